From an optimization exercise on the open Yosys and OpenROAD flow, aimed at small area; shortcuts taken in it are not production practice. RTL that was checked went through simulation tests only; none was proved equivalent to the original. Runs are listed by start time; runs that overlapped did not see each other's results, and the first one shown may already differ from the original design. Not every run is shown, and edits may drop behaviour that the tests do not exercise. The RTL of runs 2 to 7, 20 to 22, 26 and 27 was laid out without a check of its function.

==> flow/design.v <==
module input_debounce(CLK, RESET, Btn, Btn_pulse);
input CLK;
input RESET;
input Btn;
output Btn_pulse;
localparam [10:0] RST = 11'd58;
reg s;
reg P;
reg [10:0] C;
assign Btn_pulse = P;
wire last = (C[9] == 1'b0) && (C[7:0] == 8'b0011_0000);
wire go   = (Btn ^ s) & ~P;            
wire adv  = go & ~last;
wire [10:0] Cs = {C[9:0], ~(C[10] ^ C[8])};
always @(posedge CLK, posedge RESET)
begin
	if (RESET) begin
		s <= 1'b0;
		P <= 1'b0;
		C <= RST;
	end
	else begin
		C <= adv ? Cs : RST;
		if (go & last) s <= ~s;
		P <= go & last & ~s;
	end
end
endmodule
module hvsync_generator(clk, reset, vga_h_sync, vga_v_sync, xb, xs, yb, ys);
input clk;
input reset;
output vga_h_sync, vga_v_sync;
output reg [3:0] xb;
output reg [5:0] xs;
output reg [3:0] yb;
output reg [5:0] ys;
reg vga_HS, vga_VS;
wire xs_end = (xs == 6'd50);
wire x_wrap = xs_end && (xb == 4'd15);
wire x_800  = (xb == 4'd13) && (xs == 6'd30);    
wire y_521  = (yb == 4'd9)  && (ys == 6'd31);    
wire ys_end = (ys == 6'd50);
wire y_wrap = (yb == 4'd10) && (ys == 6'd21);
always @(posedge clk)
begin
	if (reset) begin
		xb <= 4'd13; xs <= 6'd31;
	end
	else if (x_wrap) begin
		xb <= 4'd0; xs <= 6'd0;
	end
	else if (xs_end) begin
		xb <= xb + 4'd1; xs <= 6'd1;
	end
	else
		xs <= xs + 6'd1;
end
always @(posedge clk)
begin
	if (reset) begin
		yb <= 4'd9; ys <= 6'd32;
	end
	else if (y_521 || x_800) begin
		if (y_wrap) begin
			yb <= 4'd0; ys <= 6'd0;
		end
		else if (ys_end) begin
			yb <= yb + 4'd1; ys <= 6'd1;
		end
		else
			ys <= ys + 6'd1;
	end
end
always @(posedge clk)
begin
	vga_HS <= ((xb == 4'd10) && (xs >= 6'd36)) || (xb == 4'd11) || ((xb == 4'd12) && (xs <= 6'd31));
	vga_VS <= ((yb == 4'd8) && (ys == 6'd50)) || ((yb == 4'd9) && (ys == 6'd1));
end
assign vga_h_sync = ~vga_HS;
assign vga_v_sync = ~vga_VS;
endmodule
module display_interface(
	CLK, RESET,
	HSYNC, VSYNC, R, G, B,
	PIECE, CUR_SQ, NEXT_SQ, COL_END,
	CURSOR_ADDR, SELECT_ADDR, SELECT_EN
	);
input wire CLK, RESET;
output wire HSYNC, VSYNC;
output wire [2:0] R;
output wire [2:0] G;
output wire [1:0] B;
input wire [3:0] PIECE;
output wire [5:0] CUR_SQ;
output wire [5:0] NEXT_SQ;
output wire COL_END;
input wire [5:0] CURSOR_ADDR;
input wire [5:0] SELECT_ADDR;
input wire SELECT_EN;
wire [3:0] xb, yb;
wire [5:0] xs, ys;
hvsync_generator syncgen(.clk(CLK), .reset(RESET),
	.vga_h_sync(HSYNC), .vga_v_sync(VSYNC),
	.xb(xb), .xs(xs), .yb(yb), .ys(ys));
wire [2:0] row = yb[2:0];
wire [2:0] col = xb[2:0];
assign CUR_SQ  = {row, col};
assign NEXT_SQ = {row, (xb[3] || col == 3'd7) ? 3'd0 : col + 3'd1};
assign COL_END = (xs == 6'd50);
localparam [0:63] pawnArt = {
	8'b00000000, 8'b00000000, 8'b00000000, 8'b00000000,
	8'b00011000, 8'b00111100, 8'b01111110, 8'b01111110 };
localparam [0:63] bishopArt = {
	8'b00000000, 8'b00011000, 8'b00111100, 8'b00111100,
	8'b00011000, 8'b00011000, 8'b00111100, 8'b11100111 };
localparam [0:63] knightArt = {
	8'b00011000, 8'b01111100, 8'b11111110, 8'b11101111,
	8'b00000111, 8'b00011111, 8'b00111111, 8'b01111110 };
localparam [0:63] queenArt = {
	8'b00000000, 8'b01010101, 8'b01010101, 8'b01010101,
	8'b01010101, 8'b01111111, 8'b01111111, 8'b01111111 };
localparam [0:63] kingArt = {
	8'b00011000, 8'b01111110, 8'b00011000, 8'b00011000,
	8'b00111100, 8'b01111110, 8'b01111110, 8'b00111100 };
localparam [0:63] rookArt = {
	8'b00000000, 8'b01011010, 8'b01111110, 8'b00111100,
	8'b00011000, 8'b00011000, 8'b00111100, 8'b01111110 };
function [2:0] art_idx;
	input [5:0] s;
	begin
		if      (s <= 6'd10) art_idx = 3'd0;
		else if (s <= 6'd15) art_idx = 3'd1;
		else if (s <= 6'd20) art_idx = 3'd2;
		else if (s <= 6'd25) art_idx = 3'd3;
		else if (s <= 6'd30) art_idx = 3'd4;
		else if (s <= 6'd35) art_idx = 3'd5;
		else if (s <= 6'd40) art_idx = 3'd6;
		else                 art_idx = 3'd7;
	end
endfunction
wire [5:0] art_a = {art_idx(ys), art_idx(xs)};
reg art_bit;
always @(*) begin
	case (PIECE[2:0])
		3'd1: art_bit = pawnArt[art_a];
		3'd2: art_bit = knightArt[art_a];
		3'd3: art_bit = bishopArt[art_a];
		3'd4: art_bit = rookArt[art_a];
		3'd5: art_bit = queenArt[art_a];
		3'd6: art_bit = kingArt[art_a];
		default: art_bit = 1'b0;
	endcase
end
wire in_board = ~xb[3] && ~yb[3] && !(col == 3'd7 && xs == 6'd50) && !(row == 3'd7 && ys == 6'd50);
wire border = (xs <= 6'd5) || (xs >= 6'd45) || (ys <= 6'd5) || (ys >= 6'd45);
wire dark = row[0] ^ col[0];
localparam C_OUT = 3'd0, C_DARK = 3'd1, C_LIGHT = 3'd2, C_BLACK = 3'd3,
           C_WHITE = 3'd4, C_CURSOR = 3'd5, C_SEL = 3'd6;
reg [2:0] code;
reg [2:0] code_next;
always @(*) begin
	if (RESET || !in_board) code_next = C_OUT;
	else if (border) begin
		if (CURSOR_ADDR == CUR_SQ) code_next = C_CURSOR;
		else if (SELECT_EN && SELECT_ADDR == CUR_SQ) code_next = C_SEL;
		else code_next = dark ? C_DARK : C_LIGHT;
	end
	else if (art_bit) code_next = PIECE[3] ? C_BLACK : C_WHITE;
	else code_next = dark ? C_DARK : C_LIGHT;
end
always @(posedge CLK) code <= code_next;
reg [7:0] color;
always @(*) begin
	case (code)
		C_DARK:   color = 8'b101_000_00;
		C_LIGHT:  color = 8'b111_110_10;
		C_BLACK:  color = 8'b001_001_01;
		C_WHITE:  color = 8'b111_111_11;
		C_CURSOR: color = 8'b000_000_11;
		C_SEL:    color = 8'b111_000_00;
		default:  color = 8'b000_000_00;
	endcase
end
assign R = color[7:5];
assign G = color[4:2];
assign B = color[1:0];
endmodule
module game_logic(
	CLK, RESET,
	BtnL, BtnU, BtnR, BtnD, BtnC,
	cursor_contents, cursor_stale, ahead_empty,
	cursor_addr, selected_addr, sel_piece, dest_addr,
	state, player_to_move, move_is_legal
	);
input wire CLK, RESET;
input wire BtnL, BtnU, BtnR, BtnD, BtnC;
input wire [3:0] cursor_contents;
input wire cursor_stale;  
input wire ahead_empty;   
output reg [5:0] cursor_addr;
output reg [5:0] selected_addr;
output reg [3:0] sel_piece;
output reg [5:0] dest_addr;
output reg [2:0] state;
output wire move_is_legal;
localparam PIECE_NONE   = 3'b000;
localparam PIECE_PAWN   = 3'b001;
localparam PIECE_KNIGHT = 3'b010;
localparam PIECE_BISHOP = 3'b011;
localparam PIECE_ROOK   = 3'b100;
localparam PIECE_QUEEN  = 3'b101;
localparam PIECE_KING   = 3'b110;
localparam COLOR_WHITE  = 0;
localparam COLOR_BLACK  = 1;
localparam INITIAL = 3'b000,
	PIECE_SEL = 3'b001, PIECE_MOVE = 3'b010,
	WRITE_NEW_PIECE = 3'b011, ERASE_OLD_PIECE = 3'b100;
output reg player_to_move;
reg sel_empty;
wire [2:0] sel_type = sel_empty ? PIECE_NONE : sel_piece[2:0];
wire cur_own = (cursor_contents[3] == player_to_move) && (cursor_contents[2:0] != PIECE_NONE);
always @(posedge CLK, posedge RESET) begin
	if (RESET) begin
		state <= INITIAL;
		player_to_move <= COLOR_WHITE;
		cursor_addr <= 6'b110_100;
	end
	else begin
		case (state)
			INITIAL: state <= PIECE_SEL;
			PIECE_SEL:
				if (BtnC && cur_own) state <= PIECE_MOVE;
			PIECE_MOVE:
				if (BtnC) begin
					if (!cur_own && legal) state <= WRITE_NEW_PIECE;
					else if (!cur_own) state <= PIECE_SEL;
				end
			WRITE_NEW_PIECE: state <= ERASE_OLD_PIECE;
			ERASE_OLD_PIECE: begin
				state <= PIECE_SEL;
				player_to_move <= ~player_to_move;
			end
			default: ;
		endcase
		if      (BtnL && cursor_addr[2:0] != 3'b000) cursor_addr <= cursor_addr - 6'b000_001;
		else if (BtnR && cursor_addr[2:0] != 3'b111) cursor_addr <= cursor_addr + 6'b000_001;
		else if (BtnU && cursor_addr[5:3] != 3'b000) cursor_addr <= cursor_addr - 6'b001_000;
		else if (BtnD && cursor_addr[5:3] != 3'b111) cursor_addr <= cursor_addr + 6'b001_000;
	end
end
always @(posedge CLK) begin
	if (state == INITIAL) begin
		selected_addr <= 6'd0;
		sel_piece <= {1'b1, PIECE_ROOK};
		sel_empty <= 1'b0;
	end
	else begin
		if ((state == PIECE_SEL || state == PIECE_MOVE) && BtnC && cur_own) begin
			selected_addr <= cursor_addr;
			sel_piece <= cursor_contents;
			sel_empty <= 1'b0;
		end
		if (state == ERASE_OLD_PIECE) sel_empty <= 1'b1;
	end
	if (state == PIECE_MOVE) dest_addr <= cursor_addr;
end
wire [2:0] cr = cursor_addr[5:3], cc = cursor_addr[2:0];
wire [2:0] sr = selected_addr[5:3], sc = selected_addr[2:0];
wire [2:0] h_delta = (cc >= sc) ? cc - sc : sc - cc;
wire [2:0] v_delta = (cr >= sr) ? cr - sr : sr - cr;
wire dest_empty = (cursor_contents[2:0] == PIECE_NONE);
reg legal;
always @(*) begin
	case (sel_type)
		PIECE_PAWN:
			if (cursor_stale)
				legal = 1'b0;
			else if (player_to_move == COLOR_WHITE)
				legal = (cr < sr) && (
					  (v_delta == 3'd2 && h_delta == 3'd0 && sr == 3'b110 && dest_empty && ahead_empty)
					|| (v_delta == 3'd1 && h_delta == 3'd0 && dest_empty)
					|| (v_delta == 3'd1 && h_delta == 3'd1 && cursor_contents[3] == COLOR_BLACK && !dest_empty));
			else
				legal = (cr > sr) && (
					  (v_delta == 3'd2 && h_delta == 3'd0 && sr == 3'b001 && dest_empty && ahead_empty)
					|| (v_delta == 3'd1 && h_delta == 3'd0 && dest_empty)
					|| (v_delta == 3'd1 && h_delta == 3'd1 && cursor_contents[3] == COLOR_WHITE && !dest_empty));
		PIECE_ROOK:   legal = (h_delta == 3'd0 || v_delta == 3'd0);
		PIECE_QUEEN:  legal = (h_delta == 3'd0 || v_delta == 3'd0 || h_delta == v_delta);
		PIECE_KING:   legal = (h_delta <= 3'd1) && (v_delta <= 3'd1);
		PIECE_BISHOP: legal = (h_delta == v_delta);
		PIECE_KNIGHT: legal = (h_delta == 3'd2 && v_delta == 3'd1) || (v_delta == 3'd2 && h_delta == 3'd1);
		default:      legal = 1'b0;
	endcase
end
assign move_is_legal = legal && (state != INITIAL);
endmodule
`timescale 1ns / 1ps
module chess_top( MemOE, MemWR, RamCS, FlashCS, QuadSpiFlashCS,
		ClkPort,
		BtnL, BtnU, BtnD, BtnR, BtnC,
		Sw0,
		vga_hsync, vga_vsync,
		vga_r0, vga_r1, vga_r2,
		vga_g0, vga_g1, vga_g2,
		vga_b0, vga_b1,
		Ld0, Ld1, Ld2, Ld3, Ld4
	);
input		Sw0;
input		BtnL, BtnU, BtnD, BtnR, BtnC;
input		ClkPort;
output wire	MemOE, MemWR, RamCS, FlashCS, QuadSpiFlashCS;
assign MemOE = 1'b0;
assign MemWR = 1'b0;
assign RamCS = 1'b0;
assign FlashCS = 1'b0;
assign QuadSpiFlashCS = 1'b0;
output wire vga_hsync, vga_vsync;
output wire vga_r0, vga_r1, vga_r2;
output wire vga_g0, vga_g1, vga_g2;
output wire vga_b0, vga_b1;
output wire Ld0, Ld1, Ld2, Ld3, Ld4;
wire Reset = Sw0;
wire[2:0] vga_r;
wire[2:0] vga_g;
wire[1:0] vga_b;
assign vga_r0 = vga_r[2]; assign vga_r1 = vga_r[1]; assign vga_r2 = vga_r[0];
assign vga_g0 = vga_g[2]; assign vga_g1 = vga_g[1]; assign vga_g2 = vga_b[0];
assign vga_b0 = vga_b[1]; assign vga_b1 = vga_b[0];
wire BtnC_pulse, BtnU_pulse, BtnR_pulse, BtnL_pulse, BtnD_pulse;
input_debounce L_debounce(.CLK(ClkPort), .RESET(Reset), .Btn(BtnL), .Btn_pulse(BtnL_pulse));
input_debounce R_debounce(.CLK(ClkPort), .RESET(Reset), .Btn(BtnR), .Btn_pulse(BtnR_pulse));
input_debounce U_debounce(.CLK(ClkPort), .RESET(Reset), .Btn(BtnU), .Btn_pulse(BtnU_pulse));
input_debounce D_debounce(.CLK(ClkPort), .RESET(Reset), .Btn(BtnD), .Btn_pulse(BtnD_pulse));
input_debounce C_debounce(.CLK(ClkPort), .RESET(Reset), .Btn(BtnC), .Btn_pulse(BtnC_pulse));
function [3:0] init_piece;
	input [5:0] sq;
	reg [2:0] back;
	begin
		case (sq[2:0])
			3'd0, 3'd7: back = 3'd4;
			3'd1, 3'd6: back = 3'd2;
			3'd2, 3'd5: back = 3'd3;
			3'd3:       back = 3'd5;
			default:    back = 3'd6;
		endcase
		case (sq[5:3])
			3'd0: init_piece = {1'b1, back};
			3'd1: init_piece = 4'b1001;
			3'd6: init_piece = 4'b0001;
			3'd7: init_piece = {1'b0, back};
			default: init_piece = 4'b0000;
		endcase
	end
endfunction
wire [5:0] cursor_addr, selected_addr, dest_addr;
wire [3:0] sel_piece;
wire [2:0] logic_state;
wire [3:0] cursor_contents;
reg ahead_empty;
wire player_is_black;
game_logic logic_module(
	.CLK(ClkPort), .RESET(Reset),
	.BtnL(BtnL_pulse), .BtnU(BtnU_pulse), .BtnR(BtnR_pulse), .BtnD(BtnD_pulse), .BtnC(BtnC_pulse),
	.cursor_contents(cursor_contents), .cursor_stale(pend_dest && cursor_addr == dest_addr),
	.ahead_empty(ahead_empty),
	.cursor_addr(cursor_addr), .selected_addr(selected_addr),
	.sel_piece(sel_piece), .dest_addr(dest_addr),
	.state(logic_state), .player_to_move(player_is_black), .move_is_legal(Ld4));
assign { Ld3, Ld2, Ld1, Ld0 } = { 1'b0, logic_state };
wire st_initial = (logic_state == 3'd0);
wire st_write   = (logic_state == 3'd3);
wire st_erase   = (logic_state == 3'd4);
reg [255:0] ring;            
reg [5:0] phase;             
reg init_pending;
reg pend_dest, pend_src;     
wire [3:0] slot0  = ring[3:0];
wire [3:0] slot32 = ring[131:128];
reg [3:0] head_in;           
always @(*) begin
	if (init_pending) head_in = init_piece(phase);
	else if (pend_dest && phase == dest_addr) head_in = sel_piece;
	else if (pend_src && phase == selected_addr) head_in = 4'b0000;
	else head_in = slot0;
end
always @(posedge ClkPort) begin
	ring <= {head_in, ring[255:4]};
	phase <= st_initial ? 6'd0 : phase + 6'd1;
	init_pending <= st_initial | (init_pending & (phase != 6'd63));
	pend_dest <= ~st_initial & (st_write | (pend_dest & (phase != dest_addr)));
	pend_src  <= ~st_initial & (st_erase | (pend_src & (phase != selected_addr)));
end
wire [5:0] cursor_slot = cursor_addr - phase;
assign cursor_contents = ring[{cursor_slot, 2'b00} +: 4];
wire [5:0] ahead_sq = {(player_is_black ? 3'd2 : 3'd5), selected_addr[2:0]};
always @(posedge ClkPort)
	if (phase == ahead_sq) ahead_empty <= (head_in[2:0] == 3'b000);
wire [5:0] cur_sq, next_sq;
wire col_end;
reg [3:0] dcur, dnext;
wire [5:0] next_off = next_sq - phase;
wire [5:0] cur_off = cur_sq - phase;
always @(posedge ClkPort) begin
	if (next_off[4:0] == 5'd0) dnext <= next_off[5] ? slot32 : head_in;
	if (col_end) dcur <= (next_off == 6'd0) ? head_in : dnext;
	else if (cur_off == 6'd0) dcur <= head_in;
end
reg [3:0] disp_piece;
always @(*) begin
	if (init_pending) disp_piece = init_piece(cur_sq);
	else if (pend_dest && cur_sq == dest_addr) disp_piece = sel_piece;
	else if (pend_src && cur_sq == selected_addr) disp_piece = 4'b0000;
	else disp_piece = dcur;
end
display_interface display_interface(
	.CLK(ClkPort), .RESET(Reset),
	.HSYNC(vga_hsync), .VSYNC(vga_vsync),
	.R(vga_r), .G(vga_g), .B(vga_b),
	.PIECE(disp_piece), .CUR_SQ(cur_sq), .NEXT_SQ(next_sq), .COL_END(col_end),
	.CURSOR_ADDR(cursor_addr), .SELECT_ADDR(selected_addr),
	.SELECT_EN(logic_state == 3'd2));
endmodule
==> flow/run.sh <==
#!/bin/bash
# synth_recipe.tcl (not shown) runs the flow's synth.tcl, then flattens the netlist and writes it again
# the make line also repeats each setting of config.mk as NAME=value (left out here)
make -C /OpenROAD-flow-scripts/flow DESIGN_CONFIG=/design/flow/config.mk WORK_HOME=/design/flow/orfs CLKGATE_MAP_FILE= SYNTH_SCRIPT=/design/flow/synth_recipe.tcl finish
==> flow/config.mk <==
export PLATFORM = sky130hd
export DESIGN_NAME = chess_top
export DESIGN_NICKNAME = chess_top
export VERILOG_FILES = /design/flow/design.v
export SDC_FILE = /design/flow/constraint.sdc
export NUM_CORES = 8
export LEC_CHECK = 0
export CAP_MARGIN = 20
export CORE_MARGIN = 2
export CORE_UTILIZATION = 25
export PLACE_DENSITY = 0.45
export SLEW_MARGIN = 20
==> flow/constraint.sdc <==
create_clock -name core_clock -period 10.0 [get_ports {ClkPort}]
set_input_delay 2.0000 -clock core_clock [delete_from_list [all_inputs] [get_ports {ClkPort}]]
set_output_delay 2.0000 -clock core_clock [all_outputs]
set_load 0.01 [all_outputs]
==> results.txt, run 1 <==
- Status: no timing/DRC/antenna violations
- Part of the Yosys area used for sequential elements: 0.5101
- Cells after Synth: 1365
- Drt first pass iters: 4
- Die H: 260.4 µm
- Io pins: 27
- Routed Antenna Nets: 0
- Post-CTS Setup Inserts: 0
- Starting density of the core: 0.2540
- Post-cts repair resize count: 0
- DR WL/cell: around 15 µm
- Worst hold endpoint: ring[120]$_DFF_P_
- Setup TNS Final: 0 ps
- CTS Hold Bufs: 0
- I/O Buffers: 20
- Max Freq: 124.5 MHz
- CP startpoint kind: flip-flop
- Placed insts: 2177
- Chip width: 260.4 µm
- Syn Area/Cell: between 10 and 15 µm²
- Fraction of layout cells with a size suffix above 1: 0.1617
- Synthesis-stage register bit count: around 400
- TritonCTS clock tree: done
- Req. time, crit path: 8000 ps
- Routed WL: ~35000 µm
- CTS Sinks: 391
- Hold Path Stages: 0
- Asr flop ratio synth: 0.1918
- FF-to-FF Start: logic_module.cursor_addr[1]$_DFFE_PP0P_
- RSZ-0062 raised after global routing: false
- Initial antenna violation count: 0
- Min Tclk post-route: 8034 ps
- Vias per Instance: roughly 4.5
- Total track usage: 0.1044
- # nets final: 1434
- Max Clock Skew: about 21 ps
- DP Area: 17330 µm²
- First-pass GRT wire length: between 50000 and 60000 µm
- Max-Cap Viols: 0
- CTS buffer count: 41
- CP Class: reg -> out
- Worst-path clk slew: 60 ps
- Final std cells w/o fill: 2253
- Worst Max-Slew Pin Slew: approximately 1000 ps
- Most common cell after layout, fill and taps aside: dfxtp_1
- Most frequent cells in the layout: 301 x dfxtp_1, 75 x mux4_2, 67 x nor2_1
- Initial drt markers: 515
- Via Count: 10120
- Deepest clock path buffer count: 3
- Root Buffer: clkbuf_16
- Setup Viol. Count Final: 0
- Fin. max-slew vios: 0
- Synth-to-layout area growth: 13.66%
- Arrival @ worst endpoint: 6030 ps
- Hold wc startpoint: ring[124]$_DFF_P_
- Full die area: 67800 µm²
- Core Rows: 93
- Core ar.: approximately 65000 µm²
- Number of synthesized flops with an enable pin: 15
- Max-slew headroom: 0.3001
- Main flop type after synthesis: dfxtp_1
- RD Place Congestion: between 0.7 and 0.8
- Hold WC Path Type: reg -> reg
- H-tree depth: 2
- CP Capture Type: output pin
- Cell variety after synth: 99
- Worst-path fanout max: 64
- Worst Reg-to-Reg Cells: 10
- Total of fill cells in the finished design: 6615
- Reg-to-reg endpoint: logic_module.state[1]$_DFFE_PP0P_
- Final worst-path cycle share: 0.8034
- Final hold vios: 0
- FF-to-FF setup slack: 4980 ps
- Design area: approximately 19000 µm²
- Drt drc: 0
- Largest net degree at the start of global routing: 76
- Synth warnings: 5
- Number of diodes: 0
- Vias in the first global route: 10232
- Global route overflow: 0
- Clk Latency, worst-skew pair: approximately 560 ps
- Post-Syn Area: roughly 16000 µm²
- DP HPWL: about 23000 µm
state kept, by name (all words and copies together), names as in the netlist, 11 cells and up:
name	cells
D_debounce.C	11
ring	256
C_debounce.C	11
L_debounce.C	11
U_debounce.C	11
R_debounce.C	11
worst max path at each step:
| stage | from | to | cells after the start |
|---|---|---|---|
| after global routing | logic_module.cursor_addr[1]$_DFFE_PP0P_ | Ld4 | 11 |
| after CTS | logic_module.cursor_addr[1]$_DFFE_PP0P_ | Ld4 | 11 |
| after detailed placement | logic_module.cursor_addr[1]$_DFFE_PP0P_ | Ld4 | 11 |
| after floorplan | logic_module.cursor_addr[0]$_DFFE_PP0P_ | Ld4 | 14 |
| after global placement | logic_module.cursor_addr[1]$_DFFE_PP0P_ | Ld4 | 11 |
| final | logic_module.cursor_addr[1]$_DFFE_PP0P_ | Ld4 | 11 |
synth_stat cells, types with 22 or more instances:
cell type,count,area (µm²)
clkbuf_1,26,97.59
a21oi_1,56,280.3
o21ai_0,37,185.2
xor2_1,29,254.0
inv_1,56,210.2
dfstp_2,23,604.3
nor2_1,67,251.5
nor3_1,30,150.1
mux2i_1,23,230.2
dfrtp_1,52,1301
mux4_2,75,1689
ha_1,56,700.7
nand2b_1,35,219.0
nand3_1,33,165.2
nand2_1,51,191.4
dfxtp_1,301,6026
buf_2,22,110.1
xnor2_1,51,446.7
and2_1,30,187.7
cell type report:
class	count	area, µm²	area share
tap	855	1070	0.05728
timing repair buffer	29	267.8	0.01434
multi-input combinational	845	7392	0.3958
sequential	391	8382	0.4488
inverter	57	215.2	0.01152
clock buffer	56	1134	0.06070
clock inverter	20	216.5	0.01159
critical path, cell delays in order (launching register included):
cell and delay [ps]:
dfrtp_1 640, inv_1 260, fa_4 1520, mux4_1 420, mux4_2 490, mux2i_1 200
mux2_2 250, xor2_2 160, or4b_1 500, a311o_1 300, nor2_1 110, clkdlybuf4s50_1 560
per-layer routing:
metal | global-route usage | routed length [µm] | vias to the layer above
met2 | 0.1618 | 15510 | 129
li1 | - | - | 4935
met1 | 0.1490 | 17160 | 5013
met4 | 0.02635 | 617 | 0
met5 | 0 | 0 | -
met3 | 0.01972 | 1215 | 43
cell families after synthesis:
kind of cell / count (synthesis) / share of synthesized area
XOR/XNOR: 83 / 0.04561
multiplexers: 121 / 0.1371
flip-flops: 391 / 0.5101
AO/OA/AOI/OAI: 219 / 0.09259
adder cells (fa/ha/maj): 65 / 0.05178
other: 1 / 0.0002282
AND/OR/NAND/NOR: 351 / 0.1192
buffers and inverters: 134 / 0.04340
per-stage QoR:
stage,hold slack (ps),util,setup slack (ps)
finish,333.6,0.2887,1966
global route,346.6,0.2887,1661
CTS,334.6,0.2887,1870
detailed placement,331.4,0.2678,2476
global placement,329.3,0.2678,2567
floorplan,322.9,-,4142
Power of run 1 is not shown: the default activity estimate is doubtful for this run.
==> run 2: changes to the inputs <==
--- a/flow/design.v
+++ b/flow/design.v
@@ -26,55 +26,75 @@
 	end
 end
 endmodule
-module hvsync_generator(clk, reset, vga_h_sync, vga_v_sync, xb, xs, yb, ys);
+module hvsync_generator(clk, reset, vga_h_sync, vga_v_sync, xb, xu, xr5, yb, yu, yr5);
 input clk;
 input reset;
 output vga_h_sync, vga_v_sync;
 output reg [3:0] xb;
-output reg [5:0] xs;
+output reg [3:0] xu;
+output wire xr5;
 output reg [3:0] yb;
-output reg [5:0] ys;
+output reg [3:0] yu;
+output wire yr5;
+reg [2:0] xr, yr;
 reg vga_HS, vga_VS;
-wire xs_end = (xs == 6'd50);
-wire x_wrap = xs_end && (xb == 4'd15);
-wire x_800  = (xb == 4'd13) && (xs == 6'd30);    
-wire y_521  = (yb == 4'd9)  && (ys == 6'd31);    
-wire ys_end = (ys == 6'd50);
-wire y_wrap = (yb == 4'd10) && (ys == 6'd21);
+assign xr5 = xr[2] & ~xr[1];
+assign yr5 = yr[2] & ~yr[1];
+wire xr1 = ~xr[2] & xr[0] & ~xr[1];
+wire yr1 = ~yr[2] & yr[0] & ~yr[1];
+wire x_blk_end = xr5 && (xu == 4'd8);                
+wire x_wrap    = x_blk_end && (xb == 4'd15);
+wire x_800     = xr5 && (xu == 4'd7) && (xb == 4'd13);  
+reg [3:0] xu_next;
+always @(*) begin
+	case (xu)
+		4'd15: xu_next = 4'd0;
+		4'd0:  xu_next = 4'd1;
+		4'd1:  xu_next = 4'd2;
+		4'd2:  xu_next = 4'd3;
+		4'd3:  xu_next = 4'd7;
+		4'd7:  xu_next = 4'd6;
+		4'd6:  xu_next = 4'd5;
+		4'd5:  xu_next = 4'd4;
+		4'd4:  xu_next = 4'd8;
+		default: xu_next = 4'd15;
+	endcase
+end
+wire y_521     = yr1 && (yu == 4'd5) && (yb == 4'd9);
+wire y_blk_end = yr5 && (yu == 4'd8);
+wire y_wrap    = yr1 && (yu == 4'd3) && (yb == 4'd10);
 always @(posedge clk)
 begin
 	if (reset) begin
-		xb <= 4'd13; xs <= 6'd31;
-	end
-	else if (x_wrap) begin
-		xb <= 4'd0; xs <= 6'd0;
+		xb <= 4'd13; xu <= 4'd6; xr <= 3'b001;      
 	end
-	else if (xs_end) begin
-		xb <= xb + 4'd1; xs <= 6'd1;
+	else begin
+		xr <= {xr[1:0], (~xr[2] | ~xr[1]) & ~x_wrap};
+		if (xr5) xu <= xu_next;
+		if (x_blk_end) xb <= xb + 4'd1;
 	end
-	else
-		xs <= xs + 6'd1;
 end
 always @(posedge clk)
 begin
 	if (reset) begin
-		yb <= 4'd9; ys <= 6'd32;
+		yb <= 4'd9; yu <= 4'd5; yr <= 3'b011;       
 	end
 	else if (y_521 || x_800) begin
 		if (y_wrap) begin
-			yb <= 4'd0; ys <= 6'd0;
+			yb <= 4'd0; yu <= 4'd15; yr <= 3'b000;
 		end
-		else if (ys_end) begin
-			yb <= yb + 4'd1; ys <= 6'd1;
+		else begin
+			yr <= {yr[1:0], ~yr[2] | ~yr[1]};
+			if (yr5) yu <= (yu == 4'd8) ? 4'd15 : yu + 4'd1;
+			if (y_blk_end) yb <= yb + 4'd1;
 		end
-		else
-			ys <= ys + 6'd1;
 	end
 end
 always @(posedge clk)
 begin
-	vga_HS <= ((xb == 4'd10) && (xs >= 6'd36)) || (xb == 4'd11) || ((xb == 4'd12) && (xs <= 6'd31));
-	vga_VS <= ((yb == 4'd8) && (ys == 6'd50)) || ((yb == 4'd9) && (ys == 6'd1));
+	vga_HS <= ((xb == 4'd10) && (xu == 4'd5 || xu == 4'd4 || xu == 4'd8)) || (xb == 4'd11)
+	       || ((xb == 4'd12) && (xu == 4'd15 || xu <= 4'd3 || xu == 4'd7 || (xu == 4'd6 && xr1)));
+	vga_VS <= ((yb == 4'd8) && (yu == 4'd8) && yr5) || ((yb == 4'd9) && (yu == 4'd15) && yr1);
 end
 assign vga_h_sync = ~vga_HS;
 assign vga_v_sync = ~vga_VS;
@@ -97,62 +117,56 @@
 input wire [5:0] CURSOR_ADDR;
 input wire [5:0] SELECT_ADDR;
 input wire SELECT_EN;
-wire [3:0] xb, yb;
-wire [5:0] xs, ys;
+wire [3:0] xb, yb, xu, yu;
+wire xr5, yr5;
 hvsync_generator syncgen(.clk(CLK), .reset(RESET),
 	.vga_h_sync(HSYNC), .vga_v_sync(VSYNC),
-	.xb(xb), .xs(xs), .yb(yb), .ys(ys));
+	.xb(xb), .xu(xu), .xr5(xr5), .yb(yb), .yu(yu), .yr5(yr5));
 wire [2:0] row = yb[2:0];
 wire [2:0] col = xb[2:0];
 assign CUR_SQ  = {row, col};
 assign NEXT_SQ = {row, (xb[3] || col == 3'd7) ? 3'd0 : col + 3'd1};
-assign COL_END = (xs == 6'd50);
-localparam [0:63] pawnArt = {
-	8'b00000000, 8'b00000000, 8'b00000000, 8'b00000000,
-	8'b00011000, 8'b00111100, 8'b01111110, 8'b01111110 };
-localparam [0:63] bishopArt = {
-	8'b00000000, 8'b00011000, 8'b00111100, 8'b00111100,
-	8'b00011000, 8'b00011000, 8'b00111100, 8'b11100111 };
-localparam [0:63] knightArt = {
-	8'b00011000, 8'b01111100, 8'b11111110, 8'b11101111,
-	8'b00000111, 8'b00011111, 8'b00111111, 8'b01111110 };
-localparam [0:63] queenArt = {
-	8'b00000000, 8'b01010101, 8'b01010101, 8'b01010101,
-	8'b01010101, 8'b01111111, 8'b01111111, 8'b01111111 };
-localparam [0:63] kingArt = {
-	8'b00011000, 8'b01111110, 8'b00011000, 8'b00011000,
-	8'b00111100, 8'b01111110, 8'b01111110, 8'b00111100 };
-localparam [0:63] rookArt = {
-	8'b00000000, 8'b01011010, 8'b01111110, 8'b00111100,
-	8'b00011000, 8'b00011000, 8'b00111100, 8'b01111110 };
-function [2:0] art_idx;
-	input [5:0] s;
-	begin
-		if      (s <= 6'd10) art_idx = 3'd0;
-		else if (s <= 6'd15) art_idx = 3'd1;
-		else if (s <= 6'd20) art_idx = 3'd2;
-		else if (s <= 6'd25) art_idx = 3'd3;
-		else if (s <= 6'd30) art_idx = 3'd4;
-		else if (s <= 6'd35) art_idx = 3'd5;
-		else if (s <= 6'd40) art_idx = 3'd6;
-		else                 art_idx = 3'd7;
-	end
-endfunction
-wire [5:0] art_a = {art_idx(ys), art_idx(xs)};
+assign COL_END = (xu == 4'd8) && xr5;       
 reg art_bit;
 always @(*) begin
-	case (PIECE[2:0])
-		3'd1: art_bit = pawnArt[art_a];
-		3'd2: art_bit = knightArt[art_a];
-		3'd3: art_bit = bishopArt[art_a];
-		3'd4: art_bit = rookArt[art_a];
-		3'd5: art_bit = queenArt[art_a];
-		3'd6: art_bit = kingArt[art_a];
+	case ({PIECE[2:0], yu[2:0], xu[2:0]})
+		9'o143, 9'o147, 9'o152, 9'o153, 9'o156, 9'o157, 9'o161, 9'o162,
+		9'o163, 9'o165, 9'o166, 9'o167, 9'o171, 9'o172, 9'o173, 9'o175,
+		9'o176, 9'o177:
+			art_bit = 1'b1;
+		9'o203, 9'o207, 9'o211, 9'o212, 9'o213, 9'o216, 9'o217, 9'o220,
+		9'o221, 9'o222, 9'o223, 9'o225, 9'o226, 9'o227, 9'o230, 9'o231,
+		9'o232, 9'o234, 9'o235, 9'o236, 9'o237, 9'o244, 9'o245, 9'o246,
+		9'o253, 9'o254, 9'o255, 9'o256, 9'o257, 9'o262, 9'o263, 9'o264,
+		9'o265, 9'o266, 9'o267, 9'o271, 9'o272, 9'o273, 9'o275, 9'o276,
+		9'o277:
+			art_bit = 1'b1;
+		9'o313, 9'o317, 9'o322, 9'o323, 9'o326, 9'o327, 9'o332, 9'o333,
+		9'o336, 9'o337, 9'o343, 9'o347, 9'o353, 9'o357, 9'o362, 9'o363,
+		9'o366, 9'o367, 9'o370, 9'o371, 9'o372, 9'o374, 9'o375, 9'o376:
+			art_bit = 1'b1;
+		9'o411, 9'o413, 9'o415, 9'o417, 9'o421, 9'o422, 9'o423, 9'o425,
+		9'o426, 9'o427, 9'o432, 9'o433, 9'o436, 9'o437, 9'o443, 9'o447,
+		9'o453, 9'o457, 9'o462, 9'o463, 9'o466, 9'o467, 9'o471, 9'o472,
+		9'o473, 9'o475, 9'o476, 9'o477:
+			art_bit = 1'b1;
+		9'o511, 9'o513, 9'o514, 9'o516, 9'o521, 9'o523, 9'o524, 9'o526,
+		9'o531, 9'o533, 9'o534, 9'o536, 9'o541, 9'o543, 9'o544, 9'o546,
+		9'o551, 9'o552, 9'o553, 9'o554, 9'o555, 9'o556, 9'o557, 9'o561,
+		9'o562, 9'o563, 9'o564, 9'o565, 9'o566, 9'o567, 9'o571, 9'o572,
+		9'o573, 9'o574, 9'o575, 9'o576, 9'o577:
+			art_bit = 1'b1;
+		9'o603, 9'o607, 9'o611, 9'o612, 9'o613, 9'o615, 9'o616, 9'o617,
+		9'o623, 9'o627, 9'o633, 9'o637, 9'o642, 9'o643, 9'o646, 9'o647,
+		9'o651, 9'o652, 9'o653, 9'o655, 9'o656, 9'o657, 9'o661, 9'o662,
+		9'o663, 9'o665, 9'o666, 9'o667, 9'o672, 9'o673, 9'o676, 9'o677:
+			art_bit = 1'b1;
 		default: art_bit = 1'b0;
 	endcase
 end
-wire in_board = ~xb[3] && ~yb[3] && !(col == 3'd7 && xs == 6'd50) && !(row == 3'd7 && ys == 6'd50);
-wire border = (xs <= 6'd5) || (xs >= 6'd45) || (ys <= 6'd5) || (ys >= 6'd45);
+wire in_board = ~xb[3] && ~yb[3] && !(col == 3'd7 && COL_END) && !(row == 3'd7 && yu == 4'd8 && yr5);
+wire border = (xu == 4'd15) || (xu == 4'd8) || (xu == 4'd4 && xr5)
+           || (yu == 4'd15) || (yu == 4'd8) || (yu == 4'd7 && yr5);
 wire dark = row[0] ^ col[0];
 localparam C_OUT = 3'd0, C_DARK = 3'd1, C_LIGHT = 3'd2, C_BLACK = 3'd3,
            C_WHITE = 3'd4, C_CURSOR = 3'd5, C_SEL = 3'd6;
@@ -242,10 +256,10 @@
 			end
 			default: ;
 		endcase
-		if      (BtnL && cursor_addr[2:0] != 3'b000) cursor_addr <= cursor_addr - 6'b000_001;
-		else if (BtnR && cursor_addr[2:0] != 3'b111) cursor_addr <= cursor_addr + 6'b000_001;
-		else if (BtnU && cursor_addr[5:3] != 3'b000) cursor_addr <= cursor_addr - 6'b001_000;
-		else if (BtnD && cursor_addr[5:3] != 3'b111) cursor_addr <= cursor_addr + 6'b001_000;
+		if      (BtnL && cursor_addr[2:0] != 3'b000) cursor_addr[2:0] <= cursor_addr[2:0] - 3'd1;
+		else if (BtnR && cursor_addr[2:0] != 3'b111) cursor_addr[2:0] <= cursor_addr[2:0] + 3'd1;
+		else if (BtnU && cursor_addr[5:3] != 3'b000) cursor_addr[5:3] <= cursor_addr[5:3] - 3'd1;
+		else if (BtnD && cursor_addr[5:3] != 3'b111) cursor_addr[5:3] <= cursor_addr[5:3] + 3'd1;
 	end
 end
 always @(posedge CLK) begin
@@ -399,17 +413,17 @@
 wire [5:0] cur_sq, next_sq;
 wire col_end;
 reg [3:0] dcur, dnext;
-wire [5:0] next_off = next_sq - phase;
-wire [5:0] cur_off = cur_sq - phase;
+wire next_any  = (next_sq[4:0] == phase[4:0]);      
+wire next_head = next_any && (next_sq[5] == phase[5]);
+wire cur_head  = (cur_sq == phase);
 always @(posedge ClkPort) begin
-	if (next_off[4:0] == 5'd0) dnext <= next_off[5] ? slot32 : head_in;
-	if (col_end) dcur <= (next_off == 6'd0) ? head_in : dnext;
-	else if (cur_off == 6'd0) dcur <= head_in;
+	if (next_any) dnext <= next_head ? head_in : slot32;
+	if (col_end) dcur <= next_head ? head_in : dnext;
+	else if (cur_head) dcur <= head_in;
 end
 reg [3:0] disp_piece;
 always @(*) begin
-	if (init_pending) disp_piece = init_piece(cur_sq);
-	else if (pend_dest && cur_sq == dest_addr) disp_piece = sel_piece;
+	if (pend_dest && cur_sq == dest_addr) disp_piece = sel_piece;
 	else if (pend_src && cur_sq == selected_addr) disp_piece = 4'b0000;
 	else disp_piece = dcur;
 end
--- a/flow/config.mk
+++ b/flow/config.mk
@@ -8,5 +8,7 @@
 export CAP_MARGIN = 20
 export CORE_MARGIN = 2
 export CORE_UTILIZATION = 25
+export CTS_BUF_LIST = sky130_fd_sc_hd__clkbuf_4
+export CTS_CLUSTER_SIZE = 30
 export PLACE_DENSITY = 0.45
 export SLEW_MARGIN = 20
==> run 2 against run 1 <==
  * Non-clock buffer count increased by 1
  * Sequential cell count increased by 2
  * Worst hold slack got worse by 13 ps
  * Utilization increased by 0.28 points
  * Register-to-register slack got worse by 250 ps
  * Setup slack got worse by 310 ps
  * Sequential share of layout area increased by 2.0 points
  * Largest cell class unchanged
  * Highest routed layer is now met5
==> results.txt, run 2 <==
- Status: no timing/DRC/antenna violations
- Post-CTS Setup Inserts: 0
- Post-Syn Area: around 16000 µm²
- Routed Antenna Nets: 0
- Max Clock Skew: 49.01 ps
- Worst Max-Slew Pin Slew: about 950 ps
- Vias in the first global route: 10474
- Most common cell after layout, fill and taps aside: dfxtp_1
- RSZ-0062 raised after global routing: false
- Core Rows: 91
- RD Place Congestion: 0.8010
- Die H: 253.6 µm
- CP Capture Type: output pin
- Starting density of the core: 0.2528
- Cell with the most instances after synthesis: dfxtp_1
- Synth warnings: 5
- Cells after Synth: around 1300
- Number of synthesized flops with an enable pin: 15
- CP Class: reg -> out
- Most flops, register: ring
- CTS buffer count: between 100 and 150
- CTS Sinks: 393
- Hold slack final: 320.4 ps
- Top post-synthesis cells by area: dfxtp_1 39%, dfrtp_1 8.4%, mux4_2 7.5%
- Full die area: 64300 µm²
- Vias per Instance: 4.355
- DP HPWL: 22130 µm
- Part of the Yosys area used for sequential elements: 0.5409
- Via Count: 10096
- Worst-path clk slew: 60 ps
- Root Buffer: clkbuf_4
- Max stage delay on crit path: 1390 ps
- Max reg flops: around 260
- Setup TNS Final: 0 ps
- FF-to-FF setup slack: about 4700 ps
- Max Freq: 119.9 MHz
- Largest net degree at the start of global routing: 76
- DR WL/cell: 14.59 µm
- Clk Latency, worst-skew pair: 820 ps
- Min Tclk post-route: ~8300 ps
- Synth area leader: dfxtp_1
- Setup Viol. Count Final: 0
- Final worst-path cycle share: 0.8343
- Core ar.: 61600 µm²
- Main flop type after synthesis: dfxtp_1
- Io pins: 27
- CP startpoint kind: flip-flop
- Worst-path fanout max: 49
- Global route overflow: 0
- Initial drt markers: 450
- TritonCTS clock tree: done
- Fin. max-slew vios: 0
- Total track usage: 0.1087
- Deepest clock path buffer count: 3
- H-tree depth: 3
- First-pass GRT wire length: 55500 µm
- Most frequent cells in the layout: 303 x dfxtp_1, 157 x clkbuf_4, 81 x nand2_1
- Top cells by count, synth: 303 x dfxtp_1, 81 x nand2_1, 63 x mux2i_1
- Synthesis-stage register bit count: 393
- Final hold vios: 0
- Drt first pass iters: 4
- CTS Hold Bufs: 0
- Fraction of layout cells with a size suffix above 1: 0.1974
- Yosys top cell area share: 0.3896
- Hold WC Path Type: reg -> reg
- Cell Chain, Critical Path: inv_1, fa_4, buf_4, mux4_2, mux4_2, a21oi_1, a22oi_1, nor3_2, nand2_1, a221o_1, a21oi_1, clkdlybuf4s50_1
- I/O Buffers: 20
- Initial antenna violation count: 2
- Drt drc: 0
- Asr flop ratio synth: 0.1908
- Max-Cap Viols: 0
- Synth-to-layout area growth: 15.32%
- Chip width: approximately 250 µm
- Arrival @ worst endpoint: 6340 ps
- Post-cts repair resize count: 0
- Req. time, crit path: 8000 ps
- Routed WL: 33820 µm
- Cell variety after synth: 77
- Max-slew headroom: 0.3658
- # nets final: 1443
- Syn Area/Cell: 11.74 µm²
- CP max-delay cell: fa_4
## run 2: layer usage
layer	vias up	track usage	share of wire	routed length, µm
met5	-	0	0.00038	13
met1	4897	0.1393	0.48	16230
li1	4924	-	-	-
met2	206	0.1687	0.45	15060
met3	67	0.03042	0.050	1681
met4	2	0.05173	0.025	830
## run 2: worst max-delay path, delay by kind of cell, from the launching register on
kind	cells	cell delay, ps
muxes	2	830
DFF	1	610
buffers and inverters	3	1230
AOI/OAI and AO/OA	4	930
and+or+nand+nor	2	490
adders and majority gates	1	1390
## run 2: layout make-up
class | instances | area [µm²]
Antenna cell | 2 | 5.005
Timing Repair Buffer | 30 | 275.3
Clock inverter | 36 | 165.2
Sequential cell | 393 | 8422
Clock buffer | 157 | 1179
Multi-Input combinational cell | 818 | 6694
Inverter | 45 | 170.2
Tap cell | 837 | 1047
Fill cell | 6303 | 43640
## run 2: worst paths after layout
kind / from / end / cells after the start
setup reg to reg: logic_module.cursor_addr[1]$_DFFE_PP0N_ / logic_module.selected_addr[3]$_SDFFE_PP0P_ / 14
hold / removal: ring[48]$_DFF_P_ / ring[44]$_DFF_P_ / 0
setup / recovery: logic_module.cursor_addr[1]$_DFFE_PP0N_ / Ld4 / 12
hold reg to reg: ring[48]$_DFF_P_ / ring[44]$_DFF_P_ / 0
max in group asynchronous: Sw0 / R_debounce.C[2]$_DFF_PP0_ / 3
min in group asynchronous: Sw0 / logic_module.state[2]$_DFFE_PP0P_ / 3
## run 2: kinds of logic after synthesis
family / Yosys count / share of synthesized area
other cells: 1 / 0.0002408
flops: 393 / 0.5409
simple gates: 390 / 0.1371
compound gates: 163 / 0.06975
mux: 137 / 0.1345
fa+ha+maj: 42 / 0.03712
xor+xnor: 80 / 0.04620
buf+inv: 120 / 0.03423
## run 2: metrics by stage
stage	area (µm²)	cells	setup slack [ps]	utilization
floorplan	15590	1331	4221	-
global placement	16610	2123	2504	0.2696
detailed placement	16610	2123	2435	0.2696
CTS	17950	2316	1501	0.2914
global route	17950	2317	1244	0.2915
finish	17960	2318	1657	0.2915
Power of run 2 is not shown: the default activity estimate is doubtful for this run.
==> run 3: changes to the inputs <==
--- a/flow/config.mk
+++ b/flow/config.mk
@@ -7,8 +7,7 @@
 export LEC_CHECK = 0
 export CAP_MARGIN = 20
 export CORE_MARGIN = 2
-export CORE_UTILIZATION = 25
-export CTS_BUF_LIST = sky130_fd_sc_hd__clkbuf_4
-export CTS_CLUSTER_SIZE = 30
-export PLACE_DENSITY = 0.45
+export CORE_UTILIZATION = 60
+export CTS_BUF_LIST = sky130_fd_sc_hd__clkbuf_8
+export PLACE_DENSITY = 0.7
 export SLEW_MARGIN = 20
==> run 3 against run 2 <==
  * Fmax increased by 3.3%
  * Die area decreased by 58%
  * Sequential cell count unchanged
  * Utilization increased by 40 points
  * Setup slack improved by 270 ps
==> results.txt, run 3 <==
- Final std cells w/o fill: 1727
- Top post-synthesis cells by area: dfxtp_1 39%, dfrtp_1 8.4%, mux4_2 7.5%
- DR WL/cell: 17.50 µm
- Initial antenna violation count: 1
- Routed Antenna Nets: 0
- Chip width: about 170 µm
- CP Capture Type: output pin
- Cell with the most instances after synthesis: dfxtp_1
- Synth warnings: 5
- Post-Syn Area: 15570 µm²
- Arrival @ worst endpoint: 6080 ps
- H-tree depth: 2
- Full die area: 27260 µm²
- Drt first pass iters: 5
- Global route overflow: 0
- # nets final: 1396
- Hold WC Path Type: reg -> reg
- CTS Sinks: 393
- CTS buffer count: 61
- Register area: 8422 µm²
- FF-to-FF Start: logic_module.cursor_addr[0]$_DFFE_PP0N_
- Vias in the first global route: 9714
- Min Tclk post-route: 8075 ps
- RSZ-0062 raised after global routing: false
- Cells after Synth: 1326
- Largest net degree at the start of global routing: 86
- Fraction of layout cells with a size suffix above 1: 0.1632
- Setup Viol. Count Final: 0
- Synth area leader: dfxtp_1
- Routed WL: 30220 µm
- Deepest clock path buffer count: 3
- Req. time, crit path: ~8000 ps
- Worst-path fanout max: 68
- Final worst-path cycle share: 0.8075
- Synth-to-layout area growth: 12.11%
- Multi-input gate area: 6694 µm²
- Placed insts: 1613
- Max Freq: 123.8 MHz
- Asr flop ratio synth: 0.1908
- I/O Buffers: 20
- Main flop type after synthesis: dfxtp_1
- Total of fill cells in the finished design: 1856
- Most flops, register: ring
- TritonCTS clock tree: done
- Max-slew headroom: 0.3390
- Io pins: 27
- Synthesis-stage register bit count: 393
- Yosys top cell area share: 0.3896
- Via Count: 9876
- Initial drt markers: 703
- Number of diodes: 0
- Total track usage: 0.2282
- Drt drc: 0
- Max-Cap Viols: 0
- Post-CTS Setup Inserts: 0
- RD Place Congestion: 0.8568
- Part of the Yosys area used for sequential elements: 0.5409
- Root Buffer: clkbuf_8
- Status: no timing/DRC/antenna violations
- Setup TNS Final: 0 ps
- Final hold vios: 0
- Starting density of the core: 0.6148
- Number of synthesized flops with an enable pin: 15
- Worst-path clk slew: 60 ps
- Crit. Startpoint: logic_module.cursor_addr[0]$_DFFE_PP0N_
- Clk Latency, worst-skew pair: slightly above 600 ps
- Vias per Instance: 5.719
- CP Class: reg -> out
- CP startpoint kind: flip-flop
- Core Rows: 58
- Most common cell after layout, fill and taps aside: dfxtp_1
- CTS Hold Bufs: 0
- Core ar.: 25330 µm²
- Max reg flops: 256
- DP HPWL: 19890 µm
- Die H: 165.1 µm
- Cell variety after synth: between 70 and 80
- Syn Area/Cell: approximately 12 µm²
- Fin. max-slew vios: 0
- Hold wc startpoint: ring[224]$_DFF_P_
- Worst Max-Slew Pin Slew: a little under 1000 ps
- Most frequent cells in the layout: 303 x dfxtp_1, 90 x clkbuf_8, 81 x nand2_1
- Post-cts repair resize count: 0
- Max Clock Skew: 17.98 ps
- Top cells by count, synth: 303 x dfxtp_1, 81 x nand2_1, 63 x mux2i_1
- First-pass GRT wire length: 49200 µm
## run 3: cell counts after synthesis
No cell type changed its count.
## run 3: logic make-up (layout without fill, tap and decap cells)
| group | Yosys count | count (layout) | synth area share |
|---|---|---|---|
| simple gates | 390 | 390 | 0.1371 |
| flops | 393 | 393 | 0.5409 |
| buf+inv | 120 | 186 | 0.03423 |
| xor+xnor | 80 | 80 | 0.04620 |
| fa+ha+maj | 42 | 42 | 0.03712 |
| mux | 137 | 137 | 0.1345 |
| compound gates | 163 | 163 | 0.06975 |
| other cells | 1 | 6 | 0.0002408 |
## run 3: layout make-up
type / instances / area share
sequential: 393 / 0.4824
multi-input combinational: 818 / 0.3835
clock buffer: 90 / 0.07096
tap: 330 / 0.02365
timing repair buffer: 28 / 0.01534
clock inverter: 23 / 0.01441
inverter: 45 / 0.009748
## run 3: path summary, 6_finish.rpt
check / end / slack, ps / depth (start not counted)
worst max-delay path: Ld4 / 1920 / 14
worst min-delay path: ring[220]$_DFF_P_ / 340 / 0
worst max register to register: logic_module.sel_piece[2]$_SDFFE_PP1P_ / 4580 / 13
worst min register to register: ring[220]$_DFF_P_ / 340 / 0
max in group asynchronous: R_debounce.C[6]$_DFF_PP0_ / 7200 / 3
min in group asynchronous: logic_module.cursor_addr[3]$_DFFE_PP0P_ / 2310 / 3
## run 3: per-layer routing
| layer | routed length [µm] | GRT usage |
|---|---|---|
| met2 | 13900 | 0.3629 |
| met1 | 14100 | 0.3160 |
| met3 | 1353 | 0.04196 |
| met5 | 0 | 0 |
| met4 | 860 | 0.08024 |
## run 3: metrics by stage
step / instance area (µm²) / util / hold WS, ps / worst slack, ps
after floorplan: 15590 / - / 322.4 / 4221
after global placement: 15950 / 0.6298 / 326.5 / 2620
after detailed placement: 15950 / 0.6298 / 327.9 / 2552
after CTS: 17440 / 0.6887 / 322.0 / 1887
after global routing: 17460 / 0.6893 / 330.6 / 1544
final: 17460 / 0.6893 / 341.4 / 1925
## run 3: worst max-delay path, stage by stage, from the launching register on
cell and delay (ps):
dfrtp_1 560, inv_1 220, ha_4 220, fa_4 1300
buf_4 470, mux4_2 360, mux2i_1 160, mux2i_1 110
a2bb2o_1 270, a31oi_1 70, nor3_2 450, nand2_1 100
a221o_1 350, a21oi_1 170, clkdlybuf4s50_1 560
Power of run 3 is not shown: the default activity estimate is doubtful for this run.
==> run 4: changes to the inputs <==
--- a/flow/config.mk
+++ b/flow/config.mk
@@ -7,7 +7,9 @@
 export LEC_CHECK = 0
 export CAP_MARGIN = 20
 export CORE_MARGIN = 2
-export CORE_UTILIZATION = 60
-export CTS_BUF_LIST = sky130_fd_sc_hd__clkbuf_8
-export PLACE_DENSITY = 0.7
+export CORE_UTILIZATION = 50
+export CTS_BUF_LIST = sky130_fd_sc_hd__clkbuf_16
+export CTS_CLUSTER_DIAMETER = 80
+export CTS_CLUSTER_SIZE = 22
+export PLACE_DENSITY = 0.65
 export SLEW_MARGIN = 20
==> run 4 against run 3 <==
  * Still clean
  * Die area increased by 19%
  * Critical path depth down 1
  * Routed wire length shrank 3.2%
  * Utilization shrank 14 points
  * Sequential share of layout area up 2.3 points
  * Fmax decreased by 0.32%
  * Synthesized cell count stayed put
  * Largest cell class unchanged
==> results.txt, run 4 <==
- DR WL/cell: 17.11 µm
- Top post-synthesis cells by area: dfxtp_1 39%, dfrtp_1 8.4%, mux4_2 7.5%
- Worst-path clk slew: 90 ps
- Synth area leader: dfxtp_1
- Met3 Wirelength: 891 µm
- Req. time, crit path: 8000 ps
- Total track usage: 0.1809
- TritonCTS clock tree: done
- DP HPWL: 20000 µm
- Max Clock Skew: 15.60 ps
- FF-to-FF Start: logic_module.cursor_addr[0]$_DFFE_PP0N_
- Part of the Yosys area used for sequential elements: 0.5409
- Die H: 180.5 µm
- CP Capture Type: output pin
- Io pins: 27
- Via Count: 9452
- DR top layer: met4
- CTS buffer count: 22
- Synth warnings: 5
- Max reg flops: 256
- Cell variety after synth: 77
- Post-Syn Area: 15570 µm²
- Hold Path Stages: 0
- Routed WL: 29260 µm
- Main flop type after synthesis: dfxtp_1
- Post-Synth Adder-Cell Area: 0.03712
- Multi-input gate area: 6694 µm²
- Global route overflow: 0
- First-pass GRT wire length: 48980 µm
- Vias per Instance: 5.527
- FF-to-FF setup slack: 4680 ps
- Worst Max-Slew Pin Slew: 1128 ps
- # nets final: around 1400
- Fin. max-slew vios: 0
- Worst-path fanout max: 60
- CP Class: reg -> out
- Reg-to-reg endpoint: logic_module.selected_addr[1]$_SDFFE_PP0P_
- Number of diodes: 0
- Chip width: between 150 and 200 µm
- Clk Latency, worst-skew pair: ~550 ps
- Starting density of the core: 0.5090
- Post-cts repair resize count: 0
- Total of fill cells in the finished design: 2607
- Max-slew headroom: 0.2471
- Drt first pass iters: 5
- Drt drc: 0
- Post-CTS Setup Inserts: 0
- Initial drt markers: 518
- Hold WC Path Type: reg -> reg
- Final worst-path cycle share: 0.8101
- Worst Reg-to-Reg Cells: 15
- Vias in the first global route: 9438
- Setup TNS Final: 0 ps
- Synth-to-layout area growth: 7.063%
- Final hold vios: 0
- Register area: about 8400 µm²
- Synthesis-stage register bit count: 393
- Mux contribution to synthesized area: 0.1345
- Cells after Synth: ~1300
- Deepest clock path buffer count: 3
- CTS Sinks: a little under 400
- Most common cell after layout, fill and taps aside: dfxtp_1
- Asr flop ratio synth: 0.1908
- Cell with the most instances after synthesis: dfxtp_1
- Post-synthesis xor/xnor area fraction: 0.04620
- Status: no timing/DRC/antenna violations
- Yosys top cell area share: 0.3896
- Fraction of layout cells with a size suffix above 1: 0.1126
- Initial antenna violation count: 0
- Max-Cap Viols: 0
- Root Buffer: clkbuf_16
- Core Rows: 64
- Simple-Gate Fraction of Synth Area: 0.1371
- Arrival @ worst endpoint: 6100 ps
- Wl on met1: between 10000 and 15000 µm
- Largest net degree at the start of global routing: 86
- Routed Antenna Nets: 0
- Top cells by count, synth: 303 x dfxtp_1, 81 x nand2_1, 63 x mux2i_1
- Most frequent cells in the layout: 303 x dfxtp_1, 81 x nand2_1, 63 x mux2i_1
- RD Place Congestion: about 0.83
- Worst hold endpoint: ring[142]$_DFF_P_
- Number of synthesized flops with an enable pin: 15
- Max Freq: 123.4 MHz
- Core ar.: roughly 30000 µm²
- Syn Area/Cell: ~12 µm²
- Wire length on met2: 13510 µm
- Post-synthesis compound-gate area fraction: 0.06975
- Full die area: 32570 µm²
- Setup Viol. Count Final: 0
- RSZ-0062 raised after global routing: false
- I/O Buffers: 20
- Min Tclk post-route: 8101 ps
- CTS Hold Bufs: 0
- H-tree depth: 1
- Largest family of logic cells by synthesized area: simple AND/OR/NAND/NOR gates
- Hold wc startpoint: ring[146]$_DFF_P_
- Most flops, register: ring
- CP startpoint kind: flip-flop
run 4: cell counts after synthesis:
No cell type changed its count.
run 4: per-stage QoR:
step                      hold slack, ps  setup WS [ps]    util  cell area [µm²]  cells
final                              339.6           1899  0.5450            16670   1710
after detailed placement           330.9           2404  0.5239            16030   1678
after floorplan                    322.4           4221       -            15590   1331
after global routing               352.7           1561  0.5450            16670   1710
after global placement             327.3           2485  0.5239            16030   1678
after CTS                          340.7           1815  0.5445            16660   1709
run 4: how the worst max path moves through the flow:
stage                                                       start   to
final                     logic_module.cursor_addr[0]$_DFFE_PP0N_  Ld4
after global routing      logic_module.cursor_addr[1]$_DFFE_PP0N_  Ld4
after CTS                 logic_module.cursor_addr[1]$_DFFE_PP0N_  Ld4
after detailed placement  logic_module.cursor_addr[1]$_DFFE_PP0N_  Ld4
after global placement    logic_module.cursor_addr[0]$_DFFE_PP0N_  Ld4
after floorplan           logic_module.cursor_addr[0]$_DFFE_PP0N_  Ld4
run 4: layer usage:
metal	global-route usage	vias to the layer above
li1	-	4642
met1	0.2574	4634
met2	0.2945	137
met3	0.02183	39
met4	0.04710	0
met5	0	-
run 4: cells by family after synthesis:
kind of cell | count (synthesis)
flip-flops | 393
AND/OR/NAND/NOR | 390
AO/OA/AOI/OAI | 163
multiplexers | 137
buffers and inverters | 120
XOR/XNOR | 80
adder cells (fa/ha/maj) | 42
other | 1
run 4: cell type report:
cell class | count | area share
inverters | 45 | 0.01021
repair buffers | 27 | 0.01561
clock buffers | 22 | 0.03302
multi-input cells | 818 | 0.4015
clock inverters | 9 | 0.004728
flip-flops and latches | 393 | 0.5052
well taps | 396 | 0.02972
run 4: critical path, cell delays in order (launching register included):
cell and delay [ps]:
dfrtp_1 560, inv_1 230, ha_4 220, fa_4 1270
buf_4 500, mux4_2 370, mux4_2 460, mux2i_1 130
mux2i_1 140, nor3_2 450, nand2_1 100, a221o_1 350
a21oi_1 150, clkdlybuf4s50_1 580
Power of run 4 is not shown: the default activity estimate is doubtful for this run.
==> run 5: changes to the inputs <==
--- a/flow/config.mk
+++ b/flow/config.mk
@@ -9,7 +9,7 @@
 export CORE_MARGIN = 2
 export CORE_UTILIZATION = 50
 export CTS_BUF_LIST = sky130_fd_sc_hd__clkbuf_16
-export CTS_CLUSTER_DIAMETER = 80
-export CTS_CLUSTER_SIZE = 22
+export CTS_CLUSTER_DIAMETER = 100
+export CTS_CLUSTER_SIZE = 30
 export PLACE_DENSITY = 0.65
 export SLEW_MARGIN = 20
==> run 5 against run 4 <==
  * Still clean
  * Highest routed layer unchanged
  * Critical path type unchanged
  * Critical path depth is the same
  * Cell area shrank 0.71%
  * Utilization shrank 0.38 points
  * Sequential cell count is the same
==> results.txt, run 5 <==
- Clk Latency, worst-skew pair: 540 ps
- Max Freq: 122.8 MHz
- Final worst-path cycle share: 0.8143
- Vias per Instance: 5.519
- CP Capture Type: output pin
- RD Place Congestion: 0.8280
- Die H: 180.5 µm
- Most common cell after layout, fill and taps aside: dfxtp_1
- Wire length on met2: 13420 µm
- Setup Viol. Count Final: 0
- # nets final: 1352
- Most frequent cells in the layout: 303 x dfxtp_1, 81 x nand2_1, 63 x mux2i_1
- Vias in the first global route: ~9400
- I/O Buffers: 20
- FF-to-FF Start: logic_module.cursor_addr[0]$_DFFE_PP0N_
- Part of the Yosys area used for sequential elements: 0.5409
- CP Class: reg -> out
- Synth warnings: 5
- Hold Path Stages: 0
- Crit. path cell count: 13
- Cells after Synth: 1326
- DP HPWL: roughly 20000 µm
- Req. time, crit path: 8000 ps
- Post-Syn Area: 15570 µm²
- Starting density of the core: 0.5090
- Chip width: between 150 and 200 µm
- Max stage delay on crit path: 1280 ps
- Global route overflow: 0
- CTS buffer count: 17
- Syn Area/Cell: between 10 and 15 µm²
- Synth-to-layout area growth: 6.308%
- Via Count: 9405
- Max Clock Skew: 31.41 ps
- First-pass GRT wire length: 48760 µm
- Cell Chain, Critical Path: inv_1, ha_4, fa_4, buf_4, mux4_2, mux4_2, mux2i_1, mux2i_1, nor3_2, nand2_1, a221o_1, a21oi_1, clkdlybuf4s50_1
- Total track usage: 0.1800
- Top cells by count, synth: 303 x dfxtp_1, 81 x nand2_1, 63 x mux2i_1
- Max reg flops: 256
- Core ar.: just over 30000 µm²
- CTS Hold Bufs: 0
- CP startpoint kind: flip-flop
- Post-cts repair resize count: 0
- Min Tclk post-route: ~8100 ps
- TritonCTS clock tree: done
- Drt drc: 0
- Worst Reg-to-Reg Cells: 15
- Routed WL: 29070 µm
- Asr flop ratio synth: 0.1908
- Synth area leader: dfxtp_1
- Largest net degree at the start of global routing: 86
- Reg-to-reg endpoint: logic_module.selected_addr[1]$_SDFFE_PP0P_
- RSZ-0062 raised after global routing: false
- CTS Sinks: around 400
- Fraction of layout cells with a size suffix above 1: 0.1086
- Worst-path fanout max: 60
- Worst Max-Slew Pin Slew: 865.6 ps
- Buffers & Inverters on Critical Path: 3
- H-tree depth: 1
- Total of fill cells in the finished design: 2631
- Arrival @ worst endpoint: around 6100 ps
- Met3 Wirelength: 854 µm
- Final design utilization: 0.5411
- Max-slew headroom: 0.4217
- Number of diodes: 0
- Full die area: about 33000 µm²
- Cell variety after synth: 77
- Most flops, register: ring
- DR WL/cell: 17.06 µm
- Wl on met1: 14060 µm
- Top post-synthesis cells by area: dfxtp_1 39%, dfrtp_1 8.4%, mux4_2 7.5%
- Root Buffer: clkbuf_16
- DR top layer: met4
- Worst-path clk slew: between 100 and 150 ps
- Final hold vios: 0
- Yosys top cell area share: 0.3896
- Routed Antenna Nets: 0
- Synthesis-stage register bit count: 393
- Max-Cap Viols: 0
- Status: no timing/DRC/antenna violations
- Hold WC Path Type: reg -> reg
- Io pins: 27
- Hold wc startpoint: ring[42]$_DFF_P_
- FF-to-FF setup slack: 4620 ps
- Setup TNS Final: 0 ps
- Core Rows: 64
- Main flop type after synthesis: dfxtp_1
- CP max-delay cell: fa_4
- Drt first pass iters: 5
- Initial drt markers: 474
- Post-CTS Setup Inserts: 0
- Cell with the most instances after synthesis: dfxtp_1
- Worst hold endpoint: ring[38]$_DFF_P_
- Worst path top cell family by delay: adder cells
- Deepest clock path buffer count: 3
- Initial antenna violation count: 0
- Fin. max-slew vios: 0
- Number of synthesized flops with an enable pin: 15
-- run 5: layout make-up --
cell class / count / area, µm² / area share
Inverter: 45 / 170.2 / 0.01028
Tap cell: 396 / 495.5 / 0.02993
Clock inverter: 7 / 58.81 / 0.003553
Multi-Input combinational cell: 818 / 6694 / 0.4044
Sequential cell: 393 / 8422 / 0.5088
Clock buffer: 17 / 425.4 / 0.02570
Timing Repair Buffer: 28 / 287.8 / 0.01738
-- run 5: layer usage --
metal | track usage | vias up
met5 | 0 | -
met4 | 0.04903 | 0
met3 | 0.01960 | 39
met2 | 0.2911 | 136
met1 | 0.2582 | 4589
li1 | - | 4641
-- run 5: worst register-to-register path: stages, from the launching register on --
cell,delay (ps)
dfrtp_1,580
inv_1,230
ha_4,220
fa_4,1280
buf_4,530
nand3b_1,130
mux2_2,280
nand4_1,90
mux2i_1,70
mux2i_1,420
mux2_2,250
nand4b_1,190
nor4_4,630
buf_6,250
nand2_1,70
o31ai_1,90
-- run 5: how the worst max path moves through the flow --
stage                                                       start  end  slack, ps
after CTS                 logic_module.cursor_addr[1]$_DFFE_PP0N_  Ld4       1820
after floorplan           logic_module.cursor_addr[0]$_DFFE_PP0N_  Ld4       4220
after global routing      logic_module.cursor_addr[1]$_DFFE_PP0N_  Ld4       1570
after detailed placement  logic_module.cursor_addr[1]$_DFFE_PP0N_  Ld4       2400
final                     logic_module.cursor_addr[0]$_DFFE_PP0N_  Ld4       1860
after global placement    logic_module.cursor_addr[0]$_DFFE_PP0N_  Ld4       2480
-- run 5: stage by stage --
| stage | cell area, µm² | cells | worst slack [ps] | hold WS (ps) |
|---|---|---|---|---|
| 2_1_floorplan | 15590 | 1331 | 4221 | 322.4 |
| 4_1_cts | 16510 | 1702 | 1818 | 329.4 |
| 6_report | 16550 | 1704 | 1857 | 327.5 |
| 3_5_place_dp | 16030 | 1678 | 2404 | 330.9 |
| 3_3_place_gp | 16030 | 1678 | 2485 | 327.3 |
| 5_1_grt | 16550 | 1704 | 1574 | 326.8 |
-- run 5: logic make-up after synthesis --
| kind of cell | after synthesis | synth area share |
|---|---|---|
| multiplexers | 137 | 0.1345 |
| buffers and inverters | 120 | 0.03423 |
| flip-flops | 393 | 0.5409 |
| AND/OR/NAND/NOR | 390 | 0.1371 |
| other | 1 | 0.0002408 |
| adder cells (fa/ha/maj) | 42 | 0.03712 |
| XOR/XNOR | 80 | 0.04620 |
| AO/OA/AOI/OAI | 163 | 0.06975 |
Power of run 5 is not shown: the default activity estimate is doubtful for this run.
==> run 6: changes to the inputs <==
--- a/flow/config.mk
+++ b/flow/config.mk
@@ -7,9 +7,9 @@
 export LEC_CHECK = 0
 export CAP_MARGIN = 20
 export CORE_MARGIN = 2
-export CORE_UTILIZATION = 50
+export CORE_UTILIZATION = 70
 export CTS_BUF_LIST = sky130_fd_sc_hd__clkbuf_16
 export CTS_CLUSTER_DIAMETER = 100
 export CTS_CLUSTER_SIZE = 30
-export PLACE_DENSITY = 0.65
+export PLACE_DENSITY = 0.85
 export SLEW_MARGIN = 20
==> run 6 against run 5 <==
  * Highest routed layer unchanged
  * Largest cell class unchanged
  * Register-to-register slack worse by 40 ps
  * Via count up 2.8%
  * Utilization up 21 points
  * Worst hold slack better by 1.5 ps
  * Area after synthesis unchanged
  * Critical endpoint unchanged
  * Sequential share of layout area up 0.49 points
  * Fmax down 0.54%
  * Sequential cell count unchanged
  * Clock-buffer cell count unchanged
==> results.txt, run 6 <==
- Global route overflow: 0
- Most flops, register: ring
- Chip width: ~150 µm
- Most frequent cells in the layout: 303 x dfxtp_1, 81 x nand2_1, 63 x mux2i_1
- Via Count: about 9700
- Most common cell after layout, fill and taps aside: dfxtp_1
- I/O Buffers: 20
- Total track usage: 0.2544
- Hold WC Path Type: reg -> reg
- Cells after Synth: 1326
- Max Clock Skew: 37.69 ps
- CTS buffer count: 17
- Setup TNS Final: 0 ps
- Vias per Instance: 6.081
- Arrival @ worst endpoint: 6190 ps
- Post-CTS Setup Inserts: 0
- Post-cts repair resize count: 0
- Clk Latency, worst-skew pair: approximately 540 ps
- Status: no timing/DRC/antenna violations
- Max-Cap Viols: 0
- Req. time, crit path: 8000 ps
- CTS Hold Bufs: 0
- Number of synthesized flops with an enable pin: 15
- Drt drc: 0
- Worst Max-Slew Pin Slew: ~900 ps
- Cell Chain, Critical Path: inv_1, fa_4, buf_4, nand3b_1, mux2_2, nand4_1, mux2i_1, mux2i_1, mux2_2, nand4b_1, nand4bb_1, a221o_1, a21oi_1, clkdlybuf4s50_1
- Asr flop ratio synth: 0.1908
- TritonCTS clock tree: done
- Worst-path fanout max: 57
- Synth warnings: 5
- Setup Viol. Count Final: 0
- Worst path top cell family by delay: adder cells
- Post-Syn Area: 15570 µm²
- Cell variety after synth: between 70 and 80
- CP Class: reg -> out
- Synth-to-layout area growth: 5.295%
- First-pass GRT wire length: 49000 µm
- Worst-path clk slew: 110 ps
- Buffers & Inverters on Critical Path: 3
- Deepest clock path buffer count: 3
- CP Capture Type: output pin
- Yosys top cell area share: 0.3896
- CTS Sinks: 393
- Largest net degree at the start of global routing: 86
- Final worst-path cycle share: 0.8187
- DP HPWL: 20180 µm
- Fin. max-slew vios: 0
- Synthesis-stage register bit count: 393
- Max stage delay on crit path: 1450 ps
- Top post-synthesis cells by area: dfxtp_1 39%, dfrtp_1 8.4%, mux4_2 7.5%
- Min Tclk post-route: 8187 ps
- Initial antenna violation count: 0
- Fraction of layout cells with a size suffix above 1: 0.1084
- CP max-delay cell: fa_4
- Core ar.: 21820 µm²
- Number of diodes: 0
- Routed WL: 29620 µm
- Io pins: 27
- Final hold vios: 0
- Syn Area/Cell: 11.74 µm²
- Starting density of the core: 0.7135
- Max Freq: 122.1 MHz
- Root Buffer: clkbuf_16
- DR WL/cell: 18.63 µm
- Initial drt markers: 682
- Synth area leader: dfxtp_1
- Core Rows: 54
- Full die area: 23450 µm²
- Top cells by count, synth: 303 x dfxtp_1, 81 x nand2_1, 63 x mux2i_1
- Drt first pass iters: 5
- Cell with the most instances after synthesis: dfxtp_1
- Main flop type after synthesis: dfxtp_1
- CP startpoint kind: flip-flop
- Routed Antenna Nets: 0
- RD Place Congestion: 0.8983
- Max reg flops: 256
- Part of the Yosys area used for sequential elements: 0.5409
- Max-slew headroom: 0.3946
- Hold slack final: ~330 ps
- # nets final: around 1400
- H-tree depth: 1
- Die H: 153.1 µm
- Vias in the first global route: about 10000
- RSZ-0062 raised after global routing: false
[run 6: worst paths after layout]
path                                                         start                                    endpoint  slack (ps)  cells past startpoint
min in group asynchronous                                      Sw0           logic_module.state[2]$_DFFE_PP0P_        2360                      3
hold / removal                                   ring[183]$_DFF_P_                           ring[179]$_DFF_P_         330                      0
max in group asynchronous                                      Sw0                    R_debounce.s$_DFFE_PP0P_        7130                      3
setup / recovery           logic_module.cursor_addr[1]$_DFFE_PP0N_                                         Ld4        1810                     14
hold reg to reg                                  ring[183]$_DFF_P_                           ring[179]$_DFF_P_         330                      0
setup reg to reg           logic_module.cursor_addr[1]$_DFFE_PP0N_  logic_module.selected_addr[4]$_SDFFE_PP0P_        4580                     14
[run 6: logic make-up (layout without fill, tap and decap cells)]
group,count (synthesis),after routing,share of synthesized area
xor+xnor,80,80,0.04620
fa+ha+maj,42,42,0.03712
mux,137,137,0.1345
compound gates,163,163,0.06975
other cells,1,6,0.0002408
buf+inv,120,99,0.03423
flops,393,393,0.5409
simple gates,390,390,0.1371
[run 6: final cells by class]
cell class | instances | area, µm²
Sequential cell | 393 | 8422
Clock buffer | 17 | 425.4
Clock inverter | 9 | 66.31
Timing Repair Buffer | 28 | 267.8
Multi-Input combinational cell | 818 | 6694
Fill cell | 1405 | 5428
Tap cell | 280 | 350.3
Inverter | 45 | 170.2
[run 6: metrics by stage]
stage / std cells / utilization / area, µm² / setup WS (ps)
finish: 1590 / 0.7513 / 16400 / 1813
global route: 1590 / 0.7513 / 16400 / 1474
CTS: 1589 / 0.7506 / 16380 / 1870
detailed placement: 1563 / 0.7281 / 15890 / 2434
global placement: 1563 / 0.7281 / 15890 / 2595
floorplan: 1331 / - / 15590 / 4221
[run 6: per-layer routing]
metal	vias up	track usage	wire, µm
li1	4635	-	-
met2	254	0.4235	14220
met4	0	0.07716	884
met1	4709	0.3563	13210
met5	-	0	0
met3	71	0.02779	1312
Power of run 6 is not shown: the default activity estimate is doubtful for this run.
==> run 7: changes to the inputs <==
--- a/flow/config.mk
+++ b/flow/config.mk
@@ -7,9 +7,9 @@
 export LEC_CHECK = 0
 export CAP_MARGIN = 20
 export CORE_MARGIN = 2
-export CORE_UTILIZATION = 70
+export CORE_UTILIZATION = 50
 export CTS_BUF_LIST = sky130_fd_sc_hd__clkbuf_16
-export CTS_CLUSTER_DIAMETER = 100
+export CTS_CLUSTER_DIAMETER = 60
 export CTS_CLUSTER_SIZE = 30
-export PLACE_DENSITY = 0.85
+export PLACE_DENSITY = 0.8
 export SLEW_MARGIN = 20
==> run 7 against run 6 <==
  * Worst hold slack improved by 13 ps
  * Cell area rose by 3.5%
  * Register-to-register slack barely moved
  * Utilization fell by 20 points
  * Synthesized cell count did not move
  * Via count rose by 1.3%
  * Critical path depth rose by 1
  * Die area rose by 39%
  * Critical endpoint unchanged
  * Highest routed layer unchanged
==> results.txt, run 7 <==
- Worst Max-Slew Pin Slew: 949.0 ps
- Max Freq: 120.6 MHz
- DP Worst Slack: between 2000 and 2500 ps
- Top cells by count, synth: 303 x dfxtp_1, 81 x nand2_1, 63 x mux2i_1
- Post-cts repair resize count: 0
- Hold WC Path Type: reg -> reg
- Root Buffer: clkbuf_16
- Drt first pass iters: 5
- Vias per Instance: 5.678
- Req. time, crit path: 8000 ps
- Most frequent cells in the layout: 303 x dfxtp_1, 81 x nand2_1, 63 x mux2i_1
- Core ar.: 30590 µm²
- CP startpoint kind: flip-flop
- # nets final: 1360
- DP HPWL: about 20000 µm
- First-pass GRT wire length: 49310 µm
- CP max-delay cell: fa_4
- Chip width: 180.5 µm
- CTS Sinks: slightly below 400
- Max reg flops: 256
- H-tree depth: 1
- Max stage delay on crit path: between 1000 and 1500 ps
- Most common cell after layout, fill and taps aside: dfxtp_1
- DR WL/cell: 16.99 µm
- Full die area: 32570 µm²
- Initial drt markers: 686
- Fin. max-slew vios: 0
- Post-CTS Setup Inserts: 0
- Die H: about 180 µm
- Clk Latency, worst-skew pair: 560 ps
- Starting density of the core: 0.5090
- RD Place Congestion: 0.8728
- Cells after Synth: 1326
- Status: no timing/DRC/antenna violations
- Cell Chain, Critical Path: inv_1, ha_4, fa_4, buf_4, nand3b_1, mux2_2, nand4_1, mux2i_1, mux2i_1, mux2_2, nand4b_1, nand4bb_1, a221o_1, a21oi_1, clkdlybuf4s50_1
- Via Count: 9794
- Final worst slack: 1706 ps
- Deepest clock path buffer count: 3
- TritonCTS clock tree: done
- Post-Syn Area: between 15000 and 20000 µm²
- Final hold vios: 0
- Max-Cap Viols: 0
- Asr flop ratio synth: 0.1908
- Top post-synthesis cells by area: dfxtp_1 39%, dfrtp_1 8.4%, mux4_2 7.5%
- DP Area: around 16000 µm²
- Total track usage: 0.1808
- Most flops, register: ring
- Max Clock Skew: 25.30 ps
- CTS buffer count: 25
- Part of the Yosys area used for sequential elements: 0.5409
- Placed insts: 1679
- Routed WL: 29310 µm
- Final worst-path cycle share: 0.8294
- Routed Antenna Nets: 0
- Syn Area/Cell: 11.74 µm²
- Setup TNS Final: 0 ps
- Design area: 16970 µm²
- Cell variety after synth: 77
- Global route overflow: 0
- Synthesis-stage register bit count: just under 400
- Number of diodes: 0
- Largest net degree at the start of global routing: 86
- Synth-to-layout area growth: 8.967%
- Drt drc: 0
- Core Rows: 64
- Final std cells w/o fill: 1725
- CTS Hold Bufs: 0
- Arrival @ worst endpoint: 6290 ps
- RSZ-0062 raised after global routing: false
- Fraction of layout cells with a size suffix above 1: 0.1257
- Cell with the most instances after synthesis: dfxtp_1
- Setup Viol. Count Final: 0
- Io pins: 27
- Total of fill cells in the finished design: 2425
- Synth warnings: 5
- Multi-input gate area: 6694 µm²
- Register area: 8422 µm²
- I/O Buffers: 20
- Number of synthesized flops with an enable pin: 15
- Worst-path clk slew: 100 ps
- Vias in the first global route: 9752
- Initial antenna violation count: 0
- CP Capture Type: output pin
- Worst-path fanout max: 66
- Min Tclk post-route: 8294 ps
- Max-slew headroom: 0.3673
- Yosys top cell area share: 0.3896
- CP Class: reg -> out
- Synth area leader: dfxtp_1
- Main flop type after synthesis: dfxtp_1
## run 7: cell count changes in the layout (fill, tap and decap cells not counted), sizes merged
cell / previous run / this run
clkbuf: 17 / 26
inv: 49 / 52
clkinvlp: 0 / 1
clkinv: 5 / 11
## run 7: worst paths after layout
kind,startpoint,end,slack [ps],cells after the start
worst max register to register,logic_module.cursor_addr[0]$_DFFE_PP0N_,logic_module.selected_addr[5]$_SDFFE_PP0P_,4580,15
worst max-delay path,logic_module.cursor_addr[0]$_DFFE_PP0N_,Ld4,1710,15
max in group asynchronous,Sw0,R_debounce.C[6]$_DFF_PP0_,7110,3
worst min register to register,ring[80]$_DFF_P_,ring[76]$_DFF_P_,340,0
min in group asynchronous,Sw0,U_debounce.C[2]$_DFF_PP0_,2360,3
worst min-delay path,ring[80]$_DFF_P_,ring[76]$_DFF_P_,340,0
## run 7: kinds of logic (layout without fill, tap and decap cells)
kind of cell,after synthesis,after routing,synth area share
flip-flops,393,393,0.5409
buffers and inverters,120,118,0.03423
multiplexers,137,137,0.1345
AND/OR/NAND/NOR,390,390,0.1371
XOR/XNOR,80,80,0.04620
adder cells (fa/ha/maj),42,42,0.03712
AO/OA/AOI/OAI,163,163,0.06975
other,1,6,0.0002408
## run 7: worst max-delay path: cells and delay by family, from the launching register on
family	cells	cell delay [ps]
multiplexers	4	1140
flip-flops	1	580
AND/OR/NAND/NOR	4	580
AO/OA/AOI/OAI	2	610
adder cells (fa/ha/maj)	2	1580
buffers and inverters	3	1230
## run 7: cell type report
| cell class | instances | area share |
|---|---|---|
| clock buffers | 26 | 0.03835 |
| clock inverters | 19 | 0.01578 |
| inverters | 45 | 0.01003 |
| multi-input cells | 818 | 0.3945 |
| flip-flops and latches | 393 | 0.4964 |
| well taps | 396 | 0.02920 |
| repair buffers | 28 | 0.01578 |
## run 7: per-stage QoR
step | hold slack [ps] | utilization
finish | 341.7 | 0.5547
global route | 353.9 | 0.5547
CTS | 345.6 | 0.5542
detailed placement | 328.0 | 0.5242
global placement | 325.3 | 0.5242
floorplan | 322.4 | -
## run 7: routing by layer
layer  wire length [µm]  up-vias  track usage
li1                   -     4665            -
met1              13390     4836       0.2485
met2              13790      240       0.2965
met3               1364       53      0.02526
met4                765        0      0.05871
met5                  0        -            0
Power of run 7 is not shown: the default activity estimate is doubtful for this run.
==> run 8: changes to the inputs <==
--- a/flow/design.v
+++ b/flow/design.v
@@ -280,8 +280,10 @@
 end
 wire [2:0] cr = cursor_addr[5:3], cc = cursor_addr[2:0];
 wire [2:0] sr = selected_addr[5:3], sc = selected_addr[2:0];
-wire [2:0] h_delta = (cc >= sc) ? cc - sc : sc - cc;
-wire [2:0] v_delta = (cr >= sr) ? cr - sr : sr - cr;
+wire [3:0] dh = {1'b0, cc} - {1'b0, sc};
+wire [3:0] dv = {1'b0, cr} - {1'b0, sr};
+wire [2:0] h_delta = (dh[2:0] ^ {3{dh[3]}}) + {2'b0, dh[3]};
+wire [2:0] v_delta = (dv[2:0] ^ {3{dv[3]}}) + {2'b0, dv[3]};
 wire dest_empty = (cursor_contents[2:0] == PIECE_NONE);
 reg legal;
 always @(*) begin
@@ -391,19 +393,21 @@
 reg pend_dest, pend_src;     
 wire [3:0] slot0  = ring[3:0];
 wire [3:0] slot32 = ring[131:128];
+wire absorb_dest = pend_dest && (phase == dest_addr);
+wire absorb_src  = pend_src && (phase == selected_addr);
 reg [3:0] head_in;           
 always @(*) begin
 	if (init_pending) head_in = init_piece(phase);
-	else if (pend_dest && phase == dest_addr) head_in = sel_piece;
-	else if (pend_src && phase == selected_addr) head_in = 4'b0000;
+	else if (absorb_dest) head_in = sel_piece;
+	else if (absorb_src) head_in = 4'b0000;
 	else head_in = slot0;
 end
 always @(posedge ClkPort) begin
 	ring <= {head_in, ring[255:4]};
 	phase <= st_initial ? 6'd0 : phase + 6'd1;
 	init_pending <= st_initial | (init_pending & (phase != 6'd63));
-	pend_dest <= ~st_initial & (st_write | (pend_dest & (phase != dest_addr)));
-	pend_src  <= ~st_initial & (st_erase | (pend_src & (phase != selected_addr)));
+	pend_dest <= ~st_initial & (st_write | (pend_dest & ~absorb_dest));
+	pend_src  <= ~st_initial & (st_erase | (pend_src & ~absorb_src));
 end
 wire [5:0] cursor_slot = cursor_addr - phase;
 assign cursor_contents = ring[{cursor_slot, 2'b00} +: 4];
@@ -415,11 +419,13 @@
 reg [3:0] dcur, dnext;
 wire next_any  = (next_sq[4:0] == phase[4:0]);      
 wire next_head = next_any && (next_sq[5] == phase[5]);
-wire cur_head  = (cur_sq == phase);
+wire cur_is_dest = (cur_sq == dest_addr);
+wire cur_is_src  = (cur_sq == selected_addr);
 always @(posedge ClkPort) begin
 	if (next_any) dnext <= next_head ? head_in : slot32;
 	if (col_end) dcur <= next_head ? head_in : dnext;
-	else if (cur_head) dcur <= head_in;
+	else if (absorb_dest && cur_is_dest) dcur <= sel_piece;
+	else if (absorb_src && cur_is_src) dcur <= 4'b0000;
 end
 reg [3:0] disp_piece;
 always @(*) begin
--- a/flow/config.mk
+++ b/flow/config.mk
@@ -7,9 +7,9 @@
 export LEC_CHECK = 0
 export CAP_MARGIN = 20
 export CORE_MARGIN = 2
-export CORE_UTILIZATION = 50
+export CORE_UTILIZATION = 60
 export CTS_BUF_LIST = sky130_fd_sc_hd__clkbuf_16
-export CTS_CLUSTER_DIAMETER = 60
-export CTS_CLUSTER_SIZE = 30
-export PLACE_DENSITY = 0.8
+export CTS_CLUSTER_DIAMETER = 90
+export CTS_CLUSTER_SIZE = 26
+export PLACE_DENSITY = 0.75
 export SLEW_MARGIN = 20
==> run 8 against run 7 <==
  * Cell area is 5.0% lower
  * Area after synthesis is 1.9% lower
  * Global-route usage is 3.9 points higher
  * Routed wire length is 3.1% lower
  * Sequential cell count stayed put
  * Register-to-register slack better by 140 ps
  * Clock-buffer cell count is 7 lower
  * Setup slack better by 350 ps
  * Sequential share of layout area is 2.6 points higher
  * Critical path depth is 2 lower
  * Critical path type unchanged
==> results.txt, run 8 <==
- Status: no timing/DRC/antenna violations
- Final design utilization: 0.6419
- Total of fill cells in the finished design: 1894
- Main flop type after synthesis: dfxtp_1
- Synth area leader: dfxtp_1
- Part of the Yosys area used for sequential elements: 0.5513
- TritonCTS clock tree: done
- Max reg flops: 256
- Asr flop ratio synth: 0.1908
- Via Count: 9081
- Chip width: approximately 160 µm
- Cell variety after synth: 82
- Setup TNS Final: 0 ps
- Min Tclk post-route: roughly 8000 ps
- Worst Max-Slew Pin Slew: 1055 ps
- CTS Sinks: roughly 390
- Cell with the most instances after synthesis: dfxtp_1
- Synth-to-layout area growth: 5.513%
- H-tree depth: 1
- Starting density of the core: 0.6084
- Fin. max-slew vios: 0
- Max Freq: 125.9 MHz
- Clk Latency, worst-skew pair: 530 ps
- Io pins: 27
- Max-Cap Viols: 0
- DR WL/cell: roughly 18 µm
- Core Rows: 58
- Most flops, register: ring
- Synth warnings: 5
- FF-to-FF setup slack: 4720 ps
- Worst-path clk slew: 110 ps
- Fraction of layout cells with a size suffix above 1: 0.1288
- Number of diodes: 0
- CP Class: reg -> out
- Vias in the first global route: ~9100
- Initial antenna violation count: 0
- Drt first pass iters: 5
- Max Clock Skew: 22.02 ps
- Worst-path fanout max: 34
- RD Place Congestion: about 0.89
- Most common cell after layout, fill and taps aside: dfxtp_1
- Final hold vios: 0
- Yosys top cell area share: 0.3971
- # nets final: ~1300
- Req. time, crit path: 8000 ps
- Routed WL: 28410 µm
- Reg-to-reg endpoint: logic_module.sel_piece[3]$_SDFFE_PN1P_
- RSZ-0062 raised after global routing: false
- Number of synthesized flops with an enable pin: 15
- CTS Hold Bufs: 0
- I/O Buffers: 20
- CTS buffer count: 19
- Worst hold endpoint: ring[35]$_DFF_P_
- Setup Viol. Count Final: 0
- Post-Syn Area: 15280 µm²
- Initial drt markers: 675
- Top cells by count, synth: 303 x dfxtp_1, 72 x mux4_2, 72 x nand2_1
- CP Capture Type: output pin
- Root Buffer: clkbuf_16
- Top post-synthesis cells by area: dfxtp_1 40%, mux4_2 11%, dfrtp_1 8.5%
- CP startpoint kind: flip-flop
- Vias per Instance: 5.777
- Cells after Synth: 1253
- Largest net degree at the start of global routing: a little over 80
- Core ar.: 25110 µm²
- First-pass GRT wire length: 47400 µm
- Post-CTS Setup Inserts: 0
- Die H: 163.6 µm
- Total track usage: 0.2195
- Most frequent cells in the layout: 303 x dfxtp_1, 72 x mux4_2, 72 x nand2_1
- Arrival @ worst endpoint: 5940 ps
- Global route overflow: 0
- Hold Path Stages: 0
- Hold WC Path Type: reg -> reg
- Final worst-path cycle share: 0.7944
- FF-to-FF Start: logic_module.cursor_addr[0]$_DFFE_PP0N_
- Post-cts repair resize count: 0
- Synthesis-stage register bit count: a little under 400
- Syn Area/Cell: 12.19 µm²
- Full die area: approximately 27000 µm²
- DP HPWL: between 15000 and 20000 µm
- Worst Reg-to-Reg Cells: 12
- Drt drc: 0
- Deepest clock path buffer count: 3
- Hold wc startpoint: ring[39]$_DFF_P_
- Max-slew headroom: 0.2903
- Routed Antenna Nets: 0
## run 8: cell families after synthesis
family,after synthesis,share of synthesized area
flops,393,0.5513
mux,124,0.1417
other cells,1,0.0002455
fa+ha+maj,38,0.03391
xor+xnor,82,0.04751
compound gates,142,0.06168
simple gates,355,0.1259
buf+inv,118,0.03776
## run 8: how the worst max path moves through the flow
| stage | start | to | slack (ps) | cells after the start |
|---|---|---|---|---|
| 6_report | logic_module.cursor_addr[0]$_DFFE_PP0N_ | Ld4 | 2060 | 13 |
| 5_1_grt | logic_module.cursor_addr[0]$_DFFE_PP0N_ | Ld4 | 1890 | 13 |
| 4_1_cts | logic_module.cursor_addr[0]$_DFFE_PP0N_ | Ld4 | 2060 | 13 |
| 3_5_place_dp | logic_module.cursor_addr[0]$_DFFE_PP0N_ | Ld4 | 2670 | 13 |
| 3_3_place_gp | logic_module.cursor_addr[0]$_DFFE_PP0N_ | Ld4 | 2880 | 13 |
| 2_1_floorplan | logic_module.cursor_addr[0]$_DFFE_PP0N_ | Ld4 | 4310 | 14 |
## run 8: layout make-up
class | count | area (µm²) | share of cell area
repair buffers | 27 | 256.5 | 0.01591
clock buffers | 19 | 475.5 | 0.02950
flip-flops and latches | 393 | 8422 | 0.5225
inverters | 46 | 173.9 | 0.01079
clock inverters | 10 | 63.81 | 0.003959
multi-input cells | 747 | 6314 | 0.3917
well taps | 330 | 412.9 | 0.02562
## run 8: critical path: stages, from the launching register on
cell and delay (ps):
dfrtp_1 570, inv_1 220, ha_4 210, fa_2 1070
buf_4 540, mux4_2 390, mux2_4 270, o211a_1 240
o211a_1 260, o41ai_1 570, mux2i_1 200, a21oi_1 240
nor2_1 70, clkdlybuf4s50_1 520
## run 8: per-stage QoR
stage,setup slack [ps],instance area (µm²),instances,hold slack (ps)
2_1_floorplan,4306,15290,1258,325.9
3_3_place_gp,2877,15570,1543,327.6
3_5_place_dp,2674,15570,1543,332.3
4_1_cts,2063,16110,1572,341.2
5_1_grt,1892,16120,1572,341.3
6_report,2056,16120,1572,336.3
## run 8: layer usage
layer / track usage / wire length (µm)
met2: 0.3644 / 13320
met1: 0.3165 / 13520
met5: 0 / 0
met4: 0.04386 / 442
met3: 0.02362 / 1121
Power of run 8 is not shown: the default activity estimate is doubtful for this run.
==> run 9: changes to the inputs <==
--- a/flow/config.mk
+++ b/flow/config.mk
@@ -7,9 +7,9 @@
 export LEC_CHECK = 0
 export CAP_MARGIN = 20
 export CORE_MARGIN = 2
-export CORE_UTILIZATION = 60
+export CORE_UTILIZATION = 50
 export CTS_BUF_LIST = sky130_fd_sc_hd__clkbuf_16
-export CTS_CLUSTER_DIAMETER = 90
-export CTS_CLUSTER_SIZE = 26
-export PLACE_DENSITY = 0.75
+export CTS_CLUSTER_DIAMETER = 100
+export CTS_CLUSTER_SIZE = 30
+export PLACE_DENSITY = 0.65
 export SLEW_MARGIN = 20
==> run 9 against run 8 <==
  * Die area increased by 19%
  * Area after synthesis unchanged
  * Global-route usage decreased by 3.5 points
  * Sequential cell count unchanged
  * Fmax increased by 0.35%
  * First-iteration DRC count decreased by 5.5%
  * Clock-buffer cell count decreased by 2
  * Setup slack improved by 27 ps
  * Cell count increased by 3.6%
  * Synthesized cell count unchanged
  * Via count decreased by 1.0%
  * Non-clock buffer count unchanged
  * Critical endpoint unchanged
==> results.txt, run 9 <==
- Most frequent cells in the layout: 303 x dfxtp_1, 72 x mux4_2, 72 x nand2_1
- Initial antenna violation count: 0
- Core ar.: 29870 µm²
- Req. time, crit path: about 8000 ps
- Status: no timing/DRC/antenna violations
- I/O Buffers: 20
- Post-Syn Area: 15280 µm²
- Part of the Yosys area used for sequential elements: 0.5513
- Die H: 178.8 µm
- Global route overflow: 0
- Synth-to-layout area growth: 5.635%
- Drt first pass iters: 5
- Final hold vios: 0
- CTS buffer count: 17
- Syn Area/Cell: 12.19 µm²
- Drt drc: 0
- # nets final: 1276
- Worst-path clk slew: 110 ps
- Most Crowded Layer GR: met1
- Asr flop ratio synth: 0.1908
- Min Tclk post-route: 7917 ps
- RSZ-0062 raised after global routing: false
- Initial drt markers: around 640
- Number of diodes: 0
- Setup TNS Final: 0 ps
- First-pass GRT wire length: approximately 47000 µm
- Synthesis-stage register bit count: 393
- CP startpoint kind: flip-flop
- GRT met1 Usage: 0.2869
- Cells after Synth: roughly 1300
- Main flop type after synthesis: dfxtp_1
- Fraction of layout cells with a size suffix above 1: 0.1260
- Post-cts repair resize count: 0
- Core Rows: 63
- GRT met2 Usage: 0.2715
- Worst-path fanout max: 36
- RD Place Congestion: approximately 0.85
- CTS Sinks: 393
- Root Buffer: clkbuf_16
- Arrival @ worst endpoint: 5920 ps
- H-tree depth: 1
- Full die area: 31970 µm²
- Vias in the first global route: 8871
- Setup Viol. Count Final: 0
- DR WL/cell: between 15 and 20 µm
- Max Clock Skew: 28.36 ps
- Starting density of the core: 0.5113
- Final worst-path cycle share: 0.7917
- TritonCTS clock tree: done
- Cell variety after synth: 82
- Synth area leader: dfxtp_1
- Cell with the most instances after synthesis: dfxtp_1
- Io pins: 27
- Top cells by count, synth: 303 x dfxtp_1, 72 x mux4_2, 72 x nand2_1
- Max Freq: 126.3 MHz
- Routed WL: around 28000 µm
- Most flops, register: ring
- Routing usage on met3: 0.02332
- Hold WC Path Type: reg -> reg
- Deepest clock path buffer count: 3
- Worst Max-Slew Pin Slew: 1076 ps
- Chip width: roughly 180 µm
- CP Capture Type: output pin
- Post-CTS Setup Inserts: 0
- Via Count: 8986
- Most common cell after layout, fill and taps aside: dfxtp_1
- CTS Hold Bufs: 0
- Max reg flops: 256
- Clk Latency, worst-skew pair: 540 ps
- Total track usage: 0.1843
- Max-slew headroom: 0.2829
- Synth warnings: 5
- Vias per Instance: between 5 and 6
- Max-Cap Viols: 0
- Largest net degree at the start of global routing: 83
- Routed Antenna Nets: 0
- Fin. max-slew vios: 0
- DP HPWL: 19530 µm
- Yosys top cell area share: 0.3971
- Top post-synthesis cells by area: dfxtp_1 40%, mux4_2 11%, dfrtp_1 8.5%
- Number of synthesized flops with an enable pin: 15
- CP Class: reg -> out
==> run 9: cell type report <==
class / count / area, µm²
fill: 2539 / 13740
sequential: 393 / 8422
multi-input combinational: 747 / 6311
tap: 390 / 488.0
clock buffer: 17 / 425.4
timing repair buffer: 27 / 256.5
inverter: 46 / 173.9
clock inverter: 8 / 60.06
==> run 9: critical path, cell delays in order, from the launching register on <==
cell,delay [ps]
dfrtp_1,560
inv_1,210
ha_4,210
fa_2,1240
buf_4,510
mux4_2,360
nand3_1,90
o211ai_1,90
o211a_1,180
nor4_1,570
o41ai_1,190
mux2i_1,210
a21oi_1,120
nor2_1,240
clkdlybuf4s50_1,580
==> run 9: logic make-up (layout without fill, tap and decap cells) <==
kind of cell,after synthesis,after routing,synth area share
compound gates,142,142,0.06168
xor+xnor,82,82,0.04751
fa+ha+maj,38,38,0.03391
buf+inv,118,98,0.03776
flops,393,393,0.5513
mux,124,124,0.1417
other cells,1,6,0.0002455
simple gates,355,355,0.1259
==> run 9: stage by stage <==
step             util  worst slack, ps  std cells  hold slack, ps  area (µm²)
4_1_cts        0.5400             2070       1628           345.2       16130
3_5_place_dp   0.5238             2673       1603           330.9       15650
5_1_grt        0.5401             1861       1628           341.2       16140
2_1_floorplan       -             4306       1258           325.9       15290
3_3_place_gp   0.5238             2788       1603           329.9       15650
6_report       0.5401             2083       1628           340.0       16140
==> run 9: final timing paths <==
check / to / start / slack (ps) / depth (start not counted)
min reg2reg: ring[172]$_DFF_P_ / ring[176]$_DFF_P_ / 340 / 0
max reg2reg: logic_module.sel_piece[3]$_SDFFE_PN1P_ / logic_module.cursor_addr[0]$_DFFE_PP0N_ / 4880 / 13
min in group asynchronous: logic_module.player_to_move$_DFFE_PP0P_ / Sw0 / 2460 / 3
max in group asynchronous: R_debounce.C[8]$_DFF_PP0_ / Sw0 / 6970 / 3
min: ring[172]$_DFF_P_ / ring[176]$_DFF_P_ / 340 / 0
max: Ld4 / logic_module.cursor_addr[0]$_DFFE_PP0N_ / 2080 / 14
==> run 9: per-layer routing <==
layer / up-vias / routed length [µm]
met4: 0 / 588
met2: 164 / 12080
met3: 38 / 1115
met1: 4414 / 14540
met5: - / 0
li1: 4370 / -
Power of run 9 is not shown: the default activity estimate is doubtful for this run.
==> run 10: changes to the inputs <==
--- a/flow/design.v
+++ b/flow/design.v
@@ -3,28 +3,30 @@
 input RESET;
 input Btn;
 output Btn_pulse;
-localparam [10:0] RST = 11'd58;
+localparam [10:0] FIRST = 11'd117;      
 reg s;
 reg P;
+reg idle;
 reg [10:0] C;
 assign Btn_pulse = P;
 wire last = (C[9] == 1'b0) && (C[7:0] == 8'b0011_0000);
 wire go   = (Btn ^ s) & ~P;            
-wire adv  = go & ~last;
-wire [10:0] Cs = {C[9:0], ~(C[10] ^ C[8])};
+wire done = go & ~idle & last;         
 always @(posedge CLK, posedge RESET)
 begin
 	if (RESET) begin
 		s <= 1'b0;
 		P <= 1'b0;
-		C <= RST;
+		idle <= 1'b1;
 	end
 	else begin
-		C <= adv ? Cs : RST;
-		if (go & last) s <= ~s;
-		P <= go & last & ~s;
+		if (done) s <= ~s;
+		P <= done & ~s;
+		idle <= ~go | done;
 	end
 end
+always @(posedge CLK)
+	C <= idle ? FIRST : {C[9:0], ~(C[10] ^ C[8])};
 endmodule
 module hvsync_generator(clk, reset, vga_h_sync, vga_v_sync, xb, xu, xr5, yb, yu, yr5);
 input clk;
--- a/flow/config.mk
+++ b/flow/config.mk
@@ -7,9 +7,9 @@
 export LEC_CHECK = 0
 export CAP_MARGIN = 20
 export CORE_MARGIN = 2
-export CORE_UTILIZATION = 50
+export CORE_UTILIZATION = 60
 export CTS_BUF_LIST = sky130_fd_sc_hd__clkbuf_16
-export CTS_CLUSTER_DIAMETER = 100
-export CTS_CLUSTER_SIZE = 30
-export PLACE_DENSITY = 0.65
+export CTS_CLUSTER_DIAMETER = 90
+export CTS_CLUSTER_SIZE = 26
+export PLACE_DENSITY = 0.75
 export SLEW_MARGIN = 20
==> run 10 against run 9 <==
  * Setup slack gained 300 ps
  * Critical endpoint unchanged
  * Highest routed layer unchanged
  * Sequential cell count grew 5
  * Clock-buffer cell count grew 2
  * Cell area shrank 2.2%
==> results.txt, run 10 <==
- Hold Path Stages: 0
- FF-to-FF Start: logic_module.cursor_addr[0]$_DFFE_PP0N_
- TritonCTS clock tree: done
- Multi-input gate area: 6203 µm²
- Main flop type after synthesis: dfxtp_1
- Register area: 8253 µm²
- Reg-to-reg endpoint: logic_module.sel_piece[0]$_SDFFE_PN0P_
- CTS Hold Bufs: 0
- Drt drc: 0
- Core ar.: about 24000 µm²
- Most flops, register: ring
- Worst hold endpoint: ring[134]$_DFF_P_
- Top post-synthesis cells by area: dfxtp_1 48%, mux4_2 9.6%, edfxtp_1 3.0%
- Final hold vios: 0
- Starting density of the core: 0.6125
- CP Capture Type: output pin
- Initial drt markers: 584
- Initial antenna violation count: 0
- Synth warnings: 5
- Worst-path fanout max: 33
- Final worst-path cycle share: 0.7616
- Total track usage: 0.2124
- Routed Antenna Nets: 0
- Worst Reg-to-Reg Cells: 13
- Syn Area/Cell: 11.88 µm²
- Part of the Yosys area used for sequential elements: 0.5524
- Synth-to-layout area growth: 5.594%
- DP HPWL: 18360 µm
- CP Class: reg -> out
- CTS buffer count: 19
- Via Count: approximately 9000
- DP Area: 15220 µm²
- Post-cts repair resize count: 0
- Arrival @ worst endpoint: 5620 ps
- Die H: about 160 µm
- Max Freq: 131.3 MHz
- CTS Sinks: 398
- Fin. max-slew vios: 0
- Setup TNS Final: 0 ps
- Final std cells w/o fill: 1566
- Number of synthesized flops with an enable pin: 15
- Cells after Synth: between 1000 and 1500
- RSZ-0062 raised after global routing: false
- Min Tclk post-route: 7616 ps
- Post-Syn Area: around 15000 µm²
- Vias per Instance: around 5.7
- Max-Cap Viols: 0
- Synthesis-stage register bit count: 398
- Global route overflow: 0
- Worst-path clk slew: 110 ps
- Chip width: 161.8 µm
- Max Clock Skew: about 23 ps
- Total of fill cells in the finished design: 1900
- CP startpoint kind: flip-flop
- Post-CTS Setup Inserts: 0
- First-pass GRT wire length: 45530 µm
- H-tree depth: 1
- Top cells by count, synth: 358 x dfxtp_1, 92 x nor2_1, 67 x nand2_1
- Worst Max-Slew Pin Slew: ~940 ps
- Most common cell after layout, fill and taps aside: dfxtp_1
- FF-to-FF setup slack: 5050 ps
- Design area: 15780 µm²
- Cell with the most instances after synthesis: dfxtp_1
- Root Buffer: clkbuf_16
- Number of diodes: 0
- Cell variety after synth: between 70 and 80
- Max reg flops: 256
- I/O Buffers: 20
- Largest net degree at the start of global routing: 38
- RD Place Congestion: between 0.8 and 0.9
- Core Rows: 57
- Max-slew headroom: 0.3668
- Fraction of layout cells with a size suffix above 1: 0.1329
- Routed WL: 27210 µm
- Setup Viol. Count Final: 0
- Placed insts: 1536
- Full die area: between 20000 and 30000 µm²
- Deepest clock path buffer count: 3
- Final worst slack: between 2000 and 2500 ps
- DR WL/cell: 17.38 µm
- Most frequent cells in the layout: 358 x dfxtp_1, 92 x nor2_1, 67 x nand2_1
- Status: no timing/DRC/antenna violations
- Yosys top cell area share: 0.4797
- DP Worst Slack: 2960 ps
- Req. time, crit path: 8000 ps
- Synth area leader: dfxtp_1
- Io pins: 27
- # nets final: around 1300
- Hold wc startpoint: ring[138]$_DFF_P_
- Clk Latency, worst-skew pair: 530 ps
- Drt first pass iters: 5
- Vias in the first global route: 8903
- Hold WC Path Type: reg -> reg
- Asr flop ratio synth: 0.06281
-- run 10: metal layers --
metal	GRT usage	share of wire
met5	0	0
met4	0.04787	0.016
met3	0.02375	0.038
met2	0.3408	0.46
met1	0.3143	0.49
-- run 10: worst max path at each step --
stage                                                       start   to  slack [ps]  cells past startpoint
final                     logic_module.cursor_addr[0]$_DFFE_PP0N_  Ld4        2380                     14
after global routing      logic_module.cursor_addr[0]$_DFFE_PP0N_  Ld4        2000                     14
after CTS                 logic_module.cursor_addr[0]$_DFFE_PP0N_  Ld4        2330                     13
after detailed placement  logic_module.cursor_addr[0]$_DFFE_PP0N_  Ld4        2960                     14
after global placement    logic_module.cursor_addr[0]$_DFFE_PP0N_  Ld4        3060                     14
after floorplan           logic_module.cursor_addr[0]$_DFFE_PP0N_  Ld4        4330                     16
-- run 10: worst max-delay path, stage by stage, from the launching register on --
cell	delay, ps
dfrtp_1	540
inv_1	220
ha_4	210
fa_2	1100
buf_4	530
mux4_2	270
nor2b_1	130
a211oi_1	60
a211oi_1	400
mux2i_1	420
o211ai_1	140
mux2i_1	180
a21oi_1	120
nor2_1	170
clkdlybuf4s50_1	560
-- run 10: kinds of logic after synthesis --
kind of cell               Yosys count  share of synthesized area
AOI/OAI and AO/OA                  152                    0.06725
xor gates and xnor gates            82                    0.04908
adders and majority gates           37                    0.03400
buffers and inverters              113                    0.03576
DFF                                398                     0.5524
muxes                              129                     0.1423
other                                1                  0.0002510
and+or+nand+nor                    346                     0.1189
-- run 10: final cells by class --
| type | instances | area share |
|---|---|---|
| inverter | 36 | 0.008566 |
| clock buffer | 19 | 0.03014 |
| tap | 324 | 0.02570 |
| timing repair buffer | 26 | 0.01555 |
| multi-input combinational | 752 | 0.3932 |
| clock inverter | 11 | 0.003648 |
| sequential | 398 | 0.5232 |
-- run 10: metrics by stage --
| stage | utilization | hold WS [ps] |
|---|---|---|
| global route | 0.6468 | 347.5 |
| detailed placement | 0.6242 | 332.5 |
| floorplan | - | 325.9 |
| finish | 0.6468 | 337.8 |
| CTS | 0.6460 | 341.9 |
| global placement | 0.6242 | 326.8 |
Power of run 10 is not shown: the default activity estimate is doubtful for this run.
==> run 11: changes to the inputs <==
--- a/flow/design.v
+++ b/flow/design.v
@@ -170,8 +170,7 @@
 wire border = (xu == 4'd15) || (xu == 4'd8) || (xu == 4'd4 && xr5)
            || (yu == 4'd15) || (yu == 4'd8) || (yu == 4'd7 && yr5);
 wire dark = row[0] ^ col[0];
-localparam C_OUT = 3'd0, C_DARK = 3'd1, C_LIGHT = 3'd2, C_BLACK = 3'd3,
-           C_WHITE = 3'd4, C_CURSOR = 3'd5, C_SEL = 3'd6;
+localparam C_OUT = 3'd7, C_DARK = 3'd3, C_LIGHT = 3'd5, C_BLACK = 3'd0, C_WHITE = 3'd1, C_CURSOR = 3'd2, C_SEL = 3'd4;
 reg [2:0] code;
 reg [2:0] code_next;
 always @(*) begin
@@ -205,7 +204,7 @@
 	CLK, RESET,
 	BtnL, BtnU, BtnR, BtnD, BtnC,
 	cursor_contents, cursor_stale, ahead_empty,
-	cursor_addr, selected_addr, sel_piece, dest_addr,
+	cursor_addr, selected_addr, sel_piece, sel_empty, dest_addr,
 	state, player_to_move, move_is_legal
 	);
 input wire CLK, RESET;
@@ -232,7 +231,7 @@
 	PIECE_SEL = 3'b001, PIECE_MOVE = 3'b010,
 	WRITE_NEW_PIECE = 3'b011, ERASE_OLD_PIECE = 3'b100;
 output reg player_to_move;
-reg sel_empty;
+output reg sel_empty;
 wire [2:0] sel_type = sel_empty ? PIECE_NONE : sel_piece[2:0];
 wire cur_own = (cursor_contents[3] == player_to_move) && (cursor_contents[2:0] != PIECE_NONE);
 always @(posedge CLK, posedge RESET) begin
@@ -373,6 +372,7 @@
 endfunction
 wire [5:0] cursor_addr, selected_addr, dest_addr;
 wire [3:0] sel_piece;
+wire sel_empty;
 wire [2:0] logic_state;
 wire [3:0] cursor_contents;
 reg ahead_empty;
@@ -383,7 +383,7 @@
 	.cursor_contents(cursor_contents), .cursor_stale(pend_dest && cursor_addr == dest_addr),
 	.ahead_empty(ahead_empty),
 	.cursor_addr(cursor_addr), .selected_addr(selected_addr),
-	.sel_piece(sel_piece), .dest_addr(dest_addr),
+	.sel_piece(sel_piece), .sel_empty(sel_empty), .dest_addr(dest_addr),
 	.state(logic_state), .player_to_move(player_is_black), .move_is_legal(Ld4));
 assign { Ld3, Ld2, Ld1, Ld0 } = { 1'b0, logic_state };
 wire st_initial = (logic_state == 3'd0);
@@ -392,11 +392,11 @@
 reg [255:0] ring;            
 reg [5:0] phase;             
 reg init_pending;
-reg pend_dest, pend_src;     
+reg pend_dest;               
 wire [3:0] slot0  = ring[3:0];
 wire [3:0] slot32 = ring[131:128];
 wire absorb_dest = pend_dest && (phase == dest_addr);
-wire absorb_src  = pend_src && (phase == selected_addr);
+wire absorb_src  = sel_empty && (phase == selected_addr);
 reg [3:0] head_in;           
 always @(*) begin
 	if (init_pending) head_in = init_piece(phase);
@@ -409,10 +409,23 @@
 	phase <= st_initial ? 6'd0 : phase + 6'd1;
 	init_pending <= st_initial | (init_pending & (phase != 6'd63));
 	pend_dest <= ~st_initial & (st_write | (pend_dest & ~absorb_dest));
-	pend_src  <= ~st_initial & (st_erase | (pend_src & ~absorb_src));
 end
-wire [5:0] cursor_slot = cursor_addr - phase;
-assign cursor_contents = ring[{cursor_slot, 2'b00} +: 4];
+function [1:0] mod3;
+	input [2:0] v;
+	case (v)
+		3'd0, 3'd3, 3'd6: mod3 = 2'd0;
+		3'd1, 3'd4, 3'd7: mod3 = 2'd1;
+		default:          mod3 = 2'd2;
+	endcase
+endfunction
+reg [3:0] box [0:8];
+wire [3:0] head_dr = {1'b0, phase[5:3]} - {1'b0, cursor_addr[5:3]};
+wire [3:0] head_dc = {1'b0, phase[2:0]} - {1'b0, cursor_addr[2:0]};
+wire head_near = (head_dr == 4'd0 || head_dr == 4'd1 || head_dr == 4'd15)
+              && (head_dc == 4'd0 || head_dc == 4'd1 || head_dc == 4'd15);
+always @(posedge ClkPort)
+	if (head_near) box[mod3(phase[5:3]) * 3 + mod3(phase[2:0])] <= head_in;
+assign cursor_contents = box[mod3(cursor_addr[5:3]) * 3 + mod3(cursor_addr[2:0])];
 wire [5:0] ahead_sq = {(player_is_black ? 3'd2 : 3'd5), selected_addr[2:0]};
 always @(posedge ClkPort)
 	if (phase == ahead_sq) ahead_empty <= (head_in[2:0] == 3'b000);
@@ -432,7 +445,7 @@
 reg [3:0] disp_piece;
 always @(*) begin
 	if (pend_dest && cur_sq == dest_addr) disp_piece = sel_piece;
-	else if (pend_src && cur_sq == selected_addr) disp_piece = 4'b0000;
+	else if (sel_empty && cur_sq == selected_addr) disp_piece = 4'b0000;
 	else disp_piece = dcur;
 end
 display_interface display_interface(
==> run 11 against run 10 <==
  * Cell count decreased by 1.0%
  * Via count fell by 8.7%
  * Utilization barely moved
  * Non-clock buffer count down 2
  * Worst hold slack worse by 12 ps
==> results.txt, run 11 <==
- Status: no timing/DRC/antenna violations
- Fin. max-slew vios: 0
- Initial drt markers: 558
- H-tree depth: 1
- Number of diodes: 0
- DP Worst Slack: 2844 ps
- Core ar.: 24180 µm²
- TritonCTS clock tree: done
- Core Rows: between 50 and 60
- Req. time, crit path: approximately 8000 ps
- Cells after Synth: 1215
- Asr flop ratio synth: 0.05774
- Most common cell after layout, fill and taps aside: dfxtp_1
- Cell with the most instances after synthesis: dfxtp_1
- Hold WC Path Type: reg -> reg
- Global route overflow: 0
- Post-CTS Setup Inserts: 0
- Most flops, register: ring
- Fraction of layout cells with a size suffix above 1: 0.07341
- Max-slew headroom: 0.3747
- Vias per Instance: 5.226
- DR WL/cell: 15.45 µm
- CP Class: reg -> out
- Synth warnings: 5
- RD Place Congestion: 0.8655
- Post-cts repair resize count: 0
- Main flop type after synthesis: dfxtp_1
- Syn Area/Cell: 12.08 µm²
- Worst path top cell family by delay: adder cells
- Synthesis-stage register bit count: 433
- DP HPWL: between 15000 and 20000 µm
- Most frequent cells in the layout: 357 x dfxtp_1, 77 x nand2_1, 72 x nor2_1
- CP max-delay cell: a2111oi_0
- Starting density of the core: 0.6068
- Synth area leader: dfxtp_1
- Root Buffer: clkbuf_16
- CP Capture Type: output pin
- Routed Antenna Nets: 0
- Setup TNS Final: 0 ps
- Max Freq: 129.6 MHz
- CTS Sinks: roughly 430
- Io pins: 27
- Worst-path clk slew: approximately 100 ps
- Final std cells w/o fill: 1550
- First-pass GRT wire length: roughly 40000 µm
- Arrival @ worst endpoint: 5710 ps
- Placed insts: 1515
- Drt first pass iters: 5
- Drt drc: 0
- Yosys top cell area share: 0.4871
- CTS Hold Bufs: 0
- RSZ-0062 raised after global routing: false
- Top post-synthesis cells by area: dfxtp_1 49%, edfxtp_1 10%, ha_1 4.5%
- Die H: 160.4 µm
- Routed WL: 23940 µm
- Post-Syn Area: 14670 µm²
- I/O Buffers: 20
- Initial antenna violation count: 0
- Critical Path Most Common Cell: ha_1
- Chip width: 160.4 µm
- Part of the Yosys area used for sequential elements: 0.6348
- Top cells by count, synth: 357 x dfxtp_1, 77 x nand2_1, 72 x nor2_1
- Full die area: 25720 µm²
- # nets final: 1281
- Synth-to-layout area growth: 6.661%
- Buffers & Inverters on Critical Path: 3
- Final worst slack: about 2300 ps
- CP startpoint kind: flip-flop
- Final hold vios: 0
- Cell Chain, Critical Path: inv_1, ha_1, a21o_1, a2111oi_0, ha_1, ha_1, inv_1, fa_1, mux4_2, mux2_2, mux2i_2, xor2_1, nor4_1, a21o_1, a31oi_1, nor2_1, clkdlybuf4s50_1
- Largest net degree at the start of global routing: 28
- CTS buffer count: 21
- Deepest clock path buffer count: 3
- Clk Latency, worst-skew pair: 530 ps
- Worst-path fanout max: 11
- Max Clock Skew: roughly 11 ps
- Cell variety after synth: 82
- Max-Cap Viols: 0
- Vias in the first global route: 7907
- Number of synthesized flops with an enable pin: 51
- Max stage delay on crit path: 750 ps
- Setup Viol. Count Final: 0
- Total track usage: 0.1915
- Worst Max-Slew Pin Slew: between 900 and 1000 ps
- Min Tclk post-route: roughly 7700 ps
- Via Count: between 8000 and 9000
- Max reg flops: 256
- Final worst-path cycle share: 0.7713
-- run 11: worst register-to-register path: cells and delay by family (launching register included) --
kind,cells,cell delay (ps)
xor+xnor,1,210
simple gates,3,530
flops,1,650
compound gates,2,930
buf+inv,2,250
mux,4,1030
fa+ha+maj,4,1300
-- run 11: cell families after synthesis --
kind of cell | after synthesis | share of synthesized area
buffers and inverters | 99 | 0.03147
XOR/XNOR | 79 | 0.04716
flip-flops | 433 | 0.6348
adder cells (fa/ha/maj) | 60 | 0.05475
other | 1 | 0.0002556
AND/OR/NAND/NOR | 347 | 0.1247
multiplexers | 53 | 0.04238
AO/OA/AOI/OAI | 143 | 0.06447
-- run 11: routing by layer --
layer | GRT usage | share of wire | up-vias
met5 | 0 | 0 | -
met4 | 0.05283 | 0.022 | 0
met3 | 0.02350 | 0.035 | 32
met2 | 0.3158 | 0.46 | 131
met1 | 0.2706 | 0.48 | 3832
li1 | - | - | 4105
-- run 11: through the flow --
stage | hold slack [ps] | area (µm²) | util
after global placement | 310.3 | 15040 | 0.6220
final | 325.9 | 15650 | 0.6473
after floorplan | 309.6 | 14690 | -
after detailed placement | 312.1 | 15040 | 0.6220
after global routing | 331.0 | 15650 | 0.6473
after CTS | 324.8 | 15650 | 0.6471
-- run 11: cell type report --
class / instances / area [µm²]
Clock buffer: 21 / 525.5
Clock inverter: 14 / 82.58
Fill cell: 1845 / 8528
Inverter: 46 / 172.7
Multi-Input combinational cell: 688 / 4918
Sequential cell: 433 / 9314
Tap cell: 324 / 405.4
Timing Repair Buffer: 24 / 230.2
-- run 11: final timing paths --
check                                                         from  depth (start not counted)  slack, ps                                          to
max                        logic_module.cursor_addr[1]$_DFFE_PP0N_                         17       2290                                         Ld4
min                                               ring[53]$_DFF_P_                          0        330                            ring[49]$_DFF_P_
max reg2reg                logic_module.cursor_addr[1]$_DFFE_PP0N_                         16       4980  logic_module.selected_addr[1]$_SDFFE_PP0P_
min reg2reg                                       ring[53]$_DFF_P_                          0        330                            ring[49]$_DFF_P_
max in group asynchronous                                      Sw0                          3       7070                   R_debounce.idle$_DFF_PP1_
min in group asynchronous                                      Sw0                          2       2210                    D_debounce.s$_DFFE_PP0P_
Power of run 11 is not shown: the default activity estimate is doubtful for this run.
==> run 12: changes to the inputs <==
--- a/flow/config.mk
+++ b/flow/config.mk
@@ -7,9 +7,9 @@
 export LEC_CHECK = 0
 export CAP_MARGIN = 20
 export CORE_MARGIN = 2
-export CORE_UTILIZATION = 60
+export CORE_UTILIZATION = 70
 export CTS_BUF_LIST = sky130_fd_sc_hd__clkbuf_16
-export CTS_CLUSTER_DIAMETER = 90
-export CTS_CLUSTER_SIZE = 26
-export PLACE_DENSITY = 0.75
+export CTS_CLUSTER_DIAMETER = 80
+export CTS_CLUSTER_SIZE = 32
+export PLACE_DENSITY = 0.8
 export SLEW_MARGIN = 20
==> run 12 against run 11 <==
  * Cell count decreased by 3.7%
  * Utilization increased by 11 points
  * Critical endpoint unchanged
  * First-iteration DRC count decreased by 39%
  * Clock-buffer cell count decreased by 2
  * Highest routed layer unchanged
  * Sequential cell count unchanged
  * Cell area decreased by 0.72%
==> results.txt, run 12 <==
- Post-synthesis xor/xnor area fraction: 0.04716
- Synth area leader: dfxtp_1
- First-pass GRT wire length: 41170 µm
- Full die area: ~22000 µm²
- Number of synthesized flops with an enable pin: 51
- Max-slew headroom: 0.2778
- Initial antenna violation count: 0
- Max reg flops: 256
- Chip width: roughly 150 µm
- Synth warnings: 5
- Status: no timing/DRC/antenna violations
- Setup TNS Final: 0 ps
- Top cells by count, synth: 357 x dfxtp_1, 77 x nand2_1, 72 x nor2_1
- Io pins: 27
- Post-CTS Setup Inserts: 0
- CTS buffer count: 18
- Max Freq: 129.6 MHz
- CTS Sinks: 433
- Top post-synthesis cells by area: dfxtp_1 49%, edfxtp_1 10%, ha_1 4.5%
- Max Clock Skew: 32.43 ps
- Largest net degree at the start of global routing: 35
- DP HPWL: 16500 µm
- Max-Cap Viols: 0
- Largest family of logic cells by synthesized area: simple AND/OR/NAND/NOR gates
- Simple-Gate Fraction of Synth Area: 0.1247
- Number of diodes: 0
- RSZ-0062 raised after global routing: false
- Cells after Synth: roughly 1200
- CTS Hold Bufs: 0
- Total track usage: 0.2337
- Core Rows: 52
- DR WL/cell: 16.93 µm
- # nets final: 1279
- Mux contribution to synthesized area: 0.04238
- Setup Viol. Count Final: 0
- Fin. max-slew vios: 0
- Vias in the first global route: a little under 8000
- RD Place Congestion: 0.8876
- Asr flop ratio synth: 0.05774
- Most frequent cells in the layout: 357 x dfxtp_1, 77 x nand2_1, 72 x nor2_1
- Cell variety after synth: 82
- H-tree depth: 1
- Final worst-path cycle share: 0.7717
- Syn Area/Cell: 12.08 µm²
- Die H: 148.8 µm
- Yosys top cell area share: 0.4871
- Min Tclk post-route: 7717 ps
- Post-Synth Adder-Cell Area: 0.05475
- Final hold vios: 0
- Core ar.: 20430 µm²
- Post-synthesis compound-gate area fraction: 0.06447
- TritonCTS clock tree: done
- Root Buffer: clkbuf_16
- Part of the Yosys area used for sequential elements: 0.6348
- Synth-to-layout area growth: 5.893%
- Main flop type after synthesis: dfxtp_1
- Worst Max-Slew Pin Slew: 1073 ps
- Routed Antenna Nets: 0
- Post-cts repair resize count: 0
- Synthesis-stage register bit count: 433
- Initial drt markers: 340
- Worst-path clk slew: roughly 120 ps
- CP Capture Type: output pin
- Post-Syn Area: 14670 µm²
- Most common cell after layout, fill and taps aside: dfxtp_1
- Vias per Instance: 5.510
- CP startpoint kind: flip-flop
- Via Count: 8226
- Clk Latency, worst-skew pair: 530 ps
- Drt first pass iters: 4
- Routed WL: 25270 µm
- Cell with the most instances after synthesis: dfxtp_1
- Arrival @ worst endpoint: ~5700 ps
- Most flops, register: ring
- Starting density of the core: 0.7182
- Hold WC Path Type: reg -> reg
- CP Class: reg -> out
- Fraction of layout cells with a size suffix above 1: 0.07032
- Req. time, crit path: 8000 ps
- I/O Buffers: 20
- Drt drc: 0
- Worst-path fanout max: 11
- Deepest clock path buffer count: 3
- Global route overflow: 0
## run 12: cell families (layout without fill, tap and decap cells)
family	Yosys count	in the layout
muxes	53	53
and+or+nand+nor	347	347
AOI/OAI and AO/OA	143	143
other	1	6
adders and majority gates	60	60
buffers and inverters	99	102
xor gates and xnor gates	79	79
DFF	433	433
## run 12: worst paths after layout
check	start	to	slack [ps]	cells after the start
setup / recovery	logic_module.cursor_addr[1]$_DFFE_PP0N_	Ld4	2280	17
hold / removal	ring[134]$_DFF_P_	ring[130]$_DFF_P_	320	0
setup reg to reg	logic_module.cursor_addr[1]$_DFFE_PP0N_	logic_module.selected_addr[2]$_SDFFE_PP0P_	4960	16
hold reg to reg	ring[134]$_DFF_P_	ring[130]$_DFF_P_	320	0
max in group asynchronous	Sw0	logic_module.cursor_addr[2]$_DFFE_PP1N_	7340	3
min in group asynchronous	Sw0	D_debounce.P$_DFF_PP0_	2300	3
## run 12: per-layer routing
layer  part of all wire  GRT usage
met5                  0          0
met4              0.031    0.08190
met3              0.045    0.02813
met2               0.47     0.3831
met1               0.46     0.3262
## run 12: critical path, cell delays in order (launching register included)
cell,delay (ps)
dfrtp_1,560
ha_1,290
ha_1,200
a21o_1,160
a2111oi_0,800
ha_1,370
ha_1,190
inv_1,70
fa_1,530
mux4_2,320
mux2_2,290
mux2i_2,180
xor2_1,110
nor4_1,250
a21o_1,140
a31oi_1,70
nor2_1,120
clkdlybuf4s50_1,540
## run 12: final cells by class
cell class | instances | area [µm²]
flip-flops and latches | 433 | 9314
multi-input cells | 688 | 4915
fillers | 1325 | 4893
clock buffers | 19 | 475.5
well taps | 270 | 337.8
repair buffers | 25 | 237.7
inverters | 46 | 172.7
clock inverters | 12 | 83.83
## run 12: metrics by stage
stage               cells  area [µm²]  worst slack (ps)  hold slack, ps  utilization
floorplan            1220       14690              3977           309.6            -
global placement     1461       14970              2986           309.9       0.7327
detailed placement   1461       14970              2896           312.1       0.7327
CTS                  1492       15530              2304           322.2       0.7601
global route         1493       15540              2046           333.4       0.7605
finish               1493       15540              2283           317.7       0.7605
Power of run 12 is not shown: the default activity estimate is doubtful for this run.
==> run 13: changes to the inputs <==
==> flow/flow/run.sh (new file) <==
#!/bin/bash
# Standard layout, with the port buffers made from the smallest buffer cell.
bash standard.sh BUFFER_PORTS_ARGS="-buffer_cell sky130_fd_sc_hd__buf_1" finish > standard.log 2>&1
==> flow/standard.sh (new file) <==
#!/bin/bash
# synth_recipe.tcl (not shown) runs the flow's synth.tcl, then flattens the netlist and writes it again
# the make line also repeats each setting of config.mk as NAME=value (left out here)
make -C /OpenROAD-flow-scripts/flow DESIGN_CONFIG=/design/flow/config.mk WORK_HOME=/design/flow/orfs CLKGATE_MAP_FILE= SYNTH_SCRIPT=/design/flow/synth_recipe.tcl "${@:-finish}"
--- a/flow/config.mk
+++ b/flow/config.mk
@@ -7,9 +7,9 @@
 export LEC_CHECK = 0
 export CAP_MARGIN = 20
 export CORE_MARGIN = 2
-export CORE_UTILIZATION = 70
+export CORE_UTILIZATION = 60
 export CTS_BUF_LIST = sky130_fd_sc_hd__clkbuf_16
-export CTS_CLUSTER_DIAMETER = 80
-export CTS_CLUSTER_SIZE = 32
-export PLACE_DENSITY = 0.8
+export CTS_CLUSTER_DIAMETER = 90
+export CTS_CLUSTER_SIZE = 26
+export PLACE_DENSITY = 0.75
 export SLEW_MARGIN = 20
removed: flow/run.sh
==> run 13 against run 12 <==
  * Die area up 16%
  * Fmax up 5.0%
  * Global-route usage down 4.3 points
  * Cell count up 3.8%
  * Highest routed layer unchanged
  * Largest cell class unchanged
  * Still clean on timing, DRC and antenna
  * Clock skew down 6.3 ps
  * First-iteration DRC count up 63%
==> results.txt, run 13 <==
- CP startpoint kind: flip-flop
- Setup TNS Final: 0 ps
- I/O Buffers: 20
- Max Freq: 136.1 MHz
- Status: no timing/DRC/antenna violations
- Setup Viol. Count Final: 0
- Initial drt markers: 555
- H-tree depth: 1
- Min Tclk post-route: 7348 ps
- Routed WL: 24030 µm
- CP max-delay cell: a2111oi_0
- Worst path top cell family by delay: adder cells
- Main flop type after synthesis: dfxtp_1
- Top cells by count, synth: 357 x dfxtp_1, 77 x nand2_1, 72 x nor2_1
- RD Place Congestion: 0.8543
- Cell Chain, Critical Path: inv_1, ha_1, a21o_1, a2111oi_0, ha_1, ha_1, inv_1, fa_1, mux4_2, mux2_2, mux2i_2, xor2_1, nor4_1, a21o_1, a31oi_1, nor2_1, buf_1
- Routing usage on met3: 0.02660
- Full die area: 25720 µm²
- Total track usage: 0.1909
- FF-to-FF setup slack: 4950 ps
- # nets final: 1281
- Synthesis-stage register bit count: 433
- Initial antenna violation count: 0
- Critical Path Most Common Cell: ha_1
- CTS Hold Bufs: 0
- Post-CTS Setup Inserts: 0
- CTS Sinks: approximately 430
- Max Clock Skew: 26.11 ps
- CP Capture Type: output pin
- Max-slew headroom: 0.3965
- Core ar.: 24180 µm²
- Max stage delay on crit path: 780 ps
- Io pins: 27
- First-pass GRT wire length: approximately 40000 µm
- RSZ-0062 raised after global routing: false
- Req. time, crit path: 8000 ps
- Synth-to-layout area growth: 5.944%
- Max reg flops: about 260
- Fraction of layout cells with a size suffix above 1: 0.07341
- Most Crowded Layer GR: met2
- Yosys top cell area share: 0.4871
- DR WL/cell: 15.50 µm
- Fin. max-slew vios: 0
- Chip width: 160.4 µm
- Largest net degree at the start of global routing: 28
- Arrival @ worst endpoint: 5350 ps
- Register area: 9314 µm²
- Cell variety after synth: 82
- Worst-path clk slew: 100 ps
- Deepest clock path buffer count: 3
- Number of diodes: 0
- Top post-synthesis cells by area: dfxtp_1 49%, edfxtp_1 10%, ha_1 4.5%
- Routed Antenna Nets: 0
- Drt first pass iters: 5
- Synth warnings: 5
- Worst-path fanout max: 11
- Drt drc: 0
- Cell with the most instances after synthesis: dfxtp_1
- Synth area leader: dfxtp_1
- Most frequent cells in the layout: 357 x dfxtp_1, 77 x nand2_1, 72 x nor2_1
- Final worst-path cycle share: 0.7348
- Post-cts repair resize count: 0
- Starting density of the core: 0.6068
- Clk Latency, worst-skew pair: 540 ps
- CP Class: reg -> out
- GRT met2 Usage: 0.3101
- Die H: 160.4 µm
- Vias per Instance: 5.287
- Buffers & Inverters on Critical Path: 3
- Cells after Synth: 1215
- Most flops, register: ring
- TritonCTS clock tree: done
- GRT met1 Usage: 0.2685
- Multi-input gate area: 4918 µm²
- Max-Cap Viols: 0
- Vias in the first global route: 7967
- Final hold vios: 0
- Total of fill cells in the finished design: 1820
- Part of the Yosys area used for sequential elements: 0.6348
- DP HPWL: between 15000 and 20000 µm
- Syn Area/Cell: 12.08 µm²
- Number of synthesized flops with an enable pin: 51
- Root Buffer: clkbuf_16
- Worst Max-Slew Pin Slew: about 880 ps
- Hold WC Path Type: reg -> reg
- Core Rows: 57
- Global route overflow: 0
- CTS buffer count: 21
- Via Count: 8195
- Post-Syn Area: 14670 µm²
- Most common cell after layout, fill and taps aside: dfxtp_1
- Asr flop ratio synth: 0.05774
-- run 13: cell type report --
cell class	instances	share of cell area
multi-input cells	688	0.3164
inverters	46	0.01111
clock inverters	14	0.006601
repair buffers	24	0.006762
flip-flops and latches	433	0.5992
well taps	324	0.02608
clock buffers	21	0.03381
-- run 13: kinds of logic after synthesis --
| group | after synthesis | share of synthesized area |
|---|---|---|
| AO/OA/AOI/OAI | 143 | 0.06447 |
| buffers and inverters | 99 | 0.03147 |
| adder cells (fa/ha/maj) | 60 | 0.05475 |
| other | 1 | 0.0002556 |
| XOR/XNOR | 79 | 0.04716 |
| multiplexers | 53 | 0.04238 |
| flip-flops | 433 | 0.6348 |
| AND/OR/NAND/NOR | 347 | 0.1247 |
-- run 13: worst paths after layout --
path | cells after the start | endpoint | from
worst min-delay path | 0 | ring[164]$_DFF_P_ | ring[168]$_DFF_P_
worst max-delay path | 17 | Ld4 | logic_module.cursor_addr[1]$_DFFE_PP0N_
worst max register to register | 16 | logic_module.sel_piece[2]$_SDFFE_PP1P_ | logic_module.cursor_addr[1]$_DFFE_PP0N_
max in group asynchronous | 3 | logic_module.cursor_addr[4]$_DFFE_PP1P_ | Sw0
min in group asynchronous | 2 | D_debounce.s$_DFFE_PP0P_ | Sw0
worst min register to register | 0 | ring[164]$_DFF_P_ | ring[168]$_DFF_P_
-- run 13: stage by stage --
| step | worst slack, ps | hold WS [ps] | instance area [µm²] | utilization | instances |
|---|---|---|---|---|---|
| finish | 2652 | 312.9 | 15540 | 0.6429 | 1550 |
| global route | 2278 | 333.9 | 15540 | 0.6429 | 1550 |
| CTS | 2620 | 328.2 | 15540 | 0.6428 | 1550 |
| detailed placement | 3217 | 312.1 | 14910 | 0.6168 | 1515 |
| global placement | 3300 | 310.0 | 14910 | 0.6168 | 1515 |
| floorplan | 3977 | 309.6 | 14690 | - | 1220 |
-- run 13: per-layer routing --
layer  up-vias  wire, µm
li1       4105         -
met2       147     10820
met5         -         0
met1      3891     11670
met4         0       713
met3        52       830
-- run 13: worst register-to-register path, cell delays in order (launching register included) --
cell and delay, ps:
dfrtp_1 630, inv_1 180, ha_1 220, a21o_1 180
a2111oi_0 780, ha_1 360, ha_1 190, inv_1 60
fa_1 520, mux4_2 330, mux2_2 280, mux2i_2 200
xor2_1 210, nand2b_1 140, nand3b_4 340, mux2i_1 230
nand2_1 70
Power of run 13 is not shown: the default activity estimate is doubtful for this run.
==> run 14: changes to the inputs <==
==> flow/run.sh (new file) <==
#!/bin/bash
# synth_recipe.tcl (not shown) runs the flow's synth.tcl, then flattens the netlist and writes it again
# the make line also repeats each setting of config.mk as NAME=value (left out here)
make -C /OpenROAD-flow-scripts/flow DESIGN_CONFIG=/design/flow/config.mk WORK_HOME=/design/flow/orfs CLKGATE_MAP_FILE= SYNTH_SCRIPT=/design/flow/synth_recipe.tcl finish
--- a/flow/config.mk
+++ b/flow/config.mk
@@ -9,7 +9,7 @@
 export CORE_MARGIN = 2
 export CORE_UTILIZATION = 60
 export CTS_BUF_LIST = sky130_fd_sc_hd__clkbuf_16
-export CTS_CLUSTER_DIAMETER = 90
-export CTS_CLUSTER_SIZE = 26
-export PLACE_DENSITY = 0.75
+export CTS_CLUSTER_DIAMETER = 100
+export CTS_CLUSTER_SIZE = 32
+export PLACE_DENSITY = 0.9
 export SLEW_MARGIN = 20
removed: flow/flow/run.sh
removed: flow/standard.sh
==> run 14 against run 13 <==
  * Global-route usage up 0.93 points
  * Still clean
  * Cell area down 0.10%
  * Non-clock buffer count unchanged
  * Cell count down 0.45%
  * Setup slack lost 670 ps
  * Highest routed layer unchanged
  * Routed wire length is 5.9% higher
  * Sequential cell count stayed put
  * Register-to-register slack got worse by 120 ps
  * Utilization shrank 0.067 points
  * Synthesized cell count stayed put
  * Clock-buffer cell count shrank 4
  * Die area is the same
==> results.txt, run 14 <==
- Drt first pass iters: 6
- CP startpoint kind: flip-flop
- Synth area leader: dfxtp_1
- Full die area: 25720 µm²
- Routed WL: 25450 µm
- Post-cts repair resize count: 0
- Total track usage: 0.2001
- Root Buffer: clkbuf_16
- Cell Chain, Critical Path: inv_1, ha_1, a21o_1, a2111oi_0, ha_1, ha_1, inv_1, fa_1, mux4_2, mux2_2, mux2i_2, xor2_1, nor4_1, a21o_1, a31oi_1, nor2_1, clkdlybuf4s50_1
- First-pass GRT wire length: 42180 µm
- CTS Sinks: roughly 430
- Cell with the most instances after synthesis: dfxtp_1
- Worst Max-Slew Pin Slew: ~860 ps
- Drt drc: 0
- Status: no timing/DRC/antenna violations
- Via Count: 8493
- CP Capture Type: output pin
- Max-Cap Viols: 0
- Largest net degree at the start of global routing: 34
- Max reg flops: approximately 260
- DR WL/cell: 16.50 µm
- Initial drt markers: roughly 650
- Most flops, register: ring
- Die H: 160.4 µm
- Buffers & Inverters on Critical Path: 3
- Worst path top cell family by delay: adder cells
- Worst-path fanout max: 11
- Req. time, crit path: 8000 ps
- Top cells by count, synth: 357 x dfxtp_1, 77 x nand2_1, 72 x nor2_1
- Synth warnings: 5
- Final worst-path cycle share: 0.8020
- Max-slew headroom: 0.4109
- DP Worst Slack: 2688 ps
- Final design utilization: 0.6422
- Most common cell after layout, fill and taps aside: dfxtp_1
- Clk Latency, worst-skew pair: 530 ps
- Register area: 9314 µm²
- RSZ-0062 raised after global routing: false
- Top post-synthesis cells by area: dfxtp_1 49%, edfxtp_1 10%, ha_1 4.5%
- Number of diodes: 0
- Post-Syn Area: around 15000 µm²
- Synth-to-layout area growth: 5.833%
- Vias per Instance: 5.504
- Syn Area/Cell: roughly 12 µm²
- Setup Viol. Count Final: 0
- Deepest clock path buffer count: 3
- Most frequent cells in the layout: 357 x dfxtp_1, 77 x nand2_1, 72 x nor2_1
- # nets final: between 1000 and 1500
- I/O Buffers: 20
- Max stage delay on crit path: 770 ps
- Asr flop ratio synth: 0.05774
- H-tree depth: 1
- Final hold vios: 0
- Cell variety after synth: a little over 80
- Final worst slack: 1980 ps
- Worst-path clk slew: 110 ps
- Starting density of the core: 0.6068
- Chip width: around 160 µm
- Global route overflow: 0
- Max Freq: between 100 and 150 MHz
- Io pins: 27
- Setup TNS Final: 0 ps
- Cells after Synth: 1215
- Number of synthesized flops with an enable pin: between 50 and 60
- Vias in the first global route: 8391
- Post-CTS Setup Inserts: 0
- Core Rows: 57
- Yosys top cell area share: 0.4871
- Max Clock Skew: 12.90 ps
- Min Tclk post-route: 8020 ps
- Synthesis-stage register bit count: 433
- Hold WC Path Type: reg -> reg
- CTS Hold Bufs: 0
- Multi-input gate area: ~4900 µm²
- Fraction of layout cells with a size suffix above 1: 0.06809
- Core ar.: around 24000 µm²
- RD Place Congestion: 0.9099
- Initial antenna violation count: 0
- TritonCTS clock tree: done
- Critical Path Most Common Cell: ha_1
- Total of fill cells in the finished design: approximately 1800
- Routed Antenna Nets: 0
- Part of the Yosys area used for sequential elements: 0.6348
- CP Class: reg -> out
- Arrival @ worst endpoint: about 6000 ps
- CTS buffer count: 17
- DP HPWL: 17510 µm
- Main flop type after synthesis: dfxtp_1
- CP max-delay cell: a2111oi_0
- Fin. max-slew vios: 0
## run 14: final cells by class
| type | instances | share of cell area |
|---|---|---|
| clock inverters | 11 | 0.003787 |
| repair buffers | 24 | 0.01483 |
| well taps | 324 | 0.02611 |
| multi-input cells | 688 | 0.3169 |
| inverters | 46 | 0.01112 |
| clock buffers | 17 | 0.02740 |
| flip-flops and latches | 433 | 0.5998 |
## run 14: per-layer routing
layer | vias up | wire length [µm] | GRT usage
met1 | 4095 | 11200 | 0.2650
met5 | - | 0 | 0
li1 | 4086 | - | -
met4 | 0 | 833 | 0.07289
met2 | 247 | 12240 | 0.3402
met3 | 65 | 1182 | 0.02660
## run 14: cell families after synthesis
kind of cell / Yosys count / synth area share
XOR/XNOR: 79 / 0.04716
AND/OR/NAND/NOR: 347 / 0.1247
adder cells (fa/ha/maj): 60 / 0.05475
other: 1 / 0.0002556
buffers and inverters: 99 / 0.03147
multiplexers: 53 / 0.04238
flip-flops: 433 / 0.6348
AO/OA/AOI/OAI: 143 / 0.06447
## run 14: final timing paths
path | from | to | slack, ps | cells after the start
max | logic_module.cursor_addr[1]$_DFFE_PP0N_ | Ld4 | 1980 | 17
min | ring[146]$_DFF_P_ | ring[142]$_DFF_P_ | 330 | 0
min in group asynchronous | Sw0 | D_debounce.P$_DFF_PP0_ | 2250 | 2
max in group asynchronous | Sw0 | C_debounce.idle$_DFF_PP1_ | 7050 | 3
max reg2reg | logic_module.cursor_addr[1]$_DFFE_PP0N_ | logic_module.selected_addr[0]$_SDFFE_PP0P_ | 4830 | 16
min reg2reg | ring[146]$_DFF_P_ | ring[142]$_DFF_P_ | 330 | 0
## run 14: per-stage QoR
step           hold slack [ps]  std cells  cell area [µm²]
4_1_cts                  331.9       1543            15520
3_3_place_gp             311.4       1515            15040
2_1_floorplan            309.6       1220            14690
3_5_place_dp             312.1       1515            15040
5_1_grt                  338.4       1543            15530
6_report                 329.0       1543            15530
Power of run 14 is not shown: the default activity estimate is doubtful for this run.
==> run 15: changes to the inputs <==
--- a/flow/config.mk
+++ b/flow/config.mk
@@ -9,7 +9,7 @@
 export CORE_MARGIN = 2
 export CORE_UTILIZATION = 60
 export CTS_BUF_LIST = sky130_fd_sc_hd__clkbuf_16
-export CTS_CLUSTER_DIAMETER = 100
-export CTS_CLUSTER_SIZE = 32
-export PLACE_DENSITY = 0.9
+export CTS_CLUSTER_DIAMETER = 70
+export CTS_CLUSTER_SIZE = 30
+export PLACE_DENSITY = 0.75
 export SLEW_MARGIN = 20
==> run 15 against run 14 <==
  * Sequential cell count unchanged
  * Critical path type unchanged
  * Critical endpoint unchanged
  * Worst hold slack worse by 23 ps
  * Critical path depth did not move
  * Utilization up 1.1 points
  * Via count is 4.2% lower
  * Still clean on timing, DRC and antenna
  * Area after synthesis did not move
  * Cell area increased by 1.7%
  * Synthesized cell count stayed put
  * Clock skew grew 16 ps
==> results.txt, run 15 <==
- Most common cell after layout, fill and taps aside: dfxtp_1
- Mux contribution to synthesized area: 0.04238
- Post-Syn Area: 14670 µm²
- Worst path top cell family by delay: adder cells
- CP startpoint kind: flip-flop
- Routed WL: 24220 µm
- CTS buffer count: 22
- Max-slew headroom: 0.3914
- CP Class: reg -> out
- Asr flop ratio synth: 0.05774
- Max-Cap Viols: 0
- Drt first pass iters: 5
- Chip width: between 150 and 200 µm
- Part of the Yosys area used for sequential elements: 0.6348
- Min Tclk post-route: 7726 ps
- H-tree depth: 1
- Starting density of the core: 0.6068
- Most flops, register: ring
- Full die area: between 20000 and 30000 µm²
- DP HPWL: 16320 µm
- Worst-path clk slew: 100 ps
- Worst Max-Slew Pin Slew: 904.6 ps
- Max Freq: 129.4 MHz
- Vias in the first global route: between 8000 and 9000
- Vias per Instance: 5.244
- Number of diodes: 0
- Max reg flops: 256
- Fin. max-slew vios: 0
- DR WL/cell: 15.61 µm
- RD Place Congestion: between 0.8 and 0.9
- Setup Viol. Count Final: 0
- Initial drt markers: 544
- Die H: 160.4 µm
- Largest net degree at the start of global routing: 32
- Top post-synthesis cells by area: dfxtp_1 49%, edfxtp_1 10%, ha_1 4.5%
- First-pass GRT wire length: 40450 µm
- Top cells by count, synth: 357 x dfxtp_1, 77 x nand2_1, 72 x nor2_1
- Cell Chain, Critical Path: inv_1, ha_1, a21o_1, a2111oi_0, ha_1, ha_1, inv_1, fa_1, mux4_2, mux2_2, mux2i_2, xor2_1, nor4_1, a21o_1, a31oi_1, nor2_1, clkdlybuf4s50_1
- Via Count: 8139
- Post-synthesis compound-gate area fraction: 0.06447
- Most frequent cells in the layout: 357 x dfxtp_1, 77 x nand2_1, 72 x nor2_1
- Hold WC Path Type: reg -> reg
- Post-cts repair resize count: 0
- RSZ-0062 raised after global routing: false
- Synth-to-layout area growth: 7.607%
- Synth area leader: dfxtp_1
- Io pins: 27
- Global route overflow: 0
- Arrival @ worst endpoint: 5730 ps
- Wire length on met2: around 11000 µm
- Critical Path Most Common Cell: ha_1
- Met3 Wirelength: 849 µm
- Worst-path fanout max: 11
- Total track usage: 0.1926
- Post-Synth Adder-Cell Area: 0.05475
- DR top layer: met4
- CTS Hold Bufs: 0
- Final hold vios: 0
- Yosys top cell area share: 0.4871
- Clk Latency, worst-skew pair: 550 ps
- Buffers & Inverters on Critical Path: 3
- Post-synthesis xor/xnor area fraction: 0.04716
- Routed Antenna Nets: 0
- Req. time, crit path: about 8000 ps
- Setup TNS Final: 0 ps
- CP Capture Type: output pin
- Drt drc: 0
- Initial antenna violation count: 0
- Max stage delay on crit path: ~740 ps
- Cell with the most instances after synthesis: dfxtp_1
- Status: no timing/DRC/antenna violations
- Syn Area/Cell: approximately 12 µm²
- # nets final: 1282
- Main flop type after synthesis: dfxtp_1
- I/O Buffers: 20
- Largest family of logic cells by synthesized area: simple AND/OR/NAND/NOR gates
- Core Rows: 57
- Max Clock Skew: 28.58 ps
- Number of synthesized flops with an enable pin: 51
- Synthesis-stage register bit count: 433
- TritonCTS clock tree: done
- Cells after Synth: 1215
- Core ar.: 24180 µm²
- Final worst-path cycle share: 0.7726
- Fraction of layout cells with a size suffix above 1: 0.07736
- Post-CTS Setup Inserts: 0
- Deepest clock path buffer count: 3
- Root Buffer: clkbuf_16
- CP max-delay cell: a2111oi_0
- Wl on met1: 11860 µm
- Synth warnings: 5
- CTS Sinks: 433
- Simple-Gate Fraction of Synth Area: 0.1247
- Cell variety after synth: ~80
-- run 15: layer usage --
layer / GRT usage / up-vias
li1: - / 4101
met1: 0.2701 / 3852
met2: 0.3154 / 144
met3: 0.02634 / 42
met4: 0.05815 / 0
met5: 0 / -
-- run 15: stage by stage --
stage,hold slack [ps],setup WS [ps],std cells,util,area (µm²)
floorplan,309.6,3977,1220,-,14690
global placement,310.3,2905,1515,0.6220,15040
detailed placement,312.1,2844,1515,0.6220,15040
CTS,307.5,2241,1552,0.6528,15780
global route,306.7,1894,1552,0.6530,15790
finish,306.4,2274,1552,0.6530,15790
-- run 15: kinds of logic after synthesis --
group | after synthesis
compound gates | 143
xor+xnor | 79
fa+ha+maj | 60
buf+inv | 99
flops | 433
mux | 53
other cells | 1
simple gates | 347
-- run 15: area by class of cell --
class | instances | area (µm²)
clock inverter | 15 | 196.4
clock buffer | 22 | 550.5
inverter | 46 | 172.7
timing repair buffer | 24 | 230.2
tap | 324 | 405.4
fill | 1815 | 8389
multi-input combinational | 688 | 4918
sequential | 433 | 9314
-- run 15: final timing paths --
check                                                        start                                          to  slack, ps  cells past startpoint
min in group asynchronous                                      Sw0                    D_debounce.s$_DFFE_PP0P_       2200                      2
hold / removal                                   ring[179]$_DFF_P_                           ring[175]$_DFF_P_        310                      0
setup / recovery           logic_module.cursor_addr[1]$_DFFE_PP0N_                                         Ld4       2270                     17
max in group asynchronous                                      Sw0     logic_module.cursor_addr[4]$_DFFE_PP1P_       7060                      3
hold reg to reg                                  ring[179]$_DFF_P_                           ring[175]$_DFF_P_        310                      0
setup reg to reg           logic_module.cursor_addr[1]$_DFFE_PP0N_  logic_module.selected_addr[1]$_SDFFE_PP0P_       4980                     16
Power of run 15 is not shown: the default activity estimate is doubtful for this run.
==> run 16: changes to the inputs <==
==> flow/flow/run.sh (new file) <==
#!/bin/bash
bash standard.sh BUFFER_PORTS_ARGS="-buffer_cell sky130_fd_sc_hd__buf_1" CTS_ARGS="-sink_clustering_enable -repair_clock_nets -buf_list sky130_fd_sc_hd__clkbuf_8 -sink_clustering_size 20 -sink_clustering_max_diameter 70" finish > standard.log 2>&1
==> flow/standard.sh (new file) <==
#!/bin/bash
# synth_recipe.tcl (not shown) runs the flow's synth.tcl, then flattens the netlist and writes it again
# the make line also repeats each setting of config.mk as NAME=value (left out here)
make -C /OpenROAD-flow-scripts/flow DESIGN_CONFIG=/design/flow/config.mk WORK_HOME=/design/flow/orfs CLKGATE_MAP_FILE= SYNTH_SCRIPT=/design/flow/synth_recipe.tcl "${@:-finish}"
--- a/flow/config.mk
+++ b/flow/config.mk
@@ -9,7 +9,7 @@
 export CORE_MARGIN = 2
 export CORE_UTILIZATION = 60
 export CTS_BUF_LIST = sky130_fd_sc_hd__clkbuf_16
-export CTS_CLUSTER_DIAMETER = 70
-export CTS_CLUSTER_SIZE = 30
+export CTS_CLUSTER_DIAMETER = 90
+export CTS_CLUSTER_SIZE = 26
 export PLACE_DENSITY = 0.75
 export SLEW_MARGIN = 20
removed: flow/run.sh
==> run 16 against run 15 <==
  * Still clean
  * Global-route usage fell by 0.33 points
  * Utilization is 1.4 points lower
  * Sequential share of layout area rose by 1.3 points
  * Clock skew shrank 3.8 ps
  * Worst hold slack better by 16 ps
  * Via count up 0.75%
  * Die area unchanged
  * Clock-buffer cell count rose by 5
  * Sequential cell count stayed put
  * Critical path type unchanged
  * Critical endpoint unchanged
==> results.txt, run 16 <==
- Status: no timing/DRC/antenna violations
- Arrival @ worst endpoint: around 5400 ps
- Top cells by count, synth: 357 x dfxtp_1, 77 x nand2_1, 72 x nor2_1
- Fin. max-slew vios: 0
- Post-Syn Area: 14670 µm²
- Simple-Gate Fraction of Synth Area: 0.1247
- Initial antenna violation count: 0
- Post-Synth Adder-Cell Area: 0.05475
- Final worst-path cycle share: 0.7364
- RSZ-0062 raised after global routing: false
- Max Clock Skew: 24.76 ps
- Cell variety after synth: 82
- GRT met1 Usage: 0.2676
- Drt first pass iters: 5
- Synth area leader: dfxtp_1
- Max Freq: 135.8 MHz
- Full die area: about 26000 µm²
- Worst-path fanout max: 11
- Hold WC Path Type: reg -> reg
- Setup TNS Final: 0 ps
- Vias per Instance: 5.260
- Routed Antenna Nets: 0
- Req. time, crit path: 8000 ps
- Cell Chain, Critical Path: inv_1, ha_1, a21o_1, a2111oi_0, ha_1, ha_1, inv_1, fa_1, mux4_2, mux2_2, mux2i_2, xor2_1, nor4_1, a21o_1, a31oi_1, nor2_1, buf_1
- Fraction of layout cells with a size suffix above 1: 0.07854
- Drt drc: 0
- Die H: 160.4 µm
- Number of synthesized flops with an enable pin: 51
- Post-CTS Setup Inserts: 0
- CP startpoint kind: flip-flop
- Root Buffer: clkbuf_8
- # nets final: 1287
- Buffers & Inverters on Critical Path: 3
- Max-Cap Viols: 0
- Post-cts repair resize count: 0
- CP Class: reg -> out
- Critical Path Most Common Cell: ha_1
- GRT met2 Usage: 0.2987
- Io pins: 27
- Synth warnings: 5
- Most common cell after layout, fill and taps aside: dfxtp_1
- Min Tclk post-route: 7364 ps
- Syn Area/Cell: 12.08 µm²
- Main flop type after synthesis: dfxtp_1
- FF-to-FF setup slack: 5020 ps
- I/O Buffers: 20
- Number of diodes: 0
- Chip width: 160.4 µm
- Worst-path clk slew: between 100 and 150 ps
- Most frequent cells in the layout: 357 x dfxtp_1, 77 x nand2_1, 72 x nor2_1
- Most flops, register: ring
- CP max-delay cell: a2111oi_0
- Yosys top cell area share: 0.4871
- TritonCTS clock tree: done
- H-tree depth: 1
- Global route overflow: 0
- Largest family of logic cells by synthesized area: simple AND/OR/NAND/NOR gates
- Post-synthesis compound-gate area fraction: 0.06447
- Worst path top cell family by delay: adder cells
- CTS Hold Bufs: 0
- Mux contribution to synthesized area: 0.04238
- DR WL/cell: between 15 and 20 µm
- RD Place Congestion: 0.8543
- Max-slew headroom: 0.3781
- Asr flop ratio synth: 0.05774
- CTS buffer count: 27
- Core ar.: 24180 µm²
- Deepest clock path buffer count: 3
- Clk Latency, worst-skew pair: 620 ps
- Routed WL: 23900 µm
- Total track usage: 0.1893
- Final hold vios: 0
- Routing usage on met3: 0.02893
- Starting density of the core: 0.6068
- First-pass GRT wire length: 39730 µm
- Synthesis-stage register bit count: 433
- Post-synthesis xor/xnor area fraction: 0.04716
- Core Rows: 57
- Setup Viol. Count Final: 0
- Final design utilization: 0.6389
- Initial drt markers: 543
- Max reg flops: 256
- Vias in the first global route: 7961
- Most Crowded Layer GR: met2
- Synth-to-layout area growth: 5.279%
- Cells after Synth: 1215
- Via Count: ~8000
- CTS Sinks: 433
- Cell with the most instances after synthesis: dfxtp_1
- DP HPWL: around 16000 µm
- Worst Max-Slew Pin Slew: 924.3 ps
- Part of the Yosys area used for sequential elements: 0.6348
- Max stage delay on crit path: slightly above 700 ps
- Largest net degree at the start of global routing: 23
- Top post-synthesis cells by area: dfxtp_1 49%, edfxtp_1 10%, ha_1 4.5%
- CP Capture Type: output pin
## run 16: layer usage
metal | up-vias | share of wire
li1 | 4113 | -
met1 | 3865 | 0.48
met2 | 171 | 0.44
met3 | 51 | 0.043
met4 | 0 | 0.033
met5 | - | 0
## run 16: cell families after synthesis
kind of cell / Yosys count
xor gates and xnor gates: 79
muxes: 53
and+or+nand+nor: 347
AOI/OAI and AO/OA: 143
DFF: 433
buffers and inverters: 99
other: 1
adders and majority gates: 60
## run 16: stage by stage
step | hold slack, ps | area [µm²] | cells | worst slack [ps]
final | 322.3 | 15450 | 1559 | 2636
after global routing | 335.2 | 15450 | 1559 | 2182
after CTS | 328.5 | 15440 | 1559 | 2511
after detailed placement | 312.1 | 14910 | 1515 | 3217
after global placement | 310.0 | 14910 | 1515 | 3300
after floorplan | 309.6 | 14690 | 1220 | 3977
## run 16: worst register-to-register path, stage by stage, from the launching register on
cell	delay, ps
dfrtp_1	640
inv_1	180
ha_1	220
a21o_1	180
a2111oi_0	720
ha_1	360
ha_1	190
inv_1	60
fa_1	530
mux4_2	330
mux2_2	280
mux2i_2	190
xor2_1	210
nand2b_1	150
nand3b_4	350
mux2i_1	240
nor2_1	50
## run 16: final timing paths
| check | endpoint | depth (start not counted) | start |
|---|---|---|---|
| worst max register to register | logic_module.selected_addr[1]$_SDFFE_PP0P_ | 16 | logic_module.cursor_addr[1]$_DFFE_PP0N_ |
| worst min register to register | ring[65]$_DFF_P_ | 0 | ring[69]$_DFF_P_ |
| worst max-delay path | Ld4 | 17 | logic_module.cursor_addr[1]$_DFFE_PP0N_ |
| worst min-delay path | ring[65]$_DFF_P_ | 0 | ring[69]$_DFF_P_ |
| max in group asynchronous | logic_module.cursor_addr[2]$_DFFE_PP1N_ | 3 | Sw0 |
| min in group asynchronous | U_debounce.s$_DFFE_PP0P_ | 2 | Sw0 |
## run 16: layout make-up
| class | instances | area [µm²] |
|---|---|---|
| well taps | 324 | 405.4 |
| fillers | 1834 | 8731 |
| clock inverters | 17 | 158.9 |
| repair buffers | 24 | 105.1 |
| clock buffers | 27 | 371.6 |
| inverters | 46 | 172.7 |
| flip-flops and latches | 433 | 9314 |
| multi-input cells | 688 | 4918 |
Power of run 16 is not shown: the default activity estimate is doubtful for this run.
==> run 17: changes to the inputs <==
==> flow/flow/run.sh (replaced) <==
#!/bin/bash
bash standard.sh BUFFER_PORTS_ARGS="-buffer_cell sky130_fd_sc_hd__buf_1" CTS_ARGS="-sink_clustering_enable -repair_clock_nets -buf_list sky130_fd_sc_hd__clkbuf_16 -sink_clustering_buffer sky130_fd_sc_hd__clkbuf_8 -sink_clustering_size 16 -sink_clustering_max_diameter 60" finish > standard.log 2>&1
==> run 17 against run 16 <==
  * Still clean on timing, DRC and antenna
  * Global-route usage up 0.33 points
  * First-iteration DRC count up 3.1%
  * Setup slack better by 58 ps
  * Cell count up 0.83%
  * Synthesized cell count unchanged
  * Cell area up 1.0%
  * Critical path type unchanged
  * Largest cell class unchanged
==> results.txt, run 17 <==
- Wire length on met2: 10580 µm
- Vias in the first global route: 8087
- Post-synthesis xor/xnor area fraction: 0.04716
- Req. time, crit path: 8000 ps
- Syn Area/Cell: 12.08 µm²
- Min Tclk post-route: 7305 ps
- Top post-synthesis cells by area: dfxtp_1 49%, edfxtp_1 10%, ha_1 4.5%
- Core ar.: between 20000 and 25000 µm²
- Critical Path Sink: Ld4
- Main flop type after synthesis: dfxtp_1
- RD Place Congestion: roughly 0.85
- Crit. Startpoint: logic_module.cursor_addr[1]$_DFFE_PP0N_
- Setup Viol. Count Final: 0
- Routed WL: approximately 24000 µm
- Worst Reg-to-Reg Cells: 16
- Mux contribution to synthesized area: 0.04238
- Root Buffer: clkbuf_16
- Post-CTS Setup Inserts: 0
- Worst Max-Slew Pin Slew: 907.8 ps
- Total of fill cells in the finished design: 1816
- Post-Synth Adder-Cell Area: 0.05475
- H-tree depth: 2
- CP Capture Type: output pin
- Max-slew headroom: 0.3892
- Fraction of layout cells with a size suffix above 1: 0.08574
- DP HPWL: 16110 µm
- CTS buffer count: 35
- Total track usage: 0.1926
- Worst-path fanout max: 11
- DR WL/cell: between 15 and 20 µm
- Simple-Gate Fraction of Synth Area: 0.1247
- Arrival @ worst endpoint: 5310 ps
- Post-Syn Area: 14670 µm²
- Via Count: 8257
- Io pins: 27
- Chip width: ~160 µm
- Post-synthesis compound-gate area fraction: 0.06447
- Max Clock Skew: 14.85 ps
- Max-Cap Viols: 0
- Setup TNS Final: 0 ps
- DR top layer: met4
- FF-to-FF setup slack: roughly 5000 ps
- Hold WC Path Type: reg -> reg
- Part of the Yosys area used for sequential elements: 0.6348
- Reg-to-reg endpoint: logic_module.sel_piece[2]$_SDFFE_PP1P_
- Placed insts: 1515
- Most frequent cells in the layout: 357 x dfxtp_1, 77 x nand2_1, 72 x nor2_1
- Top cells by count, synth: 357 x dfxtp_1, 77 x nand2_1, 72 x nor2_1
- Synthesis-stage register bit count: roughly 430
- CP Class: reg -> out
- Starting density of the core: 0.6068
- Final hold vios: 0
- Cell with the most instances after synthesis: dfxtp_1
- Asr flop ratio synth: 0.05774
- CTS Sinks: 433
- Synth warnings: 5
- Cells after Synth: approximately 1200
- Vias per Instance: around 5.3
- Drt drc: 0
- FF-to-FF Start: logic_module.cursor_addr[1]$_DFFE_PP0N_
- First-pass GRT wire length: 40140 µm
- Max reg flops: 256
- Fin. max-slew vios: 0
- Initial antenna violation count: 0
- RSZ-0062 raised after global routing: false
- Worst-path clk slew: 100 ps
- CTS Hold Bufs: 0
- Largest net degree at the start of global routing: 23
- # nets final: 1295
- Cell variety after synth: 82
- TritonCTS clock tree: done
- Full die area: 25720 µm²
- Deepest clock path buffer count: 3
- Initial drt markers: 560
- Routed Antenna Nets: 0
- I/O Buffers: 20
- Met3 Wirelength: 977 µm
- Max Freq: approximately 140 MHz
- Wl on met1: 11770 µm
- Synth-to-layout area growth: 6.353%
- Drt first pass iters: 5
- Synth area leader: dfxtp_1
- Post-cts repair resize count: 0
- Die H: 160.4 µm
- Final std cells w/o fill: 1572
- Final worst-path cycle share: 0.7305
- Number of synthesized flops with an enable pin: about 50
- CP startpoint kind: flip-flop
- Global route overflow: 0
- Clk Latency, worst-skew pair: 500 ps
- Most common cell after layout, fill and taps aside: dfxtp_1
- Status: no timing/DRC/antenna violations
- Yosys top cell area share: 0.4871
- Core Rows: 57
- Largest family of logic cells by synthesized area: simple AND/OR/NAND/NOR gates
- Number of diodes: 0
- Most flops, register: ring
## run 17: kinds of logic after synthesis
family | Yosys count
buffers and inverters | 99
AO/OA/AOI/OAI | 143
flip-flops | 433
other | 1
XOR/XNOR | 79
multiplexers | 53
AND/OR/NAND/NOR | 347
adder cells (fa/ha/maj) | 60
## run 17: cell type report
type                       count  area [µm²]  area share
clock inverter                21       125.1    0.008019
sequential                   433        9314      0.5969
multi-input combinational    688        4918      0.3152
clock buffer                  36       563.0     0.03608
timing repair buffer          24       105.1    0.006736
tap                          324       405.4     0.02598
inverter                      46       172.7     0.01107
## run 17: stage by stage
stage	instance area, µm²	util	hold slack (ps)	worst slack, ps
finish	15600	0.6454	323.6	2695
global placement	14910	0.6168	310.0	3300
floorplan	14690	-	309.6	3977
detailed placement	14910	0.6168	312.1	3217
global route	15600	0.6454	326.2	2315
CTS	15600	0.6452	324.5	2657
## run 17: how the worst min path moves through the flow
stage,depth (start not counted),end,from,slack (ps)
floorplan,0,ring[0]$_DFF_P_,ring[4]$_DFF_P_,310
global placement,0,ring[130]$_DFF_P_,ring[134]$_DFF_P_,310
detailed placement,0,ring[212]$_DFF_P_,ring[216]$_DFF_P_,310
CTS,0,ring[150]$_DFF_P_,ring[154]$_DFF_P_,320
global route,0,ring[165]$_DFF_P_,ring[169]$_DFF_P_,330
finish,0,ring[100]$_DFF_P_,ring[104]$_DFF_P_,320
## run 17: critical path, stage by stage (launching register included)
cell and delay (ps):
dfrtp_1 550, ha_1 290, ha_1 190, a21o_1 160, a2111oi_0 780, ha_1 360, ha_1 190, inv_1 60
fa_1 520, mux4_2 330, mux2_2 280, mux2i_2 200, xor2_1 110, nor4_1 270, a21o_1 140, a31oi_1 70
nor2_1 130, buf_1 160
## run 17: routing by layer
layer | track usage | vias up
met4 | 0.08272 | 0
met5 | 0 | -
met2 | 0.3009 | 170
met3 | 0.03306 | 54
li1 | - | 4133
met1 | 0.2680 | 3900
Power of run 17 is not shown: the default activity estimate is doubtful for this run.
==> run 18: changes to the inputs <==
==> flow/flow/run.sh (replaced) <==
#!/bin/bash
bash standard.sh BUFFER_PORTS_ARGS="-buffer_cell sky130_fd_sc_hd__buf_1" CTS_ARGS="-sink_clustering_enable -repair_clock_nets -buf_list sky130_fd_sc_hd__clkbuf_4 -sink_clustering_size 10 -sink_clustering_max_diameter 40" finish > standard.log 2>&1
==> run 18 against run 17 <==
  * Area after synthesis is the same
  * Still clean on timing, DRC and antenna
  * Worst hold slack lost 9.7 ps
  * Synthesized cell count is the same
==> results.txt, run 18 <==
- Status: no timing/DRC/antenna violations
- Vias per Instance: 5.223
- Most common cell after layout, fill and taps aside: dfxtp_1
- RD Place Congestion: 0.8543
- Top post-synthesis cells by area: dfxtp_1 49%, edfxtp_1 10%, ha_1 4.5%
- CP Class: reg -> out
- Post-cts repair resize count: 0
- # nets final: 1315
- Core ar.: 24180 µm²
- Core Rows: 57
- Buffers & Inverters on Critical Path: 3
- Min Tclk post-route: 7517 ps
- Syn Area/Cell: 12.08 µm²
- Vias in the first global route: 8243
- Arrival @ worst endpoint: 5520 ps
- Crit. Startpoint: logic_module.cursor_addr[1]$_DFFE_PP0N_
- Max-slew headroom: 0.3841
- Post-Syn Area: 14670 µm²
- Most frequent cells in the layout: 357 x dfxtp_1, 77 x nand2_1, 72 x nor2_1
- Drt drc: 0
- Max stage delay on crit path: slightly below 800 ps
- Worst-path clk slew: 110 ps
- Fraction of layout cells with a size suffix above 1: 0.1158
- Total of fill cells in the finished design: 1851
- Largest net degree at the start of global routing: 23
- Worst Reg-to-Reg Cells: 16
- Routed Antenna Nets: 0
- Part of the Yosys area used for sequential elements: 0.6348
- Deepest clock path buffer count: 3
- CTS buffer count: 55
- CP max-delay cell: a2111oi_0
- Starting density of the core: 0.6068
- RSZ-0062 raised after global routing: false
- Chip width: 160.4 µm
- Routed WL: ~24000 µm
- Worst path top cell family by delay: adder cells
- H-tree depth: 2
- Cell with the most instances after synthesis: dfxtp_1
- I/O Buffers: 20
- DR WL/cell: 15.00 µm
- CTS Sinks: 433
- Number of synthesized flops with an enable pin: 51
- Synth-to-layout area growth: 6.200%
- First-pass GRT wire length: 40270 µm
- Cells after Synth: 1215
- TritonCTS clock tree: done
- Critical Path Sink: Ld4
- Critical Path Most Common Cell: ha_1
- Via Count: between 8000 and 9000
- CP Capture Type: output pin
- Initial drt markers: ~500
- Req. time, crit path: 8000 ps
- FF-to-FF Start: logic_module.cursor_addr[1]$_DFFE_PP0N_
- Setup TNS Final: 0 ps
- Yosys top cell area share: 0.4871
- Reg-to-reg endpoint: logic_module.sel_piece[2]$_SDFFE_PP1P_
- Final worst-path cycle share: 0.7517
- Most flops, register: ring
- Root Buffer: clkbuf_4
- Clk Latency, worst-skew pair: 710 ps
- Synth warnings: 5
- Asr flop ratio synth: 0.05774
- Io pins: 27
- Worst-path fanout max: 11
- Full die area: 25720 µm²
- Worst Max-Slew Pin Slew: 915.4 ps
- FF-to-FF setup slack: 4920 ps
- Final hold vios: 0
- DP HPWL: 16110 µm
- Hold WC Path Type: reg -> reg
- Die H: 160.4 µm
- Max reg flops: 256
- Initial antenna violation count: 1
- Global route overflow: 0
- Synthesis-stage register bit count: around 430
- Crit. path cell count: 17
- CTS Hold Bufs: 0
- Max Clock Skew: approximately 35 ps
- Main flop type after synthesis: dfxtp_1
- Setup Viol. Count Final: 0
- Cell Chain, Critical Path: inv_1, ha_1, a21o_1, a2111oi_0, ha_1, ha_1, inv_1, fa_1, mux4_2, mux2_2, mux2i_2, xor2_1, nor4_1, a21o_1, a31oi_1, nor2_1, buf_1
- Post-CTS Setup Inserts: 0
- Top cells by count, synth: 357 x dfxtp_1, 77 x nand2_1, 72 x nor2_1
- CP startpoint kind: flip-flop
- Max-Cap Viols: 0
- Cell variety after synth: just over 80
- Max Freq: 133.0 MHz
- Synth area leader: dfxtp_1
- Total track usage: 0.1929
- Fin. max-slew vios: 0
- Drt first pass iters: 8
run 18: cell counts after synthesis:
No cell type changed its count.
run 18: per-layer routing:
layer | vias to the layer above | track usage | routed length (µm)
met1 | 3969 | 0.2630 | 11660
li1 | 4213 | - | -
met2 | 148 | 0.3022 | 10690
met4 | 0 | 0.08231 | 748
met5 | - | 0 | 0
met3 | 48 | 0.04003 | 965
run 18: kinds of logic after synthesis:
| family | count (synthesis) | synth area share |
|---|---|---|
| flops | 433 | 0.6348 |
| simple gates | 347 | 0.1247 |
| compound gates | 143 | 0.06447 |
| buf+inv | 99 | 0.03147 |
| xor+xnor | 79 | 0.04716 |
| fa+ha+maj | 60 | 0.05475 |
| mux | 53 | 0.04238 |
| other cells | 1 | 0.0002556 |
run 18: through the flow:
stage	setup slack, ps	utilization	hold slack, ps	cell area [µm²]	std cells
CTS	2410	0.6441	321.3	15570	1602
detailed placement	3217	0.6168	312.1	14910	1515
floorplan	3977	-	309.6	14690	1220
global placement	3300	0.6168	310.0	14910	1515
global route	2075	0.6445	322.9	15580	1604
finish	2483	0.6445	313.9	15580	1604
run 18: final cells by class:
type / count / area (µm²) / share of cell area
clock buffer: 69 / 518.0 / 0.03325
timing repair buffer: 24 / 105.1 / 0.006745
multi-input combinational: 688 / 4918 / 0.3157
tap: 324 / 405.4 / 0.02602
inverter: 46 / 172.7 / 0.01108
clock inverter: 18 / 142.6 / 0.009154
antenna: 2 / 5.005 / 0.0003212
sequential: 433 / 9314 / 0.5978
run 18: how the worst min path moves through the flow:
stage / startpoint / end / slack, ps / cells after the start
final: ring[25]$_DFF_P_ / ring[21]$_DFF_P_ / 310 / 0
after global placement: ring[134]$_DFF_P_ / ring[130]$_DFF_P_ / 310 / 0
after global routing: ring[70]$_DFF_P_ / ring[66]$_DFF_P_ / 320 / 0
after floorplan: ring[4]$_DFF_P_ / ring[0]$_DFF_P_ / 310 / 0
after CTS: ring[70]$_DFF_P_ / ring[66]$_DFF_P_ / 320 / 0
after detailed placement: ring[216]$_DFF_P_ / ring[212]$_DFF_P_ / 310 / 0
Power of run 18 is not shown: the default activity estimate is doubtful for this run.
==> run 19: changes to the inputs <==
==> flow/flow/run.sh (replaced) <==
#!/bin/bash
bash standard.sh BUFFER_PORTS_ARGS="-buffer_cell sky130_fd_sc_hd__buf_1" CTS_ARGS="-sink_clustering_enable -repair_clock_nets -buf_list sky130_fd_sc_hd__clkbuf_8 -sink_clustering_size 16 -sink_clustering_max_diameter 60" finish > standard.log 2>&1
==> run 19 against run 18 <==
  * Synthesized cell count unchanged
  * Sequential share of layout area up 0.16 points
  * Setup slack better by 170 ps
  * Clock skew down 10 ps
  * Cell count down 2.0%
  * Worst hold slack better by 7.4 ps
  * Routed wire length down 0.34%
  * First-iteration DRC count up 1.4%
  * Area after synthesis unchanged
  * Global-route usage down 0.20 points
  * Utilization down 0.17 points
  * Non-clock buffer count unchanged
  * Critical endpoint unchanged
  * Largest cell class unchanged
==> results.txt, run 19 <==
- CTS Hold Bufs: 0
- Simple-Gate Fraction of Synth Area: 0.1247
- Drt drc: 0
- Hold WC Path Type: reg -> reg
- Io pins: 27
- Cell with the most instances after synthesis: dfxtp_1
- Synth-to-layout area growth: 5.918%
- Post-synthesis xor/xnor area fraction: 0.04716
- Setup TNS Final: 0 ps
- Worst Max-Slew Pin Slew: 915.1 ps
- Top post-synthesis cells by area: dfxtp_1 49%, edfxtp_1 10%, ha_1 4.5%
- Max-Cap Viols: 0
- Final worst-path cycle share: 0.7352
- Chip width: 160.4 µm
- CP max-delay cell: a2111oi_0
- DR WL/cell: roughly 15 µm
- Critical Path Most Common Cell: ha_1
- Largest net degree at the start of global routing: 23
- CTS Sinks: 433
- Starting density of the core: 0.6068
- Clk Latency, worst-skew pair: ~560 ps
- RD Place Congestion: about 0.85
- Status: no timing/DRC/antenna violations
- CP Class: reg -> out
- Req. time, crit path: 8000 ps
- H-tree depth: 2
- Most frequent cells in the layout: 357 x dfxtp_1, 77 x nand2_1, 72 x nor2_1
- Number of synthesized flops with an enable pin: between 50 and 60
- Synth warnings: 5
- Drt first pass iters: 5
- Most flops, register: ring
- Setup Viol. Count Final: 0
- Global route overflow: 0
- Fin. max-slew vios: 0
- Worst-path clk slew: 90 ps
- Post-synthesis compound-gate area fraction: 0.06447
- Min Tclk post-route: ~7400 ps
- Synthesis-stage register bit count: 433
- Fraction of layout cells with a size suffix above 1: 0.08654
- Largest family of logic cells by synthesized area: simple AND/OR/NAND/NOR gates
- Post-cts repair resize count: 0
- Arrival @ worst endpoint: around 5400 ps
- CP Capture Type: output pin
- Post-CTS Setup Inserts: 0
- Asr flop ratio synth: 0.05774
- Core ar.: 24180 µm²
- Initial drt markers: 513
- Synth area leader: dfxtp_1
- Max Clock Skew: 24.80 ps
- DP HPWL: 16110 µm
- Cell Chain, Critical Path: ha_1, ha_1, a21o_1, a2111oi_0, ha_1, ha_1, inv_1, fa_1, mux4_2, mux2_2, mux2i_2, xor2_1, nor4_1, a21o_1, a31oi_1, nor2_1, buf_1
- Cells after Synth: 1215
- # nets final: 1295
- Routed WL: 23990 µm
- Vias per Instance: 5.252
- Syn Area/Cell: approximately 12 µm²
- Max reg flops: between 200 and 300
- Worst-path fanout max: 11
- Routed Antenna Nets: 0
- Yosys top cell area share: 0.4871
- Core Rows: 57
- Post-Synth Adder-Cell Area: 0.05475
- Placed insts: 1515
- First-pass GRT wire length: ~40000 µm
- Mux contribution to synthesized area: 0.04238
- Main flop type after synthesis: dfxtp_1
- Max Freq: ~140 MHz
- Max stage delay on crit path: 780 ps
- CP startpoint kind: flip-flop
- Post-Syn Area: around 15000 µm²
- Root Buffer: clkbuf_8
- Final std cells w/o fill: 1572
- TritonCTS clock tree: done
- Final hold vios: 0
- Top cells by count, synth: 357 x dfxtp_1, 77 x nand2_1, 72 x nor2_1
- CTS buffer count: 35
- Full die area: 25720 µm²
- RSZ-0062 raised after global routing: false
- Part of the Yosys area used for sequential elements: 0.6348
- Max-slew headroom: 0.3843
- Via Count: 8256
- Initial antenna violation count: 0
- Deepest clock path buffer count: 3
- Die H: 160.4 µm
- Vias in the first global route: 8043
- Most common cell after layout, fill and taps aside: dfxtp_1
- Cell variety after synth: 82
- Total track usage: 0.1908
- I/O Buffers: 20
- Number of diodes: 0
[run 19: cell counts after synthesis]
No cell type changed its count.
[run 19: metal layers]
| layer | track usage | wire length (µm) | vias to the layer above |
|---|---|---|---|
| li1 | - | - | 4139 |
| met3 | 0.03280 | 973 | 55 |
| met1 | 0.2664 | 11730 | 3894 |
| met4 | 0.07617 | 735 | 0 |
| met5 | 0 | 0 | - |
| met2 | 0.2999 | 10550 | 168 |
[run 19: layout make-up]
| type | count | area [µm²] |
|---|---|---|
| Clock inverter | 21 | 128.9 |
| Inverter | 46 | 172.7 |
| Timing Repair Buffer | 24 | 105.1 |
| Sequential cell | 433 | 9314 |
| Clock buffer | 36 | 495.5 |
| Multi-Input combinational cell | 688 | 4918 |
| Fill cell | 1831 | 8637 |
| Tap cell | 324 | 405.4 |
[run 19: final timing paths]
path	start	to	slack [ps]	cells after the start
max in group asynchronous	Sw0	R_debounce.idle$_DFF_PP1_	7580	3
worst max-delay path	logic_module.cursor_addr[1]$_DFFE_PP0N_	Ld4	2650	17
worst max register to register	logic_module.cursor_addr[1]$_DFFE_PP0N_	logic_module.selected_addr[0]$_SDFFE_PP0P_	4960	16
worst min register to register	ring[169]$_DFF_P_	ring[165]$_DFF_P_	320	0
min in group asynchronous	Sw0	U_debounce.s$_DFFE_PP0P_	1740	2
worst min-delay path	ring[169]$_DFF_P_	ring[165]$_DFF_P_	320	0
[run 19: cell families after synthesis]
| logic type | after synthesis |
|---|---|
| AO/OA/AOI/OAI | 143 |
| XOR/XNOR | 79 |
| adder cells (fa/ha/maj) | 60 |
| buffers and inverters | 99 |
| flip-flops | 433 |
| multiplexers | 53 |
| other | 1 |
| AND/OR/NAND/NOR | 347 |
[run 19: worst max-delay path: cells and delay by family (launching register included)]
| family | cells | cell delay, ps |
|---|---|---|
| xor+xnor | 1 | 110 |
| mux | 3 | 810 |
| fa+ha+maj | 5 | 1560 |
| buf+inv | 2 | 220 |
| simple gates | 2 | 400 |
| flops | 1 | 550 |
| compound gates | 4 | 1150 |
[run 19: metrics by stage]
step	instance area [µm²]	hold WS [ps]	setup slack, ps	util
5_1_grt	15540	325.7	2258	0.6428
6_report	15540	321.4	2648	0.6428
2_1_floorplan	14690	309.6	3977	-
4_1_cts	15540	315.2	2597	0.6426
3_3_place_gp	14910	310.0	3300	0.6168
3_5_place_dp	14910	312.1	3217	0.6168
Power of run 19 is not shown: the default activity estimate is doubtful for this run.
==> run 20: changes to the inputs <==
--- a/flow/design.v
+++ b/flow/design.v
@@ -380,7 +380,7 @@
 game_logic logic_module(
 	.CLK(ClkPort), .RESET(Reset),
 	.BtnL(BtnL_pulse), .BtnU(BtnU_pulse), .BtnR(BtnR_pulse), .BtnD(BtnD_pulse), .BtnC(BtnC_pulse),
-	.cursor_contents(cursor_contents), .cursor_stale(pend_dest && cursor_addr == dest_addr),
+	.cursor_contents(cursor_contents), .cursor_stale(pend_dest && cursor_addr[3] == dest_addr[3] && cursor_addr[0] == dest_addr[0]),
 	.ahead_empty(ahead_empty),
 	.cursor_addr(cursor_addr), .selected_addr(selected_addr),
 	.sel_piece(sel_piece), .sel_empty(sel_empty), .dest_addr(dest_addr),
==> flow/flow/run.sh (replaced) <==
#!/bin/bash
# Standard layout, with the port buffers made from the smallest buffer cell.
bash standard.sh BUFFER_PORTS_ARGS="-buffer_cell sky130_fd_sc_hd__buf_1" finish > standard.log 2>&1
==> run 20 against run 19 <==
  * Global-route usage up 0.69 points
  * First-iteration DRC count increased by 31%
  * Die area grew 0.16%
  * Sequential cell count unchanged
  * Via count up 2.6%
  * Worst hold slack worse by 1.5 ps
==> results.txt, run 20 <==
- Status: no timing/DRC/antenna violations
- Post-Syn Area: 14700 µm²
- H-tree depth: 1
- Max Freq: 141.6 MHz
- Final hold vios: 0
- TritonCTS clock tree: done
- Mux contribution to synthesized area: 0.03806
- Io pins: 27
- Yosys top cell area share: 0.4863
- Post-CTS Setup Inserts: 0
- Most common cell after layout, fill and taps aside: dfxtp_1
- Req. time, crit path: roughly 8000 ps
- Worst-path fanout max: 9
- Asr flop ratio synth: 0.05774
- Design area: 15550 µm²
- Most flops, register: ring
- Largest family of logic cells by synthesized area: simple AND/OR/NAND/NOR gates
- Cell Chain, Critical Path: inv_1, ha_1, and2_0, a211oi_1, nand2_1, ha_1, ha_1, inv_1, fa_1, mux4_2, mux2i_1, or3_1, a221oi_1, a211oi_1, nor2_1, buf_1
- Main flop type after synthesis: dfxtp_1
- Hold WC Path Type: reg -> reg
- Cells after Synth: 1233
- Worst Max-Slew Pin Slew: 1033 ps
- Chip width: 160.5 µm
- Max reg flops: 256
- # nets final: 1298
- Drt first pass iters: 5
- Number of synthesized flops with an enable pin: roughly 50
- Vias in the first global route: 8088
- Die H: 160.5 µm
- Post-cts repair resize count: 0
- Simple-Gate Fraction of Synth Area: 0.1268
- Setup Viol. Count Final: 0
- Drt drc: 0
- CP Class: reg -> out
- Global route overflow: 0
- Post-synthesis xor/xnor area fraction: 0.04529
- Total of fill cells in the finished design: between 1500 and 2000
- CP startpoint kind: flip-flop
- Core Rows: 57
- Total track usage: 0.1978
- Worst-path clk slew: 110 ps
- Max-Cap Viols: 0
- Syn Area/Cell: 11.92 µm²
- Setup TNS Final: 0 ps
- Clk Latency, worst-skew pair: roughly 540 ps
- CTS Hold Bufs: 0
- DP HPWL: 17100 µm
- Max stage delay on crit path: roughly 700 ps
- Min Tclk post-route: 7063 ps
- DR WL/cell: 16.17 µm
- Initial antenna violation count: 0
- Max Clock Skew: 16.51 ps
- First-pass GRT wire length: 41480 µm
- Synth area leader: dfxtp_1
- Deepest clock path buffer count: 3
- Post-Synth Adder-Cell Area: 0.05466
- Full die area: 25760 µm²
- Critical Path Most Common Cell: ha_1
- Synthesis-stage register bit count: 433
- Initial drt markers: about 670
- CP Capture Type: output pin
- RSZ-0062 raised after global routing: false
- Top cells by count, synth: 357 x dfxtp_1, 77 x nor2_1, 72 x nand2_1
- Cell with the most instances after synthesis: dfxtp_1
- Max-slew headroom: 0.3059
- Part of the Yosys area used for sequential elements: 0.6337
- CP max-delay cell: dfstp_2
- Routed Antenna Nets: 0
- Final worst-path cycle share: 0.7063
- Cell variety after synth: 80
- Top post-synthesis cells by area: dfxtp_1 49%, edfxtp_1 10%, ha_1 4.5%
- Post-synthesis compound-gate area fraction: 0.07100
- Number of diodes: 0
- Synth warnings: 5
- Routed WL: approximately 25000 µm
- DP Area: between 10000 and 15000 µm²
- Arrival @ worst endpoint: a little over 5000 ps
- Most frequent cells in the layout: 357 x dfxtp_1, 77 x nor2_1, 72 x nand2_1
- Synth-to-layout area growth: 5.781%
- RD Place Congestion: approximately 0.9
- Final design utilization: 0.6430
- CTS buffer count: 20
- I/O Buffers: 20
- Core ar.: between 20000 and 25000 µm²
- Fraction of layout cells with a size suffix above 1: 0.05887
- FF-to-FF setup slack: 4780 ps
- Vias per Instance: 5.418
- CTS Sinks: 433
- Via Count: around 8500
- Starting density of the core: 0.6079
- Largest net degree at the start of global routing: 34
- Fin. max-slew vios: 0
- Root Buffer: clkbuf_16
-- run 20: cell types whose count changed after synthesis, sizes merged, moves of 6 or more --
cell / change
xnor2: +6
xor2: -9
and3: +7
nor3: +6
nand2b: -8
-- run 20: final timing paths --
path / startpoint / endpoint / cells after the start
setup / recovery: logic_module.cursor_addr[4]$_DFFE_PP1P_ / Ld4 / 16
hold / removal: ring[14]$_DFF_P_ / ring[10]$_DFF_P_ / 0
setup reg to reg: logic_module.cursor_addr[4]$_DFFE_PP1P_ / logic_module.sel_piece[0]$_SDFFE_PP0P_ / 15
hold reg to reg: ring[14]$_DFF_P_ / ring[10]$_DFF_P_ / 0
max in group asynchronous: Sw0 / L_debounce.idle$_DFF_PP1_ / 3
min in group asynchronous: Sw0 / R_debounce.s$_DFFE_PP0P_ / 3
-- run 20: layout make-up --
type	instances	area, µm²	share of cell area
Inverter	50	187.7	0.01207
Tap cell	324	405.4	0.02608
Timing Repair Buffer	23	97.59	0.006278
Sequential cell	433	9314	0.5991
Multi-Input combinational cell	703	4964	0.3193
Clock buffer	21	525.5	0.03380
Clock inverter	10	52.55	0.003380
-- run 20: stage by stage --
stage	setup slack [ps]	hold slack, ps	instances
final	2937	319.9	1564
after global routing	2545	333.9	1564
after CTS	2933	321.9	1564
after detailed placement	3520	312.1	1533
after global placement	3582	310.7	1533
after floorplan	4106	309.6	1238
-- run 20: logic make-up (layout without fill, tap and decap cells) --
kind of cell,Yosys count,count (layout)
other,1,6
flip-flops,433,433
AND/OR/NAND/NOR,353,353
buffers and inverters,102,104
adder cells (fa/ha/maj),60,60
multiplexers,49,49
XOR/XNOR,76,76
AO/OA/AOI/OAI,159,159
-- run 20: metal layers --
metal  global-route usage  part of all wire  vias up
met5                    0                 0        -
met4              0.07289             0.035        0
met3              0.02531             0.042       54
met2               0.3154              0.45      203
met1               0.2796              0.47     4039
li1                     -                 -     4177
-- run 20: critical path: cells and delay by family (launching register included) --
kind / cells / cell delay (ps)
AOI/OAI and AO/OA: 3 / 760
adders and majority gates: 4 / 1320
buffers and inverters: 3 / 340
DFF: 1 / 690
muxes: 2 / 820
and+or+nand+nor: 4 / 610
Power of run 20 is not shown: the default activity estimate is doubtful for this run.
==> run 21: changes to the inputs <==
--- a/flow/config.mk
+++ b/flow/config.mk
@@ -7,9 +7,9 @@
 export LEC_CHECK = 0
 export CAP_MARGIN = 20
 export CORE_MARGIN = 2
-export CORE_UTILIZATION = 60
+export CORE_UTILIZATION = 70
 export CTS_BUF_LIST = sky130_fd_sc_hd__clkbuf_16
 export CTS_CLUSTER_DIAMETER = 90
 export CTS_CLUSTER_SIZE = 26
-export PLACE_DENSITY = 0.75
+export PLACE_DENSITY = 0.9
 export SLEW_MARGIN = 20
==> run 21 against run 20 <==
  * Non-clock buffer count shrank 1
  * Clock-buffer cell count fell by 1
  * Synthesized cell count unchanged
  * Critical path type unchanged
  * Worst hold slack got worse by 3.3 ps
==> results.txt, run 21 <==
- Post-cts repair resize count: 0
- Yosys top cell area share: 0.4863
- CTS Sinks: between 400 and 500
- # nets final: 1297
- DP Worst Slack: 3486 ps
- CP Class: reg -> out
- DP HPWL: 17780 µm
- CP Capture Type: output pin
- Hold wc startpoint: ring[155]$_DFF_P_
- Number of diodes: 0
- Reg-to-reg endpoint: logic_module.selected_addr[2]$_SDFFE_PP0P_
- Worst Max-Slew Pin Slew: 1055 ps
- Clk Latency, worst-skew pair: ~550 ps
- Final worst slack: 2873 ps
- Top post-synthesis cells by area: dfxtp_1 49%, edfxtp_1 10%, ha_1 4.5%
- Most flops, register: ring
- FF-to-FF Start: logic_module.cursor_addr[4]$_DFFE_PP1P_
- Hold WC Path Type: reg -> reg
- Worst-path fanout max: 10
- Cell with the most instances after synthesis: dfxtp_1
- Arrival @ worst endpoint: 5130 ps
- Starting density of the core: 0.7058
- Fraction of layout cells with a size suffix above 1: 0.05811
- TritonCTS clock tree: done
- Post-CTS Setup Inserts: 0
- Most frequent cells in the layout: 357 x dfxtp_1, 77 x nor2_1, 72 x nand2_1
- Syn Area/Cell: 11.92 µm²
- Post-Syn Area: 14700 µm²
- I/O Buffers: 20
- Initial antenna violation count: 0
- CTS buffer count: 20
- Synthesis-stage register bit count: 433
- Full die area: 22170 µm²
- Setup Viol. Count Final: 0
- Placed insts: 1483
- Req. time, crit path: 8000 ps
- Final hold vios: 0
- RD Place Congestion: a little over 0.9
- Via Count: about 8700
- Core ar.: 20820 µm²
- Fin. max-slew vios: 0
- RSZ-0062 raised after global routing: false
- CP startpoint kind: flip-flop
- Cell variety after synth: 80
- Design area: about 15000 µm²
- Largest net degree at the start of global routing: 29
- DR WL/cell: 17.32 µm
- Initial drt markers: 499
- Vias in the first global route: 8637
- Hold Path Stages: 0
- Routed Antenna Nets: 0
- Synth area leader: dfxtp_1
- Root Buffer: clkbuf_16
- Chip width: 148.9 µm
- FF-to-FF setup slack: slightly below 5000 ps
- Max reg flops: 256
- Hold slack final: about 320 ps
- Worst-path clk slew: 100 ps
- Routed WL: about 26000 µm
- Final worst-path cycle share: 0.7127
- Synth-to-layout area growth: 5.372%
- Asr flop ratio synth: 0.05774
- Io pins: 27
- Synth warnings: 5
- Top cells by count, synth: 357 x dfxtp_1, 77 x nor2_1, 72 x nand2_1
- Most common cell after layout, fill and taps aside: dfxtp_1
- Max-slew headroom: 0.2912
- Total of fill cells in the finished design: between 1000 and 1500
- Main flop type after synthesis: dfxtp_1
- Min Tclk post-route: 7127 ps
- Number of synthesized flops with an enable pin: 51
- Max Clock Skew: 22.34 ps
- CTS Hold Bufs: 0
- Vias per Instance: approximately 5.7
- Worst hold endpoint: ring[151]$_DFF_P_
- Cells after Synth: 1233
- Status: no timing/DRC/antenna violations
- Drt first pass iters: 5
- Part of the Yosys area used for sequential elements: 0.6337
- Die H: 148.9 µm
- Drt drc: 0
- Core Rows: 53
- Final design utilization: 0.7437
- Total track usage: 0.2448
- Worst Reg-to-Reg Cells: 15
- First-pass GRT wire length: 43160 µm
- Setup TNS Final: 0 ps
- H-tree depth: 1
- Final std cells w/o fill: 1514
- Global route overflow: 0
- DP Area: roughly 15000 µm²
- Deepest clock path buffer count: 3
- Max Freq: 140.3 MHz
- Max-Cap Viols: 0
## run 21: cell types whose count changed in the layout (fill, tap and decap cells not counted)
| cell | previous run | this run |
|---|---|---|
| inv_4 | 1 | 0 |
| o22ai_2 | 0 | 1 |
| o22ai_1 | 3 | 2 |
| bufinv_16 | 0 | 1 |
| clkinv_1 | 1 | 3 |
| inv_1 | 56 | 55 |
| clkbuf_16 | 21 | 20 |
| buf_4 | 3 | 2 |
## run 21: worst max path at each step
stage / startpoint / to / slack [ps] / depth (start not counted)
after global routing: logic_module.cursor_addr[4]$_DFFE_PP1P_ / Ld4 / 2570 / 16
after floorplan: logic_module.cursor_addr[4]$_DFFE_PP1P_ / Ld4 / 4110 / 15
after detailed placement: logic_module.cursor_addr[4]$_DFFE_PP1P_ / Ld4 / 3490 / 16
after global placement: logic_module.cursor_addr[1]$_DFFE_PP0N_ / Ld4 / 3600 / 15
after CTS: logic_module.cursor_addr[1]$_DFFE_PP0N_ / Ld4 / 2880 / 15
final: logic_module.cursor_addr[1]$_DFFE_PP0N_ / Ld4 / 2870 / 15
## run 21: area by class of cell
cell class              count  area, µm²  area share
multi-input cells         703       4970      0.3209
repair buffers             22      90.09    0.005817
inverters                  50      187.7     0.01212
flip-flops and latches    433       9314      0.6014
clock buffers              20      500.5     0.03232
well taps                 275      344.1     0.02222
clock inverters            11      80.08    0.005171
## run 21: metal layers
metal / wire length [µm] / vias to the layer above / GRT usage
li1: - / 4173 / -
met1: 10840 / 4154 / 0.3039
met2: 12830 / 287 / 0.4279
met3: 1493 / 87 / 0.03700
met4: 1065 / 0 / 0.1043
met5: 0 / - / 0
## run 21: worst max-delay path, cell delays in order, from the launching register on
cell and delay (ps):
dfrtp_1 550, ha_1 290, ha_1 190, a21o_1 160
a2111oi_0 490, ha_1 320, ha_1 200, inv_1 70
fa_1 520, mux4_2 390, mux2i_2 70, or3_1 400
a221oi_1 320, a211oi_1 150, nor2_1 260, buf_1 190
## run 21: kinds of logic (layout without fill, tap and decap cells)
family | Yosys count | count (layout) | share of synthesized area
buffers and inverters | 102 | 103 | 0.03022
DFF | 433 | 433 | 0.6337
adders and majority gates | 60 | 60 | 0.05466
other | 1 | 6 | 0.0002552
AOI/OAI and AO/OA | 159 | 159 | 0.07100
xor gates and xnor gates | 76 | 76 | 0.04529
muxes | 49 | 49 | 0.03806
and+or+nand+nor | 353 | 353 | 0.1268
Power of run 21 is not shown: the default activity estimate is doubtful for this run.
==> run 22: changes to the inputs <==
--- a/flow/config.mk
+++ b/flow/config.mk
@@ -7,9 +7,9 @@
 export LEC_CHECK = 0
 export CAP_MARGIN = 20
 export CORE_MARGIN = 2
-export CORE_UTILIZATION = 70
+export CORE_UTILIZATION = 60
 export CTS_BUF_LIST = sky130_fd_sc_hd__clkbuf_16
-export CTS_CLUSTER_DIAMETER = 90
-export CTS_CLUSTER_SIZE = 26
-export PLACE_DENSITY = 0.9
+export CTS_CLUSTER_DIAMETER = 100
+export CTS_CLUSTER_SIZE = 28
+export PLACE_DENSITY = 0.85
 export SLEW_MARGIN = 20
==> run 22 against run 21 <==
  * Utilization fell by 10 points
  * Critical path depth rose by 1
  * Critical path type unchanged
  * Routed wire length shrank 1.0%
  * Clock-buffer cell count shrank 1
  * Setup slack got worse by 59 ps
  * Register-to-register slack is essentially flat
  * Sequential cell count stayed put
  * Clock skew increased by 0.74 ps
  * Still clean
  * Area after synthesis stayed put
  * Sequential share of layout area shrank 0.087 points
  * Global-route usage down 4.4 points
==> results.txt, run 22 <==
- Vias in the first global route: 8236
- Setup Viol. Count Final: 0
- Largest family of logic cells by synthesized area: simple AND/OR/NAND/NOR gates
- Drt first pass iters: 5
- Yosys top cell area share: 0.4863
- CTS buffer count: 19
- Deepest clock path buffer count: 3
- Full die area: 25760 µm²
- Final worst-path cycle share: 0.7186
- Core ar.: 24180 µm²
- Global route overflow: 0
- Io pins: 27
- Post-synthesis compound-gate area fraction: 0.07100
- Routed Antenna Nets: 0
- Max Clock Skew: 23.09 ps
- Most frequent cells in the layout: 357 x dfxtp_1, 77 x nor2_1, 72 x nand2_1
- Largest net degree at the start of global routing: 30
- Cells after Synth: 1233
- Setup TNS Final: 0 ps
- Synth area leader: dfxtp_1
- Worst-path clk slew: 110 ps
- Synthesis-stage register bit count: 433
- Worst-path fanout max: 9
- Most common cell after layout, fill and taps aside: dfxtp_1
- Root Buffer: clkbuf_16
- Min Tclk post-route: between 7000 and 8000 ps
- Cell with the most instances after synthesis: dfxtp_1
- Max-Cap Viols: 0
- Routed WL: 25960 µm
- Simple-Gate Fraction of Synth Area: 0.1268
- DP HPWL: approximately 18000 µm
- Chip width: 160.5 µm
- Core Rows: 57
- Number of synthesized flops with an enable pin: 51
- Arrival @ worst endpoint: 5190 ps
- Post-cts repair resize count: 0
- Asr flop ratio synth: 0.05774
- Post-Synth Adder-Cell Area: 0.05466
- # nets final: 1298
- Final hold vios: 0
- Total track usage: 0.2006
- Clk Latency, worst-skew pair: 540 ps
- RSZ-0062 raised after global routing: false
- I/O Buffers: 20
- Req. time, crit path: roughly 8000 ps
- Max reg flops: 256
- Main flop type after synthesis: dfxtp_1
- Fin. max-slew vios: 0
- TritonCTS clock tree: done
- Initial antenna violation count: 0
- Worst Max-Slew Pin Slew: approximately 1000 ps
- CP Class: reg -> out
- Synth-to-layout area growth: 5.525%
- Max-slew headroom: 0.3064
- Top cells by count, synth: 357 x dfxtp_1, 77 x nor2_1, 72 x nand2_1
- CTS Hold Bufs: 0
- Initial drt markers: 677
- Starting density of the core: 0.6079
- Via Count: 8561
- Part of the Yosys area used for sequential elements: 0.6337
- Most flops, register: ring
- Max Freq: 139.2 MHz
- Die H: 160.5 µm
- CP Capture Type: output pin
- Synth warnings: 5
- Hold WC Path Type: reg -> reg
- Mux contribution to synthesized area: 0.03806
- Syn Area/Cell: ~12 µm²
- Post-CTS Setup Inserts: 0
- First-pass GRT wire length: 41740 µm
- Fraction of layout cells with a size suffix above 1: 0.05802
- Top post-synthesis cells by area: dfxtp_1 49%, edfxtp_1 10%, ha_1 4.5%
- RD Place Congestion: 0.9038
- DR WL/cell: around 17 µm
- CP startpoint kind: flip-flop
- H-tree depth: 1
- Vias per Instance: about 5.5
- Post-synthesis xor/xnor area fraction: 0.04529
- Status: no timing/DRC/antenna violations
- Number of diodes: 0
- Cell variety after synth: 80
- Drt drc: 0
- CTS Sinks: 433
- Post-Syn Area: about 15000 µm²
[run 22: cell counts after synthesis]
Identical to the previous run, type by type.
[run 22: cell type report]
type / instances / area [µm²]
clock buffers: 19 / 475.5
clock inverters: 12 / 63.81
fillers: 1827 / 8668
repair buffers: 24 / 105.1
flip-flops and latches: 433 / 9314
inverters: 50 / 187.7
well taps: 324 / 405.4
multi-input cells: 703 / 4957
[run 22: cells by family after synthesis]
group                    count (synthesis)
flip-flops                             433
XOR/XNOR                                76
AO/OA/AOI/OAI                          159
AND/OR/NAND/NOR                        353
other                                    1
multiplexers                            49
adder cells (fa/ha/maj)                 60
buffers and inverters                  102
[run 22: worst paths after layout]
path	startpoint	endpoint	slack, ps	depth (start not counted)
worst max-delay path	logic_module.cursor_addr[4]$_DFFE_PP1P_	Ld4	2810	16
worst max register to register	logic_module.cursor_addr[4]$_DFFE_PP1P_	logic_module.selected_addr[0]$_SDFFE_PP0P_	4820	15
min in group asynchronous	Sw0	logic_module.state[0]$_DFFE_PP0P_	1620	3
worst min register to register	ring[15]$_DFF_P_	ring[11]$_DFF_P_	320	0
worst min-delay path	ring[15]$_DFF_P_	ring[11]$_DFF_P_	320	0
max in group asynchronous	Sw0	logic_module.cursor_addr[4]$_DFFE_PP1P_	7660	4
[run 22: per-stage QoR]
step	area (µm²)	setup WS [ps]	cells	hold WS [ps]	utilization
after detailed placement	14970	3452	1534	312.1	0.6192
after CTS	15510	2874	1565	326.0	0.6415
after global placement	14970	3543	1534	310.1	0.6192
after floorplan	14720	4106	1238	309.6	-
final	15510	2814	1565	320.3	0.6415
after global routing	15510	2493	1565	335.5	0.6415
[run 22: routing by layer]
layer | vias to the layer above | track usage | share of wire
met5 | - | 0 | 0
met4 | 0 | 0.07821 | 0.036
met3 | 72 | 0.02712 | 0.046
met2 | 235 | 0.3262 | 0.47
met1 | 4077 | 0.2757 | 0.45
li1 | 4177 | - | -
[run 22: worst max-delay path, stage by stage (launching register included)]
cell,delay (ps)
dfstp_2,680
inv_1,140
ha_1,240
and2_0,170
a211oi_1,390
nand2_1,120
ha_1,300
ha_1,140
inv_1,50
fa_1,650
mux4_2,560
mux2i_2,210
or3_1,220
a221oi_1,100
a211oi_1,450
nor2_1,90
buf_1,140
Power of run 22 is not shown: the default activity estimate is doubtful for this run.
==> run 23: changes to the inputs <==
--- a/flow/design.v
+++ b/flow/design.v
@@ -6,27 +6,27 @@
 localparam [10:0] FIRST = 11'd117;      
 reg s;
 reg P;
-reg idle;
+reg busy;                     
 reg [10:0] C;
 assign Btn_pulse = P;
 wire last = (C[9] == 1'b0) && (C[7:0] == 8'b0011_0000);
 wire go   = (Btn ^ s) & ~P;            
-wire done = go & ~idle & last;         
+wire done = go & busy & last;         
 always @(posedge CLK, posedge RESET)
 begin
 	if (RESET) begin
 		s <= 1'b0;
 		P <= 1'b0;
-		idle <= 1'b1;
+		busy <= 1'b0;
 	end
 	else begin
 		if (done) s <= ~s;
 		P <= done & ~s;
-		idle <= ~go | done;
+		busy <= go & ~done;
 	end
 end
 always @(posedge CLK)
-	C <= idle ? FIRST : {C[9:0], ~(C[10] ^ C[8])};
+	C <= busy ? {C[9:0], ~(C[10] ^ C[8])} : FIRST;
 endmodule
 module hvsync_generator(clk, reset, vga_h_sync, vga_v_sync, xb, xu, xr5, yb, yu, yr5);
 input clk;
--- a/flow/config.mk
+++ b/flow/config.mk
@@ -9,7 +9,7 @@
 export CORE_MARGIN = 2
 export CORE_UTILIZATION = 60
 export CTS_BUF_LIST = sky130_fd_sc_hd__clkbuf_16
-export CTS_CLUSTER_DIAMETER = 100
-export CTS_CLUSTER_SIZE = 28
-export PLACE_DENSITY = 0.85
+export CTS_CLUSTER_DIAMETER = 90
+export CTS_CLUSTER_SIZE = 26
+export PLACE_DENSITY = 0.75
 export SLEW_MARGIN = 20
==> run 23 against run 22 <==
  * Still clean on timing, DRC and antenna
  * Die area is 0.36% higher
  * Synthesized cell count is 0.57% higher
  * Routed wire length is 4.9% lower
  * Worst hold slack worse by 11 ps
  * First-iteration DRC count is 6.2% lower
  * Clock skew is 16 ps higher
  * Critical path type unchanged
  * Highest routed layer unchanged
==> results.txt, run 23 <==
- Status: no timing/DRC/antenna violations
- Post-Synth Adder-Cell Area: 0.05446
- Cell with the most instances after synthesis: dfxtp_1
- Most frequent cells in the layout: 357 x dfxtp_1, 77 x nand2_1, 70 x nor2_1
- CTS Sinks: 433
- Syn Area/Cell: 11.90 µm²
- Min Tclk post-route: between 7000 and 8000 ps
- Simple-Gate Fraction of Synth Area: 0.1293
- Worst-path fanout max: 9
- Req. time, crit path: ~8000 ps
- Post-synthesis xor/xnor area fraction: 0.04453
- Drt first pass iters: 7
- Part of the Yosys area used for sequential elements: 0.6310
- Synth-to-layout area growth: 5.471%
- Routed Antenna Nets: 0
- Io pins: 27
- DP Area: 14990 µm²
- Max Freq: 139.6 MHz
- # nets final: ~1300
- Chip width: 160.8 µm
- Number of diodes: 0
- Total track usage: 0.1950
- Max-Cap Viols: 0
- Fraction of layout cells with a size suffix above 1: 0.03939
- Via Count: about 8400
- Top cells by count, synth: 357 x dfxtp_1, 77 x nand2_1, 70 x nor2_1
- Most common cell after layout, fill and taps aside: dfxtp_1
- Starting density of the core: 0.6083
- Final hold vios: 0
- Post-Syn Area: 14750 µm²
- Drt drc: 0
- Deepest clock path buffer count: 3
- Clk Latency, worst-skew pair: between 500 and 600 ps
- Core ar.: 24250 µm²
- DP HPWL: 16800 µm
- First-pass GRT wire length: 41080 µm
- Design area: 15560 µm²
- Worst Max-Slew Pin Slew: approximately 1100 ps
- Yosys top cell area share: 0.4845
- Routed WL: between 20000 and 25000 µm
- TritonCTS clock tree: done
- Max reg flops: 256
- Largest family of logic cells by synthesized area: simple AND/OR/NAND/NOR gates
- Cell variety after synth: 83
- Arrival @ worst endpoint: 5160 ps
- H-tree depth: 1
- Cells after Synth: 1240
- CP Class: reg -> out
- Hold Path Stages: 0
- Worst-path clk slew: 100 ps
- Synth area leader: dfxtp_1
- Full die area: around 26000 µm²
- Max Clock Skew: 39.22 ps
- RD Place Congestion: 0.8832
- DR WL/cell: 15.75 µm
- Setup TNS Final: 0 ps
- Synthesis-stage register bit count: 433
- Post-synthesis compound-gate area fraction: 0.06964
- Vias in the first global route: 7930
- Root Buffer: clkbuf_16
- Most flops, register: ring
- Max-slew headroom: 0.2795
- Fin. max-slew vios: 0
- Hold WC Path Type: reg -> reg
- Initial drt markers: 635
- CTS Hold Bufs: 0
- CTS buffer count: 20
- CP Capture Type: output pin
- Post-cts repair resize count: 0
- Top post-synthesis cells by area: dfxtp_1 48%, edfxtp_1 10%, ha_1 4.5%
- CP startpoint kind: flip-flop
- Worst Reg-to-Reg Cells: 15
- Vias per Instance: around 5.4
- Main flop type after synthesis: dfxtp_1
- Number of synthesized flops with an enable pin: 51
- I/O Buffers: 20
- Asr flop ratio synth: 0.05774
- Total of fill cells in the finished design: 1856
- RSZ-0062 raised after global routing: false
- Die H: 160.8 µm
- Setup Viol. Count Final: 0
- Synth warnings: 5
- Post-CTS Setup Inserts: 0
- Mux contribution to synthesized area: 0.03792
- Final worst-path cycle share: 0.7165
- Global route overflow: 0
- Largest net degree at the start of global routing: 28
- Initial antenna violation count: 0
- Core Rows: 57
## run 23: final timing paths
kind / to / slack [ps] / start
hold reg to reg: ring[162]$_DFF_P_ / 310 / ring[166]$_DFF_P_
min in group asynchronous: logic_module.cursor_addr[0]$_DFFE_PP0N_ / 1670 / Sw0
setup / recovery: Ld4 / 2840 / logic_module.cursor_addr[4]$_DFFE_PP1P_
max in group asynchronous: logic_module.state[0]$_DFFE_PP0P_ / 7680 / Sw0
setup reg to reg: logic_module.sel_piece[3]$_SDFFE_PP1P_ / 4800 / logic_module.cursor_addr[4]$_DFFE_PP1P_
hold / removal: ring[162]$_DFF_P_ / 310 / ring[166]$_DFF_P_
## run 23: per-stage QoR
stage / hold WS, ps / setup slack (ps) / utilization / cells
final: 309.4 / 2835 / 0.6416 / 1568
after global placement: 309.9 / 3550 / 0.6180 / 1538
after CTS: 323.6 / 2836 / 0.6413 / 1568
after floorplan: 309.6 / 4088 / - / 1245
after detailed placement: 312.1 / 3421 / 0.6180 / 1538
after global routing: 321.4 / 2479 / 0.6416 / 1568
## run 23: cell type report
type,count,area [µm²],area share
clock buffers,21,525.5,0.03378
multi-input cells,705,4982,0.3203
clock inverters,9,40.04,0.002574
inverters,53,198.9,0.01279
well taps,324,405.4,0.02606
repair buffers,23,97.59,0.006273
flip-flops and latches,433,9308,0.5983
## run 23: logic make-up after synthesis
group                    count (synthesis)
flip-flops                             433
AND/OR/NAND/NOR                        357
AO/OA/AOI/OAI                          158
buffers and inverters                  107
XOR/XNOR                                75
adder cells (fa/ha/maj)                 60
multiplexers                            49
other                                    1
## run 23: worst max-delay path, cell delays in order, from the launching register on
cell and delay [ps]:
dfstp_2 680, inv_1 150, ha_1 250, and2_0 180, a211oi_1 350, nand2_1 100, ha_1 290, ha_1 140
inv_1 50, fa_1 650, mux4_2 530, mux2i_1 270, or3_1 240, a221oi_1 110, a211oi_1 410, nor2_1 90
buf_1 140
## run 23: per-layer routing
| layer | GRT usage | wire length (µm) | vias to the layer above | part of all wire |
|---|---|---|---|---|
| met4 | 0.06331 | 706 | 0 | 0.029 |
| met1 | 0.2811 | 11750 | 4009 | 0.48 |
| met2 | 0.3066 | 11040 | 173 | 0.45 |
| li1 | - | - | 4196 | - |
| met5 | 0 | 0 | - | 0 |
| met3 | 0.02867 | 1200 | 57 | 0.049 |
Power of run 23 is not shown: the default activity estimate is doubtful for this run.
==> run 24: changes to the inputs <==
==> flow/flow/run.sh (replaced) <==
#!/bin/bash
bash standard.sh BUFFER_PORTS_ARGS="-buffer_cell sky130_fd_sc_hd__buf_1" RECOVER_POWER=100 finish > standard.log 2>&1
==> run 24 against run 23 <==
  * Now fails the layout checks on capacitance limit, slew limit
  * Area after synthesis is the same
  * Fmax is 1.8% lower
  * Register-to-register slack worse by 1900 ps
  * Non-clock buffer count did not move
  * Routed wire length barely moved
  * Global-route usage did not move
  * Critical endpoint unchanged
  * Largest cell class unchanged
  * Highest routed layer unchanged
==> results.txt, run 24 <==
- Simple-Gate Fraction of Synth Area: 0.1293
- Max Clock Skew: just under 40 ps
- Main flop type after synthesis: dfxtp_1
- Initial antenna violation count: 0
- Most flops, register: ring
- CTS Sinks: 433
- Max Freq: approximately 140 MHz
- Final worst-path cycle share: 0.7293
- Fraction of layout cells with a size suffix above 1: 0.03055
- Setup Viol. Count Final: 0
- Core Rows: 57
- Largest family of logic cells by synthesized area: simple AND/OR/NAND/NOR gates
- Chip width: ~160 µm
- Yosys top cell area share: 0.4845
- Final worst slack: 2707 ps
- # nets final: 1303
- Setup TNS Final: 0 ps
- Most frequent cells in the layout: 357 x dfxtp_1, 77 x nand2_1, 70 x nor2_1
- Cell Chain, Critical Path: inv_1, ha_1, and2_0, a211oi_1, nand2_1, ha_1, ha_1, inv_1, fa_1, mux4_2, mux2i_1, or3_1, a221oi_1, a211oi_1, nor2_1, buf_1
- Initial drt markers: 670
- Final hold vios: 0
- RSZ-0062 raised after global routing: false
- First-pass GRT wire length: 41080 µm
- Routed WL: between 20000 and 25000 µm
- Max stage delay on crit path: between 700 and 800 ps
- Routed Antenna Nets: 0
- Number of diodes: 0
- Fin. max-slew vios: 13
- I/O Buffers: 20
- Full die area: 25850 µm²
- Req. time, crit path: 8000 ps
- Largest net degree at the start of global routing: 28
- Number of synthesized flops with an enable pin: 51
- Post-synthesis compound-gate area fraction: 0.06964
- Top cells by count, synth: 357 x dfxtp_1, 77 x nand2_1, 70 x nor2_1
- Worst-path clk slew: 100 ps
- Max-slew headroom: -1.111
- Total track usage: 0.1950
- CTS buffer count: 20
- Max reg flops: 256
- Core ar.: 24250 µm²
- Post-CTS Setup Inserts: 0
- Starting density of the core: 0.6083
- CP startpoint kind: flip-flop
- Post-Synth Adder-Cell Area: 0.05446
- Post-synthesis xor/xnor area fraction: 0.04453
- CP max-delay cell: dfstp_1
- Root Buffer: clkbuf_16
- Synth-to-layout area growth: 5.217%
- CTS Hold Bufs: 0
- Buffers & Inverters on Critical Path: 3
- DP Area: 14990 µm²
- Vias per Instance: 5.365
- Arrival @ worst endpoint: approximately 5300 ps
- Cells after Synth: 1240
- Synth area leader: dfxtp_1
- H-tree depth: 1
- DR WL/cell: 15.74 µm
- Hold WC Path Type: reg -> reg
- CP Class: reg -> out
- Syn Area/Cell: 11.90 µm²
- DP Worst Slack: roughly 3400 ps
- Drt first pass iters: 7
- Asr flop ratio synth: 0.05774
- CP Capture Type: output pin
- Post-cts repair resize count: 0
- Worst path top cell family by delay: adder cells
- Synth warnings: 5
- TritonCTS clock tree: done
- Most common cell after layout, fill and taps aside: dfxtp_1
- Part of the Yosys area used for sequential elements: 0.6310
- Status: failed layout checks
- Io pins: 27
- Min Tclk post-route: 7294 ps
- Worst-path fanout max: 9
- Design area: 15520 µm²
- Post-Syn Area: 14750 µm²
- Die H: between 150 and 200 µm
- Cell with the most instances after synthesis: dfxtp_1
- Vias in the first global route: 7930
- Global route overflow: 0
- Synthesis-stage register bit count: 433
- Critical Path Most Common Cell: ha_1
- Worst Max-Slew Pin Slew: 3137 ps
- Via Count: 8413
- RD Place Congestion: 0.8832
- Mux contribution to synthesized area: 0.03792
- Deepest clock path buffer count: 3
- Drt drc: 0
- Layout Check Fails: capacitance limit, slew limit
- Top post-synthesis cells by area: dfxtp_1 48%, edfxtp_1 10%, ha_1 4.5%
- Clk Latency, worst-skew pair: 550 ps
- Cell variety after synth: 83
- DP HPWL: 16800 µm
- Max-Cap Viols: 1
[run 24: metrics by stage]
stage          instances  hold WS, ps    util
4_1_cts             1568        323.6  0.6413
6_report            1568        310.8  0.6400
5_1_grt             1568        321.4  0.6400
3_5_place_dp        1538        312.1  0.6180
3_3_place_gp        1538        309.9  0.6180
2_1_floorplan       1245        309.6       -
[run 24: worst register-to-register path: stages, from the launching register on]
cell      delay (ps)
dfstp_1          780
inv_1            190
ha_1             270
and2_0           180
a211oi_1         350
nand2_1          100
ha_1             290
ha_1             140
inv_1             50
fa_1             650
mux4_2           540
mux2i_1          230
nor3_1           160
nor4_1          2470
nand2_1          440
o211ai_1         240
[run 24: final cells by class]
type,count,area [µm²]
Multi-Input combinational cell,705,4956
Timing Repair Buffer,23,86.33
Clock inverter,9,40.04
Clock buffer,21,525.5
Tap cell,324,405.4
Sequential cell,433,9308
Fill cell,1864,8728
Inverter,53,198.9
[run 24: path summary, 6_finish.rpt]
| kind | slack, ps | end | startpoint | depth (start not counted) |
|---|---|---|---|---|
| max | 2710 | Ld4 | logic_module.cursor_addr[4]$_DFFE_PP1P_ | 16 |
| min | 310 | ring[162]$_DFF_P_ | ring[166]$_DFF_P_ | 0 |
| max reg2reg | 2890 | logic_module.sel_piece[3]$_SDFFE_PP1P_ | logic_module.cursor_addr[4]$_DFFE_PP1P_ | 15 |
| min reg2reg | 310 | ring[162]$_DFF_P_ | ring[166]$_DFF_P_ | 0 |
| max in group asynchronous | 6750 | logic_module.state[0]$_DFFE_PP0P_ | Sw0 | 4 |
| min in group asynchronous | 1930 | logic_module.cursor_addr[0]$_DFFE_PP0N_ | Sw0 | 3 |
[run 24: routing by layer]
metal	track usage	part of all wire	vias up	routed length (µm)
li1	-	-	4195	-
met1	0.2811	0.48	3968	11810
met2	0.3066	0.44	188	10940
met3	0.02867	0.048	62	1177
met4	0.06331	0.030	0	751
met5	0	0	-	0
[run 24: cell families after synthesis]
| family | after synthesis |
|---|---|
| fa+ha+maj | 60 |
| buf+inv | 107 |
| compound gates | 158 |
| flops | 433 |
| mux | 49 |
| xor+xnor | 75 |
| other cells | 1 |
| simple gates | 357 |
Power of run 24 is not shown: the default activity estimate is doubtful for this run.
==> run 25: changes to the inputs <==
==> flow/flow/run.sh (replaced) <==
#!/bin/bash
bash standard.sh BUFFER_PORTS_ARGS="-buffer_cell sky130_fd_sc_hd__buf_1" REMOVE_ABC_BUFFERS=1 finish > standard.log 2>&1
==> run 25 against run 24 <==
  * Now clean on timing, DRC and antenna
  * Via count increased by 0.64%
  * Setup slack improved by 130 ps
  * Sequential cell count unchanged
  * Cell count increased by 0.32%
  * Sequential share of layout area decreased by 0.42 points
  * Worst hold slack improved by 8.4 ps
  * Non-clock buffer count increased by 1
  * Utilization increased by 0.45 points
  * Area after synthesis unchanged
  * Clock skew decreased by 19 ps
  * Die area unchanged
  * Fmax increased by 1.9%
  * Highest routed layer unchanged
==> results.txt, run 25 <==
- Status: no timing/DRC/antenna violations
- CP Class: reg -> out
- Setup TNS Final: 0 ps
- Via Count: 8467
- Routed WL: 25160 µm
- Worst-path fanout max: 9
- Main flop type after synthesis: dfxtp_1
- Die H: ~160 µm
- Synth-to-layout area growth: 5.954%
- DR top layer: met4
- Crit. Startpoint: logic_module.cursor_addr[4]$_DFFE_PP1P_
- Drt drc: 0
- Fraction of layout cells with a size suffix above 1: 0.04163
- Post-Syn Area: roughly 15000 µm²
- Synthesis-stage register bit count: between 400 and 500
- Req. time, crit path: roughly 8000 ps
- Global route overflow: 0
- # nets final: 1305
- Reg-to-reg endpoint: logic_module.sel_piece[2]$_SDFFE_PP1P_
- Final hold vios: 0
- Hold WC Path Type: reg -> reg
- Worst Max-Slew Pin Slew: 1084 ps
- FF-to-FF setup slack: about 4800 ps
- Arrival @ worst endpoint: 5160 ps
- Worst-path clk slew: 100 ps
- Vias per Instance: 5.383
- DP HPWL: 17140 µm
- Yosys top cell area share: 0.4845
- Vias in the first global route: 8482
- Most frequent cells in the layout: 357 x dfxtp_1, 77 x nand2_1, 70 x nor2_1
- Wire length on met2: ~11000 µm
- Fin. max-slew vios: 0
- Most flops, register: ring
- Multi-input gate area: 4982 µm²
- Max-slew headroom: 0.2721
- FF-to-FF Start: logic_module.cursor_addr[4]$_DFFE_PP1P_
- Worst Reg-to-Reg Cells: 15
- Cells after Synth: 1240
- Critical Path Sink: Ld4
- TritonCTS clock tree: done
- DR WL/cell: 15.99 µm
- Largest net degree at the start of global routing: 28
- Deepest clock path buffer count: 3
- First-pass GRT wire length: between 40000 and 50000 µm
- Met3 Wirelength: about 1300 µm
- Number of synthesized flops with an enable pin: slightly above 50
- Core Rows: 57
- Post-cts repair resize count: 0
- Post-CTS Setup Inserts: 0
- Most common cell after layout, fill and taps aside: dfxtp_1
- RSZ-0062 raised after global routing: false
- Synth warnings: 5
- CTS Sinks: between 400 and 500
- Max-Cap Viols: 0
- Asr flop ratio synth: 0.05774
- Min Tclk post-route: 7160 ps
- Part of the Yosys area used for sequential elements: 0.6310
- Cell with the most instances after synthesis: dfxtp_1
- Max reg flops: approximately 260
- I/O Buffers: 20
- Register area: 9308 µm²
- H-tree depth: 1
- Core ar.: approximately 24000 µm²
- Drt first pass iters: 7
- Routed Antenna Nets: 0
- Full die area: about 26000 µm²
- Final worst-path cycle share: 0.7160
- CTS buffer count: 21
- Total track usage: 0.2008
- Starting density of the core: 0.6083
- Initial antenna violation count: 0
- Clk Latency, worst-skew pair: between 500 and 600 ps
- Wl on met1: around 12000 µm
- Syn Area/Cell: 11.90 µm²
- Cell variety after synth: 83
- Chip width: 160.8 µm
- Root Buffer: clkbuf_16
- Top cells by count, synth: 357 x dfxtp_1, 77 x nand2_1, 70 x nor2_1
- CTS Hold Bufs: 0
- RD Place Congestion: 0.9001
- Setup Viol. Count Final: 0
- Total of fill cells in the finished design: 1844
- CP startpoint kind: flip-flop
- Max Clock Skew: about 20 ps
- Number of diodes: 0
- Io pins: 27
- Max Freq: 139.7 MHz
- Top post-synthesis cells by area: dfxtp_1 48%, edfxtp_1 10%, ha_1 4.5%
- Initial drt markers: 682
- CP Capture Type: output pin
- Synth area leader: dfxtp_1
==> run 25: worst max-delay path, stage by stage, from the launching register on <==
cell      delay [ps]
dfstp_2          670
inv_1            150
ha_1             250
and2_0           170
a211oi_1         360
nand2_1          100
ha_1             290
ha_1             130
inv_1             50
fa_1             660
mux4_2           540
mux2i_1          280
or3_1            250
a221oi_1         110
a211oi_1         380
nor2_1            90
buf_1            140
==> run 25: logic make-up after synthesis <==
group | count (synthesis) | share of synthesized area
DFF | 433 | 0.6310
and+or+nand+nor | 357 | 0.1293
AOI/OAI and AO/OA | 158 | 0.06964
buffers and inverters | 107 | 0.03291
xor gates and xnor gates | 75 | 0.04453
adders and majority gates | 60 | 0.05446
muxes | 49 | 0.03792
other | 1 | 0.0002542
==> run 25: through the flow <==
stage / setup WS, ps / hold WS (ps) / cells / utilization / cell area (µm²)
after floorplan: 4088 / 309.6 / 1191 / - / 14480
after global placement: 3510 / 310.5 / 1539 / 0.6183 / 14990
after detailed placement: 3442 / 312.1 / 1539 / 0.6183 / 14990
after CTS: 2825 / 325.0 / 1573 / 0.6443 / 15620
after global routing: 2528 / 328.8 / 1573 / 0.6445 / 15630
final: 2840 / 319.2 / 1573 / 0.6445 / 15630
==> run 25: how the worst min path moves through the flow <==
stage	cells past startpoint	start	end	slack (ps)
2_1_floorplan	0	ring[4]$_DFF_P_	ring[0]$_DFF_P_	310
3_3_place_gp	0	ring[168]$_DFF_P_	ring[164]$_DFF_P_	310
3_5_place_dp	0	ring[211]$_DFF_P_	ring[207]$_DFF_P_	310
4_1_cts	0	ring[120]$_DFF_P_	ring[116]$_DFF_P_	320
5_1_grt	0	ring[35]$_DFF_P_	ring[31]$_DFF_P_	330
6_report	0	ring[238]$_DFF_P_	ring[234]$_DFF_P_	320
==> run 25: routing by layer <==
layer / track usage / vias to the layer above
met4: 0.07792 / 0
li1: - / 4208
met1: 0.2789 / 3989
met5: 0 / -
met2: 0.3166 / 202
met3: 0.03590 / 68
==> run 25: area by class of cell <==
cell class	instances	area share
clock inverter	12	0.005044
inverter	53	0.01273
clock buffer	22	0.03523
tap	324	0.02594
timing repair buffer	24	0.006725
sequential	433	0.5956
multi-input combinational	705	0.3188
Power of run 25 is not shown: the default activity estimate is doubtful for this run.
==> run 26: changes to the inputs <==
--- a/flow/design.v
+++ b/flow/design.v
@@ -397,6 +397,7 @@
 wire [3:0] slot32 = ring[131:128];
 wire absorb_dest = pend_dest && (phase == dest_addr);
 wire absorb_src  = sel_empty && (phase == selected_addr);
+wire phase_last = (phase[4:0] == 5'd16);
 reg [3:0] head_in;           
 always @(*) begin
 	if (init_pending) head_in = init_piece(phase);
@@ -406,9 +407,10 @@
 end
 always @(posedge ClkPort) begin
 	ring <= {head_in, ring[255:4]};
-	phase <= st_initial ? 6'd0 : phase + 6'd1;
-	init_pending <= st_initial | (init_pending & (phase != 6'd63));
-	pend_dest <= ~st_initial & (st_write | (pend_dest & ~absorb_dest));
+	phase <= st_initial ? 6'd0 : {phase[5] ^ phase_last,
+	                              phase[3:0], phase[4] ^ phase[2] ^ (phase[3:0] == 4'd0)};
+	init_pending <= st_initial | (init_pending & ~(phase_last & phase[5]));
+	pend_dest <= st_write | (pend_dest & ~absorb_dest);
 end
 function [1:0] mod3;
 	input [2:0] v;
==> flow/flow/run.sh (replaced) <==
#!/bin/bash
# Standard layout, with the port buffers made from the smallest buffer cell.
bash standard.sh BUFFER_PORTS_ARGS="-buffer_cell sky130_fd_sc_hd__buf_1" finish > standard.log 2>&1
==> run 26 against run 25 <==
  * Still clean
  * Cell count down 2.9%
  * Utilization is 0.60 points higher
  * Synthesized cell count decreased by 3.7%
  * Fmax is 2.5% lower
  * Via count shrank 4.3%
  * Critical path depth unchanged
  * Non-clock buffer count up 1
  * Worst hold slack worse by 2.5 ps
  * Cell area is 1.7% lower
  * Clock-buffer cell count down 1
  * Critical endpoint unchanged
  * Largest cell class unchanged
  * Highest routed layer unchanged
==> results.txt, run 26 <==
- Routed WL: 24210 µm
- Root Buffer: clkbuf_16
- Drt first pass iters: 7
- Register area: 9308 µm²
- Cell with the most instances after synthesis: dfxtp_1
- Max Clock Skew: approximately 19 ps
- Drt drc: 0
- CTS buffer count: 20
- DP Worst Slack: 3173 ps
- H-tree depth: 1
- Part of the Yosys area used for sequential elements: 0.6420
- Core Rows: 56
- Global route overflow: 0
- CTS Hold Bufs: 0
- Main flop type after synthesis: dfxtp_1
- Post-cts repair resize count: 0
- Chip width: 159.4 µm
- Number of diodes: 0
- Fraction of layout cells with a size suffix above 1: 0.04301
- Syn Area/Cell: 12.14 µm²
- Initial drt markers: 708
- Min Tclk post-route: around 7300 ps
- Deepest clock path buffer count: 3
- Hold WC Path Type: reg -> reg
- RSZ-0062 raised after global routing: false
- Total track usage: 0.1922
- RD Place Congestion: 0.8577
- DR WL/cell: between 15 and 20 µm
- Asr flop ratio synth: 0.05774
- Cells after Synth: approximately 1200
- TritonCTS clock tree: done
- Req. time, crit path: 8000 ps
- CTS Sinks: 433
- Initial antenna violation count: 0
- # nets final: 1261
- Final worst-path cycle share: 0.7343
- First-pass GRT wire length: 40380 µm
- Io pins: 27
- Cell variety after synth: 79
- Most frequent cells in the layout: 357 x dfxtp_1, 68 x nand2_1, 65 x nor2_1
- Fin. max-slew vios: 0
- Vias per Instance: around 5.3
- Synthesis-stage register bit count: roughly 430
- Full die area: 25420 µm²
- Worst-path clk slew: approximately 110 ps
- Hold Path Stages: 0
- I/O Buffers: 20
- CP Class: reg -> out
- Final design utilization: 0.6505
- Post-Syn Area: 14500 µm²
- Worst Max-Slew Pin Slew: 996.3 ps
- Via Count: 8103
- Final hold vios: 0
- Status: no timing/DRC/antenna violations
- Top post-synthesis cells by area: dfxtp_1 49%, edfxtp_1 11%, ha_1 4.5%
- Multi-input gate area: about 4800 µm²
- Synth-to-layout area growth: 5.955%
- Routed Antenna Nets: 0
- Post-CTS Setup Inserts: 0
- Clk Latency, worst-skew pair: 540 ps
- Die H: 159.4 µm
- Number of synthesized flops with an enable pin: 51
- Total of fill cells in the finished design: 1815
- Final worst slack: 2657 ps
- Synth area leader: dfxtp_1
- Largest net degree at the start of global routing: 28
- Top cells by count, synth: 357 x dfxtp_1, 68 x nand2_1, 65 x nor2_1
- Worst Reg-to-Reg Cells: 15
- CP startpoint kind: flip-flop
- Vias in the first global route: 8024
- Setup TNS Final: 0 ps
- Max Freq: about 140 MHz
- Max reg flops: approximately 260
- Arrival @ worst endpoint: 5340 ps
- Most flops, register: ring
- Yosys top cell area share: 0.4930
- Setup Viol. Count Final: 0
- Starting density of the core: 0.6140
- Synth warnings: 5
- Max-Cap Viols: 0
- Worst-path fanout max: 10
- DP HPWL: 16520 µm
- CP Capture Type: output pin
- Most common cell after layout, fill and taps aside: dfxtp_1
- Core ar.: 23610 µm²
- Max-slew headroom: 0.3313
[run 26: changes by cell type in the layout (fill, tap and decap cells not counted), sizes merged, moves of 5 or more]
cell and change:
nand2 -9, o21a -5, a31oi -7, nand2b +7, and2 -5, nand3 -5
nor2 -5, xnor2 -7
[run 26: cell families (layout without fill, tap and decap cells)]
logic type	count (synthesis)	in the layout	share of synthesized area
and+or+nand+nor	331	331	0.1213
DFF	433	433	0.6420
buffers and inverters	100	110	0.03098
adders and majority gates	59	59	0.05454
other	1	6	0.0002587
AOI/OAI and AO/OA	146	146	0.06645
muxes	52	52	0.04091
xor gates and xnor gates	72	72	0.04350
[run 26: layer usage]
metal / track usage / wire length (µm)
met3: 0.03100 / 1112
met4: 0.04917 / 580
met1: 0.2664 / 11420
met2: 0.3180 / 11090
met5: 0 / 0
[run 26: area by class of cell]
type                            count  share of cell area
Clock inverter                     15            0.004724
Clock buffer                       21             0.03421
Multi-Input combinational cell    666              0.3098
Timing Repair Buffer               25            0.007331
Inverter                           49             0.01197
Sequential cell                   433              0.6059
Tap cell                          319             0.02598
[run 26: final timing paths]
check / start / to / slack [ps]
min: ring[210]$_DFF_P_ / ring[206]$_DFF_P_ / 320
max in group asynchronous: Sw0 / logic_module.cursor_addr[2]$_DFFE_PP1N_ / 7420
max reg2reg: logic_module.cursor_addr[1]$_DFFE_PP0N_ / logic_module.sel_piece[0]$_SDFFE_PP0P_ / 4540
min in group asynchronous: Sw0 / C_debounce.s$_DFFE_PP0P_ / 1780
max: logic_module.cursor_addr[1]$_DFFE_PP0N_ / Ld4 / 2660
min reg2reg: ring[210]$_DFF_P_ / ring[206]$_DFF_P_ / 320
[run 26: worst max-delay path: stages (launching register included)]
cell and delay, ps:
dfrtp_1 550, ha_1 290, ha_1 200, a21o_1 170, a2111oi_0 630, ha_1 250, ha_1 140, inv_1 50
fa_1 650, mux4_2 540, mux2i_1 220, nor3_1 130, or4_1 440, a211oi_2 190, nor3_1 100, nor2_1 120
buf_1 160
[run 26: per-stage QoR]
| step | hold WS, ps | instance area (µm²) | cells |
|---|---|---|---|
| after detailed placement | 312.1 | 14760 | 1491 |
| final | 316.7 | 15360 | 1528 |
| after global placement | 310.3 | 14760 | 1491 |
| after floorplan | 309.6 | 14520 | 1199 |
| after global routing | 327.4 | 15360 | 1528 |
| after CTS | 323.2 | 15350 | 1527 |
Power of run 26 is not shown: the default activity estimate is doubtful for this run.
==> run 27: changes to the inputs <==
--- a/flow/design.v
+++ b/flow/design.v
@@ -214,7 +214,8 @@
 input wire ahead_empty;   
 output reg [5:0] cursor_addr;
 output reg [5:0] selected_addr;
-output reg [3:0] sel_piece;
+output wire [3:0] sel_piece;   
+reg [2:0] sel_kind;
 output reg [5:0] dest_addr;
 output reg [2:0] state;
 output wire move_is_legal;
@@ -232,7 +233,8 @@
 	WRITE_NEW_PIECE = 3'b011, ERASE_OLD_PIECE = 3'b100;
 output reg player_to_move;
 output reg sel_empty;
-wire [2:0] sel_type = sel_empty ? PIECE_NONE : sel_piece[2:0];
+wire [2:0] sel_type = sel_empty ? PIECE_NONE : sel_kind;
+assign sel_piece = {(state == ERASE_OLD_PIECE) ? player_to_move : ~player_to_move, sel_kind};
 wire cur_own = (cursor_contents[3] == player_to_move) && (cursor_contents[2:0] != PIECE_NONE);
 always @(posedge CLK, posedge RESET) begin
 	if (RESET) begin
@@ -266,13 +268,13 @@
 always @(posedge CLK) begin
 	if (state == INITIAL) begin
 		selected_addr <= 6'd0;
-		sel_piece <= {1'b1, PIECE_ROOK};
+		sel_kind <= PIECE_ROOK;
 		sel_empty <= 1'b0;
 	end
 	else begin
 		if ((state == PIECE_SEL || state == PIECE_MOVE) && BtnC && cur_own) begin
 			selected_addr <= cursor_addr;
-			sel_piece <= cursor_contents;
+			sel_kind <= cursor_contents[2:0];
 			sel_empty <= 1'b0;
 		end
 		if (state == ERASE_OLD_PIECE) sel_empty <= 1'b1;
==> run 27 against run 26 <==
  * Setup slack got worse by 99 ps
  * Routed wire length decreased by 0.16%
  * Synthesized cell count increased by 0.42%
  * Largest cell class unchanged
==> results.txt, run 27 <==
- Root Buffer: clkbuf_16
- Design area: 15420 µm²
- Crit. path cell count: 16
- Fraction of layout cells with a size suffix above 1: 0.04959
- Max Freq: 134.4 MHz
- Cells after Synth: 1199
- DP HPWL: 16330 µm
- FF-to-FF Start: logic_module.cursor_addr[1]$_DFFE_PP0N_
- Main flop type after synthesis: dfxtp_1
- Synth-to-layout area growth: 6.078%
- Hold slack final: 312.0 ps
- DP Area: between 10000 and 15000 µm²
- Hold wc startpoint: ring[6]$_DFF_P_
- Drt drc: 0
- Most flops, register: ring
- Asr flop ratio synth: 0.05787
- Global route overflow: 0
- Starting density of the core: 0.6155
- Synth area leader: dfxtp_1
- Worst Reg-to-Reg Cells: 16
- RSZ-0062 raised after global routing: false
- Worst Max-Slew Pin Slew: 1064 ps
- Max-Cap Viols: 0
- # nets final: 1265
- Part of the Yosys area used for sequential elements: 0.6391
- Routed WL: 24170 µm
- Chip width: about 160 µm
- CTS Sinks: 432
- Wl on met1: 11390 µm
- DR WL/cell: 15.81 µm
- First-pass GRT wire length: between 30000 and 40000 µm
- Req. time, crit path: 8000 ps
- Max stage delay on crit path: 760 ps
- Top cells by count, synth: 356 x dfxtp_1, 70 x nand2_1, 60 x nor2_1
- Worst-path fanout max: 10
- Final worst-path cycle share: 0.7442
- Most common cell after layout, fill and taps aside: dfxtp_1
- CP Capture Type: output pin
- RD Place Congestion: 0.8656
- Status: no timing/DRC/antenna violations
- Synth warnings: 5
- Syn Area/Cell: 12.12 µm²
- CP startpoint kind: flip-flop
- Worst path top cell family by delay: adder cells
- Initial drt markers: 587
- Yosys top cell area share: 0.4904
- Final hold vios: 0
- CTS buffer count: 20
- Setup Viol. Count Final: 0
- Hold WC Path Type: reg -> reg
- Buffers & Inverters on Critical Path: 2
- Most frequent cells in the layout: 356 x dfxtp_1, 70 x nand2_1, 62 x inv_1
- Full die area: 25480 µm²
- DR top layer: met4
- Met3 Wirelength: about 1100 µm
- Worst-path clk slew: approximately 110 ps
- FF-to-FF setup slack: 4670 ps
- Vias per Instance: between 5 and 6
- Via Count: 8118
- Cell with the most instances after synthesis: dfxtp_1
- Critical Path Sink: Ld4
- Top post-synthesis cells by area: dfxtp_1 49%, edfxtp_1 11%, ha_1 4.5%
- Cell variety after synth: 76
- Post-CTS Setup Inserts: 0
- Min Tclk post-route: 7442 ps
- Critical Path Most Common Cell: ha_1
- I/O Buffers: 20
- Number of diodes: 0
- Fin. max-slew vios: 0
- Core ar.: 23610 µm²
- Io pins: 27
- Setup TNS Final: 0 ps
- Initial antenna violation count: 0
- Max-slew headroom: 0.2862
- CP Class: reg -> out
- Drt first pass iters: 7
- Crit. Startpoint: logic_module.cursor_addr[1]$_DFFE_PP0N_
- Max Clock Skew: between 20 and 25 ps
- Post-cts repair resize count: 0
- TritonCTS clock tree: done
- CTS Hold Bufs: 0
- Deepest clock path buffer count: 3
- H-tree depth: 1
- Largest net degree at the start of global routing: 29
- Routed Antenna Nets: 0
- Reg-to-reg endpoint: logic_module.sel_kind[2]$_SDFFE_PP1P_
- Clk Latency, worst-skew pair: 550 ps
- CP max-delay cell: a2111oi_0
- Wire length on met2: between 10000 and 15000 µm
- Number of synthesized flops with an enable pin: 51
- Synthesis-stage register bit count: 432
- Die H: 159.6 µm
- Post-Syn Area: roughly 15000 µm²
- Arrival @ worst endpoint: 5440 ps
- Vias in the first global route: 7834
- Core Rows: 56
- Max reg flops: 256
- Total track usage: 0.1903
- Cell Chain, Critical Path: ha_1, ha_1, a21o_1, a2111oi_0, ha_1, ha_1, inv_1, fa_1, mux4_2, mux2i_1, or3_1, nand2_2, nor4bb_1, a21oi_1, nor2_1, buf_1
## run 27: cell types whose count changed in the layout (fill, tap and decap cells not counted), sizes merged, moves of 5 or more
cell | previous run | this run
and2 | 32 | 37
inv | 59 | 64
nor2 | 65 | 60
nor3 | 28 | 20
o31ai | 0 | 5
## run 27: worst register-to-register path: stages, from the launching register on
cell and delay [ps]:
dfrtp_1 560, ha_1 300, ha_1 200, a21o_1 170
a2111oi_0 760, ha_1 270, ha_1 140, inv_1 40
fa_1 670, mux4_2 550, mux2i_1 210, or3_1 200
nand2_2 100, nor3_2 560, buf_6 230, mux2i_1 220
nand2b_1 70
## run 27: per-stage QoR
stage / util / setup slack [ps] / instances
floorplan: - / 3998 / 1204
global placement: 0.6264 / 3322 / 1495
detailed placement: 0.6269 / 3117 / 1496
CTS: 0.6526 / 2494 / 1529
global route: 0.6529 / 2245 / 1529
finish: 0.6529 / 2558 / 1529
## run 27: cells by family (layout without fill, tap and decap cells)
group           after synthesis  after routing  synth area share
fa+ha+maj                    59             59           0.05441
mux                          56             56           0.04546
other cells                   1              6         0.0002580
buf+inv                     106            112           0.03237
xor+xnor                     71             71           0.04279
flops                       432            432            0.6391
compound gates              153            153           0.06793
simple gates                321            321            0.1177
## run 27: routing by layer
| layer | vias to the layer above | GRT usage |
|---|---|---|
| li1 | 4055 | - |
| met1 | 3790 | 0.2655 |
| met2 | 221 | 0.3017 |
| met3 | 52 | 0.02597 |
| met4 | 0 | 0.07934 |
| met5 | - | 0 |
## run 27: area by class of cell
class                           count  area [µm²]
Sequential cell                   432        9288
Fill cell                        1805        8197
Multi-Input combinational cell    666        4807
Clock buffer                       20       500.5
Tap cell                          319       399.1
Inverter                           55       206.4
Timing Repair Buffer               24       108.9
Clock inverter                     13       106.4
## run 27: worst min-delay path by stage
stage	slack, ps	end	cells after the start
after floorplan	310	ring[0]$_DFF_P_	0
after global routing	320	ring[2]$_DFF_P_	0
final	310	ring[2]$_DFF_P_	0
after detailed placement	310	ring[166]$_DFF_P_	0
after CTS	310	ring[2]$_DFF_P_	0
after global placement	310	ring[21]$_DFF_P_	0
Power of run 27 is not shown: the default activity estimate is doubtful for this run.
==> run 28: changes to the inputs <==
--- a/flow/design.v
+++ b/flow/design.v
@@ -214,8 +214,7 @@
 input wire ahead_empty;   
 output reg [5:0] cursor_addr;
 output reg [5:0] selected_addr;
-output wire [3:0] sel_piece;   
-reg [2:0] sel_kind;
+output reg [3:0] sel_piece;
 output reg [5:0] dest_addr;
 output reg [2:0] state;
 output wire move_is_legal;
@@ -233,8 +232,7 @@
 	WRITE_NEW_PIECE = 3'b011, ERASE_OLD_PIECE = 3'b100;
 output reg player_to_move;
 output reg sel_empty;
-wire [2:0] sel_type = sel_empty ? PIECE_NONE : sel_kind;
-assign sel_piece = {(state == ERASE_OLD_PIECE) ? player_to_move : ~player_to_move, sel_kind};
+wire [2:0] sel_type = sel_empty ? PIECE_NONE : sel_piece[2:0];
 wire cur_own = (cursor_contents[3] == player_to_move) && (cursor_contents[2:0] != PIECE_NONE);
 always @(posedge CLK, posedge RESET) begin
 	if (RESET) begin
@@ -268,13 +266,13 @@
 always @(posedge CLK) begin
 	if (state == INITIAL) begin
 		selected_addr <= 6'd0;
-		sel_kind <= PIECE_ROOK;
+		sel_piece <= {1'b1, PIECE_ROOK};
 		sel_empty <= 1'b0;
 	end
 	else begin
 		if ((state == PIECE_SEL || state == PIECE_MOVE) && BtnC && cur_own) begin
 			selected_addr <= cursor_addr;
-			sel_kind <= cursor_contents[2:0];
+			sel_piece <= cursor_contents;
 			sel_empty <= 1'b0;
 		end
 		if (state == ERASE_OLD_PIECE) sel_empty <= 1'b1;
@@ -383,7 +381,7 @@
 	.CLK(ClkPort), .RESET(Reset),
 	.BtnL(BtnL_pulse), .BtnU(BtnU_pulse), .BtnR(BtnR_pulse), .BtnD(BtnD_pulse), .BtnC(BtnC_pulse),
 	.cursor_contents(cursor_contents), .cursor_stale(pend_dest && cursor_addr[3] == dest_addr[3] && cursor_addr[0] == dest_addr[0]),
-	.ahead_empty(ahead_empty),
+	.ahead_empty(ahead_empty && !(pend_dest && dest_addr == ahead_sq)),
 	.cursor_addr(cursor_addr), .selected_addr(selected_addr),
 	.sel_piece(sel_piece), .sel_empty(sel_empty), .dest_addr(dest_addr),
 	.state(logic_state), .player_to_move(player_is_black), .move_is_legal(Ld4));
--- a/flow/config.mk
+++ b/flow/config.mk
@@ -9,7 +9,7 @@
 export CORE_MARGIN = 2
 export CORE_UTILIZATION = 60
 export CTS_BUF_LIST = sky130_fd_sc_hd__clkbuf_16
-export CTS_CLUSTER_DIAMETER = 90
-export CTS_CLUSTER_SIZE = 26
-export PLACE_DENSITY = 0.75
+export CTS_CLUSTER_DIAMETER = 100
+export CTS_CLUSTER_SIZE = 28
+export PLACE_DENSITY = 0.85
 export SLEW_MARGIN = 20
==> run 28 against run 27 <==
  * Area after synthesis grew 0.62%
  * Critical path depth shrank 1
  * Critical endpoint unchanged
  * First-iteration DRC count is 41% higher
  * Largest cell class unchanged
  * Cell count is 0.26% higher
  * Non-clock buffer count up 2
  * Cell area rose by 0.23%
  * Setup slack gained 8.0 ps
  * Register-to-register slack improved by 280 ps
==> results.txt, run 28 <==
- Io pins: 27
- Fraction of layout cells with a size suffix above 1: 0.04632
- Max Freq: 134.5 MHz
- Worst hold endpoint: ring[244]$_DFF_P_
- Vias per Instance: 5.480
- Yosys top cell area share: 0.4887
- Final worst-path cycle share: 0.7434
- Drt first pass iters: 5
- Req. time, crit path: 8000 ps
- Worst path top cell family by delay: compound AO/OA/AOI/OAI gates
- Setup TNS Final: 0 ps
- Max reg flops: 256
- Hold slack final: about 320 ps
- Setup Viol. Count Final: 0
- Deepest clock path buffer count: 3
- I/O Buffers: 20
- Status: no timing/DRC/antenna violations
- Global route overflow: 0
- Max-Cap Viols: 0
- Synth area leader: dfxtp_1
- Die H: 160.1 µm
- CTS Hold Bufs: 0
- TritonCTS clock tree: done
- Max Clock Skew: around 30 ps
- DP Area: around 15000 µm²
- Total of fill cells in the finished design: 1826
- Number of diodes: 0
- Worst-path clk slew: 120 ps
- Post-Syn Area: 14620 µm²
- Vias in the first global route: 8136
- Min Tclk post-route: 7434 ps
- CP Class: reg -> out
- Worst-path fanout max: 10
- Arrival @ worst endpoint: 5430 ps
- Via Count: 8401
- Hold Path Stages: 0
- Hold wc startpoint: ring[248]$_DFF_P_
- Clk Latency, worst-skew pair: 540 ps
- DP Worst Slack: 3152 ps
- Initial antenna violation count: 0
- Synth warnings: 5
- Starting density of the core: 0.6066
- Top post-synthesis cells by area: dfxtp_1 49%, edfxtp_1 10%, ha_1 4.4%
- Final std cells w/o fill: between 1500 and 2000
- Hold WC Path Type: reg -> reg
- RD Place Congestion: 0.8779
- Final hold vios: 0
- Synth-to-layout area growth: 5.665%
- CTS Sinks: 433
- Design area: 15450 µm²
- Cells after Synth: 1198
- Cell with the most instances after synthesis: dfxtp_1
- First-pass GRT wire length: 41760 µm
- Cell variety after synth: 80
- Most common cell after layout, fill and taps aside: dfxtp_1
- DP HPWL: approximately 17000 µm
- Number of synthesized flops with an enable pin: slightly above 50
- Largest net degree at the start of global routing: 30
- Cell Chain, Critical Path: inv_1, ha_1, a21o_1, a2111oi_0, ha_1, ha_1, mux4_1, mux2_4, mux2i_4, xor2_2, or4_1, a211oi_1, a311oi_1, nor2_1, buf_1
- Max stage delay on crit path: 650 ps
- FF-to-FF Start: logic_module.cursor_addr[1]$_DFFE_PP0N_
- Worst Max-Slew Pin Slew: ~1100 ps
- Final design utilization: 0.6410
- Core Rows: 57
- Asr flop ratio synth: 0.05774
- Full die area: 25640 µm²
- Root Buffer: clkbuf_16
- FF-to-FF setup slack: 4950 ps
- Main flop type after synthesis: dfxtp_1
- Top cells by count, synth: 357 x dfxtp_1, 73 x nand2_1, 58 x nor2_1
- Max-slew headroom: 0.2925
- CP startpoint kind: flip-flop
- Fin. max-slew vios: 0
- Reg-to-reg endpoint: logic_module.sel_piece[0]$_SDFFE_PP0P_
- CP Capture Type: output pin
- Final worst slack: 2566 ps
- CP max-delay cell: a2111oi_0
- Initial drt markers: 829
- Total track usage: 0.2008
- CTS buffer count: 19
- Routed WL: 25960 µm
- Critical Path Most Common Cell: ha_1
- Drt drc: 0
- Buffers & Inverters on Critical Path: 2
- Routed Antenna Nets: 0
- Chip width: 160.1 µm
- Core ar.: 24110 µm²
- DR WL/cell: 16.93 µm
- Post-cts repair resize count: 0
- Part of the Yosys area used for sequential elements: 0.6365
- Synthesis-stage register bit count: 433
- RSZ-0062 raised after global routing: false
- H-tree depth: 1
- Placed insts: 1501
- # nets final: 1264
- Most frequent cells in the layout: 357 x dfxtp_1, 73 x nand2_1, 58 x nor2_1
- Post-CTS Setup Inserts: 0
- Syn Area/Cell: 12.21 µm²
- Worst Reg-to-Reg Cells: 14
- Most flops, register: ring
[run 28: cell count changes after synthesis, moves of 7 or more]
cell     change
mux2i_1     -21
nor3_1      +10
nand3_1      +9
o21ai_0      +9
mux4_1       +8
o21ai_1      -8
xnor2_1      +8
a21oi_1      -7
[run 28: worst register-to-register path: cells and delay by family, from the launching register on]
kind,cells,cell delay [ps]
DFF,1,640
buffers and inverters,1,180
adders and majority gates,3,1020
xor gates and xnor gates,1,170
and+or+nand+nor,3,680
muxes,4,1480
AOI/OAI and AO/OA,2,830
[run 28: worst max-delay path by stage]
stage | startpoint | endpoint | slack [ps] | cells past startpoint
global placement | logic_module.cursor_addr[1]$_DFFE_PP0N_ | Ld4 | 3300 | 15
finish | logic_module.cursor_addr[1]$_DFFE_PP0N_ | Ld4 | 2570 | 15
CTS | logic_module.cursor_addr[1]$_DFFE_PP0N_ | Ld4 | 2570 | 15
detailed placement | logic_module.cursor_addr[1]$_DFFE_PP0N_ | Ld4 | 3150 | 15
global route | logic_module.cursor_addr[1]$_DFFE_PP0N_ | Ld4 | 2200 | 15
floorplan | logic_module.cursor_addr[4]$_DFFE_PP1P_ | Ld4 | 3740 | 17
[run 28: routing by layer]
layer | track usage | vias up | wire length [µm]
met5 | 0 | - | 0
li1 | - | 4071 | -
met4 | 0.07412 | 0 | 937
met2 | 0.3298 | 264 | 11930
met3 | 0.02779 | 68 | 1356
met1 | 0.2745 | 3998 | 11740
[run 28: layout make-up]
| type | instances | area, µm² | area share |
|---|---|---|---|
| clock buffer | 19 | 475.5 | 0.03077 |
| timing repair buffer | 26 | 120.1 | 0.007774 |
| sequential | 433 | 9308 | 0.6024 |
| clock inverter | 13 | 66.31 | 0.004292 |
| multi-input combinational | 671 | 4900 | 0.3171 |
| tap | 324 | 405.4 | 0.02624 |
| inverter | 47 | 176.4 | 0.01142 |
[run 28: cells by family after synthesis]
group / Yosys count / share of synthesized area
xor gates and xnor gates: 76 / 0.04603
and+or+nand+nor: 337 / 0.1242
muxes: 46 / 0.04312
buffers and inverters: 99 / 0.03012
other: 1 / 0.0002564
adders and majority gates: 60 / 0.05476
DFF: 433 / 0.6365
AOI/OAI and AO/OA: 146 / 0.06495
Power of run 28 is not shown: the default activity estimate is doubtful for this run.
==> run 29: changes to the inputs <==
==> flow/run.sh (new file) <==
#!/bin/bash
# synth_recipe.tcl (not shown) runs the flow's synth.tcl, then flattens the netlist and writes it again
# the make line also repeats each setting of config.mk as NAME=value (left out here)
make -C /OpenROAD-flow-scripts/flow DESIGN_CONFIG=/design/flow/config.mk WORK_HOME=/design/flow/orfs CLKGATE_MAP_FILE= SYNTH_SCRIPT=/design/flow/synth_recipe.tcl finish
--- a/flow/config.mk
+++ b/flow/config.mk
@@ -9,7 +9,7 @@
 export CORE_MARGIN = 2
 export CORE_UTILIZATION = 60
 export CTS_BUF_LIST = sky130_fd_sc_hd__clkbuf_16
-export CTS_CLUSTER_DIAMETER = 100
-export CTS_CLUSTER_SIZE = 28
-export PLACE_DENSITY = 0.85
+export CTS_CLUSTER_DIAMETER = 90
+export CTS_CLUSTER_SIZE = 26
+export PLACE_DENSITY = 0.75
 export SLEW_MARGIN = 20
removed: flow/flow/run.sh
removed: flow/standard.sh
==> run 29 against run 28 <==
  * Die area did not move
  * Sequential cell count did not move
  * Global-route usage fell by 0.30 points
  * Synthesized cell count did not move
  * Register-to-register slack barely moved
  * Clock skew fell by 15 ps
  * Routed wire length fell by 2.2%
  * Highest routed layer unchanged
==> results.txt, run 29 <==
- Cell Chain, Critical Path: inv_1, ha_1, and2_0, a211oi_1, nand2_1, ha_1, ha_1, inv_1, fa_1, mux4_1, mux2_4, mux2i_4, xor2_2, or4_1, a211oi_1, a311oi_1, nor2_1, clkdlybuf4s50_1
- Most frequent cells in the layout: 357 x dfxtp_1, 73 x nand2_1, 58 x nor2_1
- Cell variety after synth: 80
- Post-Syn Area: 14620 µm²
- Min Tclk post-route: around 7700 ps
- CP Class: reg -> out
- Post-CTS Setup Inserts: 0
- Worst-path clk slew: 100 ps
- Top cells by count, synth: 357 x dfxtp_1, 73 x nand2_1, 58 x nor2_1
- Initial drt markers: between 600 and 700
- Synthesis-stage register bit count: about 430
- Initial antenna violation count: 0
- Top post-synthesis cells by area: dfxtp_1 49%, edfxtp_1 10%, ha_1 4.4%
- Routed WL: 25400 µm
- Root Buffer: clkbuf_16
- Main flop type after synthesis: dfxtp_1
- Multi-input gate area: roughly 5000 µm²
- Cell with the most instances after synthesis: dfxtp_1
- Deepest clock path buffer count: 3
- Max-slew headroom: 0.3353
- Max-Cap Viols: 0
- Number of synthesized flops with an enable pin: 51
- Wire length on met2: 11260 µm
- CTS buffer count: 21
- Io pins: 27
- Buffers & Inverters on Critical Path: 3
- # nets final: 1265
- Die H: between 150 and 200 µm
- Hold WC Path Type: reg -> reg
- Status: no timing/DRC/antenna violations
- Chip width: 160.1 µm
- Asr flop ratio synth: 0.05774
- Arrival @ worst endpoint: 5720 ps
- Synth area leader: dfxtp_1
- Max Clock Skew: 15.42 ps
- CP max-delay cell: dfstp_2
- CP startpoint kind: flip-flop
- Clk Latency, worst-skew pair: 530 ps
- Wl on met1: 11890 µm
- Vias in the first global route: 7981
- Register area: 9308 µm²
- TritonCTS clock tree: done
- Setup Viol. Count Final: 0
- Vias per Instance: about 5.4
- I/O Buffers: 20
- DR WL/cell: 16.53 µm
- Part of the Yosys area used for sequential elements: 0.6365
- Final hold vios: 0
- Hold slack final: ~320 ps
- H-tree depth: 1
- CTS Hold Bufs: 0
- RD Place Congestion: roughly 0.87
- Largest net degree at the start of global routing: 28
- RSZ-0062 raised after global routing: false
- Routed Antenna Nets: 0
- First-pass GRT wire length: 41180 µm
- Worst path top cell family by delay: adder cells
- Syn Area/Cell: ~12 µm²
- Global route overflow: 0
- DP HPWL: 17260 µm
- DR top layer: met4
- Starting density of the core: 0.6066
- Cells after Synth: about 1200
- Post-cts repair resize count: 0
- CTS Sinks: 433
- Number of diodes: 0
- Setup TNS Final: 0 ps
- Synth-to-layout area growth: 7.051%
- Core ar.: 24110 µm²
- DP Worst Slack: 2827 ps
- Max reg flops: 256
- Final worst slack: 2278 ps
- Met3 Wirelength: around 1300 µm
- Critical Path Most Common Cell: ha_1
- Full die area: 25640 µm²
- Fin. max-slew vios: 0
- Most flops, register: ring
- Req. time, crit path: roughly 8000 ps
- Via Count: 8312
- Core Rows: 57
- Worst Max-Slew Pin Slew: 989.4 ps
- Drt drc: 0
- Total track usage: 0.1978
- Max Freq: approximately 130 MHz
- CP Capture Type: output pin
- Most common cell after layout, fill and taps aside: dfxtp_1
- Yosys top cell area share: 0.4887
- Max stage delay on crit path: ~700 ps
- Total of fill cells in the finished design: 1892
- Drt first pass iters: 5
- Fraction of layout cells with a size suffix above 1: 0.05116
- Final worst-path cycle share: 0.7722
- Worst-path fanout max: 9
- Synth warnings: 5
## run 29: cell counts after synthesis
No cell type changed its count.
## run 29: cells by family after synthesis
group / count (synthesis) / synth area share
AO/OA/AOI/OAI: 146 / 0.06495
XOR/XNOR: 76 / 0.04603
multiplexers: 46 / 0.04312
other: 1 / 0.0002564
adder cells (fa/ha/maj): 60 / 0.05476
AND/OR/NAND/NOR: 337 / 0.1242
buffers and inverters: 99 / 0.03012
flip-flops: 433 / 0.6365
## run 29: area by class of cell
class	instances	area share
Tap cell	324	0.02590
Timing Repair Buffer	25	0.01519
Multi-Input combinational cell	671	0.3136
Inverter	47	0.01127
Sequential cell	433	0.5946
Clock inverter	15	0.005915
Clock buffer	21	0.03357
## run 29: worst reg2reg max path, cell delays in order, from the launching register on
cell and delay (ps):
dfstp_2 680, inv_1 150, ha_1 250, and2_0 170, a211oi_1 370, nand2_1 100
ha_1 290, ha_1 140, inv_1 50, fa_1 610, mux4_1 320, mux2_4 290
mux2i_4 180, xor2_2 160, nor2b_4 270, nand4b_4 330, mux2_1 450, nor2_1 150
## run 29: metal layers
| layer | global-route usage | vias to the layer above |
|---|---|---|
| met5 | 0 | - |
| met4 | 0.08067 | 0 |
| met3 | 0.03221 | 58 |
| met2 | 0.3152 | 198 |
| met1 | 0.2723 | 3975 |
| li1 | - | 4081 |
## run 29: worst paths after layout
path / depth (start not counted) / endpoint / start / slack (ps)
worst max-delay path: 18 / Ld4 / logic_module.cursor_addr[4]$_DFFE_PP1P_ / 2280
worst min-delay path: 0 / ring[26]$_DFF_P_ / ring[30]$_DFF_P_ / 320
worst max register to register: 17 / logic_module.sel_piece[0]$_SDFFE_PP0P_ / logic_module.cursor_addr[4]$_DFFE_PP1P_ / 4960
worst min register to register: 0 / ring[26]$_DFF_P_ / ring[30]$_DFF_P_ / 320
max in group asynchronous: 3 / U_debounce.s$_DFFE_PP0P_ / Sw0 / 6960
min in group asynchronous: 2 / logic_module.cursor_addr[3]$_DFFE_PP0P_ / Sw0 / 2250
## run 29: metrics by stage
| step | util | std cells | cell area (µm²) |
|---|---|---|---|
| 3_3_place_gp | 0.6232 | 1500 | 15020 |
| 3_5_place_dp | 0.6232 | 1500 | 15020 |
| 6_report | 0.6494 | 1536 | 15650 |
| 2_1_floorplan | - | 1203 | 14640 |
| 4_1_cts | 0.6488 | 1536 | 15640 |
| 5_1_grt | 0.6494 | 1536 | 15650 |
Power of run 29 is not shown: the default activity estimate is doubtful for this run.
==> run 30: changes to the inputs <==
--- a/flow/design.v
+++ b/flow/design.v
@@ -381,7 +381,7 @@
 	.CLK(ClkPort), .RESET(Reset),
 	.BtnL(BtnL_pulse), .BtnU(BtnU_pulse), .BtnR(BtnR_pulse), .BtnD(BtnD_pulse), .BtnC(BtnC_pulse),
 	.cursor_contents(cursor_contents), .cursor_stale(pend_dest && cursor_addr[3] == dest_addr[3] && cursor_addr[0] == dest_addr[0]),
-	.ahead_empty(ahead_empty && !(pend_dest && dest_addr == ahead_sq)),
+	.ahead_empty(ahead_empty && !(pend_dest && ahead_is_dest)),
 	.cursor_addr(cursor_addr), .selected_addr(selected_addr),
 	.sel_piece(sel_piece), .sel_empty(sel_empty), .dest_addr(dest_addr),
 	.state(logic_state), .player_to_move(player_is_black), .move_is_legal(Ld4));
@@ -421,14 +421,21 @@
 	endcase
 endfunction
 reg [3:0] box [0:8];
-wire [3:0] head_dr = {1'b0, phase[5:3]} - {1'b0, cursor_addr[5:3]};
-wire [3:0] head_dc = {1'b0, phase[2:0]} - {1'b0, cursor_addr[2:0]};
-wire head_near = (head_dr == 4'd0 || head_dr == 4'd1 || head_dr == 4'd15)
-              && (head_dc == 4'd0 || head_dc == 4'd1 || head_dc == 4'd15);
+function near1;
+	input [2:0] a, b;
+	case ({a, b})
+		6'o00, 6'o01, 6'o10, 6'o11, 6'o12, 6'o21, 6'o22, 6'o23, 6'o32, 6'o33, 6'o34,
+		6'o43, 6'o44, 6'o45, 6'o54, 6'o55, 6'o56, 6'o65, 6'o66, 6'o67, 6'o76, 6'o77: near1 = 1'b1;
+		default: near1 = 1'b0;
+	endcase
+endfunction
+wire head_near = near1(phase[5:3], cursor_addr[5:3]) && near1(phase[2:0], cursor_addr[2:0]);
 always @(posedge ClkPort)
 	if (head_near) box[mod3(phase[5:3]) * 3 + mod3(phase[2:0])] <= head_in;
 assign cursor_contents = box[mod3(cursor_addr[5:3]) * 3 + mod3(cursor_addr[2:0])];
 wire [5:0] ahead_sq = {(player_is_black ? 3'd2 : 3'd5), selected_addr[2:0]};
+wire ahead_is_dest = (dest_addr[5] != player_is_black) && (dest_addr[3] != player_is_black)
+                  && (dest_addr[0] == selected_addr[0]);
 always @(posedge ClkPort)
 	if (phase == ahead_sq) ahead_empty <= (head_in[2:0] == 3'b000);
 wire [5:0] cur_sq, next_sq;
==> flow/flow/run.sh (new file) <==
#!/bin/bash
# Standard layout, with the port buffers made from the smallest buffer cell.
bash standard.sh BUFFER_PORTS_ARGS="-buffer_cell sky130_fd_sc_hd__buf_1" finish > standard.log 2>&1
==> flow/standard.sh (new file) <==
#!/bin/bash
# synth_recipe.tcl (not shown) runs the flow's synth.tcl, then flattens the netlist and writes it again
# the make line also repeats each setting of config.mk as NAME=value (left out here)
make -C /OpenROAD-flow-scripts/flow DESIGN_CONFIG=/design/flow/config.mk WORK_HOME=/design/flow/orfs CLKGATE_MAP_FILE= SYNTH_SCRIPT=/design/flow/synth_recipe.tcl "${@:-finish}"
--- a/flow/config.mk
+++ b/flow/config.mk
@@ -9,7 +9,7 @@
 export CORE_MARGIN = 2
 export CORE_UTILIZATION = 60
 export CTS_BUF_LIST = sky130_fd_sc_hd__clkbuf_16
-export CTS_CLUSTER_DIAMETER = 90
-export CTS_CLUSTER_SIZE = 26
-export PLACE_DENSITY = 0.75
+export CTS_CLUSTER_DIAMETER = 100
+export CTS_CLUSTER_SIZE = 28
+export PLACE_DENSITY = 0.85
 export SLEW_MARGIN = 20
removed: flow/run.sh
==> run 30 against run 29 <==
  * Highest routed layer unchanged
  * First-iteration DRC count rose by 20%
  * Synthesized cell count rose by 1.4%
  * Register-to-register slack got worse by 210 ps
  * Largest cell class unchanged
  * Fmax rose by 9.6%
  * Sequential share of layout area rose by 1.3 points
==> results.txt, run 30 <==
- CTS Hold Bufs: 0
- Global route overflow: 0
- Vias in the first global route: 8312
- Root Buffer: clkbuf_16
- Synth-to-layout area growth: 5.232%
- Largest net degree at the start of global routing: 30
- Max reg flops: 256
- Final std cells w/o fill: 1545
- GRT met2 Usage: 0.3316
- Setup TNS Final: 0 ps
- Drt drc: 0
- Max Clock Skew: 29.79 ps
- Top cells by count, synth: 357 x dfxtp_1, 74 x nand2_1, 68 x nor2_1
- Worst Max-Slew Pin Slew: around 1000 ps
- Post-synthesis compound-gate area fraction: 0.06616
- Worst-path fanout max: 11
- Post-CTS Setup Inserts: 0
- Mux contribution to synthesized area: 0.04322
- Vias per Instance: 5.412
- Post-Syn Area: 14560 µm²
- Initial drt markers: 761
- DP HPWL: ~17000 µm
- DR WL/cell: 16.27 µm
- Max Freq: 142.0 MHz
- Asr flop ratio synth: 0.05774
- Number of diodes: 0
- Full die area: 25530 µm²
- Top post-synthesis cells by area: dfxtp_1 49%, edfxtp_1 11%, ha_1 4.1%
- Synth area leader: dfxtp_1
- CP Class: reg -> out
- Status: no timing/DRC/antenna violations
- GRT met1 Usage: 0.2694
- Total of fill cells in the finished design: 1874
- CTS Sinks: 433
- Final hold vios: 0
- DP Area: 14780 µm²
- Routed WL: between 20000 and 30000 µm
- Routed Antenna Nets: 0
- Simple-Gate Fraction of Synth Area: 0.1253
- Post-synthesis xor/xnor area fraction: 0.04270
- Arrival @ worst endpoint: 5040 ps
- Cell variety after synth: 77
- Starting density of the core: 0.6041
- Placed insts: 1513
- Synthesis-stage register bit count: between 400 and 500
- Total track usage: 0.1986
- Cells after Synth: approximately 1200
- Most Crowded Layer GR: met2
- Drt first pass iters: 5
- Fraction of layout cells with a size suffix above 1: 0.03931
- Part of the Yosys area used for sequential elements: 0.6391
- Deepest clock path buffer count: 3
- Post-cts repair resize count: 0
- Die H: 159.8 µm
- CP startpoint kind: flip-flop
- Max-Cap Viols: 0
- Yosys top cell area share: 0.4908
- Hold WC Path Type: reg -> reg
- Fin. max-slew vios: 0
- Largest family of logic cells by synthesized area: simple AND/OR/NAND/NOR gates
- Min Tclk post-route: 7044 ps
- Chip width: 159.8 µm
- I/O Buffers: 20
- Routing usage on met3: 0.03091
- Max-slew headroom: 0.3260
- CTS buffer count: 19
- Number of synthesized flops with an enable pin: 51
- Cell with the most instances after synthesis: dfxtp_1
- Main flop type after synthesis: dfxtp_1
- Core Rows: between 50 and 60
- First-pass GRT wire length: 41660 µm
- Syn Area/Cell: roughly 12 µm²
- Final worst-path cycle share: 0.7044
- Io pins: 27
- Register area: 9308 µm²
- CP Capture Type: output pin
- Synth warnings: 5
- RD Place Congestion: around 0.87
- Most flops, register: ring
- Via Count: 8362
- Multi-input gate area: 4776 µm²
- Initial antenna violation count: 0
- Setup Viol. Count Final: 0
- Core ar.: 24110 µm²
- # nets final: ~1300
- Most frequent cells in the layout: 357 x dfxtp_1, 74 x nand2_1, 68 x nor2_1
- H-tree depth: 1
- RSZ-0062 raised after global routing: false
- Post-Synth Adder-Cell Area: 0.04880
- TritonCTS clock tree: done
- Worst-path clk slew: 120 ps
- Design area: 15320 µm²
- Clk Latency, worst-skew pair: between 500 and 600 ps
- Most common cell after layout, fill and taps aside: dfxtp_1
- Req. time, crit path: about 8000 ps
==> run 30: cell types whose count changed after synthesis, sizes merged, moves of 5 or more <==
cell    delta
nor2      +10
inv        +5
a21oi     +15
buf        -6
nand3b    -10
mux2i     +22
clkbuf     +8
nor3       -7
mux2      -12
o21ai      +5
o211ai     -5
==> run 30: critical path: stages (launching register included) <==
cell and delay, ps:
dfrtp_1 560, ha_1 300, ha_1 200, a21o_1 160
a2111oi_0 560, ha_1 340, ha_1 190, inv_1 60
fa_1 520, mux4_2 390, mux2i_1 80, or3_2 550
mux2i_1 210, a21oi_1 90, nor2_1 120, buf_1 160
==> run 30: final timing paths <==
kind                                                    startpoint                                          to  slack [ps]  cells past startpoint
min in group asynchronous                                      Sw0                    U_debounce.s$_DFFE_PP0P_        1810                      2
max in group asynchronous                                      Sw0     logic_module.cursor_addr[2]$_DFFE_PP1N_        7360                      3
hold reg to reg                                  ring[247]$_DFF_P_                           ring[243]$_DFF_P_         320                      0
hold / removal                                   ring[247]$_DFF_P_                           ring[243]$_DFF_P_         320                      0
setup / recovery           logic_module.cursor_addr[1]$_DFFE_PP0N_                                         Ld4        2960                     15
setup reg to reg           logic_module.cursor_addr[1]$_DFFE_PP0N_  logic_module.selected_addr[0]$_SDFFE_PP0P_        4750                     16
==> run 30: layer usage <==
layer	vias up	part of all wire	routed length (µm)
li1	4101	-	-
met1	3972	0.45	11260
met2	247	0.47	11740
met3	42	0.062	1554
met4	0	0.024	591
met5	-	0	0
==> run 30: cell families (layout without fill, tap and decap cells) <==
| group | Yosys count | count (layout) |
|---|---|---|
| DFF | 433 | 433 |
| and+or+nand+nor | 342 | 342 |
| AOI/OAI and AO/OA | 155 | 155 |
| buffers and inverters | 106 | 107 |
| xor gates and xnor gates | 71 | 71 |
| adders and majority gates | 54 | 54 |
| muxes | 53 | 53 |
| other | 1 | 6 |
==> run 30: per-stage QoR <==
| step | hold slack [ps] | setup slack, ps | util |
|---|---|---|---|
| finish | 322.9 | 2956 | 0.6357 |
| global route | 333.8 | 2612 | 0.6357 |
| CTS | 320.4 | 2917 | 0.6356 |
| detailed placement | 312.1 | 3523 | 0.6132 |
| global placement | 309.8 | 3607 | 0.6132 |
| floorplan | 309.6 | 3986 | - |
==> run 30: cell type report <==
cell class              count  share of cell area
flip-flops and latches    433              0.6074
clock buffers              19             0.03103
clock inverters            13            0.004164
multi-input cells         681              0.3116
inverters                  51             0.01249
repair buffers             24            0.006858
well taps                 324             0.02645
Power of run 30 is not shown: the default activity estimate is doubtful for this run.
==> run 31: changes to the inputs <==
--- a/flow/config.mk
+++ b/flow/config.mk
@@ -9,7 +9,7 @@
 export CORE_MARGIN = 2
 export CORE_UTILIZATION = 60
 export CTS_BUF_LIST = sky130_fd_sc_hd__clkbuf_16
-export CTS_CLUSTER_DIAMETER = 100
-export CTS_CLUSTER_SIZE = 28
-export PLACE_DENSITY = 0.85
+export CTS_CLUSTER_DIAMETER = 90
+export CTS_CLUSTER_SIZE = 26
+export PLACE_DENSITY = 0.75
 export SLEW_MARGIN = 20
==> run 31 against run 30 <==
  * Setup slack worse by 38 ps
  * Sequential share of layout area fell by 0.21 points
  * Still clean on timing, DRC and antenna
  * Highest routed layer unchanged
  * First-iteration DRC count decreased by 7.9%
  * Global-route usage decreased by 0.30 points
==> results.txt, run 31 <==
- I/O Buffers: 20
- Hold WC Path Type: reg -> reg
- Register area: 9308 µm²
- DP Worst Slack: 3514 ps
- Starting density of the core: 0.6041
- Core Rows: 57
- Min Tclk post-route: 7082 ps
- Max reg flops: 256
- Max Freq: 141.2 MHz
- Largest net degree at the start of global routing: 28
- Placed insts: 1514
- Synth warnings: 5
- Drt first pass iters: 5
- Worst Max-Slew Pin Slew: 1031 ps
- TritonCTS clock tree: done
- Fraction of layout cells with a size suffix above 1: 0.04088
- DP HPWL: 16790 µm
- Yosys top cell area share: 0.4908
- Post-CTS Setup Inserts: 0
- RD Place Congestion: 0.8737
- Number of synthesized flops with an enable pin: 51
- Worst-path clk slew: 110 ps
- Number of diodes: 0
- Top cells by count, synth: 357 x dfxtp_1, 74 x nand2_1, 68 x nor2_1
- CP Capture Type: output pin
- Deepest clock path buffer count: 3
- DR WL/cell: 15.93 µm
- Core ar.: ~24000 µm²
- Max-Cap Viols: 0
- FF-to-FF setup slack: between 4000 and 5000 ps
- Drt drc: 0
- Asr flop ratio synth: 0.05774
- Synth area leader: dfxtp_1
- RSZ-0062 raised after global routing: false
- CTS Hold Bufs: 0
- Via Count: 8234
- Max Clock Skew: 27.67 ps
- Top post-synthesis cells by area: dfxtp_1 49%, edfxtp_1 11%, ha_1 4.1%
- Initial drt markers: 701
- Final worst slack: 2918 ps
- Final design utilization: 0.6380
- Max-slew headroom: 0.3078
- CTS Sinks: 433
- Final worst-path cycle share: 0.7082
- Routed Antenna Nets: 0
- Multi-input gate area: 4782 µm²
- Fin. max-slew vios: 0
- Clk Latency, worst-skew pair: 550 ps
- CP Class: reg -> out
- Post-Syn Area: 14560 µm²
- Synthesis-stage register bit count: about 430
- Vias per Instance: 5.323
- Chip width: 159.8 µm
- Synth-to-layout area growth: 5.602%
- Arrival @ worst endpoint: 5080 ps
- Status: no timing/DRC/antenna violations
- Req. time, crit path: 8000 ps
- Syn Area/Cell: 11.99 µm²
- Final std cells w/o fill: roughly 1500
- Most flops, register: ring
- Cell with the most instances after synthesis: dfxtp_1
- Full die area: between 20000 and 30000 µm²
- Most frequent cells in the layout: 357 x dfxtp_1, 74 x nand2_1, 68 x nor2_1
- Cell variety after synth: 77
- Main flop type after synthesis: dfxtp_1
- # nets final: 1272
- Part of the Yosys area used for sequential elements: 0.6391
- Die H: 159.8 µm
- First-pass GRT wire length: 40730 µm
- Io pins: 27
- Total track usage: 0.1955
- CP startpoint kind: flip-flop
- Worst-path fanout max: 11
- H-tree depth: 1
- Initial antenna violation count: 0
- Routed WL: about 25000 µm
- Setup TNS Final: 0 ps
- Most common cell after layout, fill and taps aside: dfxtp_1
- Cells after Synth: 1215
- Total of fill cells in the finished design: approximately 1900
- Vias in the first global route: 7948
- Final hold vios: 0
- Root Buffer: clkbuf_16
- CTS buffer count: 20
- Post-cts repair resize count: 0
- Setup Viol. Count Final: 0
- Global route overflow: 0
## run 31: cell count changes in the layout (fill, tap and decap cells not counted), sizes merged
cell / before / now
clkinvlp: 0 / 1
clkinv: 2 / 1
clkbuf: 19 / 20
buf: 24 / 25
## run 31: layout make-up
class / count / area share
flip-flops and latches: 433 / 0.6052
multi-input cells: 681 / 0.3110
clock buffers: 20 / 0.03254
well taps: 324 / 0.02636
inverters: 51 / 0.01245
repair buffers: 25 / 0.007322
clock inverters: 13 / 0.005126
## run 31: final timing paths
path                                                          from                                 endpoint  cells past startpoint
setup / recovery           logic_module.cursor_addr[4]$_DFFE_PP1P_                                      Ld4                     18
hold / removal                                    ring[11]$_DFF_P_                          ring[7]$_DFF_P_                      0
setup reg to reg           logic_module.cursor_addr[4]$_DFFE_PP1P_   logic_module.sel_piece[3]$_SDFFE_PP1P_                     17
hold reg to reg                                   ring[11]$_DFF_P_                          ring[7]$_DFF_P_                      0
max in group asynchronous                                      Sw0  logic_module.cursor_addr[5]$_DFFE_PP1P_                      3
min in group asynchronous                                      Sw0                   R_debounce.P$_DFF_PP0_                      2
## run 31: metrics by stage
| step | hold slack (ps) | instance area (µm²) |
|---|---|---|
| 2_1_floorplan | 309.6 | 14580 |
| 3_3_place_gp | 309.5 | 14790 |
| 3_5_place_dp | 312.1 | 14790 |
| 4_1_cts | 320.6 | 15370 |
| 5_1_grt | 330.5 | 15380 |
| 6_report | 319.3 | 15380 |
## run 31: worst max-delay path, cell delays in order (launching register included)
cell      delay (ps)
dfstp_2          690
inv_1            130
ha_1             270
and2_1           200
a211oi_1         370
nand2_1          100
ha_1             290
ha_1             130
inv_1             40
fa_1             650
mux4_1           370
mux2_4           290
mux2i_4          150
xnor2_1          170
nand4_1          120
mux2i_1          190
a21oi_1           90
nor2_1           120
buf_1            160
## run 31: logic make-up (layout without fill, tap and decap cells)
kind of cell	Yosys count	in the layout	share of synthesized area
buffers and inverters	106	109	0.03445
AO/OA/AOI/OAI	155	155	0.06616
multiplexers	53	53	0.04322
other	1	6	0.0002575
AND/OR/NAND/NOR	342	342	0.1253
XOR/XNOR	71	71	0.04270
flip-flops	433	433	0.6391
adder cells (fa/ha/maj)	54	54	0.04880
## run 31: per-layer routing
layer,vias to the layer above,routed length (µm),track usage
met5,-,0,0
met4,0,763,0.07084
met3,49,1131,0.03377
met2,169,10890,0.3056
met1,3905,11860,0.2769
li1,4111,-,-
Power of run 31 is not shown: the default activity estimate is doubtful for this run.
==> run 32: changes to the inputs <==
--- a/flow/config.mk
+++ b/flow/config.mk
@@ -10,6 +10,6 @@
 export CORE_UTILIZATION = 60
 export CTS_BUF_LIST = sky130_fd_sc_hd__clkbuf_16
 export CTS_CLUSTER_DIAMETER = 90
-export CTS_CLUSTER_SIZE = 26
+export CTS_CLUSTER_SIZE = 24
 export PLACE_DENSITY = 0.75
 export SLEW_MARGIN = 20
==> run 32 against run 31 <==
  * Still clean
  * Synthesized cell count did not move
  * Clock skew down 0.79 ps
  * First-iteration DRC count up 3.7%
  * Clock-buffer cell count increased by 2
  * Worst hold slack better by 8.1 ps
  * Cell count rose by 0.13%
  * Via count increased by 0.47%
  * Global-route usage about the same
  * Setup slack gained 18 ps
  * Non-clock buffer count is the same
  * Critical endpoint unchanged
==> results.txt, run 32 <==
- Status: no timing/DRC/antenna violations
- Initial antenna violation count: 0
- Most frequent cells in the layout: 357 x dfxtp_1, 74 x nand2_1, 68 x nor2_1
- Largest net degree at the start of global routing: 26
- Most flops, register: ring
- Io pins: 27
- Total track usage: 0.1960
- Clk Latency, worst-skew pair: 550 ps
- TritonCTS clock tree: done
- Max Clock Skew: 26.89 ps
- Full die area: between 20000 and 30000 µm²
- Synth area leader: dfxtp_1
- Synth warnings: 5
- Core Rows: 57
- Synthesis-stage register bit count: 433
- Part of the Yosys area used for sequential elements: 0.6391
- First-pass GRT wire length: 40950 µm
- Worst-path clk slew: 100 ps
- CP startpoint kind: flip-flop
- CP Capture Type: output pin
- Final worst-path cycle share: 0.7063
- Synth-to-layout area growth: 6.049%
- Worst-path fanout max: 11
- Fin. max-slew vios: 0
- Worst Max-Slew Pin Slew: 1013 ps
- H-tree depth: 1
- Number of synthesized flops with an enable pin: 51
- Routed WL: approximately 25000 µm
- Drt drc: 0
- Routed Antenna Nets: 0
- Cell with the most instances after synthesis: dfxtp_1
- Post-cts repair resize count: 0
- CTS buffer count: 22
- Fraction of layout cells with a size suffix above 1: 0.04327
- CTS Hold Bufs: 0
- Top post-synthesis cells by area: dfxtp_1 49%, edfxtp_1 11%, ha_1 4.1%
- I/O Buffers: 20
- Final hold vios: 0
- Top cells by count, synth: 357 x dfxtp_1, 74 x nand2_1, 68 x nor2_1
- Hold WC Path Type: reg -> reg
- Vias per Instance: 5.341
- CTS Sinks: 433
- Max reg flops: 256
- Post-Syn Area: 14560 µm²
- Yosys top cell area share: 0.4908
- Req. time, crit path: roughly 8000 ps
- Syn Area/Cell: 11.99 µm²
- Root Buffer: clkbuf_16
- Hold slack final: between 300 and 400 ps
- Arrival @ worst endpoint: 5060 ps
- Vias in the first global route: 8059
- # nets final: 1274
- Cells after Synth: 1215
- RD Place Congestion: 0.8737
- Asr flop ratio synth: 0.05774
- Via Count: 8273
- RSZ-0062 raised after global routing: false
- Deepest clock path buffer count: 3
- Global route overflow: 0
- Drt first pass iters: 5
- Max-slew headroom: 0.3199
- Cell variety after synth: 77
- Post-CTS Setup Inserts: 0
- Chip width: 159.8 µm
- Starting density of the core: 0.6041
- Min Tclk post-route: 7063 ps
- Most common cell after layout, fill and taps aside: dfxtp_1
- Main flop type after synthesis: dfxtp_1
- Initial drt markers: 727
- DR WL/cell: 16.02 µm
- Setup Viol. Count Final: 0
- DP HPWL: 16790 µm
- Max-Cap Viols: 0
- Max Freq: 141.6 MHz
- Core ar.: 24110 µm²
- Setup TNS Final: 0 ps
- CP Class: reg -> out
- Die H: around 160 µm
- Number of diodes: 0
## run 32: worst paths after layout
check	slack (ps)	cells past startpoint	from	endpoint
hold reg to reg	330	0	ring[197]$_DFF_P_	ring[193]$_DFF_P_
min in group asynchronous	1770	2	Sw0	L_debounce.s$_DFFE_PP0P_
hold / removal	330	0	ring[197]$_DFF_P_	ring[193]$_DFF_P_
setup reg to reg	4670	17	logic_module.cursor_addr[4]$_DFFE_PP1P_	logic_module.sel_piece[3]$_SDFFE_PP1P_
max in group asynchronous	7420	3	Sw0	logic_module.cursor_addr[4]$_DFFE_PP1P_
setup / recovery	2940	18	logic_module.cursor_addr[4]$_DFFE_PP1P_	Ld4
## run 32: worst max-delay path, stage by stage, from the launching register on
cell and delay, ps:
dfstp_2 680, inv_1 130, ha_1 270, and2_1 200, a211oi_1 370, nand2_1 100, ha_1 290, ha_1 130
inv_1 40, fa_1 650, mux4_1 370, mux2_4 290, mux2i_4 150, xnor2_1 170, nand4_1 110, mux2i_1 180
a21oi_1 90, nor2_1 120, buf_1 160
## run 32: cell families (layout without fill, tap and decap cells)
| kind of cell | count (synthesis) | count (layout) | synth area share |
|---|---|---|---|
| flops | 433 | 433 | 0.6391 |
| simple gates | 342 | 342 | 0.1253 |
| compound gates | 155 | 155 | 0.06616 |
| buf+inv | 106 | 111 | 0.03445 |
| xor+xnor | 71 | 71 | 0.04270 |
| fa+ha+maj | 54 | 54 | 0.04880 |
| mux | 53 | 53 | 0.04322 |
| other cells | 1 | 6 | 0.0002575 |
## run 32: per-stage QoR
stage	cells	setup WS, ps	cell area (µm²)	utilization
after global placement	1514	3645	14790	0.6135
final	1549	2937	15440	0.6407
after floorplan	1220	3986	14580	-
after CTS	1549	2884	15430	0.6402
after detailed placement	1514	3514	14790	0.6135
after global routing	1549	2524	15440	0.6407
## run 32: cell type report
type,count,area [µm²]
timing repair buffer,25,112.6
sequential,433,9308
clock inverter,13,93.84
tap,324,405.4
multi-input combinational,681,4782
inverter,51,191.4
clock buffer,22,550.5
fill,1891,8662
## run 32: metal layers
metal  GRT usage  share of wire  wire, µm  up-vias
li1            -              -         -     4117
met1      0.2793           0.48     11900     3914
met2      0.3091           0.44     11010      190
met3     0.02857          0.044      1082       52
met4     0.06962          0.033       818        0
met5           0              0         0        -
Power of run 32 is not shown: the default activity estimate is doubtful for this run.
==> run 33: changes to the inputs <==
--- a/flow/config.mk
+++ b/flow/config.mk
@@ -10,6 +10,6 @@
 export CORE_UTILIZATION = 60
 export CTS_BUF_LIST = sky130_fd_sc_hd__clkbuf_16
 export CTS_CLUSTER_DIAMETER = 90
-export CTS_CLUSTER_SIZE = 24
-export PLACE_DENSITY = 0.75
+export CTS_CLUSTER_SIZE = 26
+export PLACE_DENSITY = 0.7
 export SLEW_MARGIN = 20
==> run 33 against run 32 <==
  * Still clean
  * Cell count is essentially flat
  * Sequential cell count stayed put
  * Cell area shrank 0.29%
  * Synthesized cell count is the same
==> results.txt, run 33 <==
- DR WL/cell: 15.84 µm
- Max stage delay on crit path: 690 ps
- Worst Reg-to-Reg Cells: 17
- Fraction of layout cells with a size suffix above 1: 0.04167
- Full die area: 25530 µm²
- Die H: 159.8 µm
- Yosys top cell area share: 0.4908
- Cell variety after synth: 77
- Initial antenna violation count: 0
- Buffers & Inverters on Critical Path: 3
- Min Tclk post-route: 7009 ps
- Chip width: about 160 µm
- Global route overflow: 0
- Max Clock Skew: 12.90 ps
- Io pins: 27
- Max-slew headroom: 0.2761
- Post-CTS Setup Inserts: 0
- Cells after Synth: ~1200
- Max-Cap Viols: 0
- Synthesis-stage register bit count: 433
- FF-to-FF setup slack: 4640 ps
- Total of fill cells in the finished design: 1901
- Multi-input gate area: 4776 µm²
- FF-to-FF Start: logic_module.cursor_addr[4]$_DFFE_PP1P_
- Max reg flops: ~260
- Asr flop ratio synth: 0.05774
- Root Buffer: clkbuf_16
- H-tree depth: 1
- CTS Hold Bufs: 0
- Cell with the most instances after synthesis: dfxtp_1
- First-pass GRT wire length: between 40000 and 50000 µm
- Reg-to-reg endpoint: logic_module.sel_piece[3]$_SDFFE_PP1P_
- Arrival @ worst endpoint: ~5000 ps
- CP Class: reg -> out
- Part of the Yosys area used for sequential elements: 0.6391
- TritonCTS clock tree: done
- Vias per Instance: about 5.3
- Worst Max-Slew Pin Slew: 1079 ps
- Core ar.: roughly 24000 µm²
- Critical Path Most Common Cell: ha_1
- Fin. max-slew vios: 0
- Most frequent cells in the layout: 357 x dfxtp_1, 74 x nand2_1, 68 x nor2_1
- Worst-path clk slew: 100 ps
- RSZ-0062 raised after global routing: false
- Number of diodes: 0
- Clk Latency, worst-skew pair: 530 ps
- Top post-synthesis cells by area: dfxtp_1 49%, edfxtp_1 11%, ha_1 4.1%
- Final hold vios: 0
- CTS buffer count: 21
- Starting density of the core: 0.6041
- Synth area leader: dfxtp_1
- Worst hold endpoint: ring[79]$_DFF_P_
- Drt drc: 0
- Setup Viol. Count Final: 0
- Max Freq: about 140 MHz
- # nets final: 1272
- Drt first pass iters: 5
- Number of synthesized flops with an enable pin: just over 50
- Hold wc startpoint: ring[83]$_DFF_P_
- I/O Buffers: 20
- Worst path top cell family by delay: adder cells
- DP HPWL: 16710 µm
- Total track usage: 0.1940
- Syn Area/Cell: 11.99 µm²
- CP Capture Type: output pin
- Routed WL: 24520 µm
- Most flops, register: ring
- Cell Chain, Critical Path: inv_1, ha_1, and2_1, a211oi_1, nand2_1, ha_1, ha_1, inv_1, fa_1, mux4_1, mux2_4, mux2i_4, xnor2_1, nand4_1, mux2i_1, a21oi_1, nor2_1, buf_1
- Post-Syn Area: 14560 µm²
- Via Count: 8157
- Initial drt markers: 692
- Post-cts repair resize count: 0
- Register area: 9308 µm²
- RD Place Congestion: 0.8594
- Synth-to-layout area growth: 5.739%
- Status: no timing/DRC/antenna violations
- Hold WC Path Type: reg -> reg
- Deepest clock path buffer count: 3
- Worst-path fanout max: 11
- Routed Antenna Nets: 0
- Top cells by count, synth: 357 x dfxtp_1, 74 x nand2_1, 68 x nor2_1
- Req. time, crit path: around 8000 ps
- Synth warnings: 5
- Hold Path Stages: 0
- Setup TNS Final: 0 ps
- Largest net degree at the start of global routing: 28
- CTS Sinks: 433
- Most common cell after layout, fill and taps aside: dfxtp_1
- CP max-delay cell: dfstp_2
- Main flop type after synthesis: dfxtp_1
- Core Rows: 57
- Vias in the first global route: 7787
- Final worst-path cycle share: 0.7009
- CP startpoint kind: flip-flop
run 33: cell counts after synthesis:
Identical to the previous run, type by type.
run 33: layout make-up:
| cell class | instances | area share |
|---|---|---|
| Clock buffer | 21 | 0.03413 |
| Tap cell | 324 | 0.02633 |
| Clock inverter | 14 | 0.005688 |
| Inverter | 51 | 0.01243 |
| Sequential cell | 433 | 0.6045 |
| Multi-Input combinational cell | 681 | 0.3101 |
| Timing Repair Buffer | 24 | 0.006825 |
run 33: cells by family after synthesis:
kind of cell | count (synthesis) | share of synthesized area
AOI/OAI and AO/OA | 155 | 0.06616
xor gates and xnor gates | 71 | 0.04270
adders and majority gates | 54 | 0.04880
buffers and inverters | 106 | 0.03445
DFF | 433 | 0.6391
muxes | 53 | 0.04322
other | 1 | 0.0002575
and+or+nand+nor | 342 | 0.1253
run 33: worst max path at each step:
stage                                             from  endpoint  cells after the start
4_1_cts        logic_module.cursor_addr[4]$_DFFE_PP1P_       Ld4                     18
3_3_place_gp   logic_module.cursor_addr[1]$_DFFE_PP0N_       Ld4                     15
6_report       logic_module.cursor_addr[4]$_DFFE_PP1P_       Ld4                     18
2_1_floorplan  logic_module.cursor_addr[4]$_DFFE_PP1P_       Ld4                     15
3_5_place_dp   logic_module.cursor_addr[4]$_DFFE_PP1P_       Ld4                     18
5_1_grt        logic_module.cursor_addr[4]$_DFFE_PP1P_       Ld4                     18
run 33: layer usage:
| layer | up-vias | share of wire | global-route usage |
|---|---|---|---|
| met5 | - | 0 | 0 |
| met4 | 0 | 0.030 | 0.06675 |
| met3 | 49 | 0.042 | 0.03013 |
| met2 | 168 | 0.44 | 0.3022 |
| met1 | 3827 | 0.49 | 0.2795 |
| li1 | 4113 | - | - |
run 33: through the flow:
stage / std cells / utilization / setup slack [ps] / cell area (µm²) / hold slack, ps
4_1_cts: 1548 / 0.6388 / 2919 / 15400 / 326.0
3_5_place_dp: 1513 / 0.6134 / 3522 / 14790 / 312.1
3_3_place_gp: 1513 / 0.6132 / 3633 / 14780 / 310.0
2_1_floorplan: 1220 / - / 3986 / 14580 / 309.6
5_1_grt: 1548 / 0.6388 / 2681 / 15400 / 331.9
6_report: 1548 / 0.6388 / 2991 / 15400 / 324.4
Power of run 33 is not shown: the default activity estimate is doubtful for this run.
==> run 34: changes to the inputs <==
--- a/flow/config.mk
+++ b/flow/config.mk
@@ -10,6 +10,6 @@
 export CORE_UTILIZATION = 60
 export CTS_BUF_LIST = sky130_fd_sc_hd__clkbuf_16
 export CTS_CLUSTER_DIAMETER = 90
-export CTS_CLUSTER_SIZE = 26
-export PLACE_DENSITY = 0.7
+export CTS_CLUSTER_SIZE = 28
+export PLACE_DENSITY = 0.75
 export SLEW_MARGIN = 20
==> run 34 against run 33 <==
  * Still clean on timing, DRC and antenna
  * Routed wire length rose by 0.27%
  * Synthesized cell count did not move
  * Setup slack got worse by 36 ps
  * Clock skew rose by 6.1 ps
  * Cell count fell by 0.13%
  * Worst hold slack got worse by 9.5 ps
  * Via count rose by 1.2%
==> results.txt, run 34 <==
- Post-cts repair resize count: 0
- Total of fill cells in the finished design: 1904
- Vias in the first global route: 7989
- Core Rows: between 50 and 60
- Chip width: ~160 µm
- Cell Chain, Critical Path: inv_1, ha_1, and2_1, a211oi_1, nand2_1, ha_1, ha_1, inv_1, fa_1, mux4_1, mux2_4, mux2i_4, xnor2_1, nand4_1, mux2i_1, a21oi_1, nor2_1, buf_1
- Die H: 159.8 µm
- Top cells by count, synth: 357 x dfxtp_1, 74 x nand2_1, 68 x nor2_1
- Clk Latency, worst-skew pair: 530 ps
- Fin. max-slew vios: 0
- Root Buffer: clkbuf_16
- Synth area leader: dfxtp_1
- Io pins: 27
- Deepest clock path buffer count: 3
- Final design utilization: 0.6372
- Final hold vios: 0
- CP Capture Type: output pin
- Worst path top cell family by delay: adder cells
- Setup Viol. Count Final: 0
- Core ar.: 24110 µm²
- DR WL/cell: 15.90 µm
- Worst-path fanout max: 11
- Drt drc: 0
- Arrival @ worst endpoint: 5040 ps
- Total track usage: 0.1957
- Max-slew headroom: 0.3132
- Design area: between 15000 and 20000 µm²
- Buffers & Inverters on Critical Path: 3
- Syn Area/Cell: 11.99 µm²
- Cells after Synth: 1215
- Most flops, register: ring
- Crit. Startpoint: logic_module.cursor_addr[4]$_DFFE_PP1P_
- Max reg flops: 256
- CP max-delay cell: dfstp_2
- Post-CTS Setup Inserts: 0
- Main flop type after synthesis: dfxtp_1
- Part of the Yosys area used for sequential elements: 0.6391
- Vias per Instance: about 5.3
- Initial drt markers: 651
- Routed WL: 24590 µm
- Critical Path Most Common Cell: ha_1
- Min Tclk post-route: 7045 ps
- Full die area: about 26000 µm²
- Register area: 9308 µm²
- Final worst-path cycle share: 0.7045
- Cell variety after synth: 77
- Max Clock Skew: 19.01 ps
- Number of synthesized flops with an enable pin: slightly above 50
- Status: no timing/DRC/antenna violations
- Global route overflow: 0
- I/O Buffers: 20
- Routed Antenna Nets: 0
- Yosys top cell area share: 0.4908
- Fraction of layout cells with a size suffix above 1: 0.04092
- CTS Sinks: 433
- Top post-synthesis cells by area: dfxtp_1 49%, edfxtp_1 11%, ha_1 4.1%
- Starting density of the core: 0.6041
- Worst Max-Slew Pin Slew: 1022 ps
- DP Worst Slack: 3514 ps
- First-pass GRT wire length: 40920 µm
- Hold WC Path Type: reg -> reg
- Post-Syn Area: 14560 µm²
- RD Place Congestion: 0.8737
- Max-Cap Viols: 0
- FF-to-FF setup slack: around 4700 ps
- Drt first pass iters: 5
- FF-to-FF Start: logic_module.cursor_addr[4]$_DFFE_PP1P_
- CTS buffer count: 19
- TritonCTS clock tree: done
- Asr flop ratio synth: 0.05774
- CP startpoint kind: flip-flop
- DP HPWL: around 17000 µm
- Number of diodes: 0
- RSZ-0062 raised after global routing: false
- Largest net degree at the start of global routing: 30
- Req. time, crit path: 8000 ps
- Synth-to-layout area growth: 5.482%
- DP Area: ~15000 µm²
- Cell with the most instances after synthesis: dfxtp_1
- Max stage delay on crit path: 690 ps
- Final worst slack: 2955 ps
- Synth warnings: 5
- Max Freq: 141.9 MHz
- Hold wc startpoint: ring[11]$_DFF_P_
- CTS Hold Bufs: 0
- Setup TNS Final: 0 ps
- H-tree depth: 1
- CP Class: reg -> out
- Initial antenna violation count: 0
- # nets final: 1271
- Via Count: 8252
- Most common cell after layout, fill and taps aside: dfxtp_1
- Synthesis-stage register bit count: 433
- Worst-path clk slew: around 110 ps
- Most frequent cells in the layout: 357 x dfxtp_1, 74 x nand2_1, 68 x nor2_1
- Multi-input gate area: 4782 µm²
run 34: logic make-up after synthesis:
kind of cell               Yosys count  share of synthesized area
AOI/OAI and AO/OA                  155                    0.06616
muxes                               53                    0.04322
DFF                                433                     0.6391
and+or+nand+nor                    342                     0.1253
adders and majority gates           54                    0.04880
buffers and inverters              106                    0.03445
other                                1                  0.0002575
xor gates and xnor gates            71                    0.04270
run 34: layout make-up:
cell class	count	area share
Clock buffer	19	0.03095
Sequential cell	433	0.6059
Clock inverter	13	0.005620
Multi-Input combinational cell	681	0.3113
Timing Repair Buffer	25	0.007331
Tap cell	324	0.02639
Inverter	51	0.01246
run 34: worst paths after layout:
path / endpoint / cells past startpoint
hold / removal: ring[7]$_DFF_P_ / 0
setup / recovery: Ld4 / 18
max in group asynchronous: logic_module.cursor_addr[4]$_DFFE_PP1P_ / 3
setup reg to reg: logic_module.sel_piece[3]$_SDFFE_PP1P_ / 17
min in group asynchronous: R_debounce.busy$_DFF_PP0_ / 2
hold reg to reg: ring[7]$_DFF_P_ / 0
run 34: per-layer routing:
layer  vias to the layer above  wire [µm]  global-route usage
met5                         -          0                   0
met4                         0        813             0.07002
met3                        54       1093             0.02649
met1                      3900      11730              0.2769
met2                       187      10950              0.3121
li1                       4111          -                   -
run 34: stage by stage:
stage	hold WS, ps	cells
after CTS	319.4	1546
after global routing	328.6	1546
after detailed placement	312.1	1514
after floorplan	309.6	1220
final	314.9	1546
after global placement	309.5	1514
Power of run 34 is not shown: the default activity estimate is doubtful for this run.
==> run 35: changes to the inputs <==
--- a/flow/config.mk
+++ b/flow/config.mk
@@ -7,9 +7,9 @@
 export LEC_CHECK = 0
 export CAP_MARGIN = 20
 export CORE_MARGIN = 2
-export CORE_UTILIZATION = 60
+export CORE_UTILIZATION = 50
 export CTS_BUF_LIST = sky130_fd_sc_hd__clkbuf_16
 export CTS_CLUSTER_DIAMETER = 90
-export CTS_CLUSTER_SIZE = 28
+export CTS_CLUSTER_SIZE = 26
 export PLACE_DENSITY = 0.75
 export SLEW_MARGIN = 20
==> run 35 against run 34 <==
  * Clock skew increased by 3.3 ps
  * Largest cell class unchanged
  * Register-to-register slack got worse by 70 ps
  * Cell count is 3.9% higher
  * Setup slack worse by 25 ps
  * Non-clock buffer count unchanged
  * Still clean on timing, DRC and antenna
  * Worst hold slack got worse by 1.2 ps
  * Area after synthesis unchanged
  * Cell area grew 0.51%
  * Critical path depth unchanged
  * Die area is 19% higher
  * Routed wire length down 0.93%
  * Utilization shrank 9.9 points
==> results.txt, run 35 <==
- Status: no timing/DRC/antenna violations
- Root Buffer: clkbuf_16
- Starting density of the core: 0.5074
- Top post-synthesis cells by area: dfxtp_1 49%, edfxtp_1 11%, ha_1 4.1%
- Asr flop ratio synth: 0.05774
- Arrival @ worst endpoint: roughly 5100 ps
- I/O Buffers: 20
- DP HPWL: 16640 µm
- Final design utilization: 0.5379
- Max stage delay on crit path: 690 ps
- Post-CTS Setup Inserts: 0
- Part of the Yosys area used for sequential elements: 0.6391
- CTS Hold Bufs: 0
- Number of diodes: 0
- Fraction of layout cells with a size suffix above 1: 0.03928
- Critical Path Sink: Ld4
- Fin. max-slew vios: 0
- Drt drc: 0
- Initial drt markers: around 470
- Worst Reg-to-Reg Cells: 17
- Cell Chain, Critical Path: inv_1, ha_1, and2_1, a211oi_1, nand2_1, ha_1, ha_1, inv_1, fa_1, mux4_1, mux2_4, mux2i_4, xnor2_1, nand4_1, mux2i_1, a21oi_1, nor2_1, buf_1
- Most frequent cells in the layout: 357 x dfxtp_1, 74 x nand2_1, 68 x nor2_1
- Routed Antenna Nets: 0
- Most flops, register: ring
- CTS Sinks: 433
- Vias per Instance: 5.111
- Req. time, crit path: 8000 ps
- Synth area leader: dfxtp_1
- Global route overflow: 0
- Most common cell after layout, fill and taps aside: dfxtp_1
- Initial antenna violation count: 0
- CP max-delay cell: dfstp_2
- Worst-path fanout max: 11
- Cells after Synth: approximately 1200
- Final hold vios: 0
- Synthesis-stage register bit count: 433
- Drt first pass iters: 5
- Die H: 174.7 µm
- Worst Max-Slew Pin Slew: 1077 ps
- Vias in the first global route: 8009
- Hold slack final: 313.7 ps
- CP Capture Type: output pin
- Crit. path cell count: 18
- Final worst slack: between 2000 and 3000 ps
- Largest net degree at the start of global routing: 28
- Io pins: 27
- Worst path top cell family by delay: adder cells
- Synth-to-layout area growth: 6.023%
- Number of synthesized flops with an enable pin: 51
- Worst-path clk slew: 110 ps
- RD Place Congestion: 0.8754
- Buffers & Inverters on Critical Path: 3
- TritonCTS clock tree: done
- Total track usage: 0.1625
- Max reg flops: 256
- Min Tclk post-route: 7070 ps
- Deepest clock path buffer count: 3
- RSZ-0062 raised after global routing: false
- Syn Area/Cell: 11.99 µm²
- Full die area: 30510 µm²
- Cell variety after synth: 77
- Max Freq: 141.4 MHz
- Core Rows: 62
- Final worst-path cycle share: 0.7070
- Setup Viol. Count Final: 0
- Main flop type after synthesis: dfxtp_1
- Post-Syn Area: between 10000 and 15000 µm²
- Routed WL: around 24000 µm
- Clk Latency, worst-skew pair: 550 ps
- CP startpoint kind: flip-flop
- H-tree depth: 1
- FF-to-FF Start: logic_module.cursor_addr[4]$_DFFE_PP1P_
- CP Class: reg -> out
- Hold Path Stages: 0
- Max-Cap Viols: 0
- Max Clock Skew: 22.34 ps
- Crit. Startpoint: logic_module.cursor_addr[4]$_DFFE_PP1P_
- Critical Path Most Common Cell: ha_1
- # nets final: 1272
- Yosys top cell area share: 0.4908
- Via Count: 8209
- DR WL/cell: approximately 15 µm
- Post-cts repair resize count: 0
- Core ar.: 28700 µm²
- Hold WC Path Type: reg -> reg
- Reg-to-reg endpoint: logic_module.sel_piece[3]$_SDFFE_PP1P_
- Cell with the most instances after synthesis: dfxtp_1
- Synth warnings: 5
- Top cells by count, synth: 357 x dfxtp_1, 74 x nand2_1, 68 x nor2_1
- First-pass GRT wire length: about 41000 µm
- Max-slew headroom: 0.2805
- FF-to-FF setup slack: ~4600 ps
- DP Worst Slack: 3614 ps
- CTS buffer count: 20
- Setup TNS Final: 0 ps
- Chip width: about 170 µm
==> run 35: cell types whose count changed in the layout (fill, tap and decap cells not counted) <==
cell and delta:
inv_4 +1, nor4_2 -1, clkinv_1 -1, nor4_1 +1, clkbuf_16 +1, a21oi_1 +1, bufinv_16 -1, inv_6 -1
clkinv_4 -1, a21oi_2 -1, clkinv_16 +1, inv_1 +1
==> run 35: kinds of logic after synthesis <==
family / after synthesis / share of synthesized area
compound gates: 155 / 0.06616
other cells: 1 / 0.0002575
mux: 53 / 0.04322
simple gates: 342 / 0.1253
xor+xnor: 71 / 0.04270
flops: 433 / 0.6391
fa+ha+maj: 54 / 0.04880
buf+inv: 106 / 0.03445
==> run 35: routing by layer <==
layer | GRT usage | share of wire
met1 | 0.2230 | 0.47
met2 | 0.2650 | 0.46
met3 | 0.02567 | 0.047
met4 | 0.05243 | 0.023
met5 | 0 | 0
==> run 35: final cells by class <==
cell class                      instances  area (µm²)
Timing Repair Buffer                   25       112.6
Multi-Input combinational cell        681        4772
Inverter                               51       191.4
Fill cell                            2422       13260
Clock inverter                         12       75.07
Clock buffer                           20       500.5
Tap cell                              384       480.5
Sequential cell                       433        9308
==> run 35: through the flow <==
step | area [µm²] | cells
4_1_cts | 15440 | 1606
5_1_grt | 15440 | 1606
3_3_place_gp | 14860 | 1574
2_1_floorplan | 14580 | 1220
6_report | 15440 | 1606
3_5_place_dp | 14860 | 1574
==> run 35: worst min-delay path by stage <==
stage,startpoint,end,slack [ps]
floorplan,ring[4]$_DFF_P_,ring[0]$_DFF_P_,310
global route,ring[248]$_DFF_P_,ring[244]$_DFF_P_,320
CTS,ring[13]$_DFF_P_,ring[9]$_DFF_P_,320
global placement,ring[171]$_DFF_P_,ring[167]$_DFF_P_,310
detailed placement,ring[115]$_DFF_P_,ring[111]$_DFF_P_,310
finish,ring[197]$_DFF_P_,ring[193]$_DFF_P_,310
Power of run 35 is not shown: the default activity estimate is doubtful for this run.
==> run 36: changes to the inputs <==
--- a/flow/config.mk
+++ b/flow/config.mk
@@ -7,7 +7,7 @@
 export LEC_CHECK = 0
 export CAP_MARGIN = 20
 export CORE_MARGIN = 2
-export CORE_UTILIZATION = 50
+export CORE_UTILIZATION = 70
 export CTS_BUF_LIST = sky130_fd_sc_hd__clkbuf_16
 export CTS_CLUSTER_DIAMETER = 90
 export CTS_CLUSTER_SIZE = 26
==> run 36 against run 35 <==
  * Still clean on timing, DRC and antenna
  * Cell count fell by 7.1%
  * Worst hold slack better by 8.9 ps
  * Sequential cell count did not move
  * Global-route usage grew 8.6 points
  * Register-to-register slack barely moved
  * Utilization increased by 22 points
  * Setup slack improved by 20 ps
  * Cell area shrank 0.77%
  * Synthesized cell count stayed put
  * Critical path depth is the same
  * Via count is 2.5% higher
  * Die area fell by 28%
  * Critical endpoint unchanged
==> results.txt, run 36 <==
- Io pins: 27
- CTS Sinks: 433
- Global route overflow: 0
- Max Clock Skew: roughly 22 ps
- Main flop type after synthesis: dfxtp_1
- Top post-synthesis cells by area: dfxtp_1 49%, edfxtp_1 11%, ha_1 4.1%
- Most flops, register: ring
- Vias per Instance: 5.642
- Deepest clock path buffer count: 3
- First-pass GRT wire length: 43260 µm
- H-tree depth: 1
- CTS buffer count: 21
- Total of fill cells in the finished design: approximately 1300
- Post-Syn Area: 14560 µm²
- Synthesis-stage register bit count: 433
- Clk Latency, worst-skew pair: about 530 ps
- Setup TNS Final: 0 ps
- Max-slew headroom: 0.2839
- Req. time, crit path: 8000 ps
- Post-cts repair resize count: 0
- Synth warnings: 5
- # nets final: ~1300
- Cells after Synth: 1215
- Most frequent cells in the layout: 357 x dfxtp_1, 74 x nand2_1, 68 x nor2_1
- Root Buffer: clkbuf_16
- Max stage delay on crit path: 700 ps
- Chip width: 148.2 µm
- CP Class: reg -> out
- RSZ-0062 raised after global routing: false
- Worst-path fanout max: 11
- Worst hold endpoint: ring[96]$_DFF_P_
- Worst-path clk slew: 100 ps
- Starting density of the core: 0.7174
- Status: no timing/DRC/antenna violations
- Core Rows: 52
- Setup Viol. Count Final: 0
- CP Capture Type: output pin
- DP Area: around 15000 µm²
- Buffers & Inverters on Critical Path: 3
- Arrival @ worst endpoint: a little over 5000 ps
- CTS Hold Bufs: 0
- Reg-to-reg endpoint: logic_module.sel_piece[3]$_SDFFE_PP1P_
- Full die area: approximately 22000 µm²
- Multi-input gate area: between 4000 and 5000 µm²
- Fraction of layout cells with a size suffix above 1: 0.04092
- Max reg flops: 256
- Synth area leader: dfxtp_1
- Synth-to-layout area growth: 5.206%
- Critical Path Most Common Cell: ha_1
- Drt drc: 0
- Final hold vios: 0
- Hold WC Path Type: reg -> reg
- Worst Reg-to-Reg Cells: 17
- Max-Cap Viols: 0
- Final std cells w/o fill: between 1000 and 1500
- Asr flop ratio synth: 0.05774
- Routed WL: 27040 µm
- DP Worst Slack: 3549 ps
- Part of the Yosys area used for sequential elements: 0.6391
- Die H: ~150 µm
- Via Count: 8418
- Cell variety after synth: 77
- Placed insts: 1459
- Top cells by count, synth: 357 x dfxtp_1, 74 x nand2_1, 68 x nor2_1
- Yosys top cell area share: 0.4908
- Crit. path cell count: 18
- Final worst-path cycle share: 0.7049
- Number of synthesized flops with an enable pin: about 50
- DP HPWL: between 15000 and 20000 µm
- Routed Antenna Nets: 0
- Core ar.: 20300 µm²
- Initial antenna violation count: 0
- Vias in the first global route: between 8000 and 9000
- Fin. max-slew vios: 0
- I/O Buffers: 20
- Max Freq: 141.9 MHz
- Design area: approximately 15000 µm²
- Syn Area/Cell: between 10 and 15 µm²
- Most common cell after layout, fill and taps aside: dfxtp_1
- Min Tclk post-route: 7049 ps
- Worst Max-Slew Pin Slew: 1067 ps
- TritonCTS clock tree: done
- Number of diodes: 0
- Worst path top cell family by delay: adder cells
- CP max-delay cell: dfstp_2
- CP startpoint kind: flip-flop
- Final worst slack: ~3000 ps
- Post-CTS Setup Inserts: 0
- Total track usage: 0.2487
- FF-to-FF Start: logic_module.cursor_addr[4]$_DFFE_PP1P_
- RD Place Congestion: between 0.8 and 0.9
- Drt first pass iters: 5
- Cell Chain, Critical Path: inv_1, ha_1, and2_1, a211oi_1, nand2_1, ha_1, ha_1, inv_1, fa_1, mux4_1, mux2_4, mux2i_4, xnor2_1, nand4_1, mux2i_1, a21oi_1, nor2_1, buf_1
- Hold wc startpoint: ring[100]$_DFF_P_
- Largest net degree at the start of global routing: 32
- Cell with the most instances after synthesis: dfxtp_1
- FF-to-FF setup slack: 4620 ps
- Initial drt markers: ~480
- Hold Path Stages: 0
- DR WL/cell: approximately 18 µm
- Register area: 9308 µm²
## run 36: final cells by class
class | instances | share of cell area
Multi-Input combinational cell | 681 | 0.3118
Timing Repair Buffer | 24 | 0.006860
Clock inverter | 12 | 0.004982
Clock buffer | 21 | 0.03430
Inverter | 51 | 0.01249
Sequential cell | 433 | 0.6075
Tap cell | 270 | 0.02205
## run 36: cells by family after synthesis
| group | synth area share |
|---|---|
| compound gates | 0.06616 |
| xor+xnor | 0.04270 |
| fa+ha+maj | 0.04880 |
| buf+inv | 0.03445 |
| flops | 0.6391 |
| mux | 0.04322 |
| other cells | 0.0002575 |
| simple gates | 0.1253 |
## run 36: metrics by stage
stage | utilization | hold WS, ps
2_1_floorplan | - | 309.6
3_3_place_gp | 0.7249 | 309.6
3_5_place_dp | 0.7249 | 312.1
4_1_cts | 0.7545 | 323.8
5_1_grt | 0.7547 | 323.4
6_report | 0.7547 | 322.7
## run 36: worst max path at each step
stage                                                        from   to  slack (ps)
after floorplan           logic_module.cursor_addr[4]$_DFFE_PP1P_  Ld4        3990
after global placement    logic_module.cursor_addr[1]$_DFFE_PP0N_  Ld4        3660
after detailed placement  logic_module.cursor_addr[1]$_DFFE_PP0N_  Ld4        3550
after CTS                 logic_module.cursor_addr[4]$_DFFE_PP1P_  Ld4        2940
after global routing      logic_module.cursor_addr[1]$_DFFE_PP0N_  Ld4        2580
final                     logic_module.cursor_addr[4]$_DFFE_PP1P_  Ld4        2950
## run 36: per-layer routing
| layer | GRT usage | wire length, µm | up-vias |
|---|---|---|---|
| li1 | - | - | 4130 |
| met1 | 0.3389 | 11910 | 4017 |
| met5 | 0 | 0 | - |
| met3 | 0.03129 | 1253 | 47 |
| met4 | 0.07333 | 696 | 0 |
| met2 | 0.4225 | 13180 | 224 |
Power of run 36 is not shown: the default activity estimate is doubtful for this run.
==> run 37: changes to the inputs <==
--- a/flow/config.mk
+++ b/flow/config.mk
@@ -7,9 +7,9 @@
 export LEC_CHECK = 0
 export CAP_MARGIN = 20
 export CORE_MARGIN = 2
-export CORE_UTILIZATION = 70
+export CORE_UTILIZATION = 60
 export CTS_BUF_LIST = sky130_fd_sc_hd__clkbuf_16
-export CTS_CLUSTER_DIAMETER = 90
+export CTS_CLUSTER_DIAMETER = 80
 export CTS_CLUSTER_SIZE = 26
 export PLACE_DENSITY = 0.75
 export SLEW_MARGIN = 20
==> run 37 against run 36 <==
  * Sequential share of layout area fell by 0.35 points
  * Still clean
  * Utilization shrank 12 points
  * Register-to-register slack better by 80 ps
  * Highest routed layer unchanged
  * First-iteration DRC count up 33%
  * Worst hold slack worse by 0.65 ps
  * Critical path depth unchanged
  * Die area is 16% higher
  * Area after synthesis did not move
==> results.txt, run 37 <==
- DP HPWL: 16790 µm
- FF-to-FF Start: logic_module.cursor_addr[4]$_DFFE_PP1P_
- Post-CTS Setup Inserts: 0
- Max Clock Skew: 19.02 ps
- Drt first pass iters: 5
- Max-slew headroom: 0.3120
- Full die area: 25530 µm²
- Number of synthesized flops with an enable pin: slightly above 50
- Placed insts: 1514
- Via Count: 8215
- Synth warnings: 5
- CTS Hold Bufs: 0
- Final hold vios: 0
- Hold wc startpoint: ring[11]$_DFF_P_
- Top post-synthesis cells by area: dfxtp_1 49%, edfxtp_1 11%, ha_1 4.1%
- Yosys top cell area share: 0.4908
- Arrival @ worst endpoint: 5040 ps
- Cell Chain, Critical Path: inv_1, ha_1, and2_1, a211oi_1, nand2_1, ha_1, ha_1, inv_1, fa_1, mux4_1, mux2_4, mux2i_4, xnor2_1, nand4_1, mux2i_1, a21oi_1, nor2_1, buf_1
- Req. time, crit path: 8000 ps
- CTS buffer count: 21
- Cell with the most instances after synthesis: dfxtp_1
- Root Buffer: clkbuf_16
- Synth-to-layout area growth: 5.808%
- Final worst-path cycle share: 0.7042
- Core ar.: 24110 µm²
- Routed Antenna Nets: 0
- H-tree depth: 1
- Hold WC Path Type: reg -> reg
- Worst-path clk slew: 110 ps
- TritonCTS clock tree: done
- Worst Reg-to-Reg Cells: 17
- Top cells by count, synth: 357 x dfxtp_1, 74 x nand2_1, 68 x nor2_1
- Main flop type after synthesis: dfxtp_1
- Setup TNS Final: 0 ps
- Part of the Yosys area used for sequential elements: 0.6391
- DP Worst Slack: 3514 ps
- RD Place Congestion: 0.8737
- Syn Area/Cell: 11.99 µm²
- Post-Syn Area: 14560 µm²
- Most frequent cells in the layout: 357 x dfxtp_1, 74 x nand2_1, 68 x nor2_1
- Largest net degree at the start of global routing: 28
- Worst Max-Slew Pin Slew: 1024 ps
- Worst-path fanout max: 11
- Global route overflow: 0
- Vias in the first global route: 7973
- Most flops, register: ring
- Io pins: 27
- CP startpoint kind: flip-flop
- Vias per Instance: roughly 5.3
- Synthesis-stage register bit count: 433
- Hold Path Stages: 0
- Drt drc: 0
- Max-Cap Viols: 0
- Final design utilization: 0.6392
- Worst hold endpoint: ring[7]$_DFF_P_
- Design area: 15410 µm²
- Initial drt markers: 642
- DP Area: about 15000 µm²
- FF-to-FF setup slack: 4700 ps
- Synth area leader: dfxtp_1
- CP Class: reg -> out
- Cells after Synth: 1215
- Setup Viol. Count Final: 0
- Max Freq: ~140 MHz
- DR WL/cell: 15.88 µm
- CP Capture Type: output pin
- Chip width: between 150 and 200 µm
- Number of diodes: 0
- Final worst slack: just under 3000 ps
- Routed WL: roughly 25000 µm
- Cell variety after synth: 77
- Routing usage on met3: 0.03117
- Initial antenna violation count: 0
- Most Crowded Layer GR: met2
- Reg-to-reg endpoint: logic_module.sel_piece[3]$_SDFFE_PP1P_
- Status: no timing/DRC/antenna violations
- GRT met2 Usage: 0.3066
- Starting density of the core: 0.6041
- CTS Sinks: around 430
- Final std cells w/o fill: 1549
- Asr flop ratio synth: 0.05774
- Fin. max-slew vios: 0
- Die H: around 160 µm
- # nets final: approximately 1300
- I/O Buffers: 20
- CP max-delay cell: dfstp_2
- RSZ-0062 raised after global routing: false
- First-pass GRT wire length: 40790 µm
- Critical Path Most Common Cell: ha_1
- Fraction of layout cells with a size suffix above 1: 0.04408
- Most common cell after layout, fill and taps aside: dfxtp_1
- Total of fill cells in the finished design: 1901
- Clk Latency, worst-skew pair: 540 ps
- Max stage delay on crit path: about 700 ps
- GRT met1 Usage: 0.2776
- Post-cts repair resize count: 0
- Hold slack final: 322.0 ps
- Core Rows: 57
- Min Tclk post-route: 7042 ps
- Deepest clock path buffer count: 3
- Max reg flops: approximately 260
- Total track usage: 0.1956
[run 37: cell counts after synthesis]
No cell type changed its count.
[run 37: how the worst max path moves through the flow]
stage	startpoint	endpoint	slack, ps	depth (start not counted)
2_1_floorplan	logic_module.cursor_addr[4]$_DFFE_PP1P_	Ld4	3990	15
3_3_place_gp	logic_module.cursor_addr[4]$_DFFE_PP1P_	Ld4	3650	18
3_5_place_dp	logic_module.cursor_addr[4]$_DFFE_PP1P_	Ld4	3510	18
4_1_cts	logic_module.cursor_addr[4]$_DFFE_PP1P_	Ld4	2920	18
5_1_grt	logic_module.cursor_addr[4]$_DFFE_PP1P_	Ld4	2540	18
6_report	logic_module.cursor_addr[4]$_DFFE_PP1P_	Ld4	2960	18
[run 37: kinds of logic (layout without fill, tap and decap cells)]
logic type | Yosys count | after routing | synth area share
compound gates | 155 | 155 | 0.06616
xor+xnor | 71 | 71 | 0.04270
fa+ha+maj | 54 | 54 | 0.04880
buf+inv | 106 | 111 | 0.03445
flops | 433 | 433 | 0.6391
mux | 53 | 53 | 0.04322
other cells | 1 | 6 | 0.0002575
simple gates | 342 | 342 | 0.1253
[run 37: layout make-up]
| class | instances | area [µm²] | share of cell area |
|---|---|---|---|
| Sequential cell | 433 | 9308 | 0.6041 |
| Multi-Input combinational cell | 681 | 4782 | 0.3104 |
| Clock buffer | 21 | 525.5 | 0.03410 |
| Tap cell | 324 | 405.4 | 0.02631 |
| Inverter | 51 | 191.4 | 0.01242 |
| Timing Repair Buffer | 25 | 112.6 | 0.007308 |
| Clock inverter | 14 | 83.83 | 0.005441 |
[run 37: worst max-delay path, delay by kind of cell (launching register included)]
kind                     cells  cell delay, ps
adder cells (fa/ha/maj)      4            1330
buffers and inverters        3             330
AO/OA/AOI/OAI                2             460
multiplexers                 4             980
XOR/XNOR                     1             170
AND/OR/NAND/NOR              4             530
flip-flops                   1             680
[run 37: per-layer routing]
metal  routed length [µm]  vias up
met3                 1109       54
met4                  901        0
met5                    0        -
li1                     -     4111
met2                10750      193
met1                11840     3857
Power of run 37 is not shown: the default activity estimate is doubtful for this run.
==> run 38: changes to the inputs <==
--- a/flow/config.mk
+++ b/flow/config.mk
@@ -9,7 +9,7 @@
 export CORE_MARGIN = 2
 export CORE_UTILIZATION = 60
 export CTS_BUF_LIST = sky130_fd_sc_hd__clkbuf_16
-export CTS_CLUSTER_DIAMETER = 80
+export CTS_CLUSTER_DIAMETER = 110
 export CTS_CLUSTER_SIZE = 26
 export PLACE_DENSITY = 0.75
 export SLEW_MARGIN = 20
==> run 38 against run 37 <==
  * Critical path depth unchanged
  * Area after synthesis did not move
  * Clock-buffer cell count down 1
  * Non-clock buffer count is the same
  * Global-route usage hardly changed
  * Highest routed layer unchanged
  * Utilization decreased by 0.11 points
  * Cell count decreased by 0.13%
  * Fmax decreased by 0.28%
  * Still clean
  * Die area is the same
==> results.txt, run 38 <==
- Status: no timing/DRC/antenna violations
- Main flop type after synthesis: dfxtp_1
- Largest net degree at the start of global routing: 28
- Multi-input gate area: around 4800 µm²
- CP max-delay cell: dfstp_2
- Drt first pass iters: 5
- Final worst-path cycle share: 0.7062
- Die H: 159.8 µm
- Io pins: 27
- RSZ-0062 raised after global routing: false
- Worst path top cell family by delay: adder cells
- DP HPWL: 16790 µm
- Cell variety after synth: 77
- Buffers & Inverters on Critical Path: 3
- Vias in the first global route: around 8000
- Most flops, register: ring
- Arrival @ worst endpoint: 5060 ps
- Worst Max-Slew Pin Slew: a little over 1000 ps
- Top post-synthesis cells by area: dfxtp_1 49%, edfxtp_1 11%, ha_1 4.1%
- CTS Sinks: around 430
- Drt drc: 0
- Starting density of the core: 0.6041
- Max-Cap Viols: 0
- Cells after Synth: 1215
- Routed WL: 24600 µm
- Full die area: approximately 26000 µm²
- Worst-path fanout max: 11
- Final hold vios: 0
- Syn Area/Cell: 11.99 µm²
- Post-CTS Setup Inserts: 0
- Asr flop ratio synth: 0.05774
- Clk Latency, worst-skew pair: approximately 550 ps
- Initial drt markers: 647
- Synthesis-stage register bit count: 433
- Max Clock Skew: 28.99 ps
- Yosys top cell area share: 0.4908
- Fraction of layout cells with a size suffix above 1: 0.04007
- Most common cell after layout, fill and taps aside: dfxtp_1
- Synth-to-layout area growth: 5.628%
- Critical Path Most Common Cell: ha_1
- Post-cts repair resize count: 0
- Synth area leader: dfxtp_1
- Routed Antenna Nets: 0
- Core Rows: 57
- First-pass GRT wire length: between 40000 and 50000 µm
- Vias per Instance: 5.331
- CTS Hold Bufs: 0
- H-tree depth: 1
- Max stage delay on crit path: 680 ps
- Initial antenna violation count: 0
- Post-Syn Area: 14560 µm²
- Cell with the most instances after synthesis: dfxtp_1
- Fin. max-slew vios: 0
- CTS buffer count: 20
- Part of the Yosys area used for sequential elements: 0.6391
- Worst-path clk slew: 110 ps
- Req. time, crit path: 8000 ps
- Number of synthesized flops with an enable pin: ~50
- Cell Chain, Critical Path: inv_1, ha_1, and2_1, a211oi_1, nand2_1, ha_1, ha_1, inv_1, fa_1, mux4_1, mux2_4, mux2i_4, xnor2_1, nand4_1, mux2i_1, a21oi_1, nor2_1, buf_1
- Min Tclk post-route: 7062 ps
- CP Class: reg -> out
- RD Place Congestion: between 0.8 and 0.9
- Total of fill cells in the finished design: 1892
- Deepest clock path buffer count: 3
- Top cells by count, synth: 357 x dfxtp_1, 74 x nand2_1, 68 x nor2_1
- Number of diodes: 0
- Synth warnings: 5
- I/O Buffers: 20
- Setup TNS Final: 0 ps
- Most frequent cells in the layout: 357 x dfxtp_1, 74 x nand2_1, 68 x nor2_1
- Max-slew headroom: 0.3086
- Total track usage: 0.1956
- CP Capture Type: output pin
- CP startpoint kind: flip-flop
- # nets final: around 1300
- Setup Viol. Count Final: 0
- Chip width: between 150 and 200 µm
- Via Count: 8247
- Global route overflow: 0
- Max reg flops: 256
- Hold WC Path Type: reg -> reg
- Core ar.: 24110 µm²
- Register area: 9308 µm²
- TritonCTS clock tree: done
- Max Freq: 141.6 MHz
- Root Buffer: clkbuf_16
- DR WL/cell: roughly 16 µm
==> run 38: metrics by stage <==
step | std cells | hold WS [ps] | area [µm²] | util | worst slack (ps)
after floorplan | 1220 | 309.6 | 14580 | - | 3986
after global routing | 1547 | 335.9 | 15380 | 0.6381 | 2530
after CTS | 1547 | 315.6 | 15370 | 0.6377 | 2896
after global placement | 1514 | 309.5 | 14790 | 0.6135 | 3645
after detailed placement | 1514 | 312.1 | 14790 | 0.6135 | 3514
final | 1547 | 316.2 | 15380 | 0.6381 | 2938
==> run 38: area by class of cell <==
cell class                      instances  area share
Multi-Input combinational cell        681      0.3109
Sequential cell                       433      0.6051
Clock inverter                         13    0.005368
Inverter                               51     0.01245
Tap cell                              324     0.02635
Clock buffer                           20     0.03254
Timing Repair Buffer                   25    0.007321
==> run 38: cell families after synthesis <==
group	Yosys count	share of synthesized area
AOI/OAI and AO/OA	155	0.06616
xor gates and xnor gates	71	0.04270
adders and majority gates	54	0.04880
buffers and inverters	106	0.03445
DFF	433	0.6391
muxes	53	0.04322
other	1	0.0002575
and+or+nand+nor	342	0.1253
==> run 38: routing by layer <==
metal | vias up | routed length (µm) | GRT usage
met1 | 3904 | 11670 | 0.2733
met3 | 56 | 1227 | 0.03403
li1 | 4106 | - | -
met2 | 181 | 10900 | 0.3083
met5 | - | 0 | 0
met4 | 0 | 808 | 0.07371
==> run 38: worst paths after layout <==
kind,start,end,slack (ps),depth (start not counted)
max,logic_module.cursor_addr[4]$_DFFE_PP1P_,Ld4,2940,18
min,ring[8]$_DFF_P_,ring[4]$_DFF_P_,320,0
max reg2reg,logic_module.cursor_addr[4]$_DFFE_PP1P_,logic_module.sel_piece[3]$_SDFFE_PP1P_,4690,17
min reg2reg,ring[8]$_DFF_P_,ring[4]$_DFF_P_,320,0
max in group asynchronous,Sw0,logic_module.cursor_addr[5]$_DFFE_PP1P_,7420,3
min in group asynchronous,Sw0,R_debounce.busy$_DFF_PP0_,1760,2
Power of run 38 is not shown: the default activity estimate is doubtful for this run.
==> run 39: changes to the inputs <==
==> flow/run.sh (new file) <==
#!/bin/bash
# synth_recipe.tcl (not shown) runs the flow's synth.tcl, then flattens the netlist and writes it again
# the make line also repeats each setting of config.mk as NAME=value (left out here)
make -C /OpenROAD-flow-scripts/flow DESIGN_CONFIG=/design/flow/config.mk WORK_HOME=/design/flow/orfs CLKGATE_MAP_FILE= SYNTH_SCRIPT=/design/flow/synth_recipe.tcl finish
--- a/flow/config.mk
+++ b/flow/config.mk
@@ -9,7 +9,7 @@
 export CORE_MARGIN = 2
 export CORE_UTILIZATION = 60
 export CTS_BUF_LIST = sky130_fd_sc_hd__clkbuf_16
-export CTS_CLUSTER_DIAMETER = 110
+export CTS_CLUSTER_DIAMETER = 90
 export CTS_CLUSTER_SIZE = 26
-export PLACE_DENSITY = 0.75
+export PLACE_DENSITY = 0.8
 export SLEW_MARGIN = 20
removed: flow/flow/run.sh
removed: flow/standard.sh
==> run 39 against run 38 <==
  * Still clean
  * Critical path depth is the same
  * Synthesized cell count is the same
  * Non-clock buffer count grew 1
  * Routed wire length shrank 0.53%
  * Clock-buffer cell count grew 1
  * Critical endpoint unchanged
  * Fmax shrank 4.6%
  * Global-route usage shrank 0.21 points
  * Clock skew shrank 13 ps
  * Area after synthesis is the same
  * Sequential cell count is the same
  * Die area is the same
==> results.txt, run 39 <==
- Status: no timing/DRC/antenna violations
- First-pass GRT wire length: around 40000 µm
- CP startpoint kind: flip-flop
- Cell variety after synth: 77
- Vias per Instance: 5.374
- Drt first pass iters: 5
- Number of diodes: 0
- Via Count: around 8300
- Largest family of logic cells by synthesized area: simple AND/OR/NAND/NOR gates
- Clk Latency, worst-skew pair: 540 ps
- Top post-synthesis cells by area: dfxtp_1 49%, edfxtp_1 11%, ha_1 4.1%
- Arrival @ worst endpoint: 5400 ps
- Full die area: roughly 26000 µm²
- Min Tclk post-route: 7401 ps
- RSZ-0062 raised after global routing: false
- Cells after Synth: 1215
- Post-CTS Setup Inserts: 0
- Most flops, register: ring
- CP Capture Type: output pin
- Synth area leader: dfxtp_1
- Max Clock Skew: 16.40 ps
- Simple-Gate Fraction of Synth Area: 0.1253
- Total of fill cells in the finished design: between 1500 and 2000
- Worst-path fanout max: 11
- Max-slew headroom: 0.2637
- Starting density of the core: 0.6041
- CTS Sinks: 433
- Drt drc: 0
- Vias in the first global route: 7967
- Post-Syn Area: 14560 µm²
- Number of synthesized flops with an enable pin: 51
- Fin. max-slew vios: 0
- Routed WL: between 20000 and 25000 µm
- Max reg flops: 256
- Chip width: roughly 160 µm
- Global route overflow: 0
- Hold Path Stages: 0
- Top cells by count, synth: 357 x dfxtp_1, 74 x nand2_1, 68 x nor2_1
- Final worst-path cycle share: 0.7401
- Part of the Yosys area used for sequential elements: 0.6391
- CP Class: reg -> out
- Fraction of layout cells with a size suffix above 1: 0.04245
- Syn Area/Cell: 11.99 µm²
- Die H: 159.8 µm
- # nets final: ~1300
- TritonCTS clock tree: done
- Core ar.: 24110 µm²
- CTS buffer count: 21
- Synth warnings: 5
- Main flop type after synthesis: dfxtp_1
- Largest net degree at the start of global routing: 28
- Root Buffer: clkbuf_16
- Hold WC Path Type: reg -> reg
- Post-cts repair resize count: 0
- Synthesis-stage register bit count: 433
- Synth-to-layout area growth: 6.633%
- Initial drt markers: 590
- Mux contribution to synthesized area: 0.04322
- DR WL/cell: 15.80 µm
- CTS Hold Bufs: 0
- Most frequent cells in the layout: 357 x dfxtp_1, 74 x nand2_1, 68 x nor2_1
- H-tree depth: 1
- I/O Buffers: 20
- Asr flop ratio synth: 0.05774
- RD Place Congestion: 0.8819
- Setup Viol. Count Final: 0
- Post-synthesis xor/xnor area fraction: 0.04270
- DP HPWL: ~17000 µm
- Core Rows: 57
- Io pins: 27
- Setup TNS Final: 0 ps
- Post-synthesis compound-gate area fraction: 0.06616
- Initial antenna violation count: 0
- Final hold vios: 0
- Cell with the most instances after synthesis: dfxtp_1
- Deepest clock path buffer count: 3
- Worst Max-Slew Pin Slew: around 1100 ps
- Max Freq: 135.1 MHz
- Register area: roughly 9300 µm²
- Worst Reg-to-Reg Cells: 17
- Most common cell after layout, fill and taps aside: dfxtp_1
- Yosys top cell area share: 0.4908
- Req. time, crit path: around 8000 ps
- Multi-input gate area: 4772 µm²
- Routed Antenna Nets: 0
- Worst-path clk slew: 110 ps
- Total track usage: 0.1935
- Post-Synth Adder-Cell Area: 0.04880
- Max-Cap Viols: 0
## run 39: logic make-up after synthesis
kind of cell / Yosys count
DFF: 433
and+or+nand+nor: 342
other: 1
muxes: 53
buffers and inverters: 106
adders and majority gates: 54
AOI/OAI and AO/OA: 155
xor gates and xnor gates: 71
## run 39: path summary, 6_finish.rpt
| path | endpoint | startpoint | slack (ps) |
|---|---|---|---|
| setup / recovery | Ld4 | logic_module.cursor_addr[4]$_DFFE_PP1P_ | 2600 |
| hold / removal | ring[1]$_DFF_P_ | ring[5]$_DFF_P_ | 320 |
| setup reg to reg | logic_module.sel_piece[3]$_SDFFE_PP1P_ | logic_module.cursor_addr[4]$_DFFE_PP1P_ | 4680 |
| hold reg to reg | ring[1]$_DFF_P_ | ring[5]$_DFF_P_ | 320 |
| max in group asynchronous | logic_module.cursor_addr[5]$_DFFE_PP1P_ | Sw0 | 7100 |
| min in group asynchronous | R_debounce.P$_DFF_PP0_ | Sw0 | 2120 |
## run 39: through the flow
step                      setup WS [ps]  cell area, µm²  instances  utilization  hold slack, ps
after floorplan                    3986           14580       1220            -           309.6
after global placement             3260           14910       1514       0.6187           309.8
after detailed placement           3187           14910       1514       0.6187           312.1
after CTS                          2595           15520       1548       0.6439           323.4
after global routing               2206           15530       1549       0.6442           332.3
final                              2599           15530       1549       0.6442           318.7
## run 39: layout make-up
type | instances | area share
clock inverter | 13 | 0.005237
inverter | 51 | 0.01233
sequential | 433 | 0.5994
tap | 324 | 0.02611
clock buffer | 21 | 0.03384
multi-input combinational | 681 | 0.3073
timing repair buffer | 26 | 0.01579
## run 39: layer usage
| layer | share of wire | wire length (µm) | track usage | up-vias |
|---|---|---|---|---|
| met1 | 0.47 | 11510 | 0.2702 | 3969 |
| met2 | 0.45 | 11040 | 0.3099 | 179 |
| li1 | - | - | - | 4116 |
| met4 | 0.035 | 862 | 0.06716 | 0 |
| met5 | 0 | 0 | 0 | - |
| met3 | 0.043 | 1062 | 0.03143 | 61 |
## run 39: critical path, cell delays in order (launching register included)
cell	delay [ps]
dfstp_2	670
inv_1	130
ha_1	280
and2_1	210
a211oi_1	350
nand2_1	100
ha_1	290
ha_1	130
inv_1	50
fa_1	640
mux4_1	330
mux2_4	290
mux2i_4	160
xnor2_1	170
nand4_1	110
mux2i_1	190
a21oi_1	90
nor2_1	130
clkdlybuf4s50_1	540
Power of run 39 is not shown: the default activity estimate is doubtful for this run.
==> run 40: changes to the inputs <==
==> flow/flow/run.sh (new file) <==
#!/bin/bash
# Standard layout, with the port buffers made from the smallest buffer cell.
bash standard.sh BUFFER_PORTS_ARGS="-buffer_cell sky130_fd_sc_hd__buf_1" finish > standard.log 2>&1
==> flow/standard.sh (new file) <==
#!/bin/bash
# synth_recipe.tcl (not shown) runs the flow's synth.tcl, then flattens the netlist and writes it again
# the make line also repeats each setting of config.mk as NAME=value (left out here)
make -C /OpenROAD-flow-scripts/flow DESIGN_CONFIG=/design/flow/config.mk WORK_HOME=/design/flow/orfs CLKGATE_MAP_FILE= SYNTH_SCRIPT=/design/flow/synth_recipe.tcl "${@:-finish}"
removed: flow/run.sh
==> run 40 against run 39 <==
  * First-iteration DRC count up 18%
  * Setup slack better by 350 ps
  * Die area unchanged
  * Still clean
  * Routed wire length up 1.3%
  * Cell area down 1.1%
  * Synthesized cell count unchanged
  * Sequential share of layout area up 0.69 points
  * Area after synthesis unchanged
==> results.txt, run 40 <==
- Simple-Gate Fraction of Synth Area: 0.1253
- Via Count: around 8200
- CTS buffer count: 20
- Min Tclk post-route: just over 7000 ps
- Routed WL: 24790 µm
- Largest family of logic cells by synthesized area: simple AND/OR/NAND/NOR gates
- First-pass GRT wire length: 40250 µm
- Top post-synthesis cells by area: dfxtp_1 49%, edfxtp_1 11%, ha_1 4.1%
- Worst-path fanout max: 11
- Max Freq: 141.8 MHz
- Cell variety after synth: between 70 and 80
- Post-Synth Adder-Cell Area: 0.04880
- Post-cts repair resize count: 0
- CP startpoint kind: flip-flop
- Worst-path clk slew: 100 ps
- Hold WC Path Type: reg -> reg
- Total track usage: 0.1935
- Status: no timing/DRC/antenna violations
- Synthesis-stage register bit count: 433
- Post-CTS Setup Inserts: 0
- Chip width: about 160 µm
- Setup TNS Final: 0 ps
- CTS Hold Bufs: 0
- Initial antenna violation count: 0
- Post-Syn Area: 14560 µm²
- Cells after Synth: roughly 1200
- Io pins: 27
- Initial drt markers: about 700
- Drt first pass iters: 5
- Mux contribution to synthesized area: 0.04322
- Starting density of the core: 0.6041
- RSZ-0062 raised after global routing: false
- Final worst-path cycle share: 0.7054
- Max-Cap Viols: 0
- Core ar.: around 24000 µm²
- Vias in the first global route: 7930
- Most frequent cells in the layout: 357 x dfxtp_1, 74 x nand2_1, 68 x nor2_1
- CP max-delay cell: dfstp_2
- RD Place Congestion: 0.8545
- H-tree depth: 1
- Total of fill cells in the finished design: 1848
- Worst Reg-to-Reg Cells: 17
- Max-slew headroom: 0.2971
- Cell with the most instances after synthesis: dfxtp_1
- Fin. max-slew vios: 0
- Synth warnings: 5
- Syn Area/Cell: roughly 12 µm²
- Deepest clock path buffer count: 3
- Drt drc: 0
- Critical Path Most Common Cell: ha_1
- Post-synthesis compound-gate area fraction: 0.06616
- Part of the Yosys area used for sequential elements: 0.6391
- Die H: 159.8 µm
- Most flops, register: ring
- Req. time, crit path: 8000 ps
- Vias per Instance: 5.322
- Most common cell after layout, fill and taps aside: dfxtp_1
- Number of diodes: 0
- Fraction of layout cells with a size suffix above 1: 0.03849
- Full die area: 25530 µm²
- CTS Sinks: 433
- Synth-to-layout area growth: 5.413%
- Routed Antenna Nets: 0
- # nets final: between 1000 and 1500
- Core Rows: 57
- Yosys top cell area share: 0.4908
- Asr flop ratio synth: 0.05774
- Max stage delay on crit path: 700 ps
- Max reg flops: 256
- Clk Latency, worst-skew pair: about 530 ps
- CP Capture Type: output pin
- TritonCTS clock tree: done
- DP HPWL: 16790 µm
- Setup Viol. Count Final: 0
- Largest net degree at the start of global routing: 33
- Max Clock Skew: 20.06 ps
- Root Buffer: clkbuf_16
- Arrival @ worst endpoint: 5050 ps
- Synth area leader: dfxtp_1
- Final hold vios: 0
- Top cells by count, synth: 357 x dfxtp_1, 74 x nand2_1, 68 x nor2_1
- Post-synthesis xor/xnor area fraction: 0.04270
- I/O Buffers: 20
- Hold Path Stages: 0
- Global route overflow: 0
- Worst Max-Slew Pin Slew: approximately 1000 ps
- Number of synthesized flops with an enable pin: 51
- Cell Chain, Critical Path: inv_1, ha_1, and2_1, a211oi_1, nand2_1, ha_1, ha_1, inv_1, fa_1, mux4_1, mux2_4, mux2i_4, xnor2_1, nand4_1, mux2i_1, a21oi_1, nor2_1, buf_1
- DR WL/cell: between 15 and 20 µm
- Main flop type after synthesis: dfxtp_1
- CP Class: reg -> out
[run 40: changes by cell type in the layout (fill, tap and decap cells not counted), moves of 2 or more]
| cell | previous run | this run |
|---|---|---|
| inv_1 | 59 | 61 |
| inv_6 | 4 | 0 |
| clkdlybuf4s50_1 | 20 | 0 |
| buf_1 | 0 | 20 |
[run 40: final cells by class]
cell class | count | area (µm²) | area share
flip-flops and latches | 433 | 9308 | 0.6063
multi-input cells | 681 | 4776 | 0.3111
clock buffers | 20 | 500.5 | 0.03260
well taps | 324 | 405.4 | 0.02641
inverters | 51 | 191.4 | 0.01247
repair buffers | 24 | 105.1 | 0.006847
clock inverters | 12 | 65.06 | 0.004238
[run 40: routing by layer]
layer | GRT usage | vias to the layer above | part of all wire | wire [µm]
li1 | - | 4113 | - | -
met1 | 0.2629 | 3866 | 0.46 | 11390
met2 | 0.3239 | 202 | 0.47 | 11740
met3 | 0.02883 | 41 | 0.045 | 1117
met4 | 0.05856 | 0 | 0.022 | 537
met5 | 0 | - | 0 | 0
[run 40: worst paths after layout]
kind	slack (ps)	endpoint	start
worst min-delay path	310	ring[9]$_DFF_P_	ring[13]$_DFF_P_
max in group asynchronous	7680	logic_module.cursor_addr[5]$_DFFE_PP1P_	Sw0
worst max-delay path	2950	Ld4	logic_module.cursor_addr[4]$_DFFE_PP1P_
worst min register to register	310	ring[9]$_DFF_P_	ring[13]$_DFF_P_
worst max register to register	4630	logic_module.sel_piece[3]$_SDFFE_PP1P_	logic_module.cursor_addr[4]$_DFFE_PP1P_
min in group asynchronous	1950	R_debounce.P$_DFF_PP0_	Sw0
[run 40: cell families after synthesis]
logic type,after synthesis
compound gates,155
buf+inv,106
flops,433
simple gates,342
mux,53
xor+xnor,71
fa+ha+maj,54
other cells,1
[run 40: through the flow]
stage          setup slack (ps)    util  std cells  hold WS [ps]  instance area [µm²]
2_1_floorplan              3986       -       1220         309.6                14580
3_3_place_gp               3622  0.6132       1513         309.9                14780
3_5_place_dp               3542  0.6134       1513         312.1                14790
4_1_cts                    2932  0.6368       1545         318.4                15350
5_1_grt                    2693  0.6368       1545         318.4                15350
6_report                   2946  0.6368       1545         314.1                15350
[run 40: critical path, delay by kind of cell, from the launching register on]
family | cells | cell delay (ps)
multiplexers | 4 | 980
AND/OR/NAND/NOR | 4 | 540
flip-flops | 1 | 700
buffers and inverters | 3 | 350
AO/OA/AOI/OAI | 2 | 430
XOR/XNOR | 1 | 160
adder cells (fa/ha/maj) | 4 | 1370
Power of run 40 is not shown: the default activity estimate is doubtful for this run.
==> run 41: changes to the inputs <==
--- a/flow/config.mk
+++ b/flow/config.mk
@@ -11,5 +11,6 @@
 export CTS_BUF_LIST = sky130_fd_sc_hd__clkbuf_16
 export CTS_CLUSTER_DIAMETER = 90
 export CTS_CLUSTER_SIZE = 26
+export GPL_TIMING_DRIVEN = 0
 export PLACE_DENSITY = 0.8
 export SLEW_MARGIN = 20
==> run 41 against run 40 <==
  * Still clean on timing, DRC and antenna
  * Clock skew fell by 6.4 ps
  * Highest routed layer unchanged
  * Via count is 4.8% higher
  * Worst hold slack better by 3.9 ps
  * Utilization up 1.6 points
  * Cell area grew 2.5%
  * Fmax decreased by 5.1%
  * Largest cell class unchanged
  * Clock-buffer cell count up 1
  * Critical path depth shrank 1
  * Global-route usage rose by 0.66 points
  * Register-to-register slack improved by 250 ps
==> results.txt, run 41 <==
- Final design utilization: 0.6526
- Cell with the most instances after synthesis: dfxtp_1
- Synth area leader: dfxtp_1
- Routed WL: ~26000 µm
- Core Rows: 57
- RD Place Congestion: about 0.88
- CTS Sinks: 433
- Full die area: 25530 µm²
- Vias in the first global route: approximately 8400
- CP startpoint kind: flip-flop
- Deepest clock path buffer count: 3
- Post-synthesis xor/xnor area fraction: 0.04270
- Total of fill cells in the finished design: about 1800
- Max reg flops: 256
- Post-Syn Area: 14560 µm²
- Post-Synth Adder-Cell Area: 0.04880
- Synthesis-stage register bit count: 433
- Status: no timing/DRC/antenna violations
- Multi-input gate area: 4786 µm²
- Drt first pass iters: 5
- Req. time, crit path: 8000 ps
- GRT met2 Usage: 0.3414
- First-pass GRT wire length: 41580 µm
- Arrival @ worst endpoint: 5430 ps
- Chip width: 159.8 µm
- Fraction of layout cells with a size suffix above 1: 0.05473
- Number of synthesized flops with an enable pin: 51
- Most common cell after layout, fill and taps aside: dfxtp_1
- Largest family of logic cells by synthesized area: simple AND/OR/NAND/NOR gates
- CP Capture Type: output pin
- RSZ-0062 raised after global routing: false
- CP Class: reg -> out
- DP HPWL: between 15000 and 20000 µm
- Max-Cap Viols: 0
- Asr flop ratio synth: 0.05774
- # nets final: around 1300
- Core ar.: 24110 µm²
- Fin. max-slew vios: 0
- Hold WC Path Type: reg -> reg
- Largest net degree at the start of global routing: 28
- Worst-path clk slew: 90 ps
- Cells after Synth: between 1000 and 1500
- Final worst slack: between 2000 and 3000 ps
- Worst Max-Slew Pin Slew: 856.1 ps
- Most Crowded Layer GR: met2
- Max Freq: 134.5 MHz
- Register area: 9308 µm²
- Routed Antenna Nets: 0
- Final hold vios: 0
- Worst-path fanout max: 11
- Io pins: 27
- Number of diodes: 0
- Routing usage on met3: 0.03091
- Post-CTS Setup Inserts: 0
- Final worst-path cycle share: 0.7434
- Drt drc: 0
- Main flop type after synthesis: dfxtp_1
- Part of the Yosys area used for sequential elements: 0.6391
- H-tree depth: 1
- Global route overflow: 0
- Most flops, register: ring
- Synth warnings: 5
- Mux contribution to synthesized area: 0.04322
- Most frequent cells in the layout: 357 x dfxtp_1, 74 x nand2_1, 68 x nor2_1
- Setup TNS Final: 0 ps
- Top cells by count, synth: 357 x dfxtp_1, 74 x nand2_1, 68 x nor2_1
- GRT met1 Usage: 0.2630
- Top post-synthesis cells by area: dfxtp_1 49%, edfxtp_1 11%, ha_1 4.1%
- Setup Viol. Count Final: 0
- Clk Latency, worst-skew pair: approximately 520 ps
- Die H: approximately 160 µm
- Initial drt markers: 688
- Via Count: 8613
- DP Area: 15120 µm²
- I/O Buffers: 20
- Vias per Instance: 5.373
- DP Worst Slack: 3224 ps
- Syn Area/Cell: 11.99 µm²
- CTS buffer count: 21
- Max-slew headroom: 0.4240
- Min Tclk post-route: 7434 ps
- Cell variety after synth: 77
- CTS Hold Bufs: 0
- Post-cts repair resize count: 0
- DR WL/cell: 15.94 µm
- Initial antenna violation count: 0
- Root Buffer: clkbuf_16
- Yosys top cell area share: 0.4908
- Max Clock Skew: 13.68 ps
- TritonCTS clock tree: done
- Synth-to-layout area growth: 8.024%
- Starting density of the core: 0.6041
- Total track usage: 0.2000
- Post-synthesis compound-gate area fraction: 0.06616
- Simple-Gate Fraction of Synth Area: 0.1253
- Design area: about 16000 µm²
[run 41: cell counts after synthesis]
No cell type changed its count.
[run 41: kinds of logic (layout without fill, tap and decap cells)]
logic type / count (synthesis) / after routing
adder cells (fa/ha/maj): 54 / 54
multiplexers: 53 / 53
buffers and inverters: 106 / 165
AO/OA/AOI/OAI: 155 / 155
flip-flops: 433 / 433
XOR/XNOR: 71 / 71
AND/OR/NAND/NOR: 342 / 342
other: 1 / 6
[run 41: layout make-up]
type                       instances  area share
buffer                            55     0.01980
clock buffer                      21     0.03340
clock inverter                    15    0.005488
inverter                          51     0.01217
multi-input combinational        681      0.3042
sequential                       433      0.5917
tap                              324     0.02577
timing repair buffer              23    0.007476
[run 41: worst paths after layout]
check / start / end / slack, ps / depth (start not counted)
setup / recovery: logic_module.cursor_addr[1]$_DFFE_PP0N_ / Ld4 / 2570 / 17
hold / removal: ring[211]$_DFF_P_ / ring[207]$_DFF_P_ / 320 / 0
setup reg to reg: logic_module.cursor_addr[1]$_DFFE_PP0N_ / logic_module.selected_addr[2]$_SDFFE_PP0P_ / 4880 / 17
hold reg to reg: ring[211]$_DFF_P_ / ring[207]$_DFF_P_ / 320 / 0
max in group asynchronous: Sw0 / logic_module.cursor_addr[4]$_DFFE_PP1P_ / 7730 / 4
min in group asynchronous: Sw0 / R_debounce.P$_DFF_PP0_ / 1690 / 3
[run 41: worst max-delay path, stage by stage (launching register included)]
cell	delay (ps)
dfrtp_1	590
ha_1	330
ha_1	210
a21o_1	170
a2111oi_0	650
ha_1	250
ha_1	140
inv_1	50
fa_1	640
mux4_1	350
mux2_4	300
mux2i_4	190
xnor2_1	210
nand4_1	150
mux2i_1	220
a21oi_1	140
nor2_1	140
buf_1	170
[run 41: per-layer routing]
metal / up-vias / part of all wire
met5: - / 0
met3: 56 / 0.049
met2: 207 / 0.48
met1: 4119 / 0.44
li1: 4231 / -
met4: 0 / 0.030
[run 41: stage by stage]
step                      std cells  hold WS (ps)
after floorplan                1220         309.6
after global placement         1564         310.4
after detailed placement       1567         312.1
after CTS                      1603         325.2
after global routing           1603         325.7
final                          1603         318.0
Power of run 41 is not shown: the default activity estimate is doubtful for this run.
==> run 42: changes to the inputs <==
--- a/flow/config.mk
+++ b/flow/config.mk
@@ -5,12 +5,12 @@
 export SDC_FILE = /design/flow/constraint.sdc
 export NUM_CORES = 8
 export LEC_CHECK = 0
+export ABC_AREA = 1
 export CAP_MARGIN = 20
 export CORE_MARGIN = 2
 export CORE_UTILIZATION = 60
 export CTS_BUF_LIST = sky130_fd_sc_hd__clkbuf_16
 export CTS_CLUSTER_DIAMETER = 90
 export CTS_CLUSTER_SIZE = 26
-export GPL_TIMING_DRIVEN = 0
 export PLACE_DENSITY = 0.8
 export SLEW_MARGIN = 20
==> run 42 against run 41 <==
  * Routed wire length grew 9.6%
  * Synthesized cell count grew 24%
  * Clock skew fell by 2.3 ps
  * Sequential share of layout area up 0.14 points
  * Clock-buffer cell count is 1 lower
  * Cell count increased by 16%
  * Die area up 1.9%
  * Via count increased by 13%
  * Largest cell class unchanged
  * Highest routed layer unchanged
==> results.txt, run 42 <==
- Status: no timing/DRC/antenna violations
- Routed Antenna Nets: 0
- Via Count: 9717
- Root Buffer: clkbuf_16
- Post-Synth Adder-Cell Area: 0.04721
- Clk Latency, worst-skew pair: 540 ps
- Setup TNS Final: 0 ps
- Cells after Synth: 1512
- Drt drc: 0
- Simple-Gate Fraction of Synth Area: 0.1744
- Max-Cap Viols: 0
- Arrival @ worst endpoint: slightly below 5000 ps
- Routed WL: between 20000 and 30000 µm
- DR top layer: met4
- Max-slew headroom: 0.3036
- Post-cts repair resize count: 0
- TritonCTS clock tree: done
- Met3 Wirelength: about 1700 µm
- Drt first pass iters: 6
- CTS Hold Bufs: 0
- Main flop type after synthesis: dfxtp_1
- Global route overflow: 0
- Worst-path fanout max: 10
- Multi-input gate area: 4597 µm²
- CP Class: reg -> out
- Number of diodes: 0
- Vias in the first global route: 9151
- Largest family of logic cells by synthesized area: simple AND/OR/NAND/NOR gates
- CTS buffer count: 20
- Req. time, crit path: 8000 ps
- Setup Viol. Count Final: 0
- Part of the Yosys area used for sequential elements: 0.6272
- Hold WC Path Type: reg -> reg
- Yosys top cell area share: 0.4816
- Placed insts: 1824
- Max stage delay on crit path: 640 ps
- Cell with the most instances after synthesis: dfxtp_1
- Number of synthesized flops with an enable pin: 51
- Deepest clock path buffer count: 3
- Post-synthesis xor/xnor area fraction: 0.01771
- Fin. max-slew vios: 0
- Largest net degree at the start of global routing: 32
- Die H: about 160 µm
- CP Capture Type: output pin
- DP HPWL: 19830 µm
- Final worst-path cycle share: 0.6838
- Critical Path Most Common Cell: nand2_1
- Crit. Startpoint: logic_module.cursor_addr[0]$_DFFE_PP0N_
- Synth area leader: dfxtp_1
- Initial antenna violation count: 0
- Post-Syn Area: 14840 µm²
- Starting density of the core: 0.6102
- RSZ-0062 raised after global routing: false
- Post-synthesis compound-gate area fraction: 0.06854
- Total of fill cells in the finished design: 1917
- Initial drt markers: 944
- Final std cells w/o fill: 1856
- FF-to-FF Start: logic_module.cursor_addr[0]$_DFFE_PP0N_
- Max Freq: around 150 MHz
- CP max-delay cell: a2111oi_0
- Core Rows: 57
- First-pass GRT wire length: 45800 µm
- Most frequent cells in the layout: 357 x dfxtp_1, 308 x nand2_1, 186 x inv_1
- RD Place Congestion: 0.9911
- Worst-path clk slew: ~100 ps
- Max Clock Skew: 11.38 ps
- CTS Sinks: about 430
- Hold wc startpoint: ring[51]$_DFF_P_
- Total track usage: 0.2185
- Asr flop ratio synth: 0.05774
- CP startpoint kind: flip-flop
- I/O Buffers: 20
- Most flops, register: ring
- Cell variety after synth: between 50 and 60
- Synth-to-layout area growth: 5.750%
- Final hold vios: 0
- Top post-synthesis cells by area: dfxtp_1 48%, edfxtp_1 10%, nand2_1 7.8%
- Worst Max-Slew Pin Slew: 1038 ps
- Top cells by count, synth: 357 x dfxtp_1, 308 x nand2_1, 177 x inv_1
- Max reg flops: 256
- Post-CTS Setup Inserts: 0
- Wl on met1: 12690 µm
- DR WL/cell: 15.08 µm
- Register area: 9308 µm²
- Synthesis-stage register bit count: 433
- Synth warnings: 5
- Vias per Instance: 5.235
- Fraction of layout cells with a size suffix above 1: 0.04634
- Io pins: 27
- Core ar.: 24320 µm²
- Final design utilization: 0.6453
- Cell Chain, Critical Path: clkinv_1, ha_1, inv_1, nand2_1, o21ai_0, nand2_1, a2111oi_0, ha_1, ha_1, inv_1, fa_1, inv_1, nand3_1, nand3_1, nand2_1, nor2_2, nand2_1, nand2_1, nand3_1, a21oi_1, buf_1
- Wire length on met2: 12540 µm
- H-tree depth: 1
- Mux contribution to synthesized area: 0
- Min Tclk post-route: 6838 ps
- Full die area: 26010 µm²
- Syn Area/Cell: 9.815 µm²
- # nets final: between 1500 and 2000
- Most common cell after layout, fill and taps aside: dfxtp_1
- Chip width: about 160 µm
-- run 42: cell types whose count changed after synthesis, moves of 22 or more --
cell      change
inv_1       +126
nor2_1       +44
and2_1       -36
mux2i_1      -40
nand3_1      +59
o21ai_0      +22
nand2_1     +234
xnor2_1      -30
nand2b_1     -34
clkbuf_1     -25
-- run 42: final timing paths --
path	endpoint	slack [ps]	cells after the start
max	Ld4	3160	21
min	ring[47]$_DFF_P_	320	0
max reg2reg	logic_module.sel_piece[0]$_SDFFE_PP0P_	5480	21
min reg2reg	ring[47]$_DFF_P_	320	0
max in group asynchronous	logic_module.cursor_addr[2]$_DFFE_PP1N_	7630	3
min in group asynchronous	D_debounce.busy$_DFF_PP0_	2030	3
-- run 42: final cells by class --
type,instances,area share
repair buffers,21,0.005262
well taps,324,0.02583
flip-flops and latches,433,0.5931
clock inverters,12,0.004704
inverters,192,0.04632
multi-input cells,854,0.2929
clock buffers,20,0.03189
-- run 42: layer usage --
metal | up-vias | track usage
li1 | 4860 | -
met1 | 4476 | 0.2978
met2 | 314 | 0.3566
met3 | 67 | 0.03338
met4 | 0 | 0.08157
met5 | - | 0
-- run 42: cells by family (layout without fill, tap and decap cells) --
logic type	Yosys count	after routing
other	1	6
and+or+nand+nor	592	592
DFF	433	433
xor gates and xnor gates	30	30
AOI/OAI and AO/OA	173	173
buffers and inverters	230	245
adders and majority gates	53	53
-- run 42: per-stage QoR --
stage	setup slack, ps	hold WS (ps)	cell area [µm²]
after floorplan	4656	309.6	14860
after global placement	3857	310.1	15110
after detailed placement	3770	312.1	15110
after CTS	3149	323.0	15690
after global routing	2814	328.3	15690
final	3162	324.4	15690
-- run 42: critical path: cells and delay by family (launching register included) --
| family | cells | cell delay [ps] |
|---|---|---|
| buffers and inverters | 5 | 760 |
| flip-flops | 1 | 440 |
| adder cells (fa/ha/maj) | 4 | 1370 |
| AO/OA/AOI/OAI | 3 | 850 |
| AND/OR/NAND/NOR | 9 | 900 |
Power of run 42 is not shown: the default activity estimate is doubtful for this run.
==> run 43: changes to the inputs <==
--- a/flow/design.v
+++ b/flow/design.v
@@ -377,6 +377,10 @@
 wire [3:0] cursor_contents;
 reg ahead_empty;
 wire player_is_black;
+reg pend_dest;               
+wire [5:0] ahead_sq = {(player_is_black ? 3'd2 : 3'd5), selected_addr[2:0]};
+wire ahead_is_dest = (dest_addr[5] != player_is_black) && (dest_addr[3] != player_is_black)
+                  && (dest_addr[0] == selected_addr[0]);
 game_logic logic_module(
 	.CLK(ClkPort), .RESET(Reset),
 	.BtnL(BtnL_pulse), .BtnU(BtnU_pulse), .BtnR(BtnR_pulse), .BtnD(BtnD_pulse), .BtnC(BtnC_pulse),
@@ -388,11 +392,9 @@
 assign { Ld3, Ld2, Ld1, Ld0 } = { 1'b0, logic_state };
 wire st_initial = (logic_state == 3'd0);
 wire st_write   = (logic_state == 3'd3);
-wire st_erase   = (logic_state == 3'd4);
 reg [255:0] ring;            
 reg [5:0] phase;             
 reg init_pending;
-reg pend_dest;               
 wire [3:0] slot0  = ring[3:0];
 wire [3:0] slot32 = ring[131:128];
 wire absorb_dest = pend_dest && (phase == dest_addr);
@@ -433,9 +435,6 @@
 always @(posedge ClkPort)
 	if (head_near) box[mod3(phase[5:3]) * 3 + mod3(phase[2:0])] <= head_in;
 assign cursor_contents = box[mod3(cursor_addr[5:3]) * 3 + mod3(cursor_addr[2:0])];
-wire [5:0] ahead_sq = {(player_is_black ? 3'd2 : 3'd5), selected_addr[2:0]};
-wire ahead_is_dest = (dest_addr[5] != player_is_black) && (dest_addr[3] != player_is_black)
-                  && (dest_addr[0] == selected_addr[0]);
 always @(posedge ClkPort)
 	if (phase == ahead_sq) ahead_empty <= (head_in[2:0] == 3'b000);
 wire [5:0] cur_sq, next_sq;
--- a/flow/config.mk
+++ b/flow/config.mk
@@ -5,7 +5,6 @@
 export SDC_FILE = /design/flow/constraint.sdc
 export NUM_CORES = 8
 export LEC_CHECK = 0
-export ABC_AREA = 1
 export CAP_MARGIN = 20
 export CORE_MARGIN = 2
 export CORE_UTILIZATION = 60
==> run 43 against run 42 <==
  * Still clean on timing, DRC and antenna
  * Routed wire length down 12%
  * Cell area down 1.4%
  * Non-clock buffer count up 3
  * Register-to-register slack worse by 320 ps
  * Fmax down 6.7%
  * Synthesized cell count down 19%
  * Die area down 0.95%
  * Area after synthesis down 0.98%
  * Clock-buffer cell count up 1
  * Utilization down 0.54 points
  * Clock skew up 3.6 ps
  * Setup slack worse by 490 ps
  * Largest cell class unchanged
==> results.txt, run 43 <==
- Hold wc startpoint: ring[146]$_DFF_P_
- Register area: approximately 9300 µm²
- Post-CTS Setup Inserts: 0
- CTS Sinks: 433
- Largest net degree at the start of global routing: 28
- RD Place Congestion: about 0.88
- Max-Cap Viols: 0
- Global route overflow: 0
- Starting density of the core: 0.6078
- Arrival @ worst endpoint: 5330 ps
- Syn Area/Cell: ~12 µm²
- Post-Syn Area: 14700 µm²
- Min Tclk post-route: 7328 ps
- Setup Viol. Count Final: 0
- Routed Antenna Nets: 0
- CTS Hold Bufs: 0
- Initial antenna violation count: 0
- Synthesis-stage register bit count: 433
- Top cells by count, synth: 357 x dfxtp_1, 75 x nand2_1, 56 x nor2_1
- Cells after Synth: 1220
- Core Rows: 57
- Total track usage: 0.1938
- Max Freq: 136.5 MHz
- Max reg flops: 256
- # nets final: about 1300
- Chip width: ~160 µm
- Req. time, crit path: ~8000 ps
- Via Count: 8393
- Most flops, register: ring
- Reg-to-reg endpoint: logic_module.state[1]$_DFFE_PP0P_
- Routed WL: between 20000 and 25000 µm
- Number of synthesized flops with an enable pin: 51
- Setup TNS Final: 0 ps
- Most common cell after layout, fill and taps aside: dfxtp_1
- FF-to-FF Start: logic_module.cursor_addr[1]$_DFFE_PP0N_
- Io pins: 27
- Hold Path Stages: 0
- Asr flop ratio synth: 0.05774
- Post-cts repair resize count: 0
- Drt first pass iters: 5
- Clk Latency, worst-skew pair: 520 ps
- CP startpoint kind: flip-flop
- CP Class: reg -> out
- Core ar.: 24180 µm²
- Total of fill cells in the finished design: 1857
- Hold WC Path Type: reg -> reg
- H-tree depth: 1
- DP HPWL: 16890 µm
- Initial drt markers: 691
- CTS buffer count: 20
- Max-slew headroom: 0.2434
- Final hold vios: 0
- Worst Max-Slew Pin Slew: ~1100 ps
- Worst Reg-to-Reg Cells: 14
- Multi-input gate area: 4888 µm²
- Main flop type after synthesis: dfxtp_1
- Synth-to-layout area growth: 5.279%
- Fin. max-slew vios: 0
- I/O Buffers: 20
- Most frequent cells in the layout: 357 x dfxtp_1, 75 x nand2_1, 59 x inv_1
- Drt drc: 0
- RSZ-0062 raised after global routing: false
- Synth area leader: dfxtp_1
- Final worst-path cycle share: 0.7328
- Status: no timing/DRC/antenna violations
- First-pass GRT wire length: just over 40000 µm
- Vias per Instance: between 5 and 6
- Max Clock Skew: roughly 15 ps
- TritonCTS clock tree: done
- Yosys top cell area share: 0.4863
- Worst-path clk slew: about 100 ps
- Cell with the most instances after synthesis: dfxtp_1
- Worst-path fanout max: 11
- Root Buffer: clkbuf_16
- Top post-synthesis cells by area: dfxtp_1 49%, edfxtp_1 10%, ha_1 4.1%
- FF-to-FF setup slack: 5160 ps
- Vias in the first global route: between 8000 and 9000
- Full die area: between 20000 and 30000 µm²
- Worst hold endpoint: ring[142]$_DFF_P_
- CP Capture Type: output pin
- Number of diodes: 0
- Deepest clock path buffer count: 3
- Die H: 160.5 µm
- Synth warnings: 5
- Cell variety after synth: 82
- Part of the Yosys area used for sequential elements: 0.6334
- DR WL/cell: 15.83 µm
- Fraction of layout cells with a size suffix above 1: 0.04731
- Crit. Startpoint: logic_module.cursor_addr[1]$_DFFE_PP0N_
==> run 43: cell types whose count changed after synthesis, sizes merged, moves of 24 or more <==
cell    previous run  this run
nand2b             0        38
nand3             86        25
and2               0        39
nand2            313        75
mux2i              0        33
inv              189        51
nor2             118        58
xnor2             13        37
==> run 43: final cells by class <==
cell class | instances | area share
Sequential cell | 433 | 0.6016
Timing Repair Buffer | 24 | 0.006793
Inverter | 51 | 0.01237
Tap cell | 324 | 0.02620
Multi-Input combinational cell | 686 | 0.3160
Clock buffer | 21 | 0.03397
Clock inverter | 11 | 0.003073
==> run 43: kinds of logic (layout without fill, tap and decap cells) <==
kind of cell / count (synthesis) / after routing / share of synthesized area
other cells: 1 / 6 / 0.0002552
simple gates: 337 / 337 / 0.1237
fa+ha+maj: 54 / 54 / 0.04836
mux: 50 / 50 / 0.04368
flops: 433 / 433 / 0.6334
xor+xnor: 74 / 74 / 0.04461
compound gates: 165 / 165 / 0.07075
buf+inv: 106 / 107 / 0.03525
==> run 43: critical path, stage by stage (launching register included) <==
cell and delay [ps]:
dfrtp_1 540, ha_1 300, ha_1 210, a21o_1 170
a2111oi_0 700, ha_1 370, ha_1 200, inv_1 60
fa_1 500, mux4_1 380, mux2i_1 110, or3_2 580
a41o_1 230, a21oi_1 190, nor2_1 110, buf_1 140
==> run 43: worst max path at each step <==
stage	endpoint	slack [ps]	cells past startpoint
after global routing	Ld4	2470	16
after floorplan	Ld4	4080	15
after CTS	Ld4	2710	15
after detailed placement	Ld4	3330	15
after global placement	Ld4	3480	15
final	Ld4	2670	15
==> run 43: stage by stage <==
step                      utilization  worst slack, ps  hold WS, ps  area (µm²)  cells
after floorplan                     -             4077        309.6       14710   1225
after global placement         0.6162             3479        310.0       14900   1518
after detailed placement       0.6162             3331        312.1       14900   1518
after CTS                      0.6399             2714        326.5       15470   1550
after global routing           0.6399             2466        336.3       15470   1550
final                          0.6399             2672        325.1       15470   1550
==> run 43: per-layer routing <==
metal | part of all wire | track usage | vias up
met4 | 0.040 | 0.07903 | 0
li1 | - | - | 4135
met1 | 0.47 | 0.2698 | 3954
met3 | 0.047 | 0.02841 | 76
met5 | 0 | 0 | -
met2 | 0.45 | 0.3080 | 228
Power of run 43 is not shown: the default activity estimate is doubtful for this run.
==> run 44: changes to the inputs <==
--- a/flow/design.v
+++ b/flow/design.v
@@ -442,17 +442,13 @@
 reg [3:0] dcur, dnext;
 wire next_any  = (next_sq[4:0] == phase[4:0]);      
 wire next_head = next_any && (next_sq[5] == phase[5]);
-wire cur_is_dest = (cur_sq == dest_addr);
-wire cur_is_src  = (cur_sq == selected_addr);
 always @(posedge ClkPort) begin
 	if (next_any) dnext <= next_head ? head_in : slot32;
 	if (col_end) dcur <= next_head ? head_in : dnext;
-	else if (absorb_dest && cur_is_dest) dcur <= sel_piece;
-	else if (absorb_src && cur_is_src) dcur <= 4'b0000;
 end
 reg [3:0] disp_piece;
 always @(*) begin
-	if (pend_dest && cur_sq == dest_addr) disp_piece = sel_piece;
+	if ((pend_dest || sel_empty) && cur_sq == dest_addr) disp_piece = sel_piece;
 	else if (sel_empty && cur_sq == selected_addr) disp_piece = 4'b0000;
 	else disp_piece = dcur;
 end
==> run 44 against run 43 <==
  * Sequential share of layout area is 0.43 points higher
  * Highest routed layer unchanged
  * Largest cell class unchanged
  * Critical path depth is 2 higher
  * Clock-buffer cell count stayed put
  * Area after synthesis is 1.5% lower
  * Routed wire length is 2.7% higher
  * Cell count is 1.2% lower
  * Synthesized cell count is 1.2% lower
  * Worst hold slack worse by 9.0 ps
  * Via count is 0.58% lower
==> results.txt, run 44 <==
- First-pass GRT wire length: 40970 µm
- Setup TNS Final: 0 ps
- Asr flop ratio synth: 0.05774
- Setup Viol. Count Final: 0
- Clk Latency, worst-skew pair: 540 ps
- Fin. max-slew vios: 0
- Io pins: 27
- Req. time, crit path: around 8000 ps
- Root Buffer: clkbuf_16
- Synth warnings: 5
- Top post-synthesis cells by area: dfxtp_1 49%, edfxtp_1 11%, ha_1 4.1%
- Number of diodes: 0
- Number of synthesized flops with an enable pin: 51
- I/O Buffers: 20
- H-tree depth: 1
- Die H: roughly 160 µm
- Synth area leader: dfxtp_1
- Routed WL: 25200 µm
- Worst-path clk slew: 100 ps
- Top cells by count, synth: 357 x dfxtp_1, 66 x nand2_1, 56 x nor2_1
- Max Freq: between 100 and 150 MHz
- Final hold vios: 0
- Global route overflow: 0
- DR WL/cell: between 15 and 20 µm
- Initial drt markers: 667
- CP Capture Type: output pin
- Syn Area/Cell: between 10 and 15 µm²
- Synth-to-layout area growth: 6.128%
- Min Tclk post-route: 7174 ps
- CTS buffer count: 21
- Vias in the first global route: between 8000 and 9000
- Max-Cap Viols: 0
- RD Place Congestion: about 0.92
- Worst Max-Slew Pin Slew: 794.6 ps
- CTS Hold Bufs: 0
- DP HPWL: 17270 µm
- Most flops, register: ring
- Yosys top cell area share: 0.4937
- Total track usage: 0.1972
- Core Rows: between 50 and 60
- Arrival @ worst endpoint: approximately 5200 ps
- Hold WC Path Type: reg -> reg
- Max reg flops: approximately 260
- Most frequent cells in the layout: 357 x dfxtp_1, 66 x nand2_1, 56 x nor2_1
- Chip width: 159.3 µm
- Initial antenna violation count: 0
- Largest net degree at the start of global routing: 33
- Cell variety after synth: 73
- RSZ-0062 raised after global routing: false
- Fraction of layout cells with a size suffix above 1: 0.04950
- Status: no timing/DRC/antenna violations
- CP startpoint kind: flip-flop
- Vias per Instance: between 5 and 6
- TritonCTS clock tree: done
- Core ar.: approximately 24000 µm²
- Post-cts repair resize count: 0
- Cell with the most instances after synthesis: dfxtp_1
- Synthesis-stage register bit count: around 430
- CTS Sinks: between 400 and 500
- Post-Syn Area: 14480 µm²
- Deepest clock path buffer count: 3
- Routed Antenna Nets: 0
- Cells after Synth: 1205
- Most common cell after layout, fill and taps aside: dfxtp_1
- Via Count: 8344
- CP Class: reg -> out
- Starting density of the core: 0.6130
- Final worst-path cycle share: 0.7174
- Max-slew headroom: 0.4703
- Max Clock Skew: 21.87 ps
- Part of the Yosys area used for sequential elements: 0.6430
- Worst-path fanout max: 11
- Full die area: 25380 µm²
- Drt first pass iters: 5
- # nets final: 1263
- Post-CTS Setup Inserts: 0
- Main flop type after synthesis: dfxtp_1
- Drt drc: 0
[run 44: worst paths after layout]
check / start / end / slack [ps] / cells past startpoint
min in group asynchronous: Sw0 / logic_module.cursor_addr[3]$_DFFE_PP0P_ / 1940 / 3
max reg2reg: logic_module.cursor_addr[4]$_DFFE_PP1P_ / logic_module.state[1]$_DFFE_PP0P_ / 5370 / 16
max in group asynchronous: Sw0 / logic_module.cursor_addr[2]$_DFFE_PP1N_ / 7700 / 3
max: logic_module.cursor_addr[4]$_DFFE_PP1P_ / Ld4 / 2830 / 17
min: ring[255]$_DFF_P_ / ring[251]$_DFF_P_ / 320 / 0
min reg2reg: ring[255]$_DFF_P_ / ring[251]$_DFF_P_ / 320 / 0
[run 44: kinds of logic (layout without fill, tap and decap cells)]
kind of cell             after synthesis  after routing  share of synthesized area
AO/OA/AOI/OAI                        171            171                    0.07840
multiplexers                          35             35                    0.02783
flip-flops                           433            433                     0.6430
AND/OR/NAND/NOR                      340            340                     0.1289
XOR/XNOR                              75             75                    0.04538
adder cells (fa/ha/maj)               53             53                    0.04841
other                                  1              6                  0.0002591
buffers and inverters                 97             99                    0.02783
[run 44: area by class of cell]
cell class                 instances  area [µm²]
clock buffer                      21       525.5
clock inverter                    11       75.07
fill                            1751        8250
inverter                          44       165.2
multi-input combinational        680        4792
sequential                       433        9308
tap                              319       399.1
timing repair buffer              23       97.59
[run 44: stage by stage]
stage	utilization	std cells	hold WS [ps]	cell area, µm²	setup slack [ps]
3_3_place_gp	0.6247	1498	309.8	14750	3572
6_report	0.6506	1531	316.1	15360	2826
5_1_grt	0.6506	1531	313.9	15360	2562
2_1_floorplan	-	1210	309.6	14490	4008
3_5_place_dp	0.6247	1498	312.1	14750	3488
4_1_cts	0.6501	1530	320.3	15350	2877
[run 44: critical path, cell delays in order, from the launching register on]
cell and delay, ps:
dfstp_2 670, inv_1 130, ha_1 270, and2_1 200
a211oi_1 360, nand2_1 100, ha_1 290, ha_1 140
inv_1 50, fa_1 580, nor2b_1 250, a22oi_1 110
a31o_2 300, or4_1 500, a21oi_1 220, nor2b_1 160
o21a_1 140, buf_1 160
[run 44: per-layer routing]
layer	global-route usage	share of wire	routed length, µm	up-vias
li1	-	-	-	4121
met1	0.2814	0.47	11870	3949
met3	0.02996	0.056	1407	50
met5	0.001894	0	0	-
met4	0.05826	0.026	665	0
met2	0.3144	0.45	11250	224
Power of run 44 is not shown: the default activity estimate is doubtful for this run.
==> run 45: changes to the inputs <==
--- a/flow/design.v
+++ b/flow/design.v
@@ -377,15 +377,16 @@
 wire [3:0] cursor_contents;
 reg ahead_empty;
 wire player_is_black;
-reg pend_dest;               
+wire st_erase = (logic_state == 3'd4);
+wire dest_written = st_erase | sel_empty;
 wire [5:0] ahead_sq = {(player_is_black ? 3'd2 : 3'd5), selected_addr[2:0]};
 wire ahead_is_dest = (dest_addr[5] != player_is_black) && (dest_addr[3] != player_is_black)
                   && (dest_addr[0] == selected_addr[0]);
 game_logic logic_module(
 	.CLK(ClkPort), .RESET(Reset),
 	.BtnL(BtnL_pulse), .BtnU(BtnU_pulse), .BtnR(BtnR_pulse), .BtnD(BtnD_pulse), .BtnC(BtnC_pulse),
-	.cursor_contents(cursor_contents), .cursor_stale(pend_dest && cursor_addr[3] == dest_addr[3] && cursor_addr[0] == dest_addr[0]),
-	.ahead_empty(ahead_empty && !(pend_dest && ahead_is_dest)),
+	.cursor_contents(cursor_contents), .cursor_stale(st_erase && cursor_addr[3] == dest_addr[3] && cursor_addr[0] == dest_addr[0]),
+	.ahead_empty(ahead_empty && !(st_erase && ahead_is_dest)),
 	.cursor_addr(cursor_addr), .selected_addr(selected_addr),
 	.sel_piece(sel_piece), .sel_empty(sel_empty), .dest_addr(dest_addr),
 	.state(logic_state), .player_to_move(player_is_black), .move_is_legal(Ld4));
@@ -397,7 +398,7 @@
 reg init_pending;
 wire [3:0] slot0  = ring[3:0];
 wire [3:0] slot32 = ring[131:128];
-wire absorb_dest = pend_dest && (phase == dest_addr);
+wire absorb_dest = dest_written && (phase == dest_addr);
 wire absorb_src  = sel_empty && (phase == selected_addr);
 wire phase_last = (phase[4:0] == 5'd16);
 reg [3:0] head_in;           
@@ -411,8 +412,7 @@
 	ring <= {head_in, ring[255:4]};
 	phase <= st_initial ? 6'd0 : {phase[5] ^ phase_last,
 	                              phase[3:0], phase[4] ^ phase[2] ^ (phase[3:0] == 4'd0)};
-	init_pending <= st_initial | (init_pending & ~(phase_last & phase[5]));
-	pend_dest <= st_write | (pend_dest & ~absorb_dest);
+	init_pending <= st_initial | (init_pending & ~st_write);
 end
 function [1:0] mod3;
 	input [2:0] v;
@@ -448,7 +448,7 @@
 end
 reg [3:0] disp_piece;
 always @(*) begin
-	if ((pend_dest || sel_empty) && cur_sq == dest_addr) disp_piece = sel_piece;
+	if (dest_written && cur_sq == dest_addr) disp_piece = sel_piece;
 	else if (sel_empty && cur_sq == selected_addr) disp_piece = 4'b0000;
 	else disp_piece = dcur;
 end
==> run 45 against run 44 <==
  * Still clean
  * Setup slack worse by 430 ps
  * Clock skew is 6.1 ps lower
  * Routed wire length decreased by 3.2%
  * Area after synthesis is 0.76% lower
  * Utilization shrank 0.22 points
  * Critical path type unchanged
  * Critical endpoint unchanged
  * Largest cell class unchanged
==> results.txt, run 45 <==
- Status: no timing/DRC/antenna violations
- Max-slew headroom: 0.4104
- Main flop type after synthesis: dfxtp_1
- Hold WC Path Type: reg -> reg
- Routed Antenna Nets: 0
- Synth area leader: dfxtp_1
- Number of diodes: 0
- Hold wc startpoint: ring[82]$_DFF_P_
- Yosys top cell area share: 0.4961
- Worst-path clk slew: about 110 ps
- Post-cts repair resize count: 0
- RSZ-0062 raised after global routing: false
- Cell variety after synth: 73
- Final worst-path cycle share: 0.7608
- Critical Path Most Common Cell: ha_1
- Max-Cap Viols: 0
- CP max-delay cell: a2111oi_0
- Root Buffer: clkbuf_16
- Final hold vios: 0
- Drt first pass iters: 5
- Starting density of the core: 0.6120
- Asr flop ratio synth: 0.05787
- Core ar.: 23470 µm²
- Initial antenna violation count: 0
- Max Freq: between 100 and 150 MHz
- Max stage delay on crit path: 630 ps
- Deepest clock path buffer count: 3
- CP Capture Type: output pin
- Cells after Synth: 1187
- Total of fill cells in the finished design: between 1500 and 2000
- Io pins: 27
- Most frequent cells in the layout: 356 x dfxtp_1, 67 x nor2_1, 63 x nand2_1
- Arrival @ worst endpoint: 5610 ps
- Most common cell after layout, fill and taps aside: dfxtp_1
- Synth-to-layout area growth: 5.949%
- Via Count: 8124
- Fin. max-slew vios: 0
- Req. time, crit path: 8000 ps
- TritonCTS clock tree: done
- Number of synthesized flops with an enable pin: 51
- Synth warnings: 5
- Routed WL: 24380 µm
- CP startpoint kind: flip-flop
- Min Tclk post-route: approximately 7600 ps
- CP Class: reg -> out
- Global route overflow: 0
- Top post-synthesis cells by area: dfxtp_1 50%, edfxtp_1 11%, ha_1 4.1%
- Multi-input gate area: 4690 µm²
- Drt drc: 0
- Fraction of layout cells with a size suffix above 1: 0.05046
- Syn Area/Cell: 12.10 µm²
- Post-CTS Setup Inserts: 0
- # nets final: 1240
- Most flops, register: ring
- CTS buffer count: 20
- DP HPWL: 16240 µm
- Cell Chain, Critical Path: ha_1, ha_1, a21o_1, a2111oi_0, ha_1, ha_1, inv_1, fa_1, mux4_2, mux2i_1, nor3_1, nor2_1, a2111oi_0, nor2_1, nor2_1, buf_1
- Register area: 9288 µm²
- Largest net degree at the start of global routing: 35
- DR WL/cell: 16.17 µm
- CTS Sinks: 432
- Part of the Yosys area used for sequential elements: 0.6465
- RD Place Congestion: 0.8809
- FF-to-FF Start: logic_module.cursor_addr[1]$_DFFE_PP0N_
- First-pass GRT wire length: 40230 µm
- Worst Max-Slew Pin Slew: 876.3 ps
- Cell with the most instances after synthesis: dfxtp_1
- Synthesis-stage register bit count: 432
- H-tree depth: 1
- Core Rows: between 50 and 60
- Max Clock Skew: between 15 and 20 ps
- Hold slack final: 328.0 ps
- Top cells by count, synth: 356 x dfxtp_1, 67 x nor2_1, 63 x nand2_1
- Post-Syn Area: about 14000 µm²
- Clk Latency, worst-skew pair: between 500 and 600 ps
- Crit. Startpoint: logic_module.cursor_addr[1]$_DFFE_PP0N_
- Max reg flops: 256
- Total track usage: 0.1937
- Full die area: 25200 µm²
- Vias in the first global route: 7890
- Setup Viol. Count Final: 0
- Final design utilization: 0.6484
- Worst-path fanout max: 11
- CTS Hold Bufs: 0
- Vias per Instance: 5.387
- Setup TNS Final: 0 ps
- Initial drt markers: 619
- I/O Buffers: 20
- Die H: 158.7 µm
- Chip width: 158.7 µm
run 45: area by class of cell:
class | instances | area share
Tap cell | 319 | 0.02622
Inverter | 43 | 0.01061
Timing Repair Buffer | 25 | 0.007399
Multi-Input combinational cell | 659 | 0.3081
Clock inverter | 10 | 0.004522
Clock buffer | 20 | 0.03288
Sequential cell | 432 | 0.6102
run 45: metal layers:
layer / track usage / wire, µm / vias up / part of all wire
met5: 0 / 0 / - / 0
met4: 0.06881 / 894 / 0 / 0.037
met3: 0.02926 / 1201 / 52 / 0.049
met2: 0.3098 / 10950 / 210 / 0.45
met1: 0.2704 / 11340 / 3877 / 0.46
li1: - / - / 3985 / -
run 45: worst max-delay path, delay by kind of cell, from the launching register on:
kind	cells	cell delay, ps
adder cells (fa/ha/maj)	5	1560
flip-flops	1	550
multiplexers	2	470
buffers and inverters	2	230
AND/OR/NAND/NOR	4	890
AO/OA/AOI/OAI	3	1350
run 45: kinds of logic after synthesis:
family / share of synthesized area
other cells: 0.0002611
buf+inv: 0.02961
fa+ha+maj: 0.04791
simple gates: 0.1232
xor+xnor: 0.04634
mux: 0.04259
compound gates: 0.06358
flops: 0.6465
run 45: final timing paths:
path | to | slack (ps) | cells past startpoint
min in group asynchronous | U_debounce.P$_DFF_PP0_ | 1890 | 3
max reg2reg | logic_module.selected_addr[5]$_SDFFE_PP0P_ | 4790 | 15
min reg2reg | ring[78]$_DFF_P_ | 330 | 0
max | Ld4 | 2390 | 16
max in group asynchronous | logic_module.cursor_addr[5]$_DFFE_PP1P_ | 7750 | 3
min | ring[78]$_DFF_P_ | 330 | 0
run 45: stage by stage:
| stage | std cells | worst slack, ps | cell area, µm² |
|---|---|---|---|
| after floorplan | 1192 | 3763 | 14380 |
| after global placement | 1478 | 3189 | 14630 |
| after detailed placement | 1478 | 3022 | 14640 |
| after CTS | 1508 | 2361 | 15210 |
| after global routing | 1508 | 1970 | 15220 |
| final | 1508 | 2392 | 15220 |
Power of run 45 is not shown: the default activity estimate is doubtful for this run.
==> run 46: changes to the inputs <==
==> flow/run.sh (new file) <==
#!/bin/bash
# synth_recipe.tcl (not shown) runs the flow's synth.tcl, then flattens the netlist and writes it again
# the make line also repeats each setting of config.mk as NAME=value (left out here)
make -C /OpenROAD-flow-scripts/flow DESIGN_CONFIG=/design/flow/config.mk WORK_HOME=/design/flow/orfs CLKGATE_MAP_FILE= SYNTH_SCRIPT=/design/flow/synth_recipe.tcl finish
removed: flow/flow/run.sh
removed: flow/standard.sh
==> run 46 against run 45 <==
  * Sequential share of layout area shrank 0.67 points
  * Cell area grew 1.1%
  * First-iteration DRC count shrank 11%
  * Routed wire length shrank 1.3%
  * Critical path depth is the same
  * Die area is the same
  * Critical endpoint unchanged
  * Clock-buffer cell count grew 1
  * Area after synthesis is the same
  * Synthesized cell count is the same
  * Non-clock buffer count is the same
  * Via count shrank 0.25%
==> results.txt, run 46 <==
- Status: no timing/DRC/antenna violations
- Max-slew headroom: 0.3399
- Starting density of the core: 0.6120
- Drt drc: 0
- Vias in the first global route: 7955
- First-pass GRT wire length: ~40000 µm
- CP startpoint kind: flip-flop
- Most frequent cells in the layout: 356 x dfxtp_1, 67 x nor2_1, 63 x nand2_1
- Critical Path Sink: Ld4
- Vias per Instance: 5.356
- Asr flop ratio synth: 0.05787
- Core Rows: 56
- Cell with the most instances after synthesis: dfxtp_1
- Wire length on met2: ~11000 µm
- Worst-path clk slew: around 110 ps
- Number of diodes: 0
- Total track usage: 0.1921
- Met3 Wirelength: 1061 µm
- Die H: between 150 and 200 µm
- Wl on met1: 11220 µm
- Syn Area/Cell: 12.10 µm²
- Cells after Synth: between 1000 and 1500
- Deepest clock path buffer count: 3
- Fraction of layout cells with a size suffix above 1: 0.05193
- CTS Sinks: 432
- DP Worst Slack: between 2000 and 3000 ps
- CP Class: reg -> out
- Synthesis-stage register bit count: 432
- Largest net degree at the start of global routing: 30
- Post-CTS Setup Inserts: 0
- Main flop type after synthesis: dfxtp_1
- Max Clock Skew: 25.93 ps
- CP Capture Type: output pin
- Crit. Startpoint: logic_module.cursor_addr[1]$_DFFE_PP0N_
- Global route overflow: 0
- Worst-path fanout max: 11
- Routed Antenna Nets: 0
- DP HPWL: ~16000 µm
- Req. time, crit path: 8000 ps
- Arrival @ worst endpoint: just under 6000 ps
- # nets final: 1241
- Chip width: 158.7 µm
- Worst Reg-to-Reg Cells: 15
- Root Buffer: clkbuf_16
- Via Count: 8104
- Most flops, register: ring
- Hold WC Path Type: reg -> reg
- FF-to-FF setup slack: just under 5000 ps
- Worst Max-Slew Pin Slew: 981.2 ps
- H-tree depth: 1
- Clk Latency, worst-skew pair: 540 ps
- Synth area leader: dfxtp_1
- Io pins: 27
- Reg-to-reg endpoint: logic_module.selected_addr[4]$_SDFFE_PP0P_
- Initial drt markers: 553
- TritonCTS clock tree: done
- Part of the Yosys area used for sequential elements: 0.6465
- Number of synthesized flops with an enable pin: 51
- I/O Buffers: 20
- Cell Chain, Critical Path: ha_1, ha_1, a21o_1, a2111oi_0, ha_1, ha_1, inv_1, fa_1, mux4_2, mux2i_1, nor3_1, nor2_1, a2111oi_0, nor2_1, nor2_1, clkdlybuf4s50_1
- Fin. max-slew vios: 0
- Max reg flops: about 260
- Drt first pass iters: 6
- CTS buffer count: 21
- Final worst slack: around 2100 ps
- Synth warnings: 5
- CTS Hold Bufs: 0
- Post-Syn Area: 14370 µm²
- Max Freq: 125.9 MHz
- RSZ-0062 raised after global routing: false
- Setup Viol. Count Final: 0
- Setup TNS Final: 0 ps
- Final hold vios: 0
- Synth-to-layout area growth: 7.125%
- Most common cell after layout, fill and taps aside: dfxtp_1
- Min Tclk post-route: between 7000 and 8000 ps
- CP max-delay cell: a2111oi_0
- DR WL/cell: ~16 µm
- Max-Cap Viols: 0
- Max stage delay on crit path: 610 ps
- Top cells by count, synth: 356 x dfxtp_1, 67 x nor2_1, 63 x nand2_1
- Post-cts repair resize count: 0
- Full die area: around 25000 µm²
- Routed WL: roughly 24000 µm
- Cell variety after synth: 73
- Yosys top cell area share: 0.4961
- Core ar.: 23470 µm²
- FF-to-FF Start: logic_module.cursor_addr[1]$_DFFE_PP0N_
- Critical Path Most Common Cell: ha_1
- Final worst-path cycle share: 0.7942
- RD Place Congestion: between 0.8 and 0.9
- DR top layer: met4
- Top post-synthesis cells by area: dfxtp_1 50%, edfxtp_1 11%, ha_1 4.1%
- Initial antenna violation count: 0
-- run 46: worst min path at each step --
stage	from	to	slack, ps	cells past startpoint
6_report	ring[163]$_DFF_P_	ring[159]$_DFF_P_	320	0
5_1_grt	ring[85]$_DFF_P_	ring[81]$_DFF_P_	320	0
4_1_cts	ring[163]$_DFF_P_	ring[159]$_DFF_P_	320	0
3_5_place_dp	ring[97]$_DFF_P_	ring[93]$_DFF_P_	310	0
3_3_place_gp	ring[12]$_DFF_P_	ring[8]$_DFF_P_	310	0
2_1_floorplan	ring[4]$_DFF_P_	ring[0]$_DFF_P_	310	0
-- run 46: routing by layer --
layer | vias to the layer above | GRT usage
met5 | - | 0
met4 | 0 | 0.07506
met3 | 59 | 0.02508
met2 | 200 | 0.3073
met1 | 3839 | 0.2677
li1 | 4006 | -
-- run 46: cell type report --
type                       count  area [µm²]
sequential                   432        9288
fill                        1678        8084
multi-input combinational    659        4690
clock buffer                  21       525.5
tap                          319       399.1
timing repair buffer          25       237.7
inverter                      43       161.4
clock inverter                14       87.58
-- run 46: through the flow --
| stage | cell area, µm² | cells | hold WS [ps] | util |
|---|---|---|---|---|
| 2_1_floorplan | 14380 | 1192 | 309.6 | - |
| 4_1_cts | 15370 | 1513 | 323.4 | 0.6548 |
| 6_report | 15390 | 1513 | 319.9 | 0.6556 |
| 3_3_place_gp | 14760 | 1478 | 309.8 | 0.6287 |
| 3_5_place_dp | 14760 | 1478 | 312.1 | 0.6287 |
| 5_1_grt | 15390 | 1513 | 319.9 | 0.6556 |
-- run 46: cell families (layout without fill, tap and decap cells) --
group	Yosys count	count (layout)	synth area share
AO/OA/AOI/OAI	143	143	0.06358
XOR/XNOR	76	76	0.04634
adder cells (fa/ha/maj)	52	52	0.04791
buffers and inverters	101	103	0.02961
flip-flops	432	432	0.6465
multiplexers	54	54	0.04259
other	1	6	0.0002611
AND/OR/NAND/NOR	328	328	0.1232
-- run 46: worst max-delay path: cells and delay by family (launching register included) --
family	cells	cell delay, ps
AOI/OAI and AO/OA	3	1360
and+or+nand+nor	4	850
adders and majority gates	5	1550
DFF	1	550
muxes	2	460
buffers and inverters	2	600
Power of run 46 is not shown: the default activity estimate is doubtful for this run.
==> run 47: changes to the inputs <==
==> flow/flow/run.sh (new file) <==
#!/bin/bash
# Standard layout, with the port buffers made from the smallest buffer cell.
bash standard.sh BUFFER_PORTS_ARGS="-buffer_cell sky130_fd_sc_hd__buf_1" finish > standard.log 2>&1
==> flow/standard.sh (new file) <==
#!/bin/bash
# synth_recipe.tcl (not shown) runs the flow's synth.tcl, then flattens the netlist and writes it again
# the make line also repeats each setting of config.mk as NAME=value (left out here)
make -C /OpenROAD-flow-scripts/flow DESIGN_CONFIG=/design/flow/config.mk WORK_HOME=/design/flow/orfs CLKGATE_MAP_FILE= SYNTH_SCRIPT=/design/flow/synth_recipe.tcl "${@:-finish}"
--- a/flow/config.mk
+++ b/flow/config.mk
@@ -11,5 +11,5 @@
 export CTS_BUF_LIST = sky130_fd_sc_hd__clkbuf_16
 export CTS_CLUSTER_DIAMETER = 90
 export CTS_CLUSTER_SIZE = 26
-export PLACE_DENSITY = 0.8
+export PLACE_DENSITY = 0.85
 export SLEW_MARGIN = 20
removed: flow/run.sh
==> run 47 against run 46 <==
  * Critical path type unchanged
  * Clock skew fell by 4.7 ps
  * Non-clock buffer count down 1
  * Sequential share of layout area rose by 0.67 points
  * Highest routed layer unchanged
  * Die area stayed put
  * Critical endpoint unchanged
  * Sequential cell count unchanged
  * Still clean on timing, DRC and antenna
  * Routed wire length grew 5.2%
  * Area after synthesis is the same
==> results.txt, run 47 <==
- Core Rows: 56
- CP max-delay cell: a2111oi_0
- Setup TNS Final: 0 ps
- Number of synthesized flops with an enable pin: 51
- Hold wc startpoint: ring[28]$_DFF_P_
- Part of the Yosys area used for sequential elements: 0.6465
- First-pass GRT wire length: 41280 µm
- Total track usage: 0.1993
- Final hold vios: 0
- Cells after Synth: 1187
- CP Capture Type: output pin
- CTS Hold Bufs: 0
- Clk Latency, worst-skew pair: 550 ps
- I/O Buffers: 20
- RSZ-0062 raised after global routing: false
- Cell Chain, Critical Path: ha_1, ha_1, a21o_1, a2111oi_0, ha_1, ha_1, inv_1, fa_1, mux4_2, mux2i_1, nor3_1, nor2_1, a2111oi_0, nor2_1, nor2_1, buf_1
- Top cells by count, synth: 356 x dfxtp_1, 67 x nor2_1, 63 x nand2_1
- Synth area leader: dfxtp_1
- CTS buffer count: 20
- Worst-path clk slew: 110 ps
- Initial drt markers: between 700 and 800
- Max Clock Skew: 21.22 ps
- Max stage delay on crit path: 690 ps
- Final worst-path cycle share: 0.7724
- Hold Path Stages: 0
- # nets final: 1239
- Post-cts repair resize count: 0
- Initial antenna violation count: 0
- Root Buffer: clkbuf_16
- Largest net degree at the start of global routing: 29
- Most frequent cells in the layout: 356 x dfxtp_1, 67 x nor2_1, 63 x nand2_1
- Max-Cap Viols: 0
- Io pins: 27
- Die H: 158.7 µm
- Global route overflow: 0
- Most common cell after layout, fill and taps aside: dfxtp_1
- Routed Antenna Nets: 0
- Starting density of the core: 0.6120
- Synth-to-layout area growth: 5.949%
- Hold WC Path Type: reg -> reg
- FF-to-FF setup slack: 4660 ps
- Setup Viol. Count Final: 0
- Drt first pass iters: 5
- Status: no timing/DRC/antenna violations
- Post-CTS Setup Inserts: 0
- Chip width: roughly 160 µm
- Total of fill cells in the finished design: 1697
- Worst hold endpoint: ring[24]$_DFF_P_
- CP startpoint kind: flip-flop
- TritonCTS clock tree: done
- Cell with the most instances after synthesis: dfxtp_1
- DR WL/cell: 16.79 µm
- Main flop type after synthesis: dfxtp_1
- Via Count: 8208
- H-tree depth: 1
- Final std cells w/o fill: about 1500
- DP HPWL: 16820 µm
- Arrival @ worst endpoint: roughly 5700 ps
- Deepest clock path buffer count: 3
- Max-slew headroom: 0.3609
- Yosys top cell area share: 0.4961
- Synthesis-stage register bit count: 432
- Worst Max-Slew Pin Slew: 949.9 ps
- Drt drc: 0
- Core ar.: about 23000 µm²
- Worst-path fanout max: 11
- Placed insts: around 1500
- Cell variety after synth: 73
- Critical Path Most Common Cell: ha_1
- Synth warnings: 5
- Syn Area/Cell: 12.10 µm²
- Final design utilization: 0.6484
- Most flops, register: ring
- FF-to-FF Start: logic_module.cursor_addr[1]$_DFFE_PP0N_
- Max Freq: 129.5 MHz
- Reg-to-reg endpoint: logic_module.selected_addr[1]$_SDFFE_PP0P_
- Post-Syn Area: between 10000 and 15000 µm²
- Full die area: 25200 µm²
- CTS Sinks: around 430
- RD Place Congestion: 0.9063
- Routed WL: 25310 µm
- Vias in the first global route: 8076
- Req. time, crit path: 8000 ps
- Asr flop ratio synth: 0.05787
- Top post-synthesis cells by area: dfxtp_1 50%, edfxtp_1 11%, ha_1 4.1%
- Vias per Instance: between 5 and 6
- Max reg flops: 256
- CP Class: reg -> out
- Fin. max-slew vios: 0
- Min Tclk post-route: 7724 ps
- Worst Reg-to-Reg Cells: 15
- Number of diodes: 0
- Fraction of layout cells with a size suffix above 1: 0.04966
==> run 47: layer usage <==
metal	vias to the layer above	global-route usage	wire length, µm
met2	236	0.3303	11760
li1	4007	-	-
met1	3907	0.2673	11550
met5	-	0	0
met4	0	0.07381	869
met3	58	0.02926	1128
==> run 47: kinds of logic after synthesis <==
kind of cell | synth area share
other | 0.0002611
AOI/OAI and AO/OA | 0.06358
DFF | 0.6465
xor gates and xnor gates | 0.04634
muxes | 0.04259
and+or+nand+nor | 0.1232
buffers and inverters | 0.02961
adders and majority gates | 0.04791
==> run 47: layout make-up <==
class / count / area (µm²) / share of cell area
Timing Repair Buffer: 24 / 105.1 / 0.006906
Clock buffer: 20 / 500.5 / 0.03288
Clock inverter: 10 / 70.07 / 0.004604
Tap cell: 319 / 399.1 / 0.02622
Sequential cell: 432 / 9288 / 0.6102
Multi-Input combinational cell: 659 / 4696 / 0.3085
Inverter: 43 / 161.4 / 0.01061
==> run 47: how the worst max path moves through the flow <==
| stage | from | endpoint | cells past startpoint | slack (ps) |
|---|---|---|---|---|
| 6_report | logic_module.cursor_addr[1]$_DFFE_PP0N_ | Ld4 | 16 | 2280 |
| 5_1_grt | logic_module.cursor_addr[1]$_DFFE_PP0N_ | Ld4 | 16 | 1840 |
| 4_1_cts | logic_module.cursor_addr[1]$_DFFE_PP0N_ | Ld4 | 16 | 2290 |
| 3_5_place_dp | logic_module.cursor_addr[1]$_DFFE_PP0N_ | Ld4 | 16 | 2940 |
| 3_3_place_gp | logic_module.cursor_addr[1]$_DFFE_PP0N_ | Ld4 | 16 | 3210 |
| 2_1_floorplan | logic_module.cursor_addr[4]$_DFFE_PP1P_ | Ld4 | 16 | 3760 |
==> run 47: metrics by stage <==
step                      worst slack [ps]  hold slack, ps  area [µm²]
final                                 2276           331.2       15220
after global routing                  1840           337.5       15220
after CTS                             2294           330.6       15210
after detailed placement              2942           312.1       14640
after global placement                3208           309.9       14620
after floorplan                       3763           309.6       14380
==> run 47: critical path: cells and delay by family, from the launching register on <==
kind                     cells  cell delay (ps)
AO/OA/AOI/OAI                3             1430
buffers and inverters        2              210
AND/OR/NAND/NOR              4              920
multiplexers                 2              470
flip-flops                   1              560
adder cells (fa/ha/maj)      5             1590
Power of run 47 is not shown: the default activity estimate is doubtful for this run.
==> run 48: changes to the inputs <==
--- a/flow/config.mk
+++ b/flow/config.mk
@@ -11,5 +11,5 @@
 export CTS_BUF_LIST = sky130_fd_sc_hd__clkbuf_16
 export CTS_CLUSTER_DIAMETER = 90
 export CTS_CLUSTER_SIZE = 26
-export PLACE_DENSITY = 0.85
+export PLACE_DENSITY = 0.75
 export SLEW_MARGIN = 20
==> run 48 against run 47 <==
  * Utilization is 0.13 points higher
  * Sequential cell count stayed put
  * Via count is 3.0% lower
  * Clock-buffer cell count is 2 higher
  * Non-clock buffer count is 2 higher
  * Cell count is 0.33% higher
  * Highest routed layer unchanged
==> results.txt, run 48 <==
- Syn Area/Cell: between 10 and 15 µm²
- Synth-to-layout area growth: 6.167%
- GRT met2 Usage: 0.2888
- Drt drc: 0
- DR WL/cell: 15.34 µm
- Routing usage on met3: 0.02534
- Deepest clock path buffer count: 3
- RSZ-0062 raised after global routing: false
- Final worst-path cycle share: 0.7616
- Die H: ~160 µm
- CP max-delay cell: a2111oi_0
- Most Crowded Layer GR: met2
- Synth warnings: 5
- Total track usage: 0.1850
- # nets final: 1241
- DR top layer: met4
- Number of diodes: 0
- Post-CTS Setup Inserts: 0
- Final hold vios: 0
- Wire length on met2: roughly 10000 µm
- Largest family of logic cells by synthesized area: simple AND/OR/NAND/NOR gates
- Asr flop ratio synth: 0.05787
- Full die area: roughly 25000 µm²
- Post-cts repair resize count: 0
- First-pass GRT wire length: ~39000 µm
- Core Rows: 56
- Status: no timing/DRC/antenna violations
- Initial antenna violation count: 0
- CP Class: reg -> out
- Worst Max-Slew Pin Slew: 830.1 ps
- Via Count: 7962
- Root Buffer: clkbuf_16
- Clk Latency, worst-skew pair: about 530 ps
- Post-Syn Area: around 14000 µm²
- Most frequent cells in the layout: 356 x dfxtp_1, 67 x nor2_1, 63 x nand2_1
- CTS buffer count: 20
- Cell with the most instances after synthesis: dfxtp_1
- TritonCTS clock tree: done
- FF-to-FF setup slack: 5000 ps
- Cell variety after synth: 73
- Fraction of layout cells with a size suffix above 1: 0.05113
- Met3 Wirelength: 1035 µm
- Routed Antenna Nets: 0
- Cell Chain, Critical Path: ha_1, ha_1, a21o_1, a2111oi_0, ha_1, ha_1, inv_1, fa_1, mux4_2, mux2i_1, nor3_1, nor2_1, a2111oi_0, nor2_1, nor2_1, buf_1
- Max reg flops: 256
- Yosys top cell area share: 0.4961
- Part of the Yosys area used for sequential elements: 0.6465
- Synth area leader: dfxtp_1
- Most common cell after layout, fill and taps aside: dfxtp_1
- Mux contribution to synthesized area: 0.04259
- Io pins: 27
- CP Capture Type: output pin
- Cells after Synth: 1187
- Synthesis-stage register bit count: 432
- Worst-path fanout max: 11
- Max-slew headroom: 0.4415
- Arrival @ worst endpoint: 5620 ps
- Main flop type after synthesis: dfxtp_1
- Worst path top cell family by delay: adder cells
- Starting density of the core: 0.6120
- Simple-Gate Fraction of Synth Area: 0.1232
- I/O Buffers: 20
- Min Tclk post-route: 7616 ps
- H-tree depth: 1
- Buffers & Inverters on Critical Path: 2
- Initial drt markers: 591
- Core ar.: 23470 µm²
- CTS Hold Bufs: 0
- Worst-path clk slew: 100 ps
- Setup Viol. Count Final: 0
- Hold WC Path Type: reg -> reg
- Routed WL: 23200 µm
- DP HPWL: 15710 µm
- Max-Cap Viols: 0
- Post-synthesis compound-gate area fraction: 0.06358
- Top post-synthesis cells by area: dfxtp_1 50%, edfxtp_1 11%, ha_1 4.1%
- CTS Sinks: 432
- Vias in the first global route: between 7000 and 8000
- Largest net degree at the start of global routing: 28
- GRT met1 Usage: 0.2689
- Vias per Instance: 5.266
- Wl on met1: 11480 µm
- Req. time, crit path: ~8000 ps
- Post-Synth Adder-Cell Area: 0.04791
- Max Clock Skew: ~22 ps
- Setup TNS Final: 0 ps
- Critical Path Most Common Cell: ha_1
- Fin. max-slew vios: 0
- Max Freq: 131.3 MHz
- RD Place Congestion: 0.8586
- CP startpoint kind: flip-flop
- Chip width: 158.7 µm
- Number of synthesized flops with an enable pin: ~50
- Max stage delay on crit path: 590 ps
- Top cells by count, synth: 356 x dfxtp_1, 67 x nor2_1, 63 x nand2_1
- Post-synthesis xor/xnor area fraction: 0.04634
- Most flops, register: ring
- Drt first pass iters: 4
- Global route overflow: 0
## run 48: cell families (layout without fill, tap and decap cells)
| family | after synthesis | after routing |
|---|---|---|
| adder cells (fa/ha/maj) | 52 | 52 |
| AND/OR/NAND/NOR | 328 | 328 |
| XOR/XNOR | 76 | 76 |
| AO/OA/AOI/OAI | 143 | 143 |
| other | 1 | 6 |
| buffers and inverters | 101 | 102 |
| multiplexers | 54 | 54 |
| flip-flops | 432 | 432 |
## run 48: layout make-up
| cell class | count | area [µm²] |
|---|---|---|
| Tap cell | 319 | 399.1 |
| Sequential cell | 432 | 9288 |
| Timing Repair Buffer | 26 | 120.1 |
| Clock buffer | 22 | 550.5 |
| Inverter | 43 | 161.4 |
| Multi-Input combinational cell | 659 | 4686 |
| Clock inverter | 11 | 46.29 |
| Fill cell | 1768 | 8222 |
## run 48: worst paths after layout
kind | start | end | cells after the start
worst max-delay path | logic_module.cursor_addr[1]$_DFFE_PP0N_ | Ld4 | 16
worst min-delay path | ring[193]$_DFF_P_ | ring[189]$_DFF_P_ | 0
worst max register to register | logic_module.cursor_addr[1]$_DFFE_PP0N_ | logic_module.state[1]$_DFFE_PP0P_ | 15
worst min register to register | ring[193]$_DFF_P_ | ring[189]$_DFF_P_ | 0
max in group asynchronous | Sw0 | logic_module.cursor_addr[2]$_DFFE_PP1N_ | 3
min in group asynchronous | Sw0 | logic_module.cursor_addr[0]$_DFFE_PP0N_ | 3
## run 48: metrics by stage
step | hold slack (ps) | util | setup WS, ps | instance area (µm²) | instances
6_report | 322.6 | 0.6497 | 2384 | 15250 | 1512
5_1_grt | 329.6 | 0.6497 | 1864 | 15250 | 1512
4_1_cts | 324.9 | 0.6497 | 2341 | 15250 | 1512
3_5_place_dp | 312.1 | 0.6243 | 2934 | 14650 | 1479
3_3_place_gp | 310.1 | 0.6239 | 3077 | 14640 | 1479
2_1_floorplan | 309.6 | - | 3763 | 14380 | 1192
## run 48: worst reg2reg max path, stage by stage, from the launching register on
cell and delay (ps):
dfrtp_1 540, ha_1 300, ha_1 200, a21o_1 160, a2111oi_0 590, ha_1 340, ha_1 190, inv_1 60
fa_1 520, mux4_2 380, mux2i_1 90, nor3_1 570, nor2_1 200, a2111oi_0 560, nor4_1 120, nor2_1 120
Power of run 48 is not shown: the default activity estimate is doubtful for this run.
==> run 49: changes to the inputs <==
--- a/flow/config.mk
+++ b/flow/config.mk
@@ -7,9 +7,9 @@
 export LEC_CHECK = 0
 export CAP_MARGIN = 20
 export CORE_MARGIN = 2
-export CORE_UTILIZATION = 60
+export CORE_UTILIZATION = 55
 export CTS_BUF_LIST = sky130_fd_sc_hd__clkbuf_16
 export CTS_CLUSTER_DIAMETER = 90
 export CTS_CLUSTER_SIZE = 26
-export PLACE_DENSITY = 0.75
+export PLACE_DENSITY = 0.8
 export SLEW_MARGIN = 20
==> run 49 against run 48 <==
  * Clock skew decreased by 1.3 ps
  * Worst hold slack got worse by 3.6 ps
  * Cell count is 0.99% higher
  * Critical endpoint unchanged
  * Clock-buffer cell count shrank 2
  * Routed wire length up 3.0%
  * Via count up 1.4%
  * Fmax up 1.9%
  * Still clean
  * Synthesized cell count did not move
  * First-iteration DRC count grew 18%
==> results.txt, run 49 <==
- Largest net degree at the start of global routing: 35
- Number of synthesized flops with an enable pin: between 50 and 60
- Most common cell after layout, fill and taps aside: dfxtp_1
- Most frequent cells in the layout: 356 x dfxtp_1, 67 x nor2_1, 63 x nand2_1
- Core Rows: 59
- Fin. max-slew vios: 0
- Root Buffer: clkbuf_16
- Top cells by count, synth: 356 x dfxtp_1, 67 x nor2_1, 63 x nand2_1
- Asr flop ratio synth: 0.05787
- Worst Reg-to-Reg Cells: 16
- Post-Syn Area: 14370 µm²
- H-tree depth: 1
- Chip width: roughly 170 µm
- DR WL/cell: roughly 16 µm
- TritonCTS clock tree: done
- Deepest clock path buffer count: 3
- Cells after Synth: 1187
- CTS Hold Bufs: 0
- I/O Buffers: 20
- RSZ-0062 raised after global routing: false
- RD Place Congestion: between 0.8 and 0.9
- Reg-to-reg endpoint: logic_module.sel_piece[3]$_SDFFE_PP1P_
- Cell variety after synth: 73
- Max-slew headroom: 0.3264
- Fraction of layout cells with a size suffix above 1: 0.04950
- Max-Cap Viols: 0
- Vias in the first global route: 7914
- Yosys top cell area share: 0.4961
- Cell with the most instances after synthesis: dfxtp_1
- Setup TNS Final: 0 ps
- Post-CTS Setup Inserts: 0
- Min Tclk post-route: 7477 ps
- Req. time, crit path: 8000 ps
- First-pass GRT wire length: slightly below 40000 µm
- Part of the Yosys area used for sequential elements: 0.6465
- Synth area leader: dfxtp_1
- Starting density of the core: 0.5560
- Full die area: 27430 µm²
- Routed Antenna Nets: 0
- FF-to-FF Start: logic_module.cursor_addr[4]$_DFFE_PP1P_
- CP startpoint kind: flip-flop
- Total track usage: 0.1715
- Arrival @ worst endpoint: 5480 ps
- Max reg flops: 256
- Worst-path fanout max: 11
- Synth-to-layout area growth: 6.080%
- Die H: 165.6 µm
- Drt drc: 0
- Final worst-path cycle share: 0.7477
- Core ar.: 25840 µm²
- Post-cts repair resize count: 0
- Main flop type after synthesis: dfxtp_1
- Status: no timing/DRC/antenna violations
- CTS buffer count: 20
- Drt first pass iters: 5
- Top post-synthesis cells by area: dfxtp_1 50%, edfxtp_1 11%, ha_1 4.1%
- Worst-path clk slew: 110 ps
- Initial drt markers: around 700
- Via Count: 8073
- Number of diodes: 0
- Clk Latency, worst-skew pair: 530 ps
- Final hold vios: 0
- Max Freq: 133.7 MHz
- Vias per Instance: roughly 5.3
- Critical Path Sink: Ld4
- Worst Max-Slew Pin Slew: about 1000 ps
- Most flops, register: ring
- FF-to-FF setup slack: 4840 ps
- Crit. Startpoint: logic_module.cursor_addr[1]$_DFFE_PP0N_
- Synth warnings: 5
- Syn Area/Cell: 12.10 µm²
- CP Class: reg -> out
- CTS Sinks: 432
- Max Clock Skew: 20.95 ps
- Initial antenna violation count: 0
- Synthesis-stage register bit count: 432
- Io pins: 27
- DP HPWL: around 16000 µm
- Hold WC Path Type: reg -> reg
- Setup Viol. Count Final: 0
- Hold Path Stages: 0
- Routed WL: 23890 µm
- CP Capture Type: output pin
- Global route overflow: 0
- # nets final: 1241
[run 49: cell type report]
cell class              instances  area [µm²]
clock buffers                  20       500.5
clock inverters                12       63.81
fillers                      2055       10600
inverters                      43       161.4
multi-input cells             659        4686
flip-flops and latches        432        9288
well taps                     335       419.2
repair buffers                 26       120.1
[run 49: per-layer routing]
metal / track usage / wire (µm) / up-vias
met5: 0 / 0 / -
met4: 0.06465 / 851 / 0
met3: 0.02605 / 1223 / 59
met2: 0.2733 / 10720 / 215
met1: 0.2389 / 11090 / 3802
li1: - / - / 3997
[run 49: worst max-delay path, cell delays in order (launching register included)]
cell,delay (ps)
dfrtp_1,560
ha_1,310
ha_1,200
a21o_1,160
a2111oi_0,510
ha_1,330
ha_1,200
inv_1,60
fa_1,510
mux4_2,380
mux2i_1,90
nor3_1,440
nor2_1,160
a2111oi_0,620
nor2_1,100
nor2_1,140
buf_1,160
[run 49: worst min-delay path by stage]
stage	end	from	slack (ps)
after floorplan	ring[0]$_DFF_P_	ring[4]$_DFF_P_	310
after global placement	ring[8]$_DFF_P_	ring[12]$_DFF_P_	310
after detailed placement	ring[213]$_DFF_P_	ring[217]$_DFF_P_	310
after CTS	ring[77]$_DFF_P_	ring[81]$_DFF_P_	320
after global routing	ring[65]$_DFF_P_	ring[69]$_DFF_P_	330
final	ring[77]$_DFF_P_	ring[81]$_DFF_P_	320
[run 49: cell families after synthesis]
| kind of cell | count (synthesis) | synth area share |
|---|---|---|
| other cells | 1 | 0.0002611 |
| fa+ha+maj | 52 | 0.04791 |
| flops | 432 | 0.6465 |
| compound gates | 143 | 0.06358 |
| mux | 54 | 0.04259 |
| xor+xnor | 76 | 0.04634 |
| simple gates | 328 | 0.1232 |
| buf+inv | 101 | 0.02961 |
[run 49: stage by stage]
stage          instances  hold slack, ps  cell area, µm²  setup slack (ps)    util
5_1_grt             1527           330.4           15240              2062  0.5898
6_report            1527           318.9           15240              2523  0.5898
4_1_cts             1527           324.7           15230              2528  0.5894
2_1_floorplan       1192           309.6           14380              3763       -
3_5_place_dp        1495           312.1           14670              3134  0.5676
3_3_place_gp        1495           310.2           14660              3256  0.5674
Power of run 49 is not shown: the default activity estimate is doubtful for this run.
==> run 50: changes to the inputs <==
--- a/flow/config.mk
+++ b/flow/config.mk
@@ -7,7 +7,7 @@
 export LEC_CHECK = 0
 export CAP_MARGIN = 20
 export CORE_MARGIN = 2
-export CORE_UTILIZATION = 55
+export CORE_UTILIZATION = 65
 export CTS_BUF_LIST = sky130_fd_sc_hd__clkbuf_16
 export CTS_CLUSTER_DIAMETER = 90
 export CTS_CLUSTER_SIZE = 26
==> run 50 against run 49 <==
  * Cell area is 0.30% lower
  * Sequential share of layout area is 0.18 points higher
  * Via count hardly changed
  * Critical path depth stayed put
  * Die area is 15% lower
  * Routed wire length is 2.1% higher
==> results.txt, run 50 <==
- Setup Viol. Count Final: 0
- CP Class: reg -> out
- FF-to-FF Start: logic_module.cursor_addr[1]$_DFFE_PP0N_
- Total of fill cells in the finished design: 1520
- Starting density of the core: 0.6603
- Status: no timing/DRC/antenna violations
- Hold WC Path Type: reg -> reg
- FF-to-FF setup slack: between 4000 and 5000 ps
- Initial drt markers: 520
- Initial antenna violation count: 0
- Max reg flops: approximately 260
- CP max-delay cell: a2111oi_0
- Hold wc startpoint: ring[49]$_DFF_P_
- Global route overflow: 0
- Worst hold endpoint: ring[45]$_DFF_P_
- Asr flop ratio synth: 0.05787
- Core ar.: 21760 µm²
- DR WL/cell: 16.54 µm
- Fin. max-slew vios: 0
- Cell with the most instances after synthesis: dfxtp_1
- Worst Reg-to-Reg Cells: 15
- Max-Cap Viols: 0
- Syn Area/Cell: 12.10 µm²
- Simple-Gate Fraction of Synth Area: 0.1232
- Min Tclk post-route: roughly 7700 ps
- Cell Chain, Critical Path: ha_1, ha_1, a21o_1, a2111oi_0, ha_1, ha_1, inv_1, fa_1, mux4_2, mux2i_1, nor3_1, nor2_1, a2111oi_0, nor2_1, nor2_1, buf_1
- CP startpoint kind: flip-flop
- Clk Latency, worst-skew pair: roughly 530 ps
- Worst Max-Slew Pin Slew: ~830 ps
- Worst-path clk slew: 110 ps
- Routed WL: 24390 µm
- Synth-to-layout area growth: 5.766%
- Vias per Instance: 5.473
- Most frequent cells in the layout: 356 x dfxtp_1, 67 x nor2_1, 63 x nand2_1
- Cell variety after synth: 73
- Post-Synth Adder-Cell Area: 0.04791
- Most flops, register: ring
- Main flop type after synthesis: dfxtp_1
- Max Freq: 129.8 MHz
- CTS Hold Bufs: 0
- RD Place Congestion: 0.8431
- Worst-path fanout max: 11
- Crit. Startpoint: logic_module.cursor_addr[1]$_DFFE_PP0N_
- Top cells by count, synth: 356 x dfxtp_1, 67 x nor2_1, 63 x nand2_1
- DP HPWL: 16120 µm
- Drt first pass iters: 5
- Deepest clock path buffer count: 3
- Synthesis-stage register bit count: 432
- Synth warnings: 5
- Max Clock Skew: 25.72 ps
- Final worst-path cycle share: 0.7702
- Largest net degree at the start of global routing: 29
- Io pins: 27
- Yosys top cell area share: 0.4961
- CP Capture Type: output pin
- Critical Path Most Common Cell: ha_1
- Total track usage: 0.2071
- Final hold vios: 0
- Post-cts repair resize count: 0
- Die H: between 150 and 200 µm
- Full die area: ~23000 µm²
- H-tree depth: 1
- Post-synthesis compound-gate area fraction: 0.06358
- Cells after Synth: 1187
- Hold Path Stages: 0
- Max-slew headroom: 0.4440
- Chip width: 152.7 µm
- First-pass GRT wire length: 39430 µm
- CTS buffer count: 20
- I/O Buffers: 20
- Core Rows: 54
- Reg-to-reg endpoint: logic_module.state[1]$_DFFE_PP0P_
- # nets final: about 1200
- Top post-synthesis cells by area: dfxtp_1 50%, edfxtp_1 11%, ha_1 4.1%
- Synth area leader: dfxtp_1
- Most common cell after layout, fill and taps aside: dfxtp_1
- Post-Syn Area: 14370 µm²
- CTS Sinks: 432
- Setup TNS Final: 0 ps
- Number of diodes: 0
- Post-synthesis xor/xnor area fraction: 0.04634
- TritonCTS clock tree: done
- Part of the Yosys area used for sequential elements: 0.6465
- Root Buffer: clkbuf_16
- Number of synthesized flops with an enable pin: 51
- Via Count: 8067
- Largest family of logic cells by synthesized area: simple AND/OR/NAND/NOR gates
- Req. time, crit path: 8000 ps
- Vias in the first global route: around 7700
- Mux contribution to synthesized area: 0.04259
- RSZ-0062 raised after global routing: false
- Drt drc: 0
- Post-CTS Setup Inserts: 0
- Routed Antenna Nets: 0
- Arrival @ worst endpoint: 5700 ps
- Fraction of layout cells with a size suffix above 1: 0.05025
- Max stage delay on crit path: 590 ps
-- run 50: worst max-delay path by stage --
| stage | end | cells after the start |
|---|---|---|
| after floorplan | Ld4 | 16 |
| after detailed placement | Ld4 | 16 |
| after global placement | Ld4 | 16 |
| after global routing | Ld4 | 16 |
| final | Ld4 | 16 |
| after CTS | Ld4 | 16 |
-- run 50: cell type report --
type,instances,area (µm²),share of cell area
clock buffers,21,525.5,0.03459
clock inverters,13,53.80,0.003541
inverters,43,161.4,0.01062
multi-input cells,659,4695,0.3090
flip-flops and latches,432,9288,0.6113
well taps,280,350.3,0.02306
repair buffers,26,120.1,0.007906
-- run 50: metrics by stage --
stage | area [µm²] | util | worst slack (ps) | hold slack [ps] | cells
floorplan | 14380 | - | 3763 | 309.6 | 1192
global placement | 14600 | 0.6709 | 3100 | 309.5 | 1440
detailed placement | 14610 | 0.6713 | 2980 | 312.1 | 1440
CTS | 15180 | 0.6980 | 2382 | 320.3 | 1474
global route | 15190 | 0.6984 | 2071 | 323.9 | 1474
finish | 15190 | 0.6984 | 2298 | 318.2 | 1474
-- run 50: kinds of logic after synthesis --
logic type                 count (synthesis)
AOI/OAI and AO/OA                        143
muxes                                     54
DFF                                      432
other                                      1
buffers and inverters                    101
adders and majority gates                 52
and+or+nand+nor                          328
xor gates and xnor gates                  76
-- run 50: routing by layer --
layer	vias to the layer above	wire (µm)	GRT usage	part of all wire
met5	-	0	0	0
met4	0	666	0.06834	0.027
met3	44	997	0.02332	0.041
met2	183	11110	0.3293	0.46
met1	3847	11610	0.3005	0.48
li1	3993	-	-	-
-- run 50: critical path: cells and delay by family, from the launching register on --
family	cells	cell delay, ps
simple gates	4	1000
flops	1	560
fa+ha+maj	5	1570
mux	2	470
compound gates	3	1350
buf+inv	2	210
Power of run 50 is not shown: the default activity estimate is doubtful for this run.
==> run 51: changes to the inputs <==
--- a/flow/config.mk
+++ b/flow/config.mk
@@ -7,9 +7,9 @@
 export LEC_CHECK = 0
 export CAP_MARGIN = 20
 export CORE_MARGIN = 2
-export CORE_UTILIZATION = 65
+export CORE_UTILIZATION = 60
 export CTS_BUF_LIST = sky130_fd_sc_hd__clkbuf_16
-export CTS_CLUSTER_DIAMETER = 90
-export CTS_CLUSTER_SIZE = 26
+export CTS_CLUSTER_DIAMETER = 95
+export CTS_CLUSTER_SIZE = 27
 export PLACE_DENSITY = 0.8
 export SLEW_MARGIN = 20
==> run 51 against run 50 <==
  * Worst hold slack lost 6.2 ps
  * Critical path depth did not move
  * Cell area grew 0.31%
  * Utilization decreased by 4.9 points
  * Register-to-register slack got worse by 60 ps
  * Die area up 8.1%
  * Fmax is 1.4% higher
  * Critical path type unchanged
  * Setup slack improved by 110 ps
  * Sequential share of layout area fell by 0.19 points
==> results.txt, run 51 <==
- Status: no timing/DRC/antenna violations
- Most common cell after layout, fill and taps aside: dfxtp_1
- Synth-to-layout area growth: 6.097%
- Setup TNS Final: 0 ps
- Cell variety after synth: 73
- Max reg flops: 256
- Number of diodes: 0
- H-tree depth: 1
- TritonCTS clock tree: done
- Core Rows: 56
- Req. time, crit path: 8000 ps
- Chip width: 158.7 µm
- Part of the Yosys area used for sequential elements: 0.6465
- DP HPWL: 16240 µm
- Main flop type after synthesis: dfxtp_1
- Initial drt markers: 552
- Root Buffer: clkbuf_16
- Largest net degree at the start of global routing: 35
- Clk Latency, worst-skew pair: 530 ps
- Die H: 158.7 µm
- Hold wc startpoint: ring[68]$_DFF_P_
- DR WL/cell: 16.01 µm
- Worst Reg-to-Reg Cells: 15
- Final worst-path cycle share: 0.7593
- Max Freq: roughly 130 MHz
- Io pins: 27
- Min Tclk post-route: 7593 ps
- Post-CTS Setup Inserts: 0
- Full die area: 25200 µm²
- Final hold vios: 0
- Worst Max-Slew Pin Slew: 845.4 ps
- Fin. max-slew vios: 0
- CP max-delay cell: a2111oi_0
- Critical Path Most Common Cell: ha_1
- Top post-synthesis cells by area: dfxtp_1 50%, edfxtp_1 11%, ha_1 4.1%
- Drt first pass iters: 5
- Max-slew headroom: 0.4312
- CP startpoint kind: flip-flop
- Cell Chain, Critical Path: ha_1, ha_1, a21o_1, a2111oi_0, ha_1, ha_1, inv_1, fa_1, mux4_2, mux2i_1, nor3_1, nor2_1, a2111oi_0, nor2_1, nor2_1, buf_1
- Setup Viol. Count Final: 0
- Worst hold endpoint: ring[64]$_DFF_P_
- Worst path top cell family by delay: adder cells
- Syn Area/Cell: about 12 µm²
- Synth warnings: 5
- FF-to-FF setup slack: between 4000 and 5000 ps
- Hold Path Stages: 0
- Synth area leader: dfxtp_1
- Global route overflow: 0
- Initial antenna violation count: 0
- # nets final: 1240
- Worst-path clk slew: 100 ps
- Synthesis-stage register bit count: 432
- Reg-to-reg endpoint: logic_module.selected_addr[1]$_SDFFE_PP0P_
- FF-to-FF Start: logic_module.cursor_addr[1]$_DFFE_PP0N_
- Starting density of the core: 0.6120
- Yosys top cell area share: 0.4961
- Routed Antenna Nets: 0
- Cells after Synth: between 1000 and 1500
- Routed WL: around 24000 µm
- Via Count: roughly 8000
- Deepest clock path buffer count: 3
- CTS Sinks: between 400 and 500
- Register area: 9288 µm²
- Core ar.: between 20000 and 25000 µm²
- Most flops, register: ring
- Total of fill cells in the finished design: 1743
- CTS buffer count: 20
- RD Place Congestion: 0.8809
- Hold WC Path Type: reg -> reg
- CTS Hold Bufs: 0
- Post-cts repair resize count: 0
- Buffers & Inverters on Critical Path: 2
- Total track usage: 0.1919
- Post-Syn Area: 14370 µm²
- RSZ-0062 raised after global routing: false
- Crit. Startpoint: logic_module.cursor_addr[1]$_DFFE_PP0N_
- Multi-input gate area: 4690 µm²
- Fraction of layout cells with a size suffix above 1: 0.05034
- Max-Cap Viols: 0
- Most frequent cells in the layout: 356 x dfxtp_1, 67 x nor2_1, 63 x nand2_1
- Drt drc: 0
- I/O Buffers: 20
- Asr flop ratio synth: 0.05787
- Cell with the most instances after synthesis: dfxtp_1
- Max Clock Skew: 24.36 ps
- Arrival @ worst endpoint: ~5600 ps
- First-pass GRT wire length: 40030 µm
- Vias per Instance: 5.383
- CP Capture Type: output pin
- CP Class: reg -> out
- Top cells by count, synth: 356 x dfxtp_1, 67 x nor2_1, 63 x nand2_1
- Vias in the first global route: between 7000 and 8000
- Number of synthesized flops with an enable pin: 51
- Worst-path fanout max: 11
- Max stage delay on crit path: 660 ps
run 51: cell counts after synthesis:
Identical to the previous run, type by type.
run 51: per-layer routing:
| metal | part of all wire | global-route usage | vias up | wire length [µm] |
|---|---|---|---|---|
| li1 | - | - | 3996 | - |
| met1 | 0.46 | 0.2665 | 3866 | 11230 |
| met2 | 0.45 | 0.3083 | 223 | 10890 |
| met3 | 0.051 | 0.02534 | 48 | 1227 |
| met4 | 0.035 | 0.07465 | 0 | 847 |
| met5 | 0 | 0 | - | 0 |
run 51: area by class of cell:
cell class,count,share of cell area
sequential,432,0.6094
multi-input combinational,659,0.3077
clock buffer,21,0.03448
tap,319,0.02619
inverter,43,0.01059
timing repair buffer,25,0.007389
clock inverter,12,0.004269
run 51: worst reg2reg max path: cells and delay by family, from the launching register on:
kind                       cells  cell delay, ps
AOI/OAI and AO/OA              2             830
muxes                          3             960
buffers and inverters          2             380
DFF                            1             550
adders and majority gates      5            1540
and+or+nand+nor                3             840
run 51: worst max-delay path by stage:
stage	endpoint	slack (ps)	depth (start not counted)
after global routing	Ld4	2070	16
after CTS	Ld4	2420	16
after global placement	Ld4	3190	16
after floorplan	Ld4	3760	16
after detailed placement	Ld4	3020	16
final	Ld4	2410	16
run 51: kinds of logic (layout without fill, tap and decap cells):
family,count (synthesis),in the layout,synth area share
DFF,432,432,0.6465
adders and majority gates,52,52,0.04791
other,1,6,0.0002611
AOI/OAI and AO/OA,143,143,0.06358
buffers and inverters,101,101,0.02961
xor gates and xnor gates,76,76,0.04634
muxes,54,54,0.04259
and+or+nand+nor,328,328,0.1232
run 51: metrics by stage:
stage,util,instance area (µm²),setup slack (ps),hold WS (ps),std cells
2_1_floorplan,-,14380,3763,309.6,1192
3_3_place_gp,0.6233,14630,3189,309.7,1478
3_5_place_dp,0.6238,14640,3022,312.1,1478
4_1_cts,0.6489,15230,2424,312.1,1511
5_1_grt,0.6493,15240,2068,319.6,1511
6_report,0.6493,15240,2407,312.0,1511
Power of run 51 is not shown: the default activity estimate is doubtful for this run.
==> run 52: changes to the inputs <==
--- a/flow/config.mk
+++ b/flow/config.mk
@@ -9,7 +9,7 @@
 export CORE_MARGIN = 2
 export CORE_UTILIZATION = 60
 export CTS_BUF_LIST = sky130_fd_sc_hd__clkbuf_16
-export CTS_CLUSTER_DIAMETER = 95
-export CTS_CLUSTER_SIZE = 27
+export CTS_CLUSTER_DIAMETER = 85
+export CTS_CLUSTER_SIZE = 25
 export PLACE_DENSITY = 0.8
 export SLEW_MARGIN = 20
==> run 52 against run 51 <==
  * Still clean on timing, DRC and antenna
  * Cell area rose by 0.13%
  * Die area did not move
  * Register-to-register slack barely moved
  * Sequential share of layout area shrank 0.080 points
  * Clock-buffer cell count is 1 higher
  * Routed wire length grew 0.29%
  * Area after synthesis stayed put
  * First-iteration DRC count increased by 21%
  * Global-route usage grew 0.10 points
  * Largest cell class unchanged
==> results.txt, run 52 <==
- Post-Synth Adder-Cell Area: 0.04791
- CP startpoint kind: flip-flop
- I/O Buffers: 20
- Part of the Yosys area used for sequential elements: 0.6465
- DP HPWL: roughly 16000 µm
- CTS buffer count: 21
- Cell Chain, Critical Path: ha_1, ha_1, a21o_1, a2111oi_0, ha_1, ha_1, inv_1, fa_1, mux4_2, mux2i_1, nor3_1, nor2_1, a2111oi_0, nor2_1, nor2_1, buf_1
- Initial antenna violation count: 0
- CP Capture Type: output pin
- GRT met2 Usage: 0.3091
- Synth area leader: dfxtp_1
- Largest net degree at the start of global routing: 35
- Starting density of the core: 0.6120
- Io pins: 27
- Core Rows: 56
- Routed Antenna Nets: 0
- Post-CTS Setup Inserts: 0
- Worst-path clk slew: 100 ps
- Vias per Instance: 5.351
- CTS Hold Bufs: 0
- H-tree depth: 1
- Final design utilization: 0.6502
- Syn Area/Cell: 12.10 µm²
- Max stage delay on crit path: 640 ps
- Top post-synthesis cells by area: dfxtp_1 50%, edfxtp_1 11%, ha_1 4.1%
- Core ar.: 23470 µm²
- Main flop type after synthesis: dfxtp_1
- Total track usage: 0.1930
- RSZ-0062 raised after global routing: false
- Setup TNS Final: 0 ps
- Post-synthesis xor/xnor area fraction: 0.04634
- Drt drc: 0
- Die H: 158.7 µm
- Asr flop ratio synth: 0.05787
- Root Buffer: clkbuf_16
- CP max-delay cell: a2111oi_0
- RD Place Congestion: 0.8809
- First-pass GRT wire length: 40070 µm
- Critical Path Most Common Cell: ha_1
- CP Class: reg -> out
- GRT met1 Usage: 0.2700
- Number of synthesized flops with an enable pin: 51
- Post-cts repair resize count: 0
- Multi-input gate area: 4690 µm²
- Most Crowded Layer GR: met2
- Largest family of logic cells by synthesized area: simple AND/OR/NAND/NOR gates
- Cells after Synth: about 1200
- Cell variety after synth: 73
- Post-synthesis compound-gate area fraction: 0.06358
- Fin. max-slew vios: 0
- Post-Syn Area: 14370 µm²
- Final hold vios: 0
- Global route overflow: 0
- DP Area: 14640 µm²
- Drt first pass iters: 5
- Worst-path fanout max: 11
- Req. time, crit path: 8000 ps
- Max reg flops: 256
- Routing usage on met3: 0.02691
- Max Clock Skew: 20.27 ps
- Synth warnings: 5
- Via Count: 8090
- Chip width: 158.7 µm
- Most frequent cells in the layout: 356 x dfxtp_1, 67 x nor2_1, 63 x nand2_1
- Register area: 9288 µm²
- DR WL/cell: 16.05 µm
- Most common cell after layout, fill and taps aside: dfxtp_1
- Deepest clock path buffer count: 3
- Vias in the first global route: 7867
- Mux contribution to synthesized area: 0.04259
- Max-slew headroom: 0.4183
- Clk Latency, worst-skew pair: about 530 ps
- Routed WL: 24270 µm
- Simple-Gate Fraction of Synth Area: 0.1232
- Yosys top cell area share: 0.4961
- Fraction of layout cells with a size suffix above 1: 0.05197
- Worst Max-Slew Pin Slew: about 860 ps
- Design area: ~15000 µm²
- Full die area: 25200 µm²
- TritonCTS clock tree: done
- Status: no timing/DRC/antenna violations
- CTS Sinks: about 430
- Final worst-path cycle share: 0.7592
- Synthesis-stage register bit count: ~430
- Max-Cap Viols: 0
- Total of fill cells in the finished design: 1721
- # nets final: approximately 1200
- Arrival @ worst endpoint: 5590 ps
- Most flops, register: ring
- Cell with the most instances after synthesis: dfxtp_1
- Max Freq: 131.7 MHz
- Hold WC Path Type: reg -> reg
- Number of diodes: 0
- Setup Viol. Count Final: 0
- Synth-to-layout area growth: 6.236%
- Min Tclk post-route: 7592 ps
- Initial drt markers: 667
- Top cells by count, synth: 356 x dfxtp_1, 67 x nor2_1, 63 x nand2_1
run 52: cell counts after synthesis:
No cell type changed its count.
run 52: worst max-delay path: cells and delay by family (launching register included):
kind	cells	cell delay (ps)
simple gates	4	880
buf+inv	2	230
flops	1	550
compound gates	3	1370
mux	2	470
fa+ha+maj	5	1570
run 52: metal layers:
layer	wire length, µm	vias to the layer above
met5	0	-
met4	927	0
met3	1260	50
met2	10930	217
met1	11150	3835
li1	-	3988
run 52: path summary, 6_finish.rpt:
kind / from / to / slack [ps] / cells past startpoint
setup / recovery: logic_module.cursor_addr[1]$_DFFE_PP0N_ / Ld4 / 2410 / 16
hold / removal: ring[28]$_DFF_P_ / ring[24]$_DFF_P_ / 320 / 0
setup reg to reg: logic_module.cursor_addr[1]$_DFFE_PP0N_ / logic_module.selected_addr[5]$_SDFFE_PP0P_ / 4810 / 15
hold reg to reg: ring[28]$_DFF_P_ / ring[24]$_DFF_P_ / 320 / 0
max in group asynchronous: Sw0 / logic_module.cursor_addr[2]$_DFFE_PP1N_ / 7760 / 3
min in group asynchronous: Sw0 / R_debounce.busy$_DFF_PP0_ / 1870 / 3
run 52: final cells by class:
cell class | instances | area share
Tap cell | 319 | 0.02615
Clock inverter | 12 | 0.003935
Inverter | 43 | 0.01058
Multi-Input combinational cell | 659 | 0.3073
Timing Repair Buffer | 25 | 0.007379
Sequential cell | 432 | 0.6086
Clock buffer | 22 | 0.03607
run 52: cells by family after synthesis:
| group | Yosys count |
|---|---|
| XOR/XNOR | 76 |
| buffers and inverters | 101 |
| multiplexers | 54 |
| AO/OA/AOI/OAI | 143 |
| adder cells (fa/ha/maj) | 52 |
| flip-flops | 432 |
| other | 1 |
| AND/OR/NAND/NOR | 328 |
run 52: per-stage QoR:
step                      hold WS [ps]  instances  setup slack [ps]
final                            320.5       1512              2408
after global routing             332.8       1512              2011
after CTS                        323.6       1512              2411
after detailed placement         312.1       1478              3022
after global placement           309.7       1478              3189
after floorplan                  309.6       1192              3763
Power of run 52 is not shown: the default activity estimate is doubtful for this run.

## re-timing with driven ports
How much do the figures lean on ideal ports? The routed layouts below were timed once more, with nothing changed but the port constraints. Step 1: set_driving_cell puts a clkbuf_16 on ClkPort and a buf_2 on each other input, an assumption about the parent block. Step 2 adds t to the input delays and takes it off the output delays; t is the mean of the earliest and latest rising clock arrival at the registers after step 1. Input paths then give back, and output paths get back, about the clock's delay inside the block. a / b / c = ideal / step 1 / step 2; a / b = the first two.
run	t (ns)	setup WS [ns]	worst setup path at the end	worst slew at a driven data input, ns	pins driven straight from the clock port
run 1	0.606	1.966 / 1.907 / 2.513	register to output	0.04	1
run 2	0.854	1.657 / 1.606 / 2.460	register to output	0.04	1
run 3	0.647	1.925 / 1.881 / 2.528	register to output	0.04	1
run 4	0.587	1.899 / 1.851 / 2.439	register to output	0.03	1
run 5	0.569	1.857 / 1.808 / 2.377	register to output	0.03	1
run 6	0.560	1.813 / 1.771 / 2.331	register to output	0.04	1
run 7	0.597	1.706 / 1.658 / 2.255	register to output	0.04	1
run 8	0.568	2.056 / 2.006 / 2.574	register to output	0.03	1
run 9	0.575	2.083 / 2.035 / 2.609	register to output	0.03	1
run 10	0.571	2.384 / 2.334 / 2.905	register to output	0.03	1
run 11	0.575	2.287 / 2.238 / 2.812	register to output	0.04	1
run 12	0.563	2.283 / 2.236 / 2.799	register to output	0.03	1
run 13	0.576	2.652 / 2.604 / 3.180	register to output	0.04	1
run 14	0.565	1.980 / 1.935 / 2.500	register to output	0.04	1
run 15	0.585	2.274 / 2.227 / 2.812	register to output	0.04	1
run 16	0.655	2.636 / 2.591 / 3.245	register to output	0.04	1
run 17	0.548	2.695 / 2.643 / 3.192	register to output	0.04	1
run 18	0.734	2.483 / 2.443 / 3.177	register to output	0.04	1
run 19	0.591	2.648 / 2.603 / 3.194	register to output	0.04	1
run 20	0.574	2.937 / 2.890 / 3.464	register to output	0.03	1
run 21	0.578	2.873 / 2.828 / 3.406	register to output	0.04	1
run 22	0.579	2.814 / 2.768 / 3.347	register to output	0.04	1
run 23	0.572	2.835 / 2.790 / 3.362	register to output	0.03	1
run 24	0.572	2.706 / 2.661 / 2.887	register to register	0.03	1
run 25	0.579	2.840 / 2.793 / 3.372	register to output	0.04	1
run 26	0.573	2.657 / 2.611 / 3.184	register to output	0.04	1
run 27	0.587	2.558 / 2.509 / 3.095	register to output	0.04	1
run 28	0.568	2.566 / 2.520 / 3.088	register to output	0.05	1
run 29	0.571	2.278 / 2.232 / 2.803	register to output	0.04	1
run 30	0.575	2.956 / 2.909 / 3.484	register to output	0.04	1
run 31	0.591	2.918 / 2.866 / 3.457	register to output	0.03	1
run 32	0.586	2.937 / 2.886 / 3.472	register to output	0.03	1
run 33	0.577	2.991 / 2.938 / 3.515	register to output	0.03	1
run 34	0.567	2.955 / 2.908 / 3.474	register to output	0.03	1
run 35	0.587	2.930 / 2.882 / 3.468	register to output	0.03	1
run 36	0.571	2.951 / 2.905 / 3.476	register to output	0.03	1
run 37	0.575	2.958 / 2.909 / 3.484	register to output	0.03	1
run 38	0.587	2.938 / 2.888 / 3.475	register to output	0.03	1
run 39	0.569	2.599 / 2.555 / 3.124	register to output	0.03	1
run 40	0.568	2.946 / 2.900 / 3.468	register to output	0.03	1
run 41	0.565	2.566 / 2.522 / 3.086	register to output	0.04	1
run 42	0.577	3.162 / 3.116 / 3.694	register to output	0.03	1
run 43	0.557	2.672 / 2.629 / 3.186	register to output	0.03	1
run 44	0.572	2.826 / 2.779 / 3.351	register to output	0.03	1
run 45	0.581	2.392 / 2.347 / 2.928	register to output	0.04	1
run 46	0.569	2.058 / 2.012 / 2.581	register to output	0.03	1
run 47	0.579	2.276 / 2.232 / 2.811	register to output	0.03	1
run 48	0.559	2.384 / 2.338 / 2.897	register to output	0.04	1
run 49	0.568	2.523 / 2.476 / 3.044	register to output	0.05	1
run 50	0.562	2.298 / 2.251 / 2.813	register to output	0.03	1
run 51	0.561	2.407 / 2.363 / 2.924	register to output	0.04	1
run 52	0.568	2.408 / 2.363 / 2.931	register to output	0.04	1
